This design comes from an exercise in tuning for small area, a short achievable clock period and few clock cycles per item on the open sky130 flow, not from production work. Where RTL was checked, it was by simulation tests only, not by an equivalence proof against the original. Order is by start time. A run may have started before the one above it ended, and the first run may already hold edits. Not every run is shown, and edits may drop behaviour that the tests do not exercise. Only the layout flow was run in runs 2 to 5, 9, 10, 12, 15, 19 to 21 and 40; the RTL was not checked for function there.

File: design/flow/run.sh
#!/bin/bash
# synth_recipe.tcl (not shown) runs the flow's synth.tcl, then flattens the netlist and writes it again
# the make line also repeats each setting of config.mk as NAME=value (left out here)
make -C /OpenROAD-flow-scripts/flow DESIGN_CONFIG=/design/flow/config.mk WORK_HOME=/design/flow/orfs CLKGATE_MAP_FILE= SYNTH_SCRIPT=/design/flow/synth_recipe.tcl finish
File: design/flow/config.mk
export PLATFORM = sky130hd
export DESIGN_NAME = dct_4x4_core
export DESIGN_NICKNAME = dct_4x4_core
export VERILOG_FILES = /design/flow/design.v
export SDC_FILE = /design/flow/constraint.sdc
export NUM_CORES = 4
export LEC_CHECK = 0
export CAP_MARGIN = 20
export CORE_MARGIN = 2
export CORE_UTILIZATION = 40
export PLACE_DENSITY = 0.6
export SLEW_MARGIN = 20
File: design/flow/constraint.sdc
create_clock -name core_clock -period 5.0 [get_ports {clk}]
set_input_delay 1.0000 -clock core_clock [delete_from_list [all_inputs] [get_ports {clk}]]
set_output_delay 1.0000 -clock core_clock [all_outputs]
set_load 0.01 [all_outputs]
File: design/flow/design.v
`timescale 1ns / 1ps
module valid_ready_FF #(
    parameter DATA_WIDTH = 128
)
(
    input clk,
    input reset,
    input                   i_valid,
    output                  i_ready,
    input  [DATA_WIDTH-1:0] i_data,
    output reg                  o_valid,
    input                       o_ready,
    output reg [DATA_WIDTH-1:0] o_data
);
    assign i_ready = o_ready | ~o_valid;
    always @(posedge clk) begin
        if(reset) begin
            o_valid <= 1'b0;
            o_data  <= 'd0;
        end
        else if(i_ready) begin
            o_valid <= i_valid;
            o_data  <= i_data;
        end
    end
endmodule
`timescale 1ns / 1ps
module dct_4x4 #(
    parameter PERF_OPT_ROW = 0,
    parameter PERF_OPT_COL = 0
)
(
    input clk,
    input reset,
    input          i_valid,
    output         i_ready,
    input  [255:0] i_data,
    output         o_valid,
    input          o_ready,
    output [255:0] o_data
);
    wire [127:0] i_data_128;
    wire         w_valid;
    wire         w_ready;
    wire [127:0] w_data;
    reg row_valid;
    reg col_valid;
    reg weight_valid;
    reg dct_valid;
    wire row_ready;
    wire col_ready;
    wire weight_ready;
    wire dct_ready;
    wire        [7:0] x[0:3][0:3];
    reg signed [11:0] row_out[0:3][0:3];
    reg signed [14:0] col_out[0:3][0:3];
    reg signed [19:0] weight_out[0:3][0:3];
    reg signed [15:0] dct_out[0:3][0:3];
    wire signed [5:0] coeff_A = 6'b0_00011;   
    wire signed [5:0] coeff_B = 6'b0_00101;   
    wire signed [5:0] coeff_C = 6'b0_01000;   
    genvar i,j;
    integer n, m;
    generate
        for(i=0; i<4; i=i+1) begin
            for(j=0; j<4; j=j+1) begin
                assign i_data_128[(32*i+8*j)+:8] = i_data[(64*i+16*j)+:8];
            end
        end
    endgenerate
    valid_ready_FF #(128) u_valid_ready_FF(
        clk, reset, i_valid, i_ready, i_data_128, w_valid, w_ready, w_data
    );
    generate
        for(i=0; i<4; i=i+1) begin
            for(j=0; j<4; j=j+1) begin
                assign x[i][j] = w_data[127-(32*i+8*j)-:8];
            end
        end
    endgenerate
    generate
    if(~PERF_OPT_ROW) begin
        assign w_ready = row_ready | ~row_valid;
        always @(posedge clk) begin
            if(reset) begin
                row_valid <= 'd0;
                for(n=0; n<4; n=n+1) begin
                    for(m=0; m<4; m=m+1) begin
                        row_out[n][m] <= 'd0;
                    end
                end
            end
            else if(w_ready) begin
                row_valid <= w_valid;
                row_out[0][0] <= x[0][0] + x[1][0] + x[2][0] + x[3][0];
                row_out[0][1] <= x[0][1] + x[1][1] + x[2][1] + x[3][1];
                row_out[0][2] <= x[0][2] + x[1][2] + x[2][2] + x[3][2];
                row_out[0][3] <= x[0][3] + x[1][3] + x[2][3] + x[3][3];
                row_out[1][0] <= (x[0][0]<<1) + x[1][0] - x[2][0] - (x[3][0]<<1);
                row_out[1][1] <= (x[0][1]<<1) + x[1][1] - x[2][1] - (x[3][1]<<1);
                row_out[1][2] <= (x[0][2]<<1) + x[1][2] - x[2][2] - (x[3][2]<<1);
                row_out[1][3] <= (x[0][3]<<1) + x[1][3] - x[2][3] - (x[3][3]<<1);
                row_out[2][0] <= x[0][0] - x[1][0] - x[2][0] + x[3][0];
                row_out[2][1] <= x[0][1] - x[1][1] - x[2][1] + x[3][1];
                row_out[2][2] <= x[0][2] - x[1][2] - x[2][2] + x[3][2];
                row_out[2][3] <= x[0][3] - x[1][3] - x[2][3] + x[3][3];
                row_out[3][0] <= x[0][0] - (x[1][0]<<1) + (x[2][0]<<1) - x[3][0];
                row_out[3][1] <= x[0][1] - (x[1][1]<<1) + (x[2][1]<<1) - x[3][1];
                row_out[3][2] <= x[0][2] - (x[1][2]<<1) + (x[2][2]<<1) - x[3][2];
                row_out[3][3] <= x[0][3] - (x[1][3]<<1) + (x[2][3]<<1) - x[3][3];
            end
        end
    end
    else if(PERF_OPT_ROW) begin
        assign w_ready = row_ready;
        always @(*) begin
            row_valid = w_valid;
            row_out[0][0] = x[0][0] + x[1][0] + x[2][0] + x[3][0];
            row_out[0][1] = x[0][1] + x[1][1] + x[2][1] + x[3][1];
            row_out[0][2] = x[0][2] + x[1][2] + x[2][2] + x[3][2];
            row_out[0][3] = x[0][3] + x[1][3] + x[2][3] + x[3][3];
            row_out[1][0] = (x[0][0]<<1) + x[1][0] - x[2][0] - (x[3][0]<<1);
            row_out[1][1] = (x[0][1]<<1) + x[1][1] - x[2][1] - (x[3][1]<<1);
            row_out[1][2] = (x[0][2]<<1) + x[1][2] - x[2][2] - (x[3][2]<<1);
            row_out[1][3] = (x[0][3]<<1) + x[1][3] - x[2][3] - (x[3][3]<<1);
            row_out[2][0] = x[0][0] - x[1][0] - x[2][0] + x[3][0];
            row_out[2][1] = x[0][1] - x[1][1] - x[2][1] + x[3][1];
            row_out[2][2] = x[0][2] - x[1][2] - x[2][2] + x[3][2];
            row_out[2][3] = x[0][3] - x[1][3] - x[2][3] + x[3][3];
            row_out[3][0] = x[0][0] - (x[1][0]<<1) + (x[2][0]<<1) - x[3][0];
            row_out[3][1] = x[0][1] - (x[1][1]<<1) + (x[2][1]<<1) - x[3][1];
            row_out[3][2] = x[0][2] - (x[1][2]<<1) + (x[2][2]<<1) - x[3][2];
            row_out[3][3] = x[0][3] - (x[1][3]<<1) + (x[2][3]<<1) - x[3][3];
        end
    end
    endgenerate
    generate
    if(~PERF_OPT_COL) begin
        assign row_ready = col_ready | ~col_valid;
        always @(posedge clk) begin
            if(reset) begin
                col_valid <= 'd0;
                for(n=0; n<4; n=n+1) begin
                    for(m=0; m<4; m=m+1) begin
                        col_out[n][m] <= 'd0;
                    end
                end
            end
            else if(row_ready) begin
                col_valid <= row_valid;
                col_out[0][0] <= row_out[0][0] + row_out[0][1] + row_out[0][2] + row_out[0][3];
                col_out[1][0] <= row_out[1][0] + row_out[1][1] + row_out[1][2] + row_out[1][3];
                col_out[2][0] <= row_out[2][0] + row_out[2][1] + row_out[2][2] + row_out[2][3];
                col_out[3][0] <= row_out[3][0] + row_out[3][1] + row_out[3][2] + row_out[3][3];
                col_out[0][1] <= (row_out[0][0]<<1) + row_out[0][1] - row_out[0][2] - (row_out[0][3]<<1);
                col_out[1][1] <= (row_out[1][0]<<1) + row_out[1][1] - row_out[1][2] - (row_out[1][3]<<1);
                col_out[2][1] <= (row_out[2][0]<<1) + row_out[2][1] - row_out[2][2] - (row_out[2][3]<<1);
                col_out[3][1] <= (row_out[3][0]<<1) + row_out[3][1] - row_out[3][2] - (row_out[3][3]<<1);
                col_out[0][2] <= row_out[0][0] - row_out[0][1] - row_out[0][2] + row_out[0][3];
                col_out[1][2] <= row_out[1][0] - row_out[1][1] - row_out[1][2] + row_out[1][3];
                col_out[2][2] <= row_out[2][0] - row_out[2][1] - row_out[2][2] + row_out[2][3];
                col_out[3][2] <= row_out[3][0] - row_out[3][1] - row_out[3][2] + row_out[3][3];
                col_out[0][3] <= row_out[0][0] - (row_out[0][1]<<1) + (row_out[0][2]<<1) - row_out[0][3];
                col_out[1][3] <= row_out[1][0] - (row_out[1][1]<<1) + (row_out[1][2]<<1) - row_out[1][3];
                col_out[2][3] <= row_out[2][0] - (row_out[2][1]<<1) + (row_out[2][2]<<1) - row_out[2][3];
                col_out[3][3] <= row_out[3][0] - (row_out[3][1]<<1) + (row_out[3][2]<<1) - row_out[3][3];
            end
        end
    end
    else if(PERF_OPT_COL) begin
        assign row_ready = col_ready;
        always @(*) begin
            col_valid = row_valid;
            col_out[0][0] = row_out[0][0] + row_out[0][1] + row_out[0][2] + row_out[0][3];
            col_out[1][0] = row_out[1][0] + row_out[1][1] + row_out[1][2] + row_out[1][3];
            col_out[2][0] = row_out[2][0] + row_out[2][1] + row_out[2][2] + row_out[2][3];
            col_out[3][0] = row_out[3][0] + row_out[3][1] + row_out[3][2] + row_out[3][3];
            col_out[0][1] = (row_out[0][0]<<1) + row_out[0][1] - row_out[0][2] - (row_out[0][3]<<1);
            col_out[1][1] = (row_out[1][0]<<1) + row_out[1][1] - row_out[1][2] - (row_out[1][3]<<1);
            col_out[2][1] = (row_out[2][0]<<1) + row_out[2][1] - row_out[2][2] - (row_out[2][3]<<1);
            col_out[3][1] = (row_out[3][0]<<1) + row_out[3][1] - row_out[3][2] - (row_out[3][3]<<1);
            col_out[0][2] = row_out[0][0] - row_out[0][1] - row_out[0][2] + row_out[0][3];
            col_out[1][2] = row_out[1][0] - row_out[1][1] - row_out[1][2] + row_out[1][3];
            col_out[2][2] = row_out[2][0] - row_out[2][1] - row_out[2][2] + row_out[2][3];
            col_out[3][2] = row_out[3][0] - row_out[3][1] - row_out[3][2] + row_out[3][3];
            col_out[0][3] = row_out[0][0] - (row_out[0][1]<<1) + (row_out[0][2]<<1) - row_out[0][3];
            col_out[1][3] = row_out[1][0] - (row_out[1][1]<<1) + (row_out[1][2]<<1) - row_out[1][3];
            col_out[2][3] = row_out[2][0] - (row_out[2][1]<<1) + (row_out[2][2]<<1) - row_out[2][3];
            col_out[3][3] = row_out[3][0] - (row_out[3][1]<<1) + (row_out[3][2]<<1) - row_out[3][3];
        end
    end
    endgenerate
    assign col_ready = weight_ready | ~weight_valid;
    always @(posedge clk) begin
        if(reset) begin
            weight_valid <= 'd0;
            for(n=0; n<4; n=n+1) begin
                for(m=0; m<4; m=m+1) begin
                    weight_out[n][m] <= 'd0;
                end
            end
        end
        else if(col_ready) begin
            weight_valid <= col_valid;
            weight_out[0][0] <= coeff_C * col_out[0][0];
            weight_out[0][1] <= coeff_B * col_out[0][1];
            weight_out[0][2] <= coeff_C * col_out[0][2];
            weight_out[0][3] <= coeff_B * col_out[0][3];
            weight_out[1][0] <= coeff_B * col_out[1][0];
            weight_out[1][1] <= coeff_A * col_out[1][1];
            weight_out[1][2] <= coeff_B * col_out[1][2];
            weight_out[1][3] <= coeff_A * col_out[1][3];
            weight_out[2][0] <= coeff_C * col_out[2][0];
            weight_out[2][1] <= coeff_B * col_out[2][1];
            weight_out[2][2] <= coeff_C * col_out[2][2];
            weight_out[2][3] <= coeff_B * col_out[2][3];
            weight_out[3][0] <= coeff_B * col_out[3][0];
            weight_out[3][1] <= coeff_A * col_out[3][1];
            weight_out[3][2] <= coeff_B * col_out[3][2];
            weight_out[3][3] <= coeff_A * col_out[3][3];
        end
    end
    assign dct_ready    = o_ready;
    assign weight_ready = dct_ready | ~dct_valid;
    always @(posedge clk) begin
        if(reset) begin
            dct_valid <= 'd0;
            for(n=0; n<4; n=n+1) begin
                for(m=0; m<4; m=m+1) begin
                    dct_out[n][m] <= 'd0;
                end
            end
        end
        else if(weight_ready) begin
            dct_valid <= weight_valid;
            dct_out[0][0] <= {weight_out[0][0][19], weight_out[0][0][15:5], weight_out[0][0][4:1]};
            dct_out[0][1] <= {weight_out[0][1][19], weight_out[0][1][15:5], weight_out[0][1][4:1]};
            dct_out[0][2] <= {weight_out[0][2][19], weight_out[0][2][15:5], weight_out[0][2][4:1]};
            dct_out[0][3] <= {weight_out[0][3][19], weight_out[0][3][15:5], weight_out[0][3][4:1]};
            dct_out[1][0] <= {weight_out[1][0][19], weight_out[1][0][15:5], weight_out[1][0][4:1]};
            dct_out[1][1] <= {weight_out[1][1][19], weight_out[1][1][15:5], weight_out[1][1][4:1]};
            dct_out[1][2] <= {weight_out[1][2][19], weight_out[1][2][15:5], weight_out[1][2][4:1]};
            dct_out[1][3] <= {weight_out[1][3][19], weight_out[1][3][15:5], weight_out[1][3][4:1]};
            dct_out[2][0] <= {weight_out[2][0][19], weight_out[2][0][15:5], weight_out[2][0][4:1]};
            dct_out[2][1] <= {weight_out[2][1][19], weight_out[2][1][15:5], weight_out[2][1][4:1]};
            dct_out[2][2] <= {weight_out[2][2][19], weight_out[2][2][15:5], weight_out[2][2][4:1]};
            dct_out[2][3] <= {weight_out[2][3][19], weight_out[2][3][15:5], weight_out[2][3][4:1]};
            dct_out[3][0] <= {weight_out[3][0][19], weight_out[3][0][15:5], weight_out[3][0][4:1]};
            dct_out[3][1] <= {weight_out[3][1][19], weight_out[3][1][15:5], weight_out[3][1][4:1]};
            dct_out[3][2] <= {weight_out[3][2][19], weight_out[3][2][15:5], weight_out[3][2][4:1]};
            dct_out[3][3] <= {weight_out[3][3][19], weight_out[3][3][15:5], weight_out[3][3][4:1]};
        end
    end
    assign o_valid = dct_valid;
    assign o_data = {
        dct_out[0][0], dct_out[0][1], dct_out[0][2], dct_out[0][3],
        dct_out[1][0], dct_out[1][1], dct_out[1][2], dct_out[1][3],
        dct_out[2][0], dct_out[2][1], dct_out[2][2], dct_out[2][3],
        dct_out[3][0], dct_out[3][1], dct_out[3][2], dct_out[3][3]
    };
endmodule
`timescale 1ns / 1ps
module dct_4x4_core (
    input          clk,
    input          reset,
    input          i_valid,
    output         i_ready,
    input  [255:0] i_data,
    output         o_valid,
    input          o_ready,
    output [255:0] o_data
);
    dct_4x4 #(
        .PERF_OPT_ROW(1),
        .PERF_OPT_COL(1)
    ) u_dct_4x4 (
        .clk    (clk),
        .reset  (reset),
        .i_valid(i_valid),
        .i_ready(i_ready),
        .i_data (i_data),
        .o_valid(o_valid),
        .o_ready(o_ready),
        .o_data (o_data)
    );
endmodule
==> results of run 1 <==
-- metal layers --
layer,wire (um),GRT usage [%],up-vias
li1,-,-,31590
met1,123000,37.3,30538
met2,99200,35.7,1506
met3,12700,3.21,242
met4,6700,7.03,6
met5,46,0,-
-- final cells by class --
type / count / area [um2]
tap: 2511 / 3140
clock buffer: 165 / 3350
timing repair buffer: 510 / 5020
fill: 18724 / 103000
sequential: 1046 / 20900
inverter: 655 / 2460
antenna: 1 / 2.50
multi-input combinational: 7013 / 51500
clock inverter: 56 / 683
-- worst paths after layout --
check / end / startpoint / depth (start not counted) / slack, ps
min: u_dct_4x4.dct_out[0][2]$_SDFFE_PP0P_ / u_dct_4x4.weight_out[0][3]$_SDFFE_PP0P_ / 2 / 450
max reg2reg: u_dct_4x4.col_out[14][14]$_SDFFE_PP0P_ / u_dct_4x4.row_out[13][0]$_SDFFE_PP0P_ / 18 / 350
min reg2reg: u_dct_4x4.dct_out[0][2]$_SDFFE_PP0P_ / u_dct_4x4.weight_out[0][3]$_SDFFE_PP0P_ / 2 / 450
max: u_dct_4x4.col_out[14][14]$_SDFFE_PP0P_ / u_dct_4x4.row_out[13][0]$_SDFFE_PP0P_ / 18 / 350
-- kinds of logic after synthesis --
family	Yosys count	synth area share, %
adder cells (fa/ha/maj)	1411	27.5
AO/OA/AOI/OAI	2312	18.2
other	1	0.00491
buffers and inverters	1028	5.25
multiplexers	22	0.293
flip-flops	1046	27.4
XOR/XNOR	481	5.52
AND/OR/NAND/NOR	2778	15.8
-- through the flow --
stage	hold slack, ps	utilization [%]	setup WS, ps	area [um2]
after floorplan	415	-	671	76400
after global placement	436	43.7	241	83000
after detailed placement	440	43.7	193	83000
after CTS	449	45.8	160	87100
after global routing	465	45.8	51.1	87100
final	445	45.8	349	87100
-- state kept, by name, indices dropped and copies added (netlist names) --
name	cells
u_dct_4x4.weight_out	247
u_dct_4x4.row_out	184
u_dct_4x4.row_valid	1
u_dct_4x4.weight_valid	1
u_dct_4x4.col_valid	1
u_dct_4x4.dct_out	247
u_dct_4x4.col_out	235
u_dct_4x4.u_valid_ready_FF.o_data	128
u_dct_4x4.u_valid_ready_FF.o_valid	1
u_dct_4x4.dct_valid	1
-- cells in the mapped netlist (all sizes together), types with 26 or more instances --
| library cell | number |
|---|---|
| nand2 | 1781 |
| a21oi | 1184 |
| dfxtp | 1046 |
| ha | 966 |
| inv | 655 |
| fa | 445 |
| xnor2 | 341 |
| nor2 | 333 |
| o21ai | 311 |
| clkbuf | 254 |
| a21o | 165 |
| xor2 | 140 |
| a211oi | 137 |
| nand3 | 124 |
| buf | 119 |
| nor3 | 118 |
| nor2b | 85 |
| o21a | 81 |
| o21bai | 76 |
| or3 | 56 |
| nand2b | 45 |
| and3 | 42 |
| a31oi | 41 |
| o211ai | 37 |
| a21boi | 32 |
| nor4b | 32 |
| o31ai | 28 |
| o311ai | 26 |
-- critical path: stages, from the launching register on --
cell and delay, ps:
sky130_fd_sc_hd__dfxtp_1 350, sky130_fd_sc_hd__fa_1 630, sky130_fd_sc_hd__inv_1 70, sky130_fd_sc_hd__ha_1 190, sky130_fd_sc_hd__or2_2 290, sky130_fd_sc_hd__fa_1 420
sky130_fd_sc_hd__a21o_1 210, sky130_fd_sc_hd__a21oi_2 210, sky130_fd_sc_hd__o21a_1 170, sky130_fd_sc_hd__nor3_1 80, sky130_fd_sc_hd__a2111oi_2 390, sky130_fd_sc_hd__buf_4 190
sky130_fd_sc_hd__a21oi_1 60, sky130_fd_sc_hd__xor2_1 150, sky130_fd_sc_hd__ha_1 360, sky130_fd_sc_hd__nor2b_1 170, sky130_fd_sc_hd__nor4b_1 320, sky130_fd_sc_hd__o221ai_1 200
sky130_fd_sc_hd__nand2_1 130
-- repair_timing --
action | CTS | global route
resized for setup | 0 | 2
endpoints found under the setup margin | 0 | 1
setup buffers | 0 | 0
==> results by group, run 1 <==
Placement
  • Detailed placement HPWL: 195000 um
  • PortBufs: 380
  • Final GP Congestion: 0.933
  • Post-placement cell count: 11735

Synthesis
  • Cells after Synth: 9079
  • Post-synthesis sequential element count: 1046
  • Most area-consuming cells after synthesis: sky130_fd_sc_hd__dfxtp_1 27%, sky130_fd_sc_hd__ha_1 16%, sky130_fd_sc_hd__fa_1 12%, sky130_fd_sc_hd__nand2_1 8.7%, sky130_fd_sc_hd__a21oi_1 7.8%
  • Fraction of post-synthesis cell area in the top cell type by area: 27.4%
  • EDFF count, synth: 0
  • Commonest register cell after synthesis: sky130_fd_sc_hd__dfxtp_1
  • Netlist Area Pre-Place: 76300 um2
  • Distinct cells, synth: 85
  • Avg Inst Size Synth: 8.41 um2
  • Yosys warns: 6
  • Sequential-to-total area share from yosys stat: 27.4%
  • Fraction of synthesis flops using an asynchronous set or reset pin: 0%
  • Synth area leader: sky130_fd_sc_hd__dfxtp_1

Layout
  • Fin nets: 11014
  • Share of final-layout standard cells stronger than drive strength 1: 4.11%
  • Leading cell types in the layout, fill and taps excluded: 1777 x sky130_fd_sc_hd__nand2_1, 1182 x sky130_fd_sc_hd__a21oi_1, 1046 x sky130_fd_sc_hd__dfxtp_1, 966 x sky130_fd_sc_hd__ha_1, 653 x sky130_fd_sc_hd__inv_1
  • Most common cell after layout, fill and taps aside: sky130_fd_sc_hd__nand2_1
  • Growth of design area from synthesis to finish: 14.1%
  • Number of non-filler instances in the completed layout: 11957

Clock network
  • Maximum root-to-sink buffer count: 3
  • H-Tree Depth: 3
  • Number of clock sinks: 1046
  • Clock input transition at the sequential cells of the worst setup and hold paths: 60 ps
  • Post-CTS Hold Fix Bufs: 0
  • CTS tree: done
  • Clock root buffer: sky130_fd_sc_hd__clkbuf_16
  • TritonCTS Buffers: 117
  • Clock insertion delay at the later pin of the skew report: 800 ps

Critical path
  • Top fanout value on the critical path: 7
  • Critical path startpoint category: flop
  • Critical path data required time: 5710 ps
  • Worst setup path category: reg -> reg
  • Critical path capture point type: flop
  • Worst Path Arrival: 5360 ps

Hold path
  • Class of the most critical hold timing path: reg -> reg

Timing
  • Slew @ Worst Pin: 969 ps
  • Achievable clock frequency: 215 MHz
  • Tcrit/Tclk final: 93.0%
  • Setup repair after global routing missed its margin: false
  • Worst Clk Skew: 59.8 ps
  • Count of final setup violators: 0
  • Fin. Hold Viols: 0
  • Slew headroom: 34.7%
  • Number of max-slew violations in the final report: 0
  • Setup TNS: 0 ps
  • Tmin final: 4650 ps

Detailed routing
  • Routed vias: 63882
  • Number of antenna-violating nets in the routed design: 0
  • Detailed-route DRC error count: 0
  • Post-Route WL: 242000 um
  • Detailed router's first-iteration violation count: 4241
  • TritonRoute pass-1 iters: 5
  • WL/cell: 20.2 um
  • Average vias per placed instance: 5.34

Floorplanning
  • Io pins: 518
  • Number of standard-cell rows in the floorplan: 160
  • Die Height: 441 um
  • Core Area: 190000 um2
  • Initial Utilization: 40.2%
  • Floorplan die area: 194000 um2
  • Die Wd: 441 um

Global routing
  • Maximum number of pins on one net before global-route repair: 170
  • Antenna violations before repair: 10
  • GRT Total Usage: 24.5%
  • First-pass GRT wire length: 369000 um
  • Total grt overflow: 0
  • Via count of the first global-routing pass: 60994

Status
  • Run status: no timing/DRC/antenna violations

Flow run
  • Number of violations of the max-capacitance limit: 0
Testbench counts, summed over its fixed seeds: cycles 2,088, items 2,048.
Power of run 1 is left out: the tool's default activity adds up to more than one toggle a clock period on the data nets, which glitch-free logic cannot reach.
==> run 2, diff against run 1 <==
==> design/flow/design.v (replaced) <==
`timescale 1ns / 1ps
module valid_ready_FF #(
    parameter DATA_WIDTH = 128
)
(
    input clk,
    input reset,
    input                   i_valid,
    output                  i_ready,
    input  [DATA_WIDTH-1:0] i_data,
    output reg                  o_valid,
    input                       o_ready,
    output reg [DATA_WIDTH-1:0] o_data
);
    assign i_ready = o_ready | ~o_valid;
    always @(posedge clk) begin
        if(reset) begin
            o_valid <= 1'b0;
            o_data  <= 'd0;
        end
        else if(i_ready) begin
            o_valid <= i_valid;
            o_data  <= i_data;
        end
    end
endmodule
`timescale 1ns / 1ps
module dct_4x4 (
    input  [127:0] x,
    output [255:0] y
);
    genvar i, j;
    wire signed [10:0] r [0:3][0:3];
    generate
        for (j = 0; j < 4; j = j + 1) begin : g_row
            wire signed [9:0] x0 = {2'b00, x[8*(0+j) +: 8]};
            wire signed [9:0] x1 = {2'b00, x[8*(4+j) +: 8]};
            wire signed [9:0] x2 = {2'b00, x[8*(8+j) +: 8]};
            wire signed [9:0] x3 = {2'b00, x[8*(12+j) +: 8]};
            wire signed [9:0] s03 = x0 + x3;
            wire signed [9:0] s12 = x1 + x2;
            wire signed [9:0] d03 = x0 - x3;
            wire signed [9:0] d12 = x1 - x2;
            assign r[0][j] = s03 + s12;
            assign r[2][j] = s03 - s12;
            assign r[1][j] = (d03 <<< 1) + d12;
            assign r[3][j] = d03 - (d12 <<< 1);
        end
    endgenerate
    generate
        for (i = 0; i < 4; i = i + 1) begin : g_col
            wire signed [12:0] s03 = r[i][0] + r[i][3];
            wire signed [12:0] s12 = r[i][1] + r[i][2];
            wire signed [12:0] d03 = r[i][0] - r[i][3];
            wire signed [12:0] d12 = r[i][1] - r[i][2];
            wire signed [13:0] z [0:3];
            assign z[0] = s03 + s12;
            assign z[2] = s03 - s12;
            assign z[1] = (d03 <<< 1) + d12;
            assign z[3] = d03 - (d12 <<< 1);
            for (j = 0; j < 4; j = j + 1) begin : g_w
                wire signed [15:0] zz = z[j];
                wire signed [15:0] w;
                if ((i % 2 == 0) && (j % 2 == 0)) begin : g_a8
                    assign w = zz <<< 2;                  
                end else if ((i % 2 == 1) && (j % 2 == 1)) begin : g_a3
                    assign w = zz + (zz >>> 1);           
                end else begin : g_a5
                    assign w = (zz <<< 1) + (zz >>> 1);   
                end
                assign y[16*(15-(4*i+j)) +: 16] = w;
            end
        end
    endgenerate
endmodule
`timescale 1ns / 1ps
module dct_4x4_core (
    input          clk,
    input          reset,
    input          i_valid,
    output         i_ready,
    input  [255:0] i_data,
    output         o_valid,
    input          o_ready,
    output [255:0] o_data
);
    reg         v;
    reg [127:0] x;
    assign i_ready = o_ready | ~v;
    assign o_valid = v;
    always @(posedge clk) begin
        if (reset)
            v <= 1'b0;
        else if (i_ready)
            v <= i_valid;
    end
    integer k;
    always @(posedge clk) begin
        if (i_ready & i_valid)
            for (k = 0; k < 16; k = k + 1)
                x[8*k +: 8] <= i_data[16*(15-k) +: 8];
    end
    dct_4x4 u_dct (.x(x), .y(o_data));
endmodule
==> run 2 against run 1 <==
Net effect:
- routed wire length fell by 39%
- via count is 38% lower
- global-route usage increased by 3.1 points
- sequential share of layout area is 18 points lower
- synthesized cell count fell by 53%
- hold slack improved by 94 ps
- die area down 54%
- utilization increased by 30 points
- register-to-register slack better by 2800 ps
- clock skew shrank 48 ps
- now fails the layout checks on setup timing
==> results by group, run 2 <==
Status
  • Run status: complete, but fails checks
  • Failed layout checks: setup timing

Layout
  • Most common cell after layout, fill and taps aside: sky130_fd_sc_hd__buf_4
  • Most flop-heavy register: x
  • Number of flip-flops in the largest register: 128
  • Final Core Density: 76.3% (+30 points)
  • Leading cell types in the layout, fill and taps excluded: 1681 x sky130_fd_sc_hd__buf_4, 520 x sky130_fd_sc_hd__inv_1, 502 x sky130_fd_sc_hd__ha_1, 315 x sky130_fd_sc_hd__nor2_1, 253 x sky130_fd_sc_hd__clkdlybuf4s50_1
  • Biggest regs: x: 128 flops, v: 1 flops
  • Fin nets: 7620 (-31%)
  • Number of non-filler instances in the completed layout: 7675 (-36%)
  • Number of antenna repair diodes: 0 (-1)
  • Growth of design area from synthesis to finish: 89.6%
  • Share of final-layout standard cells stronger than drive strength 1: 54.4% (+50 points)

Synthesis
  • Sequential-to-total area share from yosys stat: 11.1% (-16 points)
  • Most instantiated library cell after synthesis: sky130_fd_sc_hd__ha_1
  • Cells after Synth: 4283 (-53%)
  • Most area-consuming cells after synthesis: sky130_fd_sc_hd__ha_1 28%, sky130_fd_sc_hd__edfxtp_1 11%, sky130_fd_sc_hd__xnor2_1 11%, sky130_fd_sc_hd__inv_1 6.8%, sky130_fd_sc_hd__a21oi_1 6.1%
  • Netlist Area Pre-Place: 34800 um2 (-54%)
  • Avg Inst Size Synth: 8.12 um2 (-3.4%)
  • Fraction of post-synthesis cell area in the top cell type by area: 27.9% (+0.51 points)
  • Commonest register cell after synthesis: sky130_fd_sc_hd__edfxtp_1
  • Yosys warns: 2 (-4)
  • Distinct cells, synth: 91 (+7.1%)
  • Fraction of synthesis flops using an asynchronous set or reset pin: 0% (unchanged)
  • Synth cell count leaders: 777 x sky130_fd_sc_hd__ha_1, 633 x sky130_fd_sc_hd__inv_1, 437 x sky130_fd_sc_hd__xnor2_1, 425 x sky130_fd_sc_hd__a21oi_1, 410 x sky130_fd_sc_hd__nor2_1
  • Synth area leader: sky130_fd_sc_hd__ha_1
  • EDFF count, synth: 128 (+128)
  • Post-synthesis sequential element count: 129 (-88%)

Critical path
  • Critical path data required time: 4000 ps (-1710 ps)
  • Cell mode on critical path: sky130_fd_sc_hd__buf_4
  • Register-to-Register Path Depth: 3 (-15)
  • Slack of the worst reg-to-reg path: 3100 ps (+2750 ps)
  • Worst-path cell with the longest stage delay: sky130_fd_sc_hd__edfxtp_1
  • Worst Path Arrival: 7110 ps (+1750 ps)
  • Critical path capture point type: primary output
  • Biggest cell delay along the critical path: 410 ps (-220 ps)
  • Reg-to-reg critical path startpoint: v$_SDFFE_PP0N_
  • Top fanout value on the critical path: 3 (-4)
  • Worst setup path category: reg -> out
  • Critical path startpoint category: flop
  • R2R Path End: x[6]$_DFFE_PP_

Floorplanning
  • Initial Utilization: 40.2% (+0.052 points)
  • Die Wd: 299 um (-32%)
  • Number of standard-cell rows in the floorplan: 108 (-33%)
  • Io pins: 518 (unchanged)
  • Core Area: 86500 um2 (-54%)
  • Floorplan die area: 89400 um2 (-54%)
  • Die Height: 299 um (-32%)

Clock network
  • Maximum root-to-sink buffer count: 2 (-1)
  • CTS tree: done
  • Clock insertion delay at the later pin of the skew report: 460 ps (-340 ps)
  • Number of clock sinks: 129 (-88%)
  • H-Tree Depth: 4 (+1)
  • Post-CTS Hold Fix Bufs: 0 (unchanged)
  • TritonCTS Buffers: 17 (-85%)
  • Clock input transition at the sequential cells of the worst setup and hold paths: 70 ps (about the same)
  • Clock root buffer: sky130_fd_sc_hd__clkbuf_16

Hold path
  • Endpoint, Worst Hold: v$_SDFFE_PP0N_
  • Hold Path Depth: 2 (unchanged)
  • Class of the most critical hold timing path: reg -> reg
  • Start point of the worst min-delay path: v$_SDFFE_PP0N_

Timing
  • Setup repair after global routing missed its margin: true
  • Worst Clk Skew: 11.6 ps (-48.2 ps)
  • Fin. Hold Viols: 0 (unchanged)
  • Achievable clock frequency: 123 MHz (-43%)
  • Setup TNS: -458310 ps (-458310 ps)
  • Tcrit/Tclk final: 162% (+69 points)
  • Post-layout worst setup margin: -3110 ps (-3460 ps)
  • Number of max-slew violations in the final report: 0 (unchanged)
  • Count of final setup violators: 240 (+240)
  • Tmin final: 8110 ps (+3460 ps)
  • Slew headroom: 47.4% (+13 points)
  • Slew @ Worst Pin: 789 ps (-180 ps)

Global routing
  • Global-route layer with the greatest usage: met2
  • Met3 track demand over resource: 3.12% (-0.090 points)
  • Met1 Track Usage GR: 34.3% (-3.1 points)
  • GRT met2 Usage: 49.5% (+14 points)
  • Maximum number of pins on one net before global-route repair: 56 (-67%)
  • Total grt overflow: 0 (unchanged)
  • GRT Total Usage: 27.6% (+3.1 points)
  • Antenna violations before repair: 7 (-3)
  • First-pass GRT wire length: 198000 um (-46%)
  • Via count of the first global-routing pass: 39341 (-36%)

Detailed routing
  • Routed vias: 39758 (-38%)
  • Detailed router's first-iteration violation count: 2169 (-49%)
  • TritonRoute pass-1 iters: 5 (unchanged)
  • Post-Route WL: 147000 um (-39%)
  • Average vias per placed instance: 5.18 (-3.0%)
  • WL/cell: 19.1 um (-5.5%)
  • Number of antenna-violating nets in the routed design: 0 (unchanged)
  • Detailed-route DRC error count: 0 (unchanged)

Placement
  • Post-placement cell count: 7267 (-38%)
  • Worst slack at placement: -3050 ps (-3240 ps)
  • Final GP Congestion: 0.936 (+0.39%)
  • PortBufs: 379 (-0.26%)
  • Detailed placement HPWL: 98900 um (-49%)

Flow run
  • Number of violations of the max-capacitance limit: 0 (unchanged)
run 2: cell types whose count changed in the layout (fill, tap and decap cells not counted), moves of 164 or more:
cell                      delta
sky130_fd_sc_hd__nand2_1  -1710
sky130_fd_sc_hd__buf_4    +1570
sky130_fd_sc_hd__dfxtp_1  -1045
sky130_fd_sc_hd__a21oi_1  -1040
sky130_fd_sc_hd__ha_1      -464
sky130_fd_sc_hd__fa_1      -406
sky130_fd_sc_hd__ha_4      +236
sky130_fd_sc_hd__buf_6     +217
sky130_fd_sc_hd__o21ai_0   -212
sky130_fd_sc_hd__a21oi_2   +191
sky130_fd_sc_hd__xnor2_2   +164
run 2: metal layers:
| metal | wire length [um] | up-vias |
|---|---|---|
| met2 | 73400 | 1234 |
| met4 | 7370 | 2 |
| li1 | - | 18797 |
| met1 | 58800 | 19297 |
| met5 | 13 | - |
| met3 | 7180 | 428 |
run 2: stage by stage:
step | area, um2 | hold slack [ps]
floorplan | 36600 | 593
global placement | 52800 | 515
detailed placement | 52800 | 532
CTS | 61100 | 546
global route | 66000 | 590
finish | 66000 | 539
run 2: repair_timing:
action	4_1_cts	5_1_grt
endpoints found under the setup margin	240	241
hold endpoints to repair	0	0
gates cloned	0	0
pin swaps	635	535
buffers inserted	284	153
resized for setup	1566	754
run 2: how the worst max path moves through the flow:
stage	from	endpoint	slack (ps)
2_1_floorplan	x[80]$_DFFE_PP_	o_data[237]	-2460
3_3_place_gp	x[112]$_DFFE_PP_	o_data[237]	-2910
3_5_place_dp	x[112]$_DFFE_PP_	o_data[237]	-3050
4_1_cts	x[80]$_DFFE_PP_	o_data[237]	-2840
5_1_grt	x[80]$_DFFE_PP_	o_data[12]	-3360
6_report	x[80]$_DFFE_PP_	o_data[189]	-3110
run 2: area by class of cell:
| cell class | instances | area, um2 |
|---|---|---|
| Tap cell | 1155 | 1450 |
| Clock buffer | 18 | 429 |
| Inverter | 637 | 2480 |
| Multi-Input combinational cell | 3449 | 39300 |
| Fill cell | 5340 | 20500 |
| Clock inverter | 14 | 130 |
| Timing Repair Buffer | 2273 | 18400 |
| Sequential cell | 129 | 3860 |
run 2: cell families after synthesis:
| family | count (synthesis) | share of synthesized area (%) |
|---|---|---|
| buffers and inverters | 714 | 7.95 |
| other | 1 | 0.0108 |
| multiplexers | 13 | 0.396 |
| AO/OA/AOI/OAI | 1116 | 20.5 |
| adder cells (fa/ha/maj) | 854 | 32.3 |
| flip-flops | 129 | 11.1 |
| XOR/XNOR | 669 | 17.2 |
| AND/OR/NAND/NOR | 787 | 10.5 |
run 2: critical path: cells and delay by family (launching register included):
family | cells | cell delay, ps
xor+xnor | 4 | 820
fa+ha+maj | 5 | 1400
flops | 1 | 410
compound gates | 11 | 1610
buf+inv | 11 | 1470
simple gates | 5 | 910
Power of run 2 is left out for the same reason.
==> run 3, diff against run 2 <==
==> design/flow/design.v (replaced) <==
`timescale 1ns / 1ps
module valid_ready_FF #(
    parameter DATA_WIDTH = 128
)
(
    input clk,
    input reset,
    input                   i_valid,
    output                  i_ready,
    input  [DATA_WIDTH-1:0] i_data,
    output reg                  o_valid,
    input                       o_ready,
    output reg [DATA_WIDTH-1:0] o_data
);
    assign i_ready = o_ready | ~o_valid;
    always @(posedge clk) begin
        if(reset) begin
            o_valid <= 1'b0;
            o_data  <= 'd0;
        end
        else if(i_ready) begin
            o_valid <= i_valid;
            o_data  <= i_data;
        end
    end
endmodule
`timescale 1ns / 1ps
module dct4_bfly #(
    parameter IW = 8,     
    parameter OW = 11     
)
(
    input  signed [IW-1:0] x0, x1, x2, x3,
    output signed [OW-1:0] y0, y1, y2, y3
);
    wire signed [OW-1:0] s03 = x0 + x3;
    wire signed [OW-1:0] s12 = x1 + x2;
    wire signed [OW-1:0] d03 = x0 - x3;
    wire signed [OW-1:0] d12 = x1 - x2;
    assign y0 = s03 + s12;
    assign y2 = s03 - s12;
    assign y1 = (d03 <<< 1) + d12;
    assign y3 = d03 - (d12 <<< 1);
endmodule
`timescale 1ns / 1ps
module dct_4x4_core (
    input          clk,
    input          reset,
    input          i_valid,
    output         i_ready,
    input  [255:0] i_data,
    output         o_valid,
    input          o_ready,
    output [255:0] o_data
);
    genvar i, j;
    reg  v1, v2;
    wire en = o_ready | ~v2;
    assign i_ready = en;
    assign o_valid = v2;
    always @(posedge clk) begin
        if (reset) begin
            v1 <= 1'b0;
            v2 <= 1'b0;
        end else if (en) begin
            v1 <= i_valid;
            v2 <= v1;
        end
    end
    wire signed [10:0] rc [0:3][0:3];
    reg  signed [10:0] r  [0:3][0:3];
    generate
        for (j = 0; j < 4; j = j + 1) begin : g_c
            dct4_bfly #(.IW(10), .OW(11)) u_b (
                .x0({2'b00, i_data[240-16*j +: 8]}),
                .x1({2'b00, i_data[176-16*j +: 8]}),
                .x2({2'b00, i_data[112-16*j +: 8]}),
                .x3({2'b00, i_data[ 48-16*j +: 8]}),
                .y0(rc[0][j]), .y1(rc[1][j]), .y2(rc[2][j]), .y3(rc[3][j])
            );
            for (i = 0; i < 4; i = i + 1) begin : g_r
                always @(posedge clk)
                    if (en) r[i][j] <= rc[i][j];
            end
        end
    endgenerate
    wire signed [13:0] zc [0:3][0:3];
    reg  signed [13:0] z  [0:3][0:3];
    generate
        for (i = 0; i < 4; i = i + 1) begin : g_rw
            dct4_bfly #(.IW(11), .OW(14)) u_b (
                .x0(r[i][0]), .x1(r[i][1]), .x2(r[i][2]), .x3(r[i][3]),
                .y0(zc[i][0]), .y1(zc[i][1]), .y2(zc[i][2]), .y3(zc[i][3])
            );
            for (j = 0; j < 4; j = j + 1) begin : g_z
                always @(posedge clk)
                    if (en) z[i][j] <= zc[i][j];
            end
        end
    endgenerate
    generate
        for (i = 0; i < 4; i = i + 1) begin : g_oi
            for (j = 0; j < 4; j = j + 1) begin : g_oj
                wire signed [15:0] zz = z[i][j];
                wire signed [15:0] w;
                if ((i % 2 == 0) && (j % 2 == 0)) begin : g_a8
                    assign w = zz <<< 2;
                end else if ((i % 2 == 1) && (j % 2 == 1)) begin : g_a3
                    assign w = zz + (zz >>> 1);
                end else begin : g_a5
                    assign w = (zz <<< 1) + (zz >>> 1);
                end
                assign o_data[240-64*i-16*j +: 16] = w;
            end
        end
    endgenerate
endmodule
==> run 3 against run 2 <==
Net effect:
- highest routed layer unchanged
- clock skew rose by 11 ps
- register-to-register slack got worse by 2500 ps
- critical endpoint is now o_data[140]
- hold slack got worse by 70 ps
- synthesized cell count up 9.3%
- sequential share of layout area increased by 17 points
- now clean on timing, DRC and antenna
- final area is 25% lower
- clock-buffer cell count increased by 29
- routed wire length is 26% lower
- non-clock buffer count is 1883 lower
- cell count down 16%
- sequential cell count up 257
- synthesized area is 24% higher
==> results by group, run 3 <==
Timing
  • Achievable clock frequency: 211 MHz (+71%)
  • Tcrit/Tclk final: 94.7% (-67 points)
  • Number of max-slew violations in the final report: 0 (unchanged)
  • Fin. Hold Viols: 0 (unchanged)
  • Setup repair after global routing missed its margin: false
  • Tmin final: 4740 ps (-3370 ps)
  • Slew @ Worst Pin: 991 ps (+201 ps)
  • Setup TNS: 0 ps (+458310 ps)
  • Final hold slack: 469 ps (-70.3 ps)
  • Slew headroom: 34.0% (-13 points)
  • Worst Clk Skew: 22.5 ps (+10.9 ps)
  • Count of final setup violators: 0 (-100%)

Detailed routing
  • Detailed router's first-iteration violation count: 1790 (-17%)
  • TritonRoute pass-1 iters: 5 (unchanged)
  • Average vias per placed instance: 5.03 (-3.0%)
  • WL/cell: 16.9 um (-12%)
  • Number of antenna-violating nets in the routed design: 0 (unchanged)
  • Detailed-route DRC error count: 0 (unchanged)
  • Routed vias: 32486 (-18%)
  • Post-Route WL: 109000 um (-26%)

Global routing
  • Maximum number of pins on one net before global-route repair: 144 (+160%)
  • GRT Total Usage: 19.2% (-8.5 points)
  • Antenna violations before repair: 11 (+4)
  • First-pass GRT wire length: 167000 um (-16%)
  • Via count of the first global-routing pass: 31156 (-21%)
  • Total grt overflow: 0 (unchanged)

Critical path
  • Critical path startpoint category: flop
  • Worst setup path category: reg -> out
  • Critical path capture point type: primary output
  • R2R Path End: z[7][13]$_DFFE_PP_
  • First element of the critical path: z[7][1]$_DFFE_PP_
  • Top fanout value on the critical path: 3 (unchanged)
  • Register-to-Register Path Depth: 16 (+13)
  • Critical path data required time: 4000 ps (about the same)
  • Worst Path Arrival: 3740 ps (-3370 ps)
  • Reg-to-reg critical path startpoint: r[5][0]$_DFFE_PP_
  • Crit path capture: o_data[140]
  • Slack of the worst reg-to-reg path: 620 ps (-2480 ps)

Clock network
  • Clock insertion delay at the later pin of the skew report: 600 ps (+140 ps)
  • Clock root buffer: sky130_fd_sc_hd__clkbuf_16
  • Clock input transition at the sequential cells of the worst setup and hold paths: 60 ps (about the same)
  • CTS tree: done
  • Post-CTS Hold Fix Bufs: 0 (unchanged)
  • Maximum root-to-sink buffer count: 3 (+1)
  • Number of clock sinks: 386 (+200%)
  • Post-cts sizing count: 0 (-100%)
  • TritonCTS Buffers: 44 (+27)
  • Post-CTS Setup Inserts: 0 (-100%)
  • H-Tree Depth: 2 (-2)

Floorplanning
  • Number of standard-cell rows in the floorplan: 120 (+11%)
  • Core Area: 107000 um2 (+24%)
  • Die Height: 332 um (+11%)
  • Initial Utilization: 40.3% (+0.043 points)
  • Floorplan die area: 110000 um2 (+23%)
  • Die Wd: 332 um (+11%)
  • Io pins: 518 (unchanged)

Placement
  • Cell area after placement: 48200 um2 (-8.7%)
  • Final GP Congestion: 0.875 (-6.5%)
  • PortBufs: 379 (unchanged)
  • Detailed placement HPWL: 92900 um (-6.0%)

Layout
  • Number of flip-flops in the largest register: 216 (+69%)
  • Most flop-heavy register: z
  • Fin area: 49700 um2 (-25%)
  • Growth of design area from synthesis to finish: 15.5%
  • Filler cells: 10319 (+93%)
  • Fin nets: 6144 (-19%)
  • Most common cell after layout, fill and taps aside: sky130_fd_sc_hd__ha_1
  • Final Core Density: 46.5% (-30 points)
  • Leading cell types in the layout, fill and taps excluded: 783 x sky130_fd_sc_hd__ha_1, 696 x sky130_fd_sc_hd__inv_1, 428 x sky130_fd_sc_hd__xnor2_1, 391 x sky130_fd_sc_hd__a21oi_1, 384 x sky130_fd_sc_hd__edfxtp_1
  • Share of final-layout standard cells stronger than drive strength 1: 2.30% (-52 points)
  • Biggest regs: z: 216 flops, r: 168 flops

Synthesis
  • EDFF count, synth: 384 (+200%)
  • Synth cell count leaders: 783 x sky130_fd_sc_hd__ha_1, 696 x sky130_fd_sc_hd__inv_1, 428 x sky130_fd_sc_hd__xnor2_1, 391 x sky130_fd_sc_hd__a21oi_1, 384 x sky130_fd_sc_hd__edfxtp_1
  • Combinational family with the most area after synthesis: adder cells
  • Fraction of the mapped netlist area in compound gates: 17.3% (-3.2 points)
  • Cells after Synth: 4682 (+9.3%)
  • Most area-consuming cells after synthesis: sky130_fd_sc_hd__edfxtp_1 27%, sky130_fd_sc_hd__ha_1 23%, sky130_fd_sc_hd__xnor2_1 8.7%, sky130_fd_sc_hd__inv_1 6.1%, sky130_fd_sc_hd__a21oi_1 4.5%
  • Fraction of post-synthesis cell area in the top cell type by area: 26.8% (-1.2 points)
  • Most instantiated library cell after synthesis: sky130_fd_sc_hd__ha_1
  • Netlist Area Pre-Place: 43100 um2 (+24%)
  • Fraction of the mapped netlist area in adder cells: 26.3% (-6.1 points)
  • Area share of xor/xnor cells in the synthesized design: 12.4% (-4.8 points)
  • Avg Inst Size Synth: 9.20 um2 (+13%)
  • Synth area leader: sky130_fd_sc_hd__edfxtp_1
  • Yosys warns: 5 (+3)
  • Synthesized-area fraction occupied by and/or/nand/nor cells: 9.57% (-0.88 points)
  • Commonest register cell after synthesis: sky130_fd_sc_hd__edfxtp_1
  • Distinct cells, synth: 78 (-14%)
  • Mux contribution to synthesized area: 0.247% (-0.15 points)
  • Sequential-to-total area share from yosys stat: 26.9% (+16 points)
  • Fraction of synthesis flops using an asynchronous set or reset pin: 0% (unchanged)
  • Post-synthesis sequential element count: 386 (+200%)

Hold path
  • Hold Path Depth: 2 (unchanged)
  • Class of the most critical hold timing path: reg -> reg

Flow run
  • Number of violations of the max-capacitance limit: 0 (unchanged)

Status
  • Run status: no timing/DRC/antenna violations
-- run 3: worst max-delay path: stages (launching register included) --
cell,delay (ps)
sky130_fd_sc_hd__edfxtp_1,410
sky130_fd_sc_hd__ha_1,210
sky130_fd_sc_hd__inv_1,70
sky130_fd_sc_hd__fa_1,190
sky130_fd_sc_hd__nor2b_1,50
sky130_fd_sc_hd__o21ai_0,190
sky130_fd_sc_hd__a21boi_0,160
sky130_fd_sc_hd__o21ai_1,190
sky130_fd_sc_hd__nand2b_1,120
sky130_fd_sc_hd__a21o_1,200
sky130_fd_sc_hd__a41o_1,260
sky130_fd_sc_hd__o41a_1,320
sky130_fd_sc_hd__xor2_1,200
sky130_fd_sc_hd__clkdlybuf4s50_1,570
-- run 3: stage by stage --
stage,std cells,setup slack (ps)
global route,6457,7.70
floorplan,4691,317
finish,6462,263
global placement,6382,403
detailed placement,6382,424
CTS,6457,141
-- run 3: cell type report --
class	instances	area (um2)	share of cell area, %
Clock buffer	47	1130	2.28
Clock inverter	28	324	0.652
Antenna cell	5	12.5	0.0252
Multi-Input combinational cell	3507	28400	57.1
Tap cell	1403	1760	3.53
Sequential cell	386	11600	23.3
Timing Repair Buffer	390	3910	7.87
Inverter	696	2610	5.26
-- run 3: logic make-up (layout without fill, tap and decap cells) --
kind of cell	Yosys count	count (layout)
other cells	1	15
compound gates	1147	1147
xor+xnor	608	608
flops	386	386
buf+inv	798	1161
fa+ha+maj	859	859
simple gates	873	873
mux	10	10
-- run 3: worst min-delay path by stage --
stage	end	slack, ps	start
after global routing	v2$_SDFFE_PP0P_	490	v1$_SDFFE_PP0P_
after global placement	v2$_SDFFE_PP0P_	440	v1$_SDFFE_PP0P_
after detailed placement	v2$_SDFFE_PP0P_	470	v1$_SDFFE_PP0P_
final	v2$_SDFFE_PP0P_	470	v1$_SDFFE_PP0P_
after CTS	v2$_SDFFE_PP0P_	480	v1$_SDFFE_PP0P_
after floorplan	v2$_SDFFE_PP0P_	420	v1$_SDFFE_PP0P_
-- run 3: per-layer routing --
metal | track usage (%) | up-vias | share of wire (%)
li1 | - | 16771 | -
met1 | 27.6 | 14999 | 50
met2 | 30.1 | 611 | 43
met3 | 3.68 | 93 | 5.9
met4 | 3.24 | 12 | 1.4
met5 | 0 | - | 0.059
Power of run 3 is left out for the same reason.
==> run 4, diff against run 3 <==
==> design/flow/design.v (replaced) <==
`timescale 1ns / 1ps
module valid_ready_FF #(
    parameter DATA_WIDTH = 128
)
(
    input clk,
    input reset,
    input                   i_valid,
    output                  i_ready,
    input  [DATA_WIDTH-1:0] i_data,
    output reg                  o_valid,
    input                       o_ready,
    output reg [DATA_WIDTH-1:0] o_data
);
    assign i_ready = o_ready | ~o_valid;
    always @(posedge clk) begin
        if(reset) begin
            o_valid <= 1'b0;
            o_data  <= 'd0;
        end
        else if(i_ready) begin
            o_valid <= i_valid;
            o_data  <= i_data;
        end
    end
endmodule
`timescale 1ns / 1ps
`timescale 1ns / 1ps
module dct_4x4_core (
    input          clk,
    input          reset,
    input          i_valid,
    output         i_ready,
    input  [255:0] i_data,
    output         o_valid,
    input          o_ready,
    output [255:0] o_data
);
    reg  [2:1] v;
    wire en = o_ready | ~v[2];
    assign i_ready = en;
    assign o_valid = v[2];
    always @(posedge clk) begin
        if (reset)
            v <= 2'd0;
        else if (en)
            v <= {v[1:1], i_valid};
    end
    wire signed [8:0] x00 = {1'b0, i_data[240 +: 8]};
    wire signed [8:0] x01 = {1'b0, i_data[224 +: 8]};
    wire signed [8:0] x02 = {1'b0, i_data[208 +: 8]};
    wire signed [8:0] x03 = {1'b0, i_data[192 +: 8]};
    wire signed [8:0] x10 = {1'b0, i_data[176 +: 8]};
    wire signed [8:0] x11 = {1'b0, i_data[160 +: 8]};
    wire signed [8:0] x12 = {1'b0, i_data[144 +: 8]};
    wire signed [8:0] x13 = {1'b0, i_data[128 +: 8]};
    wire signed [8:0] x20 = {1'b0, i_data[112 +: 8]};
    wire signed [8:0] x21 = {1'b0, i_data[96 +: 8]};
    wire signed [8:0] x22 = {1'b0, i_data[80 +: 8]};
    wire signed [8:0] x23 = {1'b0, i_data[64 +: 8]};
    wire signed [8:0] x30 = {1'b0, i_data[48 +: 8]};
    wire signed [8:0] x31 = {1'b0, i_data[32 +: 8]};
    wire signed [8:0] x32 = {1'b0, i_data[16 +: 8]};
    wire signed [8:0] x33 = {1'b0, i_data[0 +: 8]};
    wire signed [9:0] s03_0;
    wire signed [9:0] s03_0_a = x00;
    wire signed [9:0] s03_0_b = x30;
    rca #(10) u_rca0 (.a(s03_0_a), .b(s03_0_b), .ci(1'b0), .s(s03_0));
    wire signed [9:0] s12_0;
    wire signed [9:0] s12_0_a = x10;
    wire signed [9:0] s12_0_b = x20;
    rca #(10) u_rca1 (.a(s12_0_a), .b(s12_0_b), .ci(1'b0), .s(s12_0));
    wire signed [8:0] d03_0;
    wire signed [8:0] d03_0_a = x00;
    wire signed [8:0] d03_0_b = x30;
    rca #(9) u_rca2 (.a(d03_0_a), .b(~d03_0_b), .ci(1'b1), .s(d03_0));
    wire signed [8:0] d12_0;
    wire signed [8:0] d12_0_a = x10;
    wire signed [8:0] d12_0_b = x20;
    rca #(9) u_rca3 (.a(d12_0_a), .b(~d12_0_b), .ci(1'b1), .s(d12_0));
    wire signed [9:0] s03_1;
    wire signed [9:0] s03_1_a = x01;
    wire signed [9:0] s03_1_b = x31;
    rca #(10) u_rca4 (.a(s03_1_a), .b(s03_1_b), .ci(1'b0), .s(s03_1));
    wire signed [9:0] s12_1;
    wire signed [9:0] s12_1_a = x11;
    wire signed [9:0] s12_1_b = x21;
    rca #(10) u_rca5 (.a(s12_1_a), .b(s12_1_b), .ci(1'b0), .s(s12_1));
    wire signed [8:0] d03_1;
    wire signed [8:0] d03_1_a = x01;
    wire signed [8:0] d03_1_b = x31;
    rca #(9) u_rca6 (.a(d03_1_a), .b(~d03_1_b), .ci(1'b1), .s(d03_1));
    wire signed [8:0] d12_1;
    wire signed [8:0] d12_1_a = x11;
    wire signed [8:0] d12_1_b = x21;
    rca #(9) u_rca7 (.a(d12_1_a), .b(~d12_1_b), .ci(1'b1), .s(d12_1));
    wire signed [9:0] s03_2;
    wire signed [9:0] s03_2_a = x02;
    wire signed [9:0] s03_2_b = x32;
    rca #(10) u_rca8 (.a(s03_2_a), .b(s03_2_b), .ci(1'b0), .s(s03_2));
    wire signed [9:0] s12_2;
    wire signed [9:0] s12_2_a = x12;
    wire signed [9:0] s12_2_b = x22;
    rca #(10) u_rca9 (.a(s12_2_a), .b(s12_2_b), .ci(1'b0), .s(s12_2));
    wire signed [8:0] d03_2;
    wire signed [8:0] d03_2_a = x02;
    wire signed [8:0] d03_2_b = x32;
    rca #(9) u_rca10 (.a(d03_2_a), .b(~d03_2_b), .ci(1'b1), .s(d03_2));
    wire signed [8:0] d12_2;
    wire signed [8:0] d12_2_a = x12;
    wire signed [8:0] d12_2_b = x22;
    rca #(9) u_rca11 (.a(d12_2_a), .b(~d12_2_b), .ci(1'b1), .s(d12_2));
    wire signed [9:0] s03_3;
    wire signed [9:0] s03_3_a = x03;
    wire signed [9:0] s03_3_b = x33;
    rca #(10) u_rca12 (.a(s03_3_a), .b(s03_3_b), .ci(1'b0), .s(s03_3));
    wire signed [9:0] s12_3;
    wire signed [9:0] s12_3_a = x13;
    wire signed [9:0] s12_3_b = x23;
    rca #(10) u_rca13 (.a(s12_3_a), .b(s12_3_b), .ci(1'b0), .s(s12_3));
    wire signed [8:0] d03_3;
    wire signed [8:0] d03_3_a = x03;
    wire signed [8:0] d03_3_b = x33;
    rca #(9) u_rca14 (.a(d03_3_a), .b(~d03_3_b), .ci(1'b1), .s(d03_3));
    wire signed [8:0] d12_3;
    wire signed [8:0] d12_3_a = x13;
    wire signed [8:0] d12_3_b = x23;
    rca #(9) u_rca15 (.a(d12_3_a), .b(~d12_3_b), .ci(1'b1), .s(d12_3));
    wire signed [10:0] r00;
    wire signed [10:0] r00_a = s03_0;
    wire signed [10:0] r00_b = s12_0;
    rca #(11) u_rca16 (.a(r00_a), .b(r00_b), .ci(1'b0), .s(r00));
    wire signed [9:0] r20;
    wire signed [9:0] r20_a = s03_0;
    wire signed [9:0] r20_b = s12_0;
    rca #(10) u_rca17 (.a(r20_a), .b(~r20_b), .ci(1'b1), .s(r20));
    wire signed [10:0] r10;
    wire signed [10:0] r10_a = (d03_0 <<< 1);
    wire signed [10:0] r10_b = d12_0;
    rca #(11) u_rca18 (.a(r10_a), .b(r10_b), .ci(1'b0), .s(r10));
    wire signed [10:0] r30;
    wire signed [10:0] r30_a = d03_0;
    wire signed [10:0] r30_b = (d12_0 <<< 1);
    rca #(11) u_rca19 (.a(r30_a), .b(~r30_b), .ci(1'b1), .s(r30));
    wire signed [10:0] r01;
    wire signed [10:0] r01_a = s03_1;
    wire signed [10:0] r01_b = s12_1;
    rca #(11) u_rca20 (.a(r01_a), .b(r01_b), .ci(1'b0), .s(r01));
    wire signed [9:0] r21;
    wire signed [9:0] r21_a = s03_1;
    wire signed [9:0] r21_b = s12_1;
    rca #(10) u_rca21 (.a(r21_a), .b(~r21_b), .ci(1'b1), .s(r21));
    wire signed [10:0] r11;
    wire signed [10:0] r11_a = (d03_1 <<< 1);
    wire signed [10:0] r11_b = d12_1;
    rca #(11) u_rca22 (.a(r11_a), .b(r11_b), .ci(1'b0), .s(r11));
    wire signed [10:0] r31;
    wire signed [10:0] r31_a = d03_1;
    wire signed [10:0] r31_b = (d12_1 <<< 1);
    rca #(11) u_rca23 (.a(r31_a), .b(~r31_b), .ci(1'b1), .s(r31));
    wire signed [10:0] r02;
    wire signed [10:0] r02_a = s03_2;
    wire signed [10:0] r02_b = s12_2;
    rca #(11) u_rca24 (.a(r02_a), .b(r02_b), .ci(1'b0), .s(r02));
    wire signed [9:0] r22;
    wire signed [9:0] r22_a = s03_2;
    wire signed [9:0] r22_b = s12_2;
    rca #(10) u_rca25 (.a(r22_a), .b(~r22_b), .ci(1'b1), .s(r22));
    wire signed [10:0] r12;
    wire signed [10:0] r12_a = (d03_2 <<< 1);
    wire signed [10:0] r12_b = d12_2;
    rca #(11) u_rca26 (.a(r12_a), .b(r12_b), .ci(1'b0), .s(r12));
    wire signed [10:0] r32;
    wire signed [10:0] r32_a = d03_2;
    wire signed [10:0] r32_b = (d12_2 <<< 1);
    rca #(11) u_rca27 (.a(r32_a), .b(~r32_b), .ci(1'b1), .s(r32));
    wire signed [10:0] r03;
    wire signed [10:0] r03_a = s03_3;
    wire signed [10:0] r03_b = s12_3;
    rca #(11) u_rca28 (.a(r03_a), .b(r03_b), .ci(1'b0), .s(r03));
    wire signed [9:0] r23;
    wire signed [9:0] r23_a = s03_3;
    wire signed [9:0] r23_b = s12_3;
    rca #(10) u_rca29 (.a(r23_a), .b(~r23_b), .ci(1'b1), .s(r23));
    wire signed [10:0] r13;
    wire signed [10:0] r13_a = (d03_3 <<< 1);
    wire signed [10:0] r13_b = d12_3;
    rca #(11) u_rca30 (.a(r13_a), .b(r13_b), .ci(1'b0), .s(r13));
    wire signed [10:0] r33;
    wire signed [10:0] r33_a = d03_3;
    wire signed [10:0] r33_b = (d12_3 <<< 1);
    rca #(11) u_rca31 (.a(r33_a), .b(~r33_b), .ci(1'b1), .s(r33));
    reg [9:0] r00_q;
    always @(posedge clk) if (en) r00_q <= r00[9:0];
    wire signed [10:0] r00_r = {1'b0, r00_q};
    reg signed [9:0] r20_q;
    always @(posedge clk) if (en) r20_q <= r20;
    wire signed [9:0] r20_r = r20_q;
    reg signed [10:0] r10_q;
    always @(posedge clk) if (en) r10_q <= r10;
    wire signed [10:0] r10_r = r10_q;
    reg signed [10:0] r30_q;
    always @(posedge clk) if (en) r30_q <= r30;
    wire signed [10:0] r30_r = r30_q;
    reg [9:0] r01_q;
    always @(posedge clk) if (en) r01_q <= r01[9:0];
    wire signed [10:0] r01_r = {1'b0, r01_q};
    reg signed [9:0] r21_q;
    always @(posedge clk) if (en) r21_q <= r21;
    wire signed [9:0] r21_r = r21_q;
    reg signed [10:0] r11_q;
    always @(posedge clk) if (en) r11_q <= r11;
    wire signed [10:0] r11_r = r11_q;
    reg signed [10:0] r31_q;
    always @(posedge clk) if (en) r31_q <= r31;
    wire signed [10:0] r31_r = r31_q;
    reg [9:0] r02_q;
    always @(posedge clk) if (en) r02_q <= r02[9:0];
    wire signed [10:0] r02_r = {1'b0, r02_q};
    reg signed [9:0] r22_q;
    always @(posedge clk) if (en) r22_q <= r22;
    wire signed [9:0] r22_r = r22_q;
    reg signed [10:0] r12_q;
    always @(posedge clk) if (en) r12_q <= r12;
    wire signed [10:0] r12_r = r12_q;
    reg signed [10:0] r32_q;
    always @(posedge clk) if (en) r32_q <= r32;
    wire signed [10:0] r32_r = r32_q;
    reg [9:0] r03_q;
    always @(posedge clk) if (en) r03_q <= r03[9:0];
    wire signed [10:0] r03_r = {1'b0, r03_q};
    reg signed [9:0] r23_q;
    always @(posedge clk) if (en) r23_q <= r23;
    wire signed [9:0] r23_r = r23_q;
    reg signed [10:0] r13_q;
    always @(posedge clk) if (en) r13_q <= r13;
    wire signed [10:0] r13_r = r13_q;
    reg signed [10:0] r33_q;
    always @(posedge clk) if (en) r33_q <= r33;
    wire signed [10:0] r33_r = r33_q;
    wire signed [11:0] S03_0;
    wire signed [11:0] S03_0_a = r00_r;
    wire signed [11:0] S03_0_b = r03_r;
    rca #(12) u_rca32 (.a(S03_0_a), .b(S03_0_b), .ci(1'b0), .s(S03_0));
    wire signed [11:0] S12_0;
    wire signed [11:0] S12_0_a = r01_r;
    wire signed [11:0] S12_0_b = r02_r;
    rca #(12) u_rca33 (.a(S12_0_a), .b(S12_0_b), .ci(1'b0), .s(S12_0));
    wire signed [10:0] D03_0;
    wire signed [10:0] D03_0_a = r00_r;
    wire signed [10:0] D03_0_b = r03_r;
    rca #(11) u_rca34 (.a(D03_0_a), .b(~D03_0_b), .ci(1'b1), .s(D03_0));
    wire signed [10:0] D12_0;
    wire signed [10:0] D12_0_a = r01_r;
    wire signed [10:0] D12_0_b = r02_r;
    rca #(11) u_rca35 (.a(D12_0_a), .b(~D12_0_b), .ci(1'b1), .s(D12_0));
    wire signed [11:0] S03_1;
    wire signed [11:0] S03_1_a = r10_r;
    wire signed [11:0] S03_1_b = r13_r;
    rca #(12) u_rca36 (.a(S03_1_a), .b(S03_1_b), .ci(1'b0), .s(S03_1));
    wire signed [11:0] S12_1;
    wire signed [11:0] S12_1_a = r11_r;
    wire signed [11:0] S12_1_b = r12_r;
    rca #(12) u_rca37 (.a(S12_1_a), .b(S12_1_b), .ci(1'b0), .s(S12_1));
    wire signed [11:0] D03_1;
    wire signed [11:0] D03_1_a = r10_r;
    wire signed [11:0] D03_1_b = r13_r;
    rca #(12) u_rca38 (.a(D03_1_a), .b(~D03_1_b), .ci(1'b1), .s(D03_1));
    wire signed [11:0] D12_1;
    wire signed [11:0] D12_1_a = r11_r;
    wire signed [11:0] D12_1_b = r12_r;
    rca #(12) u_rca39 (.a(D12_1_a), .b(~D12_1_b), .ci(1'b1), .s(D12_1));
    wire signed [10:0] S03_2;
    wire signed [10:0] S03_2_a = r20_r;
    wire signed [10:0] S03_2_b = r23_r;
    rca #(11) u_rca40 (.a(S03_2_a), .b(S03_2_b), .ci(1'b0), .s(S03_2));
    wire signed [10:0] S12_2;
    wire signed [10:0] S12_2_a = r21_r;
    wire signed [10:0] S12_2_b = r22_r;
    rca #(11) u_rca41 (.a(S12_2_a), .b(S12_2_b), .ci(1'b0), .s(S12_2));
    wire signed [10:0] D03_2;
    wire signed [10:0] D03_2_a = r20_r;
    wire signed [10:0] D03_2_b = r23_r;
    rca #(11) u_rca42 (.a(D03_2_a), .b(~D03_2_b), .ci(1'b1), .s(D03_2));
    wire signed [10:0] D12_2;
    wire signed [10:0] D12_2_a = r21_r;
    wire signed [10:0] D12_2_b = r22_r;
    rca #(11) u_rca43 (.a(D12_2_a), .b(~D12_2_b), .ci(1'b1), .s(D12_2));
    wire signed [11:0] S03_3;
    wire signed [11:0] S03_3_a = r30_r;
    wire signed [11:0] S03_3_b = r33_r;
    rca #(12) u_rca44 (.a(S03_3_a), .b(S03_3_b), .ci(1'b0), .s(S03_3));
    wire signed [11:0] S12_3;
    wire signed [11:0] S12_3_a = r31_r;
    wire signed [11:0] S12_3_b = r32_r;
    rca #(12) u_rca45 (.a(S12_3_a), .b(S12_3_b), .ci(1'b0), .s(S12_3));
    wire signed [11:0] D03_3;
    wire signed [11:0] D03_3_a = r30_r;
    wire signed [11:0] D03_3_b = r33_r;
    rca #(12) u_rca46 (.a(D03_3_a), .b(~D03_3_b), .ci(1'b1), .s(D03_3));
    wire signed [11:0] D12_3;
    wire signed [11:0] D12_3_a = r31_r;
    wire signed [11:0] D12_3_b = r32_r;
    rca #(12) u_rca47 (.a(D12_3_a), .b(~D12_3_b), .ci(1'b1), .s(D12_3));
    wire signed [12:0] z00;
    wire signed [12:0] z00_a = S03_0;
    wire signed [12:0] z00_b = S12_0;
    rca #(13) u_rca48 (.a(z00_a), .b(z00_b), .ci(1'b0), .s(z00));
    wire signed [11:0] z02;
    wire signed [11:0] z02_a = S03_0;
    wire signed [11:0] z02_b = S12_0;
    rca #(12) u_rca49 (.a(z02_a), .b(~z02_b), .ci(1'b1), .s(z02));
    wire signed [12:0] z01;
    wire signed [12:0] z01_a = (D03_0 <<< 1);
    wire signed [12:0] z01_b = D12_0;
    rca #(13) u_rca50 (.a(z01_a), .b(z01_b), .ci(1'b0), .s(z01));
    wire signed [12:0] z03;
    wire signed [12:0] z03_a = D03_0;
    wire signed [12:0] z03_b = (D12_0 <<< 1);
    rca #(13) u_rca51 (.a(z03_a), .b(~z03_b), .ci(1'b1), .s(z03));
    wire signed [12:0] z10;
    wire signed [12:0] z10_a = S03_1;
    wire signed [12:0] z10_b = S12_1;
    rca #(13) u_rca52 (.a(z10_a), .b(z10_b), .ci(1'b0), .s(z10));
    wire signed [12:0] z12;
    wire signed [12:0] z12_a = S03_1;
    wire signed [12:0] z12_b = S12_1;
    rca #(13) u_rca53 (.a(z12_a), .b(~z12_b), .ci(1'b1), .s(z12));
    wire signed [13:0] z11;
    wire signed [13:0] z11_a = (D03_1 <<< 1);
    wire signed [13:0] z11_b = D12_1;
    rca #(14) u_rca54 (.a(z11_a), .b(z11_b), .ci(1'b0), .s(z11));
    wire signed [13:0] z13;
    wire signed [13:0] z13_a = D03_1;
    wire signed [13:0] z13_b = (D12_1 <<< 1);
    rca #(14) u_rca55 (.a(z13_a), .b(~z13_b), .ci(1'b1), .s(z13));
    wire signed [11:0] z20;
    wire signed [11:0] z20_a = S03_2;
    wire signed [11:0] z20_b = S12_2;
    rca #(12) u_rca56 (.a(z20_a), .b(z20_b), .ci(1'b0), .s(z20));
    wire signed [11:0] z22;
    wire signed [11:0] z22_a = S03_2;
    wire signed [11:0] z22_b = S12_2;
    rca #(12) u_rca57 (.a(z22_a), .b(~z22_b), .ci(1'b1), .s(z22));
    wire signed [12:0] z21;
    wire signed [12:0] z21_a = (D03_2 <<< 1);
    wire signed [12:0] z21_b = D12_2;
    rca #(13) u_rca58 (.a(z21_a), .b(z21_b), .ci(1'b0), .s(z21));
    wire signed [12:0] z23;
    wire signed [12:0] z23_a = D03_2;
    wire signed [12:0] z23_b = (D12_2 <<< 1);
    rca #(13) u_rca59 (.a(z23_a), .b(~z23_b), .ci(1'b1), .s(z23));
    wire signed [12:0] z30;
    wire signed [12:0] z30_a = S03_3;
    wire signed [12:0] z30_b = S12_3;
    rca #(13) u_rca60 (.a(z30_a), .b(z30_b), .ci(1'b0), .s(z30));
    wire signed [12:0] z32;
    wire signed [12:0] z32_a = S03_3;
    wire signed [12:0] z32_b = S12_3;
    rca #(13) u_rca61 (.a(z32_a), .b(~z32_b), .ci(1'b1), .s(z32));
    wire signed [13:0] z31;
    wire signed [13:0] z31_a = (D03_3 <<< 1);
    wire signed [13:0] z31_b = D12_3;
    rca #(14) u_rca62 (.a(z31_a), .b(z31_b), .ci(1'b0), .s(z31));
    wire signed [13:0] z33;
    wire signed [13:0] z33_a = D03_3;
    wire signed [13:0] z33_b = (D12_3 <<< 1);
    rca #(14) u_rca63 (.a(z33_a), .b(~z33_b), .ci(1'b1), .s(z33));
    wire signed [15:0] y00 = z00 <<< 2;
    wire signed [15:0] y01_t;
    wire signed [15:0] y01_a = z01 <<< 2;
    wire signed [15:0] y01_b = z01;
    rca #(16) u_rca64 (.a(y01_a), .b(y01_b), .ci(1'b0), .s(y01_t));
    wire signed [14:0] y01 = y01_t >>> 1;
    wire signed [14:0] y02 = z02 <<< 2;
    wire signed [15:0] y03_t;
    wire signed [15:0] y03_a = z03 <<< 2;
    wire signed [15:0] y03_b = z03;
    rca #(16) u_rca65 (.a(y03_a), .b(y03_b), .ci(1'b0), .s(y03_t));
    wire signed [14:0] y03 = y03_t >>> 1;
    wire signed [15:0] y10_t;
    wire signed [15:0] y10_a = z10 <<< 2;
    wire signed [15:0] y10_b = z10;
    rca #(16) u_rca66 (.a(y10_a), .b(y10_b), .ci(1'b0), .s(y10_t));
    wire signed [14:0] y10 = y10_t >>> 1;
    wire signed [15:0] y11_t;
    wire signed [15:0] y11_a = z11 <<< 1;
    wire signed [15:0] y11_b = z11;
    rca #(16) u_rca67 (.a(y11_a), .b(y11_b), .ci(1'b0), .s(y11_t));
    wire signed [14:0] y11 = y11_t >>> 1;
    wire signed [15:0] y12_t;
    wire signed [15:0] y12_a = z12 <<< 2;
    wire signed [15:0] y12_b = z12;
    rca #(16) u_rca68 (.a(y12_a), .b(y12_b), .ci(1'b0), .s(y12_t));
    wire signed [14:0] y12 = y12_t >>> 1;
    wire signed [15:0] y13_t;
    wire signed [15:0] y13_a = z13 <<< 1;
    wire signed [15:0] y13_b = z13;
    rca #(16) u_rca69 (.a(y13_a), .b(y13_b), .ci(1'b0), .s(y13_t));
    wire signed [14:0] y13 = y13_t >>> 1;
    wire signed [14:0] y20 = z20 <<< 2;
    wire signed [15:0] y21_t;
    wire signed [15:0] y21_a = z21 <<< 2;
    wire signed [15:0] y21_b = z21;
    rca #(16) u_rca70 (.a(y21_a), .b(y21_b), .ci(1'b0), .s(y21_t));
    wire signed [14:0] y21 = y21_t >>> 1;
    wire signed [14:0] y22 = z22 <<< 2;
    wire signed [15:0] y23_t;
    wire signed [15:0] y23_a = z23 <<< 2;
    wire signed [15:0] y23_b = z23;
    rca #(16) u_rca71 (.a(y23_a), .b(y23_b), .ci(1'b0), .s(y23_t));
    wire signed [14:0] y23 = y23_t >>> 1;
    wire signed [15:0] y30_t;
    wire signed [15:0] y30_a = z30 <<< 2;
    wire signed [15:0] y30_b = z30;
    rca #(16) u_rca72 (.a(y30_a), .b(y30_b), .ci(1'b0), .s(y30_t));
    wire signed [14:0] y30 = y30_t >>> 1;
    wire signed [15:0] y31_t;
    wire signed [15:0] y31_a = z31 <<< 1;
    wire signed [15:0] y31_b = z31;
    rca #(16) u_rca73 (.a(y31_a), .b(y31_b), .ci(1'b0), .s(y31_t));
    wire signed [14:0] y31 = y31_t >>> 1;
    wire signed [15:0] y32_t;
    wire signed [15:0] y32_a = z32 <<< 2;
    wire signed [15:0] y32_b = z32;
    rca #(16) u_rca74 (.a(y32_a), .b(y32_b), .ci(1'b0), .s(y32_t));
    wire signed [14:0] y32 = y32_t >>> 1;
    wire signed [15:0] y33_t;
    wire signed [15:0] y33_a = z33 <<< 1;
    wire signed [15:0] y33_b = z33;
    rca #(16) u_rca75 (.a(y33_a), .b(y33_b), .ci(1'b0), .s(y33_t));
    wire signed [14:0] y33 = y33_t >>> 1;
    reg [13:0] y00_q;
    always @(posedge clk) if (en) y00_q <= y00[13:0];
    wire signed [14:0] y00_r = {1'b0, y00_q};
    reg signed [13:0] y01_q;
    always @(posedge clk) if (en) y01_q <= y01;
    wire signed [13:0] y01_r = y01_q;
    reg signed [13:0] y02_q;
    always @(posedge clk) if (en) y02_q <= y02;
    wire signed [13:0] y02_r = y02_q;
    reg signed [13:0] y03_q;
    always @(posedge clk) if (en) y03_q <= y03;
    wire signed [13:0] y03_r = y03_q;
    reg signed [13:0] y10_q;
    always @(posedge clk) if (en) y10_q <= y10;
    wire signed [13:0] y10_r = y10_q;
    reg signed [13:0] y11_q;
    always @(posedge clk) if (en) y11_q <= y11;
    wire signed [13:0] y11_r = y11_q;
    reg signed [13:0] y12_q;
    always @(posedge clk) if (en) y12_q <= y12;
    wire signed [13:0] y12_r = y12_q;
    reg signed [13:0] y13_q;
    always @(posedge clk) if (en) y13_q <= y13;
    wire signed [13:0] y13_r = y13_q;
    reg signed [13:0] y20_q;
    always @(posedge clk) if (en) y20_q <= y20;
    wire signed [13:0] y20_r = y20_q;
    reg signed [13:0] y21_q;
    always @(posedge clk) if (en) y21_q <= y21;
    wire signed [13:0] y21_r = y21_q;
    reg signed [13:0] y22_q;
    always @(posedge clk) if (en) y22_q <= y22;
    wire signed [13:0] y22_r = y22_q;
    reg signed [13:0] y23_q;
    always @(posedge clk) if (en) y23_q <= y23;
    wire signed [13:0] y23_r = y23_q;
    reg signed [13:0] y30_q;
    always @(posedge clk) if (en) y30_q <= y30;
    wire signed [13:0] y30_r = y30_q;
    reg signed [13:0] y31_q;
    always @(posedge clk) if (en) y31_q <= y31;
    wire signed [13:0] y31_r = y31_q;
    reg signed [13:0] y32_q;
    always @(posedge clk) if (en) y32_q <= y32;
    wire signed [13:0] y32_r = y32_q;
    reg signed [13:0] y33_q;
    always @(posedge clk) if (en) y33_q <= y33;
    wire signed [13:0] y33_r = y33_q;
    assign o_data[240 +: 16] = y00_r;
    assign o_data[224 +: 16] = y01_r;
    assign o_data[208 +: 16] = y02_r;
    assign o_data[192 +: 16] = y03_r;
    assign o_data[176 +: 16] = y10_r;
    assign o_data[160 +: 16] = y11_r;
    assign o_data[144 +: 16] = y12_r;
    assign o_data[128 +: 16] = y13_r;
    assign o_data[112 +: 16] = y20_r;
    assign o_data[96 +: 16] = y21_r;
    assign o_data[80 +: 16] = y22_r;
    assign o_data[64 +: 16] = y23_r;
    assign o_data[48 +: 16] = y30_r;
    assign o_data[32 +: 16] = y31_r;
    assign o_data[16 +: 16] = y32_r;
    assign o_data[0 +: 16] = y33_r;
endmodule
module rca #(parameter W = 8) (
    input  [W-1:0] a,
    input  [W-1:0] b,
    input          ci,
    output [W-1:0] s
);
    wire [W:0] c;
    assign c[0] = ci;
    genvar k;
    generate
        for (k = 0; k < W; k = k + 1) begin : g_fa
            assign s[k]   = a[k] ^ b[k] ^ c[k];
            assign c[k+1] = (a[k] & b[k]) | (c[k] & (a[k] ^ b[k]));
        end
    endgenerate
endmodule
==> run 4 against run 3 <==
Net effect:
- now fails the layout checks on setup timing
- clock skew is 3.6 ps lower
- register-to-register slack worse by 2700 ps
- die area down 30%
- clock-buffer cell count up 12
- non-clock buffer count up 402
- critical path type is now reg -> reg
- hold slack lost 18 ps
- via count down 48%
- critical endpoint is now y13_q[12]$_DFFE_PP_
==> results by group, run 4 <==
Global routing
  • Via count of the first global-routing pass: 20241 (-35%)
  • First-pass GRT wire length: 120000 um (-28%)
  • Maximum number of pins on one net before global-route repair: 138 (-4.2%)
  • Total grt overflow: 0 (unchanged)
  • Antenna violations before repair: 12 (+1)
  • GRT Total Usage: 21.2% (+2.0 points)

Hold path
  • Endpoint, Worst Hold: v[2]$_SDFFE_PP0P_
  • Class of the most critical hold timing path: reg -> reg
  • Start point of the worst min-delay path: v[1]$_SDFFE_PP0P_
  • Hold Path Depth: 2 (unchanged)

Detailed routing
  • Highest routed metal layer: met5
  • TritonRoute pass-1 iters: 5 (unchanged)
  • Detailed router's first-iteration violation count: 876 (-51%)
  • Routed vias: 17036 (-48%)
  • Average vias per placed instance: 4.32 (-14%)
  • Number of antenna-violating nets in the routed design: 0 (unchanged)
  • Detailed-route DRC error count: 0 (unchanged)
  • Routed wire length on met2: 39000 um (-17%)
  • Routed length on met1: 33600 um (-38%)
  • Post-Route WL: 79000 um (-28%)
  • Met3 wire length: 4820 um (-25%)
  • WL/cell: 20.0 um (+19%)

Critical path
  • Worst setup path category: reg -> reg
  • Reg-to-reg critical path startpoint: r10_q[0]$_DFFE_PP_
  • Critical path data required time: 5300 ps (+1300 ps)
  • Series of cell instances along the critical path: inv_1, ha_1, inv_1, fa_2, fa_2, fa_2, fa_2, fa_2, fa_2, fa_2, inv_2, fa_2, fa_2, fa_2, fa_2, fa_2, fa_1, xor2_1, ha_1, o21bai_4, fa_2
  • R2R Path End: y13_q[12]$_DFFE_PP_
  • Biggest cell delay along the critical path: 600 ps (+30 ps)
  • Register-to-Register Path Depth: 21 (+5)
  • Worst-path cell with the longest stage delay: sky130_fd_sc_hd__fa_2
  • Cell mode on critical path: sky130_fd_sc_hd__fa_2
  • Worst path bufs/invs: 3 (+1)
  • Worst Path Arrival: 7400 ps (+3660 ps)
  • Cell family contributing the most delay on the critical path: adder cells
  • Critical path capture point type: flop
  • Slack of the worst reg-to-reg path: -2100 ps (-2720 ps)
  • Critical path startpoint category: flop
  • First element of the critical path: r10_q[0]$_DFFE_PP_
  • Top fanout value on the critical path: 2 (-1)

Clock network
  • CTS tree: done
  • Maximum root-to-sink buffer count: 3 (unchanged)
  • Clock root buffer: sky130_fd_sc_hd__clkbuf_16
  • Number of clock sinks: 379 (-1.8%)
  • TritonCTS Buffers: 46 (+4.5%)
  • Clock input transition at the sequential cells of the worst setup and hold paths: 60 ps (about the same)
  • H-Tree Depth: 2 (unchanged)
  • Clock insertion delay at the later pin of the skew report: 570 ps (-30 ps)

Layout
  • Leading cell types in the layout, fill and taps excluded: 720 x sky130_fd_sc_hd__inv_1, 491 x sky130_fd_sc_hd__fa_2, 400 x sky130_fd_sc_hd__buf_4, 377 x sky130_fd_sc_hd__edfxtp_1, 347 x sky130_fd_sc_hd__clkdlybuf4s50_1
  • Share of final-layout standard cells stronger than drive strength 1: 41.2% (+39 points)
  • Final Core Density: 55.4% (+8.9 points)
  • Growth of design area from synthesis to finish: 36.9%
  • Most common cell after layout, fill and taps aside: sky130_fd_sc_hd__inv_1
  • Fin area: 41300 um2 (-17%)
  • Fin nets: 3975 (-35%)

Placement
  • Detailed placement HPWL: 68600 um (-26%)
  • Cell area after placement: 38900 um2 (-19%)
  • Final GP Congestion: 0.868 (-0.85%)
  • PortBufs: 379 (unchanged)

Synthesis
  • Most instantiated library cell after synthesis: sky130_fd_sc_hd__inv_1
  • Most area-consuming cells after synthesis: sky130_fd_sc_hd__fa_1 45%, sky130_fd_sc_hd__edfxtp_1 38%, sky130_fd_sc_hd__inv_1 11%, sky130_fd_sc_hd__ha_1 3.9%, sky130_fd_sc_hd__buf_4 1.1%
  • EDFF count, synth: 377 (-1.8%)
  • Combinational family with the most area after synthesis: adder cells
  • Commonest register cell after synthesis: sky130_fd_sc_hd__edfxtp_1
  • Distinct cells, synth: 18 (-77%)
  • Synthesized-area fraction occupied by and/or/nand/nor cells: 0.112% (-9.5 points)
  • Fraction of synthesis flops using an asynchronous set or reset pin: 0% (unchanged)
  • Fraction of the mapped netlist area in compound gates: 0.319% (-17 points)
  • Cells after Synth: 2134 (-54%)
  • Synth area leader: sky130_fd_sc_hd__fa_1
  • Synth cell count leaders: 898 x sky130_fd_sc_hd__inv_1, 682 x sky130_fd_sc_hd__fa_1, 377 x sky130_fd_sc_hd__edfxtp_1, 93 x sky130_fd_sc_hd__ha_1, 43 x sky130_fd_sc_hd__buf_4
  • Fraction of post-synthesis cell area in the top cell type by area: 45.3% (+18 points)
  • Mux contribution to synthesized area: 0.0332% (-0.21 points)
  • Yosys warns: 1 (-4)
  • Netlist Area Pre-Place: 30200 um2 (-30%)
  • Area share of xor/xnor cells in the synthesized design: 0.489% (-12 points)
  • Post-synthesis sequential element count: 379 (-1.8%)
  • Sequential-to-total area share from yosys stat: 37.7% (+11 points)
  • Avg Inst Size Synth: 14.1 um2 (+54%)
  • Fraction of the mapped netlist area in adder cells: 49.1% (+23 points)

Timing
  • Tcrit/Tclk final: 142% (+47 points)
  • Count of final setup violators: 98 (+98)
  • Number of max-slew violations in the final report: 0 (unchanged)
  • Post-layout worst setup margin: -2100 ps (-2360 ps)
  • Setup repair after global routing missed its margin: true
  • Slew @ Worst Pin: 875 ps (-116 ps)
  • Fin. Hold Viols: 0 (unchanged)
  • Worst Clk Skew: 18.9 ps (-3.58 ps)
  • Tmin final: 7100 ps (+2360 ps)
  • Achievable clock frequency: 141 MHz (-33%)
  • Slew headroom: 41.7% (+7.7 points)

Floorplanning
  • Core Area: 74600 um2 (-30%)
  • Number of standard-cell rows in the floorplan: 100 (-17%)
  • Initial Utilization: 40.4% (+0.17 points)
  • Io pins: 518 (unchanged)
  • Die Wd: 279 um (-16%)
  • Die Height: 279 um (-16%)
  • Floorplan die area: 77600 um2 (-30%)

Status
  • Failed layout checks: setup timing
  • Run status: complete, but fails checks

Flow run
  • Number of violations of the max-capacitance limit: 0 (unchanged)
## run 4: repair_timing
action,CTS,global route
setup endpoints to repair,138,124
pin swaps,208,139
hold buffers,0,0
resized for setup,293,89
buffers inserted,29,15
## run 4: layout make-up
cell class,instances,area (um2)
Fill cell,6115,33300
Multi-Input combinational cell,823,16800
Sequential cell,379,11400
Timing Repair Buffer,792,6940
Inverter,898,3440
Clock buffer,59,1260
Tap cell,969,1210
Clock inverter,25,312
Antenna cell,2,5.00
## run 4: worst max path at each step
stage	to	slack (ps)	cells past startpoint
final	y13_q[12]$_DFFE_PP_	-2100	21
after global routing	y13_q[12]$_DFFE_PP_	-2300	21
after CTS	y13_q[12]$_DFFE_PP_	-2130	21
after detailed placement	y12_q[12]$_DFFE_PP_	-2170	23
after global placement	y13_q[12]$_DFFE_PP_	-2030	21
after floorplan	y13_q[12]$_DFFE_PP_	-1880	21
## run 4: per-stage QoR
step	cells	setup TNS (ps)	hold WS (ps)	setup WS [ps]
after global placement	3823	-142260	432	-2030
final	3947	-94650	451	-2100
after CTS	3935	-100930	451	-2130
after global routing	3946	-111360	473	-2300
after floorplan	2143	-77590	419	-1880
after detailed placement	3823	-152450	438	-2170
## run 4: cell families (layout without fill, tap and decap cells)
| group | count (synthesis) | in the layout |
|---|---|---|
| AND/OR/NAND/NOR | 7 | 7 |
| buffers and inverters | 941 | 1774 |
| adder cells (fa/ha/maj) | 775 | 775 |
| other | 1 | 12 |
| multiplexers | 1 | 1 |
| XOR/XNOR | 16 | 16 |
| AO/OA/AOI/OAI | 14 | 14 |
| flip-flops | 379 | 379 |
## run 4: worst register-to-register path: stages, from the launching register on
cell and delay [ps]:
sky130_fd_sc_hd__edfxtp_1 390, sky130_fd_sc_hd__inv_1 70, sky130_fd_sc_hd__ha_1 140, sky130_fd_sc_hd__inv_1 50
sky130_fd_sc_hd__fa_2 340, sky130_fd_sc_hd__fa_2 410, sky130_fd_sc_hd__fa_2 370, sky130_fd_sc_hd__fa_2 380
sky130_fd_sc_hd__fa_2 380, sky130_fd_sc_hd__fa_2 420, sky130_fd_sc_hd__fa_2 600, sky130_fd_sc_hd__inv_2 50
sky130_fd_sc_hd__fa_2 400, sky130_fd_sc_hd__fa_2 370, sky130_fd_sc_hd__fa_2 350, sky130_fd_sc_hd__fa_2 360
sky130_fd_sc_hd__fa_2 370, sky130_fd_sc_hd__fa_1 520, sky130_fd_sc_hd__xor2_1 160, sky130_fd_sc_hd__ha_1 170
sky130_fd_sc_hd__o21bai_4 110, sky130_fd_sc_hd__fa_2 440
## run 4: layer usage
layer,global-route usage (%),vias up
li1,-,7587
met1,29.0,8936
met2,35.2,392
met3,4.48,101
met4,4.08,20
met5,0,-
Power of run 4 is left out for the same reason.
==> run 5, diff against run 4 <==
--- a/design/flow/design.v
+++ b/design/flow/design.v
@@ -192,177 +192,177 @@
     rca #(11) u_rca31 (.a(r33_a), .b(~r33_b), .ci(1'b1), .s(r33));
-    reg [9:0] r00_q;
-    always @(posedge clk) if (en) r00_q <= r00[9:0];
-    wire signed [10:0] r00_r = {1'b0, r00_q};
-    reg signed [9:0] r20_q;
-    always @(posedge clk) if (en) r20_q <= r20;
-    wire signed [9:0] r20_r = r20_q;
-    reg signed [10:0] r10_q;
-    always @(posedge clk) if (en) r10_q <= r10;
-    wire signed [10:0] r10_r = r10_q;
-    reg signed [10:0] r30_q;
-    always @(posedge clk) if (en) r30_q <= r30;
-    wire signed [10:0] r30_r = r30_q;
-    reg [9:0] r01_q;
-    always @(posedge clk) if (en) r01_q <= r01[9:0];
-    wire signed [10:0] r01_r = {1'b0, r01_q};
-    reg signed [9:0] r21_q;
-    always @(posedge clk) if (en) r21_q <= r21;
-    wire signed [9:0] r21_r = r21_q;
-    reg signed [10:0] r11_q;
-    always @(posedge clk) if (en) r11_q <= r11;
-    wire signed [10:0] r11_r = r11_q;
-    reg signed [10:0] r31_q;
-    always @(posedge clk) if (en) r31_q <= r31;
-    wire signed [10:0] r31_r = r31_q;
-    reg [9:0] r02_q;
-    always @(posedge clk) if (en) r02_q <= r02[9:0];
-    wire signed [10:0] r02_r = {1'b0, r02_q};
-    reg signed [9:0] r22_q;
-    always @(posedge clk) if (en) r22_q <= r22;
-    wire signed [9:0] r22_r = r22_q;
-    reg signed [10:0] r12_q;
-    always @(posedge clk) if (en) r12_q <= r12;
-    wire signed [10:0] r12_r = r12_q;
-    reg signed [10:0] r32_q;
-    always @(posedge clk) if (en) r32_q <= r32;
-    wire signed [10:0] r32_r = r32_q;
-    reg [9:0] r03_q;
-    always @(posedge clk) if (en) r03_q <= r03[9:0];
-    wire signed [10:0] r03_r = {1'b0, r03_q};
-    reg signed [9:0] r23_q;
-    always @(posedge clk) if (en) r23_q <= r23;
-    wire signed [9:0] r23_r = r23_q;
-    reg signed [10:0] r13_q;
-    always @(posedge clk) if (en) r13_q <= r13;
-    wire signed [10:0] r13_r = r13_q;
-    reg signed [10:0] r33_q;
-    always @(posedge clk) if (en) r33_q <= r33;
-    wire signed [10:0] r33_r = r33_q;
     wire signed [11:0] S03_0;
-    wire signed [11:0] S03_0_a = r00_r;
-    wire signed [11:0] S03_0_b = r03_r;
+    wire signed [11:0] S03_0_a = r00;
+    wire signed [11:0] S03_0_b = r03;
     rca #(12) u_rca32 (.a(S03_0_a), .b(S03_0_b), .ci(1'b0), .s(S03_0));
     wire signed [11:0] S12_0;
-    wire signed [11:0] S12_0_a = r01_r;
-    wire signed [11:0] S12_0_b = r02_r;
+    wire signed [11:0] S12_0_a = r01;
+    wire signed [11:0] S12_0_b = r02;
     rca #(12) u_rca33 (.a(S12_0_a), .b(S12_0_b), .ci(1'b0), .s(S12_0));
     wire signed [10:0] D03_0;
-    wire signed [10:0] D03_0_a = r00_r;
-    wire signed [10:0] D03_0_b = r03_r;
+    wire signed [10:0] D03_0_a = r00;
+    wire signed [10:0] D03_0_b = r03;
     rca #(11) u_rca34 (.a(D03_0_a), .b(~D03_0_b), .ci(1'b1), .s(D03_0));
     wire signed [10:0] D12_0;
-    wire signed [10:0] D12_0_a = r01_r;
-    wire signed [10:0] D12_0_b = r02_r;
+    wire signed [10:0] D12_0_a = r01;
+    wire signed [10:0] D12_0_b = r02;
     rca #(11) u_rca35 (.a(D12_0_a), .b(~D12_0_b), .ci(1'b1), .s(D12_0));
     wire signed [11:0] S03_1;
-    wire signed [11:0] S03_1_a = r10_r;
-    wire signed [11:0] S03_1_b = r13_r;
+    wire signed [11:0] S03_1_a = r10;
+    wire signed [11:0] S03_1_b = r13;
     rca #(12) u_rca36 (.a(S03_1_a), .b(S03_1_b), .ci(1'b0), .s(S03_1));
     wire signed [11:0] S12_1;
-    wire signed [11:0] S12_1_a = r11_r;
-    wire signed [11:0] S12_1_b = r12_r;
+    wire signed [11:0] S12_1_a = r11;
+    wire signed [11:0] S12_1_b = r12;
     rca #(12) u_rca37 (.a(S12_1_a), .b(S12_1_b), .ci(1'b0), .s(S12_1));
     wire signed [11:0] D03_1;
-    wire signed [11:0] D03_1_a = r10_r;
-    wire signed [11:0] D03_1_b = r13_r;
+    wire signed [11:0] D03_1_a = r10;
+    wire signed [11:0] D03_1_b = r13;
     rca #(12) u_rca38 (.a(D03_1_a), .b(~D03_1_b), .ci(1'b1), .s(D03_1));
     wire signed [11:0] D12_1;
-    wire signed [11:0] D12_1_a = r11_r;
-    wire signed [11:0] D12_1_b = r12_r;
+    wire signed [11:0] D12_1_a = r11;
+    wire signed [11:0] D12_1_b = r12;
     rca #(12) u_rca39 (.a(D12_1_a), .b(~D12_1_b), .ci(1'b1), .s(D12_1));
     wire signed [10:0] S03_2;
-    wire signed [10:0] S03_2_a = r20_r;
-    wire signed [10:0] S03_2_b = r23_r;
+    wire signed [10:0] S03_2_a = r20;
+    wire signed [10:0] S03_2_b = r23;
     rca #(11) u_rca40 (.a(S03_2_a), .b(S03_2_b), .ci(1'b0), .s(S03_2));
     wire signed [10:0] S12_2;
-    wire signed [10:0] S12_2_a = r21_r;
-    wire signed [10:0] S12_2_b = r22_r;
+    wire signed [10:0] S12_2_a = r21;
+    wire signed [10:0] S12_2_b = r22;
     rca #(11) u_rca41 (.a(S12_2_a), .b(S12_2_b), .ci(1'b0), .s(S12_2));
     wire signed [10:0] D03_2;
-    wire signed [10:0] D03_2_a = r20_r;
-    wire signed [10:0] D03_2_b = r23_r;
+    wire signed [10:0] D03_2_a = r20;
+    wire signed [10:0] D03_2_b = r23;
     rca #(11) u_rca42 (.a(D03_2_a), .b(~D03_2_b), .ci(1'b1), .s(D03_2));
     wire signed [10:0] D12_2;
-    wire signed [10:0] D12_2_a = r21_r;
-    wire signed [10:0] D12_2_b = r22_r;
+    wire signed [10:0] D12_2_a = r21;
+    wire signed [10:0] D12_2_b = r22;
     rca #(11) u_rca43 (.a(D12_2_a), .b(~D12_2_b), .ci(1'b1), .s(D12_2));
     wire signed [11:0] S03_3;
-    wire signed [11:0] S03_3_a = r30_r;
-    wire signed [11:0] S03_3_b = r33_r;
+    wire signed [11:0] S03_3_a = r30;
+    wire signed [11:0] S03_3_b = r33;
     rca #(12) u_rca44 (.a(S03_3_a), .b(S03_3_b), .ci(1'b0), .s(S03_3));
     wire signed [11:0] S12_3;
-    wire signed [11:0] S12_3_a = r31_r;
-    wire signed [11:0] S12_3_b = r32_r;
+    wire signed [11:0] S12_3_a = r31;
+    wire signed [11:0] S12_3_b = r32;
     rca #(12) u_rca45 (.a(S12_3_a), .b(S12_3_b), .ci(1'b0), .s(S12_3));
     wire signed [11:0] D03_3;
-    wire signed [11:0] D03_3_a = r30_r;
-    wire signed [11:0] D03_3_b = r33_r;
+    wire signed [11:0] D03_3_a = r30;
+    wire signed [11:0] D03_3_b = r33;
     rca #(12) u_rca46 (.a(D03_3_a), .b(~D03_3_b), .ci(1'b1), .s(D03_3));
     wire signed [11:0] D12_3;
-    wire signed [11:0] D12_3_a = r31_r;
-    wire signed [11:0] D12_3_b = r32_r;
+    wire signed [11:0] D12_3_a = r31;
+    wire signed [11:0] D12_3_b = r32;
     rca #(12) u_rca47 (.a(D12_3_a), .b(~D12_3_b), .ci(1'b1), .s(D12_3));
+    reg [10:0] S03_0_q;
+    always @(posedge clk) if (en) S03_0_q <= S03_0[10:0];
+    wire signed [11:0] S03_0_r = {1'b0, S03_0_q};
+    reg [10:0] S12_0_q;
+    always @(posedge clk) if (en) S12_0_q <= S12_0[10:0];
+    wire signed [11:0] S12_0_r = {1'b0, S12_0_q};
+    reg signed [10:0] D03_0_q;
+    always @(posedge clk) if (en) D03_0_q <= D03_0;
+    wire signed [10:0] D03_0_r = D03_0_q;
+    reg signed [10:0] D12_0_q;
+    always @(posedge clk) if (en) D12_0_q <= D12_0;
+    wire signed [10:0] D12_0_r = D12_0_q;
+    reg signed [11:0] S03_1_q;
+    always @(posedge clk) if (en) S03_1_q <= S03_1;
+    wire signed [11:0] S03_1_r = S03_1_q;
+    reg signed [11:0] S12_1_q;
+    always @(posedge clk) if (en) S12_1_q <= S12_1;
+    wire signed [11:0] S12_1_r = S12_1_q;
+    reg signed [11:0] D03_1_q;
+    always @(posedge clk) if (en) D03_1_q <= D03_1;
+    wire signed [11:0] D03_1_r = D03_1_q;
+    reg signed [11:0] D12_1_q;
+    always @(posedge clk) if (en) D12_1_q <= D12_1;
+    wire signed [11:0] D12_1_r = D12_1_q;
+    reg signed [10:0] S03_2_q;
+    always @(posedge clk) if (en) S03_2_q <= S03_2;
+    wire signed [10:0] S03_2_r = S03_2_q;
+    reg signed [10:0] S12_2_q;
+    always @(posedge clk) if (en) S12_2_q <= S12_2;
+    wire signed [10:0] S12_2_r = S12_2_q;
+    reg signed [10:0] D03_2_q;
+    always @(posedge clk) if (en) D03_2_q <= D03_2;
+    wire signed [10:0] D03_2_r = D03_2_q;
+    reg signed [10:0] D12_2_q;
+    always @(posedge clk) if (en) D12_2_q <= D12_2;
+    wire signed [10:0] D12_2_r = D12_2_q;
+    reg signed [11:0] S03_3_q;
+    always @(posedge clk) if (en) S03_3_q <= S03_3;
+    wire signed [11:0] S03_3_r = S03_3_q;
+    reg signed [11:0] S12_3_q;
+    always @(posedge clk) if (en) S12_3_q <= S12_3;
+    wire signed [11:0] S12_3_r = S12_3_q;
+    reg signed [11:0] D03_3_q;
+    always @(posedge clk) if (en) D03_3_q <= D03_3;
+    wire signed [11:0] D03_3_r = D03_3_q;
+    reg signed [11:0] D12_3_q;
+    always @(posedge clk) if (en) D12_3_q <= D12_3;
+    wire signed [11:0] D12_3_r = D12_3_q;
     wire signed [12:0] z00;
-    wire signed [12:0] z00_a = S03_0;
-    wire signed [12:0] z00_b = S12_0;
+    wire signed [12:0] z00_a = S03_0_r;
+    wire signed [12:0] z00_b = S12_0_r;
     rca #(13) u_rca48 (.a(z00_a), .b(z00_b), .ci(1'b0), .s(z00));
     wire signed [11:0] z02;
-    wire signed [11:0] z02_a = S03_0;
-    wire signed [11:0] z02_b = S12_0;
+    wire signed [11:0] z02_a = S03_0_r;
+    wire signed [11:0] z02_b = S12_0_r;
     rca #(12) u_rca49 (.a(z02_a), .b(~z02_b), .ci(1'b1), .s(z02));
     wire signed [12:0] z01;
-    wire signed [12:0] z01_a = (D03_0 <<< 1);
-    wire signed [12:0] z01_b = D12_0;
+    wire signed [12:0] z01_a = (D03_0_r <<< 1);
+    wire signed [12:0] z01_b = D12_0_r;
     rca #(13) u_rca50 (.a(z01_a), .b(z01_b), .ci(1'b0), .s(z01));
     wire signed [12:0] z03;
-    wire signed [12:0] z03_a = D03_0;
-    wire signed [12:0] z03_b = (D12_0 <<< 1);
+    wire signed [12:0] z03_a = D03_0_r;
+    wire signed [12:0] z03_b = (D12_0_r <<< 1);
     rca #(13) u_rca51 (.a(z03_a), .b(~z03_b), .ci(1'b1), .s(z03));
     wire signed [12:0] z10;
-    wire signed [12:0] z10_a = S03_1;
-    wire signed [12:0] z10_b = S12_1;
+    wire signed [12:0] z10_a = S03_1_r;
+    wire signed [12:0] z10_b = S12_1_r;
     rca #(13) u_rca52 (.a(z10_a), .b(z10_b), .ci(1'b0), .s(z10));
     wire signed [12:0] z12;
-    wire signed [12:0] z12_a = S03_1;
-    wire signed [12:0] z12_b = S12_1;
+    wire signed [12:0] z12_a = S03_1_r;
+    wire signed [12:0] z12_b = S12_1_r;
     rca #(13) u_rca53 (.a(z12_a), .b(~z12_b), .ci(1'b1), .s(z12));
     wire signed [13:0] z11;
-    wire signed [13:0] z11_a = (D03_1 <<< 1);
-    wire signed [13:0] z11_b = D12_1;
+    wire signed [13:0] z11_a = (D03_1_r <<< 1);
+    wire signed [13:0] z11_b = D12_1_r;
     rca #(14) u_rca54 (.a(z11_a), .b(z11_b), .ci(1'b0), .s(z11));
     wire signed [13:0] z13;
-    wire signed [13:0] z13_a = D03_1;
-    wire signed [13:0] z13_b = (D12_1 <<< 1);
+    wire signed [13:0] z13_a = D03_1_r;
+    wire signed [13:0] z13_b = (D12_1_r <<< 1);
     rca #(14) u_rca55 (.a(z13_a), .b(~z13_b), .ci(1'b1), .s(z13));
     wire signed [11:0] z20;
-    wire signed [11:0] z20_a = S03_2;
-    wire signed [11:0] z20_b = S12_2;
+    wire signed [11:0] z20_a = S03_2_r;
+    wire signed [11:0] z20_b = S12_2_r;
     rca #(12) u_rca56 (.a(z20_a), .b(z20_b), .ci(1'b0), .s(z20));
     wire signed [11:0] z22;
-    wire signed [11:0] z22_a = S03_2;
-    wire signed [11:0] z22_b = S12_2;
+    wire signed [11:0] z22_a = S03_2_r;
+    wire signed [11:0] z22_b = S12_2_r;
     rca #(12) u_rca57 (.a(z22_a), .b(~z22_b), .ci(1'b1), .s(z22));
     wire signed [12:0] z21;
-    wire signed [12:0] z21_a = (D03_2 <<< 1);
-    wire signed [12:0] z21_b = D12_2;
+    wire signed [12:0] z21_a = (D03_2_r <<< 1);
+    wire signed [12:0] z21_b = D12_2_r;
     rca #(13) u_rca58 (.a(z21_a), .b(z21_b), .ci(1'b0), .s(z21));
     wire signed [12:0] z23;
-    wire signed [12:0] z23_a = D03_2;
-    wire signed [12:0] z23_b = (D12_2 <<< 1);
+    wire signed [12:0] z23_a = D03_2_r;
+    wire signed [12:0] z23_b = (D12_2_r <<< 1);
     rca #(13) u_rca59 (.a(z23_a), .b(~z23_b), .ci(1'b1), .s(z23));
     wire signed [12:0] z30;
-    wire signed [12:0] z30_a = S03_3;
-    wire signed [12:0] z30_b = S12_3;
+    wire signed [12:0] z30_a = S03_3_r;
+    wire signed [12:0] z30_b = S12_3_r;
     rca #(13) u_rca60 (.a(z30_a), .b(z30_b), .ci(1'b0), .s(z30));
     wire signed [12:0] z32;
-    wire signed [12:0] z32_a = S03_3;
-    wire signed [12:0] z32_b = S12_3;
+    wire signed [12:0] z32_a = S03_3_r;
+    wire signed [12:0] z32_b = S12_3_r;
     rca #(13) u_rca61 (.a(z32_a), .b(~z32_b), .ci(1'b1), .s(z32));
     wire signed [13:0] z31;
-    wire signed [13:0] z31_a = (D03_3 <<< 1);
-    wire signed [13:0] z31_b = D12_3;
+    wire signed [13:0] z31_a = (D03_3_r <<< 1);
+    wire signed [13:0] z31_b = D12_3_r;
     rca #(14) u_rca62 (.a(z31_a), .b(z31_b), .ci(1'b0), .s(z31));
     wire signed [13:0] z33;
-    wire signed [13:0] z33_a = D03_3;
-    wire signed [13:0] z33_b = (D12_3 <<< 1);
+    wire signed [13:0] z33_a = D03_3_r;
+    wire signed [13:0] z33_b = (D12_3_r <<< 1);
     rca #(14) u_rca63 (.a(z33_a), .b(~z33_b), .ci(1'b1), .s(z33));
==> run 5 against run 4 <==
Net effect:
- the layout still fails its checks (setup timing)
- register-to-register slack better by 1100 ps
- utilization rose by 0.38 points
- fmax increased by 17%
- via count is 1.1% lower
- non-clock buffer count grew 6
- hold slack worse by 2.0 ps
- final area rose by 0.86%
- critical path depth is 2 lower
- global-route usage grew 0.43 points
- critical endpoint is now D12_1_q[10]$_DFFE_PP_
==> results by group, run 5 <==
Synthesis
  • Sequential-to-total area share from yosys stat: 38.8% (+1.1 points)
  • Synth area leader: sky130_fd_sc_hd__fa_1
  • Cells after Synth: 2053 (-3.8%)
  • EDFF count, synth: 390 (+3.4%)
  • Netlist Area Pre-Place: 30300 um2 (+0.49%)
  • Post-synthesis sequential element count: 392 (+3.4%)
  • Most instantiated library cell after synthesis: sky130_fd_sc_hd__inv_1
  • Synth cell count leaders: 832 x sky130_fd_sc_hd__inv_1, 706 x sky130_fd_sc_hd__fa_1, 390 x sky130_fd_sc_hd__edfxtp_1, 76 x sky130_fd_sc_hd__ha_1, 42 x sky130_fd_sc_hd__buf_4
  • Avg Inst Size Synth: 14.8 um2 (+4.5%)
  • Fraction of post-synthesis cell area in the top cell type by area: 46.6% (+1.4 points)
  • Distinct cells, synth: 11 (-7)
  • Yosys warns: 1 (unchanged)
  • Most area-consuming cells after synthesis: sky130_fd_sc_hd__fa_1 47%, sky130_fd_sc_hd__edfxtp_1 39%, sky130_fd_sc_hd__inv_1 10%, sky130_fd_sc_hd__ha_1 3.1%, sky130_fd_sc_hd__buf_4 1.0%
  • Commonest register cell after synthesis: sky130_fd_sc_hd__edfxtp_1
  • Fraction of synthesis flops using an asynchronous set or reset pin: 0% (unchanged)

Clock network
  • Clock insertion delay at the later pin of the skew report: 590 ps (+20 ps)
  • Clock root buffer: sky130_fd_sc_hd__clkbuf_16
  • Number of clock sinks: 392 (+3.4%)
  • Maximum root-to-sink buffer count: 3 (unchanged)
  • CTS tree: done
  • Clock input transition at the sequential cells of the worst setup and hold paths: 60 ps (about the same)
  • H-Tree Depth: 2 (unchanged)
  • TritonCTS Buffers: 46 (unchanged)

Floorplanning
  • Core Area: 74700 um2 (+0.17%)
  • Floorplan die area: 78000 um2 (+0.49%)
  • Number of standard-cell rows in the floorplan: 100 (unchanged)
  • Die Height: 279 um (+0.24%)
  • Initial Utilization: 40.6% (+0.13 points)
  • Io pins: 518 (unchanged)
  • Die Wd: 279 um (+0.24%)

Timing
  • Count of final setup violators: 113 (+15%)
  • Slew headroom: 40.9% (-0.81 points)
  • Setup TNS: -67720 ps (+26920 ps)
  • Slew @ Worst Pin: 887 ps (+12.2 ps)
  • Tmin final: 6070 ps (-1030 ps)
  • Post-layout worst setup margin: -1070 ps (+1030 ps)
  • Setup repair after global routing missed its margin: true
  • Achievable clock frequency: 165 MHz (+17%)
  • Final hold slack: 449 ps (-2.00 ps)
  • Number of max-slew violations in the final report: 0 (unchanged)
  • Fin. Hold Viols: 0 (unchanged)
  • Worst Clk Skew: 26.3 ps (+7.42 ps)
  • Tcrit/Tclk final: 121% (-21 points)

Hold path
  • Class of the most critical hold timing path: reg -> reg

Layout
  • Fin nets: 3908 (-1.7%)
  • Leading cell types in the layout, fill and taps excluded: 592 x sky130_fd_sc_hd__inv_1, 577 x sky130_fd_sc_hd__fa_2, 390 x sky130_fd_sc_hd__edfxtp_1, 378 x sky130_fd_sc_hd__buf_4, 342 x sky130_fd_sc_hd__clkdlybuf4s50_1
  • Filler cells: 5995 (-2.0%)
  • Fin area: 41600 um2 (+0.86%)
  • Number of non-filler instances in the completed layout: 3871 (-1.9%)
  • Growth of design area from synthesis to finish: 37.4%
  • Share of final-layout standard cells stronger than drive strength 1: 47.0% (+5.8 points)
  • Most common cell after layout, fill and taps aside: sky130_fd_sc_hd__inv_1

Critical path
  • Critical path startpoint category: input pin
  • Top fanout value on the critical path: 2 (unchanged)
  • Critical path capture point type: flop
  • Critical path data required time: 5320 ps (+20 ps)
  • Worst setup path category: in -> reg
  • Worst Path Arrival: 6390 ps (-1010 ps)

Global routing
  • Antenna violations before repair: 11 (-1)
  • Maximum number of pins on one net before global-route repair: 129 (-6.5%)
  • Total grt overflow: 0 (unchanged)
  • Via count of the first global-routing pass: 20079 (-0.80%)
  • First-pass GRT wire length: 122000 um (+1.6%)
  • GRT Total Usage: 21.6% (+0.43 points)

Detailed routing
  • Number of antenna-violating nets in the routed design: 0 (unchanged)
  • Routed vias: 16847 (-1.1%)
  • Post-Route WL: 79800 um (+1.0%)
  • WL/cell: 20.6 um (+3.0%)
  • Detailed-route DRC error count: 0 (unchanged)
  • Detailed router's first-iteration violation count: 852 (-2.7%)
  • TritonRoute pass-1 iters: 5 (unchanged)
  • Average vias per placed instance: 4.35 (+0.83%)

Placement
  • Post-placement cell count: 3718 (-2.7%)
  • Final GP Congestion: 0.894 (+3.0%)
  • Detailed placement HPWL: 68900 um (+0.49%)
  • Cell area after placement: 39100 um2 (+0.62%)
  • PortBufs: 379 (unchanged)

Flow run
  • Number of violations of the max-capacitance limit: 0 (unchanged)

Status
  • Failed layout checks: setup timing
  • Run status: complete, but fails checks
[run 5: cell types whose count changed after synthesis, moves of 5 or more]
cell                       previous run  this run
sky130_fd_sc_hd__ha_1                93        76
sky130_fd_sc_hd__xor2_1               7         0
sky130_fd_sc_hd__inv_1              898       832
sky130_fd_sc_hd__xnor2_1              8         0
sky130_fd_sc_hd__fa_1               682       706
sky130_fd_sc_hd__o21bai_1             5         0
sky130_fd_sc_hd__edfxtp_1           377       390
[run 5: through the flow]
stage | setup WS (ps) | util (%)
after detailed placement | -2140 | 52.3
after global routing | -1200 | 55.7
after floorplan | -1210 | -
final | -1070 | 55.7
after global placement | -2040 | 52.3
after CTS | -1410 | 55.3
[run 5: timing repair]
item / 4_1_cts / 5_1_grt
pin swaps: 183 / 169
buffers inserted: 46 / 29
gates resized for setup: 305 / 141
setup endpoints to repair: 147 / 136
hold buffers: 0 / 0
[run 5: worst max-delay path: stages]
cell and delay [ps]:
sky130_fd_sc_hd__buf_8 100, sky130_fd_sc_hd__inv_4 40, sky130_fd_sc_hd__ha_4 110, sky130_fd_sc_hd__inv_2 40, sky130_fd_sc_hd__fa_2 420, sky130_fd_sc_hd__fa_2 350, sky130_fd_sc_hd__fa_2 370, sky130_fd_sc_hd__fa_2 370
sky130_fd_sc_hd__fa_2 560, sky130_fd_sc_hd__inv_2 50, sky130_fd_sc_hd__fa_2 530, sky130_fd_sc_hd__inv_2 60, sky130_fd_sc_hd__fa_2 370, sky130_fd_sc_hd__fa_2 370, sky130_fd_sc_hd__fa_2 400, sky130_fd_sc_hd__fa_2 370
sky130_fd_sc_hd__fa_2 370, sky130_fd_sc_hd__inv_2 70, sky130_fd_sc_hd__fa_1 410
[run 5: layout make-up]
class / instances / area [um2] / share of cell area, %
repair buffers: 798 / 7110 / 17.1
clock buffers: 54 / 1240 / 2.99
inverters: 832 / 3190 / 7.67
well taps: 969 / 1210 / 2.91
flip-flops and latches: 392 / 11800 / 28.2
clock inverters: 28 / 226 / 0.544
multi-input cells: 796 / 16900 / 40.6
diodes: 2 / 5.00 / 0.0120
[run 5: cells by family after synthesis]
kind of cell | share of synthesized area, %
AO/OA/AOI/OAI | 0.0454
other | 0.0124
adder cells (fa/ha/maj) | 49.8
AND/OR/NAND/NOR | 0.0619
flip-flops | 38.8
buffers and inverters | 11.3
[run 5: final timing paths]
| path | from | end | slack (ps) | cells after the start |
|---|---|---|---|---|
| worst max-delay path | i_data[144] | D12_1_q[10]$_DFFE_PP_ | -1070 | 19 |
| worst min-delay path | v[1]$_SDFFE_PP0P_ | v[2]$_SDFFE_PP0P_ | 450 | 2 |
| worst max register to register | D03_1_q[1]$_DFFE_PP_ | y13_q[12]$_DFFE_PP_ | -960 | 16 |
| worst min register to register | v[1]$_SDFFE_PP0P_ | v[2]$_SDFFE_PP0P_ | 450 | 2 |
[run 5: per-layer routing]
metal	global-route usage [%]	routed length [um]	vias up
met3	5.27	5570	94
met1	30.2	34100	8915
met4	5.00	1750	16
met2	34.3	38300	428
li1	-	-	7394
met5	0	86	-
Power of run 5 is left out for the same reason.
==> run 6, diff against run 5 <==
==> design/flow/design.v (replaced) <==
`timescale 1ns / 1ps
module valid_ready_FF #(
    parameter DATA_WIDTH = 128
)
(
    input clk,
    input reset,
    input                   i_valid,
    output                  i_ready,
    input  [DATA_WIDTH-1:0] i_data,
    output reg                  o_valid,
    input                       o_ready,
    output reg [DATA_WIDTH-1:0] o_data
);
    assign i_ready = o_ready | ~o_valid;
    always @(posedge clk) begin
        if(reset) begin
            o_valid <= 1'b0;
            o_data  <= 'd0;
        end
        else if(i_ready) begin
            o_valid <= i_valid;
            o_data  <= i_data;
        end
    end
endmodule
`timescale 1ns / 1ps
`timescale 1ns / 1ps
module dct_4x4_core (
    input          clk,
    input          reset,
    input          i_valid,
    output         i_ready,
    input  [255:0] i_data,
    output         o_valid,
    input          o_ready,
    output [255:0] o_data
);
    reg  [2:1] v;
    wire en = o_ready | ~v[2];
    assign i_ready = en;
    assign o_valid = v[2];
    always @(posedge clk) begin
        if (reset)
            v <= 2'd0;
        else if (en)
            v <= {v[1:1], i_valid};
    end
    wire signed [8:0] x00 = {1'b0, i_data[240 +: 8]};
    wire signed [8:0] x01 = {1'b0, i_data[224 +: 8]};
    wire signed [8:0] x02 = {1'b0, i_data[208 +: 8]};
    wire signed [8:0] x03 = {1'b0, i_data[192 +: 8]};
    wire signed [8:0] x10 = {1'b0, i_data[176 +: 8]};
    wire signed [8:0] x11 = {1'b0, i_data[160 +: 8]};
    wire signed [8:0] x12 = {1'b0, i_data[144 +: 8]};
    wire signed [8:0] x13 = {1'b0, i_data[128 +: 8]};
    wire signed [8:0] x20 = {1'b0, i_data[112 +: 8]};
    wire signed [8:0] x21 = {1'b0, i_data[96 +: 8]};
    wire signed [8:0] x22 = {1'b0, i_data[80 +: 8]};
    wire signed [8:0] x23 = {1'b0, i_data[64 +: 8]};
    wire signed [8:0] x30 = {1'b0, i_data[48 +: 8]};
    wire signed [8:0] x31 = {1'b0, i_data[32 +: 8]};
    wire signed [8:0] x32 = {1'b0, i_data[16 +: 8]};
    wire signed [8:0] x33 = {1'b0, i_data[0 +: 8]};
    wire signed [9:0] s03_0 = x00 + x30;
    wire signed [9:0] s12_0 = x10 + x20;
    wire signed [8:0] d03_0 = x00 - x30;
    wire signed [8:0] d12_0 = x10 - x20;
    wire signed [9:0] s03_1 = x01 + x31;
    wire signed [9:0] s12_1 = x11 + x21;
    wire signed [8:0] d03_1 = x01 - x31;
    wire signed [8:0] d12_1 = x11 - x21;
    wire signed [9:0] s03_2 = x02 + x32;
    wire signed [9:0] s12_2 = x12 + x22;
    wire signed [8:0] d03_2 = x02 - x32;
    wire signed [8:0] d12_2 = x12 - x22;
    wire signed [9:0] s03_3 = x03 + x33;
    wire signed [9:0] s12_3 = x13 + x23;
    wire signed [8:0] d03_3 = x03 - x33;
    wire signed [8:0] d12_3 = x13 - x23;
    wire signed [10:0] r00 = s03_0 + s12_0;
    wire signed [9:0] r20 = s03_0 - s12_0;
    wire signed [10:0] r10 = (d03_0 <<< 1) + d12_0;
    wire signed [10:0] r30 = d03_0 - (d12_0 <<< 1);
    wire signed [10:0] r01 = s03_1 + s12_1;
    wire signed [9:0] r21 = s03_1 - s12_1;
    wire signed [10:0] r11 = (d03_1 <<< 1) + d12_1;
    wire signed [10:0] r31 = d03_1 - (d12_1 <<< 1);
    wire signed [10:0] r02 = s03_2 + s12_2;
    wire signed [9:0] r22 = s03_2 - s12_2;
    wire signed [10:0] r12 = (d03_2 <<< 1) + d12_2;
    wire signed [10:0] r32 = d03_2 - (d12_2 <<< 1);
    wire signed [10:0] r03 = s03_3 + s12_3;
    wire signed [9:0] r23 = s03_3 - s12_3;
    wire signed [10:0] r13 = (d03_3 <<< 1) + d12_3;
    wire signed [10:0] r33 = d03_3 - (d12_3 <<< 1);
    reg [9:0] r00_q;
    always @(posedge clk) if (en) r00_q <= r00[9:0];
    wire signed [10:0] r00_r = {1'b0, r00_q};
    reg signed [9:0] r20_q;
    always @(posedge clk) if (en) r20_q <= r20;
    wire signed [9:0] r20_r = r20_q;
    reg signed [10:0] r10_q;
    always @(posedge clk) if (en) r10_q <= r10;
    wire signed [10:0] r10_r = r10_q;
    reg signed [10:0] r30_q;
    always @(posedge clk) if (en) r30_q <= r30;
    wire signed [10:0] r30_r = r30_q;
    reg [9:0] r01_q;
    always @(posedge clk) if (en) r01_q <= r01[9:0];
    wire signed [10:0] r01_r = {1'b0, r01_q};
    reg signed [9:0] r21_q;
    always @(posedge clk) if (en) r21_q <= r21;
    wire signed [9:0] r21_r = r21_q;
    reg signed [10:0] r11_q;
    always @(posedge clk) if (en) r11_q <= r11;
    wire signed [10:0] r11_r = r11_q;
    reg signed [10:0] r31_q;
    always @(posedge clk) if (en) r31_q <= r31;
    wire signed [10:0] r31_r = r31_q;
    reg [9:0] r02_q;
    always @(posedge clk) if (en) r02_q <= r02[9:0];
    wire signed [10:0] r02_r = {1'b0, r02_q};
    reg signed [9:0] r22_q;
    always @(posedge clk) if (en) r22_q <= r22;
    wire signed [9:0] r22_r = r22_q;
    reg signed [10:0] r12_q;
    always @(posedge clk) if (en) r12_q <= r12;
    wire signed [10:0] r12_r = r12_q;
    reg signed [10:0] r32_q;
    always @(posedge clk) if (en) r32_q <= r32;
    wire signed [10:0] r32_r = r32_q;
    reg [9:0] r03_q;
    always @(posedge clk) if (en) r03_q <= r03[9:0];
    wire signed [10:0] r03_r = {1'b0, r03_q};
    reg signed [9:0] r23_q;
    always @(posedge clk) if (en) r23_q <= r23;
    wire signed [9:0] r23_r = r23_q;
    reg signed [10:0] r13_q;
    always @(posedge clk) if (en) r13_q <= r13;
    wire signed [10:0] r13_r = r13_q;
    reg signed [10:0] r33_q;
    always @(posedge clk) if (en) r33_q <= r33;
    wire signed [10:0] r33_r = r33_q;
    wire signed [11:0] S03_0 = r00_r + r03_r;
    wire signed [11:0] S12_0 = r01_r + r02_r;
    wire signed [10:0] D03_0 = r00_r - r03_r;
    wire signed [10:0] D12_0 = r01_r - r02_r;
    wire signed [11:0] S03_1 = r10_r + r13_r;
    wire signed [11:0] S12_1 = r11_r + r12_r;
    wire signed [11:0] D03_1 = r10_r - r13_r;
    wire signed [11:0] D12_1 = r11_r - r12_r;
    wire signed [10:0] S03_2 = r20_r + r23_r;
    wire signed [10:0] S12_2 = r21_r + r22_r;
    wire signed [10:0] D03_2 = r20_r - r23_r;
    wire signed [10:0] D12_2 = r21_r - r22_r;
    wire signed [11:0] S03_3 = r30_r + r33_r;
    wire signed [11:0] S12_3 = r31_r + r32_r;
    wire signed [11:0] D03_3 = r30_r - r33_r;
    wire signed [11:0] D12_3 = r31_r - r32_r;
    wire signed [12:0] z00 = S03_0 + S12_0;
    wire signed [11:0] z02 = S03_0 - S12_0;
    wire signed [12:0] z01 = (D03_0 <<< 1) + D12_0;
    wire signed [12:0] z03 = D03_0 - (D12_0 <<< 1);
    wire signed [12:0] z10 = S03_1 + S12_1;
    wire signed [12:0] z12 = S03_1 - S12_1;
    wire signed [13:0] z11 = (D03_1 <<< 1) + D12_1;
    wire signed [13:0] z13 = D03_1 - (D12_1 <<< 1);
    wire signed [11:0] z20 = S03_2 + S12_2;
    wire signed [11:0] z22 = S03_2 - S12_2;
    wire signed [12:0] z21 = (D03_2 <<< 1) + D12_2;
    wire signed [12:0] z23 = D03_2 - (D12_2 <<< 1);
    wire signed [12:0] z30 = S03_3 + S12_3;
    wire signed [12:0] z32 = S03_3 - S12_3;
    wire signed [13:0] z31 = (D03_3 <<< 1) + D12_3;
    wire signed [13:0] z33 = D03_3 - (D12_3 <<< 1);
    reg [11:0] z00_q;
    always @(posedge clk) if (en) z00_q <= z00[11:0];
    wire signed [12:0] z00_r = {1'b0, z00_q};
    reg signed [11:0] z02_q;
    always @(posedge clk) if (en) z02_q <= z02;
    wire signed [11:0] z02_r = z02_q;
    reg signed [12:0] z01_q;
    always @(posedge clk) if (en) z01_q <= z01;
    wire signed [12:0] z01_r = z01_q;
    reg signed [12:0] z03_q;
    always @(posedge clk) if (en) z03_q <= z03;
    wire signed [12:0] z03_r = z03_q;
    reg signed [12:0] z10_q;
    always @(posedge clk) if (en) z10_q <= z10;
    wire signed [12:0] z10_r = z10_q;
    reg signed [12:0] z12_q;
    always @(posedge clk) if (en) z12_q <= z12;
    wire signed [12:0] z12_r = z12_q;
    reg signed [13:0] z11_q;
    always @(posedge clk) if (en) z11_q <= z11;
    wire signed [13:0] z11_r = z11_q;
    reg signed [13:0] z13_q;
    always @(posedge clk) if (en) z13_q <= z13;
    wire signed [13:0] z13_r = z13_q;
    reg signed [11:0] z20_q;
    always @(posedge clk) if (en) z20_q <= z20;
    wire signed [11:0] z20_r = z20_q;
    reg signed [11:0] z22_q;
    always @(posedge clk) if (en) z22_q <= z22;
    wire signed [11:0] z22_r = z22_q;
    reg signed [12:0] z21_q;
    always @(posedge clk) if (en) z21_q <= z21;
    wire signed [12:0] z21_r = z21_q;
    reg signed [12:0] z23_q;
    always @(posedge clk) if (en) z23_q <= z23;
    wire signed [12:0] z23_r = z23_q;
    reg signed [12:0] z30_q;
    always @(posedge clk) if (en) z30_q <= z30;
    wire signed [12:0] z30_r = z30_q;
    reg signed [12:0] z32_q;
    always @(posedge clk) if (en) z32_q <= z32;
    wire signed [12:0] z32_r = z32_q;
    reg signed [13:0] z31_q;
    always @(posedge clk) if (en) z31_q <= z31;
    wire signed [13:0] z31_r = z31_q;
    reg signed [13:0] z33_q;
    always @(posedge clk) if (en) z33_q <= z33;
    wire signed [13:0] z33_r = z33_q;
    wire signed [15:0] y00 = z00_r <<< 2;
    wire signed [15:0] y01_t = (z01_r <<< 2) + z01_r;
    wire signed [14:0] y01 = y01_t >>> 1;
    wire signed [14:0] y02 = z02_r <<< 2;
    wire signed [15:0] y03_t = (z03_r <<< 2) + z03_r;
    wire signed [14:0] y03 = y03_t >>> 1;
    wire signed [15:0] y10_t = (z10_r <<< 2) + z10_r;
    wire signed [14:0] y10 = y10_t >>> 1;
    wire signed [15:0] y11_t = (z11_r <<< 1) + z11_r;
    wire signed [14:0] y11 = y11_t >>> 1;
    wire signed [15:0] y12_t = (z12_r <<< 2) + z12_r;
    wire signed [14:0] y12 = y12_t >>> 1;
    wire signed [15:0] y13_t = (z13_r <<< 1) + z13_r;
    wire signed [14:0] y13 = y13_t >>> 1;
    wire signed [14:0] y20 = z20_r <<< 2;
    wire signed [15:0] y21_t = (z21_r <<< 2) + z21_r;
    wire signed [14:0] y21 = y21_t >>> 1;
    wire signed [14:0] y22 = z22_r <<< 2;
    wire signed [15:0] y23_t = (z23_r <<< 2) + z23_r;
    wire signed [14:0] y23 = y23_t >>> 1;
    wire signed [15:0] y30_t = (z30_r <<< 2) + z30_r;
    wire signed [14:0] y30 = y30_t >>> 1;
    wire signed [15:0] y31_t = (z31_r <<< 1) + z31_r;
    wire signed [14:0] y31 = y31_t >>> 1;
    wire signed [15:0] y32_t = (z32_r <<< 2) + z32_r;
    wire signed [14:0] y32 = y32_t >>> 1;
    wire signed [15:0] y33_t = (z33_r <<< 1) + z33_r;
    wire signed [14:0] y33 = y33_t >>> 1;
    assign o_data[240 +: 16] = y00;
    assign o_data[224 +: 16] = y01;
    assign o_data[208 +: 16] = y02;
    assign o_data[192 +: 16] = y03;
    assign o_data[176 +: 16] = y10;
    assign o_data[160 +: 16] = y11;
    assign o_data[144 +: 16] = y12;
    assign o_data[128 +: 16] = y13;
    assign o_data[112 +: 16] = y20;
    assign o_data[96 +: 16] = y21;
    assign o_data[80 +: 16] = y22;
    assign o_data[64 +: 16] = y23;
    assign o_data[48 +: 16] = y30;
    assign o_data[32 +: 16] = y31;
    assign o_data[16 +: 16] = y32;
    assign o_data[0 +: 16] = y33;
endmodule
--- a/design/flow/config.mk
+++ b/design/flow/config.mk
@@ -9,4 +9,5 @@
 export CORE_MARGIN = 2
-export CORE_UTILIZATION = 40
-export PLACE_DENSITY = 0.6
+export CORE_UTILIZATION = 60
+export PLACE_DENSITY = 0.75
+export SETUP_SLACK_MARGIN = 0.8
 export SLEW_MARGIN = 20
==> run 6 against run 5 <==
Net effect:
- critical path depth down 4
- critical endpoint is now o_data[75]
- utilization increased by 14 points
- routed wire length up 27%
- synthesized area increased by 39%
- critical path type is now reg -> out
- register-to-register slack gained 1900 ps
- sequential share of layout area fell by 5.5 points
- die area fell by 7.2%
- fmax is 43% higher
- non-clock buffer count down 319
- global-route usage increased by 5.5 points
- now clean on timing, DRC and antenna
==> results by group, run 6 <==
Global routing
  • First-pass GRT wire length: 155000 um (+27%)
  • Via count of the first global-routing pass: 30296 (+51%)
  • Maximum number of pins on one net before global-route repair: 140 (+8.5%)
  • Total grt overflow: 0 (unchanged)
  • GRT Total Usage: 27.1% (+5.5 points)
  • Antenna violations before repair: 23 (+12)

Timing
  • Fin. Hold Viols: 0 (unchanged)
  • Number of max-slew violations in the final report: 0 (unchanged)
  • Slew headroom: 36.0% (-4.8 points)
  • Count of final setup violators: 0 (-100%)
  • Achievable clock frequency: 236 MHz (+43%)
  • Slew @ Worst Pin: 948 ps (+60.6 ps)
  • Setup TNS: 0 ps (+67720 ps)
  • Worst Clk Skew: 14.7 ps (-11.7 ps)
  • Setup repair after global routing missed its margin: true
  • Tcrit/Tclk final: 84.6% (-37 points)
  • Tmin final: 4230 ps (-1840 ps)
  • Final hold slack: 441 ps (-8.15 ps)

Layout
  • Share of final-layout standard cells stronger than drive strength 1: 6.95% (-40 points)
  • Leading cell types in the layout, fill and taps excluded: 746 x sky130_fd_sc_hd__ha_1, 689 x sky130_fd_sc_hd__inv_1, 384 x sky130_fd_sc_hd__xnor2_1, 365 x sky130_fd_sc_hd__edfxtp_1, 362 x sky130_fd_sc_hd__nor2_1
  • Growth of design area from synthesis to finish: 14.9%
  • Fin nets: 6031 (+54%)
  • Most common cell after layout, fill and taps aside: sky130_fd_sc_hd__ha_1
  • Fin area: 48400 um2 (+16%)

Placement
  • PortBufs: 379 (unchanged)
  • Detailed placement HPWL: 82900 um (+20%)
  • Cell area after placement: 45800 um2 (+17%)
  • Final GP Congestion: 0.945 (+5.7%)

Synthesis
  • Synth cell count leaders: 760 x sky130_fd_sc_hd__ha_1, 693 x sky130_fd_sc_hd__inv_1, 391 x sky130_fd_sc_hd__xnor2_1, 365 x sky130_fd_sc_hd__edfxtp_1, 365 x sky130_fd_sc_hd__nor2_1
  • Post-synthesis sequential element count: 367 (-6.4%)
  • Fraction of post-synthesis cell area in the top cell type by area: 26.0% (-21 points)
  • EDFF count, synth: 365 (-6.4%)
  • Cells after Synth: 4609 (+120%)
  • Avg Inst Size Synth: 9.14 um2 (-38%)
  • Distinct cells, synth: 82 (+71)
  • Most instantiated library cell after synthesis: sky130_fd_sc_hd__ha_1
  • Commonest register cell after synthesis: sky130_fd_sc_hd__edfxtp_1
  • Fraction of synthesis flops using an asynchronous set or reset pin: 0% (unchanged)
  • Most area-consuming cells after synthesis: sky130_fd_sc_hd__edfxtp_1 26%, sky130_fd_sc_hd__ha_1 23%, sky130_fd_sc_hd__xnor2_1 8.1%, sky130_fd_sc_hd__inv_1 6.2%, sky130_fd_sc_hd__a21oi_1 4.3%
  • Sequential-to-total area share from yosys stat: 26.1% (-13 points)
  • Netlist Area Pre-Place: 42100 um2 (+39%)
  • Synth area leader: sky130_fd_sc_hd__edfxtp_1
  • Yosys warns: 1 (unchanged)

Critical path
  • Worst setup path category: reg -> out
  • Biggest cell delay along the critical path: 390 ps (-170 ps)
  • Register-to-Register Path Depth: 18 (+2)
  • Top fanout value on the critical path: 2 (unchanged)
  • Cell family contributing the most delay on the critical path: compound AO/OA/AOI/OAI gates
  • Critical path data required time: 4000 ps (-1320 ps)
  • Worst Path Arrival: 3230 ps (-3160 ps)
  • Worst path bufs/invs: 4 (-2)
  • Series of cell instances along the critical path: ha_2, inv_1, fa_2, nor2b_2, o21ai_2, a21boi_2, o21ai_1, a21boi_1, o21a_1, nor2_1, o211ai_1, buf_4, buf_4, xor2_1, buf_2
  • Critical path startpoint category: flop
  • Total number of cells along the worst setup path: 15 (-4)
  • Critical path capture point type: primary output
  • Worst-path cell with the longest stage delay: sky130_fd_sc_hd__edfxtp_1
  • Cell mode on critical path: sky130_fd_sc_hd__buf_4

Clock network
  • Clock root buffer: sky130_fd_sc_hd__clkbuf_16
  • Clock input transition at the sequential cells of the worst setup and hold paths: 60 ps (about the same)
  • Number of clock sinks: 367 (-6.4%)
  • TritonCTS Buffers: 42 (-8.7%)
  • CTS tree: done
  • Clock insertion delay at the later pin of the skew report: 570 ps (-20 ps)
  • Post-CTS Hold Fix Bufs: 0 (unchanged)
  • Maximum root-to-sink buffer count: 3 (unchanged)
  • H-Tree Depth: 2 (unchanged)

Floorplanning
  • Number of standard-cell rows in the floorplan: 97 (-3.0%)
  • Floorplan die area: 72400 um2 (-7.2%)
  • Core Area: 69800 um2 (-6.6%)
  • Die Height: 269 um (-3.7%)
  • Io pins: 518 (unchanged)
  • Initial Utilization: 60.4% (+20 points)
  • Die Wd: 269 um (-3.7%)

Detailed routing
  • TritonRoute pass-1 iters: 7 (+2)
  • Average vias per placed instance: 5.43 (+25%)
  • Routed vias: 32116 (+91%)
  • WL/cell: 17.1 um (-17%)
  • Detailed router's first-iteration violation count: 1848 (+120%)
  • Number of antenna-violating nets in the routed design: 0 (unchanged)
  • Post-Route WL: 101000 um (+27%)
  • Detailed-route DRC error count: 0 (unchanged)

Flow run
  • Number of violations of the max-capacitance limit: 0 (unchanged)

Status
  • Run status: no timing/DRC/antenna violations

Hold path
  • Class of the most critical hold timing path: reg -> reg
  • Hold Path Depth: 2 (unchanged)
## run 6: cell count changes after synthesis, sizes merged, moves of 133 or more
cell | before | now
inv | 832 | 693
ha | 76 | 760
xor2 | 0 | 156
xnor2 | 0 | 393
o21bai | 0 | 176
nor2 | 0 | 365
nand2 | 0 | 133
fa | 706 | 76
o21ai | 0 | 162
a21oi | 1 | 360
## run 6: path summary, 6_finish.rpt
check	start	slack, ps	endpoint
max	z03_q[0]$_DFFE_PP_	770	o_data[75]
min	v[1]$_SDFFE_PP0P_	440	v[2]$_SDFFE_PP0P_
max reg2reg	r00_q[0]$_DFFE_PP_	980	z03_q[12]$_DFFE_PP_
min reg2reg	v[1]$_SDFFE_PP0P_	440	v[2]$_SDFFE_PP0P_
## run 6: what timing repair did
action | 4_1_cts | 5_1_grt
pin swaps | 52 | 92
gates resized for setup | 146 | 177
endpoints found under the setup margin | 68 | 91
setup buffers | 62 | 33
## run 6: cells by family after synthesis
| logic type | share of synthesized area [%] |
|---|---|
| compound gates | 16.9 |
| xor+xnor | 11.5 |
| fa+ha+maj | 26.2 |
| buf+inv | 9.48 |
| flops | 26.1 |
| mux | 0.306 |
| other cells | 0.00890 |
| simple gates | 9.51 |
## run 6: area by class of cell
class | instances | area (um2)
well taps | 940 | 1180
clock buffers | 51 | 1150
multi-input cells | 3352 | 27700
fillers | 5502 | 21400
repair buffers | 479 | 4480
diodes | 6 | 15.0
inverters | 693 | 2600
flip-flops and latches | 367 | 11000
clock inverters | 25 | 273
## run 6: through the flow
| step | setup WS, ps | std cells | utilization, % |
|---|---|---|---|
| floorplan | 444 | 4618 | - |
| global placement | 459 | 5736 | 65.7 |
| detailed placement | 418 | 5736 | 65.7 |
| finish | 769 | 5913 | 69.4 |
| global route | 596 | 5909 | 69.4 |
| CTS | 620 | 5874 | 68.4 |
## run 6: layer usage
layer  global-route usage, %  routed length, um
met3                    4.79               6530
met1                    38.1              47200
met5                       0                165
met2                    44.0              45600
met4                    4.91               1790
## run 6: worst min-delay path: stages, from the launching register on
cell and delay (ps):
sky130_fd_sc_hd__dfxtp_1 300, sky130_fd_sc_hd__inv_1 40, sky130_fd_sc_hd__a21oi_1 50
Testbench counts for the RTL of run 6, summed over its fixed seeds: cycles 2,064, items 2,048.
Power of run 6 is left out for the same reason.
==> run 7, diff against run 6 <==
--- a/design/flow/config.mk
+++ b/design/flow/config.mk
@@ -11,3 +11,3 @@
 export PLACE_DENSITY = 0.75
-export SETUP_SLACK_MARGIN = 0.8
+export SETUP_SLACK_MARGIN = 2.5
 export SLEW_MARGIN = 20
==> run 7 against run 6 <==
Net effect:
- the flow now stops in global routing (5_1_grt)
- synthesized area unchanged
- synthesized cell count unchanged
==> results by group, run 7 <==
Synthesis
  • Distinct cells, synth: 82 (unchanged)
  • Post-synthesis sequential element count: 367 (unchanged)
  • Combinational family with the most area after synthesis: adder cells
  • Synth area leader: sky130_fd_sc_hd__edfxtp_1
  • Most instantiated library cell after synthesis: sky130_fd_sc_hd__ha_1
  • EDFF count, synth: 365 (unchanged)
  • Fraction of synthesis flops using an asynchronous set or reset pin: 0% (unchanged)
  • Yosys warns: 1 (unchanged)
  • Fraction of post-synthesis cell area in the top cell type by area: 26.0% (unchanged)
  • Sequential-to-total area share from yosys stat: 26.1% (unchanged)
  • Netlist Area Pre-Place: 42100 um2 (unchanged)
  • Most area-consuming cells after synthesis: sky130_fd_sc_hd__edfxtp_1 26%, sky130_fd_sc_hd__ha_1 23%, sky130_fd_sc_hd__xnor2_1 8.1%, sky130_fd_sc_hd__inv_1 6.2%, sky130_fd_sc_hd__a21oi_1 4.3%
  • Area share of xor/xnor cells in the synthesized design: 11.5% (unchanged)
  • Fraction of the mapped netlist area in compound gates: 16.9% (unchanged)
  • Synth cell count leaders: 760 x sky130_fd_sc_hd__ha_1, 693 x sky130_fd_sc_hd__inv_1, 391 x sky130_fd_sc_hd__xnor2_1, 365 x sky130_fd_sc_hd__edfxtp_1, 365 x sky130_fd_sc_hd__nor2_1
  • Commonest register cell after synthesis: sky130_fd_sc_hd__edfxtp_1
  • Fraction of the mapped netlist area in adder cells: 26.2% (unchanged)
  • Synthesized-area fraction occupied by and/or/nand/nor cells: 9.51% (unchanged)
  • Cells after Synth: 4609 (unchanged)
  • Mux contribution to synthesized area: 0.306% (unchanged)
  • Avg Inst Size Synth: 9.14 um2 (unchanged)

Floorplanning
  • Die Wd: 269 um (unchanged)
  • Number of standard-cell rows in the floorplan: 97 (unchanged)
  • Io pins: 518 (unchanged)
  • Initial Utilization: 60.4% (unchanged)
  • Die Height: 269 um (unchanged)

Timing
  • Worst endpoint pin kind: primary output
  • GR repair worst EP: o_data[203]

Clock network
  • Maximum root-to-sink buffer count: 3 (unchanged)
  • TritonCTS Buffers: 45 (+7.1%)
  • Clock root buffer: sky130_fd_sc_hd__clkbuf_16
  • Number of clock sinks: 367 (unchanged)
  • H-Tree Depth: 2 (unchanged)

Placement
  • Post-placement cell count: 5737 (+0.017%)
  • Final GP Congestion: 0.936 (-0.96%)
  • PortBufs: 379 (unchanged)
  • Detailed placement HPWL: 83700 um (+1.0%)

Status
  • Run status: did not finish
  • Tool error message: [ERROR GRT-0232] Routing congestion too high. Check the congestion heatmap in the GUI.
  • Last step reached: global routing (5_1_grt)

Global routing
  • Maximum number of pins on one net before global-route repair: 145
  • GRT Total Usage: 75.4%
  • Total grt overflow: 132
## run 7: cell counts after synthesis
No cell type changed its count.
## run 7: cell families after synthesis
logic type,count (synthesis)
xor gates and xnor gates,550
other,1
buffers and inverters,899
DFF,367
adders and majority gates,836
AOI/OAI and AO/OA,1090
muxes,12
and+or+nand+nor,854
## run 7: routing by layer
metal  overflow  global-route usage (%)
met4         57                    77.4
met3          4                    62.8
met2         69                    92.5
met5          1                    26.6
met1          1                    72.4
## run 7: how the worst max path moves through the flow
stage,endpoint,slack [ps],cells past startpoint
2_1_floorplan,i_ready,440,1
3_3_place_gp,r22_q[8]$_DFFE_PP_,540,13
3_5_place_dp,r00_q[8]$_DFFE_PP_,450,17
4_1_cts,o_data[107],820,15
## run 7: repair_timing
action                                  CTS
gates resized for setup                2422
cloned                                    0
setup buffers                           707
pin swaps                               891
endpoints found under the hold margin     0
setup endpoints to repair               576
hold buffers                              0
## run 7: per-stage QoR
stage	area [um2]	hold slack, ps	setup WS [ps]
2_1_floorplan	43300	419	444
3_3_place_gp	46900	471	542
4_1_cts	59600	481	822
3_5_place_dp	46900	476	447
==> run 8, diff against run 7 <==
--- a/design/flow/config.mk
+++ b/design/flow/config.mk
@@ -11,3 +11,3 @@
 export PLACE_DENSITY = 0.75
-export SETUP_SLACK_MARGIN = 2.5
+export SETUP_SLACK_MARGIN = 1.5
 export SLEW_MARGIN = 20
==> run 8 against run 7 <==
Net effect:
- the run now finishes clean
- synthesized area is the same
- synthesized cell count did not move
==> results by group, run 8 <==
Status
  • Run status: no timing/DRC/antenna violations

Timing
  • Number of max-slew violations in the final report: 0
  • Count of final setup violators: 0
  • Tcrit/Tclk final: 85.7%
  • Achievable clock frequency: 233 MHz
  • Fin. Hold Viols: 0
  • Slew headroom: 38.2%
  • Final hold slack: 438 ps
  • Slew @ Worst Pin: 928 ps
  • Setup TNS: 0 ps
  • Setup repair after global routing missed its margin: true
  • Worst Clk Skew: 22.6 ps
  • Tmin final: 4290 ps

Synthesis
  • Cells after Synth: 4609 (unchanged)
  • Sequential-to-total area share from yosys stat: 26.1% (unchanged)
  • EDFF count, synth: 365 (unchanged)
  • Most area-consuming cells after synthesis: sky130_fd_sc_hd__edfxtp_1 26%, sky130_fd_sc_hd__ha_1 23%, sky130_fd_sc_hd__xnor2_1 8.1%, sky130_fd_sc_hd__inv_1 6.2%, sky130_fd_sc_hd__a21oi_1 4.3%
  • Fraction of synthesis flops using an asynchronous set or reset pin: 0% (unchanged)
  • Commonest register cell after synthesis: sky130_fd_sc_hd__edfxtp_1
  • Synth area leader: sky130_fd_sc_hd__edfxtp_1
  • Netlist Area Pre-Place: 42100 um2 (unchanged)
  • Yosys warns: 1 (unchanged)
  • Avg Inst Size Synth: 9.14 um2 (unchanged)
  • Distinct cells, synth: 82 (unchanged)
  • Post-synthesis sequential element count: 367 (unchanged)
  • Most instantiated library cell after synthesis: sky130_fd_sc_hd__ha_1
  • Synth cell count leaders: 760 x sky130_fd_sc_hd__ha_1, 693 x sky130_fd_sc_hd__inv_1, 391 x sky130_fd_sc_hd__xnor2_1, 365 x sky130_fd_sc_hd__edfxtp_1, 365 x sky130_fd_sc_hd__nor2_1
  • Fraction of post-synthesis cell area in the top cell type by area: 26.0% (unchanged)

Detailed routing
  • Post-Route WL: 130000 um
  • Detailed-route DRC error count: 0
  • Routed length on met1: 52600 um
  • Routed vias: 36736
  • Detailed router's first-iteration violation count: 2828
  • Routed wire length on met2: 63000 um
  • Highest routed metal layer: met5
  • WL/cell: 20.4 um
  • Number of antenna-violating nets in the routed design: 0
  • Met3 wire length: 9620 um
  • Average vias per placed instance: 5.78
  • TritonRoute pass-1 iters: 6

Global routing
  • Via count of the first global-routing pass: 33763
  • GRT Total Usage: 30.1%
  • Maximum number of pins on one net before global-route repair: 149
  • Antenna violations before repair: 24
  • Total grt overflow: 0
  • First-pass GRT wire length: 173000 um

Layout
  • Growth of design area from synthesis to finish: 35.5%
  • Fin nets: 6474
  • Leading cell types in the layout, fill and taps excluded: 622 x sky130_fd_sc_hd__inv_1, 588 x sky130_fd_sc_hd__ha_1, 413 x sky130_fd_sc_hd__buf_4, 365 x sky130_fd_sc_hd__edfxtp_1, 303 x sky130_fd_sc_hd__nor2_1
  • Most common cell after layout, fill and taps aside: sky130_fd_sc_hd__inv_1
  • Fin area: 57100 um2
  • Share of final-layout standard cells stronger than drive strength 1: 32.6%

Floorplanning
  • Core Area: 69800 um2
  • Floorplan die area: 72400 um2
  • Number of standard-cell rows in the floorplan: 97 (unchanged)
  • Initial Utilization: 60.4% (unchanged)
  • Die Wd: 269 um (unchanged)
  • Io pins: 518 (unchanged)
  • Die Height: 269 um (unchanged)

Clock network
  • CTS tree: done
  • TritonCTS Buffers: 42 (-6.7%)
  • Clock insertion delay at the later pin of the skew report: 600 ps
  • Post-CTS Hold Fix Bufs: 0 (unchanged)
  • Clock input transition at the sequential cells of the worst setup and hold paths: 60 ps
  • Maximum root-to-sink buffer count: 3 (unchanged)
  • Number of clock sinks: 367 (unchanged)
  • H-Tree Depth: 2 (unchanged)
  • Clock root buffer: sky130_fd_sc_hd__clkbuf_16

Placement
  • Final GP Congestion: 0.931 (-0.48%)
  • Cell area after placement: 45900 um2 (-2.2%)
  • PortBufs: 379 (unchanged)
  • Detailed placement HPWL: 82800 um (-1.2%)

Critical path
  • Critical path data required time: 4000 ps
  • Critical path capture point type: primary output
  • Worst-path cell with the longest stage delay: sky130_fd_sc_hd__edfxtp_1
  • Cell family contributing the most delay on the critical path: compound AO/OA/AOI/OAI gates
  • Critical path startpoint category: flop
  • Top fanout value on the critical path: 2
  • Worst path bufs/invs: 3
  • Biggest cell delay along the critical path: 470 ps
  • Series of cell instances along the critical path: buf_4, ha_4, inv_2, fa_2, nor2b_2, o21ai_2, a21boi_2, o21ai_2, a21boi_2, o21ai_1, nand2b_1, a311oi_2, xnor2_1, buf_2
  • Worst Path Arrival: 3290 ps
  • Worst setup path category: reg -> out

Flow run
  • Number of violations of the max-capacitance limit: 0

Hold path
  • Class of the most critical hold timing path: reg -> reg
## run 8: cell counts after synthesis
No cell type changed its count.
## run 8: layer usage
metal,vias to the layer above,GRT usage [%]
met5,-,0
met4,26,7.00
met2,1401,50.7
met3,349,5.52
met1,17857,40.2
li1,17103,-
## run 8: cells by family after synthesis
| group | share of synthesized area (%) |
|---|---|
| buf+inv | 9.48 |
| simple gates | 9.51 |
| fa+ha+maj | 26.2 |
| compound gates | 16.9 |
| flops | 26.1 |
| xor+xnor | 11.5 |
| other cells | 0.00890 |
| mux | 0.306 |
## run 8: worst paths after layout
path | start | depth (start not counted) | slack [ps] | end
min | v[1]$_SDFFE_PP0P_ | 2 | 440 | v[2]$_SDFFE_PP0P_
max reg2reg | r13_q[1]$_DFFE_PP_ | 14 | 1120 | z13_q[12]$_DFFE_PP_
min reg2reg | v[1]$_SDFFE_PP0P_ | 2 | 440 | v[2]$_SDFFE_PP0P_
max | z21_q[0]$_DFFE_PP_ | 14 | 710 | o_data[235]
## run 8: through the flow
step	std cells	utilization (%)	setup slack, ps
after floorplan	4618	-	444
after global placement	5735	65.8	543
after detailed placement	5735	65.8	482
after CTS	6146	74.2	818
after global routing	6353	81.8	594
final	6360	81.8	714
## run 8: worst min-delay path, cell delays in order, from the launching register on
cell	delay (ps)
sky130_fd_sc_hd__dfxtp_1	300
sky130_fd_sc_hd__inv_1	40
sky130_fd_sc_hd__a21oi_1	50
## run 8: layout make-up
| class | count | area [um2] |
|---|---|---|
| well taps | 940 | 1180 |
| multi-input cells | 3352 | 33000 |
| inverters | 693 | 2630 |
| clock buffers | 50 | 1140 |
| diodes | 10 | 25.0 |
| flip-flops and latches | 367 | 11000 |
| fillers | 3815 | 12700 |
| repair buffers | 922 | 7830 |
| clock inverters | 26 | 229 |
## run 8: what timing repair did
item,in CTS,in global routing
setup buffers,335,204
pin swaps,376,496
setup endpoints to repair,235,247
endpoints found under the hold margin,0,0
gates resized for setup,1048,892
Power of run 8 is left out for the same reason.
==> run 9, diff against run 8 <==
--- a/design/flow/design.v
+++ b/design/flow/design.v
@@ -176,94 +176,94 @@
     wire signed [13:0] z33 = D03_3 - (D12_3 <<< 1);
-    reg [11:0] z00_q;
-    always @(posedge clk) if (en) z00_q <= z00[11:0];
-    wire signed [12:0] z00_r = {1'b0, z00_q};
-    reg signed [11:0] z02_q;
-    always @(posedge clk) if (en) z02_q <= z02;
-    wire signed [11:0] z02_r = z02_q;
-    reg signed [12:0] z01_q;
-    always @(posedge clk) if (en) z01_q <= z01;
-    wire signed [12:0] z01_r = z01_q;
-    reg signed [12:0] z03_q;
-    always @(posedge clk) if (en) z03_q <= z03;
-    wire signed [12:0] z03_r = z03_q;
-    reg signed [12:0] z10_q;
-    always @(posedge clk) if (en) z10_q <= z10;
-    wire signed [12:0] z10_r = z10_q;
-    reg signed [12:0] z12_q;
-    always @(posedge clk) if (en) z12_q <= z12;
-    wire signed [12:0] z12_r = z12_q;
-    reg signed [13:0] z11_q;
-    always @(posedge clk) if (en) z11_q <= z11;
-    wire signed [13:0] z11_r = z11_q;
-    reg signed [13:0] z13_q;
-    always @(posedge clk) if (en) z13_q <= z13;
-    wire signed [13:0] z13_r = z13_q;
-    reg signed [11:0] z20_q;
-    always @(posedge clk) if (en) z20_q <= z20;
-    wire signed [11:0] z20_r = z20_q;
-    reg signed [11:0] z22_q;
-    always @(posedge clk) if (en) z22_q <= z22;
-    wire signed [11:0] z22_r = z22_q;
-    reg signed [12:0] z21_q;
-    always @(posedge clk) if (en) z21_q <= z21;
-    wire signed [12:0] z21_r = z21_q;
-    reg signed [12:0] z23_q;
-    always @(posedge clk) if (en) z23_q <= z23;
-    wire signed [12:0] z23_r = z23_q;
-    reg signed [12:0] z30_q;
-    always @(posedge clk) if (en) z30_q <= z30;
-    wire signed [12:0] z30_r = z30_q;
-    reg signed [12:0] z32_q;
-    always @(posedge clk) if (en) z32_q <= z32;
-    wire signed [12:0] z32_r = z32_q;
-    reg signed [13:0] z31_q;
-    always @(posedge clk) if (en) z31_q <= z31;
-    wire signed [13:0] z31_r = z31_q;
-    reg signed [13:0] z33_q;
-    always @(posedge clk) if (en) z33_q <= z33;
-    wire signed [13:0] z33_r = z33_q;
-    wire signed [15:0] y00 = z00_r <<< 2;
-    wire signed [15:0] y01_t = (z01_r <<< 2) + z01_r;
+    wire signed [15:0] y00 = z00 <<< 2;
+    wire signed [15:0] y01_t = (z01 <<< 2) + z01;
     wire signed [14:0] y01 = y01_t >>> 1;
-    wire signed [14:0] y02 = z02_r <<< 2;
-    wire signed [15:0] y03_t = (z03_r <<< 2) + z03_r;
+    wire signed [14:0] y02 = z02 <<< 2;
+    wire signed [15:0] y03_t = (z03 <<< 2) + z03;
     wire signed [14:0] y03 = y03_t >>> 1;
-    wire signed [15:0] y10_t = (z10_r <<< 2) + z10_r;
+    wire signed [15:0] y10_t = (z10 <<< 2) + z10;
     wire signed [14:0] y10 = y10_t >>> 1;
-    wire signed [15:0] y11_t = (z11_r <<< 1) + z11_r;
+    wire signed [15:0] y11_t = (z11 <<< 1) + z11;
     wire signed [14:0] y11 = y11_t >>> 1;
-    wire signed [15:0] y12_t = (z12_r <<< 2) + z12_r;
+    wire signed [15:0] y12_t = (z12 <<< 2) + z12;
     wire signed [14:0] y12 = y12_t >>> 1;
-    wire signed [15:0] y13_t = (z13_r <<< 1) + z13_r;
+    wire signed [15:0] y13_t = (z13 <<< 1) + z13;
     wire signed [14:0] y13 = y13_t >>> 1;
-    wire signed [14:0] y20 = z20_r <<< 2;
-    wire signed [15:0] y21_t = (z21_r <<< 2) + z21_r;
+    wire signed [14:0] y20 = z20 <<< 2;
+    wire signed [15:0] y21_t = (z21 <<< 2) + z21;
     wire signed [14:0] y21 = y21_t >>> 1;
-    wire signed [14:0] y22 = z22_r <<< 2;
-    wire signed [15:0] y23_t = (z23_r <<< 2) + z23_r;
+    wire signed [14:0] y22 = z22 <<< 2;
+    wire signed [15:0] y23_t = (z23 <<< 2) + z23;
     wire signed [14:0] y23 = y23_t >>> 1;
-    wire signed [15:0] y30_t = (z30_r <<< 2) + z30_r;
+    wire signed [15:0] y30_t = (z30 <<< 2) + z30;
     wire signed [14:0] y30 = y30_t >>> 1;
-    wire signed [15:0] y31_t = (z31_r <<< 1) + z31_r;
+    wire signed [15:0] y31_t = (z31 <<< 1) + z31;
     wire signed [14:0] y31 = y31_t >>> 1;
-    wire signed [15:0] y32_t = (z32_r <<< 2) + z32_r;
+    wire signed [15:0] y32_t = (z32 <<< 2) + z32;
     wire signed [14:0] y32 = y32_t >>> 1;
-    wire signed [15:0] y33_t = (z33_r <<< 1) + z33_r;
+    wire signed [15:0] y33_t = (z33 <<< 1) + z33;
     wire signed [14:0] y33 = y33_t >>> 1;
-    assign o_data[240 +: 16] = y00;
-    assign o_data[224 +: 16] = y01;
-    assign o_data[208 +: 16] = y02;
-    assign o_data[192 +: 16] = y03;
-    assign o_data[176 +: 16] = y10;
-    assign o_data[160 +: 16] = y11;
-    assign o_data[144 +: 16] = y12;
-    assign o_data[128 +: 16] = y13;
-    assign o_data[112 +: 16] = y20;
-    assign o_data[96 +: 16] = y21;
-    assign o_data[80 +: 16] = y22;
-    assign o_data[64 +: 16] = y23;
-    assign o_data[48 +: 16] = y30;
-    assign o_data[32 +: 16] = y31;
-    assign o_data[16 +: 16] = y32;
-    assign o_data[0 +: 16] = y33;
+    reg [13:0] y00_q;
+    always @(posedge clk) if (en) y00_q <= y00[13:0];
+    wire signed [14:0] y00_r = {1'b0, y00_q};
+    reg signed [13:0] y01_q;
+    always @(posedge clk) if (en) y01_q <= y01;
+    wire signed [13:0] y01_r = y01_q;
+    reg signed [13:0] y02_q;
+    always @(posedge clk) if (en) y02_q <= y02;
+    wire signed [13:0] y02_r = y02_q;
+    reg signed [13:0] y03_q;
+    always @(posedge clk) if (en) y03_q <= y03;
+    wire signed [13:0] y03_r = y03_q;
+    reg signed [13:0] y10_q;
+    always @(posedge clk) if (en) y10_q <= y10;
+    wire signed [13:0] y10_r = y10_q;
+    reg signed [13:0] y11_q;
+    always @(posedge clk) if (en) y11_q <= y11;
+    wire signed [13:0] y11_r = y11_q;
+    reg signed [13:0] y12_q;
+    always @(posedge clk) if (en) y12_q <= y12;
+    wire signed [13:0] y12_r = y12_q;
+    reg signed [13:0] y13_q;
+    always @(posedge clk) if (en) y13_q <= y13;
+    wire signed [13:0] y13_r = y13_q;
+    reg signed [13:0] y20_q;
+    always @(posedge clk) if (en) y20_q <= y20;
+    wire signed [13:0] y20_r = y20_q;
+    reg signed [13:0] y21_q;
+    always @(posedge clk) if (en) y21_q <= y21;
+    wire signed [13:0] y21_r = y21_q;
+    reg signed [13:0] y22_q;
+    always @(posedge clk) if (en) y22_q <= y22;
+    wire signed [13:0] y22_r = y22_q;
+    reg signed [13:0] y23_q;
+    always @(posedge clk) if (en) y23_q <= y23;
+    wire signed [13:0] y23_r = y23_q;
+    reg signed [13:0] y30_q;
+    always @(posedge clk) if (en) y30_q <= y30;
+    wire signed [13:0] y30_r = y30_q;
+    reg signed [13:0] y31_q;
+    always @(posedge clk) if (en) y31_q <= y31;
+    wire signed [13:0] y31_r = y31_q;
+    reg signed [13:0] y32_q;
+    always @(posedge clk) if (en) y32_q <= y32;
+    wire signed [13:0] y32_r = y32_q;
+    reg signed [13:0] y33_q;
+    always @(posedge clk) if (en) y33_q <= y33;
+    wire signed [13:0] y33_r = y33_q;
+    assign o_data[240 +: 16] = y00_r;
+    assign o_data[224 +: 16] = y01_r;
+    assign o_data[208 +: 16] = y02_r;
+    assign o_data[192 +: 16] = y03_r;
+    assign o_data[176 +: 16] = y10_r;
+    assign o_data[160 +: 16] = y11_r;
+    assign o_data[144 +: 16] = y12_r;
+    assign o_data[128 +: 16] = y13_r;
+    assign o_data[112 +: 16] = y20_r;
+    assign o_data[96 +: 16] = y21_r;
+    assign o_data[80 +: 16] = y22_r;
+    assign o_data[64 +: 16] = y23_r;
+    assign o_data[48 +: 16] = y30_r;
+    assign o_data[32 +: 16] = y31_r;
+    assign o_data[16 +: 16] = y32_r;
+    assign o_data[0 +: 16] = y33_r;
 endmodule
--- a/design/flow/config.mk
+++ b/design/flow/config.mk
@@ -9,5 +9,5 @@
 export CORE_MARGIN = 2
-export CORE_UTILIZATION = 60
-export PLACE_DENSITY = 0.75
-export SETUP_SLACK_MARGIN = 1.5
+export CORE_UTILIZATION = 40
+export PLACE_DENSITY = 0.6
+export SETUP_SLACK_MARGIN = 0.8
 export SLEW_MARGIN = 20
==> run 9 against run 8 <==
Net effect:
- still clean
- clock-buffer cell count is 8 higher
- clock skew decreased by 5.9 ps
- synthesized area decreased by 2.6%
- global-route usage decreased by 9.8 points
- register-to-register slack worse by 860 ps
- via count down 13%
- cell count grew 1.8%
- hold slack gained 6.1 ps
- first-iteration DRC count down 52%
- fmax shrank 9.6%
- utilization is 27 points lower
- critical path type is now reg -> reg
- critical endpoint is now y01_q[13]$_DFFE_PP_
==> results by group, run 9 <==
Status
  • Run status: no timing/DRC/antenna violations

Placement
  • Detailed placement HPWL: 88400 um (+6.8%)
  • Post-placement cell count: 6066 (+5.8%)
  • Final GP Congestion: 0.907 (-2.6%)
  • PortBufs: 379 (unchanged)

Clock network
  • Clock insertion delay at the later pin of the skew report: 610 ps (about the same)
  • Number of clock sinks: 379 (+3.3%)
  • H-Tree Depth: 2 (unchanged)
  • CTS tree: done
  • TritonCTS Buffers: 46 (+9.5%)
  • Clock input transition at the sequential cells of the worst setup and hold paths: 60 ps (about the same)
  • Clock root buffer: sky130_fd_sc_hd__clkbuf_16
  • Maximum root-to-sink buffer count: 3 (unchanged)
  • Post-CTS Hold Fix Bufs: 0 (unchanged)

Timing
  • Slew @ Worst Pin: 945 ps (+17.1 ps)
  • Setup TNS: 0 ps (unchanged)
  • Number of max-slew violations in the final report: 0 (unchanged)
  • Count of final setup violators: 0 (unchanged)
  • Worst Clk Skew: 16.7 ps (-5.90 ps)
  • Setup repair after global routing missed its margin: true
  • Tmin final: 4740 ps (+455 ps)
  • Tcrit/Tclk final: 94.8% (+9.1 points)
  • Achievable clock frequency: 211 MHz (-9.6%)
  • Slew headroom: 37.0% (-1.1 points)
  • Fin. Hold Viols: 0 (unchanged)

Layout
  • Growth of design area from synthesis to finish: 35.4% (about the same)
  • Number of non-filler instances in the completed layout: 6475 (+1.8%)
  • Multi-input combinational cell area: 31700 um2 (-4.0%)
  • Area occupied by registers: 11400 um2 (+3.3%)
  • Leading cell types in the layout, fill and taps excluded: 614 x sky130_fd_sc_hd__ha_1, 572 x sky130_fd_sc_hd__inv_1, 379 x sky130_fd_sc_hd__clkdlybuf4s50_1, 377 x sky130_fd_sc_hd__edfxtp_1
  • Share of final-layout standard cells stronger than drive strength 1: 23.3% (-9.3 points)
  • Final Core Density: 54.6% (-27 points)
  • Fin nets: 6151 (-5.0%)
  • Filler cells: 8892 (+130%)
  • Most common cell after layout, fill and taps aside: sky130_fd_sc_hd__ha_1

Critical path
  • Critical path startpoint category: flop
  • R2R Path End: y01_q[13]$_DFFE_PP_
  • Worst Path Arrival: 5080 ps (+1790 ps)
  • Critical path capture point type: flop
  • Slack of the worst reg-to-reg path: 260 ps (-860 ps)
  • Critical path data required time: 5340 ps (+1340 ps)
  • Register-to-Register Path Depth: 24 (+10)
  • Reg-to-reg critical path startpoint: r01_q[0]$_DFFE_PP_
  • Top fanout value on the critical path: 4 (+2)
  • Worst setup path category: reg -> reg

Hold path
  • Start point of the worst min-delay path: v[1]$_SDFFE_PP0P_
  • Class of the most critical hold timing path: reg -> reg
  • Endpoint, Worst Hold: v[2]$_SDFFE_PP0P_
  • Hold Path Depth: 2 (unchanged)

Detailed routing
  • Number of antenna-violating nets in the routed design: 0 (unchanged)
  • Detailed router's first-iteration violation count: 1345 (-52%)
  • Post-Route WL: 113000 um (-13%)
  • Detailed-route DRC error count: 0 (unchanged)
  • WL/cell: 17.4 um (-14%)
  • TritonRoute pass-1 iters: 5 (-1)
  • Routed vias: 31899 (-13%)
  • Average vias per placed instance: 4.93 (-15%)

Synthesis
  • Sequential-to-total area share from yosys stat: 27.7% (+1.6 points)
  • Commonest register cell after synthesis: sky130_fd_sc_hd__edfxtp_1
  • Avg Inst Size Synth: 9.43 um2 (+3.2%)
  • Distinct cells, synth: 78 (-4.9%)
  • Yosys warns: 1 (unchanged)
  • Post-synthesis sequential element count: 379 (+3.3%)
  • EDFF count, synth: 377 (+3.3%)
  • Netlist Area Pre-Place: 41000 um2 (-2.6%)
  • Fraction of synthesis flops using an asynchronous set or reset pin: 0% (unchanged)
  • Cells after Synth: 4350 (-5.6%)
  • Synth cell count leaders: 747 x sky130_fd_sc_hd__ha_1, 631 x sky130_fd_sc_hd__inv_1, 412 x sky130_fd_sc_hd__a21oi_1, 405 x sky130_fd_sc_hd__xnor2_1, 378 x sky130_fd_sc_hd__nor2_1
  • Fraction of post-synthesis cell area in the top cell type by area: 27.6% (+1.6 points)
  • Synth area leader: sky130_fd_sc_hd__edfxtp_1
  • Most instantiated library cell after synthesis: sky130_fd_sc_hd__ha_1
  • Most area-consuming cells after synthesis: sky130_fd_sc_hd__edfxtp_1 28%, sky130_fd_sc_hd__ha_1 23%, sky130_fd_sc_hd__xnor2_1 8.6%, sky130_fd_sc_hd__inv_1 5.8%, sky130_fd_sc_hd__a21oi_1 5.0%

Global routing
  • First-pass GRT wire length: 167000 um (-3.6%)
  • Met3 track demand over resource: 3.95% (-1.6 points)
  • GRT met2 Usage: 32.8% (-18 points)
  • Maximum number of pins on one net before global-route repair: 135 (-9.4%)
  • Antenna violations before repair: 32 (+33%)
  • Total grt overflow: 0 (unchanged)
  • Global-route layer with the greatest usage: met2
  • Via count of the first global-routing pass: 31023 (-8.1%)
  • GRT Total Usage: 20.3% (-9.8 points)
  • Met1 Track Usage GR: 28.2% (-12 points)

Floorplanning
  • Io pins: 518 (unchanged)
  • Floorplan die area: 105000 um2 (+45%)
  • Die Wd: 324 um (+21%)
  • Core Area: 102000 um2 (+46%)
  • Number of standard-cell rows in the floorplan: 117 (+21%)
  • Die Height: 324 um (+21%)
  • Initial Utilization: 40.3% (-20 points)

Flow run
  • Number of violations of the max-capacitance limit: 0 (unchanged)
## run 9: cell count changes after synthesis, moves of 20 or more
cell	before	now
sky130_fd_sc_hd__o21ai_0	160	96
sky130_fd_sc_hd__a21oi_1	360	412
sky130_fd_sc_hd__nor2b_1	87	65
sky130_fd_sc_hd__and3_1	24	4
sky130_fd_sc_hd__nand2_1	133	68
sky130_fd_sc_hd__a21boi_0	51	4
sky130_fd_sc_hd__buf_4	159	43
sky130_fd_sc_hd__xor2_1	156	234
sky130_fd_sc_hd__nand3_1	45	7
sky130_fd_sc_hd__a21o_1	104	151
sky130_fd_sc_hd__o21bai_1	176	231
sky130_fd_sc_hd__inv_1	693	631
## run 9: cells by family (layout without fill, tap and decap cells)
logic type,after synthesis,after routing,share of synthesized area (%)
AO/OA/AOI/OAI,1070,1070,16.7
adder cells (fa/ha/maj),829,829,26.6
buffers and inverters,734,1477,7.14
AND/OR/NAND/NOR,676,676,7.42
XOR/XNOR,646,646,14.0
flip-flops,379,379,27.7
multiplexers,15,15,0.393
other,1,15,0.00914
## run 9: per-layer routing
layer | vias up | part of all wire [%]
li1 | 16159 | -
met2 | 563 | 46
met5 | - | 0.11
met4 | 22 | 1.9
met1 | 15017 | 46
met3 | 138 | 6.4
## run 9: layout make-up
cell class,count,area share [%]
inverters,635,4.30
flip-flops and latches,379,20.5
clock inverters,24,0.478
well taps,1368,3.08
diodes,5,0.0225
clock buffers,58,2.19
repair buffers,760,12.4
multi-input cells,3246,57.1
## run 9: worst max-delay path by stage
stage | from | end | slack, ps | depth (start not counted)
2_1_floorplan | o_ready | i_ready | 360 | 1
3_3_place_gp | r01_q[2]$_DFFE_PP_ | y01_q[13]$_DFFE_PP_ | 200 | 20
3_5_place_dp | r00_q[1]$_DFFE_PP_ | y03_q[13]$_DFFE_PP_ | 160 | 24
4_1_cts | r13_q[1]$_DFFE_PP_ | y13_q[12]$_DFFE_PP_ | 380 | 19
5_1_grt | r01_q[0]$_DFFE_PP_ | y01_q[13]$_DFFE_PP_ | 90 | 24
6_report | r01_q[0]$_DFFE_PP_ | y01_q[13]$_DFFE_PP_ | 260 | 24
## run 9: through the flow
stage | hold slack, ps | worst slack (ps) | instance area, um2
finish | 444 | 259 | 55500
global route | 489 | 88.3 | 55500
CTS | 448 | 380 | 53000
detailed placement | 436 | 160 | 47400
global placement | 437 | 201 | 47400
floorplan | 419 | 364 | 42000
## run 9: critical path: stages (launching register included)
cell	delay (ps)
sky130_fd_sc_hd__edfxtp_1	400
sky130_fd_sc_hd__inv_2	80
sky130_fd_sc_hd__ha_4	150
sky130_fd_sc_hd__inv_2	40
sky130_fd_sc_hd__fa_2	400
sky130_fd_sc_hd__a21o_1	220
sky130_fd_sc_hd__a21oi_4	190
sky130_fd_sc_hd__buf_6	140
sky130_fd_sc_hd__xnor2_4	130
sky130_fd_sc_hd__ha_4	240
sky130_fd_sc_hd__buf_6	120
sky130_fd_sc_hd__a21oi_4	150
sky130_fd_sc_hd__nor2b_1	70
sky130_fd_sc_hd__o21a_1	210
sky130_fd_sc_hd__o211ai_1	290
sky130_fd_sc_hd__nor2b_4	230
sky130_fd_sc_hd__xnor2_2	80
sky130_fd_sc_hd__ha_1	330
sky130_fd_sc_hd__inv_2	90
sky130_fd_sc_hd__o21bai_4	80
sky130_fd_sc_hd__a21o_1	200
sky130_fd_sc_hd__a21oi_4	170
sky130_fd_sc_hd__buf_4	140
sky130_fd_sc_hd__nor3b_1	40
sky130_fd_sc_hd__a221o_1	260
## run 9: repair_timing
| action | 4_1_cts | 5_1_grt |
|---|---|---|
| resized for setup | 444 | 308 |
| pin swaps | 320 | 310 |
| setup endpoints to repair | 58 | 70 |
| buffers inserted | 229 | 93 |
Power of run 9 is left out for the same reason.
==> run 10, diff against run 9 <==
--- a/design/flow/design.v
+++ b/design/flow/design.v
@@ -96,82 +96,82 @@
     wire signed [10:0] r33 = d03_3 - (d12_3 <<< 1);
-    reg [9:0] r00_q;
-    always @(posedge clk) if (en) r00_q <= r00[9:0];
-    wire signed [10:0] r00_r = {1'b0, r00_q};
-    reg signed [9:0] r20_q;
-    always @(posedge clk) if (en) r20_q <= r20;
-    wire signed [9:0] r20_r = r20_q;
-    reg signed [10:0] r10_q;
-    always @(posedge clk) if (en) r10_q <= r10;
-    wire signed [10:0] r10_r = r10_q;
-    reg signed [10:0] r30_q;
-    always @(posedge clk) if (en) r30_q <= r30;
-    wire signed [10:0] r30_r = r30_q;
-    reg [9:0] r01_q;
-    always @(posedge clk) if (en) r01_q <= r01[9:0];
-    wire signed [10:0] r01_r = {1'b0, r01_q};
-    reg signed [9:0] r21_q;
-    always @(posedge clk) if (en) r21_q <= r21;
-    wire signed [9:0] r21_r = r21_q;
-    reg signed [10:0] r11_q;
-    always @(posedge clk) if (en) r11_q <= r11;
-    wire signed [10:0] r11_r = r11_q;
-    reg signed [10:0] r31_q;
-    always @(posedge clk) if (en) r31_q <= r31;
-    wire signed [10:0] r31_r = r31_q;
-    reg [9:0] r02_q;
-    always @(posedge clk) if (en) r02_q <= r02[9:0];
-    wire signed [10:0] r02_r = {1'b0, r02_q};
-    reg signed [9:0] r22_q;
-    always @(posedge clk) if (en) r22_q <= r22;
-    wire signed [9:0] r22_r = r22_q;
-    reg signed [10:0] r12_q;
-    always @(posedge clk) if (en) r12_q <= r12;
-    wire signed [10:0] r12_r = r12_q;
-    reg signed [10:0] r32_q;
-    always @(posedge clk) if (en) r32_q <= r32;
-    wire signed [10:0] r32_r = r32_q;
-    reg [9:0] r03_q;
-    always @(posedge clk) if (en) r03_q <= r03[9:0];
-    wire signed [10:0] r03_r = {1'b0, r03_q};
-    reg signed [9:0] r23_q;
-    always @(posedge clk) if (en) r23_q <= r23;
-    wire signed [9:0] r23_r = r23_q;
-    reg signed [10:0] r13_q;
-    always @(posedge clk) if (en) r13_q <= r13;
-    wire signed [10:0] r13_r = r13_q;
-    reg signed [10:0] r33_q;
-    always @(posedge clk) if (en) r33_q <= r33;
-    wire signed [10:0] r33_r = r33_q;
-    wire signed [11:0] S03_0 = r00_r + r03_r;
-    wire signed [11:0] S12_0 = r01_r + r02_r;
-    wire signed [10:0] D03_0 = r00_r - r03_r;
-    wire signed [10:0] D12_0 = r01_r - r02_r;
-    wire signed [11:0] S03_1 = r10_r + r13_r;
-    wire signed [11:0] S12_1 = r11_r + r12_r;
-    wire signed [11:0] D03_1 = r10_r - r13_r;
-    wire signed [11:0] D12_1 = r11_r - r12_r;
-    wire signed [10:0] S03_2 = r20_r + r23_r;
-    wire signed [10:0] S12_2 = r21_r + r22_r;
-    wire signed [10:0] D03_2 = r20_r - r23_r;
-    wire signed [10:0] D12_2 = r21_r - r22_r;
-    wire signed [11:0] S03_3 = r30_r + r33_r;
-    wire signed [11:0] S12_3 = r31_r + r32_r;
-    wire signed [11:0] D03_3 = r30_r - r33_r;
-    wire signed [11:0] D12_3 = r31_r - r32_r;
-    wire signed [12:0] z00 = S03_0 + S12_0;
-    wire signed [11:0] z02 = S03_0 - S12_0;
-    wire signed [12:0] z01 = (D03_0 <<< 1) + D12_0;
-    wire signed [12:0] z03 = D03_0 - (D12_0 <<< 1);
-    wire signed [12:0] z10 = S03_1 + S12_1;
-    wire signed [12:0] z12 = S03_1 - S12_1;
-    wire signed [13:0] z11 = (D03_1 <<< 1) + D12_1;
-    wire signed [13:0] z13 = D03_1 - (D12_1 <<< 1);
-    wire signed [11:0] z20 = S03_2 + S12_2;
-    wire signed [11:0] z22 = S03_2 - S12_2;
-    wire signed [12:0] z21 = (D03_2 <<< 1) + D12_2;
-    wire signed [12:0] z23 = D03_2 - (D12_2 <<< 1);
-    wire signed [12:0] z30 = S03_3 + S12_3;
-    wire signed [12:0] z32 = S03_3 - S12_3;
-    wire signed [13:0] z31 = (D03_3 <<< 1) + D12_3;
-    wire signed [13:0] z33 = D03_3 - (D12_3 <<< 1);
+    wire signed [11:0] S03_0 = r00 + r03;
+    wire signed [11:0] S12_0 = r01 + r02;
+    wire signed [10:0] D03_0 = r00 - r03;
+    wire signed [10:0] D12_0 = r01 - r02;
+    wire signed [11:0] S03_1 = r10 + r13;
+    wire signed [11:0] S12_1 = r11 + r12;
+    wire signed [11:0] D03_1 = r10 - r13;
+    wire signed [11:0] D12_1 = r11 - r12;
+    wire signed [10:0] S03_2 = r20 + r23;
+    wire signed [10:0] S12_2 = r21 + r22;
+    wire signed [10:0] D03_2 = r20 - r23;
+    wire signed [10:0] D12_2 = r21 - r22;
+    wire signed [11:0] S03_3 = r30 + r33;
+    wire signed [11:0] S12_3 = r31 + r32;
+    wire signed [11:0] D03_3 = r30 - r33;
+    wire signed [11:0] D12_3 = r31 - r32;
+    reg [10:0] S03_0_q;
+    always @(posedge clk) if (en) S03_0_q <= S03_0[10:0];
+    wire signed [11:0] S03_0_r = {1'b0, S03_0_q};
+    reg [10:0] S12_0_q;
+    always @(posedge clk) if (en) S12_0_q <= S12_0[10:0];
+    wire signed [11:0] S12_0_r = {1'b0, S12_0_q};
+    reg signed [10:0] D03_0_q;
+    always @(posedge clk) if (en) D03_0_q <= D03_0;
+    wire signed [10:0] D03_0_r = D03_0_q;
+    reg signed [10:0] D12_0_q;
+    always @(posedge clk) if (en) D12_0_q <= D12_0;
+    wire signed [10:0] D12_0_r = D12_0_q;
+    reg signed [11:0] S03_1_q;
+    always @(posedge clk) if (en) S03_1_q <= S03_1;
+    wire signed [11:0] S03_1_r = S03_1_q;
+    reg signed [11:0] S12_1_q;
+    always @(posedge clk) if (en) S12_1_q <= S12_1;
+    wire signed [11:0] S12_1_r = S12_1_q;
+    reg signed [11:0] D03_1_q;
+    always @(posedge clk) if (en) D03_1_q <= D03_1;
+    wire signed [11:0] D03_1_r = D03_1_q;
+    reg signed [11:0] D12_1_q;
+    always @(posedge clk) if (en) D12_1_q <= D12_1;
+    wire signed [11:0] D12_1_r = D12_1_q;
+    reg signed [10:0] S03_2_q;
+    always @(posedge clk) if (en) S03_2_q <= S03_2;
+    wire signed [10:0] S03_2_r = S03_2_q;
+    reg signed [10:0] S12_2_q;
+    always @(posedge clk) if (en) S12_2_q <= S12_2;
+    wire signed [10:0] S12_2_r = S12_2_q;
+    reg signed [10:0] D03_2_q;
+    always @(posedge clk) if (en) D03_2_q <= D03_2;
+    wire signed [10:0] D03_2_r = D03_2_q;
+    reg signed [10:0] D12_2_q;
+    always @(posedge clk) if (en) D12_2_q <= D12_2;
+    wire signed [10:0] D12_2_r = D12_2_q;
+    reg signed [11:0] S03_3_q;
+    always @(posedge clk) if (en) S03_3_q <= S03_3;
+    wire signed [11:0] S03_3_r = S03_3_q;
+    reg signed [11:0] S12_3_q;
+    always @(posedge clk) if (en) S12_3_q <= S12_3;
+    wire signed [11:0] S12_3_r = S12_3_q;
+    reg signed [11:0] D03_3_q;
+    always @(posedge clk) if (en) D03_3_q <= D03_3;
+    wire signed [11:0] D03_3_r = D03_3_q;
+    reg signed [11:0] D12_3_q;
+    always @(posedge clk) if (en) D12_3_q <= D12_3;
+    wire signed [11:0] D12_3_r = D12_3_q;
+    wire signed [12:0] z00 = S03_0_r + S12_0_r;
+    wire signed [11:0] z02 = S03_0_r - S12_0_r;
+    wire signed [12:0] z01 = (D03_0_r <<< 1) + D12_0_r;
+    wire signed [12:0] z03 = D03_0_r - (D12_0_r <<< 1);
+    wire signed [12:0] z10 = S03_1_r + S12_1_r;
+    wire signed [12:0] z12 = S03_1_r - S12_1_r;
+    wire signed [13:0] z11 = (D03_1_r <<< 1) + D12_1_r;
+    wire signed [13:0] z13 = D03_1_r - (D12_1_r <<< 1);
+    wire signed [11:0] z20 = S03_2_r + S12_2_r;
+    wire signed [11:0] z22 = S03_2_r - S12_2_r;
+    wire signed [12:0] z21 = (D03_2_r <<< 1) + D12_2_r;
+    wire signed [12:0] z23 = D03_2_r - (D12_2_r <<< 1);
+    wire signed [12:0] z30 = S03_3_r + S12_3_r;
+    wire signed [12:0] z32 = S03_3_r - S12_3_r;
+    wire signed [13:0] z31 = (D03_3_r <<< 1) + D12_3_r;
+    wire signed [13:0] z33 = D03_3_r - (D12_3_r <<< 1);
     wire signed [15:0] y00 = z00 <<< 2;
==> run 10 against run 9 <==
Net effect:
- die area is 5.9% higher
- synthesized area is 6.0% higher
- hold slack better by 6.7 ps
- final area is 14% higher
- clock skew is 21 ps higher
- via count is 20% higher
- sequential share of layout area is 2.0 points lower
- critical endpoint is now S03_1_q[10]$_DFFE_PP_
- clock-buffer cell count is 4 lower
- routed wire length is 15% higher
- still clean on timing, DRC and antenna
- global-route usage is 1.6 points higher
- utilization is 4.5 points higher
==> results by group, run 10 <==
Layout
  • Leading cell types in the layout, fill and taps excluded: 947 x sky130_fd_sc_hd__buf_4, 615 x sky130_fd_sc_hd__ha_1, 529 x sky130_fd_sc_hd__inv_1, 390 x sky130_fd_sc_hd__edfxtp_1, 312 x sky130_fd_sc_hd__xnor2_1
  • Growth of design area from synthesis to finish: 46.1%
  • Most common cell after layout, fill and taps aside: sky130_fd_sc_hd__buf_4
  • Fin nets: 7152 (+16%)
  • Multi-input combinational cell area: 34300 um2 (+8.3%)
  • Filler cells: 9059 (+1.9%)
  • Final Core Density: 59.1% (+4.5 points)
  • Share of final-layout standard cells stronger than drive strength 1: 32.7% (+9.4 points)
  • Number of non-filler instances in the completed layout: 7484 (+16%)
  • Area occupied by registers: 11800 um2 (+3.4%)

Clock network
  • TritonCTS Buffers: 50 (+8.7%)
  • Clock insertion delay at the later pin of the skew report: 650 ps (+40 ps)
  • Number of clock sinks: 392 (+3.4%)
  • Clock input transition at the sequential cells of the worst setup and hold paths: 60 ps (about the same)
  • CTS tree: done
  • Clock root buffer: sky130_fd_sc_hd__clkbuf_16
  • Post-CTS Hold Fix Bufs: 0 (unchanged)
  • H-Tree Depth: 2 (unchanged)
  • Maximum root-to-sink buffer count: 3 (unchanged)

Timing
  • Number of max-slew violations in the final report: 0 (unchanged)
  • Achievable clock frequency: 232 MHz (+10%)
  • Count of final setup violators: 0 (unchanged)
  • Setup repair after global routing missed its margin: true
  • Slew headroom: 34.7% (-2.3 points)
  • Worst Clk Skew: 37.9 ps (+21.2 ps)
  • Setup TNS: 0 ps (unchanged)
  • Fin. Hold Viols: 0 (unchanged)
  • Tmin final: 4310 ps (-432 ps)
  • Slew @ Worst Pin: 980 ps (+34.8 ps)
  • Tcrit/Tclk final: 86.2% (-8.6 points)

Detailed routing
  • Detailed-route DRC error count: 0 (unchanged)
  • Detailed router's first-iteration violation count: 1968 (+46%)
  • WL/cell: 17.3 um (-0.85%)
  • Average vias per placed instance: 5.10 (+3.5%)
  • TritonRoute pass-1 iters: 5 (unchanged)
  • Routed vias: 38147 (+20%)
  • Post-Route WL: 129000 um (+15%)
  • Number of antenna-violating nets in the routed design: 0 (unchanged)

Critical path
  • Critical path startpoint category: input pin
  • Worst Path Arrival: 4760 ps (-320 ps)
  • Top fanout value on the critical path: 5 (+1)
  • Critical path capture point type: flop
  • Worst setup path category: in -> reg
  • Critical path data required time: 5450 ps (+110 ps)

Synthesis
  • Cells after Synth: 4698 (+8.0%)
  • Post-synthesis sequential element count: 392 (+3.4%)
  • Netlist Area Pre-Place: 43500 um2 (+6.0%)
  • Commonest register cell after synthesis: sky130_fd_sc_hd__edfxtp_1
  • Distinct cells, synth: 81 (+3.8%)
  • Fraction of post-synthesis cell area in the top cell type by area: 26.9% (-0.65 points)
  • Fraction of synthesis flops using an asynchronous set or reset pin: 0% (unchanged)
  • Avg Inst Size Synth: 9.26 um2 (-1.9%)
  • Sequential-to-total area share from yosys stat: 27.0% (-0.66 points)
  • Synth cell count leaders: 780 x sky130_fd_sc_hd__ha_1, 624 x sky130_fd_sc_hd__inv_1, 394 x sky130_fd_sc_hd__xnor2_1, 390 x sky130_fd_sc_hd__edfxtp_1, 379 x sky130_fd_sc_hd__a21oi_1
  • EDFF count, synth: 390 (+3.4%)
  • Most instantiated library cell after synthesis: sky130_fd_sc_hd__ha_1
  • Most area-consuming cells after synthesis: sky130_fd_sc_hd__edfxtp_1 27%, sky130_fd_sc_hd__ha_1 22%, sky130_fd_sc_hd__xnor2_1 7.9%, sky130_fd_sc_hd__inv_1 5.4%, sky130_fd_sc_hd__a21oi_1 4.4%
  • Yosys warns: 1 (unchanged)
  • Synth area leader: sky130_fd_sc_hd__edfxtp_1

Flow run
  • Number of violations of the max-capacitance limit: 0 (unchanged)

Floorplanning
  • Number of standard-cell rows in the floorplan: 120 (+2.6%)
  • Die Wd: 334 um (+2.9%)
  • Floorplan die area: 111000 um2 (+5.9%)
  • Io pins: 518 (unchanged)
  • Initial Utilization: 40.4% (+0.11 points)
  • Core Area: 108000 um2 (+5.7%)
  • Die Height: 334 um (+2.9%)

Placement
  • PortBufs: 379 (unchanged)
  • Detailed placement HPWL: 103000 um (+16%)
  • Final GP Congestion: 0.921 (+1.5%)
  • Post-placement cell count: 7208 (+19%)

Status
  • Run status: no timing/DRC/antenna violations

Global routing
  • Maximum number of pins on one net before global-route repair: 139 (+3.0%)
  • GRT Total Usage: 21.9% (+1.6 points)
  • First-pass GRT wire length: 195000 um (+17%)
  • Antenna violations before repair: 34 (+6.3%)
  • Total grt overflow: 0 (unchanged)
  • Via count of the first global-routing pass: 36486 (+18%)

Hold path
  • Class of the most critical hold timing path: reg -> reg
-- run 10: cell types whose count changed after synthesis, sizes merged, moves of 33 or more --
cell,change
nand2,+75
o21ai,+62
nor3,+60
o21a,+45
a21oi,-34
nor2,-35
o21bai,-111
ha,+33
o31ai,+39
nand3,+44
a21o,-65
xor2,-64
-- run 10: cells by family after synthesis --
| group | after synthesis | synth area share [%] |
|---|---|---|
| AOI/OAI and AO/OA | 1179 | 17.9 |
| adders and majority gates | 852 | 25.8 |
| DFF | 392 | 27.0 |
| other | 1 | 0.00862 |
| xor gates and xnor gates | 570 | 11.7 |
| and+or+nand+nor | 943 | 10.4 |
| buffers and inverters | 743 | 6.80 |
| muxes | 18 | 0.420 |
-- run 10: routing by layer --
layer / up-vias / global-route usage [%] / part of all wire, %
met2: 735 / 35.9 / 46
met1: 18153 / 31.3 / 47
li1: 19112 / - / -
met5: - / 0 / 0.067
met4: 12 / 3.72 / 1.6
met3: 135 / 2.77 / 5.2
-- run 10: path summary, 6_finish.rpt --
kind,cells after the start,end,start,slack [ps]
worst max-delay path,20,S03_1_q[10]$_DFFE_PP_,i_data[192],690
worst min register to register,2,v[2]$_SDFFE_PP0P_,v[1]$_SDFFE_PP0P_,450
worst min-delay path,2,v[2]$_SDFFE_PP0P_,v[1]$_SDFFE_PP0P_,450
worst max register to register,14,y31_q[13]$_DFFE_PP_,S03_3_q[0]$_DFFE_PP_,970
-- run 10: repair_timing --
item                                    4_1_cts  5_1_grt
endpoints found under the setup margin       99       95
cloned                                        0        0
pin swaps                                   268      349
setup buffers                                99       84
resized for setup                           583      615
-- run 10: worst max-delay path, stage by stage --
cell and delay (ps):
sky130_fd_sc_hd__buf_2 130, sky130_fd_sc_hd__inv_2 70, sky130_fd_sc_hd__ha_4 130, sky130_fd_sc_hd__inv_2 30, sky130_fd_sc_hd__fa_2 380, sky130_fd_sc_hd__a21oi_2 160
sky130_fd_sc_hd__nor2_1 60, sky130_fd_sc_hd__nor2_1 130, sky130_fd_sc_hd__xnor2_1 90, sky130_fd_sc_hd__buf_4 160, sky130_fd_sc_hd__buf_6 120, sky130_fd_sc_hd__ha_4 280
sky130_fd_sc_hd__nand2b_1 90, sky130_fd_sc_hd__o21a_1 220, sky130_fd_sc_hd__o211a_1 260, sky130_fd_sc_hd__or3_4 400, sky130_fd_sc_hd__ha_4 270, sky130_fd_sc_hd__nor4_1 600
sky130_fd_sc_hd__a2111oi_4 70, sky130_fd_sc_hd__o311ai_2 100
-- run 10: through the flow --
stage	hold slack, ps	setup slack, ps	area [um2]
6_report	451	691	63500
5_1_grt	466	565	63500
4_1_cts	448	668	60200
3_5_place_dp	439	-642	55600
3_3_place_gp	429	-637	55600
2_1_floorplan	419	179	44600
-- run 10: area by class of cell --
cell class | count | area share, %
diodes | 6 | 0.0236
clock buffers | 54 | 2.03
clock inverters | 33 | 0.504
inverters | 626 | 3.81
multi-input cells | 3572 | 54.0
flip-flops and latches | 392 | 18.5
well taps | 1403 | 2.76
repair buffers | 1398 | 18.3
Power of run 10 is left out for the same reason.
==> run 11, diff against run 10 <==
--- a/design/flow/design.v
+++ b/design/flow/design.v
@@ -38,11 +38,11 @@
 );
-    reg  [2:1] v;
-    wire en = o_ready | ~v[2];
+    reg  [3:1] v;
+    wire en = o_ready | ~v[3];
     assign i_ready = en;
-    assign o_valid = v[2];
+    assign o_valid = v[3];
     always @(posedge clk) begin
         if (reset)
-            v <= 2'd0;
+            v <= 3'd0;
         else if (en)
-            v <= {v[1:1], i_valid};
+            v <= {v[2:1], i_valid};
     end
@@ -80,18 +80,66 @@
     wire signed [8:0] d12_3 = x13 - x23;
-    wire signed [10:0] r00 = s03_0 + s12_0;
-    wire signed [9:0] r20 = s03_0 - s12_0;
-    wire signed [10:0] r10 = (d03_0 <<< 1) + d12_0;
-    wire signed [10:0] r30 = d03_0 - (d12_0 <<< 1);
-    wire signed [10:0] r01 = s03_1 + s12_1;
-    wire signed [9:0] r21 = s03_1 - s12_1;
-    wire signed [10:0] r11 = (d03_1 <<< 1) + d12_1;
-    wire signed [10:0] r31 = d03_1 - (d12_1 <<< 1);
-    wire signed [10:0] r02 = s03_2 + s12_2;
-    wire signed [9:0] r22 = s03_2 - s12_2;
-    wire signed [10:0] r12 = (d03_2 <<< 1) + d12_2;
-    wire signed [10:0] r32 = d03_2 - (d12_2 <<< 1);
-    wire signed [10:0] r03 = s03_3 + s12_3;
-    wire signed [9:0] r23 = s03_3 - s12_3;
-    wire signed [10:0] r13 = (d03_3 <<< 1) + d12_3;
-    wire signed [10:0] r33 = d03_3 - (d12_3 <<< 1);
+    reg [8:0] s03_0_q;
+    always @(posedge clk) if (en) s03_0_q <= s03_0[8:0];
+    wire signed [9:0] s03_0_r = {1'b0, s03_0_q};
+    reg [8:0] s12_0_q;
+    always @(posedge clk) if (en) s12_0_q <= s12_0[8:0];
+    wire signed [9:0] s12_0_r = {1'b0, s12_0_q};
+    reg signed [8:0] d03_0_q;
+    always @(posedge clk) if (en) d03_0_q <= d03_0;
+    wire signed [8:0] d03_0_r = d03_0_q;
+    reg signed [8:0] d12_0_q;
+    always @(posedge clk) if (en) d12_0_q <= d12_0;
+    wire signed [8:0] d12_0_r = d12_0_q;
+    reg [8:0] s03_1_q;
+    always @(posedge clk) if (en) s03_1_q <= s03_1[8:0];
+    wire signed [9:0] s03_1_r = {1'b0, s03_1_q};
+    reg [8:0] s12_1_q;
+    always @(posedge clk) if (en) s12_1_q <= s12_1[8:0];
+    wire signed [9:0] s12_1_r = {1'b0, s12_1_q};
+    reg signed [8:0] d03_1_q;
+    always @(posedge clk) if (en) d03_1_q <= d03_1;
+    wire signed [8:0] d03_1_r = d03_1_q;
+    reg signed [8:0] d12_1_q;
+    always @(posedge clk) if (en) d12_1_q <= d12_1;
+    wire signed [8:0] d12_1_r = d12_1_q;
+    reg [8:0] s03_2_q;
+    always @(posedge clk) if (en) s03_2_q <= s03_2[8:0];
+    wire signed [9:0] s03_2_r = {1'b0, s03_2_q};
+    reg [8:0] s12_2_q;
+    always @(posedge clk) if (en) s12_2_q <= s12_2[8:0];
+    wire signed [9:0] s12_2_r = {1'b0, s12_2_q};
+    reg signed [8:0] d03_2_q;
+    always @(posedge clk) if (en) d03_2_q <= d03_2;
+    wire signed [8:0] d03_2_r = d03_2_q;
+    reg signed [8:0] d12_2_q;
+    always @(posedge clk) if (en) d12_2_q <= d12_2;
+    wire signed [8:0] d12_2_r = d12_2_q;
+    reg [8:0] s03_3_q;
+    always @(posedge clk) if (en) s03_3_q <= s03_3[8:0];
+    wire signed [9:0] s03_3_r = {1'b0, s03_3_q};
+    reg [8:0] s12_3_q;
+    always @(posedge clk) if (en) s12_3_q <= s12_3[8:0];
+    wire signed [9:0] s12_3_r = {1'b0, s12_3_q};
+    reg signed [8:0] d03_3_q;
+    always @(posedge clk) if (en) d03_3_q <= d03_3;
+    wire signed [8:0] d03_3_r = d03_3_q;
+    reg signed [8:0] d12_3_q;
+    always @(posedge clk) if (en) d12_3_q <= d12_3;
+    wire signed [8:0] d12_3_r = d12_3_q;
+    wire signed [10:0] r00 = s03_0_r + s12_0_r;
+    wire signed [9:0] r20 = s03_0_r - s12_0_r;
+    wire signed [10:0] r10 = (d03_0_r <<< 1) + d12_0_r;
+    wire signed [10:0] r30 = d03_0_r - (d12_0_r <<< 1);
+    wire signed [10:0] r01 = s03_1_r + s12_1_r;
+    wire signed [9:0] r21 = s03_1_r - s12_1_r;
+    wire signed [10:0] r11 = (d03_1_r <<< 1) + d12_1_r;
+    wire signed [10:0] r31 = d03_1_r - (d12_1_r <<< 1);
+    wire signed [10:0] r02 = s03_2_r + s12_2_r;
+    wire signed [9:0] r22 = s03_2_r - s12_2_r;
+    wire signed [10:0] r12 = (d03_2_r <<< 1) + d12_2_r;
+    wire signed [10:0] r32 = d03_2_r - (d12_2_r <<< 1);
+    wire signed [10:0] r03 = s03_3_r + s12_3_r;
+    wire signed [9:0] r23 = s03_3_r - s12_3_r;
+    wire signed [10:0] r13 = (d03_3_r <<< 1) + d12_3_r;
+    wire signed [10:0] r33 = d03_3_r - (d12_3_r <<< 1);
     wire signed [11:0] S03_0 = r00 + r03;
==> run 11 against run 10 <==
Net effect:
- register-to-register slack about the same
- still clean
- fmax increased by 6.7%
- synthesized cell count decreased by 0.26%
- first-iteration DRC count decreased by 3.8%
- critical path depth decreased by 2
- die area increased by 6.0%
- cell count decreased by 11%
==> results by group, run 11 <==
Status
  • Run status: no timing/DRC/antenna violations

Critical path
  • First element of the critical path: S12_3_q[0]$_DFFE_PP_
  • Critical path capture point type: flop
  • Worst path bufs/invs: 0 (-5)
  • Critical path data required time: 5370 ps (-80 ps)
  • Series of cell instances along the critical path: ha_2, fa_1, nor2b_1, o21ai_1, a21oi_1, o21ai_1, a21oi_1, o21ai_1, nand2_1, xnor2_2, ha_2, nor2_1, nor2_1, o41ai_2, or4b_1, nand3_2, o31ai_1, a211o_1
  • Top fanout value on the critical path: 3 (-2)
  • Worst-path cell with the longest stage delay: sky130_fd_sc_hd__or4b_1
  • Register-to-Register Path Depth: 18 (+4)
  • Total number of cells along the worst setup path: 18 (-10%)
  • Worst setup path category: reg -> reg
  • Slack of the worst reg-to-reg path: 960 ps (about the same)
  • Worst Path Arrival: 4410 ps (-350 ps)
  • Biggest cell delay along the critical path: 530 ps (-70 ps)
  • Critical path startpoint category: flop
  • Cell family contributing the most delay on the critical path: compound AO/OA/AOI/OAI gates
  • Reg-to-reg critical path startpoint: S12_3_q[0]$_DFFE_PP_
  • R2R Path End: y32_q[12]$_DFFE_PP_
  • Cell mode on critical path: sky130_fd_sc_hd__o21ai_1
  • Crit path capture: y32_q[12]$_DFFE_PP_

Clock network
  • TritonCTS Buffers: 66 (+32%)
  • H-Tree Depth: 3 (+1)
  • Maximum root-to-sink buffer count: 3 (unchanged)
  • Number of clock sinks: 529 (+35%)
  • Post-CTS Hold Fix Bufs: 0 (unchanged)
  • Clock root buffer: sky130_fd_sc_hd__clkbuf_16
  • Clock insertion delay at the later pin of the skew report: 640 ps (about the same)
  • CTS tree: done
  • Clock input transition at the sequential cells of the worst setup and hold paths: 70 ps (about the same)

Detailed routing
  • Number of antenna-violating nets in the routed design: 0 (unchanged)
  • Detailed router's first-iteration violation count: 1894 (-3.8%)
  • TritonRoute pass-1 iters: 6 (+1)
  • WL/cell: 16.9 um (-2.3%)
  • Post-Route WL: 113000 um (-13%)
  • Detailed-route DRC error count: 0 (unchanged)
  • Routed vias: 33287 (-13%)
  • Average vias per placed instance: 4.99 (-2.1%)

Synthesis
  • Netlist Area Pre-Place: 46100 um2 (+6.1%)
  • Commonest register cell after synthesis: sky130_fd_sc_hd__edfxtp_1
  • Fraction of the mapped netlist area in compound gates: 15.8% (-2.1 points)
  • Most instantiated library cell after synthesis: sky130_fd_sc_hd__ha_1
  • Area share of xor/xnor cells in the synthesized design: 9.96% (-1.7 points)
  • Fraction of synthesis flops using an asynchronous set or reset pin: 0% (unchanged)
  • Fraction of post-synthesis cell area in the top cell type by area: 34.2% (+7.3 points)
  • Synth area leader: sky130_fd_sc_hd__edfxtp_1
  • Cells after Synth: 4686 (-0.26%)
  • Combinational family with the most area after synthesis: adder cells
  • Most area-consuming cells after synthesis: sky130_fd_sc_hd__edfxtp_1 34%, sky130_fd_sc_hd__ha_1 21%, sky130_fd_sc_hd__xnor2_1 7.3%, sky130_fd_sc_hd__inv_1 6.1%, sky130_fd_sc_hd__a21oi_1 4.5%
  • EDFF count, synth: 526 (+35%)
  • Fraction of the mapped netlist area in adder cells: 24.2% (-1.6 points)
  • Post-synthesis sequential element count: 529 (+35%)
  • Yosys warns: 1 (unchanged)
  • Mux contribution to synthesized area: 0.393% (-0.027 points)
  • Avg Inst Size Synth: 9.84 um2 (+6.3%)
  • Distinct cells, synth: 87 (+7.4%)
  • Synthesized-area fraction occupied by and/or/nand/nor cells: 8.21% (-2.2 points)
  • Synth cell count leaders: 769 x sky130_fd_sc_hd__ha_1, 752 x sky130_fd_sc_hd__inv_1, 526 x sky130_fd_sc_hd__edfxtp_1, 419 x sky130_fd_sc_hd__a21oi_1, 383 x sky130_fd_sc_hd__xnor2_1
  • Sequential-to-total area share from yosys stat: 34.4% (+7.3 points)

Global routing
  • Antenna violations before repair: 35 (+2.9%)
  • Met3 track demand over resource: 3.65% (+0.89 points)
  • First-pass GRT wire length: 173000 um (-12%)
  • GRT met2 Usage: 29.6% (-6.3 points)
  • Total grt overflow: 0 (unchanged)
  • GRT Total Usage: 18.7% (-3.2 points)
  • Met1 Track Usage GR: 26.1% (-5.2 points)
  • Via count of the first global-routing pass: 32049 (-12%)
  • Maximum number of pins on one net before global-route repair: 158 (+14%)
  • Global-route layer with the greatest usage: met2

Timing
  • Slew @ Worst Pin: 955 ps (-24.9 ps)
  • Setup repair after global routing missed its margin: true
  • Fin. Hold Viols: 0 (unchanged)
  • Slew headroom: 36.4% (+1.7 points)
  • Worst Clk Skew: 26.8 ps (-11.1 ps)
  • Tcrit/Tclk final: 80.8% (-5.4 points)
  • Number of max-slew violations in the final report: 0 (unchanged)
  • Count of final setup violators: 0 (unchanged)
  • Achievable clock frequency: 248 MHz (+6.7%)
  • Tmin final: 4040 ps (-269 ps)

Placement
  • Detailed placement HPWL: 92600 um (-10%)
  • Final GP Congestion: 0.889 (-3.4%)
  • PortBufs: 379 (unchanged)

Layout
  • Leading cell types in the layout, fill and taps excluded: 766 x sky130_fd_sc_hd__ha_1, 752 x sky130_fd_sc_hd__inv_1, 526 x sky130_fd_sc_hd__edfxtp_1, 411 x sky130_fd_sc_hd__a21oi_1, 379 x sky130_fd_sc_hd__clkdlybuf4s50_1
  • Fin nets: 6205 (-13%)
  • Filler cells: 10655 (+18%)
  • Most common cell after layout, fill and taps aside: sky130_fd_sc_hd__ha_1
  • Final Core Density: 47.4% (-12 points)
  • Growth of design area from synthesis to finish: 17.6%
  • Share of final-layout standard cells stronger than drive strength 1: 4.11% (-29 points)

Floorplanning
  • Number of standard-cell rows in the floorplan: 124 (+3.3%)
  • Initial Utilization: 40.3% (-0.11 points)
  • Die Height: 344 um (+3.0%)
  • Core Area: 114000 um2 (+6.4%)
  • Floorplan die area: 118000 um2 (+6.0%)
  • Die Wd: 344 um (+3.0%)
  • Io pins: 518 (unchanged)

Flow run
  • Number of violations of the max-capacitance limit: 0 (unchanged)

Hold path
  • Start point of the worst min-delay path: v[2]$_SDFFE_PP0P_
  • Class of the most critical hold timing path: reg -> reg
-- run 11: changes by cell type in the layout (fill, tap and decap cells not counted), moves of 72 or more --
cell                              delta
sky130_fd_sc_hd__ha_4              -139
sky130_fd_sc_hd__a21oi_1           +154
sky130_fd_sc_hd__ha_1              +151
sky130_fd_sc_hd__buf_4             -925
sky130_fd_sc_hd__inv_2              -72
sky130_fd_sc_hd__edfxtp_1          +136
sky130_fd_sc_hd__inv_1             +223
sky130_fd_sc_hd__clkdlybuf4s50_1    +93
sky130_fd_sc_hd__a21oi_2            -90
sky130_fd_sc_hd__o21bai_1           +97
-- run 11: logic make-up (layout without fill, tap and decap cells) --
logic type	count (synthesis)	after routing
AND/OR/NAND/NOR	799	799
other	1	15
flip-flops	529	529
adder cells (fa/ha/maj)	845	845
buffers and inverters	821	1280
XOR/XNOR	522	522
multiplexers	18	18
AO/OA/AOI/OAI	1151	1151
-- run 11: layer usage --
| metal | wire, um | up-vias |
|---|---|---|
| met5 | 116 | - |
| met1 | 53200 | 15497 |
| met3 | 7460 | 164 |
| met2 | 49300 | 678 |
| met4 | 2550 | 20 |
| li1 | - | 16928 |
-- run 11: layout make-up --
| class | count | area [um2] | area share, % |
|---|---|---|---|
| tap | 1512 | 1890 | 3.49 |
| antenna | 5 | 12.5 | 0.0231 |
| sequential | 529 | 15900 | 29.2 |
| multi-input combinational | 3345 | 27300 | 50.3 |
| clock buffer | 77 | 1740 | 3.20 |
| clock inverter | 45 | 598 | 1.10 |
| timing repair buffer | 405 | 4040 | 7.45 |
| inverter | 753 | 2830 | 5.21 |
-- run 11: worst register-to-register path, cell delays in order, from the launching register on --
cell	delay, ps
sky130_fd_sc_hd__edfxtp_1	470
sky130_fd_sc_hd__ha_2	240
sky130_fd_sc_hd__fa_1	400
sky130_fd_sc_hd__nor2b_1	130
sky130_fd_sc_hd__o21ai_1	90
sky130_fd_sc_hd__a21oi_1	200
sky130_fd_sc_hd__o21ai_1	90
sky130_fd_sc_hd__a21oi_1	180
sky130_fd_sc_hd__o21ai_1	110
sky130_fd_sc_hd__nand2_1	130
sky130_fd_sc_hd__xnor2_2	90
sky130_fd_sc_hd__ha_2	360
sky130_fd_sc_hd__nor2_1	40
sky130_fd_sc_hd__nor2_1	120
sky130_fd_sc_hd__o41ai_2	110
sky130_fd_sc_hd__or4b_1	530
sky130_fd_sc_hd__nand3_2	120
sky130_fd_sc_hd__o31ai_1	90
sky130_fd_sc_hd__a211o_1	270
-- run 11: stage by stage --
step / instances / hold WS, ps / TNS, ps / worst slack [ps] / area, um2
global route: 6667 / 467 / 0 / 678 / 54200
CTS: 6648 / 450 / 0 / 744 / 53900
detailed placement: 6524 / 442 / 0 / 732 / 51500
finish: 6671 / 446 / 0 / 961 / 54200
floorplan: 4695 / 419 / -93820 / -639 / 46200
global placement: 6524 / 437 / 0 / 755 / 51500
-- run 11: how the worst min path moves through the flow --
stage                                    to  slack [ps]  cells past startpoint
after detailed placement  v[3]$_SDFFE_PP0P_         440                      2
final                     v[3]$_SDFFE_PP0P_         450                      2
after floorplan           v[3]$_SDFFE_PP0P_         420                      2
after CTS                 v[3]$_SDFFE_PP0P_         450                      2
after global routing      v[3]$_SDFFE_PP0P_         470                      2
after global placement    v[3]$_SDFFE_PP0P_         440                      2
-- run 11: what timing repair did --
| action | 4_1_cts | 5_1_grt |
|---|---|---|
| gates resized for setup | 2 | 62 |
| endpoints found under the setup margin | 4 | 33 |
| pin swaps | 0 | 17 |
| buffers inserted | 2 | 18 |
Testbench counts for the RTL of run 11, summed over its fixed seeds: cycles 2,072, items 2,048.
Power of run 11 is left out for the same reason.
==> run 12, diff against run 11 <==
==> design/flow/design.v (replaced) <==
`timescale 1ns / 1ps
module valid_ready_FF #(
    parameter DATA_WIDTH = 128
)
(
    input clk,
    input reset,
    input                   i_valid,
    output                  i_ready,
    input  [DATA_WIDTH-1:0] i_data,
    output reg                  o_valid,
    input                       o_ready,
    output reg [DATA_WIDTH-1:0] o_data
);
    assign i_ready = o_ready | ~o_valid;
    always @(posedge clk) begin
        if(reset) begin
            o_valid <= 1'b0;
            o_data  <= 'd0;
        end
        else if(i_ready) begin
            o_valid <= i_valid;
            o_data  <= i_data;
        end
    end
endmodule
`timescale 1ns / 1ps
`timescale 1ns / 1ps
module dct_4x4_core (
    input          clk,
    input          reset,
    input          i_valid,
    output         i_ready,
    input  [255:0] i_data,
    output         o_valid,
    input          o_ready,
    output [255:0] o_data
);
    reg  [3:1] v;
    wire en = o_ready | ~v[3];
    assign i_ready = en;
    assign o_valid = v[3];
    always @(posedge clk) begin
        if (reset)
            v <= 3'd0;
        else if (en)
            v <= {v[2:1], i_valid};
    end
    wire signed [8:0] x00 = {1'b0, i_data[240 +: 8]};
    wire signed [8:0] x01 = {1'b0, i_data[224 +: 8]};
    wire signed [8:0] x02 = {1'b0, i_data[208 +: 8]};
    wire signed [8:0] x03 = {1'b0, i_data[192 +: 8]};
    wire signed [8:0] x10 = {1'b0, i_data[176 +: 8]};
    wire signed [8:0] x11 = {1'b0, i_data[160 +: 8]};
    wire signed [8:0] x12 = {1'b0, i_data[144 +: 8]};
    wire signed [8:0] x13 = {1'b0, i_data[128 +: 8]};
    wire signed [8:0] x20 = {1'b0, i_data[112 +: 8]};
    wire signed [8:0] x21 = {1'b0, i_data[96 +: 8]};
    wire signed [8:0] x22 = {1'b0, i_data[80 +: 8]};
    wire signed [8:0] x23 = {1'b0, i_data[64 +: 8]};
    wire signed [8:0] x30 = {1'b0, i_data[48 +: 8]};
    wire signed [8:0] x31 = {1'b0, i_data[32 +: 8]};
    wire signed [8:0] x32 = {1'b0, i_data[16 +: 8]};
    wire signed [8:0] x33 = {1'b0, i_data[0 +: 8]};
    wire signed [9:0] s03_0 = x00 + x30;
    wire signed [9:0] s12_0 = x10 + x20;
    wire signed [8:0] d03_0 = x00 - x30;
    wire signed [8:0] d12_0 = x10 - x20;
    wire signed [9:0] s03_1 = x01 + x31;
    wire signed [9:0] s12_1 = x11 + x21;
    wire signed [8:0] d03_1 = x01 - x31;
    wire signed [8:0] d12_1 = x11 - x21;
    wire signed [9:0] s03_2 = x02 + x32;
    wire signed [9:0] s12_2 = x12 + x22;
    wire signed [8:0] d03_2 = x02 - x32;
    wire signed [8:0] d12_2 = x12 - x22;
    wire signed [9:0] s03_3 = x03 + x33;
    wire signed [9:0] s12_3 = x13 + x23;
    wire signed [8:0] d03_3 = x03 - x33;
    wire signed [8:0] d12_3 = x13 - x23;
    wire signed [10:0] r00 = s03_0 + s12_0;
    wire signed [9:0] r20 = s03_0 - s12_0;
    wire signed [10:0] r10 = (d03_0 <<< 1) + d12_0;
    wire signed [10:0] r30 = d03_0 - (d12_0 <<< 1);
    wire signed [10:0] r01 = s03_1 + s12_1;
    wire signed [9:0] r21 = s03_1 - s12_1;
    wire signed [10:0] r11 = (d03_1 <<< 1) + d12_1;
    wire signed [10:0] r31 = d03_1 - (d12_1 <<< 1);
    wire signed [10:0] r02 = s03_2 + s12_2;
    wire signed [9:0] r22 = s03_2 - s12_2;
    wire signed [10:0] r12 = (d03_2 <<< 1) + d12_2;
    wire signed [10:0] r32 = d03_2 - (d12_2 <<< 1);
    wire signed [10:0] r03 = s03_3 + s12_3;
    wire signed [9:0] r23 = s03_3 - s12_3;
    wire signed [10:0] r13 = (d03_3 <<< 1) + d12_3;
    wire signed [10:0] r33 = d03_3 - (d12_3 <<< 1);
    reg [9:0] r00_q;
    always @(posedge clk) if (en) r00_q <= r00[9:0];
    wire signed [10:0] r00_r = {1'b0, r00_q};
    reg signed [9:0] r20_q;
    always @(posedge clk) if (en) r20_q <= r20;
    wire signed [9:0] r20_r = r20_q;
    reg signed [10:0] r10_q;
    always @(posedge clk) if (en) r10_q <= r10;
    wire signed [10:0] r10_r = r10_q;
    reg signed [10:0] r30_q;
    always @(posedge clk) if (en) r30_q <= r30;
    wire signed [10:0] r30_r = r30_q;
    reg [9:0] r01_q;
    always @(posedge clk) if (en) r01_q <= r01[9:0];
    wire signed [10:0] r01_r = {1'b0, r01_q};
    reg signed [9:0] r21_q;
    always @(posedge clk) if (en) r21_q <= r21;
    wire signed [9:0] r21_r = r21_q;
    reg signed [10:0] r11_q;
    always @(posedge clk) if (en) r11_q <= r11;
    wire signed [10:0] r11_r = r11_q;
    reg signed [10:0] r31_q;
    always @(posedge clk) if (en) r31_q <= r31;
    wire signed [10:0] r31_r = r31_q;
    reg [9:0] r02_q;
    always @(posedge clk) if (en) r02_q <= r02[9:0];
    wire signed [10:0] r02_r = {1'b0, r02_q};
    reg signed [9:0] r22_q;
    always @(posedge clk) if (en) r22_q <= r22;
    wire signed [9:0] r22_r = r22_q;
    reg signed [10:0] r12_q;
    always @(posedge clk) if (en) r12_q <= r12;
    wire signed [10:0] r12_r = r12_q;
    reg signed [10:0] r32_q;
    always @(posedge clk) if (en) r32_q <= r32;
    wire signed [10:0] r32_r = r32_q;
    reg [9:0] r03_q;
    always @(posedge clk) if (en) r03_q <= r03[9:0];
    wire signed [10:0] r03_r = {1'b0, r03_q};
    reg signed [9:0] r23_q;
    always @(posedge clk) if (en) r23_q <= r23;
    wire signed [9:0] r23_r = r23_q;
    reg signed [10:0] r13_q;
    always @(posedge clk) if (en) r13_q <= r13;
    wire signed [10:0] r13_r = r13_q;
    reg signed [10:0] r33_q;
    always @(posedge clk) if (en) r33_q <= r33;
    wire signed [10:0] r33_r = r33_q;
    wire signed [11:0] S03_0 = r00_r + r03_r;
    wire signed [11:0] S12_0 = r01_r + r02_r;
    wire signed [10:0] D03_0 = r00_r - r03_r;
    wire signed [10:0] D12_0 = r01_r - r02_r;
    wire signed [11:0] S03_1 = r10_r + r13_r;
    wire signed [11:0] S12_1 = r11_r + r12_r;
    wire signed [11:0] D03_1 = r10_r - r13_r;
    wire signed [11:0] D12_1 = r11_r - r12_r;
    wire signed [10:0] S03_2 = r20_r + r23_r;
    wire signed [10:0] S12_2 = r21_r + r22_r;
    wire signed [10:0] D03_2 = r20_r - r23_r;
    wire signed [10:0] D12_2 = r21_r - r22_r;
    wire signed [11:0] S03_3 = r30_r + r33_r;
    wire signed [11:0] S12_3 = r31_r + r32_r;
    wire signed [11:0] D03_3 = r30_r - r33_r;
    wire signed [11:0] D12_3 = r31_r - r32_r;
    wire signed [12:0] z00 = S03_0 + S12_0;
    wire signed [11:0] z02 = S03_0 - S12_0;
    wire signed [12:0] z01 = (D03_0 <<< 1) + D12_0;
    wire signed [12:0] z03 = D03_0 - (D12_0 <<< 1);
    wire signed [12:0] z10 = S03_1 + S12_1;
    wire signed [12:0] z12 = S03_1 - S12_1;
    wire signed [13:0] z11 = (D03_1 <<< 1) + D12_1;
    wire signed [13:0] z13 = D03_1 - (D12_1 <<< 1);
    wire signed [11:0] z20 = S03_2 + S12_2;
    wire signed [11:0] z22 = S03_2 - S12_2;
    wire signed [12:0] z21 = (D03_2 <<< 1) + D12_2;
    wire signed [12:0] z23 = D03_2 - (D12_2 <<< 1);
    wire signed [12:0] z30 = S03_3 + S12_3;
    wire signed [12:0] z32 = S03_3 - S12_3;
    wire signed [13:0] z31 = (D03_3 <<< 1) + D12_3;
    wire signed [13:0] z33 = D03_3 - (D12_3 <<< 1);
    reg [11:0] z00_q;
    always @(posedge clk) if (en) z00_q <= z00[11:0];
    wire signed [12:0] z00_r = {1'b0, z00_q};
    reg signed [11:0] z02_q;
    always @(posedge clk) if (en) z02_q <= z02;
    wire signed [11:0] z02_r = z02_q;
    reg signed [12:0] z01_q;
    always @(posedge clk) if (en) z01_q <= z01;
    wire signed [12:0] z01_r = z01_q;
    reg signed [12:0] z03_q;
    always @(posedge clk) if (en) z03_q <= z03;
    wire signed [12:0] z03_r = z03_q;
    reg signed [12:0] z10_q;
    always @(posedge clk) if (en) z10_q <= z10;
    wire signed [12:0] z10_r = z10_q;
    reg signed [12:0] z12_q;
    always @(posedge clk) if (en) z12_q <= z12;
    wire signed [12:0] z12_r = z12_q;
    reg signed [13:0] z11_q;
    always @(posedge clk) if (en) z11_q <= z11;
    wire signed [13:0] z11_r = z11_q;
    reg signed [13:0] z13_q;
    always @(posedge clk) if (en) z13_q <= z13;
    wire signed [13:0] z13_r = z13_q;
    reg signed [11:0] z20_q;
    always @(posedge clk) if (en) z20_q <= z20;
    wire signed [11:0] z20_r = z20_q;
    reg signed [11:0] z22_q;
    always @(posedge clk) if (en) z22_q <= z22;
    wire signed [11:0] z22_r = z22_q;
    reg signed [12:0] z21_q;
    always @(posedge clk) if (en) z21_q <= z21;
    wire signed [12:0] z21_r = z21_q;
    reg signed [12:0] z23_q;
    always @(posedge clk) if (en) z23_q <= z23;
    wire signed [12:0] z23_r = z23_q;
    reg signed [12:0] z30_q;
    always @(posedge clk) if (en) z30_q <= z30;
    wire signed [12:0] z30_r = z30_q;
    reg signed [12:0] z32_q;
    always @(posedge clk) if (en) z32_q <= z32;
    wire signed [12:0] z32_r = z32_q;
    reg signed [13:0] z31_q;
    always @(posedge clk) if (en) z31_q <= z31;
    wire signed [13:0] z31_r = z31_q;
    reg signed [13:0] z33_q;
    always @(posedge clk) if (en) z33_q <= z33;
    wire signed [13:0] z33_r = z33_q;
    wire signed [15:0] y00 = z00_r <<< 2;
    wire signed [15:0] y01_t = (z01_r <<< 2) + z01_r;
    wire signed [14:0] y01 = y01_t >>> 1;
    wire signed [14:0] y02 = z02_r <<< 2;
    wire signed [15:0] y03_t = (z03_r <<< 2) + z03_r;
    wire signed [14:0] y03 = y03_t >>> 1;
    wire signed [15:0] y10_t = (z10_r <<< 2) + z10_r;
    wire signed [14:0] y10 = y10_t >>> 1;
    wire signed [15:0] y11_t = (z11_r <<< 1) + z11_r;
    wire signed [14:0] y11 = y11_t >>> 1;
    wire signed [15:0] y12_t = (z12_r <<< 2) + z12_r;
    wire signed [14:0] y12 = y12_t >>> 1;
    wire signed [15:0] y13_t = (z13_r <<< 1) + z13_r;
    wire signed [14:0] y13 = y13_t >>> 1;
    wire signed [14:0] y20 = z20_r <<< 2;
    wire signed [15:0] y21_t = (z21_r <<< 2) + z21_r;
    wire signed [14:0] y21 = y21_t >>> 1;
    wire signed [14:0] y22 = z22_r <<< 2;
    wire signed [15:0] y23_t = (z23_r <<< 2) + z23_r;
    wire signed [14:0] y23 = y23_t >>> 1;
    wire signed [15:0] y30_t = (z30_r <<< 2) + z30_r;
    wire signed [14:0] y30 = y30_t >>> 1;
    wire signed [15:0] y31_t = (z31_r <<< 1) + z31_r;
    wire signed [14:0] y31 = y31_t >>> 1;
    wire signed [15:0] y32_t = (z32_r <<< 2) + z32_r;
    wire signed [14:0] y32 = y32_t >>> 1;
    wire signed [15:0] y33_t = (z33_r <<< 1) + z33_r;
    wire signed [14:0] y33 = y33_t >>> 1;
    reg [13:0] y00_q;
    always @(posedge clk) if (en) y00_q <= y00[13:0];
    wire signed [14:0] y00_r = {1'b0, y00_q};
    reg signed [13:0] y01_q;
    always @(posedge clk) if (en) y01_q <= y01;
    wire signed [13:0] y01_r = y01_q;
    reg signed [13:0] y02_q;
    always @(posedge clk) if (en) y02_q <= y02;
    wire signed [13:0] y02_r = y02_q;
    reg signed [13:0] y03_q;
    always @(posedge clk) if (en) y03_q <= y03;
    wire signed [13:0] y03_r = y03_q;
    reg signed [13:0] y10_q;
    always @(posedge clk) if (en) y10_q <= y10;
    wire signed [13:0] y10_r = y10_q;
    reg signed [13:0] y11_q;
    always @(posedge clk) if (en) y11_q <= y11;
    wire signed [13:0] y11_r = y11_q;
    reg signed [13:0] y12_q;
    always @(posedge clk) if (en) y12_q <= y12;
    wire signed [13:0] y12_r = y12_q;
    reg signed [13:0] y13_q;
    always @(posedge clk) if (en) y13_q <= y13;
    wire signed [13:0] y13_r = y13_q;
    reg signed [13:0] y20_q;
    always @(posedge clk) if (en) y20_q <= y20;
    wire signed [13:0] y20_r = y20_q;
    reg signed [13:0] y21_q;
    always @(posedge clk) if (en) y21_q <= y21;
    wire signed [13:0] y21_r = y21_q;
    reg signed [13:0] y22_q;
    always @(posedge clk) if (en) y22_q <= y22;
    wire signed [13:0] y22_r = y22_q;
    reg signed [13:0] y23_q;
    always @(posedge clk) if (en) y23_q <= y23;
    wire signed [13:0] y23_r = y23_q;
    reg signed [13:0] y30_q;
    always @(posedge clk) if (en) y30_q <= y30;
    wire signed [13:0] y30_r = y30_q;
    reg signed [13:0] y31_q;
    always @(posedge clk) if (en) y31_q <= y31;
    wire signed [13:0] y31_r = y31_q;
    reg signed [13:0] y32_q;
    always @(posedge clk) if (en) y32_q <= y32;
    wire signed [13:0] y32_r = y32_q;
    reg signed [13:0] y33_q;
    always @(posedge clk) if (en) y33_q <= y33;
    wire signed [13:0] y33_r = y33_q;
    assign o_data[240 +: 16] = y00_r;
    assign o_data[224 +: 16] = y01_r;
    assign o_data[208 +: 16] = y02_r;
    assign o_data[192 +: 16] = y03_r;
    assign o_data[176 +: 16] = y10_r;
    assign o_data[160 +: 16] = y11_r;
    assign o_data[144 +: 16] = y12_r;
    assign o_data[128 +: 16] = y13_r;
    assign o_data[112 +: 16] = y20_r;
    assign o_data[96 +: 16] = y21_r;
    assign o_data[80 +: 16] = y22_r;
    assign o_data[64 +: 16] = y23_r;
    assign o_data[48 +: 16] = y30_r;
    assign o_data[32 +: 16] = y31_r;
    assign o_data[16 +: 16] = y32_r;
    assign o_data[0 +: 16] = y33_r;
endmodule
==> run 12 against run 11 <==
Net effect:
- final area increased by 3.0%
- global-route usage down 0.11 points
- fmax increased by 0.97%
- sequential share of layout area grew 2.0 points
- clock skew rose by 5.8 ps
==> results by group, run 12 <==
Status
  • Run status: no timing/DRC/antenna violations

Timing
  • Number of max-slew violations in the final report: 0 (unchanged)
  • Fin. Hold Viols: 0 (unchanged)
  • Slew headroom: 22.1% (-14 points)
  • Slew @ Worst Pin: 1170 ps (+214 ps)
  • Count of final setup violators: 0 (unchanged)
  • Achievable clock frequency: 250 MHz (+0.97%)
  • Final hold slack: 418 ps (-28.2 ps)
  • Setup TNS: 0 ps (unchanged)
  • Tmin final: 4000 ps (-38.9 ps)
  • Setup repair after global routing missed its margin: true
  • Tcrit/Tclk final: 80.0% (-0.78 points)
  • Worst Clk Skew: 32.6 ps (+5.84 ps)
  • Post-layout worst setup margin: 999 ps (+38.9 ps)

Clock network
  • TritonCTS Buffers: 71 (+7.6%)
  • Number of clock sinks: 581 (+9.8%)
  • Clock root buffer: sky130_fd_sc_hd__clkbuf_16
  • CTS tree: done
  • Maximum root-to-sink buffer count: 3 (unchanged)
  • Clock insertion delay at the later pin of the skew report: 650 ps (about the same)
  • Clock input transition at the sequential cells of the worst setup and hold paths: 60 ps (about the same)
  • H-Tree Depth: 3 (unchanged)

Synthesis
  • Fraction of the mapped netlist area in adder cells: 23.1% (-1.1 points)
  • Most area-consuming cells after synthesis: sky130_fd_sc_hd__edfxtp_1 36%, sky130_fd_sc_hd__ha_1 20%, sky130_fd_sc_hd__xnor2_1 7.0%, sky130_fd_sc_hd__inv_1 5.3%, sky130_fd_sc_hd__a21oi_1 3.6%
  • Synth cell count leaders: 760 x sky130_fd_sc_hd__ha_1, 679 x sky130_fd_sc_hd__inv_1, 578 x sky130_fd_sc_hd__edfxtp_1, 380 x sky130_fd_sc_hd__xnor2_1, 377 x sky130_fd_sc_hd__nor2_1
  • Mux contribution to synthesized area: 0.353% (-0.040 points)
  • Avg Inst Size Synth: 10.1 um2 (+3.0%)
  • Sequential-to-total area share from yosys stat: 36.4% (+2.0 points)
  • Netlist Area Pre-Place: 47900 um2 (+3.8%)
  • Post-synthesis sequential element count: 581 (+9.8%)
  • Fraction of the mapped netlist area in compound gates: 14.8% (-0.96 points)
  • Commonest register cell after synthesis: sky130_fd_sc_hd__edfxtp_1
  • Synthesized-area fraction occupied by and/or/nand/nor cells: 8.68% (+0.47 points)
  • Cells after Synth: 4722 (+0.77%)
  • Distinct cells, synth: 93 (+6.9%)
  • Combinational family with the most area after synthesis: adder cells
  • Fraction of post-synthesis cell area in the top cell type by area: 36.3% (+2.0 points)
  • Synth area leader: sky130_fd_sc_hd__edfxtp_1
  • Fraction of synthesis flops using an asynchronous set or reset pin: 0% (unchanged)
  • EDFF count, synth: 578 (+9.9%)
  • Area share of xor/xnor cells in the synthesized design: 10.1% (+0.17 points)
  • Yosys warns: 1 (unchanged)
  • Most instantiated library cell after synthesis: sky130_fd_sc_hd__ha_1

Floorplanning
  • Core Area: 118000 um2 (+3.5%)
  • Floorplan die area: 122000 um2 (+3.7%)
  • Number of standard-cell rows in the floorplan: 126 (+1.6%)
  • Io pins: 518 (unchanged)
  • Initial Utilization: 40.4% (+0.081 points)
  • Die Wd: 350 um (+1.8%)
  • Die Height: 350 um (+1.8%)

Layout
  • Final Core Density: 47.2% (-0.27 points)
  • Share of final-layout standard cells stronger than drive strength 1: 3.88% (-0.23 points)
  • Most common cell after layout, fill and taps aside: sky130_fd_sc_hd__ha_1
  • Fin nets: 6193 (-0.19%)
  • Leading cell types in the layout, fill and taps excluded: 759 x sky130_fd_sc_hd__ha_1, 679 x sky130_fd_sc_hd__inv_1, 578 x sky130_fd_sc_hd__edfxtp_1, 378 x sky130_fd_sc_hd__clkdlybuf4s50_1, 377 x sky130_fd_sc_hd__xnor2_1
  • Growth of design area from synthesis to finish: 16.7%

Global routing
  • Maximum number of pins on one net before global-route repair: 171 (+8.2%)
  • Via count of the first global-routing pass: 32413 (+1.1%)
  • First-pass GRT wire length: 178000 um (+2.9%)
  • Total grt overflow: 0 (unchanged)
  • GRT Total Usage: 18.6% (-0.11 points)
  • Antenna violations before repair: 22 (-37%)

Detailed routing
  • Routed vias: 33552 (+0.80%)
  • TritonRoute pass-1 iters: 5 (-1)
  • Detailed-route DRC error count: 0 (unchanged)
  • Post-Route WL: 115000 um (+2.1%)
  • Number of antenna-violating nets in the routed design: 0 (unchanged)
  • Detailed router's first-iteration violation count: 2154 (+14%)
  • WL/cell: 17.0 um (+0.85%)
  • Average vias per placed instance: 4.97 (-0.47%)

Placement
  • Final GP Congestion: 0.900 (+1.2%)
  • Worst slack at placement: 356 ps (-376 ps)
  • PortBufs: 379 (unchanged)
  • Detailed placement HPWL: 95100 um (+2.7%)

Critical path
  • Critical path data required time: 5390 ps (+20 ps)
  • Worst setup path category: in -> reg
  • Critical path capture point type: flop
  • Critical path startpoint category: input pin
  • Top fanout value on the critical path: 3 (unchanged)
  • Worst Path Arrival: 4390 ps (-20 ps)

Flow run
  • Number of violations of the max-capacitance limit: 0 (unchanged)

Hold path
  • Class of the most critical hold timing path: reg -> reg
## run 12: cell count changes after synthesis, sizes merged, moves of 20 or more
cell | before | now
edfxtp | 526 | 578
xor2 | 136 | 166
nand3 | 23 | 43
a21oi | 421 | 346
o21a | 31 | 51
o21ai | 202 | 158
inv | 752 | 680
and3 | 53 | 27
nor2 | 353 | 377
o21bai | 199 | 171
clkbuf | 19 | 44
## run 12: final timing paths
path                                          from                   to  slack [ps]  depth (start not counted)
worst max-delay path                   i_data[112]  r30_q[10]$_DFFE_PP_        1000                         15
worst min-delay path            z22_q[9]$_DFFE_PP_  y22_q[11]$_DFFE_PP_         420                          0
worst max register to register  r11_q[0]$_DFFE_PP_  z12_q[11]$_DFFE_PP_        1010                         17
worst min register to register  z22_q[9]$_DFFE_PP_  y22_q[11]$_DFFE_PP_         420                          0
## run 12: per-stage QoR
stage	instance area, um2	instances
2_1_floorplan	47900	4731
3_3_place_gp	53200	6623
3_5_place_dp	53200	6623
4_1_cts	55700	6754
5_1_grt	55800	6755
6_report	55900	6756
## run 12: layer usage
layer	global-route usage [%]	share of wire [%]	up-vias
li1	-	-	17049
met1	27.7	50	15709
met2	28.2	42	668
met3	2.91	5.5	114
met4	4.13	1.6	12
met5	0	0.063	-
## run 12: cells by family after synthesis
| group | count (synthesis) |
|---|---|
| AO/OA/AOI/OAI | 1076 |
| XOR/XNOR | 549 |
| adder cells (fa/ha/maj) | 836 |
| buffers and inverters | 777 |
| flip-flops | 581 |
| multiplexers | 16 |
| other | 1 |
| AND/OR/NAND/NOR | 886 |
## run 12: what timing repair did
item                                    in CTS  in global routing
endpoints found under the setup margin       0                 27
resized for setup                            0                 40
buffers inserted                             0                  1
hold buffers                                 0                  0
## run 12: final cells by class
type                            count  area (um2)
Tap cell                         1600        2000
Inverter                          682        2560
Sequential cell                   581       17400
Clock buffer                       79        1830
Multi-Input combinational cell   3373       27500
Antenna cell                        1        2.50
Fill cell                       11042       62500
Timing Repair Buffer              388        3900
Clock inverter                     52         622
## run 12: worst max-delay path: stages
cell and delay [ps]:
sky130_fd_sc_hd__clkdlybuf4s50_1 520, sky130_fd_sc_hd__ha_1 170, sky130_fd_sc_hd__inv_1 60, sky130_fd_sc_hd__fa_1 410, sky130_fd_sc_hd__xor2_1 410, sky130_fd_sc_hd__inv_1 160, sky130_fd_sc_hd__ha_1 360, sky130_fd_sc_hd__o21ai_0 120
sky130_fd_sc_hd__a21boi_0 250, sky130_fd_sc_hd__o21ai_1 110, sky130_fd_sc_hd__a21boi_0 240, sky130_fd_sc_hd__o21a_1 140, sky130_fd_sc_hd__nor2_1 50, sky130_fd_sc_hd__nand2b_1 140, sky130_fd_sc_hd__a31o_2 230
Power of run 12 is left out for the same reason.
==> run 13, diff against run 12 <==
==> design/flow/design.v: back to that of run 6 <==
==> design/flow/flow/run.sh (new file) <==
#!/bin/bash
# Layout flow: the standard ORFS flow, with one synthesis change: Yosys's
# full-adder extraction (extract_fa + ADDER_MAP_FILE techmap) is skipped, so
# that ABC maps the adders' logic itself.  Everything else (synth_recipe.tcl,
# flow settings, floorplan, CTS, routing) is standard.sh unchanged.
set -euo pipefail
bash standard.sh ADDER_MAP_FILE= synth > synth.log 2>&1
bash standard.sh > layout.log 2>&1
==> design/flow/standard.sh (new file) <==
#!/bin/bash
# synth_recipe.tcl (not shown) runs the flow's synth.tcl, then flattens the netlist and writes it again
# the make line also repeats each setting of config.mk as NAME=value (left out here)
make -C /OpenROAD-flow-scripts/flow DESIGN_CONFIG=/design/flow/config.mk WORK_HOME=/design/flow/orfs CLKGATE_MAP_FILE= SYNTH_SCRIPT=/design/flow/synth_recipe.tcl "${@:-finish}"
removed: design/flow/run.sh
==> run 13 against run 12 <==
Net effect:
- still clean on timing, DRC and antenna
- sequential cell count shrank 214
- cell count down 13%
- non-clock buffer count grew 555
- register-to-register slack got worse by 610 ps
- clock skew decreased by 11 ps
- final area down 12%
- utilization grew 7.6 points
- synthesized area fell by 24%
- sequential share of layout area is 8.8 points lower
- fmax shrank 15%
- synthesized cell count down 16%
- first-iteration DRC count fell by 17%
==> results by group, run 13 <==
Status
  • Run status: no timing/DRC/antenna violations

Synthesis
  • Most instantiated library cell after synthesis: sky130_fd_sc_hd__xnor2_1
  • Fraction of synthesis flops using an asynchronous set or reset pin: 0% (unchanged)
  • Sequential-to-total area share from yosys stat: 30.4% (-6.0 points)
  • Netlist Area Pre-Place: 36200 um2 (-24%)
  • Synth cell count leaders: 828 x sky130_fd_sc_hd__xnor2_1, 365 x sky130_fd_sc_hd__edfxtp_1, 338 x sky130_fd_sc_hd__maj3_1, 292 x sky130_fd_sc_hd__xor2_1, 275 x sky130_fd_sc_hd__nor2_1
  • Most area-consuming cells after synthesis: sky130_fd_sc_hd__edfxtp_1 30%, sky130_fd_sc_hd__xnor2_1 20%, sky130_fd_sc_hd__maj3_1 9.4%, sky130_fd_sc_hd__xor2_1 7.1%, sky130_fd_sc_hd__buf_4 3.3%
  • Fraction of post-synthesis cell area in the top cell type by area: 30.3% (-6.0 points)
  • Yosys warns: 1 (unchanged)
  • Commonest register cell after synthesis: sky130_fd_sc_hd__edfxtp_1
  • Post-synthesis sequential element count: 367 (-37%)
  • Synth area leader: sky130_fd_sc_hd__edfxtp_1
  • Distinct cells, synth: 81 (-13%)
  • Cells after Synth: 3974 (-16%)
  • EDFF count, synth: 365 (-37%)
  • Avg Inst Size Synth: 9.10 um2 (-10%)

Floorplanning
  • Initial Utilization: 40.2% (-0.17 points)
  • Die Height: 305 um (-13%)
  • Core Area: 89900 um2 (-24%)
  • Floorplan die area: 92800 um2 (-24%)
  • Die Wd: 305 um (-13%)
  • Number of standard-cell rows in the floorplan: 110 (-13%)
  • Io pins: 518 (unchanged)

Critical path
  • Top fanout value on the critical path: 5 (+2)
  • Critical path data required time: 4000 ps (-1390 ps)
  • Critical path capture point type: primary output
  • Worst setup path category: reg -> out
  • Critical path startpoint category: flop
  • Worst Path Arrival: 3710 ps (-680 ps)

Clock network
  • Maximum root-to-sink buffer count: 3 (unchanged)
  • CTS tree: done
  • TritonCTS Buffers: 44 (-38%)
  • Clock input transition at the sequential cells of the worst setup and hold paths: 60 ps (about the same)
  • Clock root buffer: sky130_fd_sc_hd__clkbuf_16
  • Number of clock sinks: 367 (-37%)
  • H-Tree Depth: 2 (-1)
  • Clock insertion delay at the later pin of the skew report: 590 ps (-60 ps)

Global routing
  • GRT Total Usage: 21.3% (+2.7 points)
  • Antenna violations before repair: 50 (+130%)
  • Maximum number of pins on one net before global-route repair: 177 (+3.5%)
  • First-pass GRT wire length: 155000 um (-12%)
  • Via count of the first global-routing pass: 27761 (-14%)
  • Total grt overflow: 0 (unchanged)

Detailed routing
  • Number of antenna-violating nets in the routed design: 0 (unchanged)
  • Post-Route WL: 105000 um (-8.3%)
  • TritonRoute pass-1 iters: 7 (+2)
  • WL/cell: 17.8 um (+4.8%)
  • Detailed-route DRC error count: 0 (unchanged)
  • Detailed router's first-iteration violation count: 1778 (-17%)
  • Average vias per placed instance: 5.06 (+1.8%)
  • Routed vias: 29866 (-11%)

Layout
  • Most common cell after layout, fill and taps aside: sky130_fd_sc_hd__xnor2_1
  • Growth of design area from synthesis to finish: 36.1%
  • Leading cell types in the layout, fill and taps excluded: 723 x sky130_fd_sc_hd__xnor2_1, 508 x sky130_fd_sc_hd__buf_4, 365 x sky130_fd_sc_hd__edfxtp_1, 288 x sky130_fd_sc_hd__clkdlybuf4s50_1, 270 x sky130_fd_sc_hd__maj3_2
  • Filler cells: 7944 (-28%)
  • Number of non-filler instances in the completed layout: 5907 (-13%)
  • Share of final-layout standard cells stronger than drive strength 1: 30.6% (+27 points)
  • Fin nets: 4941 (-20%)

Placement
  • Worst slack at placement: -82.8 ps (-438 ps)
  • Post-placement cell count: 5423 (-18%)
  • Detailed placement HPWL: 81000 um (-15%)
  • PortBufs: 379 (unchanged)
  • Final GP Congestion: 0.886 (-1.5%)

Timing
  • Fin. Hold Viols: 0 (unchanged)
  • Tcrit/Tclk final: 94.2% (+14 points)
  • Tmin final: 4710 ps (+710 ps)
  • Slew @ Worst Pin: 1260 ps (+94.5 ps)
  • Number of max-slew violations in the final report: 0 (unchanged)
  • Worst Clk Skew: 21.9 ps (-10.8 ps)
  • Slew headroom: 15.8% (-6.3 points)
  • Post-layout worst setup margin: 289 ps (-710 ps)
  • Achievable clock frequency: 212 MHz (-15%)
  • Count of final setup violators: 0 (unchanged)
  • Setup repair after global routing missed its margin: true

Flow run
  • Number of violations of the max-capacitance limit: 0 (unchanged)

Hold path
  • Class of the most critical hold timing path: reg -> reg
[run 13: cell count changes in the layout (fill, tap and decap cells not counted), sizes merged, moves of 213 or more]
cell	change
buf	+590
edfxtp	-213
ha	-760
inv	-474
maj3	+384
xnor2	+448
[run 13: through the flow]
stage               setup TNS (ps)  util (%)  hold WS, ps  instance area [um2]
floorplan                        0         -          419                36900
global placement             -58.5      46.5          433                41800
detailed placement            -370      46.5          442                41800
CTS                              0      51.6          450                46300
global route                     0      54.8          490                49200
finish                           0      54.8          457                49200
[run 13: cell families after synthesis]
logic type / count (synthesis) / synth area share [%]
other: 1 / 0.0104
and+or+nand+nor: 886 / 11.8
buffers and inverters: 496 / 6.83
xor gates and xnor gates: 1125 / 27.4
muxes: 32 / 0.893
DFF: 367 / 30.4
AOI/OAI and AO/OA: 683 / 11.9
adders and majority gates: 384 / 10.8
[run 13: worst max-delay path, cell delays in order, from the launching register on]
cell and delay, ps:
sky130_fd_sc_hd__edfxtp_1 460, sky130_fd_sc_hd__o32ai_2 330, sky130_fd_sc_hd__a21oi_2 70, sky130_fd_sc_hd__maj3_2 310
sky130_fd_sc_hd__maj3_2 320, sky130_fd_sc_hd__maj3_2 350, sky130_fd_sc_hd__maj3_2 350, sky130_fd_sc_hd__or3_4 340
sky130_fd_sc_hd__o211ai_1 160, sky130_fd_sc_hd__o31ai_4 130, sky130_fd_sc_hd__xnor2_1 150, sky130_fd_sc_hd__buf_2 150
[run 13: what timing repair did]
action | in CTS | in global routing
setup endpoints to repair | 156 | 146
hold buffers | 0 | 0
gates resized for setup | 533 | 417
buffers inserted | 225 | 163
pin swaps | 194 | 310
[run 13: path summary, 6_finish.rpt]
kind,startpoint,endpoint,slack [ps],depth (start not counted)
min,v[1]$_SDFFE_PP0P_,v[2]$_SDFFE_PP0P_,460,2
max,z12_q[4]$_DFFE_PP_,o_data[155],290,11
max reg2reg,r01_q[0]$_DFFE_PP_,z00_q[11]$_DFFE_PP_,400,14
min reg2reg,v[1]$_SDFFE_PP0P_,v[2]$_SDFFE_PP0P_,460,2
[run 13: cell type report]
type	count	area (um2)	share of cell area [%]
Sequential cell	367	11000	22.3
Multi-Input combinational cell	3120	26300	53.5
Clock inverter	31	373	0.757
Antenna cell	15	37.5	0.0763
Timing Repair Buffer	943	8090	16.4
Inverter	205	771	1.57
Tap cell	1176	1470	2.99
Clock buffer	50	1150	2.35
[run 13: metal layers]
metal / up-vias / track usage, % / share of wire, %
met2: 566 / 35.6 / 48
met1: 14193 / 28.5 / 45
met5: - / 0 / 0.25
li1: 14920 / - / -
met3: 145 / 4.07 / 5.4
met4: 42 / 4.88 / 2.0
Testbench counts for the RTL of run 13, summed over its fixed seeds: cycles 2,064, items 2,048.
Power of run 13 is left out for the same reason.
==> run 14, diff against run 13 <==
==> design/flow/run.sh (new file) <==
#!/bin/bash
# synth_recipe.tcl (not shown) runs the flow's synth.tcl, then flattens the netlist and writes it again
# the make line also repeats each setting of config.mk as NAME=value (left out here)
make -C /OpenROAD-flow-scripts/flow DESIGN_CONFIG=/design/flow/config.mk WORK_HOME=/design/flow/orfs CLKGATE_MAP_FILE= SYNTH_SCRIPT=/design/flow/synth_recipe.tcl finish
removed: design/flow/flow/run.sh
removed: design/flow/standard.sh
==> run 14 against run 13 <==
Net effect:
- final area up 0.12%
- sequential share of layout area about the same
- via count increased by 6.4%
==> results by group, run 14 <==
Synthesis
  • Mux contribution to synthesized area: 0.306% (-0.59 points)
  • Fraction of post-synthesis cell area in the top cell type by area: 26.0% (-4.3 points)
  • Most instantiated library cell after synthesis: sky130_fd_sc_hd__ha_1
  • Yosys warns: 1 (unchanged)
  • Avg Inst Size Synth: 9.14 um2 (+0.45%)
  • Cells after Synth: 4609 (+16%)
  • Area share of xor/xnor cells in the synthesized design: 11.5% (-16 points)
  • Sequential-to-total area share from yosys stat: 26.1% (-4.3 points)
  • Synth area leader: sky130_fd_sc_hd__edfxtp_1
  • Netlist Area Pre-Place: 42100 um2 (+16%)
  • Synthesized-area fraction occupied by and/or/nand/nor cells: 9.51% (-2.3 points)
  • Combinational family with the most area after synthesis: adder cells
  • Post-synthesis sequential element count: 367 (unchanged)
  • Synth cell count leaders: 760 x sky130_fd_sc_hd__ha_1, 693 x sky130_fd_sc_hd__inv_1, 391 x sky130_fd_sc_hd__xnor2_1, 365 x sky130_fd_sc_hd__edfxtp_1, 365 x sky130_fd_sc_hd__nor2_1
  • EDFF count, synth: 365 (unchanged)
  • Fraction of the mapped netlist area in adder cells: 26.2% (+15 points)
  • Commonest register cell after synthesis: sky130_fd_sc_hd__edfxtp_1
  • Most area-consuming cells after synthesis: sky130_fd_sc_hd__edfxtp_1 26%, sky130_fd_sc_hd__ha_1 23%, sky130_fd_sc_hd__xnor2_1 8.1%, sky130_fd_sc_hd__inv_1 6.2%, sky130_fd_sc_hd__a21oi_1 4.3%
  • Fraction of the mapped netlist area in compound gates: 16.9% (+5.0 points)
  • Distinct cells, synth: 82 (+1.2%)
  • Fraction of synthesis flops using an asynchronous set or reset pin: 0% (unchanged)

Timing
  • Achievable clock frequency: 236 MHz (+11%)
  • Tmin final: 4230 ps (-478 ps)
  • Slew @ Worst Pin: 925 ps (-338 ps)
  • Worst Clk Skew: 33.5 ps (+11.6 ps)
  • Fin. Hold Viols: 0 (unchanged)
  • Number of max-slew violations in the final report: 0 (unchanged)
  • Tcrit/Tclk final: 84.7% (-9.6 points)
  • Slew headroom: 37.5% (+22 points)
  • Setup TNS: 0 ps (unchanged)
  • Count of final setup violators: 0 (unchanged)
  • Setup repair after global routing missed its margin: true

Critical path
  • Worst Path Arrival: 3230 ps (-480 ps)
  • Slack of the worst reg-to-reg path: 1030 ps (+630 ps)
  • Cell mode on critical path: sky130_fd_sc_hd__buf_4
  • First element of the critical path: z30_q[2]$_DFFE_PP_
  • Worst path bufs/invs: 5 (+4)
  • Total number of cells along the worst setup path: 16 (+5)
  • Worst setup path category: reg -> out
  • Register-to-Register Path Depth: 16 (+2)
  • Cell family contributing the most delay on the critical path: compound AO/OA/AOI/OAI gates
  • Series of cell instances along the critical path: ha_2, inv_1, fa_2, nor2b_2, o21ai_2, a21boi_2, o21ai_2, a21boi_2, o21a_1, nor2_2, o211ai_1, buf_4, buf_4, buf_4, xor2_1, buf_2
  • Biggest cell delay along the critical path: 360 ps (-100 ps)
  • Worst-path cell with the longest stage delay: sky130_fd_sc_hd__edfxtp_1
  • Reg-to-reg critical path startpoint: r11_q[0]$_DFFE_PP_
  • Critical path data required time: 4000 ps (about the same)
  • Critical path capture point type: primary output
  • Critical path startpoint category: flop
  • R2R Path End: z12_q[11]$_DFFE_PP_
  • Crit path capture: o_data[59]
  • Top fanout value on the critical path: 2 (-3)

Floorplanning
  • Core Area: 105000 um2 (+17%)
  • Die Height: 329 um (+7.8%)
  • Floorplan die area: 108000 um2 (+16%)
  • Initial Utilization: 40.2% (-0.046 points)
  • Die Wd: 329 um (+7.8%)
  • Number of standard-cell rows in the floorplan: 119 (+8.2%)
  • Io pins: 518 (unchanged)

Clock network
  • Clock root buffer: sky130_fd_sc_hd__clkbuf_16
  • TritonCTS Buffers: 45 (+2.3%)
  • Maximum root-to-sink buffer count: 3 (unchanged)
  • Clock insertion delay at the later pin of the skew report: 600 ps (about the same)
  • H-Tree Depth: 2 (unchanged)
  • Number of clock sinks: 367 (unchanged)
  • Clock input transition at the sequential cells of the worst setup and hold paths: 60 ps (about the same)
  • CTS tree: done

Global routing
  • First-pass GRT wire length: 164000 um (+5.3%)
  • Via count of the first global-routing pass: 30316 (+9.2%)
  • GRT Total Usage: 19.2% (-2.1 points)
  • Total grt overflow: 0 (unchanged)
  • Antenna violations before repair: 14 (-72%)
  • Maximum number of pins on one net before global-route repair: 134 (-24%)

Flow run
  • Number of violations of the max-capacitance limit: 0 (unchanged)

Detailed routing
  • Number of antenna-violating nets in the routed design: 0 (unchanged)
  • WL/cell: 16.8 um (-5.9%)
  • Detailed router's first-iteration violation count: 1830 (+2.9%)
  • Routed vias: 31786 (+6.4%)
  • TritonRoute pass-1 iters: 5 (-2)
  • Average vias per placed instance: 4.98 (-1.6%)
  • Post-Route WL: 107000 um (+1.7%)
  • Detailed-route DRC error count: 0 (unchanged)

Layout
  • Share of final-layout standard cells stronger than drive strength 1: 7.72% (-23 points)
  • Filler cells: 10051 (+27%)
  • Fin nets: 6049 (+22%)
  • Leading cell types in the layout, fill and taps excluded: 745 x sky130_fd_sc_hd__ha_1, 688 x sky130_fd_sc_hd__inv_1, 385 x sky130_fd_sc_hd__xnor2_1, 365 x sky130_fd_sc_hd__edfxtp_1, 361 x sky130_fd_sc_hd__nor2_1
  • Growth of design area from synthesis to finish: 17.0%
  • Most common cell after layout, fill and taps aside: sky130_fd_sc_hd__ha_1

Hold path
  • Class of the most critical hold timing path: reg -> reg
  • Hold Path Depth: 2 (unchanged)

Placement
  • PortBufs: 379 (unchanged)
  • Final GP Congestion: 0.912 (+2.9%)
  • Detailed placement HPWL: 89200 um (+10%)

Status
  • Run status: no timing/DRC/antenna violations
## run 14: changes by cell type after synthesis, moves of 60 or more
cell	delta
sky130_fd_sc_hd__ha_1	+760
sky130_fd_sc_hd__inv_1	+489
sky130_fd_sc_hd__xnor2_1	-437
sky130_fd_sc_hd__maj3_1	-338
sky130_fd_sc_hd__o21bai_1	+168
sky130_fd_sc_hd__a21oi_1	+157
sky130_fd_sc_hd__xor2_1	-136
sky130_fd_sc_hd__nor2_1	+90
sky130_fd_sc_hd__nand2_1	-85
sky130_fd_sc_hd__a21o_1	+83
sky130_fd_sc_hd__clkbuf_1	-76
sky130_fd_sc_hd__fa_1	+76
sky130_fd_sc_hd__nand2b_1	-60
## run 14: logic make-up (layout without fill, tap and decap cells)
logic type,Yosys count,in the layout
mux,12,12
compound gates,1090,1090
other cells,1,19
xor+xnor,550,550
flops,367,367
fa+ha+maj,836,836
buf+inv,899,1270
simple gates,854,854
## run 14: layout make-up
type	count	area, um2	share of cell area, %
inverters	693	2600	5.28
multi-input cells	3352	27800	56.3
diodes	9	22.5	0.0457
flip-flops and latches	367	11000	22.3
clock buffers	52	1150	2.34
clock inverters	31	414	0.840
well taps	1391	1740	3.53
repair buffers	494	4580	9.30
## run 14: worst reg2reg max path: cells and delay by family, from the launching register on
| family | cells | cell delay, ps |
|---|---|---|
| AO/OA/AOI/OAI | 10 | 1760 |
| adder cells (fa/ha/maj) | 3 | 1130 |
| buffers and inverters | 1 | 120 |
| XOR/XNOR | 2 | 230 |
| flip-flops | 1 | 500 |
## run 14: stage by stage
step                      cells  area (um2)  util, %  hold slack [ps]  setup slack, ps
after detailed placement   6190       46400     44.3              442              311
after global routing       6380       49300     47.0              472              592
final                      6389       49300     47.0              448              767
after floorplan            4618       42200        -              419              444
after CTS                  6349       48600     46.3              451              633
after global placement     6190       46400     44.3              438              358
## run 14: worst min-delay path by stage
stage / slack [ps] / start / endpoint
floorplan: 420 / v[1]$_SDFFE_PP0P_ / v[2]$_SDFFE_PP0P_
global placement: 440 / v[1]$_SDFFE_PP0P_ / v[2]$_SDFFE_PP0P_
detailed placement: 440 / v[1]$_SDFFE_PP0P_ / v[2]$_SDFFE_PP0P_
CTS: 450 / v[1]$_SDFFE_PP0P_ / v[2]$_SDFFE_PP0P_
global route: 470 / v[1]$_SDFFE_PP0P_ / v[2]$_SDFFE_PP0P_
finish: 450 / v[1]$_SDFFE_PP0P_ / v[2]$_SDFFE_PP0P_
## run 14: timing repair
item,in CTS,in global routing
setup endpoints to repair,71,96
resized for setup,169,179
pin swaps,62,89
setup buffers,76,31
hold buffers,0,0
## run 14: layer usage
layer  track usage (%)  part of all wire (%)  vias to the layer above
met5                 0                 0.058                        -
met4              2.62                   1.1                       10
met3              2.36                   5.2                       78
met2              30.7                    44                      563
met1              28.2                    49                    14854
li1                  -                     -                    16281
Power of run 14 is left out for the same reason.
==> run 15, diff against run 14 <==
==> design/flow/design.v: back to that of run 12 <==
--- a/design/flow/config.mk
+++ b/design/flow/config.mk
@@ -11,3 +11,3 @@
 export PLACE_DENSITY = 0.6
-export SETUP_SLACK_MARGIN = 0.8
+export SETUP_SLACK_MARGIN = 1.8
 export SLEW_MARGIN = 20
==> run 15 against run 14 <==
Net effect:
- still clean on timing, DRC and antenna
- register-to-register slack gained 130 ps
- critical path depth shrank 1
- via count grew 13%
- final area grew 32%
- synthesized area grew 14%
- utilization grew 7.9 points
- first-iteration DRC count shrank 5.8%
==> results by group, run 15 <==
Critical path
  • Top fanout value on the critical path: 4 (+2)
  • Worst path bufs/invs: 1 (-4)
  • Biggest cell delay along the critical path: 500 ps (+140 ps)
  • Worst-path cell with the longest stage delay: sky130_fd_sc_hd__edfxtp_1
  • Critical path startpoint category: flop
  • Worst setup path category: reg -> reg
  • Critical path data required time: 5380 ps (+1380 ps)
  • Series of cell instances along the critical path: ha_1, nor2b_1, o21a_1, nor2_1, xnor2_1, inv_1, ha_4, nand2_1, a31oi_1, o21a_1, o21ai_2, or3_1, a32oi_2, mux2i_1, xnor2_1
  • Cell family contributing the most delay on the critical path: compound AO/OA/AOI/OAI gates
  • Worst Path Arrival: 4230 ps (+1000 ps)
  • Critical path capture point type: flop

Synthesis
  • Sequential-to-total area share from yosys stat: 36.4% (+10 points)
  • EDFF count, synth: 578 (+58%)
  • Yosys warns: 1 (unchanged)
  • Synth cell count leaders: 760 x sky130_fd_sc_hd__ha_1, 679 x sky130_fd_sc_hd__inv_1, 578 x sky130_fd_sc_hd__edfxtp_1, 380 x sky130_fd_sc_hd__xnor2_1, 377 x sky130_fd_sc_hd__nor2_1
  • Commonest register cell after synthesis: sky130_fd_sc_hd__edfxtp_1
  • Fraction of synthesis flops using an asynchronous set or reset pin: 0% (unchanged)
  • Fraction of post-synthesis cell area in the top cell type by area: 36.3% (+10 points)
  • Cells after Synth: 4722 (+2.5%)
  • Most area-consuming cells after synthesis: sky130_fd_sc_hd__edfxtp_1 36%, sky130_fd_sc_hd__ha_1 20%, sky130_fd_sc_hd__xnor2_1 7.0%, sky130_fd_sc_hd__inv_1 5.3%, sky130_fd_sc_hd__a21oi_1 3.6%
  • Distinct cells, synth: 93 (+13%)
  • Post-synthesis sequential element count: 581 (+58%)
  • Most instantiated library cell after synthesis: sky130_fd_sc_hd__ha_1
  • Synth area leader: sky130_fd_sc_hd__edfxtp_1
  • Avg Inst Size Synth: 10.1 um2 (+11%)
  • Netlist Area Pre-Place: 47900 um2 (+14%)

Floorplanning
  • Io pins: 518 (unchanged)
  • Number of standard-cell rows in the floorplan: 126 (+5.9%)
  • Floorplan die area: 122000 um2 (+13%)
  • Die Wd: 350 um (+6.5%)
  • Die Height: 350 um (+6.5%)
  • Initial Utilization: 40.4% (+0.22 points)
  • Core Area: 118000 um2 (+13%)

Timing
  • Fin. Hold Viols: 0 (unchanged)
  • Worst Clk Skew: 29.3 ps (-4.16 ps)
  • Tmin final: 3840 ps (-390 ps)
  • Slew @ Worst Pin: 1070 ps (+144 ps)
  • Count of final setup violators: 0 (unchanged)
  • Achievable clock frequency: 260 MHz (+10%)
  • Setup repair after global routing missed its margin: true
  • Slew headroom: 28.7% (-8.8 points)
  • Number of max-slew violations in the final report: 0 (unchanged)
  • Tcrit/Tclk final: 76.8% (-7.8 points)

Layout
  • Growth of design area from synthesis to finish: 35.9%
  • Fin nets: 6578 (+8.7%)
  • Leading cell types in the layout, fill and taps excluded: 587 x sky130_fd_sc_hd__inv_1, 578 x sky130_fd_sc_hd__edfxtp_1, 565 x sky130_fd_sc_hd__ha_1, 316 x sky130_fd_sc_hd__nor2_1, 314 x sky130_fd_sc_hd__clkdlybuf4s50_1
  • Most common cell after layout, fill and taps aside: sky130_fd_sc_hd__inv_1
  • Share of final-layout standard cells stronger than drive strength 1: 27.9% (+20 points)
  • Final Core Density: 54.9% (+7.9 points)

Placement
  • PortBufs: 379 (unchanged)
  • Detailed placement HPWL: 95200 um (+6.7%)
  • Final GP Congestion: 0.868 (-4.8%)

Hold path
  • Class of the most critical hold timing path: reg -> reg

Clock network
  • Maximum root-to-sink buffer count: 3 (unchanged)
  • Clock insertion delay at the later pin of the skew report: 650 ps (+50 ps)
  • Number of clock sinks: 581 (+58%)
  • Clock root buffer: sky130_fd_sc_hd__clkbuf_16
  • CTS tree: done
  • Clock input transition at the sequential cells of the worst setup and hold paths: 60 ps (about the same)
  • TritonCTS Buffers: 69 (+53%)
  • H-Tree Depth: 3 (+1)
  • Post-CTS Hold Fix Bufs: 0 (unchanged)

Status
  • Run status: no timing/DRC/antenna violations

Detailed routing
  • Detailed router's first-iteration violation count: 1723 (-5.8%)
  • Average vias per placed instance: 5.03 (+1.0%)
  • Routed vias: 35864 (+13%)
  • Post-Route WL: 128000 um (+19%)
  • Detailed-route DRC error count: 0 (unchanged)
  • TritonRoute pass-1 iters: 5 (unchanged)
  • WL/cell: 17.9 um (+6.6%)
  • Number of antenna-violating nets in the routed design: 0 (unchanged)

Global routing
  • Maximum number of pins on one net before global-route repair: 166 (+24%)
  • Antenna violations before repair: 23 (+9)
  • GRT Total Usage: 19.6% (+0.44 points)
  • Via count of the first global-routing pass: 34715 (+15%)
  • First-pass GRT wire length: 188000 um (+15%)
  • Total grt overflow: 0 (unchanged)

Flow run
  • Number of violations of the max-capacitance limit: 0 (unchanged)
==> run 15: cells by family after synthesis <==
kind of cell             synth area share (%)
buffers and inverters                    6.53
adder cells (fa/ha/maj)                  23.1
other                                 0.00784
XOR/XNOR                                 10.1
AO/OA/AOI/OAI                            14.8
AND/OR/NAND/NOR                          8.68
flip-flops                               36.4
multiplexers                            0.353
==> run 15: worst reg2reg max path: stages, from the launching register on <==
cell	delay (ps)
sky130_fd_sc_hd__edfxtp_1	500
sky130_fd_sc_hd__ha_1	350
sky130_fd_sc_hd__nor2b_1	200
sky130_fd_sc_hd__o21a_1	150
sky130_fd_sc_hd__nor2_1	50
sky130_fd_sc_hd__xnor2_1	320
sky130_fd_sc_hd__inv_1	140
sky130_fd_sc_hd__ha_4	310
sky130_fd_sc_hd__nand2_1	120
sky130_fd_sc_hd__a31oi_1	300
sky130_fd_sc_hd__o21a_1	200
sky130_fd_sc_hd__o21ai_2	80
sky130_fd_sc_hd__or3_1	340
sky130_fd_sc_hd__a32oi_2	200
sky130_fd_sc_hd__mux2i_1	240
sky130_fd_sc_hd__xnor2_1	80
==> run 15: layer usage <==
layer,global-route usage (%),share of wire (%),vias to the layer above
met5,0,0.13,-
met4,4.24,1.9,28
met3,4.33,6.1,168
met2,30.7,45,703
met1,27.7,47,17177
li1,-,-,17788
==> run 15: final timing paths <==
| check | cells after the start | to | slack, ps | from |
|---|---|---|---|---|
| setup reg to reg | 15 | z33_q[12]$_DFFE_PP_ | 1160 | r31_q[1]$_DFFE_PP_ |
| hold reg to reg | 0 | y22_q[8]$_DFFE_PP_ | 420 | z22_q[6]$_DFFE_PP_ |
| setup / recovery | 15 | z33_q[12]$_DFFE_PP_ | 1160 | r31_q[1]$_DFFE_PP_ |
| hold / removal | 0 | y22_q[8]$_DFFE_PP_ | 420 | z22_q[6]$_DFFE_PP_ |
==> run 15: metrics by stage <==
stage                     setup slack (ps)  hold slack, ps  cells  area (um2)  TNS (ps)
final                                 1160             417   7137       65000         0
after global routing                  1020             422   7133       65000         0
after floorplan                       -986             400   4731       48800   -315050
after detailed placement               477             405   6622       54100         0
after CTS                             1290             417   6995       61200         0
after global placement                 525             404   6622       54100         0
==> run 15: cell type report <==
cell class	count	area, um2
fill	10046	53400
inverter	682	2680
tap	1600	2000
clock buffer	81	1790
timing repair buffer	775	7130
clock inverter	41	418
sequential	581	17400
antenna	4	10.0
multi-input combinational	3373	33600
==> run 15: repair_timing <==
action	4_1_cts	5_1_grt
pin swaps	285	351
gates resized for setup	731	619
hold endpoints to repair	0	0
endpoints found under the setup margin	172	159
buffers inserted	251	138
Power of run 15 is left out for the same reason.
==> run 16, diff against run 15 <==
==> design/flow/design.v: back to that of run 11 <==
==> run 16 against run 15 <==
Net effect:
- global-route usage rose by 0.61 points
- clock-buffer cell count fell by 10
- via count rose by 0.98%
- still clean on timing, DRC and antenna
==> results by group, run 16 <==
Placement
  • Final GP Congestion: 0.900 (+3.7%)
  • PortBufs: 379 (unchanged)
  • Post-placement cell count: 6526 (-1.4%)
  • Detailed placement HPWL: 93200 um (-2.1%)

Synthesis
  • Sequential-to-total area share from yosys stat: 34.4% (-2.0 points)
  • Post-synthesis sequential element count: 529 (-9.0%)
  • Mux contribution to synthesized area: 0.393% (+0.040 points)
  • Synthesized-area fraction occupied by and/or/nand/nor cells: 8.21% (-0.47 points)
  • Synth cell count leaders: 769 x sky130_fd_sc_hd__ha_1, 752 x sky130_fd_sc_hd__inv_1, 526 x sky130_fd_sc_hd__edfxtp_1, 419 x sky130_fd_sc_hd__a21oi_1, 383 x sky130_fd_sc_hd__xnor2_1
  • Fraction of post-synthesis cell area in the top cell type by area: 34.2% (-2.0 points)
  • Netlist Area Pre-Place: 46100 um2 (-3.6%)
  • Fraction of the mapped netlist area in compound gates: 15.8% (+0.96 points)
  • EDFF count, synth: 526 (-9.0%)
  • Most instantiated library cell after synthesis: sky130_fd_sc_hd__ha_1
  • Most area-consuming cells after synthesis: sky130_fd_sc_hd__edfxtp_1 34%, sky130_fd_sc_hd__ha_1 21%, sky130_fd_sc_hd__xnor2_1 7.3%, sky130_fd_sc_hd__inv_1 6.1%, sky130_fd_sc_hd__a21oi_1 4.5%
  • Commonest register cell after synthesis: sky130_fd_sc_hd__edfxtp_1
  • Yosys warns: 1 (unchanged)
  • Area share of xor/xnor cells in the synthesized design: 9.96% (-0.17 points)
  • Fraction of the mapped netlist area in adder cells: 24.2% (+1.1 points)
  • Distinct cells, synth: 87 (-6.5%)
  • Synth area leader: sky130_fd_sc_hd__edfxtp_1
  • Avg Inst Size Synth: 9.84 um2 (-2.9%)
  • Fraction of synthesis flops using an asynchronous set or reset pin: 0% (unchanged)
  • Cells after Synth: 4686 (-0.76%)
  • Combinational family with the most area after synthesis: adder cells

Clock network
  • CTS tree: done
  • TritonCTS Buffers: 66 (-4.3%)
  • Clock insertion delay at the later pin of the skew report: 660 ps (about the same)
  • H-Tree Depth: 3 (unchanged)
  • Clock input transition at the sequential cells of the worst setup and hold paths: 60 ps (about the same)
  • Maximum root-to-sink buffer count: 3 (unchanged)
  • Post-CTS Hold Fix Bufs: 0 (unchanged)
  • Number of clock sinks: 529 (-9.0%)
  • Clock root buffer: sky130_fd_sc_hd__clkbuf_16

Critical path
  • Critical path startpoint category: flop
  • Reg-to-reg critical path startpoint: S12_3_q[0]$_DFFE_PP_
  • Top fanout value on the critical path: 4 (unchanged)
  • Cell mode on critical path: sky130_fd_sc_hd__o21ai_2
  • Critical path capture point type: flop
  • Biggest cell delay along the critical path: 500 ps (about the same)
  • Critical path data required time: 5390 ps (about the same)
  • Slack of the worst reg-to-reg path: 1000 ps (-160 ps)
  • Worst-path cell with the longest stage delay: sky130_fd_sc_hd__edfxtp_1
  • Worst setup path category: reg -> reg
  • R2R Path End: y32_q[12]$_DFFE_PP_
  • Series of cell instances along the critical path: buf_6, ha_4, fa_2, nor2b_1, o21ai_2, a21oi_2, o21ai_2, a21oi_2, o21ai_2, nand2_1, xnor2_2, ha_4, buf_6, o41ai_4, buf_4, nand4b_1, nand3_4, and4bb_2, a211o_1
  • Worst Path Arrival: 4390 ps (+160 ps)
  • Register-to-Register Path Depth: 19 (+4)

Hold path
  • Hold Path Depth: 2 (+2)
  • Endpoint, Worst Hold: v[3]$_SDFFE_PP0P_
  • Start point of the worst min-delay path: v[2]$_SDFFE_PP0P_
  • Class of the most critical hold timing path: reg -> reg

Layout
  • Leading cell types in the layout, fill and taps excluded: 676 x sky130_fd_sc_hd__inv_1, 625 x sky130_fd_sc_hd__ha_1, 526 x sky130_fd_sc_hd__edfxtp_1, 401 x sky130_fd_sc_hd__buf_4, 378 x sky130_fd_sc_hd__clkdlybuf4s50_1
  • Growth of design area from synthesis to finish: 39.8%
  • Share of final-layout standard cells stronger than drive strength 1: 28.9% (+1.1 points)
  • Multi-input combinational cell area: 33100 um2 (-1.3%)
  • Fin nets: 6715 (+2.1%)
  • Most common cell after layout, fill and taps aside: sky130_fd_sc_hd__inv_1
  • Area occupied by registers: 15900 um2 (-9.0%)
  • Filler cells: 9506 (-5.4%)
  • Number of non-filler instances in the completed layout: 7188 (+0.71%)

Timing
  • Achievable clock frequency: 250 MHz (-4.0%)
  • Tcrit/Tclk final: 80.1% (+3.2 points)
  • Slew @ Worst Pin: 985 ps (-83.9 ps)
  • Tmin final: 4000 ps (+162 ps)
  • Fin. Hold Viols: 0 (unchanged)
  • Worst Clk Skew: 33.0 ps (+3.73 ps)
  • Setup repair after global routing missed its margin: true
  • Slew headroom: 34.3% (+5.6 points)
  • Count of final setup violators: 0 (unchanged)
  • Number of max-slew violations in the final report: 0 (unchanged)

Status
  • Run status: no timing/DRC/antenna violations

Detailed routing
  • Detailed-route DRC error count: 0 (unchanged)
  • Met3 wire length: 8480 um (+8.3%)
  • TritonRoute pass-1 iters: 7 (+2)
  • Routed length on met1: 57500 um (-3.7%)
  • Detailed router's first-iteration violation count: 2066 (+20%)
  • Post-Route WL: 130000 um (+1.6%)
  • Highest routed metal layer: met5
  • Average vias per placed instance: 5.04 (+0.27%)
  • Number of antenna-violating nets in the routed design: 0 (unchanged)
  • Routed vias: 36216 (+0.98%)
  • Routed wire length on met2: 61100 um (+6.1%)
  • WL/cell: 18.0 um (+0.85%)

Flow run
  • Number of violations of the max-capacitance limit: 0 (unchanged)

Floorplanning
  • Number of standard-cell rows in the floorplan: 124 (-1.6%)
  • Initial Utilization: 40.3% (-0.081 points)
  • Die Height: 344 um (-1.8%)
  • Die Wd: 344 um (-1.8%)
  • Core Area: 114000 um2 (-3.4%)
  • Io pins: 518 (unchanged)
  • Floorplan die area: 118000 um2 (-3.6%)

Global routing
  • First-pass GRT wire length: 186000 um (-0.88%)
  • Antenna violations before repair: 32 (+39%)
  • Total grt overflow: 0 (unchanged)
  • Maximum number of pins on one net before global-route repair: 159 (-4.2%)
  • Via count of the first global-routing pass: 34533 (-0.52%)
  • GRT Total Usage: 20.2% (+0.61 points)
run 16: cell count changes in the layout (fill, tap and decap cells not counted), moves of 21 or more:
cell / change
sky130_fd_sc_hd__buf_4: +94
sky130_fd_sc_hd__inv_1: +89
sky130_fd_sc_hd__clkdlybuf4s50_1: +64
sky130_fd_sc_hd__ha_1: +60
sky130_fd_sc_hd__edfxtp_1: -52
sky130_fd_sc_hd__a21oi_2: +44
sky130_fd_sc_hd__ha_4: -41
sky130_fd_sc_hd__buf_6: +39
sky130_fd_sc_hd__o21bai_1: +29
sky130_fd_sc_hd__and3_1: +27
sky130_fd_sc_hd__a21oi_1: +24
sky130_fd_sc_hd__nand3_1: -24
sky130_fd_sc_hd__nand2_1: -23
sky130_fd_sc_hd__o21a_1: -21
run 16: worst max path at each step:
stage | from | to | slack (ps) | cells after the start
after global routing | S12_3_q[0]$_DFFE_PP_ | y30_q[12]$_DFFE_PP_ | 810 | 17
final | S12_3_q[0]$_DFFE_PP_ | y32_q[12]$_DFFE_PP_ | 1000 | 19
after detailed placement | S12_3_q[0]$_DFFE_PP_ | y30_q[12]$_DFFE_PP_ | 930 | 16
after CTS | S12_3_q[0]$_DFFE_PP_ | y32_q[12]$_DFFE_PP_ | 1100 | 19
after global placement | S12_3_q[0]$_DFFE_PP_ | y30_q[12]$_DFFE_PP_ | 970 | 16
after floorplan | o_ready | i_ready | -640 | 1
run 16: cell families (layout without fill, tap and decap cells):
| group | after synthesis | count (layout) |
|---|---|---|
| simple gates | 799 | 800 |
| mux | 18 | 18 |
| compound gates | 1151 | 1151 |
| xor+xnor | 522 | 522 |
| fa+ha+maj | 845 | 845 |
| flops | 529 | 529 |
| other cells | 1 | 23 |
| buf+inv | 821 | 1788 |
run 16: worst max-delay path, delay by kind of cell, from the launching register on:
kind,cells,cell delay [ps]
compound gates,7,1220
simple gates,5,790
fa+ha+maj,3,680
flops,1,500
buf+inv,3,470
xor+xnor,1,100
run 16: area by class of cell:
cell class	count	share of cell area [%]
tap	1512	2.93
multi-input combinational	3346	51.4
clock inverter	50	1.07
inverter	753	4.47
clock buffer	71	2.59
sequential	529	24.6
antenna	13	0.0504
timing repair buffer	914	12.9
run 16: per-stage QoR:
step | TNS, ps | area, um2 | hold slack [ps] | setup WS (ps) | util [%]
CTS | 0 | 59700 | 457 | 1100 | 52.2
detailed placement | 0 | 51900 | 445 | 928 | 45.4
global placement | 0 | 51900 | 439 | 968 | 45.4
finish | 0 | 64500 | 453 | 996 | 56.4
global route | 0 | 64500 | 498 | 810 | 56.4
floorplan | -93820 | 46500 | 419 | -639 | -
run 16: timing repair:
action	CTS	global route
gates resized for setup	632	681
buffers inserted	338	189
pin swaps	369	521
cloned	1	0
setup endpoints to repair	137	162
run 16: metal layers:
| metal | vias to the layer above | global-route usage [%] |
|---|---|---|
| met2 | 756 | 32.9 |
| met3 | 162 | 4.44 |
| met1 | 17321 | 27.2 |
| met4 | 24 | 5.20 |
| li1 | 17953 | - |
| met5 | - | 0 |
Testbench counts for the RTL of run 16, summed over its fixed seeds: cycles 2,072, items 2,048.
Power of run 16 is left out for the same reason.
==> run 17, diff against run 16 <==
==> design/flow/design.v: back to that of run 6 <==
--- a/design/flow/config.mk
+++ b/design/flow/config.mk
@@ -11,3 +11,4 @@
 export PLACE_DENSITY = 0.6
-export SETUP_SLACK_MARGIN = 1.8
+export SETUP_SLACK_MARGIN = 0.8
 export SLEW_MARGIN = 20
+export TNS_END_PERCENT = 10
==> run 17 against run 16 <==
Net effect:
- non-clock buffer count is 479 lower
- clock skew is 2.4 ps lower
- die area shrank 8.5%
- routed wire length is 18% lower
- synthesized cell count decreased by 1.6%
- via count decreased by 13%
- global-route usage is 1.1 points lower
- critical path type is now reg -> out
- critical endpoint is now o_data[156]
==> results by group, run 17 <==
Floorplanning
  • Number of standard-cell rows in the floorplan: 119 (-4.0%)
  • Io pins: 518 (unchanged)
  • Die Height: 329 um (-4.4%)
  • Floorplan die area: 108000 um2 (-8.5%)
  • Core Area: 105000 um2 (-8.3%)
  • Die Wd: 329 um (-4.4%)
  • Initial Utilization: 40.2% (-0.14 points)

Critical path
  • Slack of the worst reg-to-reg path: 790 ps (-210 ps)
  • Worst Path Arrival: 3420 ps (-970 ps)
  • Worst-path cell with the longest stage delay: sky130_fd_sc_hd__clkdlybuf4s50_1
  • Worst setup path category: reg -> out
  • Critical path capture point type: primary output
  • Register-to-Register Path Depth: 16 (-3)
  • Series of cell instances along the critical path: ha_1, a21o_1, a21oi_2, o21ai_0, a21oi_1, nor2b_1, o2111ai_1, nand3_1, o41a_1, xnor2_1, clkdlybuf4s50_1
  • Critical path data required time: 4000 ps (-1390 ps)
  • Top fanout value on the critical path: 3 (-1)
  • Biggest cell delay along the critical path: 540 ps (+40 ps)
  • Critical path startpoint category: flop

Timing
  • Setup TNS: 0 ps (unchanged)
  • Final hold slack: 448 ps (-4.85 ps)
  • Tcrit/Tclk final: 88.3% (+8.2 points)
  • Setup repair after global routing missed its margin: true
  • Achievable clock frequency: 226 MHz (-9.3%)
  • Fin. Hold Viols: 0 (unchanged)
  • Count of final setup violators: 0 (unchanged)
  • Worst Clk Skew: 30.6 ps (-2.41 ps)
  • Slew headroom: 26.3% (-8.0 points)
  • Number of max-slew violations in the final report: 0 (unchanged)
  • Slew @ Worst Pin: 1090 ps (+107 ps)
  • Tmin final: 4420 ps (+412 ps)

Synthesis
  • Avg Inst Size Synth: 9.14 um2 (-7.1%)
  • Post-synthesis sequential element count: 367 (-31%)
  • EDFF count, synth: 365 (-31%)
  • Fraction of post-synthesis cell area in the top cell type by area: 26.0% (-8.2 points)
  • Synth cell count leaders: 760 x sky130_fd_sc_hd__ha_1, 693 x sky130_fd_sc_hd__inv_1, 391 x sky130_fd_sc_hd__xnor2_1, 365 x sky130_fd_sc_hd__edfxtp_1, 365 x sky130_fd_sc_hd__nor2_1
  • Most instantiated library cell after synthesis: sky130_fd_sc_hd__ha_1
  • Netlist Area Pre-Place: 42100 um2 (-8.6%)
  • Synth area leader: sky130_fd_sc_hd__edfxtp_1
  • Yosys warns: 1 (unchanged)
  • Cells after Synth: 4609 (-1.6%)
  • Most area-consuming cells after synthesis: sky130_fd_sc_hd__edfxtp_1 26%, sky130_fd_sc_hd__ha_1 23%, sky130_fd_sc_hd__xnor2_1 8.1%, sky130_fd_sc_hd__inv_1 6.2%, sky130_fd_sc_hd__a21oi_1 4.3%
  • Distinct cells, synth: 82 (-5.7%)
  • Commonest register cell after synthesis: sky130_fd_sc_hd__edfxtp_1
  • Sequential-to-total area share from yosys stat: 26.1% (-8.3 points)
  • Fraction of synthesis flops using an asynchronous set or reset pin: 0% (unchanged)

Clock network
  • Clock input transition at the sequential cells of the worst setup and hold paths: 70 ps (about the same)
  • Number of clock sinks: 367 (-31%)
  • H-Tree Depth: 2 (-1)
  • Maximum root-to-sink buffer count: 3 (unchanged)
  • TritonCTS Buffers: 45 (-32%)
  • CTS tree: done
  • Clock root buffer: sky130_fd_sc_hd__clkbuf_16
  • Clock insertion delay at the later pin of the skew report: 600 ps (-60 ps)

Detailed routing
  • Average vias per placed instance: 4.97 (-1.3%)
  • TritonRoute pass-1 iters: 6 (-1)
  • Routed vias: 31470 (-13%)
  • Post-Route WL: 106000 um (-18%)
  • Number of antenna-violating nets in the routed design: 0 (unchanged)
  • WL/cell: 16.8 um (-7.1%)
  • Detailed-route DRC error count: 0 (unchanged)
  • Detailed router's first-iteration violation count: 1862 (-9.9%)

Layout
  • Fin area: 48600 um2 (-25%)
  • Share of final-layout standard cells stronger than drive strength 1: 4.89% (-24 points)
  • Fin nets: 5990 (-11%)
  • Leading cell types in the layout, fill and taps excluded: 750 x sky130_fd_sc_hd__ha_1, 690 x sky130_fd_sc_hd__inv_1, 390 x sky130_fd_sc_hd__xnor2_1, 365 x sky130_fd_sc_hd__edfxtp_1, 363 x sky130_fd_sc_hd__nor2_1
  • Final Core Density: 46.4% (-10 points)
  • Growth of design area from synthesis to finish: 15.3%
  • Filler cells: 10135 (+6.6%)
  • Most common cell after layout, fill and taps aside: sky130_fd_sc_hd__ha_1

Hold path
  • Class of the most critical hold timing path: reg -> reg
  • Hold Path Depth: 2 (unchanged)

Global routing
  • Maximum number of pins on one net before global-route repair: 134 (-16%)
  • GRT Total Usage: 19.1% (-1.1 points)
  • First-pass GRT wire length: 163000 um (-13%)
  • Antenna violations before repair: 14 (-56%)
  • Total grt overflow: 0 (unchanged)
  • Via count of the first global-routing pass: 30077 (-13%)

Placement
  • Cell area after placement: 46400 um2 (-10%)
  • Detailed placement HPWL: 89200 um (-4.3%)
  • PortBufs: 379 (unchanged)
  • Final GP Congestion: 0.912 (+1.3%)

Status
  • Run status: no timing/DRC/antenna violations

Flow run
  • Number of violations of the max-capacitance limit: 0 (unchanged)
==> run 17: cell types whose count changed in the layout (fill, tap and decap cells not counted), moves of 43 or more <==
cell,delta
sky130_fd_sc_hd__ha_1,+125
sky130_fd_sc_hd__a21oi_1,+169
sky130_fd_sc_hd__nor2_1,+60
sky130_fd_sc_hd__edfxtp_1,-161
sky130_fd_sc_hd__xnor2_1,+130
sky130_fd_sc_hd__o21ai_0,+43
sky130_fd_sc_hd__ha_4,-111
sky130_fd_sc_hd__buf_4,-348
sky130_fd_sc_hd__xnor2_2,-100
sky130_fd_sc_hd__a21oi_2,-201
sky130_fd_sc_hd__xor2_1,+60
sky130_fd_sc_hd__inv_2,-58
sky130_fd_sc_hd__o21ai_2,-55
sky130_fd_sc_hd__buf_6,-131
==> run 17: metrics by stage <==
stage	instances	worst slack [ps]
after floorplan	4618	444
after global placement	6190	358
after detailed placement	6190	311
after CTS	6303	530
after global routing	6321	433
final	6328	584
==> run 17: path summary, 6_finish.rpt <==
path / start / endpoint
worst min-delay path: v[1]$_SDFFE_PP0P_ / v[2]$_SDFFE_PP0P_
worst max register to register: r11_q[0]$_DFFE_PP_ / z12_q[11]$_DFFE_PP_
worst max-delay path: z12_q[1]$_DFFE_PP_ / o_data[156]
worst min register to register: v[1]$_SDFFE_PP0P_ / v[2]$_SDFFE_PP0P_
==> run 17: layout make-up <==
class,instances,area [um2],share of cell area (%)
well taps,1391,1740,3.58
clock buffers,52,1150,2.37
diodes,7,17.5,0.0360
inverters,693,2600,5.35
flip-flops and latches,367,11000,22.6
clock inverters,31,414,0.852
repair buffers,435,4210,8.67
multi-input cells,3352,27500,56.5
==> run 17: cells by family (layout without fill, tap and decap cells) <==
| group | Yosys count | count (layout) | share of synthesized area [%] |
|---|---|---|---|
| AOI/OAI and AO/OA | 1090 | 1090 | 16.9 |
| xor gates and xnor gates | 550 | 550 | 11.5 |
| DFF | 367 | 367 | 26.1 |
| adders and majority gates | 836 | 836 | 26.2 |
| muxes | 12 | 12 | 0.306 |
| buffers and inverters | 899 | 1211 | 9.48 |
| other | 1 | 17 | 0.00890 |
| and+or+nand+nor | 854 | 854 | 9.51 |
==> run 17: worst max-delay path: cells and delay by family (launching register included) <==
| family | cells | cell delay (ps) |
|---|---|---|
| compound gates | 6 | 1170 |
| xor+xnor | 1 | 130 |
| fa+ha+maj | 1 | 330 |
| buf+inv | 1 | 540 |
| flops | 1 | 430 |
| simple gates | 2 | 210 |
==> run 17: per-layer routing <==
layer / up-vias / share of wire (%) / track usage [%]
met5: - / 0.058 / 0
met4: 10 / 1.1 / 2.62
met3: 73 / 5.4 / 2.36
met2: 586 / 44 / 30.4
met1: 14638 / 50 / 28.2
li1: 16163 / - / -
==> run 17: timing repair <==
action | CTS | global route
endpoints found under the setup margin | 71 | 112
gates resized for setup | 86 | 80
hold buffers | 0 | 0
buffers inserted | 30 | 18
pin swaps | 39 | 45
Testbench counts for the RTL of run 17, summed over its fixed seeds: cycles 2,064, items 2,048.
Power of run 17 is left out for the same reason.
==> run 18, diff against run 17 <==
--- a/design/flow/config.mk
+++ b/design/flow/config.mk
@@ -11,3 +11,3 @@
 export PLACE_DENSITY = 0.6
-export SETUP_SLACK_MARGIN = 0.8
+export SETUP_SLACK_MARGIN = 1.1
 export SLEW_MARGIN = 20
==> run 18 against run 17 <==
Net effect:
- register-to-register slack better by 150 ps
- clock-buffer cell count did not move
- hold slack gained 1.0 ps
- worst setup slack better by 240 ps
- sequential share of layout area decreased by 0.23 points
- synthesized cell count did not move
- non-clock buffer count rose by 52
- cell count is 0.82% higher
- die area did not move
- utilization up 0.48 points
- global-route usage is 0.072 points higher
==> results by group, run 18 <==
Timing
  • Number of max-slew violations in the final report: 0 (unchanged)
  • Count of final setup violators: 0 (unchanged)
  • Worst Clk Skew: 20.6 ps (-10.0 ps)
  • Achievable clock frequency: 240 MHz (+5.8%)
  • Tmin final: 4170 ps (-242 ps)
  • Slew @ Worst Pin: 921 ps (-171 ps)
  • Setup repair after global routing missed its margin: true
  • Slew headroom: 38.6% (+12 points)
  • Tcrit/Tclk final: 83.5% (-4.8 points)
  • Fin. Hold Viols: 0 (unchanged)
  • Setup TNS: 0 ps (unchanged)

Critical path
  • Worst Path Arrival: 3170 ps (-250 ps)
  • Worst path bufs/invs: 2 (+1)
  • Worst-path cell with the longest stage delay: sky130_fd_sc_hd__clkdlybuf4s50_1
  • Critical path data required time: 4000 ps (about the same)
  • Biggest cell delay along the critical path: 540 ps (about the same)
  • Top fanout value on the critical path: 2 (-1)
  • Total number of cells along the worst setup path: 12 (+1)
  • Register-to-Register Path Depth: 13 (-3)
  • Series of cell instances along the critical path: ha_1, inv_1, fa_1, nor2b_1, o21ai_1, a21boi_1, o21ai_1, a21boi_1, o21a_1, nor2_1, xnor2_1, clkdlybuf4s50_1
  • Worst setup path category: reg -> out
  • Critical path startpoint category: flop
  • Cell family contributing the most delay on the critical path: compound AO/OA/AOI/OAI gates
  • Critical path capture point type: primary output

Layout
  • Filler cells: 10100 (-0.35%)
  • Final Core Density: 46.9% (+0.48 points)
  • Share of final-layout standard cells stronger than drive strength 1: 7.63% (+2.7 points)
  • Leading cell types in the layout, fill and taps excluded: 739 x sky130_fd_sc_hd__ha_1, 685 x sky130_fd_sc_hd__inv_1, 386 x sky130_fd_sc_hd__xnor2_1, 365 x sky130_fd_sc_hd__edfxtp_1, 361 x sky130_fd_sc_hd__nor2_1
  • Fin nets: 6042 (+0.87%)
  • Growth of design area from synthesis to finish: 16.6%
  • Most common cell after layout, fill and taps aside: sky130_fd_sc_hd__ha_1

Status
  • Run status: no timing/DRC/antenna violations

Synthesis
  • Commonest register cell after synthesis: sky130_fd_sc_hd__edfxtp_1
  • Distinct cells, synth: 82 (unchanged)
  • Synth area leader: sky130_fd_sc_hd__edfxtp_1
  • Synthesized-area fraction occupied by and/or/nand/nor cells: 9.51% (unchanged)
  • Cells after Synth: 4609 (unchanged)
  • Fraction of the mapped netlist area in compound gates: 16.9% (unchanged)
  • Netlist Area Pre-Place: 42100 um2 (unchanged)
  • Post-synthesis sequential element count: 367 (unchanged)
  • Mux contribution to synthesized area: 0.306% (unchanged)
  • Avg Inst Size Synth: 9.14 um2 (unchanged)
  • Area share of xor/xnor cells in the synthesized design: 11.5% (unchanged)
  • Synth cell count leaders: 760 x sky130_fd_sc_hd__ha_1, 693 x sky130_fd_sc_hd__inv_1, 391 x sky130_fd_sc_hd__xnor2_1, 365 x sky130_fd_sc_hd__edfxtp_1, 365 x sky130_fd_sc_hd__nor2_1
  • Combinational family with the most area after synthesis: adder cells
  • Yosys warns: 1 (unchanged)
  • Fraction of synthesis flops using an asynchronous set or reset pin: 0% (unchanged)
  • Most instantiated library cell after synthesis: sky130_fd_sc_hd__ha_1
  • Fraction of the mapped netlist area in adder cells: 26.2% (unchanged)
  • EDFF count, synth: 365 (unchanged)
  • Fraction of post-synthesis cell area in the top cell type by area: 26.0% (unchanged)
  • Sequential-to-total area share from yosys stat: 26.1% (unchanged)
  • Most area-consuming cells after synthesis: sky130_fd_sc_hd__edfxtp_1 26%, sky130_fd_sc_hd__ha_1 23%, sky130_fd_sc_hd__xnor2_1 8.1%, sky130_fd_sc_hd__inv_1 6.2%, sky130_fd_sc_hd__a21oi_1 4.3%

Clock network
  • H-Tree Depth: 2 (unchanged)
  • Number of clock sinks: 367 (unchanged)
  • CTS tree: done
  • Post-CTS Hold Fix Bufs: 0 (unchanged)
  • Clock input transition at the sequential cells of the worst setup and hold paths: 60 ps (about the same)
  • Clock insertion delay at the later pin of the skew report: 600 ps (about the same)
  • Maximum root-to-sink buffer count: 3 (unchanged)
  • TritonCTS Buffers: 45 (unchanged)
  • Clock root buffer: sky130_fd_sc_hd__clkbuf_16

Floorplanning
  • Die Height: 329 um (unchanged)
  • Die Wd: 329 um (unchanged)
  • Core Area: 105000 um2 (unchanged)
  • Initial Utilization: 40.2% (unchanged)
  • Number of standard-cell rows in the floorplan: 119 (unchanged)
  • Floorplan die area: 108000 um2 (unchanged)
  • Io pins: 518 (unchanged)

Global routing
  • GRT Total Usage: 19.2% (+0.072 points)
  • Via count of the first global-routing pass: 30046 (-0.10%)
  • Antenna violations before repair: 14 (unchanged)
  • Total grt overflow: 0 (unchanged)
  • Maximum number of pins on one net before global-route repair: 146 (+9.0%)
  • First-pass GRT wire length: 162000 um (-0.43%)

Detailed routing
  • Post-Route WL: 107000 um (+0.80%)
  • Number of antenna-violating nets in the routed design: 0 (unchanged)
  • Routed vias: 31791 (+1.0%)
  • Detailed router's first-iteration violation count: 1920 (+3.1%)
  • WL/cell: 16.8 um (about the same)
  • Average vias per placed instance: 4.98 (+0.20%)
  • TritonRoute pass-1 iters: 5 (-1)
  • Detailed-route DRC error count: 0 (unchanged)

Flow run
  • Number of violations of the max-capacitance limit: 0 (unchanged)

Placement
  • PortBufs: 379 (unchanged)
  • Detailed placement HPWL: 89500 um (+0.30%)
  • Final GP Congestion: 0.901 (-1.2%)

Hold path
  • Class of the most critical hold timing path: reg -> reg
  • Hold Path Depth: 2 (unchanged)
-- run 18: cell counts after synthesis --
Identical to the previous run, type by type.
-- run 18: metrics by stage --
step / area, um2 / hold slack (ps) / setup slack [ps] / instances
5_1_grt: 49100 / 475 / 634 / 6373
4_1_cts: 48500 / 455 / 810 / 6344
3_5_place_dp: 46400 / 445 / 398 / 6190
6_report: 49100 / 449 / 826 / 6380
3_3_place_gp: 46400 / 437 / 422 / 6190
2_1_floorplan: 42200 / 419 / 444 / 4618
-- run 18: path summary, 6_finish.rpt --
path              slack (ps)             endpoint          startpoint
setup / recovery         830          o_data[153]  z12_q[2]$_DFFE_PP_
hold / removal           450    v[2]$_SDFFE_PP0P_   v[1]$_SDFFE_PP0P_
setup reg to reg         940  z00_q[10]$_DFFE_PP_  r00_q[0]$_DFFE_PP_
hold reg to reg          450    v[2]$_SDFFE_PP0P_   v[1]$_SDFFE_PP0P_
-- run 18: layout make-up --
cell class,count,area (um2),share of cell area [%]
clock inverters,31,224,0.456
repair buffers,487,4500,9.17
clock buffers,52,1190,2.43
well taps,1391,1740,3.54
multi-input cells,3352,27800,56.7
diodes,7,17.5,0.0357
flip-flops and latches,367,11000,22.4
inverters,693,2600,5.30
-- run 18: timing repair --
item                       4_1_cts  5_1_grt
gates cloned                     0        0
setup endpoints to repair      117      193
resized for setup              188      139
pin swaps                       62       72
setup buffers                   71       29
-- run 18: logic make-up after synthesis --
family                     Yosys count
AOI/OAI and AO/OA                 1090
DFF                                367
and+or+nand+nor                    854
other                                1
adders and majority gates          836
muxes                               12
buffers and inverters              899
xor gates and xnor gates           550
-- run 18: metal layers --
metal	GRT usage, %	up-vias	part of all wire, %	wire length, um
met5	0	-	0.053	57
met4	3.20	10	1.3	1430
met3	2.88	86	5.7	6120
met2	30.1	611	44	46600
met1	28.0	14836	49	52700
li1	-	16248	-	-
-- run 18: worst register-to-register path, cell delays in order, from the launching register on --
cell	delay (ps)
sky130_fd_sc_hd__edfxtp_1	490
sky130_fd_sc_hd__ha_1	350
sky130_fd_sc_hd__fa_1	570
sky130_fd_sc_hd__inv_1	100
sky130_fd_sc_hd__fa_1	460
sky130_fd_sc_hd__nor2b_1	120
sky130_fd_sc_hd__o21ai_0	140
sky130_fd_sc_hd__a21boi_0	290
sky130_fd_sc_hd__o21ai_0	170
sky130_fd_sc_hd__a21boi_0	290
sky130_fd_sc_hd__o21ai_0	150
sky130_fd_sc_hd__a21oi_1	280
sky130_fd_sc_hd__nor4_1	70
sky130_fd_sc_hd__a311o_1	320
Power of run 18 is left out for the same reason.
==> run 19, diff against run 18 <==
==> design/flow/design.v: back to that of run 9 <==
==> design/flow/flow/run.sh (new file) <==
#!/bin/bash
# Layout flow: the standard ORFS flow (standard.sh), with two synthesis
# changes so that ABC maps the whole datapath for a delay target:
#  - Yosys's full/half-adder extraction is skipped (ADDER_MAP_FILE empty);
#  - ABC runs flow/abc_speed.script (delay-targeted map) in place of ORFS's
#    abc_speed.script, through a copy of ORFS's scripts folder that differs
#    only in that file.
# Synthesis is otherwise synth_recipe.tcl unchanged (same registers and names);
# floorplan to final layout is standard.sh unchanged.
set -euo pipefail
S="$PWD/scripts_abc"
rm -rf "$S"
cp -r "$FLOW_HOME/scripts" "$S"
cp flow/abc_speed.script "$S/abc_speed.script"
bash standard.sh SCRIPTS_DIR="$S" ADDER_MAP_FILE= synth > synth.log 2>&1
bash standard.sh > layout.log 2>&1
==> design/flow/flow/abc_speed.script (new file) <==
strash
dch
map -D 2500
topo
buffer -c
upsize -c -D 2500
dnsize -c -D 2500
==> design/flow/standard.sh (new file) <==
#!/bin/bash
# synth_recipe.tcl (not shown) runs the flow's synth.tcl, then flattens the netlist and writes it again
# the make line also repeats each setting of config.mk as NAME=value (left out here)
make -C /OpenROAD-flow-scripts/flow DESIGN_CONFIG=/design/flow/config.mk WORK_HOME=/design/flow/orfs CLKGATE_MAP_FILE= SYNTH_SCRIPT=/design/flow/synth_recipe.tcl "${@:-finish}"
--- a/design/flow/config.mk
+++ b/design/flow/config.mk
@@ -11,4 +11,3 @@
 export PLACE_DENSITY = 0.6
-export SETUP_SLACK_MARGIN = 1.1
+export SETUP_SLACK_MARGIN = 1.2
 export SLEW_MARGIN = 20
-export TNS_END_PERCENT = 10
removed: design/flow/run.sh
==> run 19 against run 18 <==
Net effect:
- clock skew grew 8.6 ps
- synthesized cell count up 29%
- critical path depth rose by 10
- sequential cell count increased by 12
- hold slack better by 8.7 ps
- highest routed layer unchanged
==> results by group, run 19 <==
Layout
  • Leading cell types in the layout, fill and taps excluded: 1375 x sky130_fd_sc_hd__nand2_1, 823 x sky130_fd_sc_hd__inv_1, 729 x sky130_fd_sc_hd__nor2_1, 377 x sky130_fd_sc_hd__edfxtp_1, 361 x sky130_fd_sc_hd__clkdlybuf4s50_1
  • Fin area: 53800 um2 (+9.6%)
  • Most common cell after layout, fill and taps aside: sky130_fd_sc_hd__nand2_1
  • Growth of design area from synthesis to finish: 40.7%
  • Fin nets: 6895 (+14%)
  • Filler cells: 8827 (-13%)
  • Share of final-layout standard cells stronger than drive strength 1: 28.7% (+21 points)

Status
  • Run status: no timing/DRC/antenna violations

Global routing
  • Met1 Track Usage GR: 32.2% (+4.2 points)
  • Total grt overflow: 0 (unchanged)
  • Maximum number of pins on one net before global-route repair: 153 (+4.8%)
  • GRT met2 Usage: 35.9% (+5.8 points)
  • Via count of the first global-routing pass: 34114 (+14%)
  • Met3 track demand over resource: 4.25% (+1.4 points)
  • Antenna violations before repair: 24 (+10)
  • GRT Total Usage: 22.9% (+3.8 points)
  • Global-route layer with the greatest usage: met2
  • First-pass GRT wire length: 178000 um (+9.9%)

Placement
  • Detailed placement HPWL: 94800 um (+6.0%)
  • Cell area after placement: 43500 um2 (-6.4%)
  • Final GP Congestion: 0.911 (+1.1%)
  • PortBufs: 379 (unchanged)

Timing
  • Achievable clock frequency: 259 MHz (+8.0%)
  • Fin. Hold Viols: 0 (unchanged)
  • Setup repair after global routing missed its margin: true
  • Slew headroom: 30.2% (-8.3 points)
  • Worst Clk Skew: 29.2 ps (+8.60 ps)
  • Slew @ Worst Pin: 1050 ps (+125 ps)
  • Number of max-slew violations in the final report: 0 (unchanged)
  • Setup TNS: 0 ps (unchanged)
  • Tcrit/Tclk final: 77.3% (-6.2 points)
  • Tmin final: 3860 ps (-310 ps)
  • Count of final setup violators: 0 (unchanged)
  • Final hold slack: 458 ps (+8.74 ps)

Clock network
  • Post-CTS Hold Fix Bufs: 0 (unchanged)
  • Number of clock sinks: 379 (+3.3%)
  • TritonCTS Buffers: 47 (+4.4%)
  • Clock input transition at the sequential cells of the worst setup and hold paths: 60 ps (about the same)
  • CTS tree: done
  • Clock root buffer: sky130_fd_sc_hd__clkbuf_16
  • Maximum root-to-sink buffer count: 3 (unchanged)
  • H-Tree Depth: 2 (unchanged)
  • Clock insertion delay at the later pin of the skew report: 650 ps (+50 ps)

Detailed routing
  • Detailed router's first-iteration violation count: 2368 (+23%)
  • Average vias per placed instance: 4.94 (-0.91%)
  • WL/cell: 15.7 um (-6.4%)
  • Number of antenna-violating nets in the routed design: 0 (unchanged)
  • TritonRoute pass-1 iters: 6 (+1)
  • Routed vias: 39255 (+23%)
  • Detailed-route DRC error count: 0 (unchanged)
  • Post-Route WL: 125000 um (+17%)

Hold path
  • Class of the most critical hold timing path: reg -> reg
  • Hold Path Depth: 2 (unchanged)
  • Start point of the worst min-delay path: v[1]$_SDFFE_PP0P_

Critical path
  • Critical path capture point type: flop
  • Cell family contributing the most delay on the critical path: simple AND/OR/NAND/NOR gates
  • Worst-path cell with the longest stage delay: sky130_fd_sc_hd__edfxtp_1
  • Worst Path Arrival: 4250 ps (+1080 ps)
  • Reg-to-reg critical path startpoint: r13_q[1]$_DFFE_PP_
  • Register-to-Register Path Depth: 22 (+9)
  • Worst path bufs/invs: 4 (+2)
  • Critical path data required time: 5390 ps (+1390 ps)
  • Worst setup path category: reg -> reg
  • Total number of cells along the worst setup path: 22 (+10)
  • Series of cell instances along the critical path: nand2_2, buf_4, buf_4, nand2_4, a31o_4, a21o_1, nand2_1, nand2_4, inv_2, nand2_1, nand2_2, o21ai_1, a31oi_2, buf_4, xor2_4, nor2_1, nor2_4, nand2_2, a31oi_4, nand4_1, o211ai_2, xor2_1
  • First element of the critical path: r13_q[1]$_DFFE_PP_
  • Critical path startpoint category: flop
  • Biggest cell delay along the critical path: 540 ps (about the same)
  • Top fanout value on the critical path: 4 (+2)
  • Slack of the worst reg-to-reg path: 1140 ps (+200 ps)

Synthesis
  • Cells after Synth: 5924 (+29%)
  • Sequential-to-total area share from yosys stat: 29.7% (+3.6 points)
  • Netlist Area Pre-Place: 38200 um2 (-9.2%)
  • Commonest register cell after synthesis: sky130_fd_sc_hd__edfxtp_1
  • Fraction of post-synthesis cell area in the top cell type by area: 29.6% (+3.6 points)
  • Synth cell count leaders: 1731 x sky130_fd_sc_hd__nand2_1, 1035 x sky130_fd_sc_hd__nor2_1, 900 x sky130_fd_sc_hd__inv_1, 377 x sky130_fd_sc_hd__edfxtp_1, 353 x sky130_fd_sc_hd__xor2_1
  • Fraction of synthesis flops using an asynchronous set or reset pin: 0% (unchanged)
  • Distinct cells, synth: 88 (+7.3%)
  • Avg Inst Size Synth: 6.46 um2 (-29%)
  • Yosys warns: 1 (unchanged)
  • Most instantiated library cell after synthesis: sky130_fd_sc_hd__nand2_1
  • Post-synthesis sequential element count: 379 (+3.3%)
  • Most area-consuming cells after synthesis: sky130_fd_sc_hd__edfxtp_1 30%, sky130_fd_sc_hd__nand2_1 17%, sky130_fd_sc_hd__nor2_1 10%, sky130_fd_sc_hd__inv_1 8.8%, sky130_fd_sc_hd__xor2_1 8.1%
  • EDFF count, synth: 377 (+3.3%)
  • Synth area leader: sky130_fd_sc_hd__edfxtp_1

Floorplanning
  • Core Area: 94900 um2 (-9.5%)
  • Die Height: 313 um (-4.7%)
  • Number of standard-cell rows in the floorplan: 113 (-5.0%)
  • Die Wd: 313 um (-4.7%)
  • Initial Utilization: 40.3% (+0.12 points)
  • Floorplan die area: 98100 um2 (-9.1%)
  • Io pins: 518 (unchanged)

Flow run
  • Number of violations of the max-capacitance limit: 0 (unchanged)
-- run 19: stage by stage --
stage | cells | setup WS (ps) | util, %
6_report | 7950 | 1140 | 56.7
5_1_grt | 7943 | 919 | 56.7
4_1_cts | 7675 | 1140 | 48.8
3_5_place_dp | 7543 | 264 | 45.8
3_3_place_gp | 7543 | 359 | 45.8
2_1_floorplan | 5933 | -2200 | -
-- run 19: repair_timing --
| item | 4_1_cts | 5_1_grt |
|---|---|---|
| gates resized for setup | 222 | 1511 |
| setup buffers | 46 | 262 |
| setup endpoints to repair | 87 | 141 |
| pin swaps | 54 | 477 |
| endpoints found under the hold margin | 0 | 0 |
-- run 19: worst register-to-register path, delay by kind of cell, from the launching register on --
family	cells	cell delay (ps)
AO/OA/AOI/OAI	6	1110
XOR/XNOR	2	280
buffers and inverters	4	540
flip-flops	1	540
AND/OR/NAND/NOR	10	1120
-- run 19: logic make-up after synthesis --
| group | count (synthesis) | share of synthesized area, % |
|---|---|---|
| compound gates | 796 | 13.4 |
| buf+inv | 970 | 9.97 |
| simple gates | 3267 | 34.9 |
| fa+ha+maj | 26 | 0.687 |
| other cells | 1 | 0.00980 |
| xor+xnor | 485 | 11.3 |
| flops | 379 | 29.7 |
-- run 19: cell type report --
type | count | area [um2] | area share [%]
multi-input combinational | 4584 | 29400 | 54.6
sequential | 379 | 11400 | 21.1
timing repair buffer | 702 | 6390 | 11.9
inverter | 921 | 3480 | 6.47
tap | 1265 | 1580 | 2.94
clock buffer | 51 | 1210 | 2.25
clock inverter | 35 | 360 | 0.670
antenna | 13 | 32.5 | 0.0604
-- run 19: routing by layer --
metal	vias up	part of all wire, %
met4	10	2.2
met3	154	6.6
li1	20084	-
met5	-	0.046
met2	879	46
met1	18128	45
-- run 19: path summary, 6_finish.rpt --
kind	endpoint
hold / removal	v[2]$_SDFFE_PP0P_
setup / recovery	y10_q[12]$_DFFE_PP_
hold reg to reg	v[2]$_SDFFE_PP0P_
setup reg to reg	y10_q[12]$_DFFE_PP_
Power of run 19 is left out for the same reason.
==> run 20, diff against run 19 <==
==> design/flow/design.v: back to that of run 10 <==
--- a/design/flow/config.mk
+++ b/design/flow/config.mk
@@ -11,3 +11,3 @@
 export PLACE_DENSITY = 0.6
-export SETUP_SLACK_MARGIN = 1.2
+export SETUP_SLACK_MARGIN = 1.6
 export SLEW_MARGIN = 20
==> run 20 against run 19 <==
Net effect:
- sequential share of layout area decreased by 1.9 points
- via count is 5.4% higher
- sequential cell count up 13
- routed wire length up 8.2%
- die area stayed put
- synthesized area unchanged
- utilization grew 7.8 points
- worst setup slack better by 72 ps
- global-route usage increased by 1.7 points
- clock skew down 9.7 ps
- register-to-register slack better by 280 ps
- final area is 14% higher
- largest cell class unchanged
==> results by group, run 20 <==
Synthesis
  • Yosys warns: 1 (unchanged)
  • Netlist Area Pre-Place: 38200 um2 (unchanged)
  • Post-synthesis sequential element count: 392 (+3.4%)
  • Most instantiated library cell after synthesis: sky130_fd_sc_hd__nand2_1
  • Commonest register cell after synthesis: sky130_fd_sc_hd__edfxtp_1
  • Fraction of synthesis flops using an asynchronous set or reset pin: 0% (unchanged)
  • EDFF count, synth: 390 (+3.4%)
  • Distinct cells, synth: 95 (+8.0%)
  • Most area-consuming cells after synthesis: sky130_fd_sc_hd__edfxtp_1 31%, sky130_fd_sc_hd__nand2_1 14%, sky130_fd_sc_hd__nor2_1 11%, sky130_fd_sc_hd__inv_1 8.4%, sky130_fd_sc_hd__xor2_1 7.2%
  • Sequential-to-total area share from yosys stat: 30.7% (+1.0 points)
  • Synth area leader: sky130_fd_sc_hd__edfxtp_1
  • Cells after Synth: 5711 (-3.6%)
  • Synth cell count leaders: 1411 x sky130_fd_sc_hd__nand2_1, 1115 x sky130_fd_sc_hd__nor2_1, 855 x sky130_fd_sc_hd__inv_1, 390 x sky130_fd_sc_hd__edfxtp_1, 315 x sky130_fd_sc_hd__xor2_1
  • Fraction of post-synthesis cell area in the top cell type by area: 30.6% (+1.0 points)
  • Avg Inst Size Synth: 6.70 um2 (+3.7%)

Hold path
  • Class of the most critical hold timing path: reg -> reg

Layout
  • Final Core Density: 64.6% (+7.8 points)
  • Area occupied by registers: 11800 um2 (+3.4%)
  • Multi-input combinational cell area: 31500 um2 (+7.1%)
  • Filler cells: 7950 (-9.9%)
  • Leading cell types in the layout, fill and taps excluded: 870 x sky130_fd_sc_hd__nand2_1, 833 x sky130_fd_sc_hd__nor2_1, 761 x sky130_fd_sc_hd__buf_4, 670 x sky130_fd_sc_hd__inv_1, 423 x sky130_fd_sc_hd__nand2_2
  • Most common cell after layout, fill and taps aside: sky130_fd_sc_hd__nand2_1
  • Number of non-filler instances in the completed layout: 8325 (+4.7%)
  • Fin nets: 7277 (+5.5%)
  • Growth of design area from synthesis to finish: 60.1%
  • Share of final-layout standard cells stronger than drive strength 1: 44.2% (+15 points)

Critical path
  • Critical path startpoint category: input pin
  • Worst setup path category: in -> reg
  • Critical path data required time: 5370 ps (-20 ps)
  • Top fanout value on the critical path: 4 (unchanged)
  • Critical path capture point type: flop
  • Worst Path Arrival: 4160 ps (-90 ps)

Placement
  • Post-placement cell count: 7552 (+0.12%)
  • PortBufs: 379 (unchanged)
  • Final GP Congestion: 0.957 (+5.1%)
  • Detailed placement HPWL: 96600 um (+1.9%)

Timing
  • Tmin final: 3790 ps (-72.1 ps)
  • Number of max-slew violations in the final report: 0 (unchanged)
  • Slew @ Worst Pin: 827 ps (-220 ps)
  • Achievable clock frequency: 264 MHz (+1.9%)
  • Tcrit/Tclk final: 75.8% (-1.4 points)
  • Count of final setup violators: 0 (unchanged)
  • Fin. Hold Viols: 0 (unchanged)
  • Worst Clk Skew: 19.5 ps (-9.67 ps)
  • Slew headroom: 44.9% (+15 points)
  • Setup repair after global routing missed its margin: true

Detailed routing
  • WL/cell: 16.2 um (+3.4%)
  • Number of antenna-violating nets in the routed design: 0 (unchanged)
  • Routed vias: 41363 (+5.4%)
  • TritonRoute pass-1 iters: 7 (+1)
  • Detailed router's first-iteration violation count: 2699 (+14%)
  • Post-Route WL: 135000 um (+8.2%)
  • Detailed-route DRC error count: 0 (unchanged)
  • Average vias per placed instance: 4.97 (+0.62%)

Clock network
  • Maximum root-to-sink buffer count: 3 (unchanged)
  • Clock insertion delay at the later pin of the skew report: 610 ps (-40 ps)
  • Clock root buffer: sky130_fd_sc_hd__clkbuf_16
  • TritonCTS Buffers: 47 (unchanged)
  • Clock input transition at the sequential cells of the worst setup and hold paths: 70 ps (about the same)
  • CTS tree: done
  • H-Tree Depth: 2 (unchanged)
  • Number of clock sinks: 392 (+3.4%)

Status
  • Run status: no timing/DRC/antenna violations

Floorplanning
  • Die Height: 313 um (unchanged)
  • Floorplan die area: 98100 um2 (unchanged)
  • Io pins: 518 (unchanged)
  • Initial Utilization: 40.3% (unchanged)
  • Number of standard-cell rows in the floorplan: 113 (unchanged)
  • Core Area: 94900 um2 (unchanged)
  • Die Wd: 313 um (unchanged)

Global routing
  • Maximum number of pins on one net before global-route repair: 136 (-11%)
  • GRT Total Usage: 24.6% (+1.7 points)
  • First-pass GRT wire length: 192000 um (+7.8%)
  • Via count of the first global-routing pass: 37132 (+8.8%)
  • Total grt overflow: 0 (unchanged)
  • Antenna violations before repair: 22 (-8.3%)

Flow run
  • Number of violations of the max-capacitance limit: 0 (unchanged)
-- run 20: cell count changes after synthesis, moves of 23 or more --
cell | previous run | this run
sky130_fd_sc_hd__or2_1 | 34 | 70
sky130_fd_sc_hd__inv_2 | 20 | 66
sky130_fd_sc_hd__nand2_2 | 31 | 62
sky130_fd_sc_hd__nand3_1 | 158 | 192
sky130_fd_sc_hd__nor2_1 | 1035 | 1115
sky130_fd_sc_hd__nand2_1 | 1731 | 1411
sky130_fd_sc_hd__o21ai_1 | 69 | 105
sky130_fd_sc_hd__o21ai_0 | 205 | 114
sky130_fd_sc_hd__nor3_1 | 45 | 22
sky130_fd_sc_hd__xor2_1 | 353 | 315
sky130_fd_sc_hd__inv_1 | 900 | 855
-- run 20: cells by family (layout without fill, tap and decap cells) --
group,Yosys count,in the layout,share of synthesized area (%)
AO/OA/AOI/OAI,754,754,13.5
XOR/XNOR,472,472,11.2
adder cells (fa/ha/maj),9,9,0.252
buffers and inverters,969,2302,9.95
flip-flops,392,392,30.7
other,1,17,0.00980
AND/OR/NAND/NOR,3114,3114,34.4
-- run 20: path summary, 6_finish.rpt --
check,cells past startpoint,end,slack (ps),from
max,25,D12_3_q[9]$_DFFE_PP_,1210,i_data[97]
min,2,v[2]$_SDFFE_PP0P_,460,v[1]$_SDFFE_PP0P_
max reg2reg,21,y12_q[13]$_DFFE_PP_,1420,S03_1_q[1]$_DFFE_PP_
min reg2reg,2,v[2]$_SDFFE_PP0P_,460,v[1]$_SDFFE_PP0P_
-- run 20: critical path, stage by stage --
cell	delay (ps)
sky130_fd_sc_hd__buf_6	100
sky130_fd_sc_hd__buf_12	130
sky130_fd_sc_hd__inv_12	50
sky130_fd_sc_hd__nand2_4	40
sky130_fd_sc_hd__maj3_2	320
sky130_fd_sc_hd__o21ai_4	100
sky130_fd_sc_hd__buf_12	140
sky130_fd_sc_hd__xor2_4	260
sky130_fd_sc_hd__buf_6	160
sky130_fd_sc_hd__nand2_8	50
sky130_fd_sc_hd__nand2_2	70
sky130_fd_sc_hd__nor2_1	40
sky130_fd_sc_hd__nand2_1	110
sky130_fd_sc_hd__nand3_4	120
sky130_fd_sc_hd__a31oi_4	220
sky130_fd_sc_hd__o21a_1	160
sky130_fd_sc_hd__or2_1	130
sky130_fd_sc_hd__nand2_2	70
sky130_fd_sc_hd__nand2_2	80
sky130_fd_sc_hd__nand2_1	50
sky130_fd_sc_hd__o21a_1	200
sky130_fd_sc_hd__buf_4	140
sky130_fd_sc_hd__buf_6	110
sky130_fd_sc_hd__xnor2_2	120
sky130_fd_sc_hd__buf_6	140
-- run 20: layout make-up --
| cell class | count | share of cell area [%] |
|---|---|---|
| timing repair buffer | 1295 | 18.5 |
| multi-input combinational | 4359 | 51.4 |
| tap | 1265 | 2.58 |
| antenna | 7 | 0.0286 |
| clock buffer | 53 | 1.96 |
| clock inverter | 32 | 0.447 |
| sequential | 392 | 19.2 |
| inverter | 922 | 5.89 |
-- run 20: metrics by stage --
stage | hold slack (ps) | area [um2] | setup WS (ps) | setup TNS [ps]
3_3_place_gp | 436 | 46000 | 73.8 | 0
6_report | 456 | 61200 | 1210 | 0
5_1_grt | 481 | 61200 | 1120 | 0
3_5_place_dp | 450 | 46000 | -2.97 | -2.97
2_1_floorplan | 426 | 39100 | -2400 | -938220
4_1_cts | 455 | 54300 | 1330 | 0
-- run 20: per-layer routing --
layer | up-vias | part of all wire, % | global-route usage (%)
met4 | 8 | 2.4 | 6.10
met3 | 207 | 6.1 | 4.23
met1 | 19561 | 44 | 33.6
met2 | 991 | 48 | 40.3
met5 | - | 0.039 | 0
li1 | 20596 | - | -
-- run 20: what timing repair did --
item                                     CTS  global route
endpoints found under the setup margin   169           159
pin swaps                                572           657
hold buffers                               0             0
endpoints found under the hold margin      0             0
buffers inserted                         412           269
resized for setup                       1354          1237
Power of run 20 is not shown: the default activity estimate is doubtful for this run.
==> run 21, diff against run 20 <==
==> design/flow/design.v: back to that of run 9 <==
--- a/design/flow/config.mk
+++ b/design/flow/config.mk
@@ -11,3 +11,2 @@
 export PLACE_DENSITY = 0.6
-export SETUP_SLACK_MARGIN = 1.6
 export SLEW_MARGIN = 20
==> run 21 against run 20 <==
Net effect:
- global-route usage fell by 2.1 points
- sequential cell count fell by 13
- routed wire length fell by 16%
- fmax fell by 11%
- register-to-register slack got worse by 680 ps
- critical endpoint is now y00_q[13]$_DFFE_PP_
- utilization fell by 17 points
- still clean on timing, DRC and antenna
- clock-buffer cell count fell by 4
- synthesized area did not move
==> results by group, run 21 <==
Clock network
  • TritonCTS Buffers: 47 (unchanged)
  • Maximum root-to-sink buffer count: 3 (unchanged)
  • Post-cts sizing count: 0 (-100%)
  • Post-CTS Hold Fix Bufs: 0 (unchanged)
  • CTS tree: done
  • Clock input transition at the sequential cells of the worst setup and hold paths: 70 ps (about the same)
  • Number of clock sinks: 379 (-3.3%)
  • Clock root buffer: sky130_fd_sc_hd__clkbuf_16
  • Post-CTS Setup Inserts: 0 (-100%)
  • H-Tree Depth: 2 (unchanged)
  • Clock insertion delay at the later pin of the skew report: 660 ps (+50 ps)

Floorplanning
  • Initial Utilization: 40.3% (unchanged)
  • Number of standard-cell rows in the floorplan: 113 (unchanged)
  • Die Height: 313 um (unchanged)
  • Die Wd: 313 um (unchanged)
  • Core Area: 94900 um2 (unchanged)
  • Io pins: 518 (unchanged)
  • Floorplan die area: 98100 um2 (unchanged)

Synthesis
  • Synth cell count leaders: 1731 x sky130_fd_sc_hd__nand2_1, 1035 x sky130_fd_sc_hd__nor2_1, 900 x sky130_fd_sc_hd__inv_1, 377 x sky130_fd_sc_hd__edfxtp_1, 353 x sky130_fd_sc_hd__xor2_1
  • Fraction of synthesis flops using an asynchronous set or reset pin: 0% (unchanged)
  • Post-synthesis sequential element count: 379 (-3.3%)
  • EDFF count, synth: 377 (-3.3%)
  • Commonest register cell after synthesis: sky130_fd_sc_hd__edfxtp_1
  • Cells after Synth: 5924 (+3.7%)
  • Most area-consuming cells after synthesis: sky130_fd_sc_hd__edfxtp_1 30%, sky130_fd_sc_hd__nand2_1 17%, sky130_fd_sc_hd__nor2_1 10%, sky130_fd_sc_hd__inv_1 8.8%, sky130_fd_sc_hd__xor2_1 8.1%
  • Yosys warns: 1 (unchanged)
  • Synth area leader: sky130_fd_sc_hd__edfxtp_1
  • Fraction of post-synthesis cell area in the top cell type by area: 29.6% (-1.0 points)
  • Most instantiated library cell after synthesis: sky130_fd_sc_hd__nand2_1
  • Netlist Area Pre-Place: 38200 um2 (unchanged)
  • Distinct cells, synth: 88 (-7.4%)
  • Avg Inst Size Synth: 6.46 um2 (-3.6%)
  • Sequential-to-total area share from yosys stat: 29.7% (-1.0 points)

Critical path
  • R2R Path End: y00_q[13]$_DFFE_PP_
  • Critical path data required time: 5400 ps (+30 ps)
  • Worst path bufs/invs: 1 (-7)
  • Worst Path Arrival: 4660 ps (+500 ps)
  • Reg-to-reg critical path startpoint: r01_q[0]$_DFFE_PP_
  • Critical path startpoint category: flop
  • Top fanout value on the critical path: 3 (-1)
  • Critical path capture point type: flop
  • Series of cell instances along the critical path: inv_1, nor2_1, nand3_1, nand2_1, a21oi_1, nor2_1, nor2_1, o21ai_0, o21bai_1, o21ai_0, a21oi_1, or2_2, nand3_1, nand2_1, nand2_1, o21ai_2, maj3_2, maj3_1
  • Register-to-Register Path Depth: 18 (-14%)
  • Biggest cell delay along the critical path: 530 ps (+210 ps)
  • Worst-path cell with the longest stage delay: sky130_fd_sc_hd__o21ai_0
  • Slack of the worst reg-to-reg path: 740 ps (-680 ps)
  • Cell family contributing the most delay on the critical path: simple AND/OR/NAND/NOR gates
  • Worst setup path category: reg -> reg

Detailed routing
  • Number of antenna-violating nets in the routed design: 0 (unchanged)
  • WL/cell: 14.8 um (-8.6%)
  • Routed vias: 36746 (-11%)
  • Detailed-route DRC error count: 0 (unchanged)
  • Detailed router's first-iteration violation count: 2491 (-7.7%)
  • TritonRoute pass-1 iters: 6 (-1)
  • Post-Route WL: 113000 um (-16%)
  • Average vias per placed instance: 4.81 (-3.1%)

Global routing
  • Via count of the first global-routing pass: 33583 (-9.6%)
  • First-pass GRT wire length: 176000 um (-8.6%)
  • Antenna violations before repair: 25 (+14%)
  • Total grt overflow: 0 (unchanged)
  • GRT Total Usage: 22.5% (-2.1 points)
  • Maximum number of pins on one net before global-route repair: 154 (+13%)

Placement
  • Detailed placement HPWL: 94700 um (-2.0%)
  • Cell area after placement: 43400 um2 (-5.5%)
  • PortBufs: 379 (unchanged)
  • Worst slack at placement: 261 ps (+264 ps)
  • Final GP Congestion: 0.934 (-2.4%)
  • Post-placement cell count: 7540 (-0.16%)

Timing
  • Count of final setup violators: 0 (unchanged)
  • Slew @ Worst Pin: 1020 ps (+191 ps)
  • Setup repair after global routing missed its margin: false
  • Tmin final: 4260 ps (+466 ps)
  • Fin. Hold Viols: 0 (unchanged)
  • Worst Clk Skew: 31.7 ps (+12.1 ps)
  • Slew headroom: 31.5% (-13 points)
  • Number of max-slew violations in the final report: 0 (unchanged)
  • Post-layout worst setup margin: 742 ps (-466 ps)
  • Achievable clock frequency: 235 MHz (-11%)
  • Tcrit/Tclk final: 85.2% (+9.3 points)

Status
  • Run status: no timing/DRC/antenna violations

Flow run
  • Number of violations of the max-capacitance limit: 0 (unchanged)

Layout
  • Leading cell types in the layout, fill and taps excluded: 1731 x sky130_fd_sc_hd__nand2_1, 1034 x sky130_fd_sc_hd__nor2_1, 899 x sky130_fd_sc_hd__inv_1, 379 x sky130_fd_sc_hd__clkdlybuf4s50_1, 377 x sky130_fd_sc_hd__edfxtp_1
  • Most common cell after layout, fill and taps aside: sky130_fd_sc_hd__nand2_1
  • Fin area: 45000 um2 (-26%)
  • Fin nets: 6584 (-9.5%)
  • Filler cells: 9674 (+22%)
  • Number of non-filler instances in the completed layout: 7635 (-8.3%)
  • Growth of design area from synthesis to finish: 17.7%
  • Share of final-layout standard cells stronger than drive strength 1: 6.23% (-38 points)

Hold path
  • Hold Path Depth: 2 (unchanged)
  • Class of the most critical hold timing path: reg -> reg
  • Endpoint, Worst Hold: v[2]$_SDFFE_PP0P_
  • Start point of the worst min-delay path: v[1]$_SDFFE_PP0P_
## run 21: worst max path at each step
stage                             from                   to  slack (ps)  cells past startpoint
floorplan                      o_ready   r00_q[0]$_DFFE_PP_       -2200                      2
detailed placement          i_data[65]   r03_q[9]$_DFFE_PP_         260                     23
global route        r01_q[0]$_DFFE_PP_  y01_q[12]$_DFFE_PP_         310                     23
finish              r01_q[0]$_DFFE_PP_  y00_q[13]$_DFFE_PP_         740                     18
global placement            i_data[65]   r03_q[9]$_DFFE_PP_         290                     23
CTS                 r01_q[0]$_DFFE_PP_  y01_q[10]$_DFFE_PP_         820                     24
## run 21: cell type report
cell class                 count  area (um2)  area share, %
antenna                       10        25.0         0.0556
clock buffer                  49        1180           2.63
clock inverter                36         379          0.842
inverter                     921        3460           7.69
multi-input combinational   4584       23100           51.3
sequential                   379       11400           25.2
tap                         1265        1580           3.51
timing repair buffer         391        3920           8.71
## run 21: cell families after synthesis
logic type                 count (synthesis)  synth area share [%]
xor gates and xnor gates                 485                  11.3
adders and majority gates                 26                 0.687
other                                      1               0.00980
DFF                                      379                  29.7
buffers and inverters                    970                  9.97
AOI/OAI and AO/OA                        796                  13.4
and+or+nand+nor                         3267                  34.9
## run 21: routing by layer
| metal | wire [um] | vias up | track usage [%] | part of all wire [%] |
|---|---|---|---|---|
| li1 | - | 19495 | - | - |
| met1 | 54900 | 16274 | 32.4 | 49 |
| met2 | 47600 | 842 | 34.9 | 42 |
| met3 | 7940 | 121 | 3.59 | 7.0 |
| met4 | 2510 | 14 | 5.98 | 2.2 |
| met5 | 92 | - | 0 | 0.081 |
## run 21: stage by stage
step           util [%]  hold slack (ps)  setup TNS, ps
6_report           47.5              461              0
5_1_grt            47.5              475              0
4_1_cts            47.4              460              0
3_5_place_dp       45.8              453              0
3_3_place_gp       45.8              447              0
2_1_floorplan         -              426        -832890
## run 21: tightest hold or removal path, stage by stage (launching register included)
cell and delay (ps):
sky130_fd_sc_hd__dfxtp_1 290, sky130_fd_sc_hd__inv_1 70, sky130_fd_sc_hd__a21oi_1 60
Power of run 21 is not shown: default switching activity piles up to over one toggle a cycle in this logic, so the estimate is an artifact.
==> run 22, diff against run 21 <==
==> design/flow/design.v: back to that of run 11 <==
--- a/design/flow/config.mk
+++ b/design/flow/config.mk
@@ -11,2 +11,3 @@
 export PLACE_DENSITY = 0.6
+export SETUP_SLACK_MARGIN = 0.8
 export SLEW_MARGIN = 20
==> run 22 against run 21 <==
Net effect:
- critical path type unchanged
- global-route usage decreased by 1.5 points
- clock-buffer cell count increased by 25
- sequential cell count increased by 150
- largest cell class unchanged
- highest routed layer unchanged
- clock skew decreased by 8.4 ps
==> results by group, run 22 <==
Status
  • Run status: no timing/DRC/antenna violations

Synthesis
  • EDFF count, synth: 526 (+40%)
  • Fraction of post-synthesis cell area in the top cell type by area: 37.7% (+8.1 points)
  • Sequential-to-total area share from yosys stat: 37.8% (+8.1 points)
  • Yosys warns: 1 (unchanged)
  • Most area-consuming cells after synthesis: sky130_fd_sc_hd__edfxtp_1 38%, sky130_fd_sc_hd__nor2_1 15%, sky130_fd_sc_hd__inv_1 10%, sky130_fd_sc_hd__xor2_1 8.0%, sky130_fd_sc_hd__nand2_1 7.8%
  • Distinct cells, synth: 77 (-13%)
  • Avg Inst Size Synth: 6.98 um2 (+8.1%)
  • Most instantiated library cell after synthesis: sky130_fd_sc_hd__nor2_1
  • Synth cell count leaders: 1694 x sky130_fd_sc_hd__nor2_1, 1128 x sky130_fd_sc_hd__inv_1, 871 x sky130_fd_sc_hd__nand2_1, 526 x sky130_fd_sc_hd__edfxtp_1, 384 x sky130_fd_sc_hd__xor2_1
  • Post-synthesis sequential element count: 529 (+40%)
  • Fraction of synthesis flops using an asynchronous set or reset pin: 0% (unchanged)
  • Cells after Synth: 6004 (+1.4%)
  • Commonest register cell after synthesis: sky130_fd_sc_hd__edfxtp_1
  • Netlist Area Pre-Place: 41900 um2 (+9.6%)
  • Synth area leader: sky130_fd_sc_hd__edfxtp_1

Global routing
  • Maximum number of pins on one net before global-route repair: 145 (-5.8%)
  • Antenna violations before repair: 31 (+24%)
  • Via count of the first global-routing pass: 34005 (+1.3%)
  • GRT Total Usage: 21.0% (-1.5 points)
  • First-pass GRT wire length: 177000 um (+0.77%)
  • Total grt overflow: 0 (unchanged)

Detailed routing
  • Routed vias: 37032 (+0.78%)
  • Detailed router's first-iteration violation count: 2400 (-3.7%)
  • Routed length on met1: 54700 um (-0.49%)
  • TritonRoute pass-1 iters: 6 (unchanged)
  • WL/cell: 14.6 um (-1.6%)
  • Met3 wire length: 6920 um (-13%)
  • Post-Route WL: 114000 um (+1.1%)
  • Highest routed metal layer: met5
  • Number of antenna-violating nets in the routed design: 0 (unchanged)
  • Routed wire length on met2: 49900 um (+4.8%)
  • Average vias per placed instance: 4.72 (-1.9%)
  • Detailed-route DRC error count: 0 (unchanged)

Critical path
  • Critical path data required time: 5350 ps (-50 ps)
  • R2R Path End: D12_1_q[10]$_DFFE_PP_
  • Register-to-Register Path Depth: 15 (-3)
  • Reg-to-reg critical path startpoint: s03_1_q[0]$_DFFE_PP_
  • Biggest cell delay along the critical path: 790 ps (+260 ps)
  • Slack of the worst reg-to-reg path: 1200 ps (+460 ps)
  • Worst setup path category: reg -> reg
  • Critical path startpoint category: flop
  • Cell family contributing the most delay on the critical path: compound AO/OA/AOI/OAI gates
  • Worst path bufs/invs: 3 (+2)
  • Worst Path Arrival: 4140 ps (-520 ps)
  • Series of cell instances along the critical path: inv_1, nor2_1, a21oi_1, inv_1, a21oi_1, nor2_1, nor2_1, inv_1, a31oi_1, or2_2, nand2_1, a21oi_1, nor2_1, a311oi_1, xor2_1
  • Cell mode on critical path: sky130_fd_sc_hd__nor2_1
  • Top fanout value on the critical path: 6 (+3)
  • Worst-path cell with the longest stage delay: sky130_fd_sc_hd__a311oi_1
  • Critical path capture point type: flop

Timing
  • Tmin final: 3800 ps (-462 ps)
  • Final hold slack: 463 ps (+1.67 ps)
  • Number of max-slew violations in the final report: 0 (unchanged)
  • Worst Clk Skew: 23.3 ps (-8.41 ps)
  • Slew headroom: 32.5% (+1.1 points)
  • Setup repair after global routing missed its margin: false
  • Setup TNS: 0 ps (unchanged)
  • Fin. Hold Viols: 0 (unchanged)
  • Tcrit/Tclk final: 75.9% (-9.2 points)
  • Count of final setup violators: 0 (unchanged)
  • Achievable clock frequency: 263 MHz (+12%)
  • Slew @ Worst Pin: 1010 ps (-5.54 ps)

Clock network
  • Maximum root-to-sink buffer count: 3 (unchanged)
  • Number of clock sinks: 529 (+40%)
  • Post-cts sizing count: 0 (unchanged)
  • TritonCTS Buffers: 67 (+43%)
  • Post-CTS Hold Fix Bufs: 0 (unchanged)
  • Clock root buffer: sky130_fd_sc_hd__clkbuf_16
  • Clock input transition at the sequential cells of the worst setup and hold paths: 60 ps (about the same)
  • CTS tree: done
  • Clock insertion delay at the later pin of the skew report: 640 ps (-20 ps)
  • H-Tree Depth: 3 (+1)
  • Post-CTS Setup Inserts: 0 (unchanged)

Layout
  • Growth of design area from synthesis to finish: 17.7% (about the same)
  • Leading cell types in the layout, fill and taps excluded: 1693 x sky130_fd_sc_hd__nor2_1, 1127 x sky130_fd_sc_hd__inv_1, 871 x sky130_fd_sc_hd__nand2_1, 526 x sky130_fd_sc_hd__edfxtp_1, 384 x sky130_fd_sc_hd__xor2_1
  • Most common cell after layout, fill and taps aside: sky130_fd_sc_hd__nor2_1
  • Fin nets: 6666 (+1.2%)
  • Share of final-layout standard cells stronger than drive strength 1: 4.75% (-1.5 points)
  • Number of non-filler instances in the completed layout: 7841 (+2.7%)
  • Final Core Density: 47.5% (+0.078 points)

Placement
  • Final GP Congestion: 0.928 (-0.55%)
  • Post-placement cell count: 7717 (+2.3%)
  • Detailed placement HPWL: 94600 um (-0.12%)
  • PortBufs: 379 (unchanged)

Floorplanning
  • Die Wd: 328 um (+4.6%)
  • Initial Utilization: 40.4% (+0.063 points)
  • Io pins: 518 (unchanged)
  • Number of standard-cell rows in the floorplan: 118 (+4.4%)
  • Die Height: 328 um (+4.6%)
  • Floorplan die area: 107000 um2 (+9.4%)
  • Core Area: 104000 um2 (+9.4%)

Flow run
  • Number of violations of the max-capacitance limit: 0 (unchanged)

Hold path
  • Hold Path Depth: 2 (unchanged)
  • Class of the most critical hold timing path: reg -> reg
  • Endpoint, Worst Hold: v[3]$_SDFFE_PP0P_
  • Start point of the worst min-delay path: v[2]$_SDFFE_PP0P_
## run 22: cell count changes in the layout (fill, tap and decap cells not counted), sizes merged, moves of 25 or more
cell and change:
nand2 -889, edfxtp +149, and2 -42, o21ai -111
nor2 +638, inv +243, xor2 +28, clkbuf +25
a31oi -31, a21oi +141
## run 22: metrics by stage
| step | setup slack [ps] | area [um2] |
|---|---|---|
| after CTS | 1320 | 49300 |
| after detailed placement | 1180 | 47200 |
| after floorplan | -4470 | 42000 |
| after global routing | 923 | 49300 |
| final | 1200 | 49300 |
| after global placement | 1210 | 47200 |
## run 22: cell type report
cell class,count,area (um2)
Clock buffer,74,1720
Clock inverter,46,453
Timing Repair Buffer,387,3880
Inverter,1163,4370
Fill cell,10326,54400
Multi-Input combinational cell,4258,21300
Tap cell,1380,1730
Sequential cell,529,15900
Antenna cell,4,10.0
## run 22: metal layers
| metal | GRT usage (%) | vias up |
|---|---|---|
| met5 | 0 | - |
| met2 | 33.2 | 720 |
| met1 | 29.2 | 16509 |
| li1 | - | 19640 |
| met4 | 5.81 | 24 |
| met3 | 4.05 | 139 |
## run 22: worst max-delay path by stage
stage,end,start,cells after the start
finish,D12_1_q[10]$_DFFE_PP_,s03_1_q[0]$_DFFE_PP_,15
detailed placement,d12_3_q[7]$_DFFE_PP_,i_data[64],15
global route,D12_1_q[10]$_DFFE_PP_,s03_1_q[0]$_DFFE_PP_,18
global placement,d12_3_q[7]$_DFFE_PP_,i_data[64],15
CTS,S03_2_q[9]$_DFFE_PP_,s12_0_q[0]$_DFFE_PP_,20
floorplan,D03_0_q[10]$_DFFE_PP_,o_ready,2
## run 22: kinds of logic (layout without fill, tap and decap cells)
group           count (synthesis)  count (layout)  share of synthesized area (%)
fa+ha+maj                      22              22                          0.534
simple gates                 2939            2939                           28.1
buf+inv                      1226            1670                           11.4
xor+xnor                      524             524                           11.0
other cells                     1              14                        0.00895
compound gates                763             763                           11.1
flops                         529             529                           37.8
## run 22: worst reg2reg max path, cell delays in order (launching register included)
cell and delay, ps:
sky130_fd_sc_hd__edfxtp_1 480, sky130_fd_sc_hd__inv_1 180, sky130_fd_sc_hd__nor2_1 100, sky130_fd_sc_hd__a21oi_1 220, sky130_fd_sc_hd__inv_1 60, sky130_fd_sc_hd__a21oi_1 270
sky130_fd_sc_hd__nor2_1 110, sky130_fd_sc_hd__nor2_1 180, sky130_fd_sc_hd__inv_1 90, sky130_fd_sc_hd__a31oi_1 160, sky130_fd_sc_hd__or2_2 180, sky130_fd_sc_hd__nand2_1 70
sky130_fd_sc_hd__a21oi_1 310, sky130_fd_sc_hd__nor2_1 180, sky130_fd_sc_hd__a311oi_1 790, sky130_fd_sc_hd__xor2_1 140
Testbench counts for the RTL of run 22, summed over its fixed seeds: cycles 2,072, items 2,048.
Power of run 22 is left out for the same reason.
==> run 23, diff against run 22 <==
==> design/flow/flow/abc_speed.script (replaced) <==
strash
dch
map -D 2000
topo
buffer -c
upsize -c -D 2000
dnsize -c -D 2000
--- a/design/flow/config.mk
+++ b/design/flow/config.mk
@@ -9,5 +9,5 @@
 export CORE_MARGIN = 2
-export CORE_UTILIZATION = 40
-export PLACE_DENSITY = 0.6
-export SETUP_SLACK_MARGIN = 0.8
+export CORE_UTILIZATION = 55
+export PLACE_DENSITY = 0.7
+export SETUP_SLACK_MARGIN = 0.6
 export SLEW_MARGIN = 20
==> run 23 against run 22 <==
Net effect:
- sequential share of layout area about the same
- clock-buffer cell count decreased by 8
- global-route usage grew 6.0 points
- first-iteration DRC count rose by 0.63%
- synthesized area up 1.6%
- largest cell class unchanged
- fmax is 8.1% higher
- critical path depth grew 3
- worst setup slack improved by 280 ps
- sequential cell count is the same
- still clean on timing, DRC and antenna
- register-to-register slack improved by 280 ps
- cell count shrank 4.2%
==> results by group, run 23 <==
Status
  • Run status: no timing/DRC/antenna violations

Critical path
  • Top fanout value on the critical path: 5 (-1)
  • Critical path capture point type: flop
  • Slack of the worst reg-to-reg path: 1490 ps (+280 ps)
  • Critical path data required time: 5280 ps (-70 ps)
  • Critical path startpoint category: flop
  • Worst setup path category: reg -> reg
  • Register-to-Register Path Depth: 18 (+3)
  • Reg-to-reg critical path startpoint: d12_1_q[1]$_DFFE_PP_
  • Worst Path Arrival: 3790 ps (-350 ps)
  • R2R Path End: S12_3_q[11]$_DFFE_PP_

Timing
  • Tmin final: 3510 ps (-285 ps)
  • Post-layout worst setup margin: 1490 ps (+285 ps)
  • Slew headroom: 26.2% (-6.3 points)
  • Fin. Hold Viols: 0 (unchanged)
  • Worst Clk Skew: 26.7 ps (+3.46 ps)
  • Setup TNS: 0 ps (unchanged)
  • Achievable clock frequency: 285 MHz (+8.1%)
  • Tcrit/Tclk final: 70.2% (-5.7 points)
  • Setup repair after global routing missed its margin: false
  • Slew @ Worst Pin: 1110 ps (+94.6 ps)
  • Number of max-slew violations in the final report: 0 (unchanged)
  • Count of final setup violators: 0 (unchanged)

Clock network
  • Post-cts sizing count: 0 (unchanged)
  • H-Tree Depth: 2 (-1)
  • TritonCTS Buffers: 60 (-10%)
  • Post-CTS Setup Inserts: 0 (unchanged)
  • Clock root buffer: sky130_fd_sc_hd__clkbuf_16
  • Post-CTS Hold Fix Bufs: 0 (unchanged)
  • Clock insertion delay at the later pin of the skew report: 640 ps (about the same)
  • Number of clock sinks: 529 (unchanged)
  • Maximum root-to-sink buffer count: 3 (unchanged)
  • Clock input transition at the sequential cells of the worst setup and hold paths: 60 ps (about the same)
  • CTS tree: done

Synthesis
  • Sequential-to-total area share from yosys stat: 37.2% (-0.58 points)
  • Avg Inst Size Synth: 7.08 um2 (+1.4%)
  • Yosys warns: 1 (unchanged)
  • EDFF count, synth: 526 (unchanged)
  • Synth cell count leaders: 1292 x sky130_fd_sc_hd__nor2_1, 1279 x sky130_fd_sc_hd__nand2_1, 1008 x sky130_fd_sc_hd__inv_1, 526 x sky130_fd_sc_hd__edfxtp_1, 362 x sky130_fd_sc_hd__xor2_1
  • Post-synthesis sequential element count: 529 (unchanged)
  • Most area-consuming cells after synthesis: sky130_fd_sc_hd__edfxtp_1 37%, sky130_fd_sc_hd__nor2_1 11%, sky130_fd_sc_hd__nand2_1 11%, sky130_fd_sc_hd__inv_1 8.9%, sky130_fd_sc_hd__xor2_1 7.4%
  • Cells after Synth: 6016 (+0.20%)
  • Most instantiated library cell after synthesis: sky130_fd_sc_hd__nor2_1
  • Synth area leader: sky130_fd_sc_hd__edfxtp_1
  • Fraction of post-synthesis cell area in the top cell type by area: 37.1% (-0.58 points)
  • Distinct cells, synth: 90 (+17%)
  • Commonest register cell after synthesis: sky130_fd_sc_hd__edfxtp_1
  • Fraction of synthesis flops using an asynchronous set or reset pin: 0% (unchanged)
  • Netlist Area Pre-Place: 42600 um2 (+1.6%)

Layout
  • Leading cell types in the layout, fill and taps excluded: 1291 x sky130_fd_sc_hd__nor2_1, 1279 x sky130_fd_sc_hd__nand2_1, 1007 x sky130_fd_sc_hd__inv_1, 526 x sky130_fd_sc_hd__edfxtp_1, 379 x sky130_fd_sc_hd__clkdlybuf4s50_1
  • Share of final-layout standard cells stronger than drive strength 1: 5.37% (+0.62 points)
  • Fin nets: 6672 (+0.090%)
  • Most common cell after layout, fill and taps aside: sky130_fd_sc_hd__nor2_1
  • Growth of design area from synthesis to finish: 16.1%
  • Final Core Density: 64.1% (+17 points)

Detailed routing
  • Average vias per placed instance: 5.01 (+6.1%)
  • Detailed-route DRC error count: 0 (unchanged)
  • Number of antenna-violating nets in the routed design: 0 (unchanged)
  • TritonRoute pass-1 iters: 8 (+2)
  • Routed vias: 37631 (+1.6%)
  • Detailed router's first-iteration violation count: 2415 (+0.63%)
  • Post-Route WL: 110000 um (-3.5%)
  • WL/cell: 14.7 um (+0.75%)

Flow run
  • Number of violations of the max-capacitance limit: 0 (unchanged)

Global routing
  • GRT Total Usage: 27.0% (+6.0 points)
  • First-pass GRT wire length: 170000 um (-3.7%)
  • Antenna violations before repair: 11 (-65%)
  • Total grt overflow: 0 (unchanged)
  • Maximum number of pins on one net before global-route repair: 173 (+19%)
  • Via count of the first global-routing pass: 33660 (-1.0%)

Placement
  • Final GP Congestion: 0.947 (+1.9%)
  • Detailed placement HPWL: 90600 um (-4.1%)
  • PortBufs: 379 (unchanged)
  • Worst slack at placement: 1090 ps (-90.5 ps)

Floorplanning
  • Die Wd: 282 um (-14%)
  • Floorplan die area: 79600 um2 (-26%)
  • Number of standard-cell rows in the floorplan: 102 (-14%)
  • Io pins: 518 (unchanged)
  • Core Area: 77100 um2 (-26%)
  • Die Height: 282 um (-14%)
  • Initial Utilization: 55.2% (+15 points)

Hold path
  • Hold Path Depth: 2 (unchanged)
  • Start point of the worst min-delay path: v[2]$_SDFFE_PP0P_
  • Endpoint, Worst Hold: v[3]$_SDFFE_PP0P_
  • Class of the most critical hold timing path: reg -> reg
run 23: critical path, stage by stage (launching register included):
cell,delay (ps)
sky130_fd_sc_hd__edfxtp_1,480
sky130_fd_sc_hd__or2_4,310
sky130_fd_sc_hd__nand3_2,90
sky130_fd_sc_hd__nand2_1,50
sky130_fd_sc_hd__nand3_1,110
sky130_fd_sc_hd__nand2_1,90
sky130_fd_sc_hd__nand2_2,110
sky130_fd_sc_hd__a31oi_1,130
sky130_fd_sc_hd__or2_2,290
sky130_fd_sc_hd__nand2_1,100
sky130_fd_sc_hd__inv_1,60
sky130_fd_sc_hd__nor2_1,200
sky130_fd_sc_hd__nor2_1,160
sky130_fd_sc_hd__o21ai_0,180
sky130_fd_sc_hd__o21ai_1,130
sky130_fd_sc_hd__nor3_1,240
sky130_fd_sc_hd__nor2_1,70
sky130_fd_sc_hd__nand2_1,80
sky130_fd_sc_hd__o21ai_0,280
run 23: per-layer routing:
layer	global-route usage (%)	up-vias	share of wire, %
met3	3.27	119	4.5
met2	47.3	693	48
met4	6.31	10	2.1
li1	-	19872	-
met1	35.5	16937	45
met5	0	-	0.066
run 23: cell type report:
type	count	area (um2)
fill	7004	27700
multi-input combinational	4409	22500
sequential	529	15900
timing repair buffer	386	3870
inverter	1026	3850
clock buffer	66	1520
tap	1040	1300
clock inverter	46	498
antenna	7	17.5
run 23: stage by stage:
step | cells | hold slack [ps] | area [um2]
after floorplan | 6025 | 426 | 42600
after global placement | 7390 | 454 | 47400
after detailed placement | 7390 | 448 | 47400
after CTS | 7502 | 463 | 49400
after global routing | 7506 | 489 | 49400
final | 7509 | 459 | 49400
run 23: logic make-up (layout without fill, tap and decap cells):
logic type / count (synthesis) / after routing / share of synthesized area (%)
buf+inv: 1087 / 1524 / 10.0
other cells: 1 / 17 / 0.00881
xor+xnor: 522 / 522 / 10.8
flops: 529 / 529 / 37.2
simple gates: 3025 / 3025 / 29.0
fa+ha+maj: 14 / 14 / 0.341
compound gates: 838 / 838 / 12.5
run 23: worst max path at each step:
stage / start / end / slack (ps) / depth (start not counted)
after detailed placement: i_data[178] / s12_0_q[8]$_DFFE_PP_ / 1090 / 12
after global placement: i_data[178] / s12_0_q[8]$_DFFE_PP_ / 1160 / 12
after global routing: S03_1_q[4]$_DFFE_PP_ / y12_q[13]$_DFFE_PP_ / 1200 / 14
after CTS: s12_1_q[0]$_DFFE_PP_ / S12_0_q[10]$_DFFE_PP_ / 1460 / 14
final: d12_1_q[1]$_DFFE_PP_ / S12_3_q[11]$_DFFE_PP_ / 1490 / 18
after floorplan: o_ready / D03_0_q[10]$_DFFE_PP_ / -4470 / 2
Power of run 23 is left out for the same reason.
==> run 24, diff against run 23 <==
--- a/design/flow/config.mk
+++ b/design/flow/config.mk
@@ -11,3 +11,3 @@
 export PLACE_DENSITY = 0.7
-export SETUP_SLACK_MARGIN = 0.6
+export SETUP_SLACK_MARGIN = 1.1
 export SLEW_MARGIN = 20
==> run 24 against run 23 <==
Net effect:
- critical path depth did not move
- fmax did not move
- worst setup slack unchanged
- clock skew did not move
- largest cell class unchanged
==> results by group, run 24 <==
Detailed routing
  • TritonRoute pass-1 iters: 8 (unchanged)
  • Detailed-route DRC error count: 0 (unchanged)
  • Average vias per placed instance: 5.01 (unchanged)
  • Detailed router's first-iteration violation count: 2415 (unchanged)
  • Routed vias: 37631 (unchanged)
  • Post-Route WL: 110000 um (unchanged)
  • Number of antenna-violating nets in the routed design: 0 (unchanged)
  • WL/cell: 14.7 um (unchanged)

Synthesis
  • Cells after Synth: 6016 (unchanged)
  • Most area-consuming cells after synthesis: sky130_fd_sc_hd__edfxtp_1 37%, sky130_fd_sc_hd__nor2_1 11%, sky130_fd_sc_hd__nand2_1 11%, sky130_fd_sc_hd__inv_1 8.9%, sky130_fd_sc_hd__xor2_1 7.4%
  • Synth cell count leaders: 1292 x sky130_fd_sc_hd__nor2_1, 1279 x sky130_fd_sc_hd__nand2_1, 1008 x sky130_fd_sc_hd__inv_1, 526 x sky130_fd_sc_hd__edfxtp_1, 362 x sky130_fd_sc_hd__xor2_1
  • Distinct cells, synth: 90 (unchanged)
  • Sequential-to-total area share from yosys stat: 37.2% (unchanged)
  • Synth area leader: sky130_fd_sc_hd__edfxtp_1
  • Fraction of synthesis flops using an asynchronous set or reset pin: 0% (unchanged)
  • Avg Inst Size Synth: 7.08 um2 (unchanged)
  • EDFF count, synth: 526 (unchanged)
  • Post-synthesis sequential element count: 529 (unchanged)
  • Fraction of post-synthesis cell area in the top cell type by area: 37.1% (unchanged)
  • Yosys warns: 1 (unchanged)
  • Commonest register cell after synthesis: sky130_fd_sc_hd__edfxtp_1
  • Netlist Area Pre-Place: 42600 um2 (unchanged)
  • Most instantiated library cell after synthesis: sky130_fd_sc_hd__nor2_1

Floorplanning
  • Number of standard-cell rows in the floorplan: 102 (unchanged)
  • Core Area: 77100 um2 (unchanged)
  • Die Wd: 282 um (unchanged)
  • Die Height: 282 um (unchanged)
  • Io pins: 518 (unchanged)
  • Initial Utilization: 55.2% (unchanged)
  • Floorplan die area: 79600 um2 (unchanged)

Critical path
  • Critical path capture point type: flop
  • Critical path data required time: 5280 ps (about the same)
  • Cell family contributing the most delay on the critical path: simple AND/OR/NAND/NOR gates
  • Worst-path cell with the longest stage delay: sky130_fd_sc_hd__edfxtp_1
  • Biggest cell delay along the critical path: 480 ps (about the same)
  • Worst Path Arrival: 3790 ps (about the same)
  • Worst setup path category: reg -> reg
  • Cell mode on critical path: sky130_fd_sc_hd__nand2_1
  • Top fanout value on the critical path: 5 (unchanged)
  • Worst path bufs/invs: 1 (unchanged)
  • Critical path startpoint category: flop
  • Series of cell instances along the critical path: or2_4, nand3_2, nand2_1, nand3_1, nand2_1, nand2_2, a31oi_1, or2_2, nand2_1, inv_1, nor2_1, nor2_1, o21ai_0, o21ai_1, nor3_1, nor2_1, nand2_1, o21ai_0
  • Register-to-Register Path Depth: 18 (unchanged)
  • Total number of cells along the worst setup path: 18 (unchanged)
  • Slack of the worst reg-to-reg path: 1490 ps (about the same)
  • Reg-to-reg critical path startpoint: d12_1_q[1]$_DFFE_PP_
  • R2R Path End: S12_3_q[11]$_DFFE_PP_

Placement
  • Post-placement cell count: 7390 (unchanged)
  • Worst slack at placement: 1090 ps (unchanged)
  • Cell area after placement: 47400 um2 (unchanged)
  • PortBufs: 379 (unchanged)
  • Final GP Congestion: 0.947 (unchanged)
  • Detailed placement HPWL: 90600 um (unchanged)

Flow run
  • Number of violations of the max-capacitance limit: 0 (unchanged)

Clock network
  • Post-CTS Setup Inserts: 0 (unchanged)
  • Clock input transition at the sequential cells of the worst setup and hold paths: 60 ps (about the same)
  • Clock insertion delay at the later pin of the skew report: 640 ps (about the same)
  • TritonCTS Buffers: 60 (unchanged)
  • Maximum root-to-sink buffer count: 3 (unchanged)
  • Post-cts sizing count: 0 (unchanged)
  • Clock root buffer: sky130_fd_sc_hd__clkbuf_16
  • Number of clock sinks: 529 (unchanged)
  • H-Tree Depth: 2 (unchanged)
  • Post-CTS Hold Fix Bufs: 0 (unchanged)
  • CTS tree: done

Hold path
  • Hold Path Depth: 2 (unchanged)
  • Class of the most critical hold timing path: reg -> reg
  • Endpoint, Worst Hold: v[3]$_SDFFE_PP0P_
  • Start point of the worst min-delay path: v[2]$_SDFFE_PP0P_

Timing
  • Post-layout worst setup margin: 1490 ps (unchanged)
  • Slew headroom: 26.2% (unchanged)
  • Setup repair after global routing missed its margin: false
  • Worst Clk Skew: 26.7 ps (unchanged)
  • Slew @ Worst Pin: 1110 ps (unchanged)
  • Fin. Hold Viols: 0 (unchanged)
  • Number of max-slew violations in the final report: 0 (unchanged)
  • Tcrit/Tclk final: 70.2% (unchanged)
  • Achievable clock frequency: 285 MHz (unchanged)
  • Count of final setup violators: 0 (unchanged)
  • Tmin final: 3510 ps (unchanged)

Global routing
  • Met1 Track Usage GR: 35.5% (unchanged)
  • Antenna violations before repair: 11 (unchanged)
  • Met3 track demand over resource: 3.27% (unchanged)
  • Maximum number of pins on one net before global-route repair: 173 (unchanged)
  • GRT met2 Usage: 47.3% (unchanged)
  • Global-route layer with the greatest usage: met2
  • Total grt overflow: 0 (unchanged)
  • Via count of the first global-routing pass: 33660 (unchanged)
  • First-pass GRT wire length: 170000 um (unchanged)
  • GRT Total Usage: 27.0% (unchanged)

Layout
  • Most common cell after layout, fill and taps aside: sky130_fd_sc_hd__nor2_1
  • Fin area: 49400 um2 (unchanged)
  • Fin nets: 6672 (unchanged)
  • Filler cells: 7004 (unchanged)
  • Leading cell types in the layout, fill and taps excluded: 1291 x sky130_fd_sc_hd__nor2_1, 1279 x sky130_fd_sc_hd__nand2_1, 1007 x sky130_fd_sc_hd__inv_1, 526 x sky130_fd_sc_hd__edfxtp_1, 379 x sky130_fd_sc_hd__clkdlybuf4s50_1
  • Growth of design area from synthesis to finish: 16.1% (unchanged)
  • Number of non-filler instances in the completed layout: 7509 (unchanged)
  • Share of final-layout standard cells stronger than drive strength 1: 5.37% (unchanged)

Status
  • Run status: no timing/DRC/antenna violations
run 24: worst register-to-register path, cell delays in order (launching register included):
cell and delay, ps:
sky130_fd_sc_hd__edfxtp_1 480, sky130_fd_sc_hd__or2_4 310, sky130_fd_sc_hd__nand3_2 90, sky130_fd_sc_hd__nand2_1 50, sky130_fd_sc_hd__nand3_1 110, sky130_fd_sc_hd__nand2_1 90
sky130_fd_sc_hd__nand2_2 110, sky130_fd_sc_hd__a31oi_1 130, sky130_fd_sc_hd__or2_2 290, sky130_fd_sc_hd__nand2_1 100, sky130_fd_sc_hd__inv_1 60, sky130_fd_sc_hd__nor2_1 200
sky130_fd_sc_hd__nor2_1 160, sky130_fd_sc_hd__o21ai_0 180, sky130_fd_sc_hd__o21ai_1 130, sky130_fd_sc_hd__nor3_1 240, sky130_fd_sc_hd__nor2_1 70, sky130_fd_sc_hd__nand2_1 80
sky130_fd_sc_hd__o21ai_0 280
run 24: layout make-up:
type | instances | area, um2 | area share [%]
inverters | 1026 | 3850 | 7.80
multi-input cells | 4409 | 22500 | 45.5
well taps | 1040 | 1300 | 2.63
clock inverters | 46 | 498 | 1.01
repair buffers | 386 | 3870 | 7.84
clock buffers | 66 | 1520 | 3.09
diodes | 7 | 17.5 | 0.0355
flip-flops and latches | 529 | 15900 | 32.1
run 24: stage by stage:
step / hold slack [ps] / util [%] / setup TNS [ps]
floorplan: 426 / - / -2362680
global placement: 454 / 61.4 / 0
finish: 459 / 64.1 / 0
global route: 489 / 64.1 / 0
detailed placement: 448 / 61.4 / 0
CTS: 463 / 64.1 / 0
run 24: cells by family after synthesis:
family	Yosys count	share of synthesized area, %
AND/OR/NAND/NOR	3025	29.0
buffers and inverters	1087	10.0
AO/OA/AOI/OAI	838	12.5
flip-flops	529	37.2
XOR/XNOR	522	10.8
adder cells (fa/ha/maj)	14	0.341
other	1	0.00881
run 24: worst max-delay path by stage:
| stage | startpoint | end |
|---|---|---|
| finish | d12_1_q[1]$_DFFE_PP_ | S12_3_q[11]$_DFFE_PP_ |
| global route | S03_1_q[4]$_DFFE_PP_ | y12_q[13]$_DFFE_PP_ |
| CTS | s12_1_q[0]$_DFFE_PP_ | S12_0_q[10]$_DFFE_PP_ |
| detailed placement | i_data[178] | s12_0_q[8]$_DFFE_PP_ |
| global placement | i_data[178] | s12_0_q[8]$_DFFE_PP_ |
| floorplan | o_ready | D03_0_q[10]$_DFFE_PP_ |
run 24: metal layers:
layer	routed length, um	up-vias	part of all wire, %
met1	49700	16937	45
li1	-	19872	-
met5	73	-	0.066
met2	53200	693	48
met4	2360	10	2.1
met3	4920	119	4.5
Power of run 24 is left out for the same reason.
==> run 25, diff against run 24 <==
==> design/flow/flow/abc_speed.script (replaced) <==
strash
dch
map -D 1750
topo
buffer -c
upsize -c -D 1750
dnsize -c -D 1750
--- a/design/flow/config.mk
+++ b/design/flow/config.mk
@@ -11,3 +11,3 @@
 export PLACE_DENSITY = 0.7
-export SETUP_SLACK_MARGIN = 1.1
+export SETUP_SLACK_MARGIN = 0.9
 export SLEW_MARGIN = 20
==> run 25 against run 24 <==
Net effect:
- still clean on timing, DRC and antenna
- worst setup slack improved by 130 ps
- die area rose by 3.3%
- synthesized area rose by 3.3%
- final area rose by 3.0%
- critical path type unchanged
- largest cell class unchanged
==> results by group, run 25 <==
Status
  • Run status: no timing/DRC/antenna violations

Critical path
  • Critical path capture point type: flop
  • Top fanout value on the critical path: 7 (+2)
  • Worst setup path category: reg -> reg
  • Register-to-Register Path Depth: 13 (-5)
  • Worst-path cell with the longest stage delay: sky130_fd_sc_hd__edfxtp_1
  • Biggest cell delay along the critical path: 530 ps (+50 ps)
  • Cell family contributing the most delay on the critical path: compound AO/OA/AOI/OAI gates
  • Worst path bufs/invs: 1 (unchanged)
  • Series of cell instances along the critical path: inv_4, nor2_2, nand3_2, nand2_1, a21oi_2, nor3_1, nor2_1, o21ai_1, a22oi_1, a21oi_1, o221ai_2, a31o_2, xor2_1
  • Worst Path Arrival: 3790 ps (about the same)
  • Critical path data required time: 5410 ps (+130 ps)
  • Critical path startpoint category: flop
  • Total number of cells along the worst setup path: 13 (-5)

Synthesis
  • Cells after Synth: 6148 (+2.2%)
  • Fraction of synthesis flops using an asynchronous set or reset pin: 0% (unchanged)
  • Yosys warns: 1 (unchanged)
  • Fraction of post-synthesis cell area in the top cell type by area: 35.9% (-1.2 points)
  • Sequential-to-total area share from yosys stat: 36.1% (-1.2 points)
  • Synth area leader: sky130_fd_sc_hd__edfxtp_1
  • Most instantiated library cell after synthesis: sky130_fd_sc_hd__nand2_1
  • Synth cell count leaders: 1564 x sky130_fd_sc_hd__nand2_1, 1083 x sky130_fd_sc_hd__nor2_1, 902 x sky130_fd_sc_hd__inv_1, 526 x sky130_fd_sc_hd__edfxtp_1, 402 x sky130_fd_sc_hd__xor2_1
  • EDFF count, synth: 526 (unchanged)
  • Commonest register cell after synthesis: sky130_fd_sc_hd__edfxtp_1
  • Avg Inst Size Synth: 7.15 um2 (+1.1%)
  • Netlist Area Pre-Place: 44000 um2 (+3.3%)
  • Most area-consuming cells after synthesis: sky130_fd_sc_hd__edfxtp_1 36%, sky130_fd_sc_hd__nand2_1 13%, sky130_fd_sc_hd__nor2_1 9.2%, sky130_fd_sc_hd__xor2_1 8.0%, sky130_fd_sc_hd__inv_1 7.7%
  • Post-synthesis sequential element count: 529 (unchanged)
  • Distinct cells, synth: 97 (+7.8%)

Floorplanning
  • Die Height: 287 um (+1.6%)
  • Floorplan die area: 82200 um2 (+3.3%)
  • Number of standard-cell rows in the floorplan: 103 (+0.98%)
  • Core Area: 79100 um2 (+2.7%)
  • Initial Utilization: 55.6% (+0.36 points)
  • Io pins: 518 (unchanged)
  • Die Wd: 287 um (+1.6%)

Placement
  • Cell area after placement: 48900 um2 (+3.1%)
  • PortBufs: 379 (unchanged)
  • Final GP Congestion: 0.973 (+2.8%)
  • Post-placement cell count: 7539 (+2.0%)
  • Worst slack at placement: 1360 ps (+272 ps)
  • Detailed placement HPWL: 96000 um (+5.9%)

Timing
  • Achievable clock frequency: 296 MHz (+3.8%)
  • Slew @ Worst Pin: 846 ps (-261 ps)
  • Number of max-slew violations in the final report: 0 (unchanged)
  • Worst Clk Skew: 42.0 ps (+15.2 ps)
  • Count of final setup violators: 0 (unchanged)
  • Fin. Hold Viols: 0 (unchanged)
  • Post-layout worst setup margin: 1620 ps (+128 ps)
  • Setup repair after global routing missed its margin: false
  • Slew headroom: 43.0% (+17 points)
  • Tmin final: 3380 ps (-128 ps)
  • Tcrit/Tclk final: 67.7% (-2.6 points)

Global routing
  • Met1 Track Usage GR: 40.3% (+4.7 points)
  • GRT Total Usage: 27.9% (+0.95 points)
  • Via count of the first global-routing pass: 36051 (+7.1%)
  • Global-route layer with the greatest usage: met2
  • First-pass GRT wire length: 183000 um (+7.7%)
  • Met3 track demand over resource: 4.01% (+0.74 points)
  • Antenna violations before repair: 17 (+6)
  • Total grt overflow: 0 (unchanged)
  • GRT met2 Usage: 44.6% (-2.7 points)
  • Maximum number of pins on one net before global-route repair: 133 (-23%)

Clock network
  • Post-CTS Setup Inserts: 0 (unchanged)
  • Post-cts sizing count: 0 (unchanged)
  • Post-CTS Hold Fix Bufs: 0 (unchanged)
  • Maximum root-to-sink buffer count: 3 (unchanged)
  • TritonCTS Buffers: 61 (+1.7%)
  • Clock root buffer: sky130_fd_sc_hd__clkbuf_16
  • H-Tree Depth: 2 (unchanged)
  • Clock insertion delay at the later pin of the skew report: 680 ps (+40 ps)
  • CTS tree: done
  • Clock input transition at the sequential cells of the worst setup and hold paths: 60 ps (about the same)
  • Number of clock sinks: 529 (unchanged)

Layout
  • Growth of design area from synthesis to finish: 15.7%
  • Fin area: 50900 um2 (+3.0%)
  • Filler cells: 7137 (+1.9%)
  • Leading cell types in the layout, fill and taps excluded: 1564 x sky130_fd_sc_hd__nand2_1, 1082 x sky130_fd_sc_hd__nor2_1, 901 x sky130_fd_sc_hd__inv_1, 526 x sky130_fd_sc_hd__edfxtp_1, 402 x sky130_fd_sc_hd__xor2_1
  • Fin nets: 6812 (+2.1%)
  • Number of non-filler instances in the completed layout: 7657 (+2.0%)
  • Most common cell after layout, fill and taps aside: sky130_fd_sc_hd__nand2_1
  • Share of final-layout standard cells stronger than drive strength 1: 7.41% (+2.0 points)

Detailed routing
  • Number of antenna-violating nets in the routed design: 0 (unchanged)
  • TritonRoute pass-1 iters: 6 (-2)
  • Detailed-route DRC error count: 0 (unchanged)
  • Post-Route WL: 117000 um (+5.9%)
  • Routed vias: 39703 (+5.5%)
  • WL/cell: 15.3 um (+3.9%)
  • Detailed router's first-iteration violation count: 2900 (+20%)
  • Average vias per placed instance: 5.19 (+3.5%)

Flow run
  • Number of violations of the max-capacitance limit: 0 (unchanged)

Hold path
  • Class of the most critical hold timing path: reg -> reg
  • Hold Path Depth: 2 (unchanged)
run 25: final timing paths:
check	from	to	slack [ps]
worst max-delay path	s03_1_q[0]$_DFFE_PP_	S12_1_q[9]$_DFFE_PP_	1620
worst min-delay path	v[1]$_SDFFE_PP0P_	v[1]$_SDFFE_PP0P_	470
worst max register to register	s03_1_q[0]$_DFFE_PP_	S12_1_q[9]$_DFFE_PP_	1620
worst min register to register	v[1]$_SDFFE_PP0P_	v[1]$_SDFFE_PP0P_	470
run 25: metrics by stage:
stage | util (%) | hold WS (ps) | TNS (ps)
floorplan | - | 426 | -2362680
global route | 64.3 | 494 | 0
detailed placement | 61.7 | 456 | 0
CTS | 64.3 | 466 | 0
global placement | 61.7 | 453 | 0
finish | 64.3 | 468 | 0
run 25: routing by layer:
| layer | vias to the layer above | wire length (um) | part of all wire [%] |
|---|---|---|---|
| li1 | 20527 | - | - |
| met1 | 18008 | 54700 | 47 |
| met2 | 991 | 51300 | 44 |
| met3 | 157 | 8290 | 7.1 |
| met4 | 20 | 2420 | 2.1 |
| met5 | - | 106 | 0.091 |
run 25: layout make-up:
class	count	area [um2]	area share, %
Multi-Input combinational cell	4643	24300	47.7
Clock inverter	49	477	0.937
Timing Repair Buffer	386	3900	7.66
Clock buffer	65	1540	3.03
Inverter	931	3500	6.88
Antenna cell	4	10.0	0.0197
Tap cell	1050	1310	2.58
Sequential cell	529	15900	31.2
run 25: cell families (layout without fill, tap and decap cells):
kind of cell | count (synthesis) | count (layout) | synth area share (%)
buffers and inverters | 985 | 1431 | 8.82
and+or+nand+nor | 3126 | 3126 | 29.3
xor gates and xnor gates | 549 | 549 | 11.1
adders and majority gates | 14 | 14 | 0.324
AOI/OAI and AO/OA | 944 | 944 | 14.4
DFF | 529 | 529 | 36.1
other | 1 | 14 | 0.00853
run 25: worst reg2reg max path: cells and delay by family (launching register included):
family | cells | cell delay (ps)
xor gates and xnor gates | 1 | 400
DFF | 1 | 530
and+or+nand+nor | 5 | 860
buffers and inverters | 1 | 90
AOI/OAI and AO/OA | 6 | 1250
Power of run 25 is left out for the same reason.
==> run 26, diff against run 25 <==
==> design/flow/flow/abc_speed.script (replaced) <==
strash
dch
map -D 2000
topo
buffer -c
upsize -c -D 2000
dnsize -c -D 2000
--- a/design/flow/config.mk
+++ b/design/flow/config.mk
@@ -11,3 +11,3 @@
 export PLACE_DENSITY = 0.7
-export SETUP_SLACK_MARGIN = 0.9
+export SETUP_SLACK_MARGIN = 1.9
 export SLEW_MARGIN = 20
==> run 26 against run 25 <==
Net effect:
- still clean on timing, DRC and antenna
- global-route usage fell by 0.60 points
- register-to-register slack improved by 250 ps
- highest routed layer unchanged
- synthesized cell count shrank 2.1%
- clock-buffer cell count is 1 higher
- critical endpoint is now y21_q[12]$_DFFE_PP_
==> results by group, run 26 <==
Timing
  • Worst Clk Skew: 26.9 ps (-15.1 ps)
  • Slew headroom: 26.1% (-17 points)
  • Setup repair after global routing missed its margin: true
  • Achievable clock frequency: 319 MHz (+7.9%)
  • Setup TNS: 0 ps (unchanged)
  • Tcrit/Tclk final: 62.7% (-4.9 points)
  • Count of final setup violators: 0 (unchanged)
  • Final hold slack: 459 ps (-8.22 ps)
  • Fin. Hold Viols: 0 (unchanged)
  • Tmin final: 3140 ps (-246 ps)
  • Slew @ Worst Pin: 1110 ps (+262 ps)
  • Number of max-slew violations in the final report: 0 (unchanged)

Synthesis
  • Netlist Area Pre-Place: 42600 um2 (-3.2%)
  • EDFF count, synth: 526 (unchanged)
  • Most area-consuming cells after synthesis: sky130_fd_sc_hd__edfxtp_1 37%, sky130_fd_sc_hd__nor2_1 11%, sky130_fd_sc_hd__nand2_1 11%, sky130_fd_sc_hd__inv_1 8.9%, sky130_fd_sc_hd__xor2_1 7.4%
  • Post-synthesis sequential element count: 529 (unchanged)
  • Synth area leader: sky130_fd_sc_hd__edfxtp_1
  • Distinct cells, synth: 90 (-7.2%)
  • Fraction of post-synthesis cell area in the top cell type by area: 37.1% (+1.2 points)
  • Yosys warns: 1 (unchanged)
  • Commonest register cell after synthesis: sky130_fd_sc_hd__edfxtp_1
  • Most instantiated library cell after synthesis: sky130_fd_sc_hd__nor2_1
  • Cells after Synth: 6016 (-2.1%)
  • Avg Inst Size Synth: 7.08 um2 (-1.1%)
  • Synth cell count leaders: 1292 x sky130_fd_sc_hd__nor2_1, 1279 x sky130_fd_sc_hd__nand2_1, 1008 x sky130_fd_sc_hd__inv_1, 526 x sky130_fd_sc_hd__edfxtp_1, 362 x sky130_fd_sc_hd__xor2_1
  • Sequential-to-total area share from yosys stat: 37.2% (+1.2 points)
  • Fraction of synthesis flops using an asynchronous set or reset pin: 0% (unchanged)

Critical path
  • Worst Path Arrival: 3520 ps (-270 ps)
  • Cell mode on critical path: sky130_fd_sc_hd__nor2_1
  • Critical path startpoint category: flop
  • Cell family contributing the most delay on the critical path: simple AND/OR/NAND/NOR gates
  • Reg-to-reg critical path startpoint: D12_2_q[2]$_DFFE_PP_
  • Worst path bufs/invs: 1 (unchanged)
  • R2R Path End: y21_q[12]$_DFFE_PP_
  • Worst setup path category: reg -> reg
  • Critical path capture point type: flop
  • Series of cell instances along the critical path: inv_2, nor2_4, nor2_4, a21oi_4, o21ai_4, or2_1, and2_4, nand2_1, nand2_2, o21ai_1, nor2_1, nor2_1, nand2_1, nor2_1, a2111oi_4, o21ai_1, maj3_2
  • Critical path data required time: 5390 ps (-20 ps)
  • Top fanout value on the critical path: 4 (-3)
  • Slack of the worst reg-to-reg path: 1860 ps (+250 ps)
  • Register-to-Register Path Depth: 17 (+4)
  • Worst-path cell with the longest stage delay: sky130_fd_sc_hd__edfxtp_1
  • Biggest cell delay along the critical path: 460 ps (-70 ps)

Layout
  • Filler cells: 6296 (-12%)
  • Most common cell after layout, fill and taps aside: sky130_fd_sc_hd__nand2_1
  • Final Core Density: 71.7% (+7.4 points)
  • Leading cell types in the layout, fill and taps excluded: 1104 x sky130_fd_sc_hd__nand2_1, 1097 x sky130_fd_sc_hd__nor2_1, 950 x sky130_fd_sc_hd__inv_1, 526 x sky130_fd_sc_hd__edfxtp_1, 378 x sky130_fd_sc_hd__clkdlybuf4s50_1
  • Fin nets: 6933 (+1.8%)
  • Growth of design area from synthesis to finish: 29.9%
  • Number of non-filler instances in the completed layout: 7768 (+1.4%)
  • Share of final-layout standard cells stronger than drive strength 1: 20.4% (+13 points)

Global routing
  • GRT met2 Usage: 48.0% (+3.4 points)
  • Maximum number of pins on one net before global-route repair: 173 (+30%)
  • First-pass GRT wire length: 173000 um (-5.9%)
  • GRT Total Usage: 27.3% (-0.60 points)
  • Via count of the first global-routing pass: 34208 (-5.1%)
  • Antenna violations before repair: 10 (-7)
  • Met3 track demand over resource: 3.54% (-0.46 points)
  • Global-route layer with the greatest usage: met2
  • Met1 Track Usage GR: 35.6% (-4.7 points)
  • Total grt overflow: 0 (unchanged)

Clock network
  • TritonCTS Buffers: 60 (-1.6%)
  • Clock input transition at the sequential cells of the worst setup and hold paths: 60 ps (about the same)
  • H-Tree Depth: 2 (unchanged)
  • CTS tree: done
  • Maximum root-to-sink buffer count: 3 (unchanged)
  • Post-CTS Hold Fix Bufs: 0 (unchanged)
  • Clock root buffer: sky130_fd_sc_hd__clkbuf_16
  • Clock insertion delay at the later pin of the skew report: 650 ps (-30 ps)
  • Number of clock sinks: 529 (unchanged)

Detailed routing
  • Routed vias: 39779 (+0.19%)
  • TritonRoute pass-1 iters: 6 (unchanged)
  • Number of antenna-violating nets in the routed design: 0 (unchanged)
  • Detailed router's first-iteration violation count: 2655 (-8.4%)
  • WL/cell: 15.5 um (+1.3%)
  • Average vias per placed instance: 5.12 (-1.2%)
  • Post-Route WL: 120000 um (+2.8%)
  • Detailed-route DRC error count: 0 (unchanged)

Status
  • Run status: no timing/DRC/antenna violations

Floorplanning
  • Core Area: 77100 um2 (-2.6%)
  • Number of standard-cell rows in the floorplan: 102 (-0.97%)
  • Initial Utilization: 55.2% (-0.36 points)
  • Floorplan die area: 79600 um2 (-3.2%)
  • Die Height: 282 um (-1.6%)
  • Die Wd: 282 um (-1.6%)
  • Io pins: 518 (unchanged)

Placement
  • PortBufs: 379 (unchanged)
  • Detailed placement HPWL: 90600 um (-5.6%)
  • Post-placement cell count: 7390 (-2.0%)
  • Final GP Congestion: 0.947 (-2.7%)

Hold path
  • Class of the most critical hold timing path: reg -> reg
  • Endpoint, Worst Hold: v[3]$_SDFFE_PP0P_
  • Hold Path Depth: 2 (unchanged)
  • Start point of the worst min-delay path: v[2]$_SDFFE_PP0P_

Flow run
  • Number of violations of the max-capacitance limit: 0 (unchanged)
[run 26: cell types whose count changed after synthesis, moves of 14 or more]
cell / previous run / this run
sky130_fd_sc_hd__nand2_2: 47 / 16
sky130_fd_sc_hd__a21oi_2: 38 / 15
sky130_fd_sc_hd__xor2_1: 402 / 362
sky130_fd_sc_hd__and2_1: 42 / 28
sky130_fd_sc_hd__nor2_1: 1083 / 1292
sky130_fd_sc_hd__nor2_2: 40 / 24
sky130_fd_sc_hd__nand2_1: 1564 / 1279
sky130_fd_sc_hd__xnor2_1: 137 / 154
sky130_fd_sc_hd__inv_1: 902 / 1008
sky130_fd_sc_hd__o211ai_1: 31 / 12
sky130_fd_sc_hd__o21ai_2: 44 / 22
sky130_fd_sc_hd__or2_1: 30 / 54
[run 26: how the worst max path moves through the flow]
| stage | slack [ps] | cells past startpoint | to | from |
|---|---|---|---|---|
| 2_1_floorplan | -4470 | 2 | D03_0_q[10]$_DFFE_PP_ | o_ready |
| 3_3_place_gp | 1160 | 12 | s12_0_q[8]$_DFFE_PP_ | i_data[178] |
| 3_5_place_dp | 1090 | 12 | s12_0_q[8]$_DFFE_PP_ | i_data[178] |
| 4_1_cts | 1790 | 16 | S12_0_q[10]$_DFFE_PP_ | s03_1_q[2]$_DFFE_PP_ |
| 5_1_grt | 1710 | 21 | y03_q[12]$_DFFE_PP_ | D03_0_q[2]$_DFFE_PP_ |
| 6_report | 1860 | 17 | y21_q[12]$_DFFE_PP_ | D12_2_q[2]$_DFFE_PP_ |
[run 26: timing repair]
item	CTS	global route
gates resized for setup	132	933
setup buffers	55	206
pin swaps	25	324
endpoints found under the setup margin	83	160
[run 26: cell type report]
cell class | instances | area (um2) | share of cell area, %
inverter | 1026 | 3860 | 6.98
multi-input combinational | 4409 | 26400 | 47.7
clock inverter | 46 | 498 | 0.901
antenna | 5 | 12.5 | 0.0226
tap | 1040 | 1300 | 2.35
sequential | 529 | 15900 | 28.7
timing repair buffer | 647 | 5880 | 10.6
clock buffer | 66 | 1520 | 2.76
[run 26: worst min-delay path, stage by stage (launching register included)]
cell                      delay (ps)
sky130_fd_sc_hd__dfxtp_1         290
sky130_fd_sc_hd__inv_1            60
sky130_fd_sc_hd__a21oi_1          60
[run 26: per-layer routing]
layer / wire length (um) / vias up
li1: - / 20382
met1: 51000 / 18333
met2: 60200 / 885
met3: 5770 / 169
met4: 3090 / 10
met5: 73 / -
[run 26: kinds of logic after synthesis]
family / Yosys count / synth area share (%)
AND/OR/NAND/NOR: 3025 / 29.0
buffers and inverters: 1087 / 10.0
AO/OA/AOI/OAI: 838 / 12.5
flip-flops: 529 / 37.2
XOR/XNOR: 522 / 10.8
adder cells (fa/ha/maj): 14 / 0.341
other: 1 / 0.00881
[run 26: per-stage QoR]
step | worst slack [ps] | instance area [um2]
2_1_floorplan | -4470 | 42600
3_3_place_gp | 1160 | 47400
3_5_place_dp | 1090 | 47400
4_1_cts | 1790 | 50300
5_1_grt | 1710 | 55300
6_report | 1860 | 55300
Power of run 26 is left out for the same reason.
==> run 27, diff against run 26 <==
==> design/flow/flow/abc_speed.script (replaced) <==
strash
dch
map -D 1750
topo
buffer -c
upsize -c -D 1750
dnsize -c -D 1750
--- a/design/flow/config.mk
+++ b/design/flow/config.mk
@@ -11,3 +11,3 @@
 export PLACE_DENSITY = 0.7
-export SETUP_SLACK_MARGIN = 1.9
+export SETUP_SLACK_MARGIN = 2.4
 export SLEW_MARGIN = 20
==> run 27 against run 26 <==
Net effect:
- critical path depth up 2
- synthesized area up 3.3%
- first-iteration DRC count up 110%
- die area up 3.3%
- global-route usage up 4.5 points
- utilization up 15 points
- worst setup slack worse by 650 ps
- critical path type unchanged
- largest cell class unchanged
==> results by group, run 27 <==
Floorplanning
  • Die Height: 287 um (+1.6%)
  • Io pins: 518 (unchanged)
  • Floorplan die area: 82200 um2 (+3.3%)
  • Core Area: 79100 um2 (+2.7%)
  • Number of standard-cell rows in the floorplan: 103 (+0.98%)
  • Die Wd: 287 um (+1.6%)
  • Initial Utilization: 55.6% (+0.36 points)

Placement
  • Detailed placement HPWL: 96300 um (+6.2%)
  • Cell area after placement: 49300 um2 (+4.1%)
  • PortBufs: 379 (unchanged)
  • Worst slack at placement: 1460 ps (+369 ps)
  • Final GP Congestion: 0.962 (+1.6%)

Critical path
  • Worst Path Arrival: 4200 ps (+680 ps)
  • Critical path capture point type: flop
  • Top fanout value on the critical path: 4 (unchanged)
  • Critical path startpoint category: flop
  • Critical path data required time: 5420 ps (+30 ps)
  • Worst setup path category: reg -> reg

Synthesis
  • Cells after Synth: 6148 (+2.2%)
  • Sequential-to-total area share from yosys stat: 36.1% (-1.2 points)
  • EDFF count, synth: 526 (unchanged)
  • Mux contribution to synthesized area: 0% (unchanged)
  • Avg Inst Size Synth: 7.15 um2 (+1.1%)
  • Most area-consuming cells after synthesis: sky130_fd_sc_hd__edfxtp_1 36%, sky130_fd_sc_hd__nand2_1 13%, sky130_fd_sc_hd__nor2_1 9.2%, sky130_fd_sc_hd__xor2_1 8.0%, sky130_fd_sc_hd__inv_1 7.7%
  • Netlist Area Pre-Place: 44000 um2 (+3.3%)
  • Fraction of the mapped netlist area in adder cells: 0.324% (-0.017 points)
  • Most instantiated library cell after synthesis: sky130_fd_sc_hd__nand2_1
  • Synth cell count leaders: 1564 x sky130_fd_sc_hd__nand2_1, 1083 x sky130_fd_sc_hd__nor2_1, 902 x sky130_fd_sc_hd__inv_1, 526 x sky130_fd_sc_hd__edfxtp_1, 402 x sky130_fd_sc_hd__xor2_1
  • Synth area leader: sky130_fd_sc_hd__edfxtp_1
  • Post-synthesis sequential element count: 529 (unchanged)
  • Distinct cells, synth: 97 (+7.8%)
  • Fraction of synthesis flops using an asynchronous set or reset pin: 0% (unchanged)
  • Fraction of post-synthesis cell area in the top cell type by area: 35.9% (-1.2 points)
  • Area share of xor/xnor cells in the synthesized design: 11.1% (+0.26 points)
  • Commonest register cell after synthesis: sky130_fd_sc_hd__edfxtp_1
  • Fraction of the mapped netlist area in compound gates: 14.4% (+1.9 points)
  • Combinational family with the most area after synthesis: simple AND/OR/NAND/NOR gates
  • Synthesized-area fraction occupied by and/or/nand/nor cells: 29.3% (+0.27 points)
  • Yosys warns: 1 (unchanged)

Detailed routing
  • Post-Route WL: 181000 um (+51%)
  • Detailed-route DRC error count: 0 (unchanged)
  • Detailed router's first-iteration violation count: 5524 (+110%)
  • Routed vias: 50776 (+28%)
  • Average vias per placed instance: 5.92 (+16%)
  • Number of antenna-violating nets in the routed design: 0 (unchanged)
  • TritonRoute pass-1 iters: 9 (+3)
  • WL/cell: 21.1 um (+37%)

Timing
  • Tcrit/Tclk final: 75.7% (+13 points)
  • Setup TNS: 0 ps (unchanged)
  • Fin. Hold Viols: 0 (unchanged)
  • Tmin final: 3790 ps (+650 ps)
  • Achievable clock frequency: 264 MHz (-17%)
  • Setup repair after global routing missed its margin: true
  • Worst Clk Skew: 52.5 ps (+25.7 ps)
  • Post-layout worst setup margin: 1210 ps (-650 ps)
  • Slew headroom: 37.4% (+11 points)
  • Count of final setup violators: 0 (unchanged)
  • Slew @ Worst Pin: 939 ps (-169 ps)
  • Number of max-slew violations in the final report: 0 (unchanged)

Status
  • Run status: no timing/DRC/antenna violations

Global routing
  • Total grt overflow: 0 (unchanged)
  • First-pass GRT wire length: 210000 um (+22%)
  • Maximum number of pins on one net before global-route repair: 165 (-4.6%)
  • Via count of the first global-routing pass: 41726 (+22%)
  • Antenna violations before repair: 48 (+38)
  • GRT Total Usage: 31.8% (+4.5 points)

Layout
  • Fin area: 69000 um2 (+25%)
  • Fin nets: 7713 (+11%)
  • Most common cell after layout, fill and taps aside: sky130_fd_sc_hd__nand2_1
  • Leading cell types in the layout, fill and taps excluded: 976 x sky130_fd_sc_hd__nand2_1, 712 x sky130_fd_sc_hd__buf_4, 709 x sky130_fd_sc_hd__inv_1, 683 x sky130_fd_sc_hd__nor2_1, 526 x sky130_fd_sc_hd__edfxtp_1
  • Growth of design area from synthesis to finish: 56.9%
  • Share of final-layout standard cells stronger than drive strength 1: 43.5% (+23 points)

Clock network
  • Clock insertion delay at the later pin of the skew report: 720 ps (+70 ps)
  • Number of clock sinks: 529 (unchanged)
  • Clock input transition at the sequential cells of the worst setup and hold paths: 70 ps (about the same)
  • Clock root buffer: sky130_fd_sc_hd__clkbuf_16
  • H-Tree Depth: 2 (unchanged)
  • TritonCTS Buffers: 58 (-3.3%)
  • Maximum root-to-sink buffer count: 3 (unchanged)
  • CTS tree: done

Hold path
  • Class of the most critical hold timing path: reg -> reg

Flow run
  • Number of violations of the max-capacitance limit: 0 (unchanged)
run 27: cell types whose count changed in the layout (fill, tap and decap cells not counted), moves of 129 or more:
cell	before	now
sky130_fd_sc_hd__buf_4	252	712
sky130_fd_sc_hd__buf_6	14	183
sky130_fd_sc_hd__inv_1	950	709
sky130_fd_sc_hd__nand2_2	162	438
sky130_fd_sc_hd__nand2_4	30	192
sky130_fd_sc_hd__nor2_1	1097	683
sky130_fd_sc_hd__nor2_4	87	216
run 27: through the flow:
step,hold WS (ps),utilization [%],instances
after global routing,489,87.1,8560
after global placement,451,62.3,7538
final,465,87.2,8573
after CTS,466,75.4,8140
after detailed placement,458,62.3,7538
after floorplan,426,-,6157
run 27: path summary, 6_finish.rpt:
| check | endpoint | slack (ps) | cells past startpoint | start |
|---|---|---|---|---|
| setup / recovery | y10_q[13]$_DFFE_PP_ | 1210 | 19 | S03_1_q[1]$_DFFE_PP_ |
| hold / removal | v[3]$_SDFFE_PP0P_ | 470 | 2 | v[2]$_SDFFE_PP0P_ |
| setup reg to reg | y10_q[13]$_DFFE_PP_ | 1210 | 19 | S03_1_q[1]$_DFFE_PP_ |
| hold reg to reg | v[3]$_SDFFE_PP0P_ | 470 | 2 | v[2]$_SDFFE_PP0P_ |
run 27: kinds of logic after synthesis:
group                      after synthesis
buffers and inverters                  985
DFF                                    529
AOI/OAI and AO/OA                      944
xor gates and xnor gates               549
and+or+nand+nor                       3126
adders and majority gates               14
other                                    1
run 27: metal layers:
layer | vias to the layer above | wire [um] | track usage, %
met3 | 1202 | 20200 | 4.55
met1 | 23587 | 63900 | 42.0
met5 | - | 290 | 0
met4 | 42 | 13500 | 9.69
met2 | 3630 | 83300 | 54.0
li1 | 22315 | - | -
run 27: critical path: stages, from the launching register on:
cell                        delay (ps)
sky130_fd_sc_hd__edfxtp_1          560
sky130_fd_sc_hd__inv_1             140
sky130_fd_sc_hd__nand2_2           100
sky130_fd_sc_hd__nand2_4            80
sky130_fd_sc_hd__nand3_4           100
sky130_fd_sc_hd__nand3_2           220
sky130_fd_sc_hd__o21a_1            260
sky130_fd_sc_hd__buf_4             180
sky130_fd_sc_hd__nand2_4           130
sky130_fd_sc_hd__and2_4            210
sky130_fd_sc_hd__nand2_4            70
sky130_fd_sc_hd__a21boi_4          390
sky130_fd_sc_hd__o21bai_4          230
sky130_fd_sc_hd__nand2_2           140
sky130_fd_sc_hd__nand2_4            90
sky130_fd_sc_hd__a31o_4            270
sky130_fd_sc_hd__nand2_1            60
sky130_fd_sc_hd__nand2_1            70
sky130_fd_sc_hd__nand3_1            90
sky130_fd_sc_hd__o2111ai_2         110
run 27: what timing repair did:
action                                 in CTS  in global routing
buffers inserted                          494                411
endpoints found under the hold margin       0                  0
resized for setup                        1319               1556
hold buffers                                0                  0
setup endpoints to repair                 502                515
pin swaps                                 498                778
run 27: cell type report:
type / instances / area [um2]
Multi-Input combinational cell: 4643 / 34700
Antenna cell: 22 / 55.1
Timing Repair Buffer: 1290 / 11500
Inverter: 931 / 3670
Tap cell: 1050 / 1310
Clock buffer: 61 / 1460
Clock inverter: 47 / 443
Fill cell: 3866 / 10100
Sequential cell: 529 / 15900
Power of run 27 is left out for the same reason.
==> run 28, diff against run 27 <==
--- a/design/flow/config.mk
+++ b/design/flow/config.mk
@@ -11,3 +11,3 @@
 export PLACE_DENSITY = 0.7
-export SETUP_SLACK_MARGIN = 2.4
+export SETUP_SLACK_MARGIN = 2.0
 export SLEW_MARGIN = 20
==> run 28 against run 27 <==
Net effect:
- critical path depth decreased by 6
- synthesized area is the same
- routed wire length is 32% lower
- still clean
- largest cell class unchanged
- cell count is 9.1% lower
- clock-buffer cell count grew 4
- hold slack gained 2.8 ps
- die area is the same
- global-route usage fell by 3.7 points
- register-to-register slack improved by 760 ps
- first-iteration DRC count is 47% lower
- non-clock buffer count is 770 lower
- synthesized cell count is the same
- critical path type unchanged
==> results by group, run 28 <==
Floorplanning
  • Die Height: 287 um (unchanged)
  • Die Wd: 287 um (unchanged)
  • Initial Utilization: 55.6% (unchanged)
  • Floorplan die area: 82200 um2 (unchanged)
  • Core Area: 79100 um2 (unchanged)
  • Io pins: 518 (unchanged)
  • Number of standard-cell rows in the floorplan: 103 (unchanged)

Global routing
  • Antenna violations before repair: 18 (-63%)
  • Maximum number of pins on one net before global-route repair: 133 (-19%)
  • Via count of the first global-routing pass: 36241 (-13%)
  • GRT Total Usage: 28.1% (-3.7 points)
  • First-pass GRT wire length: 184000 um (-12%)
  • Total grt overflow: 0 (unchanged)

Flow run
  • Number of violations of the max-capacitance limit: 0 (unchanged)

Critical path
  • Worst Path Arrival: 3400 ps (-800 ps)
  • Biggest cell delay along the critical path: 500 ps (-60 ps)
  • Critical path data required time: 5370 ps (-50 ps)
  • Register-to-Register Path Depth: 13 (-6)
  • Reg-to-reg critical path startpoint: s12_3_q[0]$_DFFE_PP_
  • Cell family contributing the most delay on the critical path: compound AO/OA/AOI/OAI gates
  • Series of cell instances along the critical path: inv_2, o211ai_4, nand2_1, nand3_2, nand2_2, nand2_4, a31oi_4, xor2_2, nand2_1, nand2_4, o21ai_1, a31oi_2, xor2_1
  • R2R Path End: D03_3_q[7]$_DFFE_PP_
  • First element of the critical path: s12_3_q[0]$_DFFE_PP_
  • Critical path capture point type: flop
  • Top fanout value on the critical path: 5 (+1)
  • Worst path bufs/invs: 1 (-1)
  • Critical path startpoint category: flop
  • Worst-path cell with the longest stage delay: sky130_fd_sc_hd__edfxtp_1
  • Slack of the worst reg-to-reg path: 1970 ps (+760 ps)
  • Worst setup path category: reg -> reg

Synthesis
  • Most instantiated library cell after synthesis: sky130_fd_sc_hd__nand2_1
  • Yosys warns: 1 (unchanged)
  • Fraction of post-synthesis cell area in the top cell type by area: 35.9% (unchanged)
  • Synth area leader: sky130_fd_sc_hd__edfxtp_1
  • Avg Inst Size Synth: 7.15 um2 (unchanged)
  • Netlist Area Pre-Place: 44000 um2 (unchanged)
  • Post-synthesis sequential element count: 529 (unchanged)
  • Synth cell count leaders: 1564 x sky130_fd_sc_hd__nand2_1, 1083 x sky130_fd_sc_hd__nor2_1, 902 x sky130_fd_sc_hd__inv_1, 526 x sky130_fd_sc_hd__edfxtp_1, 402 x sky130_fd_sc_hd__xor2_1
  • EDFF count, synth: 526 (unchanged)
  • Fraction of synthesis flops using an asynchronous set or reset pin: 0% (unchanged)
  • Most area-consuming cells after synthesis: sky130_fd_sc_hd__edfxtp_1 36%, sky130_fd_sc_hd__nand2_1 13%, sky130_fd_sc_hd__nor2_1 9.2%, sky130_fd_sc_hd__xor2_1 8.0%, sky130_fd_sc_hd__inv_1 7.7%
  • Commonest register cell after synthesis: sky130_fd_sc_hd__edfxtp_1
  • Sequential-to-total area share from yosys stat: 36.1% (unchanged)
  • Cells after Synth: 6148 (unchanged)
  • Distinct cells, synth: 97 (unchanged)

Layout
  • Fin nets: 6946 (-9.9%)
  • Leading cell types in the layout, fill and taps excluded: 1441 x sky130_fd_sc_hd__nand2_1, 953 x sky130_fd_sc_hd__nor2_1, 876 x sky130_fd_sc_hd__inv_1, 526 x sky130_fd_sc_hd__edfxtp_1, 377 x sky130_fd_sc_hd__clkdlybuf4s50_1
  • Share of final-layout standard cells stronger than drive strength 1: 16.9% (-27 points)
  • Growth of design area from synthesis to finish: 23.9%
  • Most common cell after layout, fill and taps aside: sky130_fd_sc_hd__nand2_1

Clock network
  • Clock insertion delay at the later pin of the skew report: 680 ps (-40 ps)
  • CTS tree: done
  • H-Tree Depth: 2 (unchanged)
  • TritonCTS Buffers: 61 (+5.2%)
  • Number of clock sinks: 529 (unchanged)
  • Clock root buffer: sky130_fd_sc_hd__clkbuf_16
  • Post-CTS Hold Fix Bufs: 0 (unchanged)
  • Maximum root-to-sink buffer count: 3 (unchanged)
  • Clock input transition at the sequential cells of the worst setup and hold paths: 60 ps (about the same)

Detailed routing
  • Detailed router's first-iteration violation count: 2952 (-47%)
  • Routed vias: 40815 (-20%)
  • Post-Route WL: 122000 um (-32%)
  • Number of antenna-violating nets in the routed design: 0 (unchanged)
  • TritonRoute pass-1 iters: 6 (-3)
  • WL/cell: 15.7 um (-26%)
  • Average vias per placed instance: 5.24 (-12%)
  • Detailed-route DRC error count: 0 (unchanged)

Timing
  • Achievable clock frequency: 330 MHz (+25%)
  • Setup repair after global routing missed its margin: true
  • Tcrit/Tclk final: 60.6% (-15 points)
  • Tmin final: 3030 ps (-757 ps)
  • Worst Clk Skew: 43.9 ps (-8.67 ps)
  • Count of final setup violators: 0 (unchanged)
  • Slew @ Worst Pin: 752 ps (-188 ps)
  • Number of max-slew violations in the final report: 0 (unchanged)
  • Fin. Hold Viols: 0 (unchanged)
  • Slew headroom: 49.9% (+13 points)
  • Setup TNS: 0 ps (unchanged)

Hold path
  • Start point of the worst min-delay path: v[1]$_SDFFE_PP0P_
  • Class of the most critical hold timing path: reg -> reg
  • Hold Path Depth: 2 (unchanged)
  • Endpoint, Worst Hold: v[1]$_SDFFE_PP0P_

Placement
  • PortBufs: 379 (unchanged)
  • Detailed placement HPWL: 96000 um (-0.29%)
  • Final GP Congestion: 0.973 (+1.2%)

Status
  • Run status: no timing/DRC/antenna violations
## run 28: cell types whose count changed in the layout (fill, tap and decap cells not counted), sizes merged, moves of 3 or more
cell,before,now
dlymetal6s2s,22,1
buf,912,141
dlygate4sd2,36,0
diode,22,2
clkbuf,63,66
clkdlybuf4s50,316,377
inv,929,936
clkinv,31,27
## run 28: worst max path at each step
stage	depth (start not counted)	to
floorplan	2	D03_0_q[10]$_DFFE_PP_
global placement	13	s12_3_q[8]$_DFFE_PP_
detailed placement	13	s12_3_q[8]$_DFFE_PP_
CTS	4	i_ready
global route	18	y10_q[13]$_DFFE_PP_
finish	13	D03_3_q[7]$_DFFE_PP_
## run 28: worst reg2reg max path: stages, from the launching register on
cell                       delay, ps
sky130_fd_sc_hd__edfxtp_1        500
sky130_fd_sc_hd__inv_2           180
sky130_fd_sc_hd__o211ai_4        100
sky130_fd_sc_hd__nand2_1         100
sky130_fd_sc_hd__nand3_2          80
sky130_fd_sc_hd__nand2_2         110
sky130_fd_sc_hd__nand2_4          80
sky130_fd_sc_hd__a31oi_4         310
sky130_fd_sc_hd__xor2_2          190
sky130_fd_sc_hd__nand2_1         100
sky130_fd_sc_hd__nand2_4         110
sky130_fd_sc_hd__o21ai_1          80
sky130_fd_sc_hd__a31oi_2         300
sky130_fd_sc_hd__xor2_1          490
## run 28: timing repair
action                                  CTS  global route
pin swaps                                10           155
endpoints found under the setup margin   37           157
resized for setup                        40           651
setup buffers                            18           116
## run 28: area by class of cell
type | count | area [um2]
inverters | 931 | 3500
clock buffers | 65 | 1540
flip-flops and latches | 529 | 15900
fillers | 6808 | 24600
diodes | 2 | 5.00
well taps | 1050 | 1310
clock inverters | 49 | 477
multi-input cells | 4643 | 26900
repair buffers | 520 | 4930
## run 28: logic make-up (layout without fill, tap and decap cells)
kind of cell / count (synthesis) / count (layout) / share of synthesized area, %
and+or+nand+nor: 3126 / 3126 / 29.3
buffers and inverters: 985 / 1565 / 8.82
xor gates and xnor gates: 549 / 549 / 11.1
other: 1 / 12 / 0.00853
AOI/OAI and AO/OA: 944 / 944 / 14.4
DFF: 529 / 529 / 36.1
adders and majority gates: 14 / 14 / 0.324
## run 28: per-stage QoR
stage / cells / setup WS (ps) / utilization, % / instance area, um2 / hold WS (ps)
3_3_place_gp: 7539 / 1370 / 61.7 / 48900 / 453
6_report: 7789 / 1970 / 68.9 / 54500 / 468
4_1_cts: 7671 / 1920 / 64.7 / 51200 / 465
5_1_grt: 7787 / 1800 / 68.9 / 54500 / 494
2_1_floorplan: 6157 / -4470 / - / 44000 / 426
3_5_place_dp: 7539 / 1360 / 61.7 / 48900 / 456
## run 28: metal layers
metal	share of wire, %	global-route usage [%]	vias up
met4	1.9	6.03	20
met5	0.087	0	-
li1	-	-	20735
met2	45	44.9	1066
met1	46	40.4	18827
met3	6.6	4.05	167
Power of run 28 is left out for the same reason.
==> run 29, diff against run 28 <==
--- a/design/flow/config.mk
+++ b/design/flow/config.mk
@@ -9,4 +9,4 @@
 export CORE_MARGIN = 2
-export CORE_UTILIZATION = 55
-export PLACE_DENSITY = 0.7
+export CORE_UTILIZATION = 65
+export PLACE_DENSITY = 0.8
 export SETUP_SLACK_MARGIN = 2.0
==> run 29 against run 28 <==
Net effect:
- cell count fell by 1.7%
- via count grew 5.5%
- worst setup slack lost 84 ps
- synthesized cell count stayed put
- die area down 15%
- register-to-register slack worse by 80 ps
- clock-buffer cell count fell by 2
- synthesized area unchanged
- final area is 0.58% higher
- sequential cell count is the same
- fmax down 2.7%
- still clean
==> results by group, run 29 <==
Layout
  • Fin nets: 6987 (+0.59%)
  • Growth of design area from synthesis to finish: 24.6%
  • Filler cells: 4413 (-35%)
  • Final Core Density: 81.8% (+13 points)
  • Area occupied by registers: 15900 um2 (unchanged)
  • Multi-input combinational cell area: 27100 um2 (+0.93%)
  • Leading cell types in the layout, fill and taps excluded: 1434 x sky130_fd_sc_hd__nand2_1, 950 x sky130_fd_sc_hd__nor2_1, 870 x sky130_fd_sc_hd__inv_1, 526 x sky130_fd_sc_hd__edfxtp_1, 378 x sky130_fd_sc_hd__clkdlybuf4s50_1
  • Share of final-layout standard cells stronger than drive strength 1: 18.1% (+1.2 points)
  • Most common cell after layout, fill and taps aside: sky130_fd_sc_hd__nand2_1
  • Fin area: 54800 um2 (+0.58%)

Critical path
  • Cell family contributing the most delay on the critical path: simple AND/OR/NAND/NOR gates
  • Biggest cell delay along the critical path: 440 ps (-60 ps)
  • Top fanout value on the critical path: 7 (+2)
  • R2R Path End: y10_q[12]$_DFFE_PP_
  • Series of cell instances along the critical path: nor2_1, nor2_4, inv_1, nand3_1, o211ai_4, nand2_1, nand2_1, nand2_1, nand2_1, nor2_1, nor2_2, nand3_1, o21ai_2, a31o_2, nand3_1, nand3b_1, nand2_1
  • Worst Path Arrival: 3520 ps (+120 ps)
  • Cell mode on critical path: sky130_fd_sc_hd__nand2_1
  • Register-to-Register Path Depth: 17 (+4)
  • Reg-to-reg critical path startpoint: S12_1_q[3]$_DFFE_PP_
  • Critical path startpoint category: flop
  • Worst setup path category: reg -> reg
  • Slack of the worst reg-to-reg path: 1890 ps (-80 ps)
  • Worst path bufs/invs: 1 (unchanged)
  • Critical path data required time: 5400 ps (+30 ps)
  • Critical path capture point type: flop
  • Worst-path cell with the longest stage delay: sky130_fd_sc_hd__edfxtp_1

Timing
  • Final hold slack: 466 ps (-2.40 ps)
  • Worst Clk Skew: 45.5 ps (+1.67 ps)
  • Setup repair after global routing missed its margin: true
  • Achievable clock frequency: 321 MHz (-2.7%)
  • Tmin final: 3110 ps (+83.8 ps)
  • Tcrit/Tclk final: 62.3% (+1.7 points)
  • Number of max-slew violations in the final report: 0 (unchanged)
  • Count of final setup violators: 0 (unchanged)
  • Setup TNS: 0 ps (unchanged)
  • Slew @ Worst Pin: 955 ps (+204 ps)
  • Slew headroom: 36.3% (-14 points)
  • Fin. Hold Viols: 0 (unchanged)

Global routing
  • Maximum number of pins on one net before global-route repair: 125 (-6.0%)
  • Met1 Track Usage GR: 44.8% (+4.4 points)
  • GRT Total Usage: 33.5% (+5.5 points)
  • First-pass GRT wire length: 189000 um (+2.5%)
  • Met3 track demand over resource: 5.79% (+1.7 points)
  • Via count of the first global-routing pass: 38057 (+5.0%)
  • Total grt overflow: 0 (unchanged)
  • GRT met2 Usage: 56.3% (+11 points)
  • Antenna violations before repair: 17 (-1)
  • Global-route layer with the greatest usage: met2

Status
  • Run status: no timing/DRC/antenna violations

Placement
  • Final GP Congestion: 0.986 (+1.3%)
  • Cell area after placement: 48600 um2 (-0.48%)
  • PortBufs: 379 (unchanged)
  • Detailed placement HPWL: 95100 um (-0.93%)

Synthesis
  • Avg Inst Size Synth: 7.15 um2 (unchanged)
  • Fraction of post-synthesis cell area in the top cell type by area: 35.9% (unchanged)
  • Synth area leader: sky130_fd_sc_hd__edfxtp_1
  • Sequential-to-total area share from yosys stat: 36.1% (unchanged)
  • Commonest register cell after synthesis: sky130_fd_sc_hd__edfxtp_1
  • Post-synthesis sequential element count: 529 (unchanged)
  • Distinct cells, synth: 97 (unchanged)
  • Netlist Area Pre-Place: 44000 um2 (unchanged)
  • Most area-consuming cells after synthesis: sky130_fd_sc_hd__edfxtp_1 36%, sky130_fd_sc_hd__nand2_1 13%, sky130_fd_sc_hd__nor2_1 9.2%, sky130_fd_sc_hd__xor2_1 8.0%, sky130_fd_sc_hd__inv_1 7.7%
  • Fraction of synthesis flops using an asynchronous set or reset pin: 0% (unchanged)
  • Synth cell count leaders: 1564 x sky130_fd_sc_hd__nand2_1, 1083 x sky130_fd_sc_hd__nor2_1, 902 x sky130_fd_sc_hd__inv_1, 526 x sky130_fd_sc_hd__edfxtp_1, 402 x sky130_fd_sc_hd__xor2_1
  • Cells after Synth: 6148 (unchanged)
  • Most instantiated library cell after synthesis: sky130_fd_sc_hd__nand2_1
  • Yosys warns: 1 (unchanged)
  • EDFF count, synth: 526 (unchanged)

Flow run
  • Number of violations of the max-capacitance limit: 0 (unchanged)

Detailed routing
  • TritonRoute pass-1 iters: 8 (+2)
  • Post-Route WL: 131000 um (+7.2%)
  • Average vias per placed instance: 5.62 (+7.3%)
  • Detailed-route DRC error count: 0 (unchanged)
  • Detailed router's first-iteration violation count: 4225 (+43%)
  • WL/cell: 17.1 um (+9.0%)
  • Number of antenna-violating nets in the routed design: 0 (unchanged)
  • Routed vias: 43061 (+5.5%)

Hold path
  • Endpoint, Worst Hold: v[3]$_SDFFE_PP0P_
  • Class of the most critical hold timing path: reg -> reg
  • Hold Path Depth: 2 (unchanged)
  • Start point of the worst min-delay path: v[2]$_SDFFE_PP0P_

Floorplanning
  • Floorplan die area: 69800 um2 (-15%)
  • Initial Utilization: 65.6% (+10 points)
  • Io pins: 518 (unchanged)
  • Number of standard-cell rows in the floorplan: 95 (-7.8%)
  • Die Wd: 264 um (-7.9%)
  • Core Area: 67000 um2 (-15%)
  • Die Height: 264 um (-7.9%)

Clock network
  • Clock input transition at the sequential cells of the worst setup and hold paths: 70 ps (about the same)
  • TritonCTS Buffers: 58 (-4.9%)
  • CTS tree: done
  • Number of clock sinks: 529 (unchanged)
  • Maximum root-to-sink buffer count: 3 (unchanged)
  • Clock root buffer: sky130_fd_sc_hd__clkbuf_16
  • H-Tree Depth: 2 (unchanged)
  • Post-CTS Hold Fix Bufs: 0 (unchanged)
  • Clock insertion delay at the later pin of the skew report: 660 ps (-20 ps)
==> run 29: cell count changes in the layout (fill, tap and decap cells not counted), sizes merged <==
cell | before | now
dlymetal6s2s | 1 | 0
clkdlybuf4s50 | 377 | 378
clkbuf | 66 | 64
inv | 936 | 934
bufinv | 5 | 6
buf | 141 | 185
clkinvlp | 12 | 7
diode | 2 | 8
clkinv | 27 | 30
==> run 29: timing repair <==
item / CTS / global route
pin swaps: 6 / 188
setup buffers: 23 / 157
gates resized for setup: 49 / 709
endpoints found under the setup margin: 58 / 167
==> run 29: worst min-delay path, delay by kind of cell (launching register included) <==
family,cells,cell delay [ps]
compound gates,1,60
buf+inv,1,70
flops,1,300
==> run 29: worst max-delay path by stage <==
stage | startpoint | to | cells after the start
final | S12_1_q[3]$_DFFE_PP_ | y10_q[12]$_DFFE_PP_ | 17
after global routing | S12_1_q[1]$_DFFE_PP_ | y10_q[12]$_DFFE_PP_ | 19
after CTS | o_ready | i_ready | 4
after detailed placement | i_data[96] | d12_1_q[7]$_DFFE_PP_ | 15
after global placement | i_data[96] | d12_1_q[7]$_DFFE_PP_ | 15
after floorplan | o_ready | D03_0_q[10]$_DFFE_PP_ | 2
==> run 29: per-layer routing <==
layer,vias to the layer above,wire (um)
met4,18,4420
met3,357,11700
li1,20855,-
met2,1947,62100
met5,-,117
met1,19884,52800
==> run 29: cells by family after synthesis <==
family	Yosys count	share of synthesized area, %
AO/OA/AOI/OAI	944	14.4
XOR/XNOR	549	11.1
adder cells (fa/ha/maj)	14	0.324
buffers and inverters	985	8.82
flip-flops	529	36.1
other	1	0.00853
AND/OR/NAND/NOR	3126	29.3
==> run 29: final cells by class <==
cell class                      instances  share of cell area, %
Multi-Input combinational cell       4643                   49.5
Inverter                              931                   6.40
Tap cell                              873                   1.99
Timing Repair Buffer                  564                   9.59
Sequential cell                       529                   28.9
Antenna cell                            8                 0.0365
Clock buffer                           63                   2.72
Clock inverter                         46                  0.847
==> run 29: through the flow <==
step                setup slack, ps  std cells
finish                         1890       7657
global route                   1730       7650
CTS                            1940       7492
detailed placement             1170       7360
global placement               1230       7360
floorplan                     -4470       6157
Power of run 29 is left out for the same reason.
==> run 30, diff against run 29 <==
==> design/flow/flow/abc_speed.script (replaced) <==
strash
dch
map -D 1600
topo
buffer -c
upsize -c -D 1600
dnsize -c -D 1600
--- a/design/flow/config.mk
+++ b/design/flow/config.mk
@@ -9,5 +9,5 @@
 export CORE_MARGIN = 2
-export CORE_UTILIZATION = 65
-export PLACE_DENSITY = 0.8
-export SETUP_SLACK_MARGIN = 2.0
+export CORE_UTILIZATION = 55
+export PLACE_DENSITY = 0.7
+export SETUP_SLACK_MARGIN = 2.1
 export SLEW_MARGIN = 20
==> run 30 against run 29 <==
Net effect:
- clock skew fell by 10 ps
- synthesized area rose by 5.8%
- first-iteration DRC count down 22%
- sequential cell count stayed put
- largest cell class unchanged
==> results by group, run 30 <==
Detailed routing
  • Post-Route WL: 143000 um (+9.1%)
  • Number of antenna-violating nets in the routed design: 0 (unchanged)
  • Highest routed metal layer: met5
  • Detailed-route DRC error count: 0 (unchanged)
  • Detailed router's first-iteration violation count: 3289 (-22%)
  • Routed length on met1: 60000 um (+14%)
  • Met3 wire length: 8690 um (-26%)
  • Routed wire length on met2: 68300 um (+9.9%)
  • Routed vias: 46412 (+7.8%)
  • WL/cell: 16.7 um (-2.5%)
  • TritonRoute pass-1 iters: 5 (-3)
  • Average vias per placed instance: 5.42 (-3.6%)

Synthesis
  • Combinational family with the most area after synthesis: simple AND/OR/NAND/NOR gates
  • Yosys warns: 1 (unchanged)
  • Mux contribution to synthesized area: 0% (unchanged)
  • Fraction of the mapped netlist area in compound gates: 15.3% (+0.96 points)
  • Fraction of the mapped netlist area in adder cells: 0.430% (+0.11 points)
  • Distinct cells, synth: 89 (-8.2%)
  • Most instantiated library cell after synthesis: sky130_fd_sc_hd__nand2_1
  • Sequential-to-total area share from yosys stat: 34.1% (-2.0 points)
  • Synthesized-area fraction occupied by and/or/nand/nor cells: 32.3% (+3.0 points)
  • EDFF count, synth: 526 (unchanged)
  • Fraction of post-synthesis cell area in the top cell type by area: 34.0% (-2.0 points)
  • Commonest register cell after synthesis: sky130_fd_sc_hd__edfxtp_1
  • Most area-consuming cells after synthesis: sky130_fd_sc_hd__edfxtp_1 34%, sky130_fd_sc_hd__nand2_1 16%, sky130_fd_sc_hd__nor2_1 8.4%, sky130_fd_sc_hd__inv_1 7.3%, sky130_fd_sc_hd__xor2_1 7.2%
  • Synth area leader: sky130_fd_sc_hd__edfxtp_1
  • Cells after Synth: 6760 (+10%)
  • Synth cell count leaders: 1934 x sky130_fd_sc_hd__nand2_1, 1040 x sky130_fd_sc_hd__nor2_1, 907 x sky130_fd_sc_hd__inv_1, 526 x sky130_fd_sc_hd__edfxtp_1, 385 x sky130_fd_sc_hd__xor2_1
  • Fraction of synthesis flops using an asynchronous set or reset pin: 0% (unchanged)
  • Post-synthesis sequential element count: 529 (unchanged)
  • Avg Inst Size Synth: 6.88 um2 (-3.8%)
  • Area share of xor/xnor cells in the synthesized design: 9.38% (-1.7 points)
  • Netlist Area Pre-Place: 46500 um2 (+5.8%)

Timing
  • Tcrit/Tclk final: 59.7% (-2.5 points)
  • Achievable clock frequency: 335 MHz (+4.3%)
  • Fin. Hold Viols: 0 (unchanged)
  • Slew @ Worst Pin: 991 ps (+35.6 ps)
  • Setup repair after global routing missed its margin: true
  • Worst Clk Skew: 35.1 ps (-10.4 ps)
  • Final hold slack: 473 ps (+7.49 ps)
  • Count of final setup violators: 0 (unchanged)
  • Tmin final: 2990 ps (-127 ps)
  • Number of max-slew violations in the final report: 0 (unchanged)
  • Slew headroom: 33.7% (-2.6 points)

Clock network
  • Maximum root-to-sink buffer count: 3 (unchanged)
  • Clock root buffer: sky130_fd_sc_hd__clkbuf_16
  • Clock input transition at the sequential cells of the worst setup and hold paths: 70 ps (about the same)
  • CTS tree: done
  • H-Tree Depth: 2 (unchanged)
  • TritonCTS Buffers: 61 (+5.2%)
  • Number of clock sinks: 529 (unchanged)
  • Clock insertion delay at the later pin of the skew report: 680 ps (+20 ps)

Placement
  • Detailed placement HPWL: 110000 um (+15%)
  • Final GP Congestion: 0.950 (-3.7%)
  • Post-placement cell count: 8236 (+12%)
  • PortBufs: 379 (unchanged)

Hold path
  • Start point of the worst min-delay path: v[1]$_SDFFE_PP0P_
  • Endpoint, Worst Hold: v[1]$_SDFFE_PP0P_
  • Hold Path Depth: 2 (unchanged)
  • Class of the most critical hold timing path: reg -> reg

Layout
  • Most common cell after layout, fill and taps aside: sky130_fd_sc_hd__nand2_1
  • Leading cell types in the layout, fill and taps excluded: 1708 x sky130_fd_sc_hd__nand2_1, 878 x sky130_fd_sc_hd__inv_1, 860 x sky130_fd_sc_hd__nor2_1, 526 x sky130_fd_sc_hd__edfxtp_1, 377 x sky130_fd_sc_hd__clkdlybuf4s50_1
  • Growth of design area from synthesis to finish: 27.1%
  • Final Core Density: 70.6% (-11 points)
  • Fin nets: 7629 (+9.2%)
  • Share of final-layout standard cells stronger than drive strength 1: 19.1% (+0.96 points)
  • Filler cells: 6874 (+56%)
  • Number of non-filler instances in the completed layout: 8561 (+12%)

Global routing
  • Antenna violations before repair: 8 (-9)
  • Maximum number of pins on one net before global-route repair: 140 (+12%)
  • Total grt overflow: 0 (unchanged)
  • GRT Total Usage: 30.2% (-3.3 points)
  • First-pass GRT wire length: 209000 um (+10%)
  • Via count of the first global-routing pass: 40967 (+7.6%)

Critical path
  • First element of the critical path: D12_0_q[1]$_DFFE_PP_
  • Biggest cell delay along the critical path: 400 ps (-40 ps)
  • Worst-path cell with the longest stage delay: sky130_fd_sc_hd__edfxtp_1
  • Top fanout value on the critical path: 4 (-3)
  • Cell family contributing the most delay on the critical path: simple AND/OR/NAND/NOR gates
  • R2R Path End: y03_q[10]$_DFFE_PP_
  • Worst path bufs/invs: 2 (+1)
  • Worst Path Arrival: 3350 ps (-170 ps)
  • Critical path startpoint category: flop
  • Reg-to-reg critical path startpoint: D12_0_q[1]$_DFFE_PP_
  • Critical path data required time: 5360 ps (-40 ps)
  • Register-to-Register Path Depth: 18 (+1)
  • Critical path capture point type: flop
  • Worst setup path category: reg -> reg
  • Series of cell instances along the critical path: buf_4, nand2_1, nand2_2, nor2_4, nand2_2, nand2_2, a21oi_2, buf_4, o21bai_4, a31oi_4, nand2_1, nand2_4, nand2_2, nand2_4, nor2_4, nand4_1, nand4_1, nand2_1
  • Slack of the worst reg-to-reg path: 2010 ps (+130 ps)
  • Cell mode on critical path: sky130_fd_sc_hd__nand2_2

Status
  • Run status: no timing/DRC/antenna violations

Flow run
  • Number of violations of the max-capacitance limit: 0 (unchanged)

Floorplanning
  • Floorplan die area: 86900 um2 (+25%)
  • Io pins: 518 (unchanged)
  • Die Wd: 295 um (+12%)
  • Initial Utilization: 55.6% (-10 points)
  • Die Height: 295 um (+12%)
  • Core Area: 83700 um2 (+25%)
  • Number of standard-cell rows in the floorplan: 106 (+12%)
run 30: cell families (layout without fill, tap and decap cells):
kind of cell | after synthesis | count (layout)
xor gates and xnor gates | 493 | 493
other | 1 | 16
and+or+nand+nor | 3617 | 3617
AOI/OAI and AO/OA | 1100 | 1100
DFF | 529 | 529
adders and majority gates | 20 | 20
buffers and inverters | 1000 | 1652
run 30: worst max-delay path by stage:
stage                            end  slack [ps]  cells past startpoint
3_3_place_gp    s03_2_q[8]$_DFFE_PP_        1350                     12
2_1_floorplan  D03_0_q[10]$_DFFE_PP_       -4470                      2
5_1_grt          y03_q[10]$_DFFE_PP_        1940                     16
3_5_place_dp    s03_2_q[8]$_DFFE_PP_        1300                     12
6_report         y03_q[10]$_DFFE_PP_        2010                     18
4_1_cts        S12_2_q[10]$_DFFE_PP_        2050                     13
run 30: layer usage:
| metal | vias up | track usage, % |
|---|---|---|
| li1 | 23246 | - |
| met1 | 21408 | 39.3 |
| met2 | 1466 | 51.4 |
| met3 | 286 | 3.70 |
| met4 | 6 | 11.3 |
| met5 | - | 0 |
run 30: what timing repair did:
| item | CTS | global route |
|---|---|---|
| setup buffers | 27 | 177 |
| endpoints found under the setup margin | 85 | 191 |
| hold buffers | 0 | 0 |
| pin swaps | 12 | 247 |
| gates resized for setup | 98 | 969 |
run 30: worst register-to-register path, stage by stage, from the launching register on:
cell                       delay (ps)
sky130_fd_sc_hd__edfxtp_1         400
sky130_fd_sc_hd__buf_4            170
sky130_fd_sc_hd__nand2_1           80
sky130_fd_sc_hd__nand2_2           70
sky130_fd_sc_hd__nor2_4           180
sky130_fd_sc_hd__nand2_2          100
sky130_fd_sc_hd__nand2_2          110
sky130_fd_sc_hd__a21oi_2           70
sky130_fd_sc_hd__buf_4            140
sky130_fd_sc_hd__o21bai_4         260
sky130_fd_sc_hd__a31oi_4          130
sky130_fd_sc_hd__nand2_1          120
sky130_fd_sc_hd__nand2_4           80
sky130_fd_sc_hd__nand2_2          110
sky130_fd_sc_hd__nand2_4           90
sky130_fd_sc_hd__nor2_4           110
sky130_fd_sc_hd__nand4_1          170
sky130_fd_sc_hd__nand4_1          150
sky130_fd_sc_hd__nand2_1          130
run 30: cell type report:
cell class / count / area, um2 / share of cell area, %
multi-input cells: 5240 / 30700 / 52.0
flip-flops and latches: 529 / 15900 / 26.8
repair buffers: 591 / 5430 / 9.19
inverters: 946 / 3570 / 6.04
clock buffers: 66 / 1570 / 2.65
well taps: 1134 / 1420 / 2.40
clock inverters: 49 / 527 / 0.891
diodes: 6 / 15.0 / 0.0254
run 30: metrics by stage:
stage / area [um2] / setup TNS, ps / setup WS (ps)
2_1_floorplan: 46600 / -2362680 / -4470
3_3_place_gp: 51500 / 0 / 1350
3_5_place_dp: 51500 / 0 / 1300
4_1_cts: 54200 / 0 / 2050
5_1_grt: 59100 / 0 / 1940
6_report: 59100 / 0 / 2010
Power of run 30 is left out for the same reason.
==> run 31, diff against run 30 <==
==> design/flow/flow/abc_speed.script (replaced) <==
strash
dch
map -D 1750
topo
buffer -c
upsize -c -D 1750
dnsize -c -D 1750
strash
dch
map -D 1750
topo
buffer -c
upsize -c -D 1750
dnsize -c -D 1750
--- a/design/flow/config.mk
+++ b/design/flow/config.mk
@@ -11,3 +11,3 @@
 export PLACE_DENSITY = 0.7
-export SETUP_SLACK_MARGIN = 2.1
+export SETUP_SLACK_MARGIN = 2.0
 export SLEW_MARGIN = 20
==> run 31 against run 30 <==
Net effect:
- still clean
- cell count fell by 9.4%
- final area down 5.4%
- via count fell by 12%
- clock skew is 10 ps lower
- highest routed layer unchanged
==> results by group, run 31 <==
Status
  • Run status: no timing/DRC/antenna violations

Floorplanning
  • Die Height: 283 um (-4.1%)
  • Floorplan die area: 79900 um2 (-8.1%)
  • Number of standard-cell rows in the floorplan: 102 (-3.8%)
  • Initial Utilization: 55.3% (-0.28 points)
  • Core Area: 77200 um2 (-7.7%)
  • Die Wd: 283 um (-4.1%)
  • Io pins: 518 (unchanged)

Timing
  • Setup repair after global routing missed its margin: true
  • Slew @ Worst Pin: 1050 ps (+61.0 ps)
  • Fin. Hold Viols: 0 (unchanged)
  • Achievable clock frequency: 320 MHz (-4.5%)
  • Slew headroom: 29.9% (-3.8 points)
  • Tcrit/Tclk final: 62.5% (+2.8 points)
  • Tmin final: 3130 ps (+140 ps)
  • Count of final setup violators: 0 (unchanged)
  • Number of max-slew violations in the final report: 0 (unchanged)
  • Worst Clk Skew: 24.9 ps (-10.2 ps)
  • Setup TNS: 0 ps (unchanged)

Hold path
  • Hold Path Depth: 2 (unchanged)
  • Endpoint, Worst Hold: v[1]$_SDFFE_PP0P_
  • Class of the most critical hold timing path: reg -> reg
  • Start point of the worst min-delay path: v[1]$_SDFFE_PP0P_

Layout
  • Fin area: 55900 um2 (-5.4%)
  • Growth of design area from synthesis to finish: 30.9%
  • Fin nets: 6909 (-9.4%)
  • Most common cell after layout, fill and taps aside: sky130_fd_sc_hd__nand2_1
  • Area occupied by registers: 15900 um2 (unchanged)
  • Filler cells: 6229 (-9.4%)
  • Multi-input combinational cell area: 27300 um2 (-11%)
  • Share of final-layout standard cells stronger than drive strength 1: 21.5% (+2.5 points)
  • Leading cell types in the layout, fill and taps excluded: 1214 x sky130_fd_sc_hd__nand2_1, 944 x sky130_fd_sc_hd__nor2_1, 831 x sky130_fd_sc_hd__inv_1, 526 x sky130_fd_sc_hd__edfxtp_1, 378 x sky130_fd_sc_hd__clkdlybuf4s50_1

Global routing
  • GRT Total Usage: 29.1% (-1.1 points)
  • Via count of the first global-routing pass: 35794 (-13%)
  • Total grt overflow: 0 (unchanged)
  • Maximum number of pins on one net before global-route repair: 164 (+17%)
  • First-pass GRT wire length: 183000 um (-12%)
  • Antenna violations before repair: 24 (+16)

Synthesis
  • Commonest register cell after synthesis: sky130_fd_sc_hd__edfxtp_1
  • Yosys warns: 1 (unchanged)
  • EDFF count, synth: 526 (unchanged)
  • Post-synthesis sequential element count: 529 (unchanged)
  • Distinct cells, synth: 91 (+2.2%)
  • Fraction of synthesis flops using an asynchronous set or reset pin: 0% (unchanged)
  • Sequential-to-total area share from yosys stat: 37.1% (+3.0 points)
  • Cells after Synth: 5978 (-12%)
  • Netlist Area Pre-Place: 42700 um2 (-8.2%)
  • Synth area leader: sky130_fd_sc_hd__edfxtp_1
  • Most area-consuming cells after synthesis: sky130_fd_sc_hd__edfxtp_1 37%, sky130_fd_sc_hd__nand2_1 13%, sky130_fd_sc_hd__nor2_1 9.2%, sky130_fd_sc_hd__inv_1 7.6%, sky130_fd_sc_hd__xor2_1 6.4%
  • Fraction of post-synthesis cell area in the top cell type by area: 37.0% (+3.0 points)
  • Synth cell count leaders: 1469 x sky130_fd_sc_hd__nand2_1, 1045 x sky130_fd_sc_hd__nor2_1, 863 x sky130_fd_sc_hd__inv_1, 526 x sky130_fd_sc_hd__edfxtp_1, 320 x sky130_fd_sc_hd__nand3_1
  • Avg Inst Size Synth: 7.14 um2 (+3.8%)
  • Most instantiated library cell after synthesis: sky130_fd_sc_hd__nand2_1

Critical path
  • Worst setup path category: reg -> reg
  • Cell family contributing the most delay on the critical path: compound AO/OA/AOI/OAI gates
  • Biggest cell delay along the critical path: 380 ps (-20 ps)
  • Slack of the worst reg-to-reg path: 1870 ps (-140 ps)
  • Series of cell instances along the critical path: buf_4, nand2_4, o21bai_4, a21oi_4, nor2_2, nor2_2, o21a_1, buf_4, o211ai_1, nand2_2, buf_6, nand3_4, inv_2, a21oi_2, nand2_1, o21ai_2, a21oi_2
  • Total number of cells along the worst setup path: 17 (-1)
  • Critical path data required time: 5380 ps (+20 ps)
  • Critical path capture point type: flop
  • Reg-to-reg critical path startpoint: S03_0_q[0]$_DFFE_PP_
  • Register-to-Register Path Depth: 17 (-1)
  • Worst path bufs/invs: 4 (+2)
  • Top fanout value on the critical path: 5 (+1)
  • Critical path startpoint category: flop
  • R2R Path End: y01_q[12]$_DFFE_PP_
  • Worst-path cell with the longest stage delay: sky130_fd_sc_hd__o211ai_1
  • Worst Path Arrival: 3510 ps (+160 ps)

Clock network
  • CTS tree: done
  • TritonCTS Buffers: 61 (unchanged)
  • Clock insertion delay at the later pin of the skew report: 650 ps (-30 ps)
  • Clock input transition at the sequential cells of the worst setup and hold paths: 60 ps (about the same)
  • Maximum root-to-sink buffer count: 3 (unchanged)
  • Clock root buffer: sky130_fd_sc_hd__clkbuf_16
  • Post-CTS Hold Fix Bufs: 0 (unchanged)
  • H-Tree Depth: 2 (unchanged)
  • Number of clock sinks: 529 (unchanged)

Flow run
  • Number of violations of the max-capacitance limit: 0 (unchanged)

Detailed routing
  • TritonRoute pass-1 iters: 8 (+3)
  • Post-Route WL: 128000 um (-11%)
  • Routed vias: 40922 (-12%)
  • WL/cell: 16.4 um (-1.6%)
  • Average vias per placed instance: 5.27 (-2.7%)
  • Number of antenna-violating nets in the routed design: 0 (unchanged)
  • Detailed-route DRC error count: 0 (unchanged)
  • Detailed router's first-iteration violation count: 2661 (-19%)

Placement
  • Cell area after placement: 47500 um2 (-7.7%)
  • Detailed placement HPWL: 95300 um (-13%)
  • Final GP Congestion: 0.942 (-0.84%)
  • PortBufs: 379 (unchanged)
==> run 31: worst reg2reg max path, cell delays in order, from the launching register on <==
cell	delay, ps
sky130_fd_sc_hd__edfxtp_1	350
sky130_fd_sc_hd__buf_4	190
sky130_fd_sc_hd__nand2_4	100
sky130_fd_sc_hd__o21bai_4	180
sky130_fd_sc_hd__a21oi_4	120
sky130_fd_sc_hd__nor2_2	140
sky130_fd_sc_hd__nor2_2	60
sky130_fd_sc_hd__o21a_1	230
sky130_fd_sc_hd__buf_4	150
sky130_fd_sc_hd__o211ai_1	380
sky130_fd_sc_hd__nand2_2	190
sky130_fd_sc_hd__buf_6	170
sky130_fd_sc_hd__nand3_4	100
sky130_fd_sc_hd__inv_2	50
sky130_fd_sc_hd__a21oi_2	160
sky130_fd_sc_hd__nand2_1	80
sky130_fd_sc_hd__o21ai_2	160
sky130_fd_sc_hd__a21oi_2	70
==> run 31: metrics by stage <==
stage               worst slack (ps)  hold WS (ps)  instances  utilization (%)
floorplan                      -4470           426       5987                -
global placement                1210           449       7359             61.6
detailed placement              1160           461       7359             61.6
CTS                             1940           470       7522             65.4
global route                    1760           495       7754             72.4
finish                          1870           470       7758             72.4
==> run 31: area by class of cell <==
cell class,instances,area share (%)
multi-input cells,4527,48.9
flip-flops and latches,529,28.4
repair buffers,652,10.7
inverters,878,5.92
clock buffers,74,2.89
well taps,1040,2.33
clock inverters,41,0.817
diodes,17,0.0761
==> run 31: worst max-delay path by stage <==
stage	start	to	slack [ps]
finish	S03_0_q[0]$_DFFE_PP_	y01_q[12]$_DFFE_PP_	1870
global placement	i_data[129]	d12_3_q[8]$_DFFE_PP_	1210
floorplan	o_ready	D03_0_q[10]$_DFFE_PP_	-4470
CTS	s03_1_q[0]$_DFFE_PP_	S12_2_q[10]$_DFFE_PP_	1940
detailed placement	i_data[66]	s12_3_q[8]$_DFFE_PP_	1160
global route	D03_0_q[1]$_DFFE_PP_	y01_q[11]$_DFFE_PP_	1760
==> run 31: what timing repair did <==
| item | CTS | global route |
|---|---|---|
| resized for setup | 135 | 978 |
| hold endpoints to repair | 0 | 0 |
| pin swaps | 34 | 365 |
| setup buffers | 48 | 219 |
| setup endpoints to repair | 115 | 179 |
==> run 31: metal layers <==
metal	GRT usage, %	routed length, um	vias up
li1	-	-	20762
met1	37.9	54100	18872
met2	49.5	61600	1041
met3	3.91	6840	233
met4	10.3	4840	14
met5	0	85	-
==> run 31: cells by family after synthesis <==
family                   count (synthesis)  share of synthesized area, %
AO/OA/AOI/OAI                          855                          13.0
XOR/XNOR                               467                          9.63
adder cells (fa/ha/maj)                 16                         0.381
buffers and inverters                  931                          8.64
flip-flops                             529                          37.1
other                                    1                       0.00878
AND/OR/NAND/NOR                       3179                          31.2
Power of run 31 is left out for the same reason.
==> run 32, diff against run 31 <==
==> design/flow/flow/abc_speed.script (replaced) <==
strash
dch
map -D 2000
topo
buffer -c
upsize -c -D 2000
dnsize -c -D 2000
strash
dch
map -D 2000
topo
buffer -c
upsize -c -D 2000
dnsize -c -D 2000
--- a/design/flow/config.mk
+++ b/design/flow/config.mk
@@ -11,3 +11,3 @@
 export PLACE_DENSITY = 0.7
-export SETUP_SLACK_MARGIN = 2.0
+export SETUP_SLACK_MARGIN = 2.1
 export SLEW_MARGIN = 20
==> run 32 against run 31 <==
Net effect:
- clock-buffer cell count shrank 4
- register-to-register slack lost 360 ps
- first-iteration DRC count grew 43%
- via count grew 6.1%
- sequential cell count is the same
- fmax shrank 10%
- global-route usage grew 1.4 points
- utilization grew 12 points
- routed wire length grew 17%
- critical path type unchanged
- largest cell class unchanged
- highest routed layer unchanged
==> results by group, run 32 <==
Timing
  • Worst Clk Skew: 24.9 ps (-0.00680 ps)
  • Tcrit/Tclk final: 69.8% (+7.2 points)
  • Tmin final: 3490 ps (+362 ps)
  • Final hold slack: 474 ps (+3.77 ps)
  • Number of max-slew violations in the final report: 0 (unchanged)
  • Count of final setup violators: 0 (unchanged)
  • Slew @ Worst Pin: 1120 ps (+68.0 ps)
  • Slew headroom: 25.3% (-4.5 points)
  • Fin. Hold Viols: 0 (unchanged)
  • Achievable clock frequency: 287 MHz (-10%)
  • Setup repair after global routing missed its margin: true

Detailed routing
  • WL/cell: 19.3 um (+17%)
  • TritonRoute pass-1 iters: 6 (-2)
  • Detailed-route DRC error count: 0 (unchanged)
  • Post-Route WL: 149000 um (+17%)
  • Average vias per placed instance: 5.60 (+6.2%)
  • Detailed router's first-iteration violation count: 3795 (+43%)
  • Routed vias: 43404 (+6.1%)
  • Number of antenna-violating nets in the routed design: 0 (unchanged)

Clock network
  • Maximum root-to-sink buffer count: 3 (unchanged)
  • Clock input transition at the sequential cells of the worst setup and hold paths: 60 ps (about the same)
  • Number of clock sinks: 529 (unchanged)
  • H-Tree Depth: 2 (unchanged)
  • Clock root buffer: sky130_fd_sc_hd__clkbuf_16
  • Post-CTS Hold Fix Bufs: 0 (unchanged)
  • Clock insertion delay at the later pin of the skew report: 650 ps (about the same)
  • TritonCTS Buffers: 58 (-4.9%)
  • CTS tree: done

Flow run
  • Number of violations of the max-capacitance limit: 0 (unchanged)

Floorplanning
  • Core Area: 74100 um2 (-4.1%)
  • Die Height: 277 um (-2.1%)
  • Floorplan die area: 76600 um2 (-4.1%)
  • Die Wd: 277 um (-2.1%)
  • Number of standard-cell rows in the floorplan: 100 (-2.0%)
  • Io pins: 518 (unchanged)
  • Initial Utilization: 55.3% (about the same)

Critical path
  • Crit path capture: D03_2_q[10]$_DFFE_PP_
  • Total number of cells along the worst setup path: 19 (+2)
  • Worst Path Arrival: 3860 ps (+350 ps)
  • First element of the critical path: s03_3_q[0]$_DFFE_PP_
  • Critical path data required time: 5370 ps (about the same)
  • Worst path bufs/invs: 2 (-2)
  • Cell mode on critical path: sky130_fd_sc_hd__nor2_2
  • Cell family contributing the most delay on the critical path: simple AND/OR/NAND/NOR gates
  • Slack of the worst reg-to-reg path: 1510 ps (-360 ps)
  • Series of cell instances along the critical path: buf_6, o21ai_4, a21oi_1, nor2_2, nor2_2, inv_1, nand2_2, nor2_2, nor2_2, o21bai_2, a21oi_2, nor2_4, nor2_2, a21oi_4, nand2_2, a21oi_4, nor2_1, nand2_1, nand2_2
  • Worst setup path category: reg -> reg
  • Biggest cell delay along the critical path: 540 ps (+160 ps)
  • Worst-path cell with the longest stage delay: sky130_fd_sc_hd__edfxtp_1
  • Critical path startpoint category: flop
  • Top fanout value on the critical path: 4 (-1)
  • Register-to-Register Path Depth: 19 (+2)
  • Critical path capture point type: flop
  • R2R Path End: D03_2_q[10]$_DFFE_PP_
  • Reg-to-reg critical path startpoint: s03_3_q[0]$_DFFE_PP_

Global routing
  • Total grt overflow: 0 (unchanged)
  • GRT Total Usage: 30.5% (+1.4 points)
  • Maximum number of pins on one net before global-route repair: 179 (+9.1%)
  • First-pass GRT wire length: 186000 um (+2.0%)
  • Via count of the first global-routing pass: 36707 (+2.6%)
  • Antenna violations before repair: 21 (-13%)

Placement
  • PortBufs: 379 (unchanged)
  • Final GP Congestion: 0.944 (+0.25%)
  • Detailed placement HPWL: 86300 um (-9.4%)

Synthesis
  • Yosys warns: 1 (unchanged)
  • Netlist Area Pre-Place: 40900 um2 (-4.1%)
  • EDFF count, synth: 526 (unchanged)
  • Post-synthesis sequential element count: 529 (unchanged)
  • Sequential-to-total area share from yosys stat: 38.7% (+1.6 points)
  • Fraction of post-synthesis cell area in the top cell type by area: 38.6% (+1.6 points)
  • Cells after Synth: 5524 (-7.6%)
  • Synth area leader: sky130_fd_sc_hd__edfxtp_1
  • Avg Inst Size Synth: 7.41 um2 (+3.7%)
  • Most area-consuming cells after synthesis: sky130_fd_sc_hd__edfxtp_1 39%, sky130_fd_sc_hd__nand2_1 11%, sky130_fd_sc_hd__nor2_1 10%, sky130_fd_sc_hd__xor2_1 7.9%, sky130_fd_sc_hd__inv_1 7.8%
  • Most instantiated library cell after synthesis: sky130_fd_sc_hd__nand2_1
  • Distinct cells, synth: 88 (-3.3%)
  • Commonest register cell after synthesis: sky130_fd_sc_hd__edfxtp_1
  • Synth cell count leaders: 1202 x sky130_fd_sc_hd__nand2_1, 1126 x sky130_fd_sc_hd__nor2_1, 851 x sky130_fd_sc_hd__inv_1, 526 x sky130_fd_sc_hd__edfxtp_1, 368 x sky130_fd_sc_hd__xor2_1
  • Fraction of synthesis flops using an asynchronous set or reset pin: 0% (unchanged)

Layout
  • Fin nets: 6975 (+0.96%)
  • Leading cell types in the layout, fill and taps excluded: 856 x sky130_fd_sc_hd__nor2_1, 757 x sky130_fd_sc_hd__nand2_1, 739 x sky130_fd_sc_hd__inv_1, 634 x sky130_fd_sc_hd__buf_4, 526 x sky130_fd_sc_hd__edfxtp_1
  • Multi-input combinational cell area: 29500 um2 (+7.8%)
  • Growth of design area from synthesis to finish: 52.3%
  • Area occupied by registers: 15900 um2 (unchanged)
  • Filler cells: 4046 (-35%)
  • Most common cell after layout, fill and taps aside: sky130_fd_sc_hd__nor2_1
  • Share of final-layout standard cells stronger than drive strength 1: 38.9% (+17 points)

Hold path
  • Class of the most critical hold timing path: reg -> reg

Status
  • Run status: no timing/DRC/antenna violations
-- run 32: cells by family after synthesis --
| group | Yosys count | synth area share [%] |
|---|---|---|
| buffers and inverters | 924 | 8.89 |
| and+or+nand+nor | 2745 | 27.4 |
| muxes | 1 | 0.0275 |
| DFF | 529 | 38.7 |
| other | 1 | 0.00916 |
| adders and majority gates | 16 | 0.400 |
| xor gates and xnor gates | 560 | 12.2 |
| AOI/OAI and AO/OA | 748 | 12.3 |
-- run 32: worst min path at each step --
stage | start | endpoint | depth (start not counted) | slack [ps]
global route | v[2]$_SDFFE_PP0P_ | v[2]$_SDFFE_PP0P_ | 2 | 510
finish | v[2]$_SDFFE_PP0P_ | v[2]$_SDFFE_PP0P_ | 2 | 470
detailed placement | v[2]$_SDFFE_PP0P_ | v[3]$_SDFFE_PP0P_ | 2 | 460
floorplan | v[2]$_SDFFE_PP0P_ | v[3]$_SDFFE_PP0P_ | 2 | 430
global placement | v[2]$_SDFFE_PP0P_ | v[3]$_SDFFE_PP0P_ | 2 | 440
CTS | v[2]$_SDFFE_PP0P_ | v[2]$_SDFFE_PP0P_ | 2 | 470
-- run 32: area by class of cell --
class                           count  area share [%]
Sequential cell                   529            25.4
Antenna cell                       12          0.0482
Tap cell                          969            1.94
Inverter                          879            5.40
Multi-Input combinational cell   4080            47.3
Clock buffer                       70            2.50
Clock inverter                     40           0.713
Timing Repair Buffer             1167            16.7
-- run 32: what timing repair did --
item	CTS	global route
gates cloned	0	0
pin swaps	435	689
setup endpoints to repair	188	208
setup buffers	419	365
resized for setup	952	1225
-- run 32: tightest hold or removal path, cell delays in order (launching register included) --
cell                       delay, ps
sky130_fd_sc_hd__dfxtp_1         300
sky130_fd_sc_hd__inv_1            70
sky130_fd_sc_hd__a211oi_1         60
-- run 32: metal layers --
| metal | wire [um] | GRT usage [%] |
|---|---|---|
| met1 | 54500 | 38.9 |
| met5 | 92 | 0 |
| met3 | 12100 | 4.00 |
| met2 | 73700 | 53.9 |
| met4 | 8940 | 9.50 |
-- run 32: per-stage QoR --
step	TNS (ps)	area, um2	utilization (%)	instances	worst slack, ps
final	0	62300	84.2	7746	1510
after global routing	0	62300	84.1	7741	1420
after CTS	0	54600	73.7	7369	1840
after detailed placement	0	45700	61.7	6840	1000
after global placement	0	45700	61.7	6840	985
after floorplan	-2362680	41000	-	5533	-4470
Power of run 32 is left out for the same reason.
==> run 33, diff against run 32 <==
==> design/flow/flow/abc_speed.script (replaced) <==
strash
dch
map -D 1750
topo
buffer -c
upsize -c -D 1750
dnsize -c -D 1750
--- a/design/flow/config.mk
+++ b/design/flow/config.mk
@@ -9,5 +9,5 @@
 export CORE_MARGIN = 2
-export CORE_UTILIZATION = 55
-export PLACE_DENSITY = 0.7
-export SETUP_SLACK_MARGIN = 2.1
+export CORE_UTILIZATION = 50
+export PLACE_DENSITY = 0.65
+export SETUP_SLACK_MARGIN = 2.0
 export SLEW_MARGIN = 20
==> run 33 against run 32 <==
Net effect:
- still clean
- sequential share of layout area increased by 3.5 points
- fmax increased by 14%
- final area decreased by 12%
- register-to-register slack improved by 420 ps
- clock skew decreased by 0.90 ps
- first-iteration DRC count decreased by 31%
- critical endpoint is now D03_0_q[9]$_DFFE_PP_
==> results by group, run 33 <==
Synthesis
  • Post-synthesis sequential element count: 529 (unchanged)
  • Commonest register cell after synthesis: sky130_fd_sc_hd__edfxtp_1
  • Cells after Synth: 6148 (+11%)
  • Sequential-to-total area share from yosys stat: 36.1% (-2.7 points)
  • Fraction of post-synthesis cell area in the top cell type by area: 35.9% (-2.7 points)
  • Synth cell count leaders: 1564 x sky130_fd_sc_hd__nand2_1, 1083 x sky130_fd_sc_hd__nor2_1, 902 x sky130_fd_sc_hd__inv_1, 526 x sky130_fd_sc_hd__edfxtp_1, 402 x sky130_fd_sc_hd__xor2_1
  • EDFF count, synth: 526 (unchanged)
  • Avg Inst Size Synth: 7.15 um2 (-3.5%)
  • Netlist Area Pre-Place: 44000 um2 (+7.4%)
  • Synth area leader: sky130_fd_sc_hd__edfxtp_1
  • Most area-consuming cells after synthesis: sky130_fd_sc_hd__edfxtp_1 36%, sky130_fd_sc_hd__nand2_1 13%, sky130_fd_sc_hd__nor2_1 9.2%, sky130_fd_sc_hd__xor2_1 8.0%, sky130_fd_sc_hd__inv_1 7.7%
  • Yosys warns: 1 (unchanged)
  • Fraction of synthesis flops using an asynchronous set or reset pin: 0% (unchanged)
  • Most instantiated library cell after synthesis: sky130_fd_sc_hd__nand2_1
  • Distinct cells, synth: 97 (+10%)

Placement
  • PortBufs: 379 (unchanged)
  • Cell area after placement: 49000 um2 (+7.1%)
  • Final GP Congestion: 0.942 (-0.19%)
  • Worst slack at placement: 1160 ps (+161 ps)
  • Detailed placement HPWL: 97200 um (+13%)

Clock network
  • Number of clock sinks: 529 (unchanged)
  • TritonCTS Buffers: 61 (+5.2%)
  • Clock root buffer: sky130_fd_sc_hd__clkbuf_16
  • Maximum root-to-sink buffer count: 3 (unchanged)
  • Clock input transition at the sequential cells of the worst setup and hold paths: 60 ps (about the same)
  • H-Tree Depth: 2 (unchanged)
  • Post-CTS Hold Fix Bufs: 0 (unchanged)
  • Clock insertion delay at the later pin of the skew report: 670 ps (+20 ps)
  • CTS tree: done

Floorplanning
  • Number of standard-cell rows in the floorplan: 108 (+8.0%)
  • Floorplan die area: 90300 um2 (+18%)
  • Initial Utilization: 50.5% (-4.7 points)
  • Die Height: 301 um (+8.6%)
  • Core Area: 87000 um2 (+17%)
  • Io pins: 518 (unchanged)
  • Die Wd: 301 um (+8.6%)

Layout
  • Fin area: 54800 um2 (-12%)
  • Leading cell types in the layout, fill and taps excluded: 1433 x sky130_fd_sc_hd__nand2_1, 964 x sky130_fd_sc_hd__nor2_1, 869 x sky130_fd_sc_hd__inv_1, 526 x sky130_fd_sc_hd__edfxtp_1, 377 x sky130_fd_sc_hd__clkdlybuf4s50_1
  • Share of final-layout standard cells stronger than drive strength 1: 17.0% (-22 points)
  • Growth of design area from synthesis to finish: 24.6%
  • Filler cells: 7873 (+95%)
  • Area occupied by registers: 15900 um2 (unchanged)
  • Most common cell after layout, fill and taps aside: sky130_fd_sc_hd__nand2_1
  • Multi-input combinational cell area: 26900 um2 (-8.9%)
  • Fin nets: 6962 (-0.19%)

Timing
  • Slew @ Worst Pin: 1250 ps (+134 ps)
  • Post-layout worst setup margin: 1940 ps (+424 ps)
  • Count of final setup violators: 0 (unchanged)
  • Tcrit/Tclk final: 61.3% (-8.5 points)
  • Slew headroom: 16.4% (-8.9 points)
  • Number of max-slew violations in the final report: 0 (unchanged)
  • Setup repair after global routing missed its margin: true
  • Tmin final: 3060 ps (-424 ps)
  • Worst Clk Skew: 24.0 ps (-0.902 ps)
  • Final hold slack: 458 ps (-15.8 ps)
  • Fin. Hold Viols: 0 (unchanged)
  • Achievable clock frequency: 326 MHz (+14%)

Detailed routing
  • Routed vias: 40163 (-7.5%)
  • WL/cell: 15.5 um (-19%)
  • Average vias per placed instance: 5.08 (-9.4%)
  • Detailed-route DRC error count: 0 (unchanged)
  • TritonRoute pass-1 iters: 6 (unchanged)
  • Detailed router's first-iteration violation count: 2624 (-31%)
  • Post-Route WL: 123000 um (-18%)
  • Number of antenna-violating nets in the routed design: 0 (unchanged)

Global routing
  • Via count of the first global-routing pass: 35451 (-3.4%)
  • First-pass GRT wire length: 184000 um (-1.1%)
  • Total grt overflow: 0 (unchanged)
  • Antenna violations before repair: 14 (-33%)
  • GRT Total Usage: 25.7% (-4.8 points)
  • Maximum number of pins on one net before global-route repair: 175 (-2.2%)

Critical path
  • Critical path data required time: 5430 ps (+60 ps)
  • Worst setup path category: reg -> reg
  • Critical path startpoint category: flop
  • Top fanout value on the critical path: 5 (+1)
  • Worst Path Arrival: 3500 ps (-360 ps)
  • Critical path capture point type: flop

Flow run
  • Number of violations of the max-capacitance limit: 0 (unchanged)

Hold path
  • Class of the most critical hold timing path: reg -> reg

Status
  • Run status: no timing/DRC/antenna violations
run 33: cell count changes in the layout (fill, tap and decap cells not counted), moves of 99 or more:
cell / before / now
sky130_fd_sc_hd__a21oi_1: 67 / 202
sky130_fd_sc_hd__buf_4: 634 / 152
sky130_fd_sc_hd__buf_6: 142 / 3
sky130_fd_sc_hd__inv_1: 739 / 869
sky130_fd_sc_hd__nand2_1: 757 / 1433
sky130_fd_sc_hd__nand2_2: 362 / 163
sky130_fd_sc_hd__nand2_4: 119 / 16
sky130_fd_sc_hd__nor2_1: 856 / 964
sky130_fd_sc_hd__xor2_1: 268 / 367
run 33: cells by family after synthesis:
kind of cell | count (synthesis) | share of synthesized area [%]
adders and majority gates | 14 | 0.324
buffers and inverters | 985 | 8.82
xor gates and xnor gates | 549 | 11.1
AOI/OAI and AO/OA | 944 | 14.4
other | 1 | 0.00853
DFF | 529 | 36.1
and+or+nand+nor | 3126 | 29.3
run 33: per-layer routing:
| metal | global-route usage, % | routed length, um |
|---|---|---|
| met1 | 37.2 | 57900 |
| met5 | 0 | 70 |
| met3 | 3.73 | 7570 |
| met4 | 4.64 | 2030 |
| met2 | 41.3 | 55400 |
run 33: stage by stage:
stage	utilization [%]	setup TNS, ps	instances
after detailed placement	56.3	0	7642
after CTS	59.0	0	7772
final	63.0	0	7910
after global placement	56.3	0	7642
after floorplan	-	-2362680	6157
after global routing	62.9	0	7905
run 33: cell type report:
cell class | count | share of cell area (%)
tap | 1155 | 2.64
inverter | 931 | 6.41
clock buffer | 69 | 2.88
antenna | 5 | 0.0228
multi-input combinational | 4643 | 49.0
timing repair buffer | 536 | 9.16
sequential | 529 | 28.9
clock inverter | 42 | 0.923
run 33: repair_timing:
action	4_1_cts	5_1_grt
buffers inserted	19	133
gates resized for setup	51	650
setup endpoints to repair	38	157
pin swaps	14	162
cloned	0	0
run 33: critical path, stage by stage (launching register included):
cell and delay, ps:
sky130_fd_sc_hd__edfxtp_1 480, sky130_fd_sc_hd__buf_4 190, sky130_fd_sc_hd__nand2_4 70, sky130_fd_sc_hd__inv_4 40, sky130_fd_sc_hd__a21boi_4 170, sky130_fd_sc_hd__o21a_1 200
sky130_fd_sc_hd__buf_6 120, sky130_fd_sc_hd__o21bai_4 90, sky130_fd_sc_hd__a21oi_2 170, sky130_fd_sc_hd__or2_4 150, sky130_fd_sc_hd__and2_4 160, sky130_fd_sc_hd__nand3_4 90
sky130_fd_sc_hd__nand2_4 120, sky130_fd_sc_hd__nand2_1 70, sky130_fd_sc_hd__o21ai_2 140, sky130_fd_sc_hd__nand2_1 80, sky130_fd_sc_hd__o21ai_2 120, sky130_fd_sc_hd__xor2_2 370
run 33: final timing paths:
check / start / end / cells past startpoint / slack, ps
max reg2reg: s12_3_q[0]$_DFFE_PP_ / D03_0_q[9]$_DFFE_PP_ / 17 / 1940
max: s12_3_q[0]$_DFFE_PP_ / D03_0_q[9]$_DFFE_PP_ / 17 / 1940
min reg2reg: v[2]$_SDFFE_PP0P_ / v[3]$_SDFFE_PP0P_ / 2 / 460
min: v[2]$_SDFFE_PP0P_ / v[3]$_SDFFE_PP0P_ / 2 / 460
Power of run 33 is left out for the same reason.
==> run 34, diff against run 33 <==
--- a/design/flow/config.mk
+++ b/design/flow/config.mk
@@ -9,5 +9,5 @@
 export CORE_MARGIN = 2
-export CORE_UTILIZATION = 50
-export PLACE_DENSITY = 0.65
-export SETUP_SLACK_MARGIN = 2.0
+export CORE_UTILIZATION = 55
+export PLACE_DENSITY = 0.7
+export SETUP_SLACK_MARGIN = 1.9
 export SLEW_MARGIN = 20
==> run 34 against run 33 <==
Net effect:
- cell count fell by 2.2%
- clock-buffer cell count fell by 4
- routed wire length fell by 3.0%
- global-route usage rose by 2.2 points
- hold slack improved by 9.4 ps
- final area fell by 3.7%
- largest cell class unchanged
- clock skew rose by 18 ps
- fmax barely moved
- critical path type is now in -> out
- still clean on timing, DRC and antenna
- sequential cell count did not move
- first-iteration DRC count rose by 10%
- via count rose by 0.29%
- die area fell by 9.0%
==> results by group, run 34 <==
Status
  • Run status: no timing/DRC/antenna violations

Floorplanning
  • Io pins: 518 (unchanged)
  • Floorplan die area: 82200 um2 (-9.0%)
  • Core Area: 79100 um2 (-9.1%)
  • Number of standard-cell rows in the floorplan: 103 (-4.6%)
  • Die Wd: 287 um (-4.6%)
  • Initial Utilization: 55.6% (+5.0 points)
  • Die Height: 287 um (-4.6%)

Timing
  • Slew @ Worst Pin: 811 ps (-443 ps)
  • Fin. Hold Viols: 0 (unchanged)
  • Worst Clk Skew: 41.6 ps (+17.6 ps)
  • Final hold slack: 468 ps (+9.44 ps)
  • Setup repair after global routing missed its margin: true
  • Tcrit/Tclk final: 61.3% (about the same)
  • Slew headroom: 45.9% (+30 points)
  • Count of final setup violators: 0 (unchanged)
  • Number of max-slew violations in the final report: 0 (unchanged)
  • Achievable clock frequency: 326 MHz (about the same)
  • Tmin final: 3060 ps (-0.650 ps)

Synthesis
  • Post-synthesis sequential element count: 529 (unchanged)
  • Fraction of synthesis flops using an asynchronous set or reset pin: 0% (unchanged)
  • Fraction of the mapped netlist area in adder cells: 0.324% (unchanged)
  • Avg Inst Size Synth: 7.15 um2 (unchanged)
  • Synthesized-area fraction occupied by and/or/nand/nor cells: 29.3% (unchanged)
  • Most instantiated library cell after synthesis: sky130_fd_sc_hd__nand2_1
  • Commonest register cell after synthesis: sky130_fd_sc_hd__edfxtp_1
  • Area share of xor/xnor cells in the synthesized design: 11.1% (unchanged)
  • Combinational family with the most area after synthesis: simple AND/OR/NAND/NOR gates
  • Distinct cells, synth: 97 (unchanged)
  • Netlist Area Pre-Place: 44000 um2 (unchanged)
  • Cells after Synth: 6148 (unchanged)
  • Mux contribution to synthesized area: 0% (unchanged)
  • Fraction of post-synthesis cell area in the top cell type by area: 35.9% (unchanged)
  • Yosys warns: 1 (unchanged)
  • Synth cell count leaders: 1564 x sky130_fd_sc_hd__nand2_1, 1083 x sky130_fd_sc_hd__nor2_1, 902 x sky130_fd_sc_hd__inv_1, 526 x sky130_fd_sc_hd__edfxtp_1, 402 x sky130_fd_sc_hd__xor2_1
  • EDFF count, synth: 526 (unchanged)
  • Most area-consuming cells after synthesis: sky130_fd_sc_hd__edfxtp_1 36%, sky130_fd_sc_hd__nand2_1 13%, sky130_fd_sc_hd__nor2_1 9.2%, sky130_fd_sc_hd__xor2_1 8.0%, sky130_fd_sc_hd__inv_1 7.7%
  • Sequential-to-total area share from yosys stat: 36.1% (unchanged)
  • Synth area leader: sky130_fd_sc_hd__edfxtp_1
  • Fraction of the mapped netlist area in compound gates: 14.4% (unchanged)

Critical path
  • Critical path data required time: 4000 ps (-1430 ps)
  • Critical path startpoint category: input pin
  • Critical path capture point type: primary output
  • Worst Path Arrival: 2060 ps (-1440 ps)
  • Top fanout value on the critical path: 4 (-1)
  • Worst-path cell with the longest stage delay: sky130_fd_sc_hd__clkdlybuf4s50_1
  • Series of cell instances along the critical path: clkdlybuf4s50_1, nor2_4, clkinvlp_4, clkbuf_2
  • Worst setup path category: in -> out
  • Biggest cell delay along the critical path: 440 ps (-40 ps)

Detailed routing
  • TritonRoute pass-1 iters: 6 (unchanged)
  • Post-Route WL: 119000 um (-3.0%)
  • Number of antenna-violating nets in the routed design: 0 (unchanged)
  • Detailed router's first-iteration violation count: 2892 (+10%)
  • Detailed-route DRC error count: 0 (unchanged)
  • Average vias per placed instance: 5.21 (+2.6%)
  • Routed vias: 40280 (+0.29%)
  • WL/cell: 15.4 um (-0.73%)

Flow run
  • Number of violations of the max-capacitance limit: 0 (unchanged)

Layout
  • Leading cell types in the layout, fill and taps excluded: 1518 x sky130_fd_sc_hd__nand2_1, 1024 x sky130_fd_sc_hd__nor2_1, 896 x sky130_fd_sc_hd__inv_1, 526 x sky130_fd_sc_hd__edfxtp_1
  • Growth of design area from synthesis to finish: 19.9%
  • Most common cell after layout, fill and taps aside: sky130_fd_sc_hd__nand2_1
  • Share of final-layout standard cells stronger than drive strength 1: 11.9% (-5.0 points)
  • Fin nets: 6888 (-1.1%)

Placement
  • PortBufs: 379 (unchanged)
  • Final GP Congestion: 0.973 (+3.3%)
  • Detailed placement HPWL: 96000 um (-1.2%)

Global routing
  • Total grt overflow: 0 (unchanged)
  • Maximum number of pins on one net before global-route repair: 133 (-24%)
  • Via count of the first global-routing pass: 36094 (+1.8%)
  • Antenna violations before repair: 19 (+5)
  • GRT Total Usage: 28.0% (+2.2 points)
  • First-pass GRT wire length: 184000 um (-0.25%)

Clock network
  • Number of clock sinks: 529 (unchanged)
  • CTS tree: done
  • H-Tree Depth: 2 (unchanged)
  • TritonCTS Buffers: 61 (unchanged)
  • Clock insertion delay at the later pin of the skew report: 680 ps (about the same)
  • Post-CTS Hold Fix Bufs: 0 (unchanged)
  • Clock root buffer: sky130_fd_sc_hd__clkbuf_16
  • Clock input transition at the sequential cells of the worst setup and hold paths: 60 ps (about the same)
  • Maximum root-to-sink buffer count: 3 (unchanged)

Hold path
  • Class of the most critical hold timing path: reg -> reg
-- run 34: cell count changes in the layout (fill, tap and decap cells not counted), moves of 22 or more --
cell | previous run | this run
sky130_fd_sc_hd__nand2_2 | 163 | 84
sky130_fd_sc_hd__a21oi_1 | 202 | 243
sky130_fd_sc_hd__inv_2 | 55 | 32
sky130_fd_sc_hd__nand2_1 | 1433 | 1518
sky130_fd_sc_hd__o21ai_0 | 154 | 177
sky130_fd_sc_hd__buf_4 | 152 | 76
sky130_fd_sc_hd__nor2_2 | 124 | 86
sky130_fd_sc_hd__inv_1 | 869 | 896
sky130_fd_sc_hd__a21oi_2 | 84 | 53
sky130_fd_sc_hd__nor2_1 | 964 | 1024
sky130_fd_sc_hd__nor2_4 | 50 | 28
-- run 34: metal layers --
layer	track usage, %	part of all wire (%)	wire (um)
met5	0	0.089	106
met4	6.16	2.0	2390
met3	4.00	7.0	8400
met2	44.6	44	53100
met1	40.3	46	55300
-- run 34: what timing repair did --
item / in CTS / in global routing
hold endpoints to repair: 0 / 0
gates cloned: 0 / 0
endpoints found under the setup margin: 12 / 110
setup buffers: 3 / 73
pin swaps: 1 / 60
gates resized for setup: 15 / 308
-- run 34: stage by stage --
stage / TNS (ps) / cells / worst slack (ps) / cell area [um2] / util [%]
global route: 0 / 7730 / 1740 / 52700 / 66.6
floorplan: -2362680 / 6157 / -4470 / 44000 / -
global placement: 0 / 7539 / 1370 / 48900 / 61.7
CTS: 0 / 7656 / 1760 / 51000 / 64.4
detailed placement: 0 / 7539 / 1360 / 48900 / 61.7
finish: 0 / 7733 / 1940 / 52700 / 66.7
-- run 34: final timing paths --
| check | cells after the start | slack (ps) | from | end |
|---|---|---|---|---|
| setup / recovery | 4 | 1940 | o_ready | i_ready |
| hold reg to reg | 2 | 470 | v[1]$_SDFFE_PP0P_ | v[1]$_SDFFE_PP0P_ |
| hold / removal | 2 | 470 | v[1]$_SDFFE_PP0P_ | v[1]$_SDFFE_PP0P_ |
| setup reg to reg | 16 | 1960 | s12_3_q[0]$_DFFE_PP_ | D03_3_q[6]$_DFFE_PP_ |
-- run 34: critical path: cells and delay by family --
kind | cells | cell delay [ps]
buffers and inverters | 3 | 850
AND/OR/NAND/NOR | 1 | 210
-- run 34: layout make-up --
cell class,count,area (um2)
Clock inverter,49,477
Fill cell,6983,26400
Timing Repair Buffer,462,4480
Clock buffer,65,1540
Tap cell,1050,1310
Inverter,931,3500
Antenna cell,4,10.0
Sequential cell,529,15900
Multi-Input combinational cell,4643,25600
-- run 34: logic make-up after synthesis --
logic type               count (synthesis)
buffers and inverters                  985
AND/OR/NAND/NOR                       3126
flip-flops                             529
other                                    1
AO/OA/AOI/OAI                          944
XOR/XNOR                               549
adder cells (fa/ha/maj)                 14
Power of run 34 is left out for the same reason.
==> run 35, diff against run 34 <==
--- a/design/flow/config.mk
+++ b/design/flow/config.mk
@@ -11,3 +11,3 @@
 export PLACE_DENSITY = 0.7
-export SETUP_SLACK_MARGIN = 1.9
+export SETUP_SLACK_MARGIN = 1.8
 export SLEW_MARGIN = 20
==> run 35 against run 34 <==
Net effect:
- non-clock buffer count down 49
- final area down 2.0%
- via count down 0.67%
- critical path type unchanged
- cell count down 0.65%
- worst setup slack worse by 95 ps
- routed wire length down 1.2%
- hold slack about the same
- global-route usage about the same
- utilization down 1.3 points
- die area unchanged
- register-to-register slack worse by 80 ps
==> results by group, run 35 <==
Clock network
  • TritonCTS Buffers: 61 (unchanged)
  • CTS tree: done
  • Clock input transition at the sequential cells of the worst setup and hold paths: 60 ps (about the same)
  • H-Tree Depth: 2 (unchanged)
  • Number of clock sinks: 529 (unchanged)
  • Maximum root-to-sink buffer count: 3 (unchanged)
  • Clock insertion delay at the later pin of the skew report: 680 ps (about the same)
  • Clock root buffer: sky130_fd_sc_hd__clkbuf_16

Placement
  • Detailed placement HPWL: 96000 um (unchanged)
  • Post-placement cell count: 7539 (unchanged)
  • PortBufs: 379 (unchanged)
  • Final GP Congestion: 0.973 (unchanged)
  • Cell area after placement: 48900 um2 (unchanged)

Layout
  • Growth of design area from synthesis to finish: 17.5%
  • Number of non-filler instances in the completed layout: 7683 (-0.65%)
  • Most common cell after layout, fill and taps aside: sky130_fd_sc_hd__nand2_1
  • Share of final-layout standard cells stronger than drive strength 1: 9.26% (-2.7 points)
  • Fin nets: 6839 (-0.71%)
  • Fin area: 51700 um2 (-2.0%)
  • Leading cell types in the layout, fill and taps excluded: 1549 x sky130_fd_sc_hd__nand2_1, 1057 x sky130_fd_sc_hd__nor2_1, 901 x sky130_fd_sc_hd__inv_1, 526 x sky130_fd_sc_hd__edfxtp_1, 387 x sky130_fd_sc_hd__xor2_1

Synthesis
  • Distinct cells, synth: 97 (unchanged)
  • Avg Inst Size Synth: 7.15 um2 (unchanged)
  • Netlist Area Pre-Place: 44000 um2 (unchanged)
  • Yosys warns: 1 (unchanged)
  • Most area-consuming cells after synthesis: sky130_fd_sc_hd__edfxtp_1 36%, sky130_fd_sc_hd__nand2_1 13%, sky130_fd_sc_hd__nor2_1 9.2%, sky130_fd_sc_hd__xor2_1 8.0%, sky130_fd_sc_hd__inv_1 7.7%
  • Cells after Synth: 6148 (unchanged)
  • Fraction of post-synthesis cell area in the top cell type by area: 35.9% (unchanged)
  • Commonest register cell after synthesis: sky130_fd_sc_hd__edfxtp_1
  • Fraction of synthesis flops using an asynchronous set or reset pin: 0% (unchanged)
  • Post-synthesis sequential element count: 529 (unchanged)
  • Synth area leader: sky130_fd_sc_hd__edfxtp_1
  • EDFF count, synth: 526 (unchanged)
  • Most instantiated library cell after synthesis: sky130_fd_sc_hd__nand2_1
  • Sequential-to-total area share from yosys stat: 36.1% (unchanged)
  • Synth cell count leaders: 1564 x sky130_fd_sc_hd__nand2_1, 1083 x sky130_fd_sc_hd__nor2_1, 902 x sky130_fd_sc_hd__inv_1, 526 x sky130_fd_sc_hd__edfxtp_1, 402 x sky130_fd_sc_hd__xor2_1

Critical path
  • Reg-to-reg critical path startpoint: s03_2_q[0]$_DFFE_PP_
  • Worst path bufs/invs: 3 (unchanged)
  • Critical path capture point type: primary output
  • Slack of the worst reg-to-reg path: 1880 ps (-80 ps)
  • Critical path data required time: 4000 ps (about the same)
  • Top fanout value on the critical path: 4 (unchanged)
  • Critical path startpoint category: input pin
  • Worst Path Arrival: 2160 ps (+100 ps)
  • First element of the critical path: o_ready
  • Cell family contributing the most delay on the critical path: buffers and inverters
  • Worst setup path category: in -> out
  • Biggest cell delay along the critical path: 440 ps (about the same)
  • Series of cell instances along the critical path: clkdlybuf4s50_1, nor2_4, clkinvlp_4, clkdlybuf4s15_1
  • Worst-path cell with the longest stage delay: sky130_fd_sc_hd__clkdlybuf4s50_1

Timing
  • Tcrit/Tclk final: 63.2% (+1.9 points)
  • Setup repair after global routing missed its margin: true
  • Slew headroom: 48.4% (+2.5 points)
  • Count of final setup violators: 0 (unchanged)
  • Slew @ Worst Pin: 774 ps (-37.3 ps)
  • Tmin final: 3160 ps (+95.0 ps)
  • Fin. Hold Viols: 0 (unchanged)
  • Worst Clk Skew: 38.3 ps (-3.26 ps)
  • Setup TNS: 0 ps (unchanged)
  • Achievable clock frequency: 317 MHz (-3.0%)
  • Number of max-slew violations in the final report: 0 (unchanged)

Floorplanning
  • Initial Utilization: 55.6% (unchanged)
  • Io pins: 518 (unchanged)
  • Floorplan die area: 82200 um2 (unchanged)
  • Number of standard-cell rows in the floorplan: 103 (unchanged)
  • Die Height: 287 um (unchanged)
  • Die Wd: 287 um (unchanged)
  • Core Area: 79100 um2 (unchanged)

Detailed routing
  • Routed vias: 40012 (-0.67%)
  • Number of antenna-violating nets in the routed design: 0 (unchanged)
  • TritonRoute pass-1 iters: 8 (+2)
  • Detailed-route DRC error count: 0 (unchanged)
  • Detailed router's first-iteration violation count: 2852 (-1.4%)
  • Post-Route WL: 118000 um (-1.2%)
  • Average vias per placed instance: 5.21 (about the same)
  • WL/cell: 15.3 um (-0.59%)

Global routing
  • Total grt overflow: 0 (unchanged)
  • Antenna violations before repair: 20 (+1)
  • GRT Total Usage: 27.9% (about the same)
  • Via count of the first global-routing pass: 36062 (-0.089%)
  • Maximum number of pins on one net before global-route repair: 133 (unchanged)
  • First-pass GRT wire length: 184000 um (-0.10%)

Hold path
  • Class of the most critical hold timing path: reg -> reg
  • Start point of the worst min-delay path: v[1]$_SDFFE_PP0P_

Status
  • Run status: no timing/DRC/antenna violations

Flow run
  • Number of violations of the max-capacitance limit: 0 (unchanged)
## run 35: cell counts after synthesis
No cell type changed its count.
## run 35: worst min-delay path: cells and delay by family (launching register included)
family	cells	cell delay (ps)
DFF	1	310
AOI/OAI and AO/OA	1	60
and+or+nand+nor	1	60
## run 35: final timing paths
path,to,cells past startpoint
hold reg to reg,v[1]$_SDFFE_PP0P_,2
hold / removal,v[1]$_SDFFE_PP0P_,2
setup / recovery,i_ready,4
setup reg to reg,S12_1_q[10]$_DFFE_PP_,17
## run 35: what timing repair did
item	in CTS	in global routing
setup buffers	0	27
endpoints found under the setup margin	7	75
gates resized for setup	8	131
hold buffers	0	0
pin swaps	1	15
## run 35: cell type report
cell class	instances	area, um2
sequential	529	15900
antenna	3	7.51
clock inverter	49	477
clock buffer	65	1540
multi-input combinational	4643	24900
inverter	931	3500
tap	1050	1310
timing repair buffer	413	4110
fill	7066	27400
## run 35: kinds of logic (layout without fill, tap and decap cells)
kind of cell,after synthesis,in the layout,synth area share [%]
flip-flops,529,529,36.1
AO/OA/AOI/OAI,944,944,14.4
buffers and inverters,985,1458,8.82
other,1,13,0.00853
AND/OR/NAND/NOR,3126,3126,29.3
XOR/XNOR,549,549,11.1
adder cells (fa/ha/maj),14,14,0.324
## run 35: per-stage QoR
step | utilization [%] | hold slack [ps] | worst slack, ps
final | 65.3 | 468 | 1840
after detailed placement | 61.7 | 456 | 1360
after global routing | 65.3 | 494 | 1700
after CTS | 64.3 | 466 | 1760
after floorplan | - | 426 | -4470
after global placement | 61.7 | 453 | 1370
## run 35: per-layer routing
| metal | vias to the layer above | global-route usage (%) | share of wire (%) |
|---|---|---|---|
| met5 | - | 0 | 0.091 |
| met4 | 20 | 6.05 | 2.1 |
| met3 | 155 | 4.01 | 7.1 |
| met2 | 1047 | 44.6 | 44 |
| met1 | 18225 | 40.3 | 46 |
| li1 | 20565 | - | - |
Power of run 35 is left out for the same reason.
==> run 36, diff against run 35 <==
==> design/flow/flow/abc_speed.script (replaced) <==
strash
dch
map -D 1750
topo
buffer -c
upsize -c -D 1750
dnsize -c -D 1750
strash
dch
map -D 1750
topo
buffer -c
upsize -c -D 1750
dnsize -c -D 1750
--- a/design/flow/config.mk
+++ b/design/flow/config.mk
@@ -11,3 +11,3 @@
 export PLACE_DENSITY = 0.7
-export SETUP_SLACK_MARGIN = 1.8
+export SETUP_SLACK_MARGIN = 1.9
 export SLEW_MARGIN = 20
==> run 36 against run 35 <==
Net effect:
- fmax grew 2.9%
- synthesized area shrank 2.9%
- synthesized cell count shrank 2.8%
- critical path depth grew 14
- sequential cell count is the same
- non-clock buffer count grew 128
==> results by group, run 36 <==
Detailed routing
  • Detailed router's first-iteration violation count: 2653 (-7.0%)
  • Post-Route WL: 123000 um (+4.2%)
  • Routed vias: 39982 (-0.075%)
  • Number of antenna-violating nets in the routed design: 0 (unchanged)
  • TritonRoute pass-1 iters: 7 (-1)
  • Detailed-route DRC error count: 0 (unchanged)
  • Average vias per placed instance: 5.23 (+0.38%)
  • WL/cell: 16.1 um (+4.7%)

Synthesis
  • EDFF count, synth: 526 (unchanged)
  • Fraction of synthesis flops using an asynchronous set or reset pin: 0% (unchanged)
  • Most area-consuming cells after synthesis: sky130_fd_sc_hd__edfxtp_1 37%, sky130_fd_sc_hd__nand2_1 13%, sky130_fd_sc_hd__nor2_1 9.2%, sky130_fd_sc_hd__inv_1 7.6%, sky130_fd_sc_hd__xor2_1 6.4%
  • Yosys warns: 1 (unchanged)
  • Distinct cells, synth: 91 (-6.2%)
  • Sequential-to-total area share from yosys stat: 37.1% (+1.1 points)
  • Most instantiated library cell after synthesis: sky130_fd_sc_hd__nand2_1
  • Commonest register cell after synthesis: sky130_fd_sc_hd__edfxtp_1
  • Synth area leader: sky130_fd_sc_hd__edfxtp_1
  • Synth cell count leaders: 1469 x sky130_fd_sc_hd__nand2_1, 1045 x sky130_fd_sc_hd__nor2_1, 863 x sky130_fd_sc_hd__inv_1, 526 x sky130_fd_sc_hd__edfxtp_1, 320 x sky130_fd_sc_hd__nand3_1
  • Cells after Synth: 5978 (-2.8%)
  • Avg Inst Size Synth: 7.14 um2 (-0.14%)
  • Fraction of post-synthesis cell area in the top cell type by area: 37.0% (+1.1 points)
  • Netlist Area Pre-Place: 42700 um2 (-2.9%)
  • Post-synthesis sequential element count: 529 (unchanged)

Global routing
  • Antenna violations before repair: 25 (+25%)
  • Maximum number of pins on one net before global-route repair: 164 (+23%)
  • Total grt overflow: 0 (unchanged)
  • Via count of the first global-routing pass: 35511 (-1.5%)
  • GRT Total Usage: 28.9% (+0.93 points)
  • First-pass GRT wire length: 181000 um (-1.3%)

Timing
  • Setup repair after global routing missed its margin: true
  • Number of max-slew violations in the final report: 0 (unchanged)
  • Achievable clock frequency: 326 MHz (+2.9%)
  • Worst Clk Skew: 29.0 ps (-9.31 ps)
  • Tmin final: 3070 ps (-87.5 ps)
  • Slew @ Worst Pin: 1050 ps (+280 ps)
  • Fin. Hold Viols: 0 (unchanged)
  • Setup TNS: 0 ps (unchanged)
  • Tcrit/Tclk final: 61.4% (-1.8 points)
  • Post-layout worst setup margin: 1930 ps (+87.5 ps)
  • Slew headroom: 29.7% (-19 points)
  • Count of final setup violators: 0 (unchanged)

Critical path
  • Worst Path Arrival: 3400 ps (+1240 ps)
  • Critical path startpoint category: flop
  • Critical path data required time: 5330 ps (+1330 ps)
  • Worst setup path category: reg -> reg
  • Critical path capture point type: flop
  • Top fanout value on the critical path: 4 (unchanged)

Clock network
  • Clock input transition at the sequential cells of the worst setup and hold paths: 60 ps (about the same)
  • Post-CTS Hold Fix Bufs: 0 (unchanged)
  • CTS tree: done
  • TritonCTS Buffers: 61 (unchanged)
  • Clock root buffer: sky130_fd_sc_hd__clkbuf_16
  • Number of clock sinks: 529 (unchanged)
  • H-Tree Depth: 2 (unchanged)
  • Maximum root-to-sink buffer count: 3 (unchanged)
  • Clock insertion delay at the later pin of the skew report: 650 ps (-30 ps)

Flow run
  • Number of violations of the max-capacitance limit: 0 (unchanged)

Floorplanning
  • Core Area: 77200 um2 (-2.4%)
  • Io pins: 518 (unchanged)
  • Initial Utilization: 55.3% (-0.27 points)
  • Number of standard-cell rows in the floorplan: 102 (-0.97%)
  • Die Wd: 283 um (-1.4%)
  • Die Height: 283 um (-1.4%)
  • Floorplan die area: 79900 um2 (-2.9%)

Placement
  • Final GP Congestion: 0.942 (-3.2%)
  • Detailed placement HPWL: 95300 um (-0.73%)
  • Worst slack at placement: 1160 ps (-207 ps)
  • PortBufs: 379 (unchanged)

Status
  • Run status: no timing/DRC/antenna violations

Hold path
  • Class of the most critical hold timing path: reg -> reg

Layout
  • Most common cell after layout, fill and taps aside: sky130_fd_sc_hd__nand2_1
  • Fin nets: 6798 (-0.60%)
  • Share of final-layout standard cells stronger than drive strength 1: 15.8% (+6.5 points)
  • Leading cell types in the layout, fill and taps excluded: 1326 x sky130_fd_sc_hd__nand2_1, 975 x sky130_fd_sc_hd__nor2_1, 848 x sky130_fd_sc_hd__inv_1, 526 x sky130_fd_sc_hd__edfxtp_1, 378 x sky130_fd_sc_hd__clkdlybuf4s50_1
  • Growth of design area from synthesis to finish: 25.1%
run 36: final cells by class:
cell class,instances,area (um2)
multi-input cells,4527,25800
clock buffers,74,1620
repair buffers,541,5090
clock inverters,41,457
fillers,6578,23800
diodes,18,45.0
inverters,878,3300
flip-flops and latches,529,15900
well taps,1040,1300
run 36: logic make-up (layout without fill, tap and decap cells):
group / after synthesis / count (layout) / share of synthesized area (%)
AO/OA/AOI/OAI: 855 / 855 / 13.0
XOR/XNOR: 467 / 467 / 9.63
adder cells (fa/ha/maj): 16 / 16 / 0.381
buffers and inverters: 931 / 1534 / 8.64
flip-flops: 529 / 529 / 37.1
other: 1 / 28 / 0.00878
AND/OR/NAND/NOR: 3179 / 3179 / 31.2
run 36: worst max-delay path, stage by stage (launching register included):
cell                        delay (ps)
sky130_fd_sc_hd__edfxtp_1          510
sky130_fd_sc_hd__buf_4             170
sky130_fd_sc_hd__nand2_2            50
sky130_fd_sc_hd__nand2_2            70
sky130_fd_sc_hd__nand2_2            80
sky130_fd_sc_hd__a21oi_2           160
sky130_fd_sc_hd__o21a_1            190
sky130_fd_sc_hd__o21bai_2          100
sky130_fd_sc_hd__nor2_2            120
sky130_fd_sc_hd__nor2_2             70
sky130_fd_sc_hd__a21oi_2           190
sky130_fd_sc_hd__buf_4             170
sky130_fd_sc_hd__a21o_1            140
sky130_fd_sc_hd__nand2_1           100
sky130_fd_sc_hd__nand3_4           110
sky130_fd_sc_hd__and2_4            160
sky130_fd_sc_hd__nand4_1           110
sky130_fd_sc_hd__o2111ai_2         110
sky130_fd_sc_hd__o21ai_2           150
run 36: worst paths after layout:
path / cells past startpoint / slack (ps) / endpoint / start
max reg2reg: 18 / 1930 / D03_3_q[11]$_DFFE_PP_ / s12_3_q[0]$_DFFE_PP_
min: 2 / 470 / v[1]$_SDFFE_PP0P_ / v[1]$_SDFFE_PP0P_
min reg2reg: 2 / 470 / v[1]$_SDFFE_PP0P_ / v[1]$_SDFFE_PP0P_
max: 18 / 1930 / D03_3_q[11]$_DFFE_PP_ / s12_3_q[0]$_DFFE_PP_
run 36: timing repair:
action / CTS / global route
setup endpoints to repair: 61 / 167
gates resized for setup: 41 / 633
setup buffers: 26 / 130
pin swaps: 4 / 184
run 36: per-stage QoR:
step	hold slack, ps	area (um2)	instances	utilization (%)
after floorplan	426	42700	5987	-
after global placement	449	47500	7359	61.6
after detailed placement	461	47500	7359	61.6
after CTS	470	50000	7500	64.7
after global routing	495	53400	7643	69.2
final	469	53400	7648	69.2
run 36: metal layers:
layer  vias up  share of wire (%)  GRT usage, %
met2       948                 48          49.1
met1     18265                 43          37.7
li1      20567                  -             -
met3       188                5.9          3.93
met4        14                3.4          9.84
met5         -              0.072             0
Power of run 36 is left out for the same reason.
==> run 37, diff against run 36 <==
==> design/flow/flow/abc_speed.script (replaced) <==
strash
dch
map -D 1750
topo
buffer -c
upsize -c -D 1750
dnsize -c -D 1750
--- a/design/flow/config.mk
+++ b/design/flow/config.mk
@@ -10,2 +10,3 @@
 export CORE_UTILIZATION = 55
+export CTS_BUF_LIST = sky130_fd_sc_hd__clkbuf_4 sky130_fd_sc_hd__clkbuf_8
 export PLACE_DENSITY = 0.7
==> run 37 against run 36 <==
Net effect:
- worst setup slack about the same
- clock skew up 6.0 ps
- synthesized area up 3.0%
- sequential cell count unchanged
- final area down 1.6%
- sequential share of layout area up 0.49 points
- fmax about the same
- utilization down 2.8 points
- critical path depth down 14
- highest routed layer unchanged
- non-clock buffer count down 86
- critical path type is now in -> out
==> results by group, run 37 <==
Status
  • Run status: no timing/DRC/antenna violations

Critical path
  • Series of cell instances along the critical path: clkdlybuf4s50_1, nor2_4, clkinvlp_4, clkbuf_2
  • Slack of the worst reg-to-reg path: 1950 ps (+20 ps)
  • Top fanout value on the critical path: 4 (unchanged)
  • Critical path data required time: 4000 ps (-1330 ps)
  • Critical path startpoint category: input pin
  • R2R Path End: D03_0_q[7]$_DFFE_PP_
  • Worst path bufs/invs: 3 (+1)
  • Biggest cell delay along the critical path: 440 ps (-70 ps)
  • Worst setup path category: in -> out
  • Worst Path Arrival: 2070 ps (-1330 ps)
  • Cell family contributing the most delay on the critical path: buffers and inverters
  • Reg-to-reg critical path startpoint: s12_0_q[0]$_DFFE_PP_
  • Critical path capture point type: primary output
  • Worst-path cell with the longest stage delay: sky130_fd_sc_hd__clkdlybuf4s50_1
  • Register-to-Register Path Depth: 17 (-1)

Layout
  • Leading cell types in the layout, fill and taps excluded: 1521 x sky130_fd_sc_hd__nand2_1, 1032 x sky130_fd_sc_hd__nor2_1, 894 x sky130_fd_sc_hd__inv_1, 526 x sky130_fd_sc_hd__edfxtp_1, 378 x sky130_fd_sc_hd__clkdlybuf4s50_1
  • Growth of design area from synthesis to finish: 19.5%
  • Most common cell after layout, fill and taps aside: sky130_fd_sc_hd__nand2_1
  • Fin area: 52600 um2 (-1.6%)
  • Share of final-layout standard cells stronger than drive strength 1: 12.3% (-3.5 points)
  • Fin nets: 6914 (+1.7%)

Hold path
  • Hold Path Depth: 2 (unchanged)
  • Endpoint, Worst Hold: v[3]$_SDFFE_PP0P_
  • Class of the most critical hold timing path: reg -> reg
  • Start point of the worst min-delay path: v[2]$_SDFFE_PP0P_

Global routing
  • Total grt overflow: 0 (unchanged)
  • Global-route layer with the greatest usage: met2
  • GRT met2 Usage: 44.4% (-4.8 points)
  • Via count of the first global-routing pass: 36262 (+2.1%)
  • GRT Total Usage: 28.0% (-0.84 points)
  • Antenna violations before repair: 25 (unchanged)
  • Met3 track demand over resource: 4.13% (+0.20 points)
  • Maximum number of pins on one net before global-route repair: 133 (-19%)
  • Met1 Track Usage GR: 40.2% (+2.4 points)
  • First-pass GRT wire length: 184000 um (+1.4%)

Detailed routing
  • Detailed router's first-iteration violation count: 2794 (+5.3%)
  • Detailed-route DRC error count: 0 (unchanged)
  • Number of antenna-violating nets in the routed design: 0 (unchanged)
  • Routed vias: 40269 (+0.72%)
  • TritonRoute pass-1 iters: 6 (-1)
  • Average vias per placed instance: 5.18 (-1.0%)
  • WL/cell: 15.3 um (-4.6%)
  • Post-Route WL: 119000 um (-3.0%)

Synthesis
  • Synth area leader: sky130_fd_sc_hd__edfxtp_1
  • Yosys warns: 1 (unchanged)
  • Area share of xor/xnor cells in the synthesized design: 11.1% (+1.5 points)
  • Synthesized-area fraction occupied by and/or/nand/nor cells: 29.3% (-1.9 points)
  • Most instantiated library cell after synthesis: sky130_fd_sc_hd__nand2_1
  • Post-synthesis sequential element count: 529 (unchanged)
  • EDFF count, synth: 526 (unchanged)
  • Commonest register cell after synthesis: sky130_fd_sc_hd__edfxtp_1
  • Netlist Area Pre-Place: 44000 um2 (+3.0%)
  • Distinct cells, synth: 97 (+6.6%)
  • Most area-consuming cells after synthesis: sky130_fd_sc_hd__edfxtp_1 36%, sky130_fd_sc_hd__nand2_1 13%, sky130_fd_sc_hd__nor2_1 9.2%, sky130_fd_sc_hd__xor2_1 8.0%, sky130_fd_sc_hd__inv_1 7.7%
  • Fraction of synthesis flops using an asynchronous set or reset pin: 0% (unchanged)
  • Fraction of the mapped netlist area in adder cells: 0.324% (-0.057 points)
  • Avg Inst Size Synth: 7.15 um2 (+0.14%)
  • Cells after Synth: 6148 (+2.8%)
  • Sequential-to-total area share from yosys stat: 36.1% (-1.1 points)
  • Fraction of post-synthesis cell area in the top cell type by area: 35.9% (-1.1 points)
  • Fraction of the mapped netlist area in compound gates: 14.4% (+1.4 points)
  • Mux contribution to synthesized area: 0% (unchanged)
  • Synth cell count leaders: 1564 x sky130_fd_sc_hd__nand2_1, 1083 x sky130_fd_sc_hd__nor2_1, 902 x sky130_fd_sc_hd__inv_1, 526 x sky130_fd_sc_hd__edfxtp_1, 402 x sky130_fd_sc_hd__xor2_1
  • Combinational family with the most area after synthesis: simple AND/OR/NAND/NOR gates

Timing
  • Tmin final: 3070 ps (+0.0100 ps)
  • Tcrit/Tclk final: 61.4% (about the same)
  • Setup repair after global routing missed its margin: true
  • Worst Clk Skew: 35.0 ps (+6.01 ps)
  • Achievable clock frequency: 326 MHz (about the same)
  • Fin. Hold Viols: 0 (unchanged)
  • Slew @ Worst Pin: 799 ps (-255 ps)
  • Count of final setup violators: 0 (unchanged)
  • Number of max-slew violations in the final report: 0 (unchanged)
  • Slew headroom: 46.7% (+17 points)

Placement
  • PortBufs: 379 (unchanged)
  • Final GP Congestion: 0.973 (+3.3%)
  • Detailed placement HPWL: 96000 um (+0.74%)
  • Cell area after placement: 48900 um2 (+2.8%)

Clock network
  • Clock root buffer: sky130_fd_sc_hd__clkbuf_8
  • Number of clock sinks: 529 (unchanged)
  • H-Tree Depth: 3 (+1)
  • Clock input transition at the sequential cells of the worst setup and hold paths: 60 ps (about the same)
  • Maximum root-to-sink buffer count: 3 (unchanged)
  • Clock insertion delay at the later pin of the skew report: 720 ps (+70 ps)
  • Post-CTS Hold Fix Bufs: 0 (unchanged)
  • CTS tree: done
  • TritonCTS Buffers: 94 (+54%)

Floorplanning
  • Core Area: 79100 um2 (+2.5%)
  • Die Height: 287 um (+1.5%)
  • Number of standard-cell rows in the floorplan: 103 (+0.98%)
  • Io pins: 518 (unchanged)
  • Die Wd: 287 um (+1.5%)
  • Initial Utilization: 55.6% (+0.27 points)
  • Floorplan die area: 82200 um2 (+2.9%)

Flow run
  • Number of violations of the max-capacitance limit: 0 (unchanged)
## run 37: timing repair
action	CTS	global route
pin swaps	1	51
setup endpoints to repair	10	100
gates resized for setup	12	289
buffers inserted	4	65
## run 37: metal layers
metal  routed length, um  up-vias
li1                    -    20714
met3                8190      164
met4                2620       20
met2               52800     1023
met1               55500    18348
met5                 127        -
## run 37: tightest hold or removal path: stages (launching register included)
cell	delay, ps
sky130_fd_sc_hd__dfxtp_1	300
sky130_fd_sc_hd__inv_1	70
sky130_fd_sc_hd__a21oi_1	60
## run 37: stage by stage
| step | hold slack [ps] | util (%) | setup TNS [ps] | worst slack, ps | cells |
|---|---|---|---|---|---|
| floorplan | 426 | - | -2362680 | -4470 | 6157 |
| detailed placement | 456 | 61.7 | 0 | 1360 | 7539 |
| CTS | 464 | 64.3 | 0 | 1760 | 7710 |
| global placement | 453 | 61.7 | 0 | 1370 | 7539 |
| global route | 494 | 66.4 | 0 | 1790 | 7778 |
| finish | 461 | 66.4 | 0 | 1930 | 7781 |
## run 37: cell type report
cell class                      count  area, um2
Sequential cell                   529      15900
Inverter                          931       3500
Multi-Input combinational cell   4643      25500
Clock buffer                      119       1480
Tap cell                         1050       1310
Fill cell                        7046      26600
Antenna cell                        6       15.0
Timing Repair Buffer              455       4420
Clock inverter                     48        492
## run 37: kinds of logic after synthesis
group           count (synthesis)
simple gates                 3126
flops                         529
compound gates                944
other cells                     1
fa+ha+maj                      14
xor+xnor                      549
buf+inv                       985
## run 37: how the worst max path moves through the flow
| stage | from | to | cells after the start |
|---|---|---|---|
| final | o_ready | i_ready | 4 |
| after global routing | s12_3_q[2]$_DFFE_PP_ | D03_0_q[9]$_DFFE_PP_ | 16 |
| after CTS | o_ready | i_ready | 4 |
| after detailed placement | i_data[128] | s12_3_q[8]$_DFFE_PP_ | 13 |
| after global placement | i_data[128] | s12_3_q[8]$_DFFE_PP_ | 13 |
| after floorplan | o_ready | D03_0_q[10]$_DFFE_PP_ | 2 |
Power of run 37 is left out for the same reason.
==> run 38, diff against run 37 <==
==> design/flow/flow/abc_speed.script (replaced) <==
strash
dch
map -D 1650
topo
buffer -c
upsize -c -D 1650
dnsize -c -D 1650
--- a/design/flow/config.mk
+++ b/design/flow/config.mk
@@ -10,5 +10,4 @@
 export CORE_UTILIZATION = 55
-export CTS_BUF_LIST = sky130_fd_sc_hd__clkbuf_4 sky130_fd_sc_hd__clkbuf_8
 export PLACE_DENSITY = 0.7
-export SETUP_SLACK_MARGIN = 1.9
+export SETUP_SLACK_MARGIN = 2.0
 export SLEW_MARGIN = 20
==> run 38 against run 37 <==
Net effect:
- critical path depth up 12
- fmax increased by 1.9%
- utilization rose by 2.4 points
- sequential share of layout area down 1.7 points
- clock-buffer cell count is 49 lower
- via count grew 9.5%
- non-clock buffer count up 66
- register-to-register slack better by 40 ps
- cell count is 5.4% higher
==> results by group, run 38 <==
Clock network
  • Number of clock sinks: 529 (unchanged)
  • Post-CTS Hold Fix Bufs: 0 (unchanged)
  • TritonCTS Buffers: 60 (-36%)
  • Clock input transition at the sequential cells of the worst setup and hold paths: 60 ps (about the same)
  • Maximum root-to-sink buffer count: 3 (unchanged)
  • H-Tree Depth: 2 (-1)
  • Clock insertion delay at the later pin of the skew report: 650 ps (-70 ps)
  • CTS tree: done
  • Clock root buffer: sky130_fd_sc_hd__clkbuf_16

Global routing
  • First-pass GRT wire length: 202000 um (+10%)
  • Antenna violations before repair: 16 (-36%)
  • GRT Total Usage: 29.5% (+1.5 points)
  • Maximum number of pins on one net before global-route repair: 183 (+38%)
  • Total grt overflow: 0 (unchanged)
  • Via count of the first global-routing pass: 39425 (+8.7%)

Critical path
  • Worst setup path category: reg -> reg
  • Slack of the worst reg-to-reg path: 1990 ps (+40 ps)
  • Register-to-Register Path Depth: 16 (-1)
  • Critical path startpoint category: flop
  • Critical path data required time: 5410 ps (+1410 ps)
  • Worst Path Arrival: 3430 ps (+1360 ps)
  • Top fanout value on the critical path: 4 (unchanged)
  • Critical path capture point type: flop
  • R2R Path End: S12_2_q[8]$_DFFE_PP_
  • Reg-to-reg critical path startpoint: s12_2_q[1]$_DFFE_PP_

Synthesis
  • Most area-consuming cells after synthesis: sky130_fd_sc_hd__edfxtp_1 35%, sky130_fd_sc_hd__nand2_1 16%, sky130_fd_sc_hd__nor2_1 8.9%, sky130_fd_sc_hd__inv_1 7.6%, sky130_fd_sc_hd__xor2_1 7.6%
  • Synth cell count leaders: 1897 x sky130_fd_sc_hd__nand2_1, 1068 x sky130_fd_sc_hd__nor2_1, 914 x sky130_fd_sc_hd__inv_1, 526 x sky130_fd_sc_hd__edfxtp_1, 389 x sky130_fd_sc_hd__xor2_1
  • Yosys warns: 1 (unchanged)
  • EDFF count, synth: 526 (unchanged)
  • Commonest register cell after synthesis: sky130_fd_sc_hd__edfxtp_1
  • Avg Inst Size Synth: 6.88 um2 (-3.9%)
  • Fraction of synthesis flops using an asynchronous set or reset pin: 0% (unchanged)
  • Fraction of post-synthesis cell area in the top cell type by area: 35.1% (-0.84 points)
  • Sequential-to-total area share from yosys stat: 35.2% (-0.84 points)
  • Netlist Area Pre-Place: 45000 um2 (+2.4%)
  • Cells after Synth: 6548 (+6.5%)
  • Distinct cells, synth: 86 (-11%)
  • Synth area leader: sky130_fd_sc_hd__edfxtp_1
  • Post-synthesis sequential element count: 529 (unchanged)
  • Most instantiated library cell after synthesis: sky130_fd_sc_hd__nand2_1

Hold path
  • Start point of the worst min-delay path: v[2]$_SDFFE_PP0P_
  • Hold Path Depth: 2 (unchanged)
  • Class of the most critical hold timing path: reg -> reg
  • Endpoint, Worst Hold: v[3]$_SDFFE_PP0P_

Floorplanning
  • Initial Utilization: 55.7% (+0.14 points)
  • Floorplan die area: 84200 um2 (+2.3%)
  • Number of standard-cell rows in the floorplan: 104 (+0.97%)
  • Core Area: 80800 um2 (+2.1%)
  • Die Wd: 290 um (+1.2%)
  • Die Height: 290 um (+1.2%)
  • Io pins: 518 (unchanged)

Layout
  • Share of final-layout standard cells stronger than drive strength 1: 14.4% (+2.1 points)
  • Number of non-filler instances in the completed layout: 8205 (+5.4%)
  • Growth of design area from synthesis to finish: 23.6%
  • Leading cell types in the layout, fill and taps excluded: 1770 x sky130_fd_sc_hd__nand2_1, 920 x sky130_fd_sc_hd__nor2_1, 887 x sky130_fd_sc_hd__inv_1, 526 x sky130_fd_sc_hd__edfxtp_1, 377 x sky130_fd_sc_hd__clkdlybuf4s50_1
  • Fin nets: 7348 (+6.3%)
  • Most common cell after layout, fill and taps aside: sky130_fd_sc_hd__nand2_1

Detailed routing
  • Detailed router's first-iteration violation count: 3067 (+9.8%)
  • Average vias per placed instance: 5.37 (+3.8%)
  • TritonRoute pass-1 iters: 5 (-1)
  • Number of antenna-violating nets in the routed design: 0 (unchanged)
  • Post-Route WL: 132000 um (+11%)
  • Detailed-route DRC error count: 0 (unchanged)
  • WL/cell: 16.1 um (+4.8%)
  • Routed vias: 44098 (+9.5%)

Timing
  • Final hold slack: 461 ps (+0.327 ps)
  • Tmin final: 3010 ps (-57.5 ps)
  • Slew @ Worst Pin: 1040 ps (+239 ps)
  • Slew headroom: 30.8% (-16 points)
  • Number of max-slew violations in the final report: 0 (unchanged)
  • Achievable clock frequency: 332 MHz (+1.9%)
  • Tcrit/Tclk final: 60.3% (-1.1 points)
  • Worst Clk Skew: 18.9 ps (-16.2 ps)
  • Setup repair after global routing missed its margin: true
  • Count of final setup violators: 0 (unchanged)
  • Fin. Hold Viols: 0 (unchanged)

Flow run
  • Number of violations of the max-capacitance limit: 0 (unchanged)

Placement
  • Detailed placement HPWL: 103000 um (+7.5%)
  • Final GP Congestion: 0.989 (+1.6%)
  • PortBufs: 379 (unchanged)
  • Post-placement cell count: 7952 (+5.5%)

Status
  • Run status: no timing/DRC/antenna violations
[run 38: worst max-delay path by stage]
| stage | from | to | slack (ps) | cells after the start |
|---|---|---|---|---|
| final | s12_2_q[1]$_DFFE_PP_ | S12_2_q[8]$_DFFE_PP_ | 1990 | 16 |
| after global routing | s03_3_q[0]$_DFFE_PP_ | S03_2_q[10]$_DFFE_PP_ | 1840 | 16 |
| after CTS | o_ready | i_ready | 1950 | 4 |
| after detailed placement | i_data[18] | s03_2_q[8]$_DFFE_PP_ | 1130 | 12 |
| after global placement | i_data[18] | s03_2_q[8]$_DFFE_PP_ | 1180 | 12 |
| after floorplan | o_ready | D03_0_q[10]$_DFFE_PP_ | -4470 | 2 |
[run 38: timing repair]
| action | 4_1_cts | 5_1_grt |
|---|---|---|
| pin swaps | 6 | 140 |
| resized for setup | 69 | 681 |
| gates cloned | 0 | 0 |
| endpoints found under the setup margin | 62 | 182 |
| setup buffers | 15 | 119 |
[run 38: kinds of logic (layout without fill, tap and decap cells)]
| group | count (synthesis) | count (layout) | synth area share (%) |
|---|---|---|---|
| adders and majority gates | 14 | 14 | 0.314 |
| xor gates and xnor gates | 508 | 508 | 9.93 |
| DFF | 529 | 529 | 35.2 |
| AOI/OAI and AO/OA | 1003 | 1003 | 14.2 |
| other | 1 | 17 | 0.00833 |
| and+or+nand+nor | 3514 | 3514 | 31.8 |
| buffers and inverters | 979 | 1560 | 8.55 |
[run 38: layout make-up]
type / count / area (um2)
antenna: 7 / 17.5
clock buffer: 70 / 1570
fill: 6991 / 25200
multi-input combinational: 5049 / 28000
clock inverter: 42 / 450
sequential: 529 / 15900
inverter: 927 / 3500
tap: 1060 / 1330
timing repair buffer: 521 / 4900
[run 38: per-stage QoR]
stage	instance area [um2]	TNS, ps	utilization (%)	worst slack, ps
after CTS	52300	0	64.7	1950
after detailed placement	49900	0	61.8	1130
after global placement	49900	0	61.8	1180
final	55600	0	68.8	1990
after floorplan	45100	-2362680	-	-4470
after global routing	55600	0	68.8	1840
[run 38: metal layers]
layer	track usage, %	vias to the layer above	routed length, um
li1	-	22264	-
met1	42.3	20315	60900
met2	47.1	1320	58800
met3	4.73	181	9230
met4	6.39	18	2600
met5	0	-	120
[run 38: critical path: stages, from the launching register on]
cell and delay [ps]:
sky130_fd_sc_hd__edfxtp_1 460, sky130_fd_sc_hd__inv_1 100, sky130_fd_sc_hd__nand2_1 60, sky130_fd_sc_hd__a21boi_2 170, sky130_fd_sc_hd__or2_1 240, sky130_fd_sc_hd__nand2_1 90, sky130_fd_sc_hd__nand3_1 100, sky130_fd_sc_hd__nand2_1 160
sky130_fd_sc_hd__nand2_1 70, sky130_fd_sc_hd__o21ai_0 150, sky130_fd_sc_hd__nand3_1 120, sky130_fd_sc_hd__nand2_1 140, sky130_fd_sc_hd__nand2_1 120, sky130_fd_sc_hd__o21bai_2 170, sky130_fd_sc_hd__nand3_1 90, sky130_fd_sc_hd__o211ai_1 160
sky130_fd_sc_hd__xor2_2 370
Power of run 38 is left out for the same reason.
==> run 39, diff against run 38 <==
==> design/flow/flow/abc_speed.script (replaced) <==
strash
dch
map -D 1900
topo
buffer -c
upsize -c -D 1900
dnsize -c -D 1900
--- a/design/flow/config.mk
+++ b/design/flow/config.mk
@@ -11,3 +11,3 @@
 export PLACE_DENSITY = 0.7
-export SETUP_SLACK_MARGIN = 2.0
+export SETUP_SLACK_MARGIN = 1.8
 export SLEW_MARGIN = 20
==> run 39 against run 38 <==
Net effect:
- via count shrank 12%
- sequential cell count unchanged
- clock skew increased by 10 ps
- routed wire length fell by 12%
- worst setup slack got worse by 230 ps
==> results by group, run 39 <==
Status
  • Run status: no timing/DRC/antenna violations

Synthesis
  • Commonest register cell after synthesis: sky130_fd_sc_hd__edfxtp_1
  • Synth cell count leaders: 1380 x sky130_fd_sc_hd__nand2_1, 1187 x sky130_fd_sc_hd__nor2_1, 960 x sky130_fd_sc_hd__inv_1, 526 x sky130_fd_sc_hd__edfxtp_1, 395 x sky130_fd_sc_hd__xor2_1
  • Most area-consuming cells after synthesis: sky130_fd_sc_hd__edfxtp_1 36%, sky130_fd_sc_hd__nand2_1 12%, sky130_fd_sc_hd__nor2_1 10%, sky130_fd_sc_hd__inv_1 8.3%, sky130_fd_sc_hd__xor2_1 8.0%
  • Post-synthesis sequential element count: 529 (unchanged)
  • Fraction of synthesis flops using an asynchronous set or reset pin: 0% (unchanged)
  • Cells after Synth: 6051 (-7.6%)
  • Yosys warns: 1 (unchanged)
  • Fraction of post-synthesis cell area in the top cell type by area: 36.4% (+1.3 points)
  • Sequential-to-total area share from yosys stat: 36.6% (+1.3 points)
  • Distinct cells, synth: 97 (+13%)
  • Synth area leader: sky130_fd_sc_hd__edfxtp_1
  • Netlist Area Pre-Place: 43400 um2 (-3.7%)
  • Most instantiated library cell after synthesis: sky130_fd_sc_hd__nand2_1
  • Avg Inst Size Synth: 7.17 um2 (+4.3%)
  • EDFF count, synth: 526 (unchanged)

Floorplanning
  • Floorplan die area: 81100 um2 (-3.6%)
  • Core Area: 77700 um2 (-3.8%)
  • Io pins: 518 (unchanged)
  • Die Height: 285 um (-1.8%)
  • Number of standard-cell rows in the floorplan: 102 (-1.9%)
  • Die Wd: 285 um (-1.8%)
  • Initial Utilization: 55.8% (+0.092 points)

Timing
  • Slew @ Worst Pin: 764 ps (-274 ps)
  • Tmin final: 3240 ps (+228 ps)
  • Slew headroom: 49.0% (+18 points)
  • Count of final setup violators: 0 (unchanged)
  • Setup repair after global routing missed its margin: true
  • Tcrit/Tclk final: 64.8% (+4.6 points)
  • Fin. Hold Viols: 0 (unchanged)
  • Worst Clk Skew: 29.2 ps (+10.4 ps)
  • Achievable clock frequency: 308 MHz (-7.0%)
  • Number of max-slew violations in the final report: 0 (unchanged)
  • Post-layout worst setup margin: 1760 ps (-228 ps)

Clock network
  • Clock root buffer: sky130_fd_sc_hd__clkbuf_16
  • Number of clock sinks: 529 (unchanged)
  • Clock insertion delay at the later pin of the skew report: 650 ps (about the same)
  • H-Tree Depth: 2 (unchanged)
  • Post-CTS Hold Fix Bufs: 0 (unchanged)
  • TritonCTS Buffers: 59 (-1.7%)
  • Clock input transition at the sequential cells of the worst setup and hold paths: 60 ps (about the same)
  • Maximum root-to-sink buffer count: 3 (unchanged)
  • CTS tree: done

Flow run
  • Number of violations of the max-capacitance limit: 0 (unchanged)

Global routing
  • GRT Total Usage: 27.5% (-2.0 points)
  • Antenna violations before repair: 18 (+2)
  • First-pass GRT wire length: 179000 um (-12%)
  • Via count of the first global-routing pass: 35232 (-11%)
  • Maximum number of pins on one net before global-route repair: 119 (-35%)
  • Total grt overflow: 0 (unchanged)

Placement
  • Detailed placement HPWL: 93000 um (-9.9%)
  • Worst slack at placement: 1150 ps (+23.0 ps)
  • Cell area after placement: 48200 um2 (-3.4%)
  • Final GP Congestion: 0.938 (-5.1%)
  • PortBufs: 379 (unchanged)
  • Post-placement cell count: 7430 (-6.6%)

Layout
  • Growth of design area from synthesis to finish: 20.1%
  • Fin nets: 6793 (-7.6%)
  • Leading cell types in the layout, fill and taps excluded: 1335 x sky130_fd_sc_hd__nand2_1, 1121 x sky130_fd_sc_hd__nor2_1, 947 x sky130_fd_sc_hd__inv_1, 526 x sky130_fd_sc_hd__edfxtp_1, 378 x sky130_fd_sc_hd__clkdlybuf4s50_1
  • Filler cells: 6819 (-2.5%)
  • Share of final-layout standard cells stronger than drive strength 1: 12.1% (-2.3 points)
  • Final Core Density: 67.0% (-1.8 points)
  • Most common cell after layout, fill and taps aside: sky130_fd_sc_hd__nand2_1
  • Number of non-filler instances in the completed layout: 7622 (-7.1%)
  • Fin area: 52100 um2 (-6.4%)

Detailed routing
  • Routed vias: 38657 (-12%)
  • Detailed router's first-iteration violation count: 2554 (-17%)
  • Average vias per placed instance: 5.07 (-5.6%)
  • Number of antenna-violating nets in the routed design: 0 (unchanged)
  • WL/cell: 15.2 um (-5.1%)
  • TritonRoute pass-1 iters: 7 (+2)
  • Post-Route WL: 116000 um (-12%)
  • Detailed-route DRC error count: 0 (unchanged)

Critical path
  • Critical path capture point type: flop
  • Critical path data required time: 5370 ps (-40 ps)
  • Worst Path Arrival: 3610 ps (+180 ps)
  • Worst setup path category: reg -> reg
  • Critical path startpoint category: flop
  • Top fanout value on the critical path: 8 (+4)

Hold path
  • Class of the most critical hold timing path: reg -> reg
==> run 39: worst max-delay path: stages, from the launching register on <==
cell and delay [ps]:
sky130_fd_sc_hd__edfxtp_1 490, sky130_fd_sc_hd__inv_4 160, sky130_fd_sc_hd__nand2_1 90, sky130_fd_sc_hd__nand2_2 120
sky130_fd_sc_hd__nand2_1 70, sky130_fd_sc_hd__nand2_2 100, sky130_fd_sc_hd__nand2_2 90, sky130_fd_sc_hd__a31oi_4 230
sky130_fd_sc_hd__buf_4 140, sky130_fd_sc_hd__or2_2 90, sky130_fd_sc_hd__nand2_1 80, sky130_fd_sc_hd__nor2_1 240
sky130_fd_sc_hd__nor2_2 110, sky130_fd_sc_hd__a21oi_2 170, sky130_fd_sc_hd__nand2_1 70, sky130_fd_sc_hd__nand2_1 140
sky130_fd_sc_hd__a32oi_4 140, sky130_fd_sc_hd__xor2_2 450
==> run 39: worst paths after layout <==
| kind | from | end | slack, ps | cells after the start |
|---|---|---|---|---|
| worst max register to register | s03_2_q[0]$_DFFE_PP_ | D12_2_q[9]$_DFFE_PP_ | 1760 | 17 |
| worst max-delay path | s03_2_q[0]$_DFFE_PP_ | D12_2_q[9]$_DFFE_PP_ | 1760 | 17 |
| worst min-delay path | v[2]$_SDFFE_PP0P_ | v[3]$_SDFFE_PP0P_ | 460 | 2 |
| worst min register to register | v[2]$_SDFFE_PP0P_ | v[3]$_SDFFE_PP0P_ | 460 | 2 |
==> run 39: area by class of cell <==
type	instances	area, um2	area share, %
multi-input cells	4476	24700	47.4
repair buffers	468	4530	8.70
diodes	2	5.00	0.00961
clock inverters	41	430	0.826
well taps	1040	1300	2.50
inverters	999	3760	7.23
flip-flops and latches	529	15900	30.4
clock buffers	67	1510	2.89
==> run 39: cells by family (layout without fill, tap and decap cells) <==
group                      Yosys count  in the layout  share of synthesized area [%]
and+or+nand+nor                   3022           3022                           28.7
buffers and inverters             1055           1575                           9.56
AOI/OAI and AO/OA                  874            874                           13.5
xor gates and xnor gates           555            555                           11.4
DFF                                529            529                           36.6
adders and majority gates           15             15                          0.366
other                                1             12                        0.00865
==> run 39: through the flow <==
step | hold WS (ps) | TNS (ps)
finish | 464 | 0
global route | 506 | 0
CTS | 465 | 0
detailed placement | 456 | 0
global placement | 454 | 0
floorplan | 426 | -2362680
==> run 39: layer usage <==
metal | global-route usage [%] | vias up | routed length, um | share of wire [%]
li1 | - | 20188 | - | -
met1 | 36.5 | 17450 | 51300 | 44
met2 | 46.9 | 824 | 54500 | 47
met3 | 3.99 | 171 | 6500 | 5.6
met4 | 7.72 | 24 | 3580 | 3.1
met5 | 0 | - | 173 | 0.15
==> run 39: repair_timing <==
action | in CTS | in global routing
endpoints found under the hold margin | 0 | 0
endpoints found under the setup margin | 25 | 120
buffers inserted | 10 | 72
cloned | 0 | 0
resized for setup | 28 | 301
pin swaps | 3 | 84
Power of run 39 is left out for the same reason.
==> run 40, diff against run 39 <==
--- a/design/flow/design.v
+++ b/design/flow/design.v
@@ -38,11 +38,11 @@
 );
-    reg  [3:1] v;
-    wire en = o_ready | ~v[3];
+    reg  [4:1] v;
+    wire en = o_ready | ~v[4];
     assign i_ready = en;
-    assign o_valid = v[3];
+    assign o_valid = v[4];
     always @(posedge clk) begin
         if (reset)
-            v <= 3'd0;
+            v <= 4'd0;
         else if (en)
-            v <= {v[2:1], i_valid};
+            v <= {v[3:1], i_valid};
     end
@@ -224,29 +224,77 @@
     wire signed [13:0] z33 = D03_3_r - (D12_3_r <<< 1);
-    wire signed [15:0] y00 = z00 <<< 2;
-    wire signed [15:0] y01_t = (z01 <<< 2) + z01;
+    reg [11:0] z00_q;
+    always @(posedge clk) if (en) z00_q <= z00[11:0];
+    wire signed [12:0] z00_r = {1'b0, z00_q};
+    reg signed [11:0] z02_q;
+    always @(posedge clk) if (en) z02_q <= z02;
+    wire signed [11:0] z02_r = z02_q;
+    reg signed [12:0] z01_q;
+    always @(posedge clk) if (en) z01_q <= z01;
+    wire signed [12:0] z01_r = z01_q;
+    reg signed [12:0] z03_q;
+    always @(posedge clk) if (en) z03_q <= z03;
+    wire signed [12:0] z03_r = z03_q;
+    reg signed [12:0] z10_q;
+    always @(posedge clk) if (en) z10_q <= z10;
+    wire signed [12:0] z10_r = z10_q;
+    reg signed [12:0] z12_q;
+    always @(posedge clk) if (en) z12_q <= z12;
+    wire signed [12:0] z12_r = z12_q;
+    reg signed [13:0] z11_q;
+    always @(posedge clk) if (en) z11_q <= z11;
+    wire signed [13:0] z11_r = z11_q;
+    reg signed [13:0] z13_q;
+    always @(posedge clk) if (en) z13_q <= z13;
+    wire signed [13:0] z13_r = z13_q;
+    reg signed [11:0] z20_q;
+    always @(posedge clk) if (en) z20_q <= z20;
+    wire signed [11:0] z20_r = z20_q;
+    reg signed [11:0] z22_q;
+    always @(posedge clk) if (en) z22_q <= z22;
+    wire signed [11:0] z22_r = z22_q;
+    reg signed [12:0] z21_q;
+    always @(posedge clk) if (en) z21_q <= z21;
+    wire signed [12:0] z21_r = z21_q;
+    reg signed [12:0] z23_q;
+    always @(posedge clk) if (en) z23_q <= z23;
+    wire signed [12:0] z23_r = z23_q;
+    reg signed [12:0] z30_q;
+    always @(posedge clk) if (en) z30_q <= z30;
+    wire signed [12:0] z30_r = z30_q;
+    reg signed [12:0] z32_q;
+    always @(posedge clk) if (en) z32_q <= z32;
+    wire signed [12:0] z32_r = z32_q;
+    reg signed [13:0] z31_q;
+    always @(posedge clk) if (en) z31_q <= z31;
+    wire signed [13:0] z31_r = z31_q;
+    reg signed [13:0] z33_q;
+    always @(posedge clk) if (en) z33_q <= z33;
+    wire signed [13:0] z33_r = z33_q;
+    wire signed [15:0] y00 = z00_r <<< 2;
+    wire signed [15:0] y01_t = (z01_r <<< 2) + z01_r;
     wire signed [14:0] y01 = y01_t >>> 1;
-    wire signed [14:0] y02 = z02 <<< 2;
-    wire signed [15:0] y03_t = (z03 <<< 2) + z03;
+    wire signed [14:0] y02 = z02_r <<< 2;
+    wire signed [15:0] y03_t = (z03_r <<< 2) + z03_r;
     wire signed [14:0] y03 = y03_t >>> 1;
-    wire signed [15:0] y10_t = (z10 <<< 2) + z10;
+    wire signed [15:0] y10_t = (z10_r <<< 2) + z10_r;
     wire signed [14:0] y10 = y10_t >>> 1;
-    wire signed [15:0] y11_t = (z11 <<< 1) + z11;
+    wire signed [15:0] y11_t = (z11_r <<< 1) + z11_r;
     wire signed [14:0] y11 = y11_t >>> 1;
-    wire signed [15:0] y12_t = (z12 <<< 2) + z12;
+    wire signed [15:0] y12_t = (z12_r <<< 2) + z12_r;
     wire signed [14:0] y12 = y12_t >>> 1;
-    wire signed [15:0] y13_t = (z13 <<< 1) + z13;
+    wire signed [15:0] y13_t = (z13_r <<< 1) + z13_r;
     wire signed [14:0] y13 = y13_t >>> 1;
-    wire signed [14:0] y20 = z20 <<< 2;
-    wire signed [15:0] y21_t = (z21 <<< 2) + z21;
+    wire signed [14:0] y20 = z20_r <<< 2;
+    wire signed [15:0] y21_t = (z21_r <<< 2) + z21_r;
     wire signed [14:0] y21 = y21_t >>> 1;
-    wire signed [14:0] y22 = z22 <<< 2;
-    wire signed [15:0] y23_t = (z23 <<< 2) + z23;
+    wire signed [14:0] y22 = z22_r <<< 2;
+    wire signed [15:0] y23_t = (z23_r <<< 2) + z23_r;
     wire signed [14:0] y23 = y23_t >>> 1;
-    wire signed [15:0] y30_t = (z30 <<< 2) + z30;
+    wire signed [15:0] y30_t = (z30_r <<< 2) + z30_r;
     wire signed [14:0] y30 = y30_t >>> 1;
-    wire signed [15:0] y31_t = (z31 <<< 1) + z31;
+    wire signed [15:0] y31_t = (z31_r <<< 1) + z31_r;
     wire signed [14:0] y31 = y31_t >>> 1;
-    wire signed [15:0] y32_t = (z32 <<< 2) + z32;
+    wire signed [15:0] y32_t = (z32_r <<< 2) + z32_r;
     wire signed [14:0] y32 = y32_t >>> 1;
-    wire signed [15:0] y33_t = (z33 <<< 1) + z33;
+    wire signed [15:0] y33_t = (z33_r <<< 1) + z33_r;
     wire signed [14:0] y33 = y33_t >>> 1;
==> design/flow/flow/abc_speed.script (replaced) <==
strash
dch
map -D 1750
topo
buffer -c
upsize -c -D 1750
dnsize -c -D 1750
--- a/design/flow/config.mk
+++ b/design/flow/config.mk
@@ -11,3 +11,3 @@
 export PLACE_DENSITY = 0.7
-export SETUP_SLACK_MARGIN = 1.8
+export SETUP_SLACK_MARGIN = 2.2
 export SLEW_MARGIN = 20
==> run 40 against run 39 <==
Net effect:
- critical path depth decreased by 3
- utilization is 4.8 points higher
- non-clock buffer count grew 224
- clock skew down 2.7 ps
- highest routed layer unchanged
- routed wire length is 7.6% higher
- die area grew 9.6%
- still clean
- first-iteration DRC count up 9.1%
- synthesized cell count down 4.9%
- final area is 18% higher
==> results by group, run 40 <==
Status
  • Run status: no timing/DRC/antenna violations

Synthesis
  • Area share of xor/xnor cells in the synthesized design: 13.0% (+1.6 points)
  • Synth area leader: sky130_fd_sc_hd__edfxtp_1
  • Netlist Area Pre-Place: 47600 um2 (+9.8%)
  • Fraction of the mapped netlist area in adder cells: 0.168% (-0.20 points)
  • Distinct cells, synth: 84 (-13%)
  • Fraction of the mapped netlist area in compound gates: 11.0% (-2.5 points)
  • Synth cell count leaders: 1318 x sky130_fd_sc_hd__nor2_1, 869 x sky130_fd_sc_hd__inv_1, 863 x sky130_fd_sc_hd__nand2_1, 730 x sky130_fd_sc_hd__edfxtp_1, 511 x sky130_fd_sc_hd__xor2_1
  • Fraction of synthesis flops using an asynchronous set or reset pin: 0% (unchanged)
  • Sequential-to-total area share from yosys stat: 46.2% (+9.7 points)
  • Combinational family with the most area after synthesis: simple AND/OR/NAND/NOR gates
  • Fraction of post-synthesis cell area in the top cell type by area: 46.0% (+9.6 points)
  • Post-synthesis sequential element count: 734 (+39%)
  • EDFF count, synth: 730 (+39%)
  • Synthesized-area fraction occupied by and/or/nand/nor cells: 21.4% (-7.2 points)
  • Yosys warns: 1 (unchanged)
  • Avg Inst Size Synth: 8.27 um2 (+15%)
  • Commonest register cell after synthesis: sky130_fd_sc_hd__edfxtp_1
  • Cells after Synth: 5755 (-4.9%)
  • Mux contribution to synthesized area: 0% (unchanged)
  • Most instantiated library cell after synthesis: sky130_fd_sc_hd__nor2_1
  • Most area-consuming cells after synthesis: sky130_fd_sc_hd__edfxtp_1 46%, sky130_fd_sc_hd__nor2_1 10%, sky130_fd_sc_hd__xor2_1 9.4%, sky130_fd_sc_hd__inv_1 6.9%, sky130_fd_sc_hd__nand2_1 6.8%

Timing
  • Slew headroom: 30.9% (-18 points)
  • Number of max-slew violations in the final report: 0 (unchanged)
  • Post-layout worst setup margin: 1910 ps (+153 ps)
  • Slew @ Worst Pin: 1040 ps (+272 ps)
  • Worst Clk Skew: 26.5 ps (-2.70 ps)
  • Fin. Hold Viols: 0 (unchanged)
  • Setup TNS: 0 ps (unchanged)
  • Count of final setup violators: 0 (unchanged)
  • Tmin final: 3090 ps (-153 ps)
  • Tcrit/Tclk final: 61.8% (-3.1 points)
  • Setup repair after global routing missed its margin: true
  • Achievable clock frequency: 324 MHz (+4.9%)

Global routing
  • Met1 Track Usage GR: 36.4% (-0.081 points)
  • Maximum number of pins on one net before global-route repair: 178 (+50%)
  • Via count of the first global-routing pass: 35498 (+0.75%)
  • First-pass GRT wire length: 185000 um (+3.6%)
  • GRT Total Usage: 26.3% (-1.2 points)
  • Met3 track demand over resource: 3.67% (-0.32 points)
  • Total grt overflow: 0 (unchanged)
  • Antenna violations before repair: 9 (-9)
  • GRT met2 Usage: 43.6% (-3.3 points)
  • Global-route layer with the greatest usage: met2

Floorplanning
  • Initial Utilization: 55.7% (-0.066 points)
  • Core Area: 85400 um2 (+9.9%)
  • Die Height: 298 um (+4.7%)
  • Die Wd: 298 um (+4.7%)
  • Floorplan die area: 88900 um2 (+9.6%)
  • Number of standard-cell rows in the floorplan: 107 (+4.9%)
  • Io pins: 518 (unchanged)

Layout
  • Fin area: 61400 um2 (+18%)
  • Multi-input combinational cell area: 25500 um2 (+3.1%)
  • Filler cells: 6517 (-4.4%)
  • Most common cell after layout, fill and taps aside: sky130_fd_sc_hd__nor2_1
  • Fin nets: 6741 (-0.77%)
  • Leading cell types in the layout, fill and taps excluded: 1186 x sky130_fd_sc_hd__nor2_1, 846 x sky130_fd_sc_hd__inv_1, 730 x sky130_fd_sc_hd__edfxtp_1, 728 x sky130_fd_sc_hd__nand2_1, 435 x sky130_fd_sc_hd__xor2_1
  • Share of final-layout standard cells stronger than drive strength 1: 20.7% (+8.6 points)
  • Area occupied by registers: 22000 um2 (+39%)
  • Growth of design area from synthesis to finish: 28.9%
  • Number of non-filler instances in the completed layout: 7690 (+0.89%)

Placement
  • PortBufs: 379 (unchanged)
  • Cell area after placement: 52600 um2 (+9.2%)
  • Worst slack at placement: 1380 ps (+230 ps)
  • Final GP Congestion: 0.953 (+1.6%)
  • Post-placement cell count: 7240 (-2.6%)
  • Detailed placement HPWL: 93600 um (+0.64%)

Detailed routing
  • Detailed-route DRC error count: 0 (unchanged)
  • WL/cell: 16.2 um (+6.6%)
  • Detailed router's first-iteration violation count: 2787 (+9.1%)
  • TritonRoute pass-1 iters: 6 (-1)
  • Average vias per placed instance: 5.15 (+1.5%)
  • Routed vias: 39576 (+2.4%)
  • Post-Route WL: 125000 um (+7.6%)
  • Number of antenna-violating nets in the routed design: 0 (unchanged)

Hold path
  • Start point of the worst min-delay path: z00_q[0]$_DFFE_PP_
  • Class of the most critical hold timing path: reg -> reg
  • Endpoint, Worst Hold: y00_q[2]$_DFFE_PP_
  • Hold Path Depth: 0 (-2)

Critical path
  • Top fanout value on the critical path: 5 (-3)
  • Worst Path Arrival: 3480 ps (-130 ps)
  • Worst setup path category: reg -> reg
  • Critical path startpoint category: flop
  • First element of the critical path: d03_0_q[1]$_DFFE_PP_
  • Slack of the worst reg-to-reg path: 1910 ps (+150 ps)
  • Critical path capture point type: flop
  • R2R Path End: D03_1_q[9]$_DFFE_PP_
  • Register-to-Register Path Depth: 14 (-3)
  • Critical path data required time: 5390 ps (+20 ps)
  • Reg-to-reg critical path startpoint: d03_0_q[1]$_DFFE_PP_

Clock network
  • Clock root buffer: sky130_fd_sc_hd__clkbuf_16
  • CTS tree: done
  • Post-CTS Hold Fix Bufs: 0 (unchanged)
  • Maximum root-to-sink buffer count: 3 (unchanged)
  • Clock input transition at the sequential cells of the worst setup and hold paths: 60 ps (about the same)
  • TritonCTS Buffers: 79 (+34%)
  • Clock insertion delay at the later pin of the skew report: 650 ps (about the same)
  • H-Tree Depth: 3 (+1)
  • Number of clock sinks: 734 (+39%)

Flow run
  • Number of violations of the max-capacitance limit: 0 (unchanged)
run 40: cell count changes after synthesis, sizes merged, moves of 24 or more:
cell / previous run / this run
a21oi: 294 / 257
edfxtp: 526 / 730
inv: 999 / 940
nand2: 1418 / 905
nand3: 136 / 107
nor2: 1249 / 1357
o21ai: 297 / 258
or2: 110 / 67
xnor2: 156 / 180
xor2: 399 / 518
run 40: stage by stage:
| step | util (%) | hold WS, ps |
|---|---|---|
| floorplan | - | 400 |
| global placement | 61.6 | 402 |
| detailed placement | 61.6 | 405 |
| CTS | 67.4 | 402 |
| global route | 71.8 | 407 |
| finish | 71.8 | 408 |
run 40: kinds of logic after synthesis:
logic type / Yosys count
AOI/OAI and AO/OA: 808
xor gates and xnor gates: 698
DFF: 734
and+or+nand+nor: 2508
other: 1
buffers and inverters: 998
adders and majority gates: 8
run 40: worst max-delay path: stages, from the launching register on:
cell                       delay [ps]
sky130_fd_sc_hd__edfxtp_1         500
sky130_fd_sc_hd__nor2_2           190
sky130_fd_sc_hd__inv_2             70
sky130_fd_sc_hd__a21oi_2          160
sky130_fd_sc_hd__inv_2             70
sky130_fd_sc_hd__a31oi_4          220
sky130_fd_sc_hd__buf_6            140
sky130_fd_sc_hd__xor2_4           210
sky130_fd_sc_hd__nor2_4            90
sky130_fd_sc_hd__nor2_4           240
sky130_fd_sc_hd__nand2_2          120
sky130_fd_sc_hd__o21ai_4          210
sky130_fd_sc_hd__nand2_2           90
sky130_fd_sc_hd__a21oi_4          160
sky130_fd_sc_hd__xor2_2           370
run 40: metal layers:
layer  vias up  part of all wire [%]
met5         -                 0.019
met4         4                   2.4
met3       170                   6.2
met2      1062                    48
met1     18427                    44
li1      19913                     -
run 40: area by class of cell:
class                   count  share of cell area (%)
diodes                      5                  0.0204
clock buffers              89                    3.28
clock inverters            52                   0.854
inverters                 942                    5.82
multi-input cells        4032                    41.5
flip-flops and latches    734                    35.9
well taps                1144                    2.33
repair buffers            692                    10.4
run 40: how the worst max path moves through the flow:
stage / cells after the start / slack (ps) / to
6_report: 14 / 1910 / D03_1_q[9]$_DFFE_PP_
5_1_grt: 14 / 1800 / S03_1_q[10]$_DFFE_PP_
4_1_cts: 15 / 2080 / S03_1_q[11]$_DFFE_PP_
3_5_place_dp: 15 / 1380 / d12_2_q[7]$_DFFE_PP_
3_3_place_gp: 15 / 1420 / d12_2_q[7]$_DFFE_PP_
2_1_floorplan: 2 / -7580 / D03_0_q[10]$_DFFE_PP_
run 40: repair_timing:
action,in CTS,in global routing
gates resized for setup,299,598
pin swaps,129,239
hold endpoints to repair,0,0
endpoints found under the setup margin,87,157
buffers inserted,131,173
Power of run 40 is not shown: the default activity estimate is doubtful for this run.

==> static timing again, ports no longer ideal <==
How much do the figures lean on ideal ports? The routed layouts below were timed once more, with nothing changed but the port constraints.
Step 1 assumes that a clkbuf_16 drives the clock port and a buf_2 every other input.
Step 2, shift: input delay + t, output delay - t, t = (earliest + latest rising clock arrival at the registers) / 2. This alone moves slack from input paths to output paths.
a / b / c = ideal ports / drivers / drivers and shift; a / b = the first two.
run | t, ns | slack for setup (ns) | hold slack, ns | latest minus earliest clock arrival (ns) | worst data-port slew with drivers (ns)
run 1 | 0.859 | 0.349 / 0.349 / 0.349 | 0.445 / 0.445 / 0.445 | 0.061 / 0.061 | 0.09
run 2 | 0.528 | -3.112 / -3.182 / -2.654 | 0.539 / 0.539 / 0.539 | 0.016 / 0.016 | 0.15
run 3 | 0.645 | 0.263 / 0.201 / 0.262 | 0.469 / 0.469 / 0.469 | 0.024 / 0.025 | 0.18
run 4 | 0.624 | -2.096 / -2.096 / -2.096 | 0.451 / 0.451 / 0.451 | 0.022 / 0.022 | 0.12
run 5 | 0.637 | -1.070 / -1.055 / -1.692 | 0.449 / 0.449 / 0.449 | 0.028 / 0.028 | 0.15
run 6 | 0.630 | 0.769 / 0.705 / 0.389 | 0.441 / 0.441 / 0.441 | 0.016 / 0.016 | 0.16
run 8 | 0.648 | 0.714 / 0.653 / 0.871 | 0.438 / 0.438 / 0.438 | 0.022 / 0.022 | 0.16
run 9 | 0.659 | 0.259 / 0.259 / 0.259 | 0.444 / 0.444 / 0.444 | 0.023 / 0.023 | 0.17
run 10 | 0.691 | 0.691 / 0.710 / 0.019 | 0.451 / 0.451 / 0.451 | 0.051 / 0.051 | 0.18
run 11 | 0.681 | 0.961 / 0.961 / 0.961 | 0.446 / 0.446 / 0.446 | 0.029 / 0.029 | 0.19
run 12 | 0.702 | 0.999 / 1.012 / 0.342 | 0.418 / 0.418 / 0.418 | 0.039 / 0.039 | 0.20
run 13 | 0.646 | 0.289 / 0.220 / 0.227 | 0.457 / 0.457 / 0.457 | 0.027 / 0.026 | 0.16
run 14 | 0.647 | 0.767 / 0.704 / 0.387 | 0.448 / 0.448 / 0.448 | 0.034 / 0.034 | 0.15
run 15 | 0.697 | 1.158 / 1.158 / 1.065 | 0.417 / 0.417 / 0.417 | 0.030 / 0.030 | 0.18
run 16 | 0.712 | 0.996 / 0.996 / 0.996 | 0.453 / 0.453 / 0.453 | 0.034 / 0.035 | 0.18
run 17 | 0.649 | 0.584 / 0.521 / 0.217 | 0.448 / 0.448 / 0.448 | 0.032 / 0.031 | 0.16
run 18 | 0.655 | 0.826 / 0.761 / 0.322 | 0.449 / 0.449 / 0.449 | 0.021 / 0.021 | 0.15
run 19 | 0.700 | 1.137 / 1.137 / 0.682 | 0.458 / 0.458 / 0.458 | 0.029 / 0.029 | 0.19
run 20 | 0.662 | 1.209 / 1.169 / 0.507 | 0.456 / 0.456 / 0.456 | 0.025 / 0.024 | 0.20
run 21 | 0.687 | 0.742 / 0.742 / 0.190 | 0.461 / 0.461 / 0.461 | 0.034 / 0.034 | 0.18
run 22 | 0.700 | 1.204 / 1.204 / 1.116 | 0.463 / 0.463 / 0.463 | 0.025 / 0.026 | 0.18
run 23 | 0.701 | 1.489 / 1.489 / 1.147 | 0.459 / 0.459 / 0.459 | 0.027 / 0.027 | 0.13
run 24 | 0.701 | 1.489 / 1.489 / 1.147 | 0.459 / 0.459 / 0.459 | 0.027 / 0.027 | 0.13
run 25 | 0.721 | 1.617 / 1.593 / 1.288 | 0.468 / 0.468 / 0.468 | 0.042 / 0.042 | 0.15
run 26 | 0.704 | 1.863 / 1.863 / 1.362 | 0.459 / 0.459 / 0.459 | 0.030 / 0.029 | 0.12
run 27 | 0.744 | 1.213 / 1.213 / 1.213 | 0.465 / 0.465 / 0.465 | 0.052 / 0.053 | 0.18
run 28 | 0.726 | 1.970 / 1.970 / 1.434 | 0.468 / 0.468 / 0.468 | 0.044 / 0.044 | 0.15
run 29 | 0.705 | 1.886 / 1.886 / 1.339 | 0.466 / 0.466 / 0.466 | 0.046 / 0.046 | 0.18
run 30 | 0.730 | 2.013 / 2.013 / 1.455 | 0.473 / 0.473 / 0.473 | 0.038 / 0.037 | 0.18
run 31 | 0.701 | 1.873 / 1.873 / 1.404 | 0.470 / 0.470 / 0.470 | 0.029 / 0.029 | 0.15
run 32 | 0.708 | 1.512 / 1.512 / 1.417 | 0.474 / 0.474 / 0.474 | 0.029 / 0.029 | 0.15
run 33 | 0.724 | 1.936 / 1.936 / 1.400 | 0.458 / 0.458 / 0.458 | 0.027 / 0.027 | 0.16
run 34 | 0.723 | 1.937 / 1.912 / 1.348 | 0.468 / 0.468 / 0.468 | 0.042 / 0.042 | 0.16
run 35 | 0.723 | 1.842 / 1.817 / 1.313 | 0.468 / 0.468 / 0.468 | 0.039 / 0.038 | 0.14
run 36 | 0.701 | 1.929 / 1.929 / 1.295 | 0.469 / 0.469 / 0.469 | 0.031 / 0.031 | 0.14
run 37 | 0.772 | 1.929 / 1.904 / 1.335 | 0.461 / 0.461 / 0.461 | 0.039 / 0.040 | 0.16
run 38 | 0.707 | 1.987 / 1.987 / 1.431 | 0.461 / 0.461 / 0.461 | 0.021 / 0.020 | 0.14
run 39 | 0.699 | 1.758 / 1.758 / 1.287 | 0.464 / 0.464 / 0.464 | 0.037 / 0.037 | 0.16
run 40 | 0.703 | 1.911 / 1.911 / 1.455 | 0.408 / 0.408 / 0.408 | 0.031 / 0.031 | 0.15
The setup slack of run 20, which loses most, moves by -0.040 ns with the drivers and by -0.702 ns with both steps.
